Background: an optimization exercise with open tools, aiming at small area and a short achievable clock period. Do not read the settings as production practice.
At most, simulation tests tie the RTL to the original design; equivalence was not proved.
Runs are listed by start time; runs that overlapped did not see each other's results, and the first one shown may already differ from the original design.
Not every run is shown, and edits may drop behaviour that the tests do not exercise.
The RTL of runs 5 to 11 was laid out without a check of its function.
No activity file was given, so power comes from the tool's default toggle rates.

==> flow/config.mk <==
export PLATFORM = sky130hd
export DESIGN_NAME = lab1
export DESIGN_NICKNAME = lab1
export VERILOG_FILES = /design/flow/design.v
export SDC_FILE = /design/flow/constraint.sdc
export NUM_CORES = 4
export LEC_CHECK = 0
export CAP_MARGIN = 20
export CORE_MARGIN = 2
export CORE_UTILIZATION = 30
export SLEW_MARGIN = 20
==> flow/constraint.sdc <==
create_clock -name core_clock -period 15.0 [get_ports {clk}]
set_input_delay 3.0000 -clock core_clock [delete_from_list [all_inputs] [get_ports {clk}]]
set_output_delay 3.0000 -clock core_clock [all_outputs]
set_load 0.01 [all_outputs]
==> flow/design.v <==
module fulladder1bit(sum, cout, x, y, cin);
   input x, y, cin;
   output sum, cout;
   assign sum = x^y^cin;
   assign cout = (x&y)|(y&cin)|(x&cin);
endmodule
module s6bitadder(overflow, sum, a, b);
   input [5:0]  a, b;
   output [5:0] sum;
   output       overflow;
   wire [4:0] coutinner;
   wire       dummy;
   fulladder1bit fa1(sum[0], coutinner[0], a[0], b[0], 1'b0);
   fulladder1bit fa2(sum[1], coutinner[1], a[1], b[1], coutinner[0]);
   fulladder1bit fa3(sum[2], coutinner[2], a[2], b[2], coutinner[1]);
   fulladder1bit fa4(sum[3], coutinner[3], a[3], b[3], coutinner[2]);
   fulladder1bit fa5(sum[4], coutinner[4], a[4], b[4], coutinner[3]);
   fulladder1bit fa6(sum[5], dummy, a[5], b[5], coutinner[4]);
   assign overflow = ((~a[5])&(~b[5])&(sum[5]))|((a[5])&(b[5])&(~sum[5]));
endmodule
module s6bitsubtractor(overflow, diff, a, b);
   input [5:0]  a, b;
   output [5:0] diff;
   output       overflow;
   wire         is32, wo;
   wire [5:0]   negb;
   s6bitadder ad1(is32, negb, ~b, 6'b000001);
   s6bitadder ad2(wo, diff, a, negb);
   assign overflow = ((is32)&((~a[5])&b[5])) |((~is32)&wo); 
endmodule
module s6bitmultiplier(product, a, b);
   input [5:0] a, b;
   output [11:0] product;
   wire [30:0]   coutinner;
   wire [19:0]   suminner;
   assign product[0] = a[0]&b[0];
   fulladder1bit fa1(product[1], coutinner[0], a[1]&b[0], a[0]&b[1], 1'b0);
   fulladder1bit fa2(suminner[0], coutinner[1], a[2]&b[0], a[1]&b[1], coutinner[0]);
   fulladder1bit fa3(product[2], coutinner[2], suminner[0], a[0]&b[2], 1'b0);
   fulladder1bit fa4(suminner[1], coutinner[3], a[3]&b[0], a[2]&b[1], a[1]&b[2]);
   fulladder1bit fa5(suminner[2], coutinner[4], a[0]&b[3], suminner[1], coutinner[1]);
   fulladder1bit fa6(product[3], coutinner[5], coutinner[2], suminner[2], 1'b0);
   fulladder1bit fa7(suminner[3], coutinner[6], a[4]&b[0], a[3]&b[1], a[2]&b[2]);
   fulladder1bit fa8(suminner[4], coutinner[7], a[1]&b[3], a[0]&b[4], suminner[3]);
   fulladder1bit fa9(suminner[5], coutinner[8], coutinner[3], coutinner[4], coutinner[5]);
   fulladder1bit fa10(product[4], coutinner[9], suminner[5], suminner[4], 1'b0);
   fulladder1bit fa11(suminner[6], coutinner[10], ~(a[5]&b[0]), a[4]&b[1], a[3]&b[2]);
   fulladder1bit fa12(suminner[7], coutinner[11], ~(a[0]&b[5]), a[1]&b[4], a[2]&b[3]);
   fulladder1bit fa13(suminner[8], coutinner[12], coutinner[6], coutinner[7], coutinner[8]);
   fulladder1bit fa14(suminner[9], coutinner[13], coutinner[9], suminner[7], suminner[6]);
   fulladder1bit fa15(product[5], coutinner[14], suminner[9], suminner[8], 1'b0);
   fulladder1bit fa16(suminner[10], coutinner[15], ~(a[5]&b[1]), a[4]&b[2], a[3]&b[3]);
   fulladder1bit fa17(suminner[11], coutinner[16], ~(a[1]&b[5]), a[2]&b[4], suminner[10]);
   fulladder1bit fa18(suminner[12], coutinner[17], coutinner[10], coutinner[11], coutinner[12]);
   fulladder1bit fa19(suminner[13], coutinner[18], suminner[11], suminner[12], coutinner[13]);
   fulladder1bit fa20(product[6], coutinner[19], suminner[13], coutinner[14], 1'b1);
   fulladder1bit fa21(suminner[14], coutinner[20], ~(a[5]&b[2]), a[4]&b[3], a[3]&b[4]);
   fulladder1bit fa22(suminner[15], coutinner[21], coutinner[15], coutinner[16], coutinner[17]);
   fulladder1bit fa23(suminner[16], coutinner[22], coutinner[18], coutinner[19], ~(a[2]&b[5]));
   fulladder1bit fa24(product[7], coutinner[23], suminner[14], suminner[15], suminner[16]);
   fulladder1bit fa25(suminner[17], coutinner[24], ~(a[5]&b[3]), a[4]&b[4], ~(a[3]&b[5]));
   fulladder1bit fa26(suminner[18], coutinner[25], coutinner[20], coutinner[21], coutinner[22]);
   fulladder1bit fa27(product[8], coutinner[26], coutinner[23], suminner[17], suminner[18]);
   fulladder1bit fa28(suminner[19], coutinner[27], ~(a[5]&b[4]), ~(a[4]&b[5]), coutinner[24]);
   fulladder1bit fa29(product[9], coutinner[28], coutinner[25], coutinner[26], suminner[19]);
   fulladder1bit fa30(product[10], coutinner[29], a[5]&b[5], coutinner[27], coutinner[28]);
   fulladder1bit fa31(product[11], coutinner[30], coutinner[29], 1'b1, 1'b0);
endmodule
module s6bitdivider(q, r, a, b);
   input [5:0] a, b;
   output [5:0] q, r;
assign q[5] = 1'b0;
assign q[4] = ((~a[5])&( a[4])&(~a[3])&(~a[2])&(~a[1])&(~a[0])&(~b[5])&(~b[4])&(~b[3])&(~b[2])&(~b[1])&( b[0])) |
    ((~a[5])&( a[4])&(~a[3])&(~a[2])&(~a[1])&( a[0])&(~b[5])&(~b[4])&(~b[3])&(~b[2])&(~b[1])&( b[0])) |
    ((~a[5])&( a[4])&(~a[3])&(~a[2])&( a[1])&(~a[0])&(~b[5])&(~b[4])&(~b[3])&(~b[2])&(~b[1])&( b[0])) |
    ((~a[5])&( a[4])&(~a[3])&(~a[2])&( a[1])&( a[0])&(~b[5])&(~b[4])&(~b[3])&(~b[2])&(~b[1])&( b[0])) |
    ((~a[5])&( a[4])&(~a[3])&( a[2])&(~a[1])&(~a[0])&(~b[5])&(~b[4])&(~b[3])&(~b[2])&(~b[1])&( b[0])) |
    ((~a[5])&( a[4])&(~a[3])&( a[2])&(~a[1])&( a[0])&(~b[5])&(~b[4])&(~b[3])&(~b[2])&(~b[1])&( b[0])) |
    ((~a[5])&( a[4])&(~a[3])&( a[2])&( a[1])&(~a[0])&(~b[5])&(~b[4])&(~b[3])&(~b[2])&(~b[1])&( b[0])) |
    ((~a[5])&( a[4])&(~a[3])&( a[2])&( a[1])&( a[0])&(~b[5])&(~b[4])&(~b[3])&(~b[2])&(~b[1])&( b[0])) |
    ((~a[5])&( a[4])&( a[3])&(~a[2])&(~a[1])&(~a[0])&(~b[5])&(~b[4])&(~b[3])&(~b[2])&(~b[1])&( b[0])) |
    ((~a[5])&( a[4])&( a[3])&(~a[2])&(~a[1])&( a[0])&(~b[5])&(~b[4])&(~b[3])&(~b[2])&(~b[1])&( b[0])) |
    ((~a[5])&( a[4])&( a[3])&(~a[2])&( a[1])&(~a[0])&(~b[5])&(~b[4])&(~b[3])&(~b[2])&(~b[1])&( b[0])) |
    ((~a[5])&( a[4])&( a[3])&(~a[2])&( a[1])&( a[0])&(~b[5])&(~b[4])&(~b[3])&(~b[2])&(~b[1])&( b[0])) |
    ((~a[5])&( a[4])&( a[3])&( a[2])&(~a[1])&(~a[0])&(~b[5])&(~b[4])&(~b[3])&(~b[2])&(~b[1])&( b[0])) |
    ((~a[5])&( a[4])&( a[3])&( a[2])&(~a[1])&( a[0])&(~b[5])&(~b[4])&(~b[3])&(~b[2])&(~b[1])&( b[0])) |
    ((~a[5])&( a[4])&( a[3])&( a[2])&( a[1])&(~a[0])&(~b[5])&(~b[4])&(~b[3])&(~b[2])&(~b[1])&( b[0])) |
    ((~a[5])&( a[4])&( a[3])&( a[2])&( a[1])&( a[0])&(~b[5])&(~b[4])&(~b[3])&(~b[2])&(~b[1])&( b[0]));
assign q[3] = ((~a[5])&(~a[4])&( a[3])&(~a[2])&(~a[1])&(~a[0])&(~b[5])&(~b[4])&(~b[3])&(~b[2])&(~b[1])&( b[0])) |
    ((~a[5])&(~a[4])&( a[3])&(~a[2])&(~a[1])&( a[0])&(~b[5])&(~b[4])&(~b[3])&(~b[2])&(~b[1])&( b[0])) |
    ((~a[5])&(~a[4])&( a[3])&(~a[2])&( a[1])&(~a[0])&(~b[5])&(~b[4])&(~b[3])&(~b[2])&(~b[1])&( b[0])) |
    ((~a[5])&(~a[4])&( a[3])&(~a[2])&( a[1])&( a[0])&(~b[5])&(~b[4])&(~b[3])&(~b[2])&(~b[1])&( b[0])) |
    ((~a[5])&(~a[4])&( a[3])&( a[2])&(~a[1])&(~a[0])&(~b[5])&(~b[4])&(~b[3])&(~b[2])&(~b[1])&( b[0])) |
    ((~a[5])&(~a[4])&( a[3])&( a[2])&(~a[1])&( a[0])&(~b[5])&(~b[4])&(~b[3])&(~b[2])&(~b[1])&( b[0])) |
    ((~a[5])&(~a[4])&( a[3])&( a[2])&( a[1])&(~a[0])&(~b[5])&(~b[4])&(~b[3])&(~b[2])&(~b[1])&( b[0])) |
    ((~a[5])&(~a[4])&( a[3])&( a[2])&( a[1])&( a[0])&(~b[5])&(~b[4])&(~b[3])&(~b[2])&(~b[1])&( b[0])) |
    ((~a[5])&( a[4])&(~a[3])&(~a[2])&(~a[1])&(~a[0])&(~b[5])&(~b[4])&(~b[3])&(~b[2])&( b[1])&(~b[0])) |
    ((~a[5])&( a[4])&(~a[3])&(~a[2])&(~a[1])&( a[0])&(~b[5])&(~b[4])&(~b[3])&(~b[2])&( b[1])&(~b[0])) |
    ((~a[5])&( a[4])&(~a[3])&(~a[2])&( a[1])&(~a[0])&(~b[5])&(~b[4])&(~b[3])&(~b[2])&( b[1])&(~b[0])) |
    ((~a[5])&( a[4])&(~a[3])&(~a[2])&( a[1])&( a[0])&(~b[5])&(~b[4])&(~b[3])&(~b[2])&( b[1])&(~b[0])) |
    ((~a[5])&( a[4])&(~a[3])&( a[2])&(~a[1])&(~a[0])&(~b[5])&(~b[4])&(~b[3])&(~b[2])&( b[1])&(~b[0])) |
    ((~a[5])&( a[4])&(~a[3])&( a[2])&(~a[1])&( a[0])&(~b[5])&(~b[4])&(~b[3])&(~b[2])&( b[1])&(~b[0])) |
    ((~a[5])&( a[4])&(~a[3])&( a[2])&( a[1])&(~a[0])&(~b[5])&(~b[4])&(~b[3])&(~b[2])&( b[1])&(~b[0])) |
    ((~a[5])&( a[4])&(~a[3])&( a[2])&( a[1])&( a[0])&(~b[5])&(~b[4])&(~b[3])&(~b[2])&( b[1])&(~b[0])) |
    ((~a[5])&( a[4])&( a[3])&(~a[2])&(~a[1])&(~a[0])&(~b[5])&(~b[4])&(~b[3])&(~b[2])&(~b[1])&( b[0])) |
    ((~a[5])&( a[4])&( a[3])&(~a[2])&(~a[1])&(~a[0])&(~b[5])&(~b[4])&(~b[3])&(~b[2])&( b[1])&(~b[0])) |
    ((~a[5])&( a[4])&( a[3])&(~a[2])&(~a[1])&(~a[0])&(~b[5])&(~b[4])&(~b[3])&(~b[2])&( b[1])&( b[0])) |
    ((~a[5])&( a[4])&( a[3])&(~a[2])&(~a[1])&( a[0])&(~b[5])&(~b[4])&(~b[3])&(~b[2])&(~b[1])&( b[0])) |
    ((~a[5])&( a[4])&( a[3])&(~a[2])&(~a[1])&( a[0])&(~b[5])&(~b[4])&(~b[3])&(~b[2])&( b[1])&(~b[0])) |
    ((~a[5])&( a[4])&( a[3])&(~a[2])&(~a[1])&( a[0])&(~b[5])&(~b[4])&(~b[3])&(~b[2])&( b[1])&( b[0])) |
    ((~a[5])&( a[4])&( a[3])&(~a[2])&( a[1])&(~a[0])&(~b[5])&(~b[4])&(~b[3])&(~b[2])&(~b[1])&( b[0])) |
    ((~a[5])&( a[4])&( a[3])&(~a[2])&( a[1])&(~a[0])&(~b[5])&(~b[4])&(~b[3])&(~b[2])&( b[1])&(~b[0])) |
    ((~a[5])&( a[4])&( a[3])&(~a[2])&( a[1])&(~a[0])&(~b[5])&(~b[4])&(~b[3])&(~b[2])&( b[1])&( b[0])) |
    ((~a[5])&( a[4])&( a[3])&(~a[2])&( a[1])&( a[0])&(~b[5])&(~b[4])&(~b[3])&(~b[2])&(~b[1])&( b[0])) |
    ((~a[5])&( a[4])&( a[3])&(~a[2])&( a[1])&( a[0])&(~b[5])&(~b[4])&(~b[3])&(~b[2])&( b[1])&(~b[0])) |
    ((~a[5])&( a[4])&( a[3])&(~a[2])&( a[1])&( a[0])&(~b[5])&(~b[4])&(~b[3])&(~b[2])&( b[1])&( b[0])) |
    ((~a[5])&( a[4])&( a[3])&( a[2])&(~a[1])&(~a[0])&(~b[5])&(~b[4])&(~b[3])&(~b[2])&(~b[1])&( b[0])) |
    ((~a[5])&( a[4])&( a[3])&( a[2])&(~a[1])&(~a[0])&(~b[5])&(~b[4])&(~b[3])&(~b[2])&( b[1])&(~b[0])) |
    ((~a[5])&( a[4])&( a[3])&( a[2])&(~a[1])&(~a[0])&(~b[5])&(~b[4])&(~b[3])&(~b[2])&( b[1])&( b[0])) |
    ((~a[5])&( a[4])&( a[3])&( a[2])&(~a[1])&( a[0])&(~b[5])&(~b[4])&(~b[3])&(~b[2])&(~b[1])&( b[0])) |
    ((~a[5])&( a[4])&( a[3])&( a[2])&(~a[1])&( a[0])&(~b[5])&(~b[4])&(~b[3])&(~b[2])&( b[1])&(~b[0])) |
    ((~a[5])&( a[4])&( a[3])&( a[2])&(~a[1])&( a[0])&(~b[5])&(~b[4])&(~b[3])&(~b[2])&( b[1])&( b[0])) |
    ((~a[5])&( a[4])&( a[3])&( a[2])&( a[1])&(~a[0])&(~b[5])&(~b[4])&(~b[3])&(~b[2])&(~b[1])&( b[0])) |
    ((~a[5])&( a[4])&( a[3])&( a[2])&( a[1])&(~a[0])&(~b[5])&(~b[4])&(~b[3])&(~b[2])&( b[1])&(~b[0])) |
    ((~a[5])&( a[4])&( a[3])&( a[2])&( a[1])&(~a[0])&(~b[5])&(~b[4])&(~b[3])&(~b[2])&( b[1])&( b[0])) |
    ((~a[5])&( a[4])&( a[3])&( a[2])&( a[1])&( a[0])&(~b[5])&(~b[4])&(~b[3])&(~b[2])&(~b[1])&( b[0])) |
    ((~a[5])&( a[4])&( a[3])&( a[2])&( a[1])&( a[0])&(~b[5])&(~b[4])&(~b[3])&(~b[2])&( b[1])&(~b[0])) |
    ((~a[5])&( a[4])&( a[3])&( a[2])&( a[1])&( a[0])&(~b[5])&(~b[4])&(~b[3])&(~b[2])&( b[1])&( b[0]));
assign q[2] = ((~a[5])&(~a[4])&(~a[3])&( a[2])&(~a[1])&(~a[0])&(~b[5])&(~b[4])&(~b[3])&(~b[2])&(~b[1])&( b[0])) |
    ((~a[5])&(~a[4])&(~a[3])&( a[2])&(~a[1])&( a[0])&(~b[5])&(~b[4])&(~b[3])&(~b[2])&(~b[1])&( b[0])) |
    ((~a[5])&(~a[4])&(~a[3])&( a[2])&( a[1])&(~a[0])&(~b[5])&(~b[4])&(~b[3])&(~b[2])&(~b[1])&( b[0])) |
    ((~a[5])&(~a[4])&(~a[3])&( a[2])&( a[1])&( a[0])&(~b[5])&(~b[4])&(~b[3])&(~b[2])&(~b[1])&( b[0])) |
    ((~a[5])&(~a[4])&( a[3])&(~a[2])&(~a[1])&(~a[0])&(~b[5])&(~b[4])&(~b[3])&(~b[2])&( b[1])&(~b[0])) |
    ((~a[5])&(~a[4])&( a[3])&(~a[2])&(~a[1])&( a[0])&(~b[5])&(~b[4])&(~b[3])&(~b[2])&( b[1])&(~b[0])) |
    ((~a[5])&(~a[4])&( a[3])&(~a[2])&( a[1])&(~a[0])&(~b[5])&(~b[4])&(~b[3])&(~b[2])&( b[1])&(~b[0])) |
    ((~a[5])&(~a[4])&( a[3])&(~a[2])&( a[1])&( a[0])&(~b[5])&(~b[4])&(~b[3])&(~b[2])&( b[1])&(~b[0])) |
    ((~a[5])&(~a[4])&( a[3])&( a[2])&(~a[1])&(~a[0])&(~b[5])&(~b[4])&(~b[3])&(~b[2])&(~b[1])&( b[0])) |
    ((~a[5])&(~a[4])&( a[3])&( a[2])&(~a[1])&(~a[0])&(~b[5])&(~b[4])&(~b[3])&(~b[2])&( b[1])&(~b[0])) |
    ((~a[5])&(~a[4])&( a[3])&( a[2])&(~a[1])&(~a[0])&(~b[5])&(~b[4])&(~b[3])&(~b[2])&( b[1])&( b[0])) |
    ((~a[5])&(~a[4])&( a[3])&( a[2])&(~a[1])&( a[0])&(~b[5])&(~b[4])&(~b[3])&(~b[2])&(~b[1])&( b[0])) |
    ((~a[5])&(~a[4])&( a[3])&( a[2])&(~a[1])&( a[0])&(~b[5])&(~b[4])&(~b[3])&(~b[2])&( b[1])&(~b[0])) |
    ((~a[5])&(~a[4])&( a[3])&( a[2])&(~a[1])&( a[0])&(~b[5])&(~b[4])&(~b[3])&(~b[2])&( b[1])&( b[0])) |
    ((~a[5])&(~a[4])&( a[3])&( a[2])&( a[1])&(~a[0])&(~b[5])&(~b[4])&(~b[3])&(~b[2])&(~b[1])&( b[0])) |
    ((~a[5])&(~a[4])&( a[3])&( a[2])&( a[1])&(~a[0])&(~b[5])&(~b[4])&(~b[3])&(~b[2])&( b[1])&(~b[0])) |
    ((~a[5])&(~a[4])&( a[3])&( a[2])&( a[1])&(~a[0])&(~b[5])&(~b[4])&(~b[3])&(~b[2])&( b[1])&( b[0])) |
    ((~a[5])&(~a[4])&( a[3])&( a[2])&( a[1])&( a[0])&(~b[5])&(~b[4])&(~b[3])&(~b[2])&(~b[1])&( b[0])) |
    ((~a[5])&(~a[4])&( a[3])&( a[2])&( a[1])&( a[0])&(~b[5])&(~b[4])&(~b[3])&(~b[2])&( b[1])&(~b[0])) |
    ((~a[5])&(~a[4])&( a[3])&( a[2])&( a[1])&( a[0])&(~b[5])&(~b[4])&(~b[3])&(~b[2])&( b[1])&( b[0])) |
    ((~a[5])&( a[4])&(~a[3])&(~a[2])&(~a[1])&(~a[0])&(~b[5])&(~b[4])&(~b[3])&(~b[2])&( b[1])&( b[0])) |
    ((~a[5])&( a[4])&(~a[3])&(~a[2])&(~a[1])&(~a[0])&(~b[5])&(~b[4])&(~b[3])&( b[2])&(~b[1])&(~b[0])) |
    ((~a[5])&( a[4])&(~a[3])&(~a[2])&(~a[1])&( a[0])&(~b[5])&(~b[4])&(~b[3])&(~b[2])&( b[1])&( b[0])) |
    ((~a[5])&( a[4])&(~a[3])&(~a[2])&(~a[1])&( a[0])&(~b[5])&(~b[4])&(~b[3])&( b[2])&(~b[1])&(~b[0])) |
    ((~a[5])&( a[4])&(~a[3])&(~a[2])&( a[1])&(~a[0])&(~b[5])&(~b[4])&(~b[3])&(~b[2])&( b[1])&( b[0])) |
    ((~a[5])&( a[4])&(~a[3])&(~a[2])&( a[1])&(~a[0])&(~b[5])&(~b[4])&(~b[3])&( b[2])&(~b[1])&(~b[0])) |
    ((~a[5])&( a[4])&(~a[3])&(~a[2])&( a[1])&( a[0])&(~b[5])&(~b[4])&(~b[3])&(~b[2])&( b[1])&( b[0])) |
    ((~a[5])&( a[4])&(~a[3])&(~a[2])&( a[1])&( a[0])&(~b[5])&(~b[4])&(~b[3])&( b[2])&(~b[1])&(~b[0])) |
    ((~a[5])&( a[4])&(~a[3])&( a[2])&(~a[1])&(~a[0])&(~b[5])&(~b[4])&(~b[3])&(~b[2])&(~b[1])&( b[0])) |
    ((~a[5])&( a[4])&(~a[3])&( a[2])&(~a[1])&(~a[0])&(~b[5])&(~b[4])&(~b[3])&(~b[2])&( b[1])&( b[0])) |
    ((~a[5])&( a[4])&(~a[3])&( a[2])&(~a[1])&(~a[0])&(~b[5])&(~b[4])&(~b[3])&( b[2])&(~b[1])&(~b[0])) |
    ((~a[5])&( a[4])&(~a[3])&( a[2])&(~a[1])&(~a[0])&(~b[5])&(~b[4])&(~b[3])&( b[2])&(~b[1])&( b[0])) |
    ((~a[5])&( a[4])&(~a[3])&( a[2])&(~a[1])&( a[0])&(~b[5])&(~b[4])&(~b[3])&(~b[2])&(~b[1])&( b[0])) |
    ((~a[5])&( a[4])&(~a[3])&( a[2])&(~a[1])&( a[0])&(~b[5])&(~b[4])&(~b[3])&(~b[2])&( b[1])&( b[0])) |
    ((~a[5])&( a[4])&(~a[3])&( a[2])&(~a[1])&( a[0])&(~b[5])&(~b[4])&(~b[3])&( b[2])&(~b[1])&(~b[0])) |
    ((~a[5])&( a[4])&(~a[3])&( a[2])&(~a[1])&( a[0])&(~b[5])&(~b[4])&(~b[3])&( b[2])&(~b[1])&( b[0])) |
    ((~a[5])&( a[4])&(~a[3])&( a[2])&( a[1])&(~a[0])&(~b[5])&(~b[4])&(~b[3])&(~b[2])&(~b[1])&( b[0])) |
    ((~a[5])&( a[4])&(~a[3])&( a[2])&( a[1])&(~a[0])&(~b[5])&(~b[4])&(~b[3])&(~b[2])&( b[1])&( b[0])) |
    ((~a[5])&( a[4])&(~a[3])&( a[2])&( a[1])&(~a[0])&(~b[5])&(~b[4])&(~b[3])&( b[2])&(~b[1])&(~b[0])) |
    ((~a[5])&( a[4])&(~a[3])&( a[2])&( a[1])&(~a[0])&(~b[5])&(~b[4])&(~b[3])&( b[2])&(~b[1])&( b[0])) |
    ((~a[5])&( a[4])&(~a[3])&( a[2])&( a[1])&( a[0])&(~b[5])&(~b[4])&(~b[3])&(~b[2])&(~b[1])&( b[0])) |
    ((~a[5])&( a[4])&(~a[3])&( a[2])&( a[1])&( a[0])&(~b[5])&(~b[4])&(~b[3])&(~b[2])&( b[1])&( b[0])) |
    ((~a[5])&( a[4])&(~a[3])&( a[2])&( a[1])&( a[0])&(~b[5])&(~b[4])&(~b[3])&( b[2])&(~b[1])&(~b[0])) |
    ((~a[5])&( a[4])&(~a[3])&( a[2])&( a[1])&( a[0])&(~b[5])&(~b[4])&(~b[3])&( b[2])&(~b[1])&( b[0])) |
    ((~a[5])&( a[4])&( a[3])&(~a[2])&(~a[1])&(~a[0])&(~b[5])&(~b[4])&(~b[3])&(~b[2])&( b[1])&(~b[0])) |
    ((~a[5])&( a[4])&( a[3])&(~a[2])&(~a[1])&(~a[0])&(~b[5])&(~b[4])&(~b[3])&( b[2])&(~b[1])&(~b[0])) |
    ((~a[5])&( a[4])&( a[3])&(~a[2])&(~a[1])&(~a[0])&(~b[5])&(~b[4])&(~b[3])&( b[2])&(~b[1])&( b[0])) |
    ((~a[5])&( a[4])&( a[3])&(~a[2])&(~a[1])&(~a[0])&(~b[5])&(~b[4])&(~b[3])&( b[2])&( b[1])&(~b[0])) |
    ((~a[5])&( a[4])&( a[3])&(~a[2])&(~a[1])&( a[0])&(~b[5])&(~b[4])&(~b[3])&(~b[2])&( b[1])&(~b[0])) |
    ((~a[5])&( a[4])&( a[3])&(~a[2])&(~a[1])&( a[0])&(~b[5])&(~b[4])&(~b[3])&( b[2])&(~b[1])&(~b[0])) |
    ((~a[5])&( a[4])&( a[3])&(~a[2])&(~a[1])&( a[0])&(~b[5])&(~b[4])&(~b[3])&( b[2])&(~b[1])&( b[0])) |
    ((~a[5])&( a[4])&( a[3])&(~a[2])&(~a[1])&( a[0])&(~b[5])&(~b[4])&(~b[3])&( b[2])&( b[1])&(~b[0])) |
    ((~a[5])&( a[4])&( a[3])&(~a[2])&( a[1])&(~a[0])&(~b[5])&(~b[4])&(~b[3])&(~b[2])&( b[1])&(~b[0])) |
    ((~a[5])&( a[4])&( a[3])&(~a[2])&( a[1])&(~a[0])&(~b[5])&(~b[4])&(~b[3])&( b[2])&(~b[1])&(~b[0])) |
    ((~a[5])&( a[4])&( a[3])&(~a[2])&( a[1])&(~a[0])&(~b[5])&(~b[4])&(~b[3])&( b[2])&(~b[1])&( b[0])) |
    ((~a[5])&( a[4])&( a[3])&(~a[2])&( a[1])&(~a[0])&(~b[5])&(~b[4])&(~b[3])&( b[2])&( b[1])&(~b[0])) |
    ((~a[5])&( a[4])&( a[3])&(~a[2])&( a[1])&( a[0])&(~b[5])&(~b[4])&(~b[3])&(~b[2])&( b[1])&(~b[0])) |
    ((~a[5])&( a[4])&( a[3])&(~a[2])&( a[1])&( a[0])&(~b[5])&(~b[4])&(~b[3])&( b[2])&(~b[1])&(~b[0])) |
    ((~a[5])&( a[4])&( a[3])&(~a[2])&( a[1])&( a[0])&(~b[5])&(~b[4])&(~b[3])&( b[2])&(~b[1])&( b[0])) |
    ((~a[5])&( a[4])&( a[3])&(~a[2])&( a[1])&( a[0])&(~b[5])&(~b[4])&(~b[3])&( b[2])&( b[1])&(~b[0])) |
    ((~a[5])&( a[4])&( a[3])&( a[2])&(~a[1])&(~a[0])&(~b[5])&(~b[4])&(~b[3])&(~b[2])&(~b[1])&( b[0])) |
    ((~a[5])&( a[4])&( a[3])&( a[2])&(~a[1])&(~a[0])&(~b[5])&(~b[4])&(~b[3])&(~b[2])&( b[1])&(~b[0])) |
    ((~a[5])&( a[4])&( a[3])&( a[2])&(~a[1])&(~a[0])&(~b[5])&(~b[4])&(~b[3])&( b[2])&(~b[1])&(~b[0])) |
    ((~a[5])&( a[4])&( a[3])&( a[2])&(~a[1])&(~a[0])&(~b[5])&(~b[4])&(~b[3])&( b[2])&(~b[1])&( b[0])) |
    ((~a[5])&( a[4])&( a[3])&( a[2])&(~a[1])&(~a[0])&(~b[5])&(~b[4])&(~b[3])&( b[2])&( b[1])&(~b[0])) |
    ((~a[5])&( a[4])&( a[3])&( a[2])&(~a[1])&(~a[0])&(~b[5])&(~b[4])&(~b[3])&( b[2])&( b[1])&( b[0])) |
    ((~a[5])&( a[4])&( a[3])&( a[2])&(~a[1])&( a[0])&(~b[5])&(~b[4])&(~b[3])&(~b[2])&(~b[1])&( b[0])) |
    ((~a[5])&( a[4])&( a[3])&( a[2])&(~a[1])&( a[0])&(~b[5])&(~b[4])&(~b[3])&(~b[2])&( b[1])&(~b[0])) |
    ((~a[5])&( a[4])&( a[3])&( a[2])&(~a[1])&( a[0])&(~b[5])&(~b[4])&(~b[3])&( b[2])&(~b[1])&(~b[0])) |
    ((~a[5])&( a[4])&( a[3])&( a[2])&(~a[1])&( a[0])&(~b[5])&(~b[4])&(~b[3])&( b[2])&(~b[1])&( b[0])) |
    ((~a[5])&( a[4])&( a[3])&( a[2])&(~a[1])&( a[0])&(~b[5])&(~b[4])&(~b[3])&( b[2])&( b[1])&(~b[0])) |
    ((~a[5])&( a[4])&( a[3])&( a[2])&(~a[1])&( a[0])&(~b[5])&(~b[4])&(~b[3])&( b[2])&( b[1])&( b[0])) |
    ((~a[5])&( a[4])&( a[3])&( a[2])&( a[1])&(~a[0])&(~b[5])&(~b[4])&(~b[3])&(~b[2])&(~b[1])&( b[0])) |
    ((~a[5])&( a[4])&( a[3])&( a[2])&( a[1])&(~a[0])&(~b[5])&(~b[4])&(~b[3])&(~b[2])&( b[1])&(~b[0])) |
    ((~a[5])&( a[4])&( a[3])&( a[2])&( a[1])&(~a[0])&(~b[5])&(~b[4])&(~b[3])&( b[2])&(~b[1])&(~b[0])) |
    ((~a[5])&( a[4])&( a[3])&( a[2])&( a[1])&(~a[0])&(~b[5])&(~b[4])&(~b[3])&( b[2])&(~b[1])&( b[0])) |
    ((~a[5])&( a[4])&( a[3])&( a[2])&( a[1])&(~a[0])&(~b[5])&(~b[4])&(~b[3])&( b[2])&( b[1])&(~b[0])) |
    ((~a[5])&( a[4])&( a[3])&( a[2])&( a[1])&(~a[0])&(~b[5])&(~b[4])&(~b[3])&( b[2])&( b[1])&( b[0])) |
    ((~a[5])&( a[4])&( a[3])&( a[2])&( a[1])&( a[0])&(~b[5])&(~b[4])&(~b[3])&(~b[2])&(~b[1])&( b[0])) |
    ((~a[5])&( a[4])&( a[3])&( a[2])&( a[1])&( a[0])&(~b[5])&(~b[4])&(~b[3])&(~b[2])&( b[1])&(~b[0])) |
    ((~a[5])&( a[4])&( a[3])&( a[2])&( a[1])&( a[0])&(~b[5])&(~b[4])&(~b[3])&( b[2])&(~b[1])&(~b[0])) |
    ((~a[5])&( a[4])&( a[3])&( a[2])&( a[1])&( a[0])&(~b[5])&(~b[4])&(~b[3])&( b[2])&(~b[1])&( b[0])) |
    ((~a[5])&( a[4])&( a[3])&( a[2])&( a[1])&( a[0])&(~b[5])&(~b[4])&(~b[3])&( b[2])&( b[1])&(~b[0])) |
    ((~a[5])&( a[4])&( a[3])&( a[2])&( a[1])&( a[0])&(~b[5])&(~b[4])&(~b[3])&( b[2])&( b[1])&( b[0]));
assign q[1] = ((~a[5])&(~a[4])&(~a[3])&(~a[2])&( a[1])&(~a[0])&(~b[5])&(~b[4])&(~b[3])&(~b[2])&(~b[1])&( b[0])) |
    ((~a[5])&(~a[4])&(~a[3])&(~a[2])&( a[1])&( a[0])&(~b[5])&(~b[4])&(~b[3])&(~b[2])&(~b[1])&( b[0])) |
    ((~a[5])&(~a[4])&(~a[3])&( a[2])&(~a[1])&(~a[0])&(~b[5])&(~b[4])&(~b[3])&(~b[2])&( b[1])&(~b[0])) |
    ((~a[5])&(~a[4])&(~a[3])&( a[2])&(~a[1])&( a[0])&(~b[5])&(~b[4])&(~b[3])&(~b[2])&( b[1])&(~b[0])) |
    ((~a[5])&(~a[4])&(~a[3])&( a[2])&( a[1])&(~a[0])&(~b[5])&(~b[4])&(~b[3])&(~b[2])&(~b[1])&( b[0])) |
    ((~a[5])&(~a[4])&(~a[3])&( a[2])&( a[1])&(~a[0])&(~b[5])&(~b[4])&(~b[3])&(~b[2])&( b[1])&(~b[0])) |
    ((~a[5])&(~a[4])&(~a[3])&( a[2])&( a[1])&(~a[0])&(~b[5])&(~b[4])&(~b[3])&(~b[2])&( b[1])&( b[0])) |
    ((~a[5])&(~a[4])&(~a[3])&( a[2])&( a[1])&( a[0])&(~b[5])&(~b[4])&(~b[3])&(~b[2])&(~b[1])&( b[0])) |
    ((~a[5])&(~a[4])&(~a[3])&( a[2])&( a[1])&( a[0])&(~b[5])&(~b[4])&(~b[3])&(~b[2])&( b[1])&(~b[0])) |
    ((~a[5])&(~a[4])&(~a[3])&( a[2])&( a[1])&( a[0])&(~b[5])&(~b[4])&(~b[3])&(~b[2])&( b[1])&( b[0])) |
    ((~a[5])&(~a[4])&( a[3])&(~a[2])&(~a[1])&(~a[0])&(~b[5])&(~b[4])&(~b[3])&(~b[2])&( b[1])&( b[0])) |
    ((~a[5])&(~a[4])&( a[3])&(~a[2])&(~a[1])&(~a[0])&(~b[5])&(~b[4])&(~b[3])&( b[2])&(~b[1])&(~b[0])) |
    ((~a[5])&(~a[4])&( a[3])&(~a[2])&(~a[1])&( a[0])&(~b[5])&(~b[4])&(~b[3])&(~b[2])&( b[1])&( b[0])) |
    ((~a[5])&(~a[4])&( a[3])&(~a[2])&(~a[1])&( a[0])&(~b[5])&(~b[4])&(~b[3])&( b[2])&(~b[1])&(~b[0])) |
    ((~a[5])&(~a[4])&( a[3])&(~a[2])&( a[1])&(~a[0])&(~b[5])&(~b[4])&(~b[3])&(~b[2])&(~b[1])&( b[0])) |
    ((~a[5])&(~a[4])&( a[3])&(~a[2])&( a[1])&(~a[0])&(~b[5])&(~b[4])&(~b[3])&(~b[2])&( b[1])&( b[0])) |
    ((~a[5])&(~a[4])&( a[3])&(~a[2])&( a[1])&(~a[0])&(~b[5])&(~b[4])&(~b[3])&( b[2])&(~b[1])&(~b[0])) |
    ((~a[5])&(~a[4])&( a[3])&(~a[2])&( a[1])&(~a[0])&(~b[5])&(~b[4])&(~b[3])&( b[2])&(~b[1])&( b[0])) |
    ((~a[5])&(~a[4])&( a[3])&(~a[2])&( a[1])&( a[0])&(~b[5])&(~b[4])&(~b[3])&(~b[2])&(~b[1])&( b[0])) |
    ((~a[5])&(~a[4])&( a[3])&(~a[2])&( a[1])&( a[0])&(~b[5])&(~b[4])&(~b[3])&(~b[2])&( b[1])&( b[0])) |
    ((~a[5])&(~a[4])&( a[3])&(~a[2])&( a[1])&( a[0])&(~b[5])&(~b[4])&(~b[3])&( b[2])&(~b[1])&(~b[0])) |
    ((~a[5])&(~a[4])&( a[3])&(~a[2])&( a[1])&( a[0])&(~b[5])&(~b[4])&(~b[3])&( b[2])&(~b[1])&( b[0])) |
    ((~a[5])&(~a[4])&( a[3])&( a[2])&(~a[1])&(~a[0])&(~b[5])&(~b[4])&(~b[3])&(~b[2])&( b[1])&(~b[0])) |
    ((~a[5])&(~a[4])&( a[3])&( a[2])&(~a[1])&(~a[0])&(~b[5])&(~b[4])&(~b[3])&( b[2])&(~b[1])&(~b[0])) |
    ((~a[5])&(~a[4])&( a[3])&( a[2])&(~a[1])&(~a[0])&(~b[5])&(~b[4])&(~b[3])&( b[2])&(~b[1])&( b[0])) |
    ((~a[5])&(~a[4])&( a[3])&( a[2])&(~a[1])&(~a[0])&(~b[5])&(~b[4])&(~b[3])&( b[2])&( b[1])&(~b[0])) |
    ((~a[5])&(~a[4])&( a[3])&( a[2])&(~a[1])&( a[0])&(~b[5])&(~b[4])&(~b[3])&(~b[2])&( b[1])&(~b[0])) |
    ((~a[5])&(~a[4])&( a[3])&( a[2])&(~a[1])&( a[0])&(~b[5])&(~b[4])&(~b[3])&( b[2])&(~b[1])&(~b[0])) |
    ((~a[5])&(~a[4])&( a[3])&( a[2])&(~a[1])&( a[0])&(~b[5])&(~b[4])&(~b[3])&( b[2])&(~b[1])&( b[0])) |
    ((~a[5])&(~a[4])&( a[3])&( a[2])&(~a[1])&( a[0])&(~b[5])&(~b[4])&(~b[3])&( b[2])&( b[1])&(~b[0])) |
    ((~a[5])&(~a[4])&( a[3])&( a[2])&( a[1])&(~a[0])&(~b[5])&(~b[4])&(~b[3])&(~b[2])&(~b[1])&( b[0])) |
    ((~a[5])&(~a[4])&( a[3])&( a[2])&( a[1])&(~a[0])&(~b[5])&(~b[4])&(~b[3])&(~b[2])&( b[1])&(~b[0])) |
    ((~a[5])&(~a[4])&( a[3])&( a[2])&( a[1])&(~a[0])&(~b[5])&(~b[4])&(~b[3])&( b[2])&(~b[1])&(~b[0])) |
    ((~a[5])&(~a[4])&( a[3])&( a[2])&( a[1])&(~a[0])&(~b[5])&(~b[4])&(~b[3])&( b[2])&(~b[1])&( b[0])) |
    ((~a[5])&(~a[4])&( a[3])&( a[2])&( a[1])&(~a[0])&(~b[5])&(~b[4])&(~b[3])&( b[2])&( b[1])&(~b[0])) |
    ((~a[5])&(~a[4])&( a[3])&( a[2])&( a[1])&(~a[0])&(~b[5])&(~b[4])&(~b[3])&( b[2])&( b[1])&( b[0])) |
    ((~a[5])&(~a[4])&( a[3])&( a[2])&( a[1])&( a[0])&(~b[5])&(~b[4])&(~b[3])&(~b[2])&(~b[1])&( b[0])) |
    ((~a[5])&(~a[4])&( a[3])&( a[2])&( a[1])&( a[0])&(~b[5])&(~b[4])&(~b[3])&(~b[2])&( b[1])&(~b[0])) |
    ((~a[5])&(~a[4])&( a[3])&( a[2])&( a[1])&( a[0])&(~b[5])&(~b[4])&(~b[3])&( b[2])&(~b[1])&(~b[0])) |
    ((~a[5])&(~a[4])&( a[3])&( a[2])&( a[1])&( a[0])&(~b[5])&(~b[4])&(~b[3])&( b[2])&(~b[1])&( b[0])) |
    ((~a[5])&(~a[4])&( a[3])&( a[2])&( a[1])&( a[0])&(~b[5])&(~b[4])&(~b[3])&( b[2])&( b[1])&(~b[0])) |
    ((~a[5])&(~a[4])&( a[3])&( a[2])&( a[1])&( a[0])&(~b[5])&(~b[4])&(~b[3])&( b[2])&( b[1])&( b[0])) |
    ((~a[5])&( a[4])&(~a[3])&(~a[2])&(~a[1])&(~a[0])&(~b[5])&(~b[4])&(~b[3])&( b[2])&(~b[1])&( b[0])) |
    ((~a[5])&( a[4])&(~a[3])&(~a[2])&(~a[1])&(~a[0])&(~b[5])&(~b[4])&(~b[3])&( b[2])&( b[1])&(~b[0])) |
    ((~a[5])&( a[4])&(~a[3])&(~a[2])&(~a[1])&(~a[0])&(~b[5])&(~b[4])&(~b[3])&( b[2])&( b[1])&( b[0])) |
    ((~a[5])&( a[4])&(~a[3])&(~a[2])&(~a[1])&(~a[0])&(~b[5])&(~b[4])&( b[3])&(~b[2])&(~b[1])&(~b[0])) |
    ((~a[5])&( a[4])&(~a[3])&(~a[2])&(~a[1])&( a[0])&(~b[5])&(~b[4])&(~b[3])&( b[2])&(~b[1])&( b[0])) |
    ((~a[5])&( a[4])&(~a[3])&(~a[2])&(~a[1])&( a[0])&(~b[5])&(~b[4])&(~b[3])&( b[2])&( b[1])&(~b[0])) |
    ((~a[5])&( a[4])&(~a[3])&(~a[2])&(~a[1])&( a[0])&(~b[5])&(~b[4])&(~b[3])&( b[2])&( b[1])&( b[0])) |
    ((~a[5])&( a[4])&(~a[3])&(~a[2])&(~a[1])&( a[0])&(~b[5])&(~b[4])&( b[3])&(~b[2])&(~b[1])&(~b[0])) |
    ((~a[5])&( a[4])&(~a[3])&(~a[2])&( a[1])&(~a[0])&(~b[5])&(~b[4])&(~b[3])&(~b[2])&(~b[1])&( b[0])) |
    ((~a[5])&( a[4])&(~a[3])&(~a[2])&( a[1])&(~a[0])&(~b[5])&(~b[4])&(~b[3])&(~b[2])&( b[1])&( b[0])) |
    ((~a[5])&( a[4])&(~a[3])&(~a[2])&( a[1])&(~a[0])&(~b[5])&(~b[4])&(~b[3])&( b[2])&(~b[1])&( b[0])) |
    ((~a[5])&( a[4])&(~a[3])&(~a[2])&( a[1])&(~a[0])&(~b[5])&(~b[4])&(~b[3])&( b[2])&( b[1])&(~b[0])) |
    ((~a[5])&( a[4])&(~a[3])&(~a[2])&( a[1])&(~a[0])&(~b[5])&(~b[4])&(~b[3])&( b[2])&( b[1])&( b[0])) |
    ((~a[5])&( a[4])&(~a[3])&(~a[2])&( a[1])&(~a[0])&(~b[5])&(~b[4])&( b[3])&(~b[2])&(~b[1])&(~b[0])) |
    ((~a[5])&( a[4])&(~a[3])&(~a[2])&( a[1])&(~a[0])&(~b[5])&(~b[4])&( b[3])&(~b[2])&(~b[1])&( b[0])) |
    ((~a[5])&( a[4])&(~a[3])&(~a[2])&( a[1])&( a[0])&(~b[5])&(~b[4])&(~b[3])&(~b[2])&(~b[1])&( b[0])) |
    ((~a[5])&( a[4])&(~a[3])&(~a[2])&( a[1])&( a[0])&(~b[5])&(~b[4])&(~b[3])&(~b[2])&( b[1])&( b[0])) |
    ((~a[5])&( a[4])&(~a[3])&(~a[2])&( a[1])&( a[0])&(~b[5])&(~b[4])&(~b[3])&( b[2])&(~b[1])&( b[0])) |
    ((~a[5])&( a[4])&(~a[3])&(~a[2])&( a[1])&( a[0])&(~b[5])&(~b[4])&(~b[3])&( b[2])&( b[1])&(~b[0])) |
    ((~a[5])&( a[4])&(~a[3])&(~a[2])&( a[1])&( a[0])&(~b[5])&(~b[4])&(~b[3])&( b[2])&( b[1])&( b[0])) |
    ((~a[5])&( a[4])&(~a[3])&(~a[2])&( a[1])&( a[0])&(~b[5])&(~b[4])&( b[3])&(~b[2])&(~b[1])&(~b[0])) |
    ((~a[5])&( a[4])&(~a[3])&(~a[2])&( a[1])&( a[0])&(~b[5])&(~b[4])&( b[3])&(~b[2])&(~b[1])&( b[0])) |
    ((~a[5])&( a[4])&(~a[3])&( a[2])&(~a[1])&(~a[0])&(~b[5])&(~b[4])&(~b[3])&(~b[2])&( b[1])&(~b[0])) |
    ((~a[5])&( a[4])&(~a[3])&( a[2])&(~a[1])&(~a[0])&(~b[5])&(~b[4])&(~b[3])&(~b[2])&( b[1])&( b[0])) |
    ((~a[5])&( a[4])&(~a[3])&( a[2])&(~a[1])&(~a[0])&(~b[5])&(~b[4])&(~b[3])&( b[2])&( b[1])&(~b[0])) |
    ((~a[5])&( a[4])&(~a[3])&( a[2])&(~a[1])&(~a[0])&(~b[5])&(~b[4])&(~b[3])&( b[2])&( b[1])&( b[0])) |
    ((~a[5])&( a[4])&(~a[3])&( a[2])&(~a[1])&(~a[0])&(~b[5])&(~b[4])&( b[3])&(~b[2])&(~b[1])&(~b[0])) |
    ((~a[5])&( a[4])&(~a[3])&( a[2])&(~a[1])&(~a[0])&(~b[5])&(~b[4])&( b[3])&(~b[2])&(~b[1])&( b[0])) |
    ((~a[5])&( a[4])&(~a[3])&( a[2])&(~a[1])&(~a[0])&(~b[5])&(~b[4])&( b[3])&(~b[2])&( b[1])&(~b[0])) |
    ((~a[5])&( a[4])&(~a[3])&( a[2])&(~a[1])&( a[0])&(~b[5])&(~b[4])&(~b[3])&(~b[2])&( b[1])&(~b[0])) |
    ((~a[5])&( a[4])&(~a[3])&( a[2])&(~a[1])&( a[0])&(~b[5])&(~b[4])&(~b[3])&(~b[2])&( b[1])&( b[0])) |
    ((~a[5])&( a[4])&(~a[3])&( a[2])&(~a[1])&( a[0])&(~b[5])&(~b[4])&(~b[3])&( b[2])&( b[1])&(~b[0])) |
    ((~a[5])&( a[4])&(~a[3])&( a[2])&(~a[1])&( a[0])&(~b[5])&(~b[4])&(~b[3])&( b[2])&( b[1])&( b[0])) |
    ((~a[5])&( a[4])&(~a[3])&( a[2])&(~a[1])&( a[0])&(~b[5])&(~b[4])&( b[3])&(~b[2])&(~b[1])&(~b[0])) |
    ((~a[5])&( a[4])&(~a[3])&( a[2])&(~a[1])&( a[0])&(~b[5])&(~b[4])&( b[3])&(~b[2])&(~b[1])&( b[0])) |
    ((~a[5])&( a[4])&(~a[3])&( a[2])&(~a[1])&( a[0])&(~b[5])&(~b[4])&( b[3])&(~b[2])&( b[1])&(~b[0])) |
    ((~a[5])&( a[4])&(~a[3])&( a[2])&( a[1])&(~a[0])&(~b[5])&(~b[4])&(~b[3])&(~b[2])&(~b[1])&( b[0])) |
    ((~a[5])&( a[4])&(~a[3])&( a[2])&( a[1])&(~a[0])&(~b[5])&(~b[4])&(~b[3])&(~b[2])&( b[1])&(~b[0])) |
    ((~a[5])&( a[4])&(~a[3])&( a[2])&( a[1])&(~a[0])&(~b[5])&(~b[4])&(~b[3])&(~b[2])&( b[1])&( b[0])) |
    ((~a[5])&( a[4])&(~a[3])&( a[2])&( a[1])&(~a[0])&(~b[5])&(~b[4])&(~b[3])&( b[2])&( b[1])&(~b[0])) |
    ((~a[5])&( a[4])&(~a[3])&( a[2])&( a[1])&(~a[0])&(~b[5])&(~b[4])&(~b[3])&( b[2])&( b[1])&( b[0])) |
    ((~a[5])&( a[4])&(~a[3])&( a[2])&( a[1])&(~a[0])&(~b[5])&(~b[4])&( b[3])&(~b[2])&(~b[1])&(~b[0])) |
    ((~a[5])&( a[4])&(~a[3])&( a[2])&( a[1])&(~a[0])&(~b[5])&(~b[4])&( b[3])&(~b[2])&(~b[1])&( b[0])) |
    ((~a[5])&( a[4])&(~a[3])&( a[2])&( a[1])&(~a[0])&(~b[5])&(~b[4])&( b[3])&(~b[2])&( b[1])&(~b[0])) |
    ((~a[5])&( a[4])&(~a[3])&( a[2])&( a[1])&(~a[0])&(~b[5])&(~b[4])&( b[3])&(~b[2])&( b[1])&( b[0])) |
    ((~a[5])&( a[4])&(~a[3])&( a[2])&( a[1])&( a[0])&(~b[5])&(~b[4])&(~b[3])&(~b[2])&(~b[1])&( b[0])) |
    ((~a[5])&( a[4])&(~a[3])&( a[2])&( a[1])&( a[0])&(~b[5])&(~b[4])&(~b[3])&(~b[2])&( b[1])&(~b[0])) |
    ((~a[5])&( a[4])&(~a[3])&( a[2])&( a[1])&( a[0])&(~b[5])&(~b[4])&(~b[3])&(~b[2])&( b[1])&( b[0])) |
    ((~a[5])&( a[4])&(~a[3])&( a[2])&( a[1])&( a[0])&(~b[5])&(~b[4])&(~b[3])&( b[2])&( b[1])&(~b[0])) |
    ((~a[5])&( a[4])&(~a[3])&( a[2])&( a[1])&( a[0])&(~b[5])&(~b[4])&(~b[3])&( b[2])&( b[1])&( b[0])) |
    ((~a[5])&( a[4])&(~a[3])&( a[2])&( a[1])&( a[0])&(~b[5])&(~b[4])&( b[3])&(~b[2])&(~b[1])&(~b[0])) |
    ((~a[5])&( a[4])&(~a[3])&( a[2])&( a[1])&( a[0])&(~b[5])&(~b[4])&( b[3])&(~b[2])&(~b[1])&( b[0])) |
    ((~a[5])&( a[4])&(~a[3])&( a[2])&( a[1])&( a[0])&(~b[5])&(~b[4])&( b[3])&(~b[2])&( b[1])&(~b[0])) |
    ((~a[5])&( a[4])&(~a[3])&( a[2])&( a[1])&( a[0])&(~b[5])&(~b[4])&( b[3])&(~b[2])&( b[1])&( b[0])) |
    ((~a[5])&( a[4])&( a[3])&(~a[2])&(~a[1])&(~a[0])&(~b[5])&(~b[4])&(~b[3])&( b[2])&(~b[1])&(~b[0])) |
    ((~a[5])&( a[4])&( a[3])&(~a[2])&(~a[1])&(~a[0])&(~b[5])&(~b[4])&(~b[3])&( b[2])&( b[1])&( b[0])) |
    ((~a[5])&( a[4])&( a[3])&(~a[2])&(~a[1])&(~a[0])&(~b[5])&(~b[4])&( b[3])&(~b[2])&(~b[1])&(~b[0])) |
    ((~a[5])&( a[4])&( a[3])&(~a[2])&(~a[1])&(~a[0])&(~b[5])&(~b[4])&( b[3])&(~b[2])&(~b[1])&( b[0])) |
    ((~a[5])&( a[4])&( a[3])&(~a[2])&(~a[1])&(~a[0])&(~b[5])&(~b[4])&( b[3])&(~b[2])&( b[1])&(~b[0])) |
    ((~a[5])&( a[4])&( a[3])&(~a[2])&(~a[1])&(~a[0])&(~b[5])&(~b[4])&( b[3])&(~b[2])&( b[1])&( b[0])) |
    ((~a[5])&( a[4])&( a[3])&(~a[2])&(~a[1])&(~a[0])&(~b[5])&(~b[4])&( b[3])&( b[2])&(~b[1])&(~b[0])) |
    ((~a[5])&( a[4])&( a[3])&(~a[2])&(~a[1])&( a[0])&(~b[5])&(~b[4])&(~b[3])&( b[2])&(~b[1])&(~b[0])) |
    ((~a[5])&( a[4])&( a[3])&(~a[2])&(~a[1])&( a[0])&(~b[5])&(~b[4])&(~b[3])&( b[2])&( b[1])&( b[0])) |
    ((~a[5])&( a[4])&( a[3])&(~a[2])&(~a[1])&( a[0])&(~b[5])&(~b[4])&( b[3])&(~b[2])&(~b[1])&(~b[0])) |
    ((~a[5])&( a[4])&( a[3])&(~a[2])&(~a[1])&( a[0])&(~b[5])&(~b[4])&( b[3])&(~b[2])&(~b[1])&( b[0])) |
    ((~a[5])&( a[4])&( a[3])&(~a[2])&(~a[1])&( a[0])&(~b[5])&(~b[4])&( b[3])&(~b[2])&( b[1])&(~b[0])) |
    ((~a[5])&( a[4])&( a[3])&(~a[2])&(~a[1])&( a[0])&(~b[5])&(~b[4])&( b[3])&(~b[2])&( b[1])&( b[0])) |
    ((~a[5])&( a[4])&( a[3])&(~a[2])&(~a[1])&( a[0])&(~b[5])&(~b[4])&( b[3])&( b[2])&(~b[1])&(~b[0])) |
    ((~a[5])&( a[4])&( a[3])&(~a[2])&( a[1])&(~a[0])&(~b[5])&(~b[4])&(~b[3])&(~b[2])&(~b[1])&( b[0])) |
    ((~a[5])&( a[4])&( a[3])&(~a[2])&( a[1])&(~a[0])&(~b[5])&(~b[4])&(~b[3])&( b[2])&(~b[1])&(~b[0])) |
    ((~a[5])&( a[4])&( a[3])&(~a[2])&( a[1])&(~a[0])&(~b[5])&(~b[4])&(~b[3])&( b[2])&( b[1])&( b[0])) |
    ((~a[5])&( a[4])&( a[3])&(~a[2])&( a[1])&(~a[0])&(~b[5])&(~b[4])&( b[3])&(~b[2])&(~b[1])&(~b[0])) |
    ((~a[5])&( a[4])&( a[3])&(~a[2])&( a[1])&(~a[0])&(~b[5])&(~b[4])&( b[3])&(~b[2])&(~b[1])&( b[0])) |
    ((~a[5])&( a[4])&( a[3])&(~a[2])&( a[1])&(~a[0])&(~b[5])&(~b[4])&( b[3])&(~b[2])&( b[1])&(~b[0])) |
    ((~a[5])&( a[4])&( a[3])&(~a[2])&( a[1])&(~a[0])&(~b[5])&(~b[4])&( b[3])&(~b[2])&( b[1])&( b[0])) |
    ((~a[5])&( a[4])&( a[3])&(~a[2])&( a[1])&(~a[0])&(~b[5])&(~b[4])&( b[3])&( b[2])&(~b[1])&(~b[0])) |
    ((~a[5])&( a[4])&( a[3])&(~a[2])&( a[1])&(~a[0])&(~b[5])&(~b[4])&( b[3])&( b[2])&(~b[1])&( b[0])) |
    ((~a[5])&( a[4])&( a[3])&(~a[2])&( a[1])&( a[0])&(~b[5])&(~b[4])&(~b[3])&(~b[2])&(~b[1])&( b[0])) |
    ((~a[5])&( a[4])&( a[3])&(~a[2])&( a[1])&( a[0])&(~b[5])&(~b[4])&(~b[3])&( b[2])&(~b[1])&(~b[0])) |
    ((~a[5])&( a[4])&( a[3])&(~a[2])&( a[1])&( a[0])&(~b[5])&(~b[4])&(~b[3])&( b[2])&( b[1])&( b[0])) |
    ((~a[5])&( a[4])&( a[3])&(~a[2])&( a[1])&( a[0])&(~b[5])&(~b[4])&( b[3])&(~b[2])&(~b[1])&(~b[0])) |
    ((~a[5])&( a[4])&( a[3])&(~a[2])&( a[1])&( a[0])&(~b[5])&(~b[4])&( b[3])&(~b[2])&(~b[1])&( b[0])) |
    ((~a[5])&( a[4])&( a[3])&(~a[2])&( a[1])&( a[0])&(~b[5])&(~b[4])&( b[3])&(~b[2])&( b[1])&(~b[0])) |
    ((~a[5])&( a[4])&( a[3])&(~a[2])&( a[1])&( a[0])&(~b[5])&(~b[4])&( b[3])&(~b[2])&( b[1])&( b[0])) |
    ((~a[5])&( a[4])&( a[3])&(~a[2])&( a[1])&( a[0])&(~b[5])&(~b[4])&( b[3])&( b[2])&(~b[1])&(~b[0])) |
    ((~a[5])&( a[4])&( a[3])&(~a[2])&( a[1])&( a[0])&(~b[5])&(~b[4])&( b[3])&( b[2])&(~b[1])&( b[0])) |
    ((~a[5])&( a[4])&( a[3])&( a[2])&(~a[1])&(~a[0])&(~b[5])&(~b[4])&(~b[3])&(~b[2])&( b[1])&(~b[0])) |
    ((~a[5])&( a[4])&( a[3])&( a[2])&(~a[1])&(~a[0])&(~b[5])&(~b[4])&(~b[3])&( b[2])&(~b[1])&(~b[0])) |
    ((~a[5])&( a[4])&( a[3])&( a[2])&(~a[1])&(~a[0])&(~b[5])&(~b[4])&( b[3])&(~b[2])&(~b[1])&(~b[0])) |
    ((~a[5])&( a[4])&( a[3])&( a[2])&(~a[1])&(~a[0])&(~b[5])&(~b[4])&( b[3])&(~b[2])&(~b[1])&( b[0])) |
    ((~a[5])&( a[4])&( a[3])&( a[2])&(~a[1])&(~a[0])&(~b[5])&(~b[4])&( b[3])&(~b[2])&( b[1])&(~b[0])) |
    ((~a[5])&( a[4])&( a[3])&( a[2])&(~a[1])&(~a[0])&(~b[5])&(~b[4])&( b[3])&(~b[2])&( b[1])&( b[0])) |
    ((~a[5])&( a[4])&( a[3])&( a[2])&(~a[1])&(~a[0])&(~b[5])&(~b[4])&( b[3])&( b[2])&(~b[1])&(~b[0])) |
    ((~a[5])&( a[4])&( a[3])&( a[2])&(~a[1])&(~a[0])&(~b[5])&(~b[4])&( b[3])&( b[2])&(~b[1])&( b[0])) |
    ((~a[5])&( a[4])&( a[3])&( a[2])&(~a[1])&(~a[0])&(~b[5])&(~b[4])&( b[3])&( b[2])&( b[1])&(~b[0])) |
    ((~a[5])&( a[4])&( a[3])&( a[2])&(~a[1])&( a[0])&(~b[5])&(~b[4])&(~b[3])&(~b[2])&( b[1])&(~b[0])) |
    ((~a[5])&( a[4])&( a[3])&( a[2])&(~a[1])&( a[0])&(~b[5])&(~b[4])&(~b[3])&( b[2])&(~b[1])&(~b[0])) |
    ((~a[5])&( a[4])&( a[3])&( a[2])&(~a[1])&( a[0])&(~b[5])&(~b[4])&( b[3])&(~b[2])&(~b[1])&(~b[0])) |
    ((~a[5])&( a[4])&( a[3])&( a[2])&(~a[1])&( a[0])&(~b[5])&(~b[4])&( b[3])&(~b[2])&(~b[1])&( b[0])) |
    ((~a[5])&( a[4])&( a[3])&( a[2])&(~a[1])&( a[0])&(~b[5])&(~b[4])&( b[3])&(~b[2])&( b[1])&(~b[0])) |
    ((~a[5])&( a[4])&( a[3])&( a[2])&(~a[1])&( a[0])&(~b[5])&(~b[4])&( b[3])&(~b[2])&( b[1])&( b[0])) |
    ((~a[5])&( a[4])&( a[3])&( a[2])&(~a[1])&( a[0])&(~b[5])&(~b[4])&( b[3])&( b[2])&(~b[1])&(~b[0])) |
    ((~a[5])&( a[4])&( a[3])&( a[2])&(~a[1])&( a[0])&(~b[5])&(~b[4])&( b[3])&( b[2])&(~b[1])&( b[0])) |
    ((~a[5])&( a[4])&( a[3])&( a[2])&(~a[1])&( a[0])&(~b[5])&(~b[4])&( b[3])&( b[2])&( b[1])&(~b[0])) |
    ((~a[5])&( a[4])&( a[3])&( a[2])&( a[1])&(~a[0])&(~b[5])&(~b[4])&(~b[3])&(~b[2])&(~b[1])&( b[0])) |
    ((~a[5])&( a[4])&( a[3])&( a[2])&( a[1])&(~a[0])&(~b[5])&(~b[4])&(~b[3])&(~b[2])&( b[1])&(~b[0])) |
    ((~a[5])&( a[4])&( a[3])&( a[2])&( a[1])&(~a[0])&(~b[5])&(~b[4])&(~b[3])&(~b[2])&( b[1])&( b[0])) |
    ((~a[5])&( a[4])&( a[3])&( a[2])&( a[1])&(~a[0])&(~b[5])&(~b[4])&(~b[3])&( b[2])&(~b[1])&(~b[0])) |
    ((~a[5])&( a[4])&( a[3])&( a[2])&( a[1])&(~a[0])&(~b[5])&(~b[4])&(~b[3])&( b[2])&(~b[1])&( b[0])) |
    ((~a[5])&( a[4])&( a[3])&( a[2])&( a[1])&(~a[0])&(~b[5])&(~b[4])&( b[3])&(~b[2])&(~b[1])&(~b[0])) |
    ((~a[5])&( a[4])&( a[3])&( a[2])&( a[1])&(~a[0])&(~b[5])&(~b[4])&( b[3])&(~b[2])&(~b[1])&( b[0])) |
    ((~a[5])&( a[4])&( a[3])&( a[2])&( a[1])&(~a[0])&(~b[5])&(~b[4])&( b[3])&(~b[2])&( b[1])&(~b[0])) |
    ((~a[5])&( a[4])&( a[3])&( a[2])&( a[1])&(~a[0])&(~b[5])&(~b[4])&( b[3])&(~b[2])&( b[1])&( b[0])) |
    ((~a[5])&( a[4])&( a[3])&( a[2])&( a[1])&(~a[0])&(~b[5])&(~b[4])&( b[3])&( b[2])&(~b[1])&(~b[0])) |
    ((~a[5])&( a[4])&( a[3])&( a[2])&( a[1])&(~a[0])&(~b[5])&(~b[4])&( b[3])&( b[2])&(~b[1])&( b[0])) |
    ((~a[5])&( a[4])&( a[3])&( a[2])&( a[1])&(~a[0])&(~b[5])&(~b[4])&( b[3])&( b[2])&( b[1])&(~b[0])) |
    ((~a[5])&( a[4])&( a[3])&( a[2])&( a[1])&(~a[0])&(~b[5])&(~b[4])&( b[3])&( b[2])&( b[1])&( b[0])) |
    ((~a[5])&( a[4])&( a[3])&( a[2])&( a[1])&( a[0])&(~b[5])&(~b[4])&(~b[3])&(~b[2])&(~b[1])&( b[0])) |
    ((~a[5])&( a[4])&( a[3])&( a[2])&( a[1])&( a[0])&(~b[5])&(~b[4])&(~b[3])&(~b[2])&( b[1])&(~b[0])) |
    ((~a[5])&( a[4])&( a[3])&( a[2])&( a[1])&( a[0])&(~b[5])&(~b[4])&(~b[3])&(~b[2])&( b[1])&( b[0])) |
    ((~a[5])&( a[4])&( a[3])&( a[2])&( a[1])&( a[0])&(~b[5])&(~b[4])&(~b[3])&( b[2])&(~b[1])&(~b[0])) |
    ((~a[5])&( a[4])&( a[3])&( a[2])&( a[1])&( a[0])&(~b[5])&(~b[4])&(~b[3])&( b[2])&(~b[1])&( b[0])) |
    ((~a[5])&( a[4])&( a[3])&( a[2])&( a[1])&( a[0])&(~b[5])&(~b[4])&( b[3])&(~b[2])&(~b[1])&(~b[0])) |
    ((~a[5])&( a[4])&( a[3])&( a[2])&( a[1])&( a[0])&(~b[5])&(~b[4])&( b[3])&(~b[2])&(~b[1])&( b[0])) |
    ((~a[5])&( a[4])&( a[3])&( a[2])&( a[1])&( a[0])&(~b[5])&(~b[4])&( b[3])&(~b[2])&( b[1])&(~b[0])) |
    ((~a[5])&( a[4])&( a[3])&( a[2])&( a[1])&( a[0])&(~b[5])&(~b[4])&( b[3])&(~b[2])&( b[1])&( b[0])) |
    ((~a[5])&( a[4])&( a[3])&( a[2])&( a[1])&( a[0])&(~b[5])&(~b[4])&( b[3])&( b[2])&(~b[1])&(~b[0])) |
    ((~a[5])&( a[4])&( a[3])&( a[2])&( a[1])&( a[0])&(~b[5])&(~b[4])&( b[3])&( b[2])&(~b[1])&( b[0])) |
    ((~a[5])&( a[4])&( a[3])&( a[2])&( a[1])&( a[0])&(~b[5])&(~b[4])&( b[3])&( b[2])&( b[1])&(~b[0])) |
    ((~a[5])&( a[4])&( a[3])&( a[2])&( a[1])&( a[0])&(~b[5])&(~b[4])&( b[3])&( b[2])&( b[1])&( b[0]));
assign q[0] = ((~a[5])&(~a[4])&(~a[3])&(~a[2])&(~a[1])&( a[0])&(~b[5])&(~b[4])&(~b[3])&(~b[2])&(~b[1])&( b[0])) |
    ((~a[5])&(~a[4])&(~a[3])&(~a[2])&( a[1])&(~a[0])&(~b[5])&(~b[4])&(~b[3])&(~b[2])&( b[1])&(~b[0])) |
    ((~a[5])&(~a[4])&(~a[3])&(~a[2])&( a[1])&( a[0])&(~b[5])&(~b[4])&(~b[3])&(~b[2])&(~b[1])&( b[0])) |
    ((~a[5])&(~a[4])&(~a[3])&(~a[2])&( a[1])&( a[0])&(~b[5])&(~b[4])&(~b[3])&(~b[2])&( b[1])&(~b[0])) |
    ((~a[5])&(~a[4])&(~a[3])&(~a[2])&( a[1])&( a[0])&(~b[5])&(~b[4])&(~b[3])&(~b[2])&( b[1])&( b[0])) |
    ((~a[5])&(~a[4])&(~a[3])&( a[2])&(~a[1])&(~a[0])&(~b[5])&(~b[4])&(~b[3])&(~b[2])&( b[1])&( b[0])) |
    ((~a[5])&(~a[4])&(~a[3])&( a[2])&(~a[1])&(~a[0])&(~b[5])&(~b[4])&(~b[3])&( b[2])&(~b[1])&(~b[0])) |
    ((~a[5])&(~a[4])&(~a[3])&( a[2])&(~a[1])&( a[0])&(~b[5])&(~b[4])&(~b[3])&(~b[2])&(~b[1])&( b[0])) |
    ((~a[5])&(~a[4])&(~a[3])&( a[2])&(~a[1])&( a[0])&(~b[5])&(~b[4])&(~b[3])&(~b[2])&( b[1])&( b[0])) |
    ((~a[5])&(~a[4])&(~a[3])&( a[2])&(~a[1])&( a[0])&(~b[5])&(~b[4])&(~b[3])&( b[2])&(~b[1])&(~b[0])) |
    ((~a[5])&(~a[4])&(~a[3])&( a[2])&(~a[1])&( a[0])&(~b[5])&(~b[4])&(~b[3])&( b[2])&(~b[1])&( b[0])) |
    ((~a[5])&(~a[4])&(~a[3])&( a[2])&( a[1])&(~a[0])&(~b[5])&(~b[4])&(~b[3])&(~b[2])&( b[1])&(~b[0])) |
    ((~a[5])&(~a[4])&(~a[3])&( a[2])&( a[1])&(~a[0])&(~b[5])&(~b[4])&(~b[3])&( b[2])&(~b[1])&(~b[0])) |
    ((~a[5])&(~a[4])&(~a[3])&( a[2])&( a[1])&(~a[0])&(~b[5])&(~b[4])&(~b[3])&( b[2])&(~b[1])&( b[0])) |
    ((~a[5])&(~a[4])&(~a[3])&( a[2])&( a[1])&(~a[0])&(~b[5])&(~b[4])&(~b[3])&( b[2])&( b[1])&(~b[0])) |
    ((~a[5])&(~a[4])&(~a[3])&( a[2])&( a[1])&( a[0])&(~b[5])&(~b[4])&(~b[3])&(~b[2])&(~b[1])&( b[0])) |
    ((~a[5])&(~a[4])&(~a[3])&( a[2])&( a[1])&( a[0])&(~b[5])&(~b[4])&(~b[3])&(~b[2])&( b[1])&(~b[0])) |
    ((~a[5])&(~a[4])&(~a[3])&( a[2])&( a[1])&( a[0])&(~b[5])&(~b[4])&(~b[3])&( b[2])&(~b[1])&(~b[0])) |
    ((~a[5])&(~a[4])&(~a[3])&( a[2])&( a[1])&( a[0])&(~b[5])&(~b[4])&(~b[3])&( b[2])&(~b[1])&( b[0])) |
    ((~a[5])&(~a[4])&(~a[3])&( a[2])&( a[1])&( a[0])&(~b[5])&(~b[4])&(~b[3])&( b[2])&( b[1])&(~b[0])) |
    ((~a[5])&(~a[4])&(~a[3])&( a[2])&( a[1])&( a[0])&(~b[5])&(~b[4])&(~b[3])&( b[2])&( b[1])&( b[0])) |
    ((~a[5])&(~a[4])&( a[3])&(~a[2])&(~a[1])&(~a[0])&(~b[5])&(~b[4])&(~b[3])&( b[2])&(~b[1])&( b[0])) |
    ((~a[5])&(~a[4])&( a[3])&(~a[2])&(~a[1])&(~a[0])&(~b[5])&(~b[4])&(~b[3])&( b[2])&( b[1])&(~b[0])) |
    ((~a[5])&(~a[4])&( a[3])&(~a[2])&(~a[1])&(~a[0])&(~b[5])&(~b[4])&(~b[3])&( b[2])&( b[1])&( b[0])) |
    ((~a[5])&(~a[4])&( a[3])&(~a[2])&(~a[1])&(~a[0])&(~b[5])&(~b[4])&( b[3])&(~b[2])&(~b[1])&(~b[0])) |
    ((~a[5])&(~a[4])&( a[3])&(~a[2])&(~a[1])&( a[0])&(~b[5])&(~b[4])&(~b[3])&(~b[2])&(~b[1])&( b[0])) |
    ((~a[5])&(~a[4])&( a[3])&(~a[2])&(~a[1])&( a[0])&(~b[5])&(~b[4])&(~b[3])&(~b[2])&( b[1])&( b[0])) |
    ((~a[5])&(~a[4])&( a[3])&(~a[2])&(~a[1])&( a[0])&(~b[5])&(~b[4])&(~b[3])&( b[2])&(~b[1])&( b[0])) |
    ((~a[5])&(~a[4])&( a[3])&(~a[2])&(~a[1])&( a[0])&(~b[5])&(~b[4])&(~b[3])&( b[2])&( b[1])&(~b[0])) |
    ((~a[5])&(~a[4])&( a[3])&(~a[2])&(~a[1])&( a[0])&(~b[5])&(~b[4])&(~b[3])&( b[2])&( b[1])&( b[0])) |
    ((~a[5])&(~a[4])&( a[3])&(~a[2])&(~a[1])&( a[0])&(~b[5])&(~b[4])&( b[3])&(~b[2])&(~b[1])&(~b[0])) |
    ((~a[5])&(~a[4])&( a[3])&(~a[2])&(~a[1])&( a[0])&(~b[5])&(~b[4])&( b[3])&(~b[2])&(~b[1])&( b[0])) |
    ((~a[5])&(~a[4])&( a[3])&(~a[2])&( a[1])&(~a[0])&(~b[5])&(~b[4])&(~b[3])&(~b[2])&( b[1])&(~b[0])) |
    ((~a[5])&(~a[4])&( a[3])&(~a[2])&( a[1])&(~a[0])&(~b[5])&(~b[4])&(~b[3])&(~b[2])&( b[1])&( b[0])) |
    ((~a[5])&(~a[4])&( a[3])&(~a[2])&( a[1])&(~a[0])&(~b[5])&(~b[4])&(~b[3])&( b[2])&( b[1])&(~b[0])) |
    ((~a[5])&(~a[4])&( a[3])&(~a[2])&( a[1])&(~a[0])&(~b[5])&(~b[4])&(~b[3])&( b[2])&( b[1])&( b[0])) |
    ((~a[5])&(~a[4])&( a[3])&(~a[2])&( a[1])&(~a[0])&(~b[5])&(~b[4])&( b[3])&(~b[2])&(~b[1])&(~b[0])) |
    ((~a[5])&(~a[4])&( a[3])&(~a[2])&( a[1])&(~a[0])&(~b[5])&(~b[4])&( b[3])&(~b[2])&(~b[1])&( b[0])) |
    ((~a[5])&(~a[4])&( a[3])&(~a[2])&( a[1])&(~a[0])&(~b[5])&(~b[4])&( b[3])&(~b[2])&( b[1])&(~b[0])) |
    ((~a[5])&(~a[4])&( a[3])&(~a[2])&( a[1])&( a[0])&(~b[5])&(~b[4])&(~b[3])&(~b[2])&(~b[1])&( b[0])) |
    ((~a[5])&(~a[4])&( a[3])&(~a[2])&( a[1])&( a[0])&(~b[5])&(~b[4])&(~b[3])&(~b[2])&( b[1])&(~b[0])) |
    ((~a[5])&(~a[4])&( a[3])&(~a[2])&( a[1])&( a[0])&(~b[5])&(~b[4])&(~b[3])&(~b[2])&( b[1])&( b[0])) |
    ((~a[5])&(~a[4])&( a[3])&(~a[2])&( a[1])&( a[0])&(~b[5])&(~b[4])&(~b[3])&( b[2])&( b[1])&(~b[0])) |
    ((~a[5])&(~a[4])&( a[3])&(~a[2])&( a[1])&( a[0])&(~b[5])&(~b[4])&(~b[3])&( b[2])&( b[1])&( b[0])) |
    ((~a[5])&(~a[4])&( a[3])&(~a[2])&( a[1])&( a[0])&(~b[5])&(~b[4])&( b[3])&(~b[2])&(~b[1])&(~b[0])) |
    ((~a[5])&(~a[4])&( a[3])&(~a[2])&( a[1])&( a[0])&(~b[5])&(~b[4])&( b[3])&(~b[2])&(~b[1])&( b[0])) |
    ((~a[5])&(~a[4])&( a[3])&(~a[2])&( a[1])&( a[0])&(~b[5])&(~b[4])&( b[3])&(~b[2])&( b[1])&(~b[0])) |
    ((~a[5])&(~a[4])&( a[3])&(~a[2])&( a[1])&( a[0])&(~b[5])&(~b[4])&( b[3])&(~b[2])&( b[1])&( b[0])) |
    ((~a[5])&(~a[4])&( a[3])&( a[2])&(~a[1])&(~a[0])&(~b[5])&(~b[4])&(~b[3])&( b[2])&(~b[1])&(~b[0])) |
    ((~a[5])&(~a[4])&( a[3])&( a[2])&(~a[1])&(~a[0])&(~b[5])&(~b[4])&(~b[3])&( b[2])&( b[1])&( b[0])) |
    ((~a[5])&(~a[4])&( a[3])&( a[2])&(~a[1])&(~a[0])&(~b[5])&(~b[4])&( b[3])&(~b[2])&(~b[1])&(~b[0])) |
    ((~a[5])&(~a[4])&( a[3])&( a[2])&(~a[1])&(~a[0])&(~b[5])&(~b[4])&( b[3])&(~b[2])&(~b[1])&( b[0])) |
    ((~a[5])&(~a[4])&( a[3])&( a[2])&(~a[1])&(~a[0])&(~b[5])&(~b[4])&( b[3])&(~b[2])&( b[1])&(~b[0])) |
    ((~a[5])&(~a[4])&( a[3])&( a[2])&(~a[1])&(~a[0])&(~b[5])&(~b[4])&( b[3])&(~b[2])&( b[1])&( b[0])) |
    ((~a[5])&(~a[4])&( a[3])&( a[2])&(~a[1])&(~a[0])&(~b[5])&(~b[4])&( b[3])&( b[2])&(~b[1])&(~b[0])) |
    ((~a[5])&(~a[4])&( a[3])&( a[2])&(~a[1])&( a[0])&(~b[5])&(~b[4])&(~b[3])&(~b[2])&(~b[1])&( b[0])) |
    ((~a[5])&(~a[4])&( a[3])&( a[2])&(~a[1])&( a[0])&(~b[5])&(~b[4])&(~b[3])&( b[2])&(~b[1])&(~b[0])) |
    ((~a[5])&(~a[4])&( a[3])&( a[2])&(~a[1])&( a[0])&(~b[5])&(~b[4])&(~b[3])&( b[2])&( b[1])&( b[0])) |
    ((~a[5])&(~a[4])&( a[3])&( a[2])&(~a[1])&( a[0])&(~b[5])&(~b[4])&( b[3])&(~b[2])&(~b[1])&(~b[0])) |
    ((~a[5])&(~a[4])&( a[3])&( a[2])&(~a[1])&( a[0])&(~b[5])&(~b[4])&( b[3])&(~b[2])&(~b[1])&( b[0])) |
    ((~a[5])&(~a[4])&( a[3])&( a[2])&(~a[1])&( a[0])&(~b[5])&(~b[4])&( b[3])&(~b[2])&( b[1])&(~b[0])) |
    ((~a[5])&(~a[4])&( a[3])&( a[2])&(~a[1])&( a[0])&(~b[5])&(~b[4])&( b[3])&(~b[2])&( b[1])&( b[0])) |
    ((~a[5])&(~a[4])&( a[3])&( a[2])&(~a[1])&( a[0])&(~b[5])&(~b[4])&( b[3])&( b[2])&(~b[1])&(~b[0])) |
    ((~a[5])&(~a[4])&( a[3])&( a[2])&(~a[1])&( a[0])&(~b[5])&(~b[4])&( b[3])&( b[2])&(~b[1])&( b[0])) |
    ((~a[5])&(~a[4])&( a[3])&( a[2])&( a[1])&(~a[0])&(~b[5])&(~b[4])&(~b[3])&(~b[2])&( b[1])&(~b[0])) |
    ((~a[5])&(~a[4])&( a[3])&( a[2])&( a[1])&(~a[0])&(~b[5])&(~b[4])&(~b[3])&( b[2])&(~b[1])&(~b[0])) |
    ((~a[5])&(~a[4])&( a[3])&( a[2])&( a[1])&(~a[0])&(~b[5])&(~b[4])&( b[3])&(~b[2])&(~b[1])&(~b[0])) |
    ((~a[5])&(~a[4])&( a[3])&( a[2])&( a[1])&(~a[0])&(~b[5])&(~b[4])&( b[3])&(~b[2])&(~b[1])&( b[0])) |
    ((~a[5])&(~a[4])&( a[3])&( a[2])&( a[1])&(~a[0])&(~b[5])&(~b[4])&( b[3])&(~b[2])&( b[1])&(~b[0])) |
    ((~a[5])&(~a[4])&( a[3])&( a[2])&( a[1])&(~a[0])&(~b[5])&(~b[4])&( b[3])&(~b[2])&( b[1])&( b[0])) |
    ((~a[5])&(~a[4])&( a[3])&( a[2])&( a[1])&(~a[0])&(~b[5])&(~b[4])&( b[3])&( b[2])&(~b[1])&(~b[0])) |
    ((~a[5])&(~a[4])&( a[3])&( a[2])&( a[1])&(~a[0])&(~b[5])&(~b[4])&( b[3])&( b[2])&(~b[1])&( b[0])) |
    ((~a[5])&(~a[4])&( a[3])&( a[2])&( a[1])&(~a[0])&(~b[5])&(~b[4])&( b[3])&( b[2])&( b[1])&(~b[0])) |
    ((~a[5])&(~a[4])&( a[3])&( a[2])&( a[1])&( a[0])&(~b[5])&(~b[4])&(~b[3])&(~b[2])&(~b[1])&( b[0])) |
    ((~a[5])&(~a[4])&( a[3])&( a[2])&( a[1])&( a[0])&(~b[5])&(~b[4])&(~b[3])&(~b[2])&( b[1])&(~b[0])) |
    ((~a[5])&(~a[4])&( a[3])&( a[2])&( a[1])&( a[0])&(~b[5])&(~b[4])&(~b[3])&(~b[2])&( b[1])&( b[0])) |
    ((~a[5])&(~a[4])&( a[3])&( a[2])&( a[1])&( a[0])&(~b[5])&(~b[4])&(~b[3])&( b[2])&(~b[1])&(~b[0])) |
    ((~a[5])&(~a[4])&( a[3])&( a[2])&( a[1])&( a[0])&(~b[5])&(~b[4])&(~b[3])&( b[2])&(~b[1])&( b[0])) |
    ((~a[5])&(~a[4])&( a[3])&( a[2])&( a[1])&( a[0])&(~b[5])&(~b[4])&( b[3])&(~b[2])&(~b[1])&(~b[0])) |
    ((~a[5])&(~a[4])&( a[3])&( a[2])&( a[1])&( a[0])&(~b[5])&(~b[4])&( b[3])&(~b[2])&(~b[1])&( b[0])) |
    ((~a[5])&(~a[4])&( a[3])&( a[2])&( a[1])&( a[0])&(~b[5])&(~b[4])&( b[3])&(~b[2])&( b[1])&(~b[0])) |
    ((~a[5])&(~a[4])&( a[3])&( a[2])&( a[1])&( a[0])&(~b[5])&(~b[4])&( b[3])&(~b[2])&( b[1])&( b[0])) |
    ((~a[5])&(~a[4])&( a[3])&( a[2])&( a[1])&( a[0])&(~b[5])&(~b[4])&( b[3])&( b[2])&(~b[1])&(~b[0])) |
    ((~a[5])&(~a[4])&( a[3])&( a[2])&( a[1])&( a[0])&(~b[5])&(~b[4])&( b[3])&( b[2])&(~b[1])&( b[0])) |
    ((~a[5])&(~a[4])&( a[3])&( a[2])&( a[1])&( a[0])&(~b[5])&(~b[4])&( b[3])&( b[2])&( b[1])&(~b[0])) |
    ((~a[5])&(~a[4])&( a[3])&( a[2])&( a[1])&( a[0])&(~b[5])&(~b[4])&( b[3])&( b[2])&( b[1])&( b[0])) |
    ((~a[5])&( a[4])&(~a[3])&(~a[2])&(~a[1])&(~a[0])&(~b[5])&(~b[4])&(~b[3])&(~b[2])&( b[1])&( b[0])) |
    ((~a[5])&( a[4])&(~a[3])&(~a[2])&(~a[1])&(~a[0])&(~b[5])&(~b[4])&(~b[3])&( b[2])&(~b[1])&( b[0])) |
    ((~a[5])&( a[4])&(~a[3])&(~a[2])&(~a[1])&(~a[0])&(~b[5])&(~b[4])&( b[3])&(~b[2])&(~b[1])&( b[0])) |
    ((~a[5])&( a[4])&(~a[3])&(~a[2])&(~a[1])&(~a[0])&(~b[5])&(~b[4])&( b[3])&(~b[2])&( b[1])&(~b[0])) |
    ((~a[5])&( a[4])&(~a[3])&(~a[2])&(~a[1])&(~a[0])&(~b[5])&(~b[4])&( b[3])&(~b[2])&( b[1])&( b[0])) |
    ((~a[5])&( a[4])&(~a[3])&(~a[2])&(~a[1])&(~a[0])&(~b[5])&(~b[4])&( b[3])&( b[2])&(~b[1])&(~b[0])) |
    ((~a[5])&( a[4])&(~a[3])&(~a[2])&(~a[1])&(~a[0])&(~b[5])&(~b[4])&( b[3])&( b[2])&(~b[1])&( b[0])) |
    ((~a[5])&( a[4])&(~a[3])&(~a[2])&(~a[1])&(~a[0])&(~b[5])&(~b[4])&( b[3])&( b[2])&( b[1])&(~b[0])) |
    ((~a[5])&( a[4])&(~a[3])&(~a[2])&(~a[1])&(~a[0])&(~b[5])&(~b[4])&( b[3])&( b[2])&( b[1])&( b[0])) |
    ((~a[5])&( a[4])&(~a[3])&(~a[2])&(~a[1])&(~a[0])&(~b[5])&( b[4])&(~b[3])&(~b[2])&(~b[1])&(~b[0])) |
    ((~a[5])&( a[4])&(~a[3])&(~a[2])&(~a[1])&( a[0])&(~b[5])&(~b[4])&(~b[3])&(~b[2])&(~b[1])&( b[0])) |
    ((~a[5])&( a[4])&(~a[3])&(~a[2])&(~a[1])&( a[0])&(~b[5])&(~b[4])&(~b[3])&(~b[2])&( b[1])&( b[0])) |
    ((~a[5])&( a[4])&(~a[3])&(~a[2])&(~a[1])&( a[0])&(~b[5])&(~b[4])&(~b[3])&( b[2])&(~b[1])&( b[0])) |
    ((~a[5])&( a[4])&(~a[3])&(~a[2])&(~a[1])&( a[0])&(~b[5])&(~b[4])&( b[3])&(~b[2])&(~b[1])&( b[0])) |
    ((~a[5])&( a[4])&(~a[3])&(~a[2])&(~a[1])&( a[0])&(~b[5])&(~b[4])&( b[3])&(~b[2])&( b[1])&(~b[0])) |
    ((~a[5])&( a[4])&(~a[3])&(~a[2])&(~a[1])&( a[0])&(~b[5])&(~b[4])&( b[3])&(~b[2])&( b[1])&( b[0])) |
    ((~a[5])&( a[4])&(~a[3])&(~a[2])&(~a[1])&( a[0])&(~b[5])&(~b[4])&( b[3])&( b[2])&(~b[1])&(~b[0])) |
    ((~a[5])&( a[4])&(~a[3])&(~a[2])&(~a[1])&( a[0])&(~b[5])&(~b[4])&( b[3])&( b[2])&(~b[1])&( b[0])) |
    ((~a[5])&( a[4])&(~a[3])&(~a[2])&(~a[1])&( a[0])&(~b[5])&(~b[4])&( b[3])&( b[2])&( b[1])&(~b[0])) |
    ((~a[5])&( a[4])&(~a[3])&(~a[2])&(~a[1])&( a[0])&(~b[5])&(~b[4])&( b[3])&( b[2])&( b[1])&( b[0])) |
    ((~a[5])&( a[4])&(~a[3])&(~a[2])&(~a[1])&( a[0])&(~b[5])&( b[4])&(~b[3])&(~b[2])&(~b[1])&(~b[0])) |
    ((~a[5])&( a[4])&(~a[3])&(~a[2])&(~a[1])&( a[0])&(~b[5])&( b[4])&(~b[3])&(~b[2])&(~b[1])&( b[0])) |
    ((~a[5])&( a[4])&(~a[3])&(~a[2])&( a[1])&(~a[0])&(~b[5])&(~b[4])&(~b[3])&(~b[2])&( b[1])&(~b[0])) |
    ((~a[5])&( a[4])&(~a[3])&(~a[2])&( a[1])&(~a[0])&(~b[5])&(~b[4])&(~b[3])&( b[2])&(~b[1])&( b[0])) |
    ((~a[5])&( a[4])&(~a[3])&(~a[2])&( a[1])&(~a[0])&(~b[5])&(~b[4])&(~b[3])&( b[2])&( b[1])&(~b[0])) |
    ((~a[5])&( a[4])&(~a[3])&(~a[2])&( a[1])&(~a[0])&(~b[5])&(~b[4])&( b[3])&(~b[2])&( b[1])&(~b[0])) |
    ((~a[5])&( a[4])&(~a[3])&(~a[2])&( a[1])&(~a[0])&(~b[5])&(~b[4])&( b[3])&(~b[2])&( b[1])&( b[0])) |
    ((~a[5])&( a[4])&(~a[3])&(~a[2])&( a[1])&(~a[0])&(~b[5])&(~b[4])&( b[3])&( b[2])&(~b[1])&(~b[0])) |
    ((~a[5])&( a[4])&(~a[3])&(~a[2])&( a[1])&(~a[0])&(~b[5])&(~b[4])&( b[3])&( b[2])&(~b[1])&( b[0])) |
    ((~a[5])&( a[4])&(~a[3])&(~a[2])&( a[1])&(~a[0])&(~b[5])&(~b[4])&( b[3])&( b[2])&( b[1])&(~b[0])) |
    ((~a[5])&( a[4])&(~a[3])&(~a[2])&( a[1])&(~a[0])&(~b[5])&(~b[4])&( b[3])&( b[2])&( b[1])&( b[0])) |
    ((~a[5])&( a[4])&(~a[3])&(~a[2])&( a[1])&(~a[0])&(~b[5])&( b[4])&(~b[3])&(~b[2])&(~b[1])&(~b[0])) |
    ((~a[5])&( a[4])&(~a[3])&(~a[2])&( a[1])&(~a[0])&(~b[5])&( b[4])&(~b[3])&(~b[2])&(~b[1])&( b[0])) |
    ((~a[5])&( a[4])&(~a[3])&(~a[2])&( a[1])&(~a[0])&(~b[5])&( b[4])&(~b[3])&(~b[2])&( b[1])&(~b[0])) |
    ((~a[5])&( a[4])&(~a[3])&(~a[2])&( a[1])&( a[0])&(~b[5])&(~b[4])&(~b[3])&(~b[2])&(~b[1])&( b[0])) |
    ((~a[5])&( a[4])&(~a[3])&(~a[2])&( a[1])&( a[0])&(~b[5])&(~b[4])&(~b[3])&(~b[2])&( b[1])&(~b[0])) |
    ((~a[5])&( a[4])&(~a[3])&(~a[2])&( a[1])&( a[0])&(~b[5])&(~b[4])&(~b[3])&( b[2])&(~b[1])&( b[0])) |
    ((~a[5])&( a[4])&(~a[3])&(~a[2])&( a[1])&( a[0])&(~b[5])&(~b[4])&(~b[3])&( b[2])&( b[1])&(~b[0])) |
    ((~a[5])&( a[4])&(~a[3])&(~a[2])&( a[1])&( a[0])&(~b[5])&(~b[4])&( b[3])&(~b[2])&( b[1])&(~b[0])) |
    ((~a[5])&( a[4])&(~a[3])&(~a[2])&( a[1])&( a[0])&(~b[5])&(~b[4])&( b[3])&(~b[2])&( b[1])&( b[0])) |
    ((~a[5])&( a[4])&(~a[3])&(~a[2])&( a[1])&( a[0])&(~b[5])&(~b[4])&( b[3])&( b[2])&(~b[1])&(~b[0])) |
    ((~a[5])&( a[4])&(~a[3])&(~a[2])&( a[1])&( a[0])&(~b[5])&(~b[4])&( b[3])&( b[2])&(~b[1])&( b[0])) |
    ((~a[5])&( a[4])&(~a[3])&(~a[2])&( a[1])&( a[0])&(~b[5])&(~b[4])&( b[3])&( b[2])&( b[1])&(~b[0])) |
    ((~a[5])&( a[4])&(~a[3])&(~a[2])&( a[1])&( a[0])&(~b[5])&(~b[4])&( b[3])&( b[2])&( b[1])&( b[0])) |
    ((~a[5])&( a[4])&(~a[3])&(~a[2])&( a[1])&( a[0])&(~b[5])&( b[4])&(~b[3])&(~b[2])&(~b[1])&(~b[0])) |
    ((~a[5])&( a[4])&(~a[3])&(~a[2])&( a[1])&( a[0])&(~b[5])&( b[4])&(~b[3])&(~b[2])&(~b[1])&( b[0])) |
    ((~a[5])&( a[4])&(~a[3])&(~a[2])&( a[1])&( a[0])&(~b[5])&( b[4])&(~b[3])&(~b[2])&( b[1])&(~b[0])) |
    ((~a[5])&( a[4])&(~a[3])&(~a[2])&( a[1])&( a[0])&(~b[5])&( b[4])&(~b[3])&(~b[2])&( b[1])&( b[0])) |
    ((~a[5])&( a[4])&(~a[3])&( a[2])&(~a[1])&(~a[0])&(~b[5])&(~b[4])&(~b[3])&( b[2])&(~b[1])&(~b[0])) |
    ((~a[5])&( a[4])&(~a[3])&( a[2])&(~a[1])&(~a[0])&(~b[5])&(~b[4])&(~b[3])&( b[2])&( b[1])&(~b[0])) |
    ((~a[5])&( a[4])&(~a[3])&( a[2])&(~a[1])&(~a[0])&(~b[5])&(~b[4])&( b[3])&(~b[2])&( b[1])&( b[0])) |
    ((~a[5])&( a[4])&(~a[3])&( a[2])&(~a[1])&(~a[0])&(~b[5])&(~b[4])&( b[3])&( b[2])&(~b[1])&(~b[0])) |
    ((~a[5])&( a[4])&(~a[3])&( a[2])&(~a[1])&(~a[0])&(~b[5])&(~b[4])&( b[3])&( b[2])&(~b[1])&( b[0])) |
    ((~a[5])&( a[4])&(~a[3])&( a[2])&(~a[1])&(~a[0])&(~b[5])&(~b[4])&( b[3])&( b[2])&( b[1])&(~b[0])) |
    ((~a[5])&( a[4])&(~a[3])&( a[2])&(~a[1])&(~a[0])&(~b[5])&(~b[4])&( b[3])&( b[2])&( b[1])&( b[0])) |
    ((~a[5])&( a[4])&(~a[3])&( a[2])&(~a[1])&(~a[0])&(~b[5])&( b[4])&(~b[3])&(~b[2])&(~b[1])&(~b[0])) |
    ((~a[5])&( a[4])&(~a[3])&( a[2])&(~a[1])&(~a[0])&(~b[5])&( b[4])&(~b[3])&(~b[2])&(~b[1])&( b[0])) |
    ((~a[5])&( a[4])&(~a[3])&( a[2])&(~a[1])&(~a[0])&(~b[5])&( b[4])&(~b[3])&(~b[2])&( b[1])&(~b[0])) |
    ((~a[5])&( a[4])&(~a[3])&( a[2])&(~a[1])&(~a[0])&(~b[5])&( b[4])&(~b[3])&(~b[2])&( b[1])&( b[0])) |
    ((~a[5])&( a[4])&(~a[3])&( a[2])&(~a[1])&(~a[0])&(~b[5])&( b[4])&(~b[3])&( b[2])&(~b[1])&(~b[0])) |
    ((~a[5])&( a[4])&(~a[3])&( a[2])&(~a[1])&( a[0])&(~b[5])&(~b[4])&(~b[3])&(~b[2])&(~b[1])&( b[0])) |
    ((~a[5])&( a[4])&(~a[3])&( a[2])&(~a[1])&( a[0])&(~b[5])&(~b[4])&(~b[3])&(~b[2])&( b[1])&( b[0])) |
    ((~a[5])&( a[4])&(~a[3])&( a[2])&(~a[1])&( a[0])&(~b[5])&(~b[4])&(~b[3])&( b[2])&(~b[1])&(~b[0])) |
    ((~a[5])&( a[4])&(~a[3])&( a[2])&(~a[1])&( a[0])&(~b[5])&(~b[4])&(~b[3])&( b[2])&( b[1])&(~b[0])) |
    ((~a[5])&( a[4])&(~a[3])&( a[2])&(~a[1])&( a[0])&(~b[5])&(~b[4])&(~b[3])&( b[2])&( b[1])&( b[0])) |
    ((~a[5])&( a[4])&(~a[3])&( a[2])&(~a[1])&( a[0])&(~b[5])&(~b[4])&( b[3])&(~b[2])&( b[1])&( b[0])) |
    ((~a[5])&( a[4])&(~a[3])&( a[2])&(~a[1])&( a[0])&(~b[5])&(~b[4])&( b[3])&( b[2])&(~b[1])&(~b[0])) |
    ((~a[5])&( a[4])&(~a[3])&( a[2])&(~a[1])&( a[0])&(~b[5])&(~b[4])&( b[3])&( b[2])&(~b[1])&( b[0])) |
    ((~a[5])&( a[4])&(~a[3])&( a[2])&(~a[1])&( a[0])&(~b[5])&(~b[4])&( b[3])&( b[2])&( b[1])&(~b[0])) |
    ((~a[5])&( a[4])&(~a[3])&( a[2])&(~a[1])&( a[0])&(~b[5])&(~b[4])&( b[3])&( b[2])&( b[1])&( b[0])) |
    ((~a[5])&( a[4])&(~a[3])&( a[2])&(~a[1])&( a[0])&(~b[5])&( b[4])&(~b[3])&(~b[2])&(~b[1])&(~b[0])) |
    ((~a[5])&( a[4])&(~a[3])&( a[2])&(~a[1])&( a[0])&(~b[5])&( b[4])&(~b[3])&(~b[2])&(~b[1])&( b[0])) |
    ((~a[5])&( a[4])&(~a[3])&( a[2])&(~a[1])&( a[0])&(~b[5])&( b[4])&(~b[3])&(~b[2])&( b[1])&(~b[0])) |
    ((~a[5])&( a[4])&(~a[3])&( a[2])&(~a[1])&( a[0])&(~b[5])&( b[4])&(~b[3])&(~b[2])&( b[1])&( b[0])) |
    ((~a[5])&( a[4])&(~a[3])&( a[2])&(~a[1])&( a[0])&(~b[5])&( b[4])&(~b[3])&( b[2])&(~b[1])&(~b[0])) |
    ((~a[5])&( a[4])&(~a[3])&( a[2])&(~a[1])&( a[0])&(~b[5])&( b[4])&(~b[3])&( b[2])&(~b[1])&( b[0])) |
    ((~a[5])&( a[4])&(~a[3])&( a[2])&( a[1])&(~a[0])&(~b[5])&(~b[4])&(~b[3])&(~b[2])&( b[1])&(~b[0])) |
    ((~a[5])&( a[4])&(~a[3])&( a[2])&( a[1])&(~a[0])&(~b[5])&(~b[4])&(~b[3])&(~b[2])&( b[1])&( b[0])) |
    ((~a[5])&( a[4])&(~a[3])&( a[2])&( a[1])&(~a[0])&(~b[5])&(~b[4])&(~b[3])&( b[2])&(~b[1])&(~b[0])) |
    ((~a[5])&( a[4])&(~a[3])&( a[2])&( a[1])&(~a[0])&(~b[5])&(~b[4])&(~b[3])&( b[2])&( b[1])&(~b[0])) |
    ((~a[5])&( a[4])&(~a[3])&( a[2])&( a[1])&(~a[0])&(~b[5])&(~b[4])&(~b[3])&( b[2])&( b[1])&( b[0])) |
    ((~a[5])&( a[4])&(~a[3])&( a[2])&( a[1])&(~a[0])&(~b[5])&(~b[4])&( b[3])&( b[2])&(~b[1])&(~b[0])) |
    ((~a[5])&( a[4])&(~a[3])&( a[2])&( a[1])&(~a[0])&(~b[5])&(~b[4])&( b[3])&( b[2])&(~b[1])&( b[0])) |
    ((~a[5])&( a[4])&(~a[3])&( a[2])&( a[1])&(~a[0])&(~b[5])&(~b[4])&( b[3])&( b[2])&( b[1])&(~b[0])) |
    ((~a[5])&( a[4])&(~a[3])&( a[2])&( a[1])&(~a[0])&(~b[5])&(~b[4])&( b[3])&( b[2])&( b[1])&( b[0])) |
    ((~a[5])&( a[4])&(~a[3])&( a[2])&( a[1])&(~a[0])&(~b[5])&( b[4])&(~b[3])&(~b[2])&(~b[1])&(~b[0])) |
    ((~a[5])&( a[4])&(~a[3])&( a[2])&( a[1])&(~a[0])&(~b[5])&( b[4])&(~b[3])&(~b[2])&(~b[1])&( b[0])) |
    ((~a[5])&( a[4])&(~a[3])&( a[2])&( a[1])&(~a[0])&(~b[5])&( b[4])&(~b[3])&(~b[2])&( b[1])&(~b[0])) |
    ((~a[5])&( a[4])&(~a[3])&( a[2])&( a[1])&(~a[0])&(~b[5])&( b[4])&(~b[3])&(~b[2])&( b[1])&( b[0])) |
    ((~a[5])&( a[4])&(~a[3])&( a[2])&( a[1])&(~a[0])&(~b[5])&( b[4])&(~b[3])&( b[2])&(~b[1])&(~b[0])) |
    ((~a[5])&( a[4])&(~a[3])&( a[2])&( a[1])&(~a[0])&(~b[5])&( b[4])&(~b[3])&( b[2])&(~b[1])&( b[0])) |
    ((~a[5])&( a[4])&(~a[3])&( a[2])&( a[1])&(~a[0])&(~b[5])&( b[4])&(~b[3])&( b[2])&( b[1])&(~b[0])) |
    ((~a[5])&( a[4])&(~a[3])&( a[2])&( a[1])&( a[0])&(~b[5])&(~b[4])&(~b[3])&(~b[2])&(~b[1])&( b[0])) |
    ((~a[5])&( a[4])&(~a[3])&( a[2])&( a[1])&( a[0])&(~b[5])&(~b[4])&(~b[3])&(~b[2])&( b[1])&(~b[0])) |
    ((~a[5])&( a[4])&(~a[3])&( a[2])&( a[1])&( a[0])&(~b[5])&(~b[4])&(~b[3])&(~b[2])&( b[1])&( b[0])) |
    ((~a[5])&( a[4])&(~a[3])&( a[2])&( a[1])&( a[0])&(~b[5])&(~b[4])&(~b[3])&( b[2])&(~b[1])&(~b[0])) |
    ((~a[5])&( a[4])&(~a[3])&( a[2])&( a[1])&( a[0])&(~b[5])&(~b[4])&(~b[3])&( b[2])&( b[1])&(~b[0])) |
    ((~a[5])&( a[4])&(~a[3])&( a[2])&( a[1])&( a[0])&(~b[5])&(~b[4])&(~b[3])&( b[2])&( b[1])&( b[0])) |
    ((~a[5])&( a[4])&(~a[3])&( a[2])&( a[1])&( a[0])&(~b[5])&(~b[4])&( b[3])&( b[2])&(~b[1])&(~b[0])) |
    ((~a[5])&( a[4])&(~a[3])&( a[2])&( a[1])&( a[0])&(~b[5])&(~b[4])&( b[3])&( b[2])&(~b[1])&( b[0])) |
    ((~a[5])&( a[4])&(~a[3])&( a[2])&( a[1])&( a[0])&(~b[5])&(~b[4])&( b[3])&( b[2])&( b[1])&(~b[0])) |
    ((~a[5])&( a[4])&(~a[3])&( a[2])&( a[1])&( a[0])&(~b[5])&(~b[4])&( b[3])&( b[2])&( b[1])&( b[0])) |
    ((~a[5])&( a[4])&(~a[3])&( a[2])&( a[1])&( a[0])&(~b[5])&( b[4])&(~b[3])&(~b[2])&(~b[1])&(~b[0])) |
    ((~a[5])&( a[4])&(~a[3])&( a[2])&( a[1])&( a[0])&(~b[5])&( b[4])&(~b[3])&(~b[2])&(~b[1])&( b[0])) |
    ((~a[5])&( a[4])&(~a[3])&( a[2])&( a[1])&( a[0])&(~b[5])&( b[4])&(~b[3])&(~b[2])&( b[1])&(~b[0])) |
    ((~a[5])&( a[4])&(~a[3])&( a[2])&( a[1])&( a[0])&(~b[5])&( b[4])&(~b[3])&(~b[2])&( b[1])&( b[0])) |
    ((~a[5])&( a[4])&(~a[3])&( a[2])&( a[1])&( a[0])&(~b[5])&( b[4])&(~b[3])&( b[2])&(~b[1])&(~b[0])) |
    ((~a[5])&( a[4])&(~a[3])&( a[2])&( a[1])&( a[0])&(~b[5])&( b[4])&(~b[3])&( b[2])&(~b[1])&( b[0])) |
    ((~a[5])&( a[4])&(~a[3])&( a[2])&( a[1])&( a[0])&(~b[5])&( b[4])&(~b[3])&( b[2])&( b[1])&(~b[0])) |
    ((~a[5])&( a[4])&(~a[3])&( a[2])&( a[1])&( a[0])&(~b[5])&( b[4])&(~b[3])&( b[2])&( b[1])&( b[0])) |
    ((~a[5])&( a[4])&( a[3])&(~a[2])&(~a[1])&(~a[0])&(~b[5])&(~b[4])&(~b[3])&( b[2])&( b[1])&( b[0])) |
    ((~a[5])&( a[4])&( a[3])&(~a[2])&(~a[1])&(~a[0])&(~b[5])&(~b[4])&( b[3])&(~b[2])&(~b[1])&(~b[0])) |
    ((~a[5])&( a[4])&( a[3])&(~a[2])&(~a[1])&(~a[0])&(~b[5])&(~b[4])&( b[3])&( b[2])&(~b[1])&( b[0])) |
    ((~a[5])&( a[4])&( a[3])&(~a[2])&(~a[1])&(~a[0])&(~b[5])&(~b[4])&( b[3])&( b[2])&( b[1])&(~b[0])) |
    ((~a[5])&( a[4])&( a[3])&(~a[2])&(~a[1])&(~a[0])&(~b[5])&(~b[4])&( b[3])&( b[2])&( b[1])&( b[0])) |
    ((~a[5])&( a[4])&( a[3])&(~a[2])&(~a[1])&(~a[0])&(~b[5])&( b[4])&(~b[3])&(~b[2])&(~b[1])&(~b[0])) |
    ((~a[5])&( a[4])&( a[3])&(~a[2])&(~a[1])&(~a[0])&(~b[5])&( b[4])&(~b[3])&(~b[2])&(~b[1])&( b[0])) |
    ((~a[5])&( a[4])&( a[3])&(~a[2])&(~a[1])&(~a[0])&(~b[5])&( b[4])&(~b[3])&(~b[2])&( b[1])&(~b[0])) |
    ((~a[5])&( a[4])&( a[3])&(~a[2])&(~a[1])&(~a[0])&(~b[5])&( b[4])&(~b[3])&(~b[2])&( b[1])&( b[0])) |
    ((~a[5])&( a[4])&( a[3])&(~a[2])&(~a[1])&(~a[0])&(~b[5])&( b[4])&(~b[3])&( b[2])&(~b[1])&(~b[0])) |
    ((~a[5])&( a[4])&( a[3])&(~a[2])&(~a[1])&(~a[0])&(~b[5])&( b[4])&(~b[3])&( b[2])&(~b[1])&( b[0])) |
    ((~a[5])&( a[4])&( a[3])&(~a[2])&(~a[1])&(~a[0])&(~b[5])&( b[4])&(~b[3])&( b[2])&( b[1])&(~b[0])) |
    ((~a[5])&( a[4])&( a[3])&(~a[2])&(~a[1])&(~a[0])&(~b[5])&( b[4])&(~b[3])&( b[2])&( b[1])&( b[0])) |
    ((~a[5])&( a[4])&( a[3])&(~a[2])&(~a[1])&(~a[0])&(~b[5])&( b[4])&( b[3])&(~b[2])&(~b[1])&(~b[0])) |
    ((~a[5])&( a[4])&( a[3])&(~a[2])&(~a[1])&( a[0])&(~b[5])&(~b[4])&(~b[3])&(~b[2])&(~b[1])&( b[0])) |
    ((~a[5])&( a[4])&( a[3])&(~a[2])&(~a[1])&( a[0])&(~b[5])&(~b[4])&(~b[3])&( b[2])&(~b[1])&( b[0])) |
    ((~a[5])&( a[4])&( a[3])&(~a[2])&(~a[1])&( a[0])&(~b[5])&(~b[4])&(~b[3])&( b[2])&( b[1])&( b[0])) |
    ((~a[5])&( a[4])&( a[3])&(~a[2])&(~a[1])&( a[0])&(~b[5])&(~b[4])&( b[3])&(~b[2])&(~b[1])&(~b[0])) |
    ((~a[5])&( a[4])&( a[3])&(~a[2])&(~a[1])&( a[0])&(~b[5])&(~b[4])&( b[3])&( b[2])&(~b[1])&( b[0])) |
    ((~a[5])&( a[4])&( a[3])&(~a[2])&(~a[1])&( a[0])&(~b[5])&(~b[4])&( b[3])&( b[2])&( b[1])&(~b[0])) |
    ((~a[5])&( a[4])&( a[3])&(~a[2])&(~a[1])&( a[0])&(~b[5])&(~b[4])&( b[3])&( b[2])&( b[1])&( b[0])) |
    ((~a[5])&( a[4])&( a[3])&(~a[2])&(~a[1])&( a[0])&(~b[5])&( b[4])&(~b[3])&(~b[2])&(~b[1])&(~b[0])) |
    ((~a[5])&( a[4])&( a[3])&(~a[2])&(~a[1])&( a[0])&(~b[5])&( b[4])&(~b[3])&(~b[2])&(~b[1])&( b[0])) |
    ((~a[5])&( a[4])&( a[3])&(~a[2])&(~a[1])&( a[0])&(~b[5])&( b[4])&(~b[3])&(~b[2])&( b[1])&(~b[0])) |
    ((~a[5])&( a[4])&( a[3])&(~a[2])&(~a[1])&( a[0])&(~b[5])&( b[4])&(~b[3])&(~b[2])&( b[1])&( b[0])) |
    ((~a[5])&( a[4])&( a[3])&(~a[2])&(~a[1])&( a[0])&(~b[5])&( b[4])&(~b[3])&( b[2])&(~b[1])&(~b[0])) |
    ((~a[5])&( a[4])&( a[3])&(~a[2])&(~a[1])&( a[0])&(~b[5])&( b[4])&(~b[3])&( b[2])&(~b[1])&( b[0])) |
    ((~a[5])&( a[4])&( a[3])&(~a[2])&(~a[1])&( a[0])&(~b[5])&( b[4])&(~b[3])&( b[2])&( b[1])&(~b[0])) |
    ((~a[5])&( a[4])&( a[3])&(~a[2])&(~a[1])&( a[0])&(~b[5])&( b[4])&(~b[3])&( b[2])&( b[1])&( b[0])) |
    ((~a[5])&( a[4])&( a[3])&(~a[2])&(~a[1])&( a[0])&(~b[5])&( b[4])&( b[3])&(~b[2])&(~b[1])&(~b[0])) |
    ((~a[5])&( a[4])&( a[3])&(~a[2])&(~a[1])&( a[0])&(~b[5])&( b[4])&( b[3])&(~b[2])&(~b[1])&( b[0])) |
    ((~a[5])&( a[4])&( a[3])&(~a[2])&( a[1])&(~a[0])&(~b[5])&(~b[4])&(~b[3])&(~b[2])&( b[1])&(~b[0])) |
    ((~a[5])&( a[4])&( a[3])&(~a[2])&( a[1])&(~a[0])&(~b[5])&(~b[4])&(~b[3])&( b[2])&(~b[1])&( b[0])) |
    ((~a[5])&( a[4])&( a[3])&(~a[2])&( a[1])&(~a[0])&(~b[5])&(~b[4])&(~b[3])&( b[2])&( b[1])&( b[0])) |
    ((~a[5])&( a[4])&( a[3])&(~a[2])&( a[1])&(~a[0])&(~b[5])&(~b[4])&( b[3])&(~b[2])&(~b[1])&(~b[0])) |
    ((~a[5])&( a[4])&( a[3])&(~a[2])&( a[1])&(~a[0])&(~b[5])&(~b[4])&( b[3])&( b[2])&( b[1])&(~b[0])) |
    ((~a[5])&( a[4])&( a[3])&(~a[2])&( a[1])&(~a[0])&(~b[5])&(~b[4])&( b[3])&( b[2])&( b[1])&( b[0])) |
    ((~a[5])&( a[4])&( a[3])&(~a[2])&( a[1])&(~a[0])&(~b[5])&( b[4])&(~b[3])&(~b[2])&(~b[1])&(~b[0])) |
    ((~a[5])&( a[4])&( a[3])&(~a[2])&( a[1])&(~a[0])&(~b[5])&( b[4])&(~b[3])&(~b[2])&(~b[1])&( b[0])) |
    ((~a[5])&( a[4])&( a[3])&(~a[2])&( a[1])&(~a[0])&(~b[5])&( b[4])&(~b[3])&(~b[2])&( b[1])&(~b[0])) |
    ((~a[5])&( a[4])&( a[3])&(~a[2])&( a[1])&(~a[0])&(~b[5])&( b[4])&(~b[3])&(~b[2])&( b[1])&( b[0])) |
    ((~a[5])&( a[4])&( a[3])&(~a[2])&( a[1])&(~a[0])&(~b[5])&( b[4])&(~b[3])&( b[2])&(~b[1])&(~b[0])) |
    ((~a[5])&( a[4])&( a[3])&(~a[2])&( a[1])&(~a[0])&(~b[5])&( b[4])&(~b[3])&( b[2])&(~b[1])&( b[0])) |
    ((~a[5])&( a[4])&( a[3])&(~a[2])&( a[1])&(~a[0])&(~b[5])&( b[4])&(~b[3])&( b[2])&( b[1])&(~b[0])) |
    ((~a[5])&( a[4])&( a[3])&(~a[2])&( a[1])&(~a[0])&(~b[5])&( b[4])&(~b[3])&( b[2])&( b[1])&( b[0])) |
    ((~a[5])&( a[4])&( a[3])&(~a[2])&( a[1])&(~a[0])&(~b[5])&( b[4])&( b[3])&(~b[2])&(~b[1])&(~b[0])) |
    ((~a[5])&( a[4])&( a[3])&(~a[2])&( a[1])&(~a[0])&(~b[5])&( b[4])&( b[3])&(~b[2])&(~b[1])&( b[0])) |
    ((~a[5])&( a[4])&( a[3])&(~a[2])&( a[1])&(~a[0])&(~b[5])&( b[4])&( b[3])&(~b[2])&( b[1])&(~b[0])) |
    ((~a[5])&( a[4])&( a[3])&(~a[2])&( a[1])&( a[0])&(~b[5])&(~b[4])&(~b[3])&(~b[2])&(~b[1])&( b[0])) |
    ((~a[5])&( a[4])&( a[3])&(~a[2])&( a[1])&( a[0])&(~b[5])&(~b[4])&(~b[3])&(~b[2])&( b[1])&(~b[0])) |
    ((~a[5])&( a[4])&( a[3])&(~a[2])&( a[1])&( a[0])&(~b[5])&(~b[4])&(~b[3])&(~b[2])&( b[1])&( b[0])) |
    ((~a[5])&( a[4])&( a[3])&(~a[2])&( a[1])&( a[0])&(~b[5])&(~b[4])&(~b[3])&( b[2])&(~b[1])&( b[0])) |
    ((~a[5])&( a[4])&( a[3])&(~a[2])&( a[1])&( a[0])&(~b[5])&(~b[4])&(~b[3])&( b[2])&( b[1])&( b[0])) |
    ((~a[5])&( a[4])&( a[3])&(~a[2])&( a[1])&( a[0])&(~b[5])&(~b[4])&( b[3])&(~b[2])&(~b[1])&(~b[0])) |
    ((~a[5])&( a[4])&( a[3])&(~a[2])&( a[1])&( a[0])&(~b[5])&(~b[4])&( b[3])&(~b[2])&(~b[1])&( b[0])) |
    ((~a[5])&( a[4])&( a[3])&(~a[2])&( a[1])&( a[0])&(~b[5])&(~b[4])&( b[3])&( b[2])&( b[1])&(~b[0])) |
    ((~a[5])&( a[4])&( a[3])&(~a[2])&( a[1])&( a[0])&(~b[5])&(~b[4])&( b[3])&( b[2])&( b[1])&( b[0])) |
    ((~a[5])&( a[4])&( a[3])&(~a[2])&( a[1])&( a[0])&(~b[5])&( b[4])&(~b[3])&(~b[2])&(~b[1])&(~b[0])) |
    ((~a[5])&( a[4])&( a[3])&(~a[2])&( a[1])&( a[0])&(~b[5])&( b[4])&(~b[3])&(~b[2])&(~b[1])&( b[0])) |
    ((~a[5])&( a[4])&( a[3])&(~a[2])&( a[1])&( a[0])&(~b[5])&( b[4])&(~b[3])&(~b[2])&( b[1])&(~b[0])) |
    ((~a[5])&( a[4])&( a[3])&(~a[2])&( a[1])&( a[0])&(~b[5])&( b[4])&(~b[3])&(~b[2])&( b[1])&( b[0])) |
    ((~a[5])&( a[4])&( a[3])&(~a[2])&( a[1])&( a[0])&(~b[5])&( b[4])&(~b[3])&( b[2])&(~b[1])&(~b[0])) |
    ((~a[5])&( a[4])&( a[3])&(~a[2])&( a[1])&( a[0])&(~b[5])&( b[4])&(~b[3])&( b[2])&(~b[1])&( b[0])) |
    ((~a[5])&( a[4])&( a[3])&(~a[2])&( a[1])&( a[0])&(~b[5])&( b[4])&(~b[3])&( b[2])&( b[1])&(~b[0])) |
    ((~a[5])&( a[4])&( a[3])&(~a[2])&( a[1])&( a[0])&(~b[5])&( b[4])&(~b[3])&( b[2])&( b[1])&( b[0])) |
    ((~a[5])&( a[4])&( a[3])&(~a[2])&( a[1])&( a[0])&(~b[5])&( b[4])&( b[3])&(~b[2])&(~b[1])&(~b[0])) |
    ((~a[5])&( a[4])&( a[3])&(~a[2])&( a[1])&( a[0])&(~b[5])&( b[4])&( b[3])&(~b[2])&(~b[1])&( b[0])) |
    ((~a[5])&( a[4])&( a[3])&(~a[2])&( a[1])&( a[0])&(~b[5])&( b[4])&( b[3])&(~b[2])&( b[1])&(~b[0])) |
    ((~a[5])&( a[4])&( a[3])&(~a[2])&( a[1])&( a[0])&(~b[5])&( b[4])&( b[3])&(~b[2])&( b[1])&( b[0])) |
    ((~a[5])&( a[4])&( a[3])&( a[2])&(~a[1])&(~a[0])&(~b[5])&(~b[4])&(~b[3])&(~b[2])&( b[1])&( b[0])) |
    ((~a[5])&( a[4])&( a[3])&( a[2])&(~a[1])&(~a[0])&(~b[5])&(~b[4])&(~b[3])&( b[2])&(~b[1])&(~b[0])) |
    ((~a[5])&( a[4])&( a[3])&( a[2])&(~a[1])&(~a[0])&(~b[5])&(~b[4])&(~b[3])&( b[2])&(~b[1])&( b[0])) |
    ((~a[5])&( a[4])&( a[3])&( a[2])&(~a[1])&(~a[0])&(~b[5])&(~b[4])&( b[3])&(~b[2])&(~b[1])&(~b[0])) |
    ((~a[5])&( a[4])&( a[3])&( a[2])&(~a[1])&(~a[0])&(~b[5])&(~b[4])&( b[3])&(~b[2])&(~b[1])&( b[0])) |
    ((~a[5])&( a[4])&( a[3])&( a[2])&(~a[1])&(~a[0])&(~b[5])&(~b[4])&( b[3])&( b[2])&( b[1])&( b[0])) |
    ((~a[5])&( a[4])&( a[3])&( a[2])&(~a[1])&(~a[0])&(~b[5])&( b[4])&(~b[3])&(~b[2])&(~b[1])&(~b[0])) |
    ((~a[5])&( a[4])&( a[3])&( a[2])&(~a[1])&(~a[0])&(~b[5])&( b[4])&(~b[3])&(~b[2])&(~b[1])&( b[0])) |
    ((~a[5])&( a[4])&( a[3])&( a[2])&(~a[1])&(~a[0])&(~b[5])&( b[4])&(~b[3])&(~b[2])&( b[1])&(~b[0])) |
    ((~a[5])&( a[4])&( a[3])&( a[2])&(~a[1])&(~a[0])&(~b[5])&( b[4])&(~b[3])&(~b[2])&( b[1])&( b[0])) |
    ((~a[5])&( a[4])&( a[3])&( a[2])&(~a[1])&(~a[0])&(~b[5])&( b[4])&(~b[3])&( b[2])&(~b[1])&(~b[0])) |
    ((~a[5])&( a[4])&( a[3])&( a[2])&(~a[1])&(~a[0])&(~b[5])&( b[4])&(~b[3])&( b[2])&(~b[1])&( b[0])) |
    ((~a[5])&( a[4])&( a[3])&( a[2])&(~a[1])&(~a[0])&(~b[5])&( b[4])&(~b[3])&( b[2])&( b[1])&(~b[0])) |
    ((~a[5])&( a[4])&( a[3])&( a[2])&(~a[1])&(~a[0])&(~b[5])&( b[4])&(~b[3])&( b[2])&( b[1])&( b[0])) |
    ((~a[5])&( a[4])&( a[3])&( a[2])&(~a[1])&(~a[0])&(~b[5])&( b[4])&( b[3])&(~b[2])&(~b[1])&(~b[0])) |
    ((~a[5])&( a[4])&( a[3])&( a[2])&(~a[1])&(~a[0])&(~b[5])&( b[4])&( b[3])&(~b[2])&(~b[1])&( b[0])) |
    ((~a[5])&( a[4])&( a[3])&( a[2])&(~a[1])&(~a[0])&(~b[5])&( b[4])&( b[3])&(~b[2])&( b[1])&(~b[0])) |
    ((~a[5])&( a[4])&( a[3])&( a[2])&(~a[1])&(~a[0])&(~b[5])&( b[4])&( b[3])&(~b[2])&( b[1])&( b[0])) |
    ((~a[5])&( a[4])&( a[3])&( a[2])&(~a[1])&(~a[0])&(~b[5])&( b[4])&( b[3])&( b[2])&(~b[1])&(~b[0])) |
    ((~a[5])&( a[4])&( a[3])&( a[2])&(~a[1])&( a[0])&(~b[5])&(~b[4])&(~b[3])&(~b[2])&(~b[1])&( b[0])) |
    ((~a[5])&( a[4])&( a[3])&( a[2])&(~a[1])&( a[0])&(~b[5])&(~b[4])&(~b[3])&(~b[2])&( b[1])&( b[0])) |
    ((~a[5])&( a[4])&( a[3])&( a[2])&(~a[1])&( a[0])&(~b[5])&(~b[4])&(~b[3])&( b[2])&(~b[1])&(~b[0])) |
    ((~a[5])&( a[4])&( a[3])&( a[2])&(~a[1])&( a[0])&(~b[5])&(~b[4])&(~b[3])&( b[2])&(~b[1])&( b[0])) |
    ((~a[5])&( a[4])&( a[3])&( a[2])&(~a[1])&( a[0])&(~b[5])&(~b[4])&( b[3])&(~b[2])&(~b[1])&(~b[0])) |
    ((~a[5])&( a[4])&( a[3])&( a[2])&(~a[1])&( a[0])&(~b[5])&(~b[4])&( b[3])&(~b[2])&(~b[1])&( b[0])) |
    ((~a[5])&( a[4])&( a[3])&( a[2])&(~a[1])&( a[0])&(~b[5])&(~b[4])&( b[3])&( b[2])&( b[1])&( b[0])) |
    ((~a[5])&( a[4])&( a[3])&( a[2])&(~a[1])&( a[0])&(~b[5])&( b[4])&(~b[3])&(~b[2])&(~b[1])&(~b[0])) |
    ((~a[5])&( a[4])&( a[3])&( a[2])&(~a[1])&( a[0])&(~b[5])&( b[4])&(~b[3])&(~b[2])&(~b[1])&( b[0])) |
    ((~a[5])&( a[4])&( a[3])&( a[2])&(~a[1])&( a[0])&(~b[5])&( b[4])&(~b[3])&(~b[2])&( b[1])&(~b[0])) |
    ((~a[5])&( a[4])&( a[3])&( a[2])&(~a[1])&( a[0])&(~b[5])&( b[4])&(~b[3])&(~b[2])&( b[1])&( b[0])) |
    ((~a[5])&( a[4])&( a[3])&( a[2])&(~a[1])&( a[0])&(~b[5])&( b[4])&(~b[3])&( b[2])&(~b[1])&(~b[0])) |
    ((~a[5])&( a[4])&( a[3])&( a[2])&(~a[1])&( a[0])&(~b[5])&( b[4])&(~b[3])&( b[2])&(~b[1])&( b[0])) |
    ((~a[5])&( a[4])&( a[3])&( a[2])&(~a[1])&( a[0])&(~b[5])&( b[4])&(~b[3])&( b[2])&( b[1])&(~b[0])) |
    ((~a[5])&( a[4])&( a[3])&( a[2])&(~a[1])&( a[0])&(~b[5])&( b[4])&(~b[3])&( b[2])&( b[1])&( b[0])) |
    ((~a[5])&( a[4])&( a[3])&( a[2])&(~a[1])&( a[0])&(~b[5])&( b[4])&( b[3])&(~b[2])&(~b[1])&(~b[0])) |
    ((~a[5])&( a[4])&( a[3])&( a[2])&(~a[1])&( a[0])&(~b[5])&( b[4])&( b[3])&(~b[2])&(~b[1])&( b[0])) |
    ((~a[5])&( a[4])&( a[3])&( a[2])&(~a[1])&( a[0])&(~b[5])&( b[4])&( b[3])&(~b[2])&( b[1])&(~b[0])) |
    ((~a[5])&( a[4])&( a[3])&( a[2])&(~a[1])&( a[0])&(~b[5])&( b[4])&( b[3])&(~b[2])&( b[1])&( b[0])) |
    ((~a[5])&( a[4])&( a[3])&( a[2])&(~a[1])&( a[0])&(~b[5])&( b[4])&( b[3])&( b[2])&(~b[1])&(~b[0])) |
    ((~a[5])&( a[4])&( a[3])&( a[2])&(~a[1])&( a[0])&(~b[5])&( b[4])&( b[3])&( b[2])&(~b[1])&( b[0])) |
    ((~a[5])&( a[4])&( a[3])&( a[2])&( a[1])&(~a[0])&(~b[5])&(~b[4])&(~b[3])&(~b[2])&( b[1])&(~b[0])) |
    ((~a[5])&( a[4])&( a[3])&( a[2])&( a[1])&(~a[0])&(~b[5])&(~b[4])&(~b[3])&( b[2])&(~b[1])&(~b[0])) |
    ((~a[5])&( a[4])&( a[3])&( a[2])&( a[1])&(~a[0])&(~b[5])&(~b[4])&(~b[3])&( b[2])&( b[1])&(~b[0])) |
    ((~a[5])&( a[4])&( a[3])&( a[2])&( a[1])&(~a[0])&(~b[5])&(~b[4])&( b[3])&(~b[2])&(~b[1])&(~b[0])) |
    ((~a[5])&( a[4])&( a[3])&( a[2])&( a[1])&(~a[0])&(~b[5])&(~b[4])&( b[3])&(~b[2])&(~b[1])&( b[0])) |
    ((~a[5])&( a[4])&( a[3])&( a[2])&( a[1])&(~a[0])&(~b[5])&(~b[4])&( b[3])&(~b[2])&( b[1])&(~b[0])) |
    ((~a[5])&( a[4])&( a[3])&( a[2])&( a[1])&(~a[0])&(~b[5])&( b[4])&(~b[3])&(~b[2])&(~b[1])&(~b[0])) |
    ((~a[5])&( a[4])&( a[3])&( a[2])&( a[1])&(~a[0])&(~b[5])&( b[4])&(~b[3])&(~b[2])&(~b[1])&( b[0])) |
    ((~a[5])&( a[4])&( a[3])&( a[2])&( a[1])&(~a[0])&(~b[5])&( b[4])&(~b[3])&(~b[2])&( b[1])&(~b[0])) |
    ((~a[5])&( a[4])&( a[3])&( a[2])&( a[1])&(~a[0])&(~b[5])&( b[4])&(~b[3])&(~b[2])&( b[1])&( b[0])) |
    ((~a[5])&( a[4])&( a[3])&( a[2])&( a[1])&(~a[0])&(~b[5])&( b[4])&(~b[3])&( b[2])&(~b[1])&(~b[0])) |
    ((~a[5])&( a[4])&( a[3])&( a[2])&( a[1])&(~a[0])&(~b[5])&( b[4])&(~b[3])&( b[2])&(~b[1])&( b[0])) |
    ((~a[5])&( a[4])&( a[3])&( a[2])&( a[1])&(~a[0])&(~b[5])&( b[4])&(~b[3])&( b[2])&( b[1])&(~b[0])) |
    ((~a[5])&( a[4])&( a[3])&( a[2])&( a[1])&(~a[0])&(~b[5])&( b[4])&(~b[3])&( b[2])&( b[1])&( b[0])) |
    ((~a[5])&( a[4])&( a[3])&( a[2])&( a[1])&(~a[0])&(~b[5])&( b[4])&( b[3])&(~b[2])&(~b[1])&(~b[0])) |
    ((~a[5])&( a[4])&( a[3])&( a[2])&( a[1])&(~a[0])&(~b[5])&( b[4])&( b[3])&(~b[2])&(~b[1])&( b[0])) |
    ((~a[5])&( a[4])&( a[3])&( a[2])&( a[1])&(~a[0])&(~b[5])&( b[4])&( b[3])&(~b[2])&( b[1])&(~b[0])) |
    ((~a[5])&( a[4])&( a[3])&( a[2])&( a[1])&(~a[0])&(~b[5])&( b[4])&( b[3])&(~b[2])&( b[1])&( b[0])) |
    ((~a[5])&( a[4])&( a[3])&( a[2])&( a[1])&(~a[0])&(~b[5])&( b[4])&( b[3])&( b[2])&(~b[1])&(~b[0])) |
    ((~a[5])&( a[4])&( a[3])&( a[2])&( a[1])&(~a[0])&(~b[5])&( b[4])&( b[3])&( b[2])&(~b[1])&( b[0])) |
    ((~a[5])&( a[4])&( a[3])&( a[2])&( a[1])&(~a[0])&(~b[5])&( b[4])&( b[3])&( b[2])&( b[1])&(~b[0])) |
    ((~a[5])&( a[4])&( a[3])&( a[2])&( a[1])&( a[0])&(~b[5])&(~b[4])&(~b[3])&(~b[2])&(~b[1])&( b[0])) |
    ((~a[5])&( a[4])&( a[3])&( a[2])&( a[1])&( a[0])&(~b[5])&(~b[4])&(~b[3])&(~b[2])&( b[1])&(~b[0])) |
    ((~a[5])&( a[4])&( a[3])&( a[2])&( a[1])&( a[0])&(~b[5])&(~b[4])&(~b[3])&( b[2])&(~b[1])&(~b[0])) |
    ((~a[5])&( a[4])&( a[3])&( a[2])&( a[1])&( a[0])&(~b[5])&(~b[4])&(~b[3])&( b[2])&( b[1])&(~b[0])) |
    ((~a[5])&( a[4])&( a[3])&( a[2])&( a[1])&( a[0])&(~b[5])&(~b[4])&( b[3])&(~b[2])&(~b[1])&(~b[0])) |
    ((~a[5])&( a[4])&( a[3])&( a[2])&( a[1])&( a[0])&(~b[5])&(~b[4])&( b[3])&(~b[2])&(~b[1])&( b[0])) |
    ((~a[5])&( a[4])&( a[3])&( a[2])&( a[1])&( a[0])&(~b[5])&(~b[4])&( b[3])&(~b[2])&( b[1])&(~b[0])) |
    ((~a[5])&( a[4])&( a[3])&( a[2])&( a[1])&( a[0])&(~b[5])&( b[4])&(~b[3])&(~b[2])&(~b[1])&(~b[0])) |
    ((~a[5])&( a[4])&( a[3])&( a[2])&( a[1])&( a[0])&(~b[5])&( b[4])&(~b[3])&(~b[2])&(~b[1])&( b[0])) |
    ((~a[5])&( a[4])&( a[3])&( a[2])&( a[1])&( a[0])&(~b[5])&( b[4])&(~b[3])&(~b[2])&( b[1])&(~b[0])) |
    ((~a[5])&( a[4])&( a[3])&( a[2])&( a[1])&( a[0])&(~b[5])&( b[4])&(~b[3])&(~b[2])&( b[1])&( b[0])) |
    ((~a[5])&( a[4])&( a[3])&( a[2])&( a[1])&( a[0])&(~b[5])&( b[4])&(~b[3])&( b[2])&(~b[1])&(~b[0])) |
    ((~a[5])&( a[4])&( a[3])&( a[2])&( a[1])&( a[0])&(~b[5])&( b[4])&(~b[3])&( b[2])&(~b[1])&( b[0])) |
    ((~a[5])&( a[4])&( a[3])&( a[2])&( a[1])&( a[0])&(~b[5])&( b[4])&(~b[3])&( b[2])&( b[1])&(~b[0])) |
    ((~a[5])&( a[4])&( a[3])&( a[2])&( a[1])&( a[0])&(~b[5])&( b[4])&(~b[3])&( b[2])&( b[1])&( b[0])) |
    ((~a[5])&( a[4])&( a[3])&( a[2])&( a[1])&( a[0])&(~b[5])&( b[4])&( b[3])&(~b[2])&(~b[1])&(~b[0])) |
    ((~a[5])&( a[4])&( a[3])&( a[2])&( a[1])&( a[0])&(~b[5])&( b[4])&( b[3])&(~b[2])&(~b[1])&( b[0])) |
    ((~a[5])&( a[4])&( a[3])&( a[2])&( a[1])&( a[0])&(~b[5])&( b[4])&( b[3])&(~b[2])&( b[1])&(~b[0])) |
    ((~a[5])&( a[4])&( a[3])&( a[2])&( a[1])&( a[0])&(~b[5])&( b[4])&( b[3])&(~b[2])&( b[1])&( b[0])) |
    ((~a[5])&( a[4])&( a[3])&( a[2])&( a[1])&( a[0])&(~b[5])&( b[4])&( b[3])&( b[2])&(~b[1])&(~b[0])) |
    ((~a[5])&( a[4])&( a[3])&( a[2])&( a[1])&( a[0])&(~b[5])&( b[4])&( b[3])&( b[2])&(~b[1])&( b[0])) |
    ((~a[5])&( a[4])&( a[3])&( a[2])&( a[1])&( a[0])&(~b[5])&( b[4])&( b[3])&( b[2])&( b[1])&(~b[0])) |
    ((~a[5])&( a[4])&( a[3])&( a[2])&( a[1])&( a[0])&(~b[5])&( b[4])&( b[3])&( b[2])&( b[1])&( b[0]));
assign r[5] = 1'b0;
assign r[4] = ((~a[5])&( a[4])&(~a[3])&(~a[2])&(~a[1])&(~a[0])&(~b[5])&( b[4])&(~b[3])&(~b[2])&(~b[1])&( b[0])) |
    ((~a[5])&( a[4])&(~a[3])&(~a[2])&(~a[1])&(~a[0])&(~b[5])&( b[4])&(~b[3])&(~b[2])&( b[1])&(~b[0])) |
    ((~a[5])&( a[4])&(~a[3])&(~a[2])&(~a[1])&(~a[0])&(~b[5])&( b[4])&(~b[3])&(~b[2])&( b[1])&( b[0])) |
    ((~a[5])&( a[4])&(~a[3])&(~a[2])&(~a[1])&(~a[0])&(~b[5])&( b[4])&(~b[3])&( b[2])&(~b[1])&(~b[0])) |
    ((~a[5])&( a[4])&(~a[3])&(~a[2])&(~a[1])&(~a[0])&(~b[5])&( b[4])&(~b[3])&( b[2])&(~b[1])&( b[0])) |
    ((~a[5])&( a[4])&(~a[3])&(~a[2])&(~a[1])&(~a[0])&(~b[5])&( b[4])&(~b[3])&( b[2])&( b[1])&(~b[0])) |
    ((~a[5])&( a[4])&(~a[3])&(~a[2])&(~a[1])&(~a[0])&(~b[5])&( b[4])&(~b[3])&( b[2])&( b[1])&( b[0])) |
    ((~a[5])&( a[4])&(~a[3])&(~a[2])&(~a[1])&(~a[0])&(~b[5])&( b[4])&( b[3])&(~b[2])&(~b[1])&(~b[0])) |
    ((~a[5])&( a[4])&(~a[3])&(~a[2])&(~a[1])&(~a[0])&(~b[5])&( b[4])&( b[3])&(~b[2])&(~b[1])&( b[0])) |
    ((~a[5])&( a[4])&(~a[3])&(~a[2])&(~a[1])&(~a[0])&(~b[5])&( b[4])&( b[3])&(~b[2])&( b[1])&(~b[0])) |
    ((~a[5])&( a[4])&(~a[3])&(~a[2])&(~a[1])&(~a[0])&(~b[5])&( b[4])&( b[3])&(~b[2])&( b[1])&( b[0])) |
    ((~a[5])&( a[4])&(~a[3])&(~a[2])&(~a[1])&(~a[0])&(~b[5])&( b[4])&( b[3])&( b[2])&(~b[1])&(~b[0])) |
    ((~a[5])&( a[4])&(~a[3])&(~a[2])&(~a[1])&(~a[0])&(~b[5])&( b[4])&( b[3])&( b[2])&(~b[1])&( b[0])) |
    ((~a[5])&( a[4])&(~a[3])&(~a[2])&(~a[1])&(~a[0])&(~b[5])&( b[4])&( b[3])&( b[2])&( b[1])&(~b[0])) |
    ((~a[5])&( a[4])&(~a[3])&(~a[2])&(~a[1])&(~a[0])&(~b[5])&( b[4])&( b[3])&( b[2])&( b[1])&( b[0])) |
    ((~a[5])&( a[4])&(~a[3])&(~a[2])&(~a[1])&( a[0])&(~b[5])&( b[4])&(~b[3])&(~b[2])&( b[1])&(~b[0])) |
    ((~a[5])&( a[4])&(~a[3])&(~a[2])&(~a[1])&( a[0])&(~b[5])&( b[4])&(~b[3])&(~b[2])&( b[1])&( b[0])) |
    ((~a[5])&( a[4])&(~a[3])&(~a[2])&(~a[1])&( a[0])&(~b[5])&( b[4])&(~b[3])&( b[2])&(~b[1])&(~b[0])) |
    ((~a[5])&( a[4])&(~a[3])&(~a[2])&(~a[1])&( a[0])&(~b[5])&( b[4])&(~b[3])&( b[2])&(~b[1])&( b[0])) |
    ((~a[5])&( a[4])&(~a[3])&(~a[2])&(~a[1])&( a[0])&(~b[5])&( b[4])&(~b[3])&( b[2])&( b[1])&(~b[0])) |
    ((~a[5])&( a[4])&(~a[3])&(~a[2])&(~a[1])&( a[0])&(~b[5])&( b[4])&(~b[3])&( b[2])&( b[1])&( b[0])) |
    ((~a[5])&( a[4])&(~a[3])&(~a[2])&(~a[1])&( a[0])&(~b[5])&( b[4])&( b[3])&(~b[2])&(~b[1])&(~b[0])) |
    ((~a[5])&( a[4])&(~a[3])&(~a[2])&(~a[1])&( a[0])&(~b[5])&( b[4])&( b[3])&(~b[2])&(~b[1])&( b[0])) |
    ((~a[5])&( a[4])&(~a[3])&(~a[2])&(~a[1])&( a[0])&(~b[5])&( b[4])&( b[3])&(~b[2])&( b[1])&(~b[0])) |
    ((~a[5])&( a[4])&(~a[3])&(~a[2])&(~a[1])&( a[0])&(~b[5])&( b[4])&( b[3])&(~b[2])&( b[1])&( b[0])) |
    ((~a[5])&( a[4])&(~a[3])&(~a[2])&(~a[1])&( a[0])&(~b[5])&( b[4])&( b[3])&( b[2])&(~b[1])&(~b[0])) |
    ((~a[5])&( a[4])&(~a[3])&(~a[2])&(~a[1])&( a[0])&(~b[5])&( b[4])&( b[3])&( b[2])&(~b[1])&( b[0])) |
    ((~a[5])&( a[4])&(~a[3])&(~a[2])&(~a[1])&( a[0])&(~b[5])&( b[4])&( b[3])&( b[2])&( b[1])&(~b[0])) |
    ((~a[5])&( a[4])&(~a[3])&(~a[2])&(~a[1])&( a[0])&(~b[5])&( b[4])&( b[3])&( b[2])&( b[1])&( b[0])) |
    ((~a[5])&( a[4])&(~a[3])&(~a[2])&( a[1])&(~a[0])&(~b[5])&( b[4])&(~b[3])&(~b[2])&( b[1])&( b[0])) |
    ((~a[5])&( a[4])&(~a[3])&(~a[2])&( a[1])&(~a[0])&(~b[5])&( b[4])&(~b[3])&( b[2])&(~b[1])&(~b[0])) |
    ((~a[5])&( a[4])&(~a[3])&(~a[2])&( a[1])&(~a[0])&(~b[5])&( b[4])&(~b[3])&( b[2])&(~b[1])&( b[0])) |
    ((~a[5])&( a[4])&(~a[3])&(~a[2])&( a[1])&(~a[0])&(~b[5])&( b[4])&(~b[3])&( b[2])&( b[1])&(~b[0])) |
    ((~a[5])&( a[4])&(~a[3])&(~a[2])&( a[1])&(~a[0])&(~b[5])&( b[4])&(~b[3])&( b[2])&( b[1])&( b[0])) |
    ((~a[5])&( a[4])&(~a[3])&(~a[2])&( a[1])&(~a[0])&(~b[5])&( b[4])&( b[3])&(~b[2])&(~b[1])&(~b[0])) |
    ((~a[5])&( a[4])&(~a[3])&(~a[2])&( a[1])&(~a[0])&(~b[5])&( b[4])&( b[3])&(~b[2])&(~b[1])&( b[0])) |
    ((~a[5])&( a[4])&(~a[3])&(~a[2])&( a[1])&(~a[0])&(~b[5])&( b[4])&( b[3])&(~b[2])&( b[1])&(~b[0])) |
    ((~a[5])&( a[4])&(~a[3])&(~a[2])&( a[1])&(~a[0])&(~b[5])&( b[4])&( b[3])&(~b[2])&( b[1])&( b[0])) |
    ((~a[5])&( a[4])&(~a[3])&(~a[2])&( a[1])&(~a[0])&(~b[5])&( b[4])&( b[3])&( b[2])&(~b[1])&(~b[0])) |
    ((~a[5])&( a[4])&(~a[3])&(~a[2])&( a[1])&(~a[0])&(~b[5])&( b[4])&( b[3])&( b[2])&(~b[1])&( b[0])) |
    ((~a[5])&( a[4])&(~a[3])&(~a[2])&( a[1])&(~a[0])&(~b[5])&( b[4])&( b[3])&( b[2])&( b[1])&(~b[0])) |
    ((~a[5])&( a[4])&(~a[3])&(~a[2])&( a[1])&(~a[0])&(~b[5])&( b[4])&( b[3])&( b[2])&( b[1])&( b[0])) |
    ((~a[5])&( a[4])&(~a[3])&(~a[2])&( a[1])&( a[0])&(~b[5])&( b[4])&(~b[3])&( b[2])&(~b[1])&(~b[0])) |
    ((~a[5])&( a[4])&(~a[3])&(~a[2])&( a[1])&( a[0])&(~b[5])&( b[4])&(~b[3])&( b[2])&(~b[1])&( b[0])) |
    ((~a[5])&( a[4])&(~a[3])&(~a[2])&( a[1])&( a[0])&(~b[5])&( b[4])&(~b[3])&( b[2])&( b[1])&(~b[0])) |
    ((~a[5])&( a[4])&(~a[3])&(~a[2])&( a[1])&( a[0])&(~b[5])&( b[4])&(~b[3])&( b[2])&( b[1])&( b[0])) |
    ((~a[5])&( a[4])&(~a[3])&(~a[2])&( a[1])&( a[0])&(~b[5])&( b[4])&( b[3])&(~b[2])&(~b[1])&(~b[0])) |
    ((~a[5])&( a[4])&(~a[3])&(~a[2])&( a[1])&( a[0])&(~b[5])&( b[4])&( b[3])&(~b[2])&(~b[1])&( b[0])) |
    ((~a[5])&( a[4])&(~a[3])&(~a[2])&( a[1])&( a[0])&(~b[5])&( b[4])&( b[3])&(~b[2])&( b[1])&(~b[0])) |
    ((~a[5])&( a[4])&(~a[3])&(~a[2])&( a[1])&( a[0])&(~b[5])&( b[4])&( b[3])&(~b[2])&( b[1])&( b[0])) |
    ((~a[5])&( a[4])&(~a[3])&(~a[2])&( a[1])&( a[0])&(~b[5])&( b[4])&( b[3])&( b[2])&(~b[1])&(~b[0])) |
    ((~a[5])&( a[4])&(~a[3])&(~a[2])&( a[1])&( a[0])&(~b[5])&( b[4])&( b[3])&( b[2])&(~b[1])&( b[0])) |
    ((~a[5])&( a[4])&(~a[3])&(~a[2])&( a[1])&( a[0])&(~b[5])&( b[4])&( b[3])&( b[2])&( b[1])&(~b[0])) |
    ((~a[5])&( a[4])&(~a[3])&(~a[2])&( a[1])&( a[0])&(~b[5])&( b[4])&( b[3])&( b[2])&( b[1])&( b[0])) |
    ((~a[5])&( a[4])&(~a[3])&( a[2])&(~a[1])&(~a[0])&(~b[5])&( b[4])&(~b[3])&( b[2])&(~b[1])&( b[0])) |
    ((~a[5])&( a[4])&(~a[3])&( a[2])&(~a[1])&(~a[0])&(~b[5])&( b[4])&(~b[3])&( b[2])&( b[1])&(~b[0])) |
    ((~a[5])&( a[4])&(~a[3])&( a[2])&(~a[1])&(~a[0])&(~b[5])&( b[4])&(~b[3])&( b[2])&( b[1])&( b[0])) |
    ((~a[5])&( a[4])&(~a[3])&( a[2])&(~a[1])&(~a[0])&(~b[5])&( b[4])&( b[3])&(~b[2])&(~b[1])&(~b[0])) |
    ((~a[5])&( a[4])&(~a[3])&( a[2])&(~a[1])&(~a[0])&(~b[5])&( b[4])&( b[3])&(~b[2])&(~b[1])&( b[0])) |
    ((~a[5])&( a[4])&(~a[3])&( a[2])&(~a[1])&(~a[0])&(~b[5])&( b[4])&( b[3])&(~b[2])&( b[1])&(~b[0])) |
    ((~a[5])&( a[4])&(~a[3])&( a[2])&(~a[1])&(~a[0])&(~b[5])&( b[4])&( b[3])&(~b[2])&( b[1])&( b[0])) |
    ((~a[5])&( a[4])&(~a[3])&( a[2])&(~a[1])&(~a[0])&(~b[5])&( b[4])&( b[3])&( b[2])&(~b[1])&(~b[0])) |
    ((~a[5])&( a[4])&(~a[3])&( a[2])&(~a[1])&(~a[0])&(~b[5])&( b[4])&( b[3])&( b[2])&(~b[1])&( b[0])) |
    ((~a[5])&( a[4])&(~a[3])&( a[2])&(~a[1])&(~a[0])&(~b[5])&( b[4])&( b[3])&( b[2])&( b[1])&(~b[0])) |
    ((~a[5])&( a[4])&(~a[3])&( a[2])&(~a[1])&(~a[0])&(~b[5])&( b[4])&( b[3])&( b[2])&( b[1])&( b[0])) |
    ((~a[5])&( a[4])&(~a[3])&( a[2])&(~a[1])&( a[0])&(~b[5])&( b[4])&(~b[3])&( b[2])&( b[1])&(~b[0])) |
    ((~a[5])&( a[4])&(~a[3])&( a[2])&(~a[1])&( a[0])&(~b[5])&( b[4])&(~b[3])&( b[2])&( b[1])&( b[0])) |
    ((~a[5])&( a[4])&(~a[3])&( a[2])&(~a[1])&( a[0])&(~b[5])&( b[4])&( b[3])&(~b[2])&(~b[1])&(~b[0])) |
    ((~a[5])&( a[4])&(~a[3])&( a[2])&(~a[1])&( a[0])&(~b[5])&( b[4])&( b[3])&(~b[2])&(~b[1])&( b[0])) |
    ((~a[5])&( a[4])&(~a[3])&( a[2])&(~a[1])&( a[0])&(~b[5])&( b[4])&( b[3])&(~b[2])&( b[1])&(~b[0])) |
    ((~a[5])&( a[4])&(~a[3])&( a[2])&(~a[1])&( a[0])&(~b[5])&( b[4])&( b[3])&(~b[2])&( b[1])&( b[0])) |
    ((~a[5])&( a[4])&(~a[3])&( a[2])&(~a[1])&( a[0])&(~b[5])&( b[4])&( b[3])&( b[2])&(~b[1])&(~b[0])) |
    ((~a[5])&( a[4])&(~a[3])&( a[2])&(~a[1])&( a[0])&(~b[5])&( b[4])&( b[3])&( b[2])&(~b[1])&( b[0])) |
    ((~a[5])&( a[4])&(~a[3])&( a[2])&(~a[1])&( a[0])&(~b[5])&( b[4])&( b[3])&( b[2])&( b[1])&(~b[0])) |
    ((~a[5])&( a[4])&(~a[3])&( a[2])&(~a[1])&( a[0])&(~b[5])&( b[4])&( b[3])&( b[2])&( b[1])&( b[0])) |
    ((~a[5])&( a[4])&(~a[3])&( a[2])&( a[1])&(~a[0])&(~b[5])&( b[4])&(~b[3])&( b[2])&( b[1])&( b[0])) |
    ((~a[5])&( a[4])&(~a[3])&( a[2])&( a[1])&(~a[0])&(~b[5])&( b[4])&( b[3])&(~b[2])&(~b[1])&(~b[0])) |
    ((~a[5])&( a[4])&(~a[3])&( a[2])&( a[1])&(~a[0])&(~b[5])&( b[4])&( b[3])&(~b[2])&(~b[1])&( b[0])) |
    ((~a[5])&( a[4])&(~a[3])&( a[2])&( a[1])&(~a[0])&(~b[5])&( b[4])&( b[3])&(~b[2])&( b[1])&(~b[0])) |
    ((~a[5])&( a[4])&(~a[3])&( a[2])&( a[1])&(~a[0])&(~b[5])&( b[4])&( b[3])&(~b[2])&( b[1])&( b[0])) |
    ((~a[5])&( a[4])&(~a[3])&( a[2])&( a[1])&(~a[0])&(~b[5])&( b[4])&( b[3])&( b[2])&(~b[1])&(~b[0])) |
    ((~a[5])&( a[4])&(~a[3])&( a[2])&( a[1])&(~a[0])&(~b[5])&( b[4])&( b[3])&( b[2])&(~b[1])&( b[0])) |
    ((~a[5])&( a[4])&(~a[3])&( a[2])&( a[1])&(~a[0])&(~b[5])&( b[4])&( b[3])&( b[2])&( b[1])&(~b[0])) |
    ((~a[5])&( a[4])&(~a[3])&( a[2])&( a[1])&(~a[0])&(~b[5])&( b[4])&( b[3])&( b[2])&( b[1])&( b[0])) |
    ((~a[5])&( a[4])&(~a[3])&( a[2])&( a[1])&( a[0])&(~b[5])&( b[4])&( b[3])&(~b[2])&(~b[1])&(~b[0])) |
    ((~a[5])&( a[4])&(~a[3])&( a[2])&( a[1])&( a[0])&(~b[5])&( b[4])&( b[3])&(~b[2])&(~b[1])&( b[0])) |
    ((~a[5])&( a[4])&(~a[3])&( a[2])&( a[1])&( a[0])&(~b[5])&( b[4])&( b[3])&(~b[2])&( b[1])&(~b[0])) |
    ((~a[5])&( a[4])&(~a[3])&( a[2])&( a[1])&( a[0])&(~b[5])&( b[4])&( b[3])&(~b[2])&( b[1])&( b[0])) |
    ((~a[5])&( a[4])&(~a[3])&( a[2])&( a[1])&( a[0])&(~b[5])&( b[4])&( b[3])&( b[2])&(~b[1])&(~b[0])) |
    ((~a[5])&( a[4])&(~a[3])&( a[2])&( a[1])&( a[0])&(~b[5])&( b[4])&( b[3])&( b[2])&(~b[1])&( b[0])) |
    ((~a[5])&( a[4])&(~a[3])&( a[2])&( a[1])&( a[0])&(~b[5])&( b[4])&( b[3])&( b[2])&( b[1])&(~b[0])) |
    ((~a[5])&( a[4])&(~a[3])&( a[2])&( a[1])&( a[0])&(~b[5])&( b[4])&( b[3])&( b[2])&( b[1])&( b[0])) |
    ((~a[5])&( a[4])&( a[3])&(~a[2])&(~a[1])&(~a[0])&(~b[5])&( b[4])&( b[3])&(~b[2])&(~b[1])&( b[0])) |
    ((~a[5])&( a[4])&( a[3])&(~a[2])&(~a[1])&(~a[0])&(~b[5])&( b[4])&( b[3])&(~b[2])&( b[1])&(~b[0])) |
    ((~a[5])&( a[4])&( a[3])&(~a[2])&(~a[1])&(~a[0])&(~b[5])&( b[4])&( b[3])&(~b[2])&( b[1])&( b[0])) |
    ((~a[5])&( a[4])&( a[3])&(~a[2])&(~a[1])&(~a[0])&(~b[5])&( b[4])&( b[3])&( b[2])&(~b[1])&(~b[0])) |
    ((~a[5])&( a[4])&( a[3])&(~a[2])&(~a[1])&(~a[0])&(~b[5])&( b[4])&( b[3])&( b[2])&(~b[1])&( b[0])) |
    ((~a[5])&( a[4])&( a[3])&(~a[2])&(~a[1])&(~a[0])&(~b[5])&( b[4])&( b[3])&( b[2])&( b[1])&(~b[0])) |
    ((~a[5])&( a[4])&( a[3])&(~a[2])&(~a[1])&(~a[0])&(~b[5])&( b[4])&( b[3])&( b[2])&( b[1])&( b[0])) |
    ((~a[5])&( a[4])&( a[3])&(~a[2])&(~a[1])&( a[0])&(~b[5])&( b[4])&( b[3])&(~b[2])&( b[1])&(~b[0])) |
    ((~a[5])&( a[4])&( a[3])&(~a[2])&(~a[1])&( a[0])&(~b[5])&( b[4])&( b[3])&(~b[2])&( b[1])&( b[0])) |
    ((~a[5])&( a[4])&( a[3])&(~a[2])&(~a[1])&( a[0])&(~b[5])&( b[4])&( b[3])&( b[2])&(~b[1])&(~b[0])) |
    ((~a[5])&( a[4])&( a[3])&(~a[2])&(~a[1])&( a[0])&(~b[5])&( b[4])&( b[3])&( b[2])&(~b[1])&( b[0])) |
    ((~a[5])&( a[4])&( a[3])&(~a[2])&(~a[1])&( a[0])&(~b[5])&( b[4])&( b[3])&( b[2])&( b[1])&(~b[0])) |
    ((~a[5])&( a[4])&( a[3])&(~a[2])&(~a[1])&( a[0])&(~b[5])&( b[4])&( b[3])&( b[2])&( b[1])&( b[0])) |
    ((~a[5])&( a[4])&( a[3])&(~a[2])&( a[1])&(~a[0])&(~b[5])&( b[4])&( b[3])&(~b[2])&( b[1])&( b[0])) |
    ((~a[5])&( a[4])&( a[3])&(~a[2])&( a[1])&(~a[0])&(~b[5])&( b[4])&( b[3])&( b[2])&(~b[1])&(~b[0])) |
    ((~a[5])&( a[4])&( a[3])&(~a[2])&( a[1])&(~a[0])&(~b[5])&( b[4])&( b[3])&( b[2])&(~b[1])&( b[0])) |
    ((~a[5])&( a[4])&( a[3])&(~a[2])&( a[1])&(~a[0])&(~b[5])&( b[4])&( b[3])&( b[2])&( b[1])&(~b[0])) |
    ((~a[5])&( a[4])&( a[3])&(~a[2])&( a[1])&(~a[0])&(~b[5])&( b[4])&( b[3])&( b[2])&( b[1])&( b[0])) |
    ((~a[5])&( a[4])&( a[3])&(~a[2])&( a[1])&( a[0])&(~b[5])&( b[4])&( b[3])&( b[2])&(~b[1])&(~b[0])) |
    ((~a[5])&( a[4])&( a[3])&(~a[2])&( a[1])&( a[0])&(~b[5])&( b[4])&( b[3])&( b[2])&(~b[1])&( b[0])) |
    ((~a[5])&( a[4])&( a[3])&(~a[2])&( a[1])&( a[0])&(~b[5])&( b[4])&( b[3])&( b[2])&( b[1])&(~b[0])) |
    ((~a[5])&( a[4])&( a[3])&(~a[2])&( a[1])&( a[0])&(~b[5])&( b[4])&( b[3])&( b[2])&( b[1])&( b[0])) |
    ((~a[5])&( a[4])&( a[3])&( a[2])&(~a[1])&(~a[0])&(~b[5])&( b[4])&( b[3])&( b[2])&(~b[1])&( b[0])) |
    ((~a[5])&( a[4])&( a[3])&( a[2])&(~a[1])&(~a[0])&(~b[5])&( b[4])&( b[3])&( b[2])&( b[1])&(~b[0])) |
    ((~a[5])&( a[4])&( a[3])&( a[2])&(~a[1])&(~a[0])&(~b[5])&( b[4])&( b[3])&( b[2])&( b[1])&( b[0])) |
    ((~a[5])&( a[4])&( a[3])&( a[2])&(~a[1])&( a[0])&(~b[5])&( b[4])&( b[3])&( b[2])&( b[1])&(~b[0])) |
    ((~a[5])&( a[4])&( a[3])&( a[2])&(~a[1])&( a[0])&(~b[5])&( b[4])&( b[3])&( b[2])&( b[1])&( b[0])) |
    ((~a[5])&( a[4])&( a[3])&( a[2])&( a[1])&(~a[0])&(~b[5])&( b[4])&( b[3])&( b[2])&( b[1])&( b[0]));
assign r[3] = ((~a[5])&(~a[4])&( a[3])&(~a[2])&(~a[1])&(~a[0])&(~b[5])&(~b[4])&( b[3])&(~b[2])&(~b[1])&( b[0])) |
    ((~a[5])&(~a[4])&( a[3])&(~a[2])&(~a[1])&(~a[0])&(~b[5])&(~b[4])&( b[3])&(~b[2])&( b[1])&(~b[0])) |
    ((~a[5])&(~a[4])&( a[3])&(~a[2])&(~a[1])&(~a[0])&(~b[5])&(~b[4])&( b[3])&(~b[2])&( b[1])&( b[0])) |
    ((~a[5])&(~a[4])&( a[3])&(~a[2])&(~a[1])&(~a[0])&(~b[5])&(~b[4])&( b[3])&( b[2])&(~b[1])&(~b[0])) |
    ((~a[5])&(~a[4])&( a[3])&(~a[2])&(~a[1])&(~a[0])&(~b[5])&(~b[4])&( b[3])&( b[2])&(~b[1])&( b[0])) |
    ((~a[5])&(~a[4])&( a[3])&(~a[2])&(~a[1])&(~a[0])&(~b[5])&(~b[4])&( b[3])&( b[2])&( b[1])&(~b[0])) |
    ((~a[5])&(~a[4])&( a[3])&(~a[2])&(~a[1])&(~a[0])&(~b[5])&(~b[4])&( b[3])&( b[2])&( b[1])&( b[0])) |
    ((~a[5])&(~a[4])&( a[3])&(~a[2])&(~a[1])&(~a[0])&(~b[5])&( b[4])&(~b[3])&(~b[2])&(~b[1])&(~b[0])) |
    ((~a[5])&(~a[4])&( a[3])&(~a[2])&(~a[1])&(~a[0])&(~b[5])&( b[4])&(~b[3])&(~b[2])&(~b[1])&( b[0])) |
    ((~a[5])&(~a[4])&( a[3])&(~a[2])&(~a[1])&(~a[0])&(~b[5])&( b[4])&(~b[3])&(~b[2])&( b[1])&(~b[0])) |
    ((~a[5])&(~a[4])&( a[3])&(~a[2])&(~a[1])&(~a[0])&(~b[5])&( b[4])&(~b[3])&(~b[2])&( b[1])&( b[0])) |
    ((~a[5])&(~a[4])&( a[3])&(~a[2])&(~a[1])&(~a[0])&(~b[5])&( b[4])&(~b[3])&( b[2])&(~b[1])&(~b[0])) |
    ((~a[5])&(~a[4])&( a[3])&(~a[2])&(~a[1])&(~a[0])&(~b[5])&( b[4])&(~b[3])&( b[2])&(~b[1])&( b[0])) |
    ((~a[5])&(~a[4])&( a[3])&(~a[2])&(~a[1])&(~a[0])&(~b[5])&( b[4])&(~b[3])&( b[2])&( b[1])&(~b[0])) |
    ((~a[5])&(~a[4])&( a[3])&(~a[2])&(~a[1])&(~a[0])&(~b[5])&( b[4])&(~b[3])&( b[2])&( b[1])&( b[0])) |
    ((~a[5])&(~a[4])&( a[3])&(~a[2])&(~a[1])&(~a[0])&(~b[5])&( b[4])&( b[3])&(~b[2])&(~b[1])&(~b[0])) |
    ((~a[5])&(~a[4])&( a[3])&(~a[2])&(~a[1])&(~a[0])&(~b[5])&( b[4])&( b[3])&(~b[2])&(~b[1])&( b[0])) |
    ((~a[5])&(~a[4])&( a[3])&(~a[2])&(~a[1])&(~a[0])&(~b[5])&( b[4])&( b[3])&(~b[2])&( b[1])&(~b[0])) |
    ((~a[5])&(~a[4])&( a[3])&(~a[2])&(~a[1])&(~a[0])&(~b[5])&( b[4])&( b[3])&(~b[2])&( b[1])&( b[0])) |
    ((~a[5])&(~a[4])&( a[3])&(~a[2])&(~a[1])&(~a[0])&(~b[5])&( b[4])&( b[3])&( b[2])&(~b[1])&(~b[0])) |
    ((~a[5])&(~a[4])&( a[3])&(~a[2])&(~a[1])&(~a[0])&(~b[5])&( b[4])&( b[3])&( b[2])&(~b[1])&( b[0])) |
    ((~a[5])&(~a[4])&( a[3])&(~a[2])&(~a[1])&(~a[0])&(~b[5])&( b[4])&( b[3])&( b[2])&( b[1])&(~b[0])) |
    ((~a[5])&(~a[4])&( a[3])&(~a[2])&(~a[1])&(~a[0])&(~b[5])&( b[4])&( b[3])&( b[2])&( b[1])&( b[0])) |
    ((~a[5])&(~a[4])&( a[3])&(~a[2])&(~a[1])&( a[0])&(~b[5])&(~b[4])&( b[3])&(~b[2])&( b[1])&(~b[0])) |
    ((~a[5])&(~a[4])&( a[3])&(~a[2])&(~a[1])&( a[0])&(~b[5])&(~b[4])&( b[3])&(~b[2])&( b[1])&( b[0])) |
    ((~a[5])&(~a[4])&( a[3])&(~a[2])&(~a[1])&( a[0])&(~b[5])&(~b[4])&( b[3])&( b[2])&(~b[1])&(~b[0])) |
    ((~a[5])&(~a[4])&( a[3])&(~a[2])&(~a[1])&( a[0])&(~b[5])&(~b[4])&( b[3])&( b[2])&(~b[1])&( b[0])) |
    ((~a[5])&(~a[4])&( a[3])&(~a[2])&(~a[1])&( a[0])&(~b[5])&(~b[4])&( b[3])&( b[2])&( b[1])&(~b[0])) |
    ((~a[5])&(~a[4])&( a[3])&(~a[2])&(~a[1])&( a[0])&(~b[5])&(~b[4])&( b[3])&( b[2])&( b[1])&( b[0])) |
    ((~a[5])&(~a[4])&( a[3])&(~a[2])&(~a[1])&( a[0])&(~b[5])&( b[4])&(~b[3])&(~b[2])&(~b[1])&(~b[0])) |
    ((~a[5])&(~a[4])&( a[3])&(~a[2])&(~a[1])&( a[0])&(~b[5])&( b[4])&(~b[3])&(~b[2])&(~b[1])&( b[0])) |
    ((~a[5])&(~a[4])&( a[3])&(~a[2])&(~a[1])&( a[0])&(~b[5])&( b[4])&(~b[3])&(~b[2])&( b[1])&(~b[0])) |
    ((~a[5])&(~a[4])&( a[3])&(~a[2])&(~a[1])&( a[0])&(~b[5])&( b[4])&(~b[3])&(~b[2])&( b[1])&( b[0])) |
    ((~a[5])&(~a[4])&( a[3])&(~a[2])&(~a[1])&( a[0])&(~b[5])&( b[4])&(~b[3])&( b[2])&(~b[1])&(~b[0])) |
    ((~a[5])&(~a[4])&( a[3])&(~a[2])&(~a[1])&( a[0])&(~b[5])&( b[4])&(~b[3])&( b[2])&(~b[1])&( b[0])) |
    ((~a[5])&(~a[4])&( a[3])&(~a[2])&(~a[1])&( a[0])&(~b[5])&( b[4])&(~b[3])&( b[2])&( b[1])&(~b[0])) |
    ((~a[5])&(~a[4])&( a[3])&(~a[2])&(~a[1])&( a[0])&(~b[5])&( b[4])&(~b[3])&( b[2])&( b[1])&( b[0])) |
    ((~a[5])&(~a[4])&( a[3])&(~a[2])&(~a[1])&( a[0])&(~b[5])&( b[4])&( b[3])&(~b[2])&(~b[1])&(~b[0])) |
    ((~a[5])&(~a[4])&( a[3])&(~a[2])&(~a[1])&( a[0])&(~b[5])&( b[4])&( b[3])&(~b[2])&(~b[1])&( b[0])) |
    ((~a[5])&(~a[4])&( a[3])&(~a[2])&(~a[1])&( a[0])&(~b[5])&( b[4])&( b[3])&(~b[2])&( b[1])&(~b[0])) |
    ((~a[5])&(~a[4])&( a[3])&(~a[2])&(~a[1])&( a[0])&(~b[5])&( b[4])&( b[3])&(~b[2])&( b[1])&( b[0])) |
    ((~a[5])&(~a[4])&( a[3])&(~a[2])&(~a[1])&( a[0])&(~b[5])&( b[4])&( b[3])&( b[2])&(~b[1])&(~b[0])) |
    ((~a[5])&(~a[4])&( a[3])&(~a[2])&(~a[1])&( a[0])&(~b[5])&( b[4])&( b[3])&( b[2])&(~b[1])&( b[0])) |
    ((~a[5])&(~a[4])&( a[3])&(~a[2])&(~a[1])&( a[0])&(~b[5])&( b[4])&( b[3])&( b[2])&( b[1])&(~b[0])) |
    ((~a[5])&(~a[4])&( a[3])&(~a[2])&(~a[1])&( a[0])&(~b[5])&( b[4])&( b[3])&( b[2])&( b[1])&( b[0])) |
    ((~a[5])&(~a[4])&( a[3])&(~a[2])&( a[1])&(~a[0])&(~b[5])&(~b[4])&( b[3])&(~b[2])&( b[1])&( b[0])) |
    ((~a[5])&(~a[4])&( a[3])&(~a[2])&( a[1])&(~a[0])&(~b[5])&(~b[4])&( b[3])&( b[2])&(~b[1])&(~b[0])) |
    ((~a[5])&(~a[4])&( a[3])&(~a[2])&( a[1])&(~a[0])&(~b[5])&(~b[4])&( b[3])&( b[2])&(~b[1])&( b[0])) |
    ((~a[5])&(~a[4])&( a[3])&(~a[2])&( a[1])&(~a[0])&(~b[5])&(~b[4])&( b[3])&( b[2])&( b[1])&(~b[0])) |
    ((~a[5])&(~a[4])&( a[3])&(~a[2])&( a[1])&(~a[0])&(~b[5])&(~b[4])&( b[3])&( b[2])&( b[1])&( b[0])) |
    ((~a[5])&(~a[4])&( a[3])&(~a[2])&( a[1])&(~a[0])&(~b[5])&( b[4])&(~b[3])&(~b[2])&(~b[1])&(~b[0])) |
    ((~a[5])&(~a[4])&( a[3])&(~a[2])&( a[1])&(~a[0])&(~b[5])&( b[4])&(~b[3])&(~b[2])&(~b[1])&( b[0])) |
    ((~a[5])&(~a[4])&( a[3])&(~a[2])&( a[1])&(~a[0])&(~b[5])&( b[4])&(~b[3])&(~b[2])&( b[1])&(~b[0])) |
    ((~a[5])&(~a[4])&( a[3])&(~a[2])&( a[1])&(~a[0])&(~b[5])&( b[4])&(~b[3])&(~b[2])&( b[1])&( b[0])) |
    ((~a[5])&(~a[4])&( a[3])&(~a[2])&( a[1])&(~a[0])&(~b[5])&( b[4])&(~b[3])&( b[2])&(~b[1])&(~b[0])) |
    ((~a[5])&(~a[4])&( a[3])&(~a[2])&( a[1])&(~a[0])&(~b[5])&( b[4])&(~b[3])&( b[2])&(~b[1])&( b[0])) |
    ((~a[5])&(~a[4])&( a[3])&(~a[2])&( a[1])&(~a[0])&(~b[5])&( b[4])&(~b[3])&( b[2])&( b[1])&(~b[0])) |
    ((~a[5])&(~a[4])&( a[3])&(~a[2])&( a[1])&(~a[0])&(~b[5])&( b[4])&(~b[3])&( b[2])&( b[1])&( b[0])) |
    ((~a[5])&(~a[4])&( a[3])&(~a[2])&( a[1])&(~a[0])&(~b[5])&( b[4])&( b[3])&(~b[2])&(~b[1])&(~b[0])) |
    ((~a[5])&(~a[4])&( a[3])&(~a[2])&( a[1])&(~a[0])&(~b[5])&( b[4])&( b[3])&(~b[2])&(~b[1])&( b[0])) |
    ((~a[5])&(~a[4])&( a[3])&(~a[2])&( a[1])&(~a[0])&(~b[5])&( b[4])&( b[3])&(~b[2])&( b[1])&(~b[0])) |
    ((~a[5])&(~a[4])&( a[3])&(~a[2])&( a[1])&(~a[0])&(~b[5])&( b[4])&( b[3])&(~b[2])&( b[1])&( b[0])) |
    ((~a[5])&(~a[4])&( a[3])&(~a[2])&( a[1])&(~a[0])&(~b[5])&( b[4])&( b[3])&( b[2])&(~b[1])&(~b[0])) |
    ((~a[5])&(~a[4])&( a[3])&(~a[2])&( a[1])&(~a[0])&(~b[5])&( b[4])&( b[3])&( b[2])&(~b[1])&( b[0])) |
    ((~a[5])&(~a[4])&( a[3])&(~a[2])&( a[1])&(~a[0])&(~b[5])&( b[4])&( b[3])&( b[2])&( b[1])&(~b[0])) |
    ((~a[5])&(~a[4])&( a[3])&(~a[2])&( a[1])&(~a[0])&(~b[5])&( b[4])&( b[3])&( b[2])&( b[1])&( b[0])) |
    ((~a[5])&(~a[4])&( a[3])&(~a[2])&( a[1])&( a[0])&(~b[5])&(~b[4])&( b[3])&( b[2])&(~b[1])&(~b[0])) |
    ((~a[5])&(~a[4])&( a[3])&(~a[2])&( a[1])&( a[0])&(~b[5])&(~b[4])&( b[3])&( b[2])&(~b[1])&( b[0])) |
    ((~a[5])&(~a[4])&( a[3])&(~a[2])&( a[1])&( a[0])&(~b[5])&(~b[4])&( b[3])&( b[2])&( b[1])&(~b[0])) |
    ((~a[5])&(~a[4])&( a[3])&(~a[2])&( a[1])&( a[0])&(~b[5])&(~b[4])&( b[3])&( b[2])&( b[1])&( b[0])) |
    ((~a[5])&(~a[4])&( a[3])&(~a[2])&( a[1])&( a[0])&(~b[5])&( b[4])&(~b[3])&(~b[2])&(~b[1])&(~b[0])) |
    ((~a[5])&(~a[4])&( a[3])&(~a[2])&( a[1])&( a[0])&(~b[5])&( b[4])&(~b[3])&(~b[2])&(~b[1])&( b[0])) |
    ((~a[5])&(~a[4])&( a[3])&(~a[2])&( a[1])&( a[0])&(~b[5])&( b[4])&(~b[3])&(~b[2])&( b[1])&(~b[0])) |
    ((~a[5])&(~a[4])&( a[3])&(~a[2])&( a[1])&( a[0])&(~b[5])&( b[4])&(~b[3])&(~b[2])&( b[1])&( b[0])) |
    ((~a[5])&(~a[4])&( a[3])&(~a[2])&( a[1])&( a[0])&(~b[5])&( b[4])&(~b[3])&( b[2])&(~b[1])&(~b[0])) |
    ((~a[5])&(~a[4])&( a[3])&(~a[2])&( a[1])&( a[0])&(~b[5])&( b[4])&(~b[3])&( b[2])&(~b[1])&( b[0])) |
    ((~a[5])&(~a[4])&( a[3])&(~a[2])&( a[1])&( a[0])&(~b[5])&( b[4])&(~b[3])&( b[2])&( b[1])&(~b[0])) |
    ((~a[5])&(~a[4])&( a[3])&(~a[2])&( a[1])&( a[0])&(~b[5])&( b[4])&(~b[3])&( b[2])&( b[1])&( b[0])) |
    ((~a[5])&(~a[4])&( a[3])&(~a[2])&( a[1])&( a[0])&(~b[5])&( b[4])&( b[3])&(~b[2])&(~b[1])&(~b[0])) |
    ((~a[5])&(~a[4])&( a[3])&(~a[2])&( a[1])&( a[0])&(~b[5])&( b[4])&( b[3])&(~b[2])&(~b[1])&( b[0])) |
    ((~a[5])&(~a[4])&( a[3])&(~a[2])&( a[1])&( a[0])&(~b[5])&( b[4])&( b[3])&(~b[2])&( b[1])&(~b[0])) |
    ((~a[5])&(~a[4])&( a[3])&(~a[2])&( a[1])&( a[0])&(~b[5])&( b[4])&( b[3])&(~b[2])&( b[1])&( b[0])) |
    ((~a[5])&(~a[4])&( a[3])&(~a[2])&( a[1])&( a[0])&(~b[5])&( b[4])&( b[3])&( b[2])&(~b[1])&(~b[0])) |
    ((~a[5])&(~a[4])&( a[3])&(~a[2])&( a[1])&( a[0])&(~b[5])&( b[4])&( b[3])&( b[2])&(~b[1])&( b[0])) |
    ((~a[5])&(~a[4])&( a[3])&(~a[2])&( a[1])&( a[0])&(~b[5])&( b[4])&( b[3])&( b[2])&( b[1])&(~b[0])) |
    ((~a[5])&(~a[4])&( a[3])&(~a[2])&( a[1])&( a[0])&(~b[5])&( b[4])&( b[3])&( b[2])&( b[1])&( b[0])) |
    ((~a[5])&(~a[4])&( a[3])&( a[2])&(~a[1])&(~a[0])&(~b[5])&(~b[4])&( b[3])&( b[2])&(~b[1])&( b[0])) |
    ((~a[5])&(~a[4])&( a[3])&( a[2])&(~a[1])&(~a[0])&(~b[5])&(~b[4])&( b[3])&( b[2])&( b[1])&(~b[0])) |
    ((~a[5])&(~a[4])&( a[3])&( a[2])&(~a[1])&(~a[0])&(~b[5])&(~b[4])&( b[3])&( b[2])&( b[1])&( b[0])) |
    ((~a[5])&(~a[4])&( a[3])&( a[2])&(~a[1])&(~a[0])&(~b[5])&( b[4])&(~b[3])&(~b[2])&(~b[1])&(~b[0])) |
    ((~a[5])&(~a[4])&( a[3])&( a[2])&(~a[1])&(~a[0])&(~b[5])&( b[4])&(~b[3])&(~b[2])&(~b[1])&( b[0])) |
    ((~a[5])&(~a[4])&( a[3])&( a[2])&(~a[1])&(~a[0])&(~b[5])&( b[4])&(~b[3])&(~b[2])&( b[1])&(~b[0])) |
    ((~a[5])&(~a[4])&( a[3])&( a[2])&(~a[1])&(~a[0])&(~b[5])&( b[4])&(~b[3])&(~b[2])&( b[1])&( b[0])) |
    ((~a[5])&(~a[4])&( a[3])&( a[2])&(~a[1])&(~a[0])&(~b[5])&( b[4])&(~b[3])&( b[2])&(~b[1])&(~b[0])) |
    ((~a[5])&(~a[4])&( a[3])&( a[2])&(~a[1])&(~a[0])&(~b[5])&( b[4])&(~b[3])&( b[2])&(~b[1])&( b[0])) |
    ((~a[5])&(~a[4])&( a[3])&( a[2])&(~a[1])&(~a[0])&(~b[5])&( b[4])&(~b[3])&( b[2])&( b[1])&(~b[0])) |
    ((~a[5])&(~a[4])&( a[3])&( a[2])&(~a[1])&(~a[0])&(~b[5])&( b[4])&(~b[3])&( b[2])&( b[1])&( b[0])) |
    ((~a[5])&(~a[4])&( a[3])&( a[2])&(~a[1])&(~a[0])&(~b[5])&( b[4])&( b[3])&(~b[2])&(~b[1])&(~b[0])) |
    ((~a[5])&(~a[4])&( a[3])&( a[2])&(~a[1])&(~a[0])&(~b[5])&( b[4])&( b[3])&(~b[2])&(~b[1])&( b[0])) |
    ((~a[5])&(~a[4])&( a[3])&( a[2])&(~a[1])&(~a[0])&(~b[5])&( b[4])&( b[3])&(~b[2])&( b[1])&(~b[0])) |
    ((~a[5])&(~a[4])&( a[3])&( a[2])&(~a[1])&(~a[0])&(~b[5])&( b[4])&( b[3])&(~b[2])&( b[1])&( b[0])) |
    ((~a[5])&(~a[4])&( a[3])&( a[2])&(~a[1])&(~a[0])&(~b[5])&( b[4])&( b[3])&( b[2])&(~b[1])&(~b[0])) |
    ((~a[5])&(~a[4])&( a[3])&( a[2])&(~a[1])&(~a[0])&(~b[5])&( b[4])&( b[3])&( b[2])&(~b[1])&( b[0])) |
    ((~a[5])&(~a[4])&( a[3])&( a[2])&(~a[1])&(~a[0])&(~b[5])&( b[4])&( b[3])&( b[2])&( b[1])&(~b[0])) |
    ((~a[5])&(~a[4])&( a[3])&( a[2])&(~a[1])&(~a[0])&(~b[5])&( b[4])&( b[3])&( b[2])&( b[1])&( b[0])) |
    ((~a[5])&(~a[4])&( a[3])&( a[2])&(~a[1])&( a[0])&(~b[5])&(~b[4])&( b[3])&( b[2])&( b[1])&(~b[0])) |
    ((~a[5])&(~a[4])&( a[3])&( a[2])&(~a[1])&( a[0])&(~b[5])&(~b[4])&( b[3])&( b[2])&( b[1])&( b[0])) |
    ((~a[5])&(~a[4])&( a[3])&( a[2])&(~a[1])&( a[0])&(~b[5])&( b[4])&(~b[3])&(~b[2])&(~b[1])&(~b[0])) |
    ((~a[5])&(~a[4])&( a[3])&( a[2])&(~a[1])&( a[0])&(~b[5])&( b[4])&(~b[3])&(~b[2])&(~b[1])&( b[0])) |
    ((~a[5])&(~a[4])&( a[3])&( a[2])&(~a[1])&( a[0])&(~b[5])&( b[4])&(~b[3])&(~b[2])&( b[1])&(~b[0])) |
    ((~a[5])&(~a[4])&( a[3])&( a[2])&(~a[1])&( a[0])&(~b[5])&( b[4])&(~b[3])&(~b[2])&( b[1])&( b[0])) |
    ((~a[5])&(~a[4])&( a[3])&( a[2])&(~a[1])&( a[0])&(~b[5])&( b[4])&(~b[3])&( b[2])&(~b[1])&(~b[0])) |
    ((~a[5])&(~a[4])&( a[3])&( a[2])&(~a[1])&( a[0])&(~b[5])&( b[4])&(~b[3])&( b[2])&(~b[1])&( b[0])) |
    ((~a[5])&(~a[4])&( a[3])&( a[2])&(~a[1])&( a[0])&(~b[5])&( b[4])&(~b[3])&( b[2])&( b[1])&(~b[0])) |
    ((~a[5])&(~a[4])&( a[3])&( a[2])&(~a[1])&( a[0])&(~b[5])&( b[4])&(~b[3])&( b[2])&( b[1])&( b[0])) |
    ((~a[5])&(~a[4])&( a[3])&( a[2])&(~a[1])&( a[0])&(~b[5])&( b[4])&( b[3])&(~b[2])&(~b[1])&(~b[0])) |
    ((~a[5])&(~a[4])&( a[3])&( a[2])&(~a[1])&( a[0])&(~b[5])&( b[4])&( b[3])&(~b[2])&(~b[1])&( b[0])) |
    ((~a[5])&(~a[4])&( a[3])&( a[2])&(~a[1])&( a[0])&(~b[5])&( b[4])&( b[3])&(~b[2])&( b[1])&(~b[0])) |
    ((~a[5])&(~a[4])&( a[3])&( a[2])&(~a[1])&( a[0])&(~b[5])&( b[4])&( b[3])&(~b[2])&( b[1])&( b[0])) |
    ((~a[5])&(~a[4])&( a[3])&( a[2])&(~a[1])&( a[0])&(~b[5])&( b[4])&( b[3])&( b[2])&(~b[1])&(~b[0])) |
    ((~a[5])&(~a[4])&( a[3])&( a[2])&(~a[1])&( a[0])&(~b[5])&( b[4])&( b[3])&( b[2])&(~b[1])&( b[0])) |
    ((~a[5])&(~a[4])&( a[3])&( a[2])&(~a[1])&( a[0])&(~b[5])&( b[4])&( b[3])&( b[2])&( b[1])&(~b[0])) |
    ((~a[5])&(~a[4])&( a[3])&( a[2])&(~a[1])&( a[0])&(~b[5])&( b[4])&( b[3])&( b[2])&( b[1])&( b[0])) |
    ((~a[5])&(~a[4])&( a[3])&( a[2])&( a[1])&(~a[0])&(~b[5])&(~b[4])&( b[3])&( b[2])&( b[1])&( b[0])) |
    ((~a[5])&(~a[4])&( a[3])&( a[2])&( a[1])&(~a[0])&(~b[5])&( b[4])&(~b[3])&(~b[2])&(~b[1])&(~b[0])) |
    ((~a[5])&(~a[4])&( a[3])&( a[2])&( a[1])&(~a[0])&(~b[5])&( b[4])&(~b[3])&(~b[2])&(~b[1])&( b[0])) |
    ((~a[5])&(~a[4])&( a[3])&( a[2])&( a[1])&(~a[0])&(~b[5])&( b[4])&(~b[3])&(~b[2])&( b[1])&(~b[0])) |
    ((~a[5])&(~a[4])&( a[3])&( a[2])&( a[1])&(~a[0])&(~b[5])&( b[4])&(~b[3])&(~b[2])&( b[1])&( b[0])) |
    ((~a[5])&(~a[4])&( a[3])&( a[2])&( a[1])&(~a[0])&(~b[5])&( b[4])&(~b[3])&( b[2])&(~b[1])&(~b[0])) |
    ((~a[5])&(~a[4])&( a[3])&( a[2])&( a[1])&(~a[0])&(~b[5])&( b[4])&(~b[3])&( b[2])&(~b[1])&( b[0])) |
    ((~a[5])&(~a[4])&( a[3])&( a[2])&( a[1])&(~a[0])&(~b[5])&( b[4])&(~b[3])&( b[2])&( b[1])&(~b[0])) |
    ((~a[5])&(~a[4])&( a[3])&( a[2])&( a[1])&(~a[0])&(~b[5])&( b[4])&(~b[3])&( b[2])&( b[1])&( b[0])) |
    ((~a[5])&(~a[4])&( a[3])&( a[2])&( a[1])&(~a[0])&(~b[5])&( b[4])&( b[3])&(~b[2])&(~b[1])&(~b[0])) |
    ((~a[5])&(~a[4])&( a[3])&( a[2])&( a[1])&(~a[0])&(~b[5])&( b[4])&( b[3])&(~b[2])&(~b[1])&( b[0])) |
    ((~a[5])&(~a[4])&( a[3])&( a[2])&( a[1])&(~a[0])&(~b[5])&( b[4])&( b[3])&(~b[2])&( b[1])&(~b[0])) |
    ((~a[5])&(~a[4])&( a[3])&( a[2])&( a[1])&(~a[0])&(~b[5])&( b[4])&( b[3])&(~b[2])&( b[1])&( b[0])) |
    ((~a[5])&(~a[4])&( a[3])&( a[2])&( a[1])&(~a[0])&(~b[5])&( b[4])&( b[3])&( b[2])&(~b[1])&(~b[0])) |
    ((~a[5])&(~a[4])&( a[3])&( a[2])&( a[1])&(~a[0])&(~b[5])&( b[4])&( b[3])&( b[2])&(~b[1])&( b[0])) |
    ((~a[5])&(~a[4])&( a[3])&( a[2])&( a[1])&(~a[0])&(~b[5])&( b[4])&( b[3])&( b[2])&( b[1])&(~b[0])) |
    ((~a[5])&(~a[4])&( a[3])&( a[2])&( a[1])&(~a[0])&(~b[5])&( b[4])&( b[3])&( b[2])&( b[1])&( b[0])) |
    ((~a[5])&(~a[4])&( a[3])&( a[2])&( a[1])&( a[0])&(~b[5])&( b[4])&(~b[3])&(~b[2])&(~b[1])&(~b[0])) |
    ((~a[5])&(~a[4])&( a[3])&( a[2])&( a[1])&( a[0])&(~b[5])&( b[4])&(~b[3])&(~b[2])&(~b[1])&( b[0])) |
    ((~a[5])&(~a[4])&( a[3])&( a[2])&( a[1])&( a[0])&(~b[5])&( b[4])&(~b[3])&(~b[2])&( b[1])&(~b[0])) |
    ((~a[5])&(~a[4])&( a[3])&( a[2])&( a[1])&( a[0])&(~b[5])&( b[4])&(~b[3])&(~b[2])&( b[1])&( b[0])) |
    ((~a[5])&(~a[4])&( a[3])&( a[2])&( a[1])&( a[0])&(~b[5])&( b[4])&(~b[3])&( b[2])&(~b[1])&(~b[0])) |
    ((~a[5])&(~a[4])&( a[3])&( a[2])&( a[1])&( a[0])&(~b[5])&( b[4])&(~b[3])&( b[2])&(~b[1])&( b[0])) |
    ((~a[5])&(~a[4])&( a[3])&( a[2])&( a[1])&( a[0])&(~b[5])&( b[4])&(~b[3])&( b[2])&( b[1])&(~b[0])) |
    ((~a[5])&(~a[4])&( a[3])&( a[2])&( a[1])&( a[0])&(~b[5])&( b[4])&(~b[3])&( b[2])&( b[1])&( b[0])) |
    ((~a[5])&(~a[4])&( a[3])&( a[2])&( a[1])&( a[0])&(~b[5])&( b[4])&( b[3])&(~b[2])&(~b[1])&(~b[0])) |
    ((~a[5])&(~a[4])&( a[3])&( a[2])&( a[1])&( a[0])&(~b[5])&( b[4])&( b[3])&(~b[2])&(~b[1])&( b[0])) |
    ((~a[5])&(~a[4])&( a[3])&( a[2])&( a[1])&( a[0])&(~b[5])&( b[4])&( b[3])&(~b[2])&( b[1])&(~b[0])) |
    ((~a[5])&(~a[4])&( a[3])&( a[2])&( a[1])&( a[0])&(~b[5])&( b[4])&( b[3])&(~b[2])&( b[1])&( b[0])) |
    ((~a[5])&(~a[4])&( a[3])&( a[2])&( a[1])&( a[0])&(~b[5])&( b[4])&( b[3])&( b[2])&(~b[1])&(~b[0])) |
    ((~a[5])&(~a[4])&( a[3])&( a[2])&( a[1])&( a[0])&(~b[5])&( b[4])&( b[3])&( b[2])&(~b[1])&( b[0])) |
    ((~a[5])&(~a[4])&( a[3])&( a[2])&( a[1])&( a[0])&(~b[5])&( b[4])&( b[3])&( b[2])&( b[1])&(~b[0])) |
    ((~a[5])&(~a[4])&( a[3])&( a[2])&( a[1])&( a[0])&(~b[5])&( b[4])&( b[3])&( b[2])&( b[1])&( b[0])) |
    ((~a[5])&( a[4])&(~a[3])&(~a[2])&(~a[1])&( a[0])&(~b[5])&(~b[4])&( b[3])&(~b[2])&(~b[1])&( b[0])) |
    ((~a[5])&( a[4])&(~a[3])&(~a[2])&( a[1])&(~a[0])&(~b[5])&(~b[4])&( b[3])&(~b[2])&( b[1])&(~b[0])) |
    ((~a[5])&( a[4])&(~a[3])&(~a[2])&( a[1])&( a[0])&(~b[5])&(~b[4])&( b[3])&(~b[2])&( b[1])&(~b[0])) |
    ((~a[5])&( a[4])&(~a[3])&(~a[2])&( a[1])&( a[0])&(~b[5])&(~b[4])&( b[3])&(~b[2])&( b[1])&( b[0])) |
    ((~a[5])&( a[4])&(~a[3])&( a[2])&(~a[1])&(~a[0])&(~b[5])&(~b[4])&( b[3])&(~b[2])&( b[1])&( b[0])) |
    ((~a[5])&( a[4])&(~a[3])&( a[2])&(~a[1])&(~a[0])&(~b[5])&(~b[4])&( b[3])&( b[2])&(~b[1])&(~b[0])) |
    ((~a[5])&( a[4])&(~a[3])&( a[2])&(~a[1])&( a[0])&(~b[5])&(~b[4])&( b[3])&(~b[2])&( b[1])&( b[0])) |
    ((~a[5])&( a[4])&(~a[3])&( a[2])&(~a[1])&( a[0])&(~b[5])&(~b[4])&( b[3])&( b[2])&(~b[1])&(~b[0])) |
    ((~a[5])&( a[4])&(~a[3])&( a[2])&(~a[1])&( a[0])&(~b[5])&(~b[4])&( b[3])&( b[2])&(~b[1])&( b[0])) |
    ((~a[5])&( a[4])&(~a[3])&( a[2])&( a[1])&(~a[0])&(~b[5])&(~b[4])&( b[3])&( b[2])&(~b[1])&(~b[0])) |
    ((~a[5])&( a[4])&(~a[3])&( a[2])&( a[1])&(~a[0])&(~b[5])&(~b[4])&( b[3])&( b[2])&(~b[1])&( b[0])) |
    ((~a[5])&( a[4])&(~a[3])&( a[2])&( a[1])&(~a[0])&(~b[5])&(~b[4])&( b[3])&( b[2])&( b[1])&(~b[0])) |
    ((~a[5])&( a[4])&(~a[3])&( a[2])&( a[1])&( a[0])&(~b[5])&(~b[4])&( b[3])&( b[2])&(~b[1])&(~b[0])) |
    ((~a[5])&( a[4])&(~a[3])&( a[2])&( a[1])&( a[0])&(~b[5])&(~b[4])&( b[3])&( b[2])&(~b[1])&( b[0])) |
    ((~a[5])&( a[4])&(~a[3])&( a[2])&( a[1])&( a[0])&(~b[5])&(~b[4])&( b[3])&( b[2])&( b[1])&(~b[0])) |
    ((~a[5])&( a[4])&(~a[3])&( a[2])&( a[1])&( a[0])&(~b[5])&(~b[4])&( b[3])&( b[2])&( b[1])&( b[0])) |
    ((~a[5])&( a[4])&( a[3])&(~a[2])&(~a[1])&(~a[0])&(~b[5])&(~b[4])&( b[3])&( b[2])&(~b[1])&( b[0])) |
    ((~a[5])&( a[4])&( a[3])&(~a[2])&(~a[1])&(~a[0])&(~b[5])&(~b[4])&( b[3])&( b[2])&( b[1])&(~b[0])) |
    ((~a[5])&( a[4])&( a[3])&(~a[2])&(~a[1])&(~a[0])&(~b[5])&(~b[4])&( b[3])&( b[2])&( b[1])&( b[0])) |
    ((~a[5])&( a[4])&( a[3])&(~a[2])&(~a[1])&(~a[0])&(~b[5])&( b[4])&(~b[3])&(~b[2])&(~b[1])&(~b[0])) |
    ((~a[5])&( a[4])&( a[3])&(~a[2])&(~a[1])&(~a[0])&(~b[5])&( b[4])&( b[3])&(~b[2])&(~b[1])&( b[0])) |
    ((~a[5])&( a[4])&( a[3])&(~a[2])&(~a[1])&(~a[0])&(~b[5])&( b[4])&( b[3])&(~b[2])&( b[1])&(~b[0])) |
    ((~a[5])&( a[4])&( a[3])&(~a[2])&(~a[1])&(~a[0])&(~b[5])&( b[4])&( b[3])&(~b[2])&( b[1])&( b[0])) |
    ((~a[5])&( a[4])&( a[3])&(~a[2])&(~a[1])&(~a[0])&(~b[5])&( b[4])&( b[3])&( b[2])&(~b[1])&(~b[0])) |
    ((~a[5])&( a[4])&( a[3])&(~a[2])&(~a[1])&(~a[0])&(~b[5])&( b[4])&( b[3])&( b[2])&(~b[1])&( b[0])) |
    ((~a[5])&( a[4])&( a[3])&(~a[2])&(~a[1])&(~a[0])&(~b[5])&( b[4])&( b[3])&( b[2])&( b[1])&(~b[0])) |
    ((~a[5])&( a[4])&( a[3])&(~a[2])&(~a[1])&(~a[0])&(~b[5])&( b[4])&( b[3])&( b[2])&( b[1])&( b[0])) |
    ((~a[5])&( a[4])&( a[3])&(~a[2])&(~a[1])&( a[0])&(~b[5])&(~b[4])&( b[3])&( b[2])&(~b[1])&( b[0])) |
    ((~a[5])&( a[4])&( a[3])&(~a[2])&(~a[1])&( a[0])&(~b[5])&(~b[4])&( b[3])&( b[2])&( b[1])&(~b[0])) |
    ((~a[5])&( a[4])&( a[3])&(~a[2])&(~a[1])&( a[0])&(~b[5])&(~b[4])&( b[3])&( b[2])&( b[1])&( b[0])) |
    ((~a[5])&( a[4])&( a[3])&(~a[2])&(~a[1])&( a[0])&(~b[5])&( b[4])&(~b[3])&(~b[2])&(~b[1])&(~b[0])) |
    ((~a[5])&( a[4])&( a[3])&(~a[2])&(~a[1])&( a[0])&(~b[5])&( b[4])&(~b[3])&(~b[2])&(~b[1])&( b[0])) |
    ((~a[5])&( a[4])&( a[3])&(~a[2])&(~a[1])&( a[0])&(~b[5])&( b[4])&( b[3])&(~b[2])&( b[1])&(~b[0])) |
    ((~a[5])&( a[4])&( a[3])&(~a[2])&(~a[1])&( a[0])&(~b[5])&( b[4])&( b[3])&(~b[2])&( b[1])&( b[0])) |
    ((~a[5])&( a[4])&( a[3])&(~a[2])&(~a[1])&( a[0])&(~b[5])&( b[4])&( b[3])&( b[2])&(~b[1])&(~b[0])) |
    ((~a[5])&( a[4])&( a[3])&(~a[2])&(~a[1])&( a[0])&(~b[5])&( b[4])&( b[3])&( b[2])&(~b[1])&( b[0])) |
    ((~a[5])&( a[4])&( a[3])&(~a[2])&(~a[1])&( a[0])&(~b[5])&( b[4])&( b[3])&( b[2])&( b[1])&(~b[0])) |
    ((~a[5])&( a[4])&( a[3])&(~a[2])&(~a[1])&( a[0])&(~b[5])&( b[4])&( b[3])&( b[2])&( b[1])&( b[0])) |
    ((~a[5])&( a[4])&( a[3])&(~a[2])&( a[1])&(~a[0])&(~b[5])&(~b[4])&( b[3])&(~b[2])&(~b[1])&( b[0])) |
    ((~a[5])&( a[4])&( a[3])&(~a[2])&( a[1])&(~a[0])&(~b[5])&(~b[4])&( b[3])&( b[2])&( b[1])&(~b[0])) |
    ((~a[5])&( a[4])&( a[3])&(~a[2])&( a[1])&(~a[0])&(~b[5])&(~b[4])&( b[3])&( b[2])&( b[1])&( b[0])) |
    ((~a[5])&( a[4])&( a[3])&(~a[2])&( a[1])&(~a[0])&(~b[5])&( b[4])&(~b[3])&(~b[2])&(~b[1])&(~b[0])) |
    ((~a[5])&( a[4])&( a[3])&(~a[2])&( a[1])&(~a[0])&(~b[5])&( b[4])&(~b[3])&(~b[2])&(~b[1])&( b[0])) |
    ((~a[5])&( a[4])&( a[3])&(~a[2])&( a[1])&(~a[0])&(~b[5])&( b[4])&(~b[3])&(~b[2])&( b[1])&(~b[0])) |
    ((~a[5])&( a[4])&( a[3])&(~a[2])&( a[1])&(~a[0])&(~b[5])&( b[4])&( b[3])&(~b[2])&( b[1])&( b[0])) |
    ((~a[5])&( a[4])&( a[3])&(~a[2])&( a[1])&(~a[0])&(~b[5])&( b[4])&( b[3])&( b[2])&(~b[1])&(~b[0])) |
    ((~a[5])&( a[4])&( a[3])&(~a[2])&( a[1])&(~a[0])&(~b[5])&( b[4])&( b[3])&( b[2])&(~b[1])&( b[0])) |
    ((~a[5])&( a[4])&( a[3])&(~a[2])&( a[1])&(~a[0])&(~b[5])&( b[4])&( b[3])&( b[2])&( b[1])&(~b[0])) |
    ((~a[5])&( a[4])&( a[3])&(~a[2])&( a[1])&(~a[0])&(~b[5])&( b[4])&( b[3])&( b[2])&( b[1])&( b[0])) |
    ((~a[5])&( a[4])&( a[3])&(~a[2])&( a[1])&( a[0])&(~b[5])&(~b[4])&( b[3])&( b[2])&( b[1])&(~b[0])) |
    ((~a[5])&( a[4])&( a[3])&(~a[2])&( a[1])&( a[0])&(~b[5])&(~b[4])&( b[3])&( b[2])&( b[1])&( b[0])) |
    ((~a[5])&( a[4])&( a[3])&(~a[2])&( a[1])&( a[0])&(~b[5])&( b[4])&(~b[3])&(~b[2])&(~b[1])&(~b[0])) |
    ((~a[5])&( a[4])&( a[3])&(~a[2])&( a[1])&( a[0])&(~b[5])&( b[4])&(~b[3])&(~b[2])&(~b[1])&( b[0])) |
    ((~a[5])&( a[4])&( a[3])&(~a[2])&( a[1])&( a[0])&(~b[5])&( b[4])&(~b[3])&(~b[2])&( b[1])&(~b[0])) |
    ((~a[5])&( a[4])&( a[3])&(~a[2])&( a[1])&( a[0])&(~b[5])&( b[4])&(~b[3])&(~b[2])&( b[1])&( b[0])) |
    ((~a[5])&( a[4])&( a[3])&(~a[2])&( a[1])&( a[0])&(~b[5])&( b[4])&( b[3])&( b[2])&(~b[1])&(~b[0])) |
    ((~a[5])&( a[4])&( a[3])&(~a[2])&( a[1])&( a[0])&(~b[5])&( b[4])&( b[3])&( b[2])&(~b[1])&( b[0])) |
    ((~a[5])&( a[4])&( a[3])&(~a[2])&( a[1])&( a[0])&(~b[5])&( b[4])&( b[3])&( b[2])&( b[1])&(~b[0])) |
    ((~a[5])&( a[4])&( a[3])&(~a[2])&( a[1])&( a[0])&(~b[5])&( b[4])&( b[3])&( b[2])&( b[1])&( b[0])) |
    ((~a[5])&( a[4])&( a[3])&( a[2])&(~a[1])&(~a[0])&(~b[5])&(~b[4])&( b[3])&(~b[2])&( b[1])&(~b[0])) |
    ((~a[5])&( a[4])&( a[3])&( a[2])&(~a[1])&(~a[0])&(~b[5])&(~b[4])&( b[3])&( b[2])&( b[1])&( b[0])) |
    ((~a[5])&( a[4])&( a[3])&( a[2])&(~a[1])&(~a[0])&(~b[5])&( b[4])&(~b[3])&(~b[2])&(~b[1])&(~b[0])) |
    ((~a[5])&( a[4])&( a[3])&( a[2])&(~a[1])&(~a[0])&(~b[5])&( b[4])&(~b[3])&(~b[2])&(~b[1])&( b[0])) |
    ((~a[5])&( a[4])&( a[3])&( a[2])&(~a[1])&(~a[0])&(~b[5])&( b[4])&(~b[3])&(~b[2])&( b[1])&(~b[0])) |
    ((~a[5])&( a[4])&( a[3])&( a[2])&(~a[1])&(~a[0])&(~b[5])&( b[4])&(~b[3])&(~b[2])&( b[1])&( b[0])) |
    ((~a[5])&( a[4])&( a[3])&( a[2])&(~a[1])&(~a[0])&(~b[5])&( b[4])&(~b[3])&( b[2])&(~b[1])&(~b[0])) |
    ((~a[5])&( a[4])&( a[3])&( a[2])&(~a[1])&(~a[0])&(~b[5])&( b[4])&( b[3])&( b[2])&(~b[1])&( b[0])) |
    ((~a[5])&( a[4])&( a[3])&( a[2])&(~a[1])&(~a[0])&(~b[5])&( b[4])&( b[3])&( b[2])&( b[1])&(~b[0])) |
    ((~a[5])&( a[4])&( a[3])&( a[2])&(~a[1])&(~a[0])&(~b[5])&( b[4])&( b[3])&( b[2])&( b[1])&( b[0])) |
    ((~a[5])&( a[4])&( a[3])&( a[2])&(~a[1])&( a[0])&(~b[5])&(~b[4])&( b[3])&(~b[2])&( b[1])&(~b[0])) |
    ((~a[5])&( a[4])&( a[3])&( a[2])&(~a[1])&( a[0])&(~b[5])&(~b[4])&( b[3])&( b[2])&( b[1])&( b[0])) |
    ((~a[5])&( a[4])&( a[3])&( a[2])&(~a[1])&( a[0])&(~b[5])&( b[4])&(~b[3])&(~b[2])&(~b[1])&(~b[0])) |
    ((~a[5])&( a[4])&( a[3])&( a[2])&(~a[1])&( a[0])&(~b[5])&( b[4])&(~b[3])&(~b[2])&(~b[1])&( b[0])) |
    ((~a[5])&( a[4])&( a[3])&( a[2])&(~a[1])&( a[0])&(~b[5])&( b[4])&(~b[3])&(~b[2])&( b[1])&(~b[0])) |
    ((~a[5])&( a[4])&( a[3])&( a[2])&(~a[1])&( a[0])&(~b[5])&( b[4])&(~b[3])&(~b[2])&( b[1])&( b[0])) |
    ((~a[5])&( a[4])&( a[3])&( a[2])&(~a[1])&( a[0])&(~b[5])&( b[4])&(~b[3])&( b[2])&(~b[1])&(~b[0])) |
    ((~a[5])&( a[4])&( a[3])&( a[2])&(~a[1])&( a[0])&(~b[5])&( b[4])&(~b[3])&( b[2])&(~b[1])&( b[0])) |
    ((~a[5])&( a[4])&( a[3])&( a[2])&(~a[1])&( a[0])&(~b[5])&( b[4])&( b[3])&( b[2])&( b[1])&(~b[0])) |
    ((~a[5])&( a[4])&( a[3])&( a[2])&(~a[1])&( a[0])&(~b[5])&( b[4])&( b[3])&( b[2])&( b[1])&( b[0])) |
    ((~a[5])&( a[4])&( a[3])&( a[2])&( a[1])&(~a[0])&(~b[5])&(~b[4])&( b[3])&(~b[2])&( b[1])&( b[0])) |
    ((~a[5])&( a[4])&( a[3])&( a[2])&( a[1])&(~a[0])&(~b[5])&( b[4])&(~b[3])&(~b[2])&(~b[1])&(~b[0])) |
    ((~a[5])&( a[4])&( a[3])&( a[2])&( a[1])&(~a[0])&(~b[5])&( b[4])&(~b[3])&(~b[2])&(~b[1])&( b[0])) |
    ((~a[5])&( a[4])&( a[3])&( a[2])&( a[1])&(~a[0])&(~b[5])&( b[4])&(~b[3])&(~b[2])&( b[1])&(~b[0])) |
    ((~a[5])&( a[4])&( a[3])&( a[2])&( a[1])&(~a[0])&(~b[5])&( b[4])&(~b[3])&(~b[2])&( b[1])&( b[0])) |
    ((~a[5])&( a[4])&( a[3])&( a[2])&( a[1])&(~a[0])&(~b[5])&( b[4])&(~b[3])&( b[2])&(~b[1])&(~b[0])) |
    ((~a[5])&( a[4])&( a[3])&( a[2])&( a[1])&(~a[0])&(~b[5])&( b[4])&(~b[3])&( b[2])&(~b[1])&( b[0])) |
    ((~a[5])&( a[4])&( a[3])&( a[2])&( a[1])&(~a[0])&(~b[5])&( b[4])&(~b[3])&( b[2])&( b[1])&(~b[0])) |
    ((~a[5])&( a[4])&( a[3])&( a[2])&( a[1])&(~a[0])&(~b[5])&( b[4])&( b[3])&( b[2])&( b[1])&( b[0])) |
    ((~a[5])&( a[4])&( a[3])&( a[2])&( a[1])&( a[0])&(~b[5])&(~b[4])&( b[3])&(~b[2])&( b[1])&( b[0])) |
    ((~a[5])&( a[4])&( a[3])&( a[2])&( a[1])&( a[0])&(~b[5])&( b[4])&(~b[3])&(~b[2])&(~b[1])&(~b[0])) |
    ((~a[5])&( a[4])&( a[3])&( a[2])&( a[1])&( a[0])&(~b[5])&( b[4])&(~b[3])&(~b[2])&(~b[1])&( b[0])) |
    ((~a[5])&( a[4])&( a[3])&( a[2])&( a[1])&( a[0])&(~b[5])&( b[4])&(~b[3])&(~b[2])&( b[1])&(~b[0])) |
    ((~a[5])&( a[4])&( a[3])&( a[2])&( a[1])&( a[0])&(~b[5])&( b[4])&(~b[3])&(~b[2])&( b[1])&( b[0])) |
    ((~a[5])&( a[4])&( a[3])&( a[2])&( a[1])&( a[0])&(~b[5])&( b[4])&(~b[3])&( b[2])&(~b[1])&(~b[0])) |
    ((~a[5])&( a[4])&( a[3])&( a[2])&( a[1])&( a[0])&(~b[5])&( b[4])&(~b[3])&( b[2])&(~b[1])&( b[0])) |
    ((~a[5])&( a[4])&( a[3])&( a[2])&( a[1])&( a[0])&(~b[5])&( b[4])&(~b[3])&( b[2])&( b[1])&(~b[0])) |
    ((~a[5])&( a[4])&( a[3])&( a[2])&( a[1])&( a[0])&(~b[5])&( b[4])&(~b[3])&( b[2])&( b[1])&( b[0]));
assign r[2] = ((~a[5])&(~a[4])&(~a[3])&( a[2])&(~a[1])&(~a[0])&(~b[5])&(~b[4])&(~b[3])&( b[2])&(~b[1])&( b[0])) |
    ((~a[5])&(~a[4])&(~a[3])&( a[2])&(~a[1])&(~a[0])&(~b[5])&(~b[4])&(~b[3])&( b[2])&( b[1])&(~b[0])) |
    ((~a[5])&(~a[4])&(~a[3])&( a[2])&(~a[1])&(~a[0])&(~b[5])&(~b[4])&(~b[3])&( b[2])&( b[1])&( b[0])) |
    ((~a[5])&(~a[4])&(~a[3])&( a[2])&(~a[1])&(~a[0])&(~b[5])&(~b[4])&( b[3])&(~b[2])&(~b[1])&(~b[0])) |
    ((~a[5])&(~a[4])&(~a[3])&( a[2])&(~a[1])&(~a[0])&(~b[5])&(~b[4])&( b[3])&(~b[2])&(~b[1])&( b[0])) |
    ((~a[5])&(~a[4])&(~a[3])&( a[2])&(~a[1])&(~a[0])&(~b[5])&(~b[4])&( b[3])&(~b[2])&( b[1])&(~b[0])) |
    ((~a[5])&(~a[4])&(~a[3])&( a[2])&(~a[1])&(~a[0])&(~b[5])&(~b[4])&( b[3])&(~b[2])&( b[1])&( b[0])) |
    ((~a[5])&(~a[4])&(~a[3])&( a[2])&(~a[1])&(~a[0])&(~b[5])&(~b[4])&( b[3])&( b[2])&(~b[1])&(~b[0])) |
    ((~a[5])&(~a[4])&(~a[3])&( a[2])&(~a[1])&(~a[0])&(~b[5])&(~b[4])&( b[3])&( b[2])&(~b[1])&( b[0])) |
    ((~a[5])&(~a[4])&(~a[3])&( a[2])&(~a[1])&(~a[0])&(~b[5])&(~b[4])&( b[3])&( b[2])&( b[1])&(~b[0])) |
    ((~a[5])&(~a[4])&(~a[3])&( a[2])&(~a[1])&(~a[0])&(~b[5])&(~b[4])&( b[3])&( b[2])&( b[1])&( b[0])) |
    ((~a[5])&(~a[4])&(~a[3])&( a[2])&(~a[1])&(~a[0])&(~b[5])&( b[4])&(~b[3])&(~b[2])&(~b[1])&(~b[0])) |
    ((~a[5])&(~a[4])&(~a[3])&( a[2])&(~a[1])&(~a[0])&(~b[5])&( b[4])&(~b[3])&(~b[2])&(~b[1])&( b[0])) |
    ((~a[5])&(~a[4])&(~a[3])&( a[2])&(~a[1])&(~a[0])&(~b[5])&( b[4])&(~b[3])&(~b[2])&( b[1])&(~b[0])) |
    ((~a[5])&(~a[4])&(~a[3])&( a[2])&(~a[1])&(~a[0])&(~b[5])&( b[4])&(~b[3])&(~b[2])&( b[1])&( b[0])) |
    ((~a[5])&(~a[4])&(~a[3])&( a[2])&(~a[1])&(~a[0])&(~b[5])&( b[4])&(~b[3])&( b[2])&(~b[1])&(~b[0])) |
    ((~a[5])&(~a[4])&(~a[3])&( a[2])&(~a[1])&(~a[0])&(~b[5])&( b[4])&(~b[3])&( b[2])&(~b[1])&( b[0])) |
    ((~a[5])&(~a[4])&(~a[3])&( a[2])&(~a[1])&(~a[0])&(~b[5])&( b[4])&(~b[3])&( b[2])&( b[1])&(~b[0])) |
    ((~a[5])&(~a[4])&(~a[3])&( a[2])&(~a[1])&(~a[0])&(~b[5])&( b[4])&(~b[3])&( b[2])&( b[1])&( b[0])) |
    ((~a[5])&(~a[4])&(~a[3])&( a[2])&(~a[1])&(~a[0])&(~b[5])&( b[4])&( b[3])&(~b[2])&(~b[1])&(~b[0])) |
    ((~a[5])&(~a[4])&(~a[3])&( a[2])&(~a[1])&(~a[0])&(~b[5])&( b[4])&( b[3])&(~b[2])&(~b[1])&( b[0])) |
    ((~a[5])&(~a[4])&(~a[3])&( a[2])&(~a[1])&(~a[0])&(~b[5])&( b[4])&( b[3])&(~b[2])&( b[1])&(~b[0])) |
    ((~a[5])&(~a[4])&(~a[3])&( a[2])&(~a[1])&(~a[0])&(~b[5])&( b[4])&( b[3])&(~b[2])&( b[1])&( b[0])) |
    ((~a[5])&(~a[4])&(~a[3])&( a[2])&(~a[1])&(~a[0])&(~b[5])&( b[4])&( b[3])&( b[2])&(~b[1])&(~b[0])) |
    ((~a[5])&(~a[4])&(~a[3])&( a[2])&(~a[1])&(~a[0])&(~b[5])&( b[4])&( b[3])&( b[2])&(~b[1])&( b[0])) |
    ((~a[5])&(~a[4])&(~a[3])&( a[2])&(~a[1])&(~a[0])&(~b[5])&( b[4])&( b[3])&( b[2])&( b[1])&(~b[0])) |
    ((~a[5])&(~a[4])&(~a[3])&( a[2])&(~a[1])&(~a[0])&(~b[5])&( b[4])&( b[3])&( b[2])&( b[1])&( b[0])) |
    ((~a[5])&(~a[4])&(~a[3])&( a[2])&(~a[1])&( a[0])&(~b[5])&(~b[4])&(~b[3])&( b[2])&( b[1])&(~b[0])) |
    ((~a[5])&(~a[4])&(~a[3])&( a[2])&(~a[1])&( a[0])&(~b[5])&(~b[4])&(~b[3])&( b[2])&( b[1])&( b[0])) |
    ((~a[5])&(~a[4])&(~a[3])&( a[2])&(~a[1])&( a[0])&(~b[5])&(~b[4])&( b[3])&(~b[2])&(~b[1])&(~b[0])) |
    ((~a[5])&(~a[4])&(~a[3])&( a[2])&(~a[1])&( a[0])&(~b[5])&(~b[4])&( b[3])&(~b[2])&(~b[1])&( b[0])) |
    ((~a[5])&(~a[4])&(~a[3])&( a[2])&(~a[1])&( a[0])&(~b[5])&(~b[4])&( b[3])&(~b[2])&( b[1])&(~b[0])) |
    ((~a[5])&(~a[4])&(~a[3])&( a[2])&(~a[1])&( a[0])&(~b[5])&(~b[4])&( b[3])&(~b[2])&( b[1])&( b[0])) |
    ((~a[5])&(~a[4])&(~a[3])&( a[2])&(~a[1])&( a[0])&(~b[5])&(~b[4])&( b[3])&( b[2])&(~b[1])&(~b[0])) |
    ((~a[5])&(~a[4])&(~a[3])&( a[2])&(~a[1])&( a[0])&(~b[5])&(~b[4])&( b[3])&( b[2])&(~b[1])&( b[0])) |
    ((~a[5])&(~a[4])&(~a[3])&( a[2])&(~a[1])&( a[0])&(~b[5])&(~b[4])&( b[3])&( b[2])&( b[1])&(~b[0])) |
    ((~a[5])&(~a[4])&(~a[3])&( a[2])&(~a[1])&( a[0])&(~b[5])&(~b[4])&( b[3])&( b[2])&( b[1])&( b[0])) |
    ((~a[5])&(~a[4])&(~a[3])&( a[2])&(~a[1])&( a[0])&(~b[5])&( b[4])&(~b[3])&(~b[2])&(~b[1])&(~b[0])) |
    ((~a[5])&(~a[4])&(~a[3])&( a[2])&(~a[1])&( a[0])&(~b[5])&( b[4])&(~b[3])&(~b[2])&(~b[1])&( b[0])) |
    ((~a[5])&(~a[4])&(~a[3])&( a[2])&(~a[1])&( a[0])&(~b[5])&( b[4])&(~b[3])&(~b[2])&( b[1])&(~b[0])) |
    ((~a[5])&(~a[4])&(~a[3])&( a[2])&(~a[1])&( a[0])&(~b[5])&( b[4])&(~b[3])&(~b[2])&( b[1])&( b[0])) |
    ((~a[5])&(~a[4])&(~a[3])&( a[2])&(~a[1])&( a[0])&(~b[5])&( b[4])&(~b[3])&( b[2])&(~b[1])&(~b[0])) |
    ((~a[5])&(~a[4])&(~a[3])&( a[2])&(~a[1])&( a[0])&(~b[5])&( b[4])&(~b[3])&( b[2])&(~b[1])&( b[0])) |
    ((~a[5])&(~a[4])&(~a[3])&( a[2])&(~a[1])&( a[0])&(~b[5])&( b[4])&(~b[3])&( b[2])&( b[1])&(~b[0])) |
    ((~a[5])&(~a[4])&(~a[3])&( a[2])&(~a[1])&( a[0])&(~b[5])&( b[4])&(~b[3])&( b[2])&( b[1])&( b[0])) |
    ((~a[5])&(~a[4])&(~a[3])&( a[2])&(~a[1])&( a[0])&(~b[5])&( b[4])&( b[3])&(~b[2])&(~b[1])&(~b[0])) |
    ((~a[5])&(~a[4])&(~a[3])&( a[2])&(~a[1])&( a[0])&(~b[5])&( b[4])&( b[3])&(~b[2])&(~b[1])&( b[0])) |
    ((~a[5])&(~a[4])&(~a[3])&( a[2])&(~a[1])&( a[0])&(~b[5])&( b[4])&( b[3])&(~b[2])&( b[1])&(~b[0])) |
    ((~a[5])&(~a[4])&(~a[3])&( a[2])&(~a[1])&( a[0])&(~b[5])&( b[4])&( b[3])&(~b[2])&( b[1])&( b[0])) |
    ((~a[5])&(~a[4])&(~a[3])&( a[2])&(~a[1])&( a[0])&(~b[5])&( b[4])&( b[3])&( b[2])&(~b[1])&(~b[0])) |
    ((~a[5])&(~a[4])&(~a[3])&( a[2])&(~a[1])&( a[0])&(~b[5])&( b[4])&( b[3])&( b[2])&(~b[1])&( b[0])) |
    ((~a[5])&(~a[4])&(~a[3])&( a[2])&(~a[1])&( a[0])&(~b[5])&( b[4])&( b[3])&( b[2])&( b[1])&(~b[0])) |
    ((~a[5])&(~a[4])&(~a[3])&( a[2])&(~a[1])&( a[0])&(~b[5])&( b[4])&( b[3])&( b[2])&( b[1])&( b[0])) |
    ((~a[5])&(~a[4])&(~a[3])&( a[2])&( a[1])&(~a[0])&(~b[5])&(~b[4])&(~b[3])&( b[2])&( b[1])&( b[0])) |
    ((~a[5])&(~a[4])&(~a[3])&( a[2])&( a[1])&(~a[0])&(~b[5])&(~b[4])&( b[3])&(~b[2])&(~b[1])&(~b[0])) |
    ((~a[5])&(~a[4])&(~a[3])&( a[2])&( a[1])&(~a[0])&(~b[5])&(~b[4])&( b[3])&(~b[2])&(~b[1])&( b[0])) |
    ((~a[5])&(~a[4])&(~a[3])&( a[2])&( a[1])&(~a[0])&(~b[5])&(~b[4])&( b[3])&(~b[2])&( b[1])&(~b[0])) |
    ((~a[5])&(~a[4])&(~a[3])&( a[2])&( a[1])&(~a[0])&(~b[5])&(~b[4])&( b[3])&(~b[2])&( b[1])&( b[0])) |
    ((~a[5])&(~a[4])&(~a[3])&( a[2])&( a[1])&(~a[0])&(~b[5])&(~b[4])&( b[3])&( b[2])&(~b[1])&(~b[0])) |
    ((~a[5])&(~a[4])&(~a[3])&( a[2])&( a[1])&(~a[0])&(~b[5])&(~b[4])&( b[3])&( b[2])&(~b[1])&( b[0])) |
    ((~a[5])&(~a[4])&(~a[3])&( a[2])&( a[1])&(~a[0])&(~b[5])&(~b[4])&( b[3])&( b[2])&( b[1])&(~b[0])) |
    ((~a[5])&(~a[4])&(~a[3])&( a[2])&( a[1])&(~a[0])&(~b[5])&(~b[4])&( b[3])&( b[2])&( b[1])&( b[0])) |
    ((~a[5])&(~a[4])&(~a[3])&( a[2])&( a[1])&(~a[0])&(~b[5])&( b[4])&(~b[3])&(~b[2])&(~b[1])&(~b[0])) |
    ((~a[5])&(~a[4])&(~a[3])&( a[2])&( a[1])&(~a[0])&(~b[5])&( b[4])&(~b[3])&(~b[2])&(~b[1])&( b[0])) |
    ((~a[5])&(~a[4])&(~a[3])&( a[2])&( a[1])&(~a[0])&(~b[5])&( b[4])&(~b[3])&(~b[2])&( b[1])&(~b[0])) |
    ((~a[5])&(~a[4])&(~a[3])&( a[2])&( a[1])&(~a[0])&(~b[5])&( b[4])&(~b[3])&(~b[2])&( b[1])&( b[0])) |
    ((~a[5])&(~a[4])&(~a[3])&( a[2])&( a[1])&(~a[0])&(~b[5])&( b[4])&(~b[3])&( b[2])&(~b[1])&(~b[0])) |
    ((~a[5])&(~a[4])&(~a[3])&( a[2])&( a[1])&(~a[0])&(~b[5])&( b[4])&(~b[3])&( b[2])&(~b[1])&( b[0])) |
    ((~a[5])&(~a[4])&(~a[3])&( a[2])&( a[1])&(~a[0])&(~b[5])&( b[4])&(~b[3])&( b[2])&( b[1])&(~b[0])) |
    ((~a[5])&(~a[4])&(~a[3])&( a[2])&( a[1])&(~a[0])&(~b[5])&( b[4])&(~b[3])&( b[2])&( b[1])&( b[0])) |
    ((~a[5])&(~a[4])&(~a[3])&( a[2])&( a[1])&(~a[0])&(~b[5])&( b[4])&( b[3])&(~b[2])&(~b[1])&(~b[0])) |
    ((~a[5])&(~a[4])&(~a[3])&( a[2])&( a[1])&(~a[0])&(~b[5])&( b[4])&( b[3])&(~b[2])&(~b[1])&( b[0])) |
    ((~a[5])&(~a[4])&(~a[3])&( a[2])&( a[1])&(~a[0])&(~b[5])&( b[4])&( b[3])&(~b[2])&( b[1])&(~b[0])) |
    ((~a[5])&(~a[4])&(~a[3])&( a[2])&( a[1])&(~a[0])&(~b[5])&( b[4])&( b[3])&(~b[2])&( b[1])&( b[0])) |
    ((~a[5])&(~a[4])&(~a[3])&( a[2])&( a[1])&(~a[0])&(~b[5])&( b[4])&( b[3])&( b[2])&(~b[1])&(~b[0])) |
    ((~a[5])&(~a[4])&(~a[3])&( a[2])&( a[1])&(~a[0])&(~b[5])&( b[4])&( b[3])&( b[2])&(~b[1])&( b[0])) |
    ((~a[5])&(~a[4])&(~a[3])&( a[2])&( a[1])&(~a[0])&(~b[5])&( b[4])&( b[3])&( b[2])&( b[1])&(~b[0])) |
    ((~a[5])&(~a[4])&(~a[3])&( a[2])&( a[1])&(~a[0])&(~b[5])&( b[4])&( b[3])&( b[2])&( b[1])&( b[0])) |
    ((~a[5])&(~a[4])&(~a[3])&( a[2])&( a[1])&( a[0])&(~b[5])&(~b[4])&( b[3])&(~b[2])&(~b[1])&(~b[0])) |
    ((~a[5])&(~a[4])&(~a[3])&( a[2])&( a[1])&( a[0])&(~b[5])&(~b[4])&( b[3])&(~b[2])&(~b[1])&( b[0])) |
    ((~a[5])&(~a[4])&(~a[3])&( a[2])&( a[1])&( a[0])&(~b[5])&(~b[4])&( b[3])&(~b[2])&( b[1])&(~b[0])) |
    ((~a[5])&(~a[4])&(~a[3])&( a[2])&( a[1])&( a[0])&(~b[5])&(~b[4])&( b[3])&(~b[2])&( b[1])&( b[0])) |
    ((~a[5])&(~a[4])&(~a[3])&( a[2])&( a[1])&( a[0])&(~b[5])&(~b[4])&( b[3])&( b[2])&(~b[1])&(~b[0])) |
    ((~a[5])&(~a[4])&(~a[3])&( a[2])&( a[1])&( a[0])&(~b[5])&(~b[4])&( b[3])&( b[2])&(~b[1])&( b[0])) |
    ((~a[5])&(~a[4])&(~a[3])&( a[2])&( a[1])&( a[0])&(~b[5])&(~b[4])&( b[3])&( b[2])&( b[1])&(~b[0])) |
    ((~a[5])&(~a[4])&(~a[3])&( a[2])&( a[1])&( a[0])&(~b[5])&(~b[4])&( b[3])&( b[2])&( b[1])&( b[0])) |
    ((~a[5])&(~a[4])&(~a[3])&( a[2])&( a[1])&( a[0])&(~b[5])&( b[4])&(~b[3])&(~b[2])&(~b[1])&(~b[0])) |
    ((~a[5])&(~a[4])&(~a[3])&( a[2])&( a[1])&( a[0])&(~b[5])&( b[4])&(~b[3])&(~b[2])&(~b[1])&( b[0])) |
    ((~a[5])&(~a[4])&(~a[3])&( a[2])&( a[1])&( a[0])&(~b[5])&( b[4])&(~b[3])&(~b[2])&( b[1])&(~b[0])) |
    ((~a[5])&(~a[4])&(~a[3])&( a[2])&( a[1])&( a[0])&(~b[5])&( b[4])&(~b[3])&(~b[2])&( b[1])&( b[0])) |
    ((~a[5])&(~a[4])&(~a[3])&( a[2])&( a[1])&( a[0])&(~b[5])&( b[4])&(~b[3])&( b[2])&(~b[1])&(~b[0])) |
    ((~a[5])&(~a[4])&(~a[3])&( a[2])&( a[1])&( a[0])&(~b[5])&( b[4])&(~b[3])&( b[2])&(~b[1])&( b[0])) |
    ((~a[5])&(~a[4])&(~a[3])&( a[2])&( a[1])&( a[0])&(~b[5])&( b[4])&(~b[3])&( b[2])&( b[1])&(~b[0])) |
    ((~a[5])&(~a[4])&(~a[3])&( a[2])&( a[1])&( a[0])&(~b[5])&( b[4])&(~b[3])&( b[2])&( b[1])&( b[0])) |
    ((~a[5])&(~a[4])&(~a[3])&( a[2])&( a[1])&( a[0])&(~b[5])&( b[4])&( b[3])&(~b[2])&(~b[1])&(~b[0])) |
    ((~a[5])&(~a[4])&(~a[3])&( a[2])&( a[1])&( a[0])&(~b[5])&( b[4])&( b[3])&(~b[2])&(~b[1])&( b[0])) |
    ((~a[5])&(~a[4])&(~a[3])&( a[2])&( a[1])&( a[0])&(~b[5])&( b[4])&( b[3])&(~b[2])&( b[1])&(~b[0])) |
    ((~a[5])&(~a[4])&(~a[3])&( a[2])&( a[1])&( a[0])&(~b[5])&( b[4])&( b[3])&(~b[2])&( b[1])&( b[0])) |
    ((~a[5])&(~a[4])&(~a[3])&( a[2])&( a[1])&( a[0])&(~b[5])&( b[4])&( b[3])&( b[2])&(~b[1])&(~b[0])) |
    ((~a[5])&(~a[4])&(~a[3])&( a[2])&( a[1])&( a[0])&(~b[5])&( b[4])&( b[3])&( b[2])&(~b[1])&( b[0])) |
    ((~a[5])&(~a[4])&(~a[3])&( a[2])&( a[1])&( a[0])&(~b[5])&( b[4])&( b[3])&( b[2])&( b[1])&(~b[0])) |
    ((~a[5])&(~a[4])&(~a[3])&( a[2])&( a[1])&( a[0])&(~b[5])&( b[4])&( b[3])&( b[2])&( b[1])&( b[0])) |
    ((~a[5])&(~a[4])&( a[3])&(~a[2])&(~a[1])&( a[0])&(~b[5])&(~b[4])&(~b[3])&( b[2])&(~b[1])&( b[0])) |
    ((~a[5])&(~a[4])&( a[3])&(~a[2])&( a[1])&(~a[0])&(~b[5])&(~b[4])&(~b[3])&( b[2])&( b[1])&(~b[0])) |
    ((~a[5])&(~a[4])&( a[3])&(~a[2])&( a[1])&( a[0])&(~b[5])&(~b[4])&(~b[3])&( b[2])&( b[1])&(~b[0])) |
    ((~a[5])&(~a[4])&( a[3])&(~a[2])&( a[1])&( a[0])&(~b[5])&(~b[4])&(~b[3])&( b[2])&( b[1])&( b[0])) |
    ((~a[5])&(~a[4])&( a[3])&( a[2])&(~a[1])&(~a[0])&(~b[5])&(~b[4])&(~b[3])&( b[2])&( b[1])&( b[0])) |
    ((~a[5])&(~a[4])&( a[3])&( a[2])&(~a[1])&(~a[0])&(~b[5])&(~b[4])&( b[3])&(~b[2])&(~b[1])&(~b[0])) |
    ((~a[5])&(~a[4])&( a[3])&( a[2])&(~a[1])&(~a[0])&(~b[5])&(~b[4])&( b[3])&( b[2])&(~b[1])&( b[0])) |
    ((~a[5])&(~a[4])&( a[3])&( a[2])&(~a[1])&(~a[0])&(~b[5])&(~b[4])&( b[3])&( b[2])&( b[1])&(~b[0])) |
    ((~a[5])&(~a[4])&( a[3])&( a[2])&(~a[1])&(~a[0])&(~b[5])&(~b[4])&( b[3])&( b[2])&( b[1])&( b[0])) |
    ((~a[5])&(~a[4])&( a[3])&( a[2])&(~a[1])&(~a[0])&(~b[5])&( b[4])&(~b[3])&(~b[2])&(~b[1])&(~b[0])) |
    ((~a[5])&(~a[4])&( a[3])&( a[2])&(~a[1])&(~a[0])&(~b[5])&( b[4])&(~b[3])&(~b[2])&(~b[1])&( b[0])) |
    ((~a[5])&(~a[4])&( a[3])&( a[2])&(~a[1])&(~a[0])&(~b[5])&( b[4])&(~b[3])&(~b[2])&( b[1])&(~b[0])) |
    ((~a[5])&(~a[4])&( a[3])&( a[2])&(~a[1])&(~a[0])&(~b[5])&( b[4])&(~b[3])&(~b[2])&( b[1])&( b[0])) |
    ((~a[5])&(~a[4])&( a[3])&( a[2])&(~a[1])&(~a[0])&(~b[5])&( b[4])&(~b[3])&( b[2])&(~b[1])&(~b[0])) |
    ((~a[5])&(~a[4])&( a[3])&( a[2])&(~a[1])&(~a[0])&(~b[5])&( b[4])&(~b[3])&( b[2])&(~b[1])&( b[0])) |
    ((~a[5])&(~a[4])&( a[3])&( a[2])&(~a[1])&(~a[0])&(~b[5])&( b[4])&(~b[3])&( b[2])&( b[1])&(~b[0])) |
    ((~a[5])&(~a[4])&( a[3])&( a[2])&(~a[1])&(~a[0])&(~b[5])&( b[4])&(~b[3])&( b[2])&( b[1])&( b[0])) |
    ((~a[5])&(~a[4])&( a[3])&( a[2])&(~a[1])&(~a[0])&(~b[5])&( b[4])&( b[3])&(~b[2])&(~b[1])&(~b[0])) |
    ((~a[5])&(~a[4])&( a[3])&( a[2])&(~a[1])&(~a[0])&(~b[5])&( b[4])&( b[3])&(~b[2])&(~b[1])&( b[0])) |
    ((~a[5])&(~a[4])&( a[3])&( a[2])&(~a[1])&(~a[0])&(~b[5])&( b[4])&( b[3])&(~b[2])&( b[1])&(~b[0])) |
    ((~a[5])&(~a[4])&( a[3])&( a[2])&(~a[1])&(~a[0])&(~b[5])&( b[4])&( b[3])&(~b[2])&( b[1])&( b[0])) |
    ((~a[5])&(~a[4])&( a[3])&( a[2])&(~a[1])&(~a[0])&(~b[5])&( b[4])&( b[3])&( b[2])&(~b[1])&(~b[0])) |
    ((~a[5])&(~a[4])&( a[3])&( a[2])&(~a[1])&(~a[0])&(~b[5])&( b[4])&( b[3])&( b[2])&(~b[1])&( b[0])) |
    ((~a[5])&(~a[4])&( a[3])&( a[2])&(~a[1])&(~a[0])&(~b[5])&( b[4])&( b[3])&( b[2])&( b[1])&(~b[0])) |
    ((~a[5])&(~a[4])&( a[3])&( a[2])&(~a[1])&(~a[0])&(~b[5])&( b[4])&( b[3])&( b[2])&( b[1])&( b[0])) |
    ((~a[5])&(~a[4])&( a[3])&( a[2])&(~a[1])&( a[0])&(~b[5])&(~b[4])&(~b[3])&( b[2])&( b[1])&( b[0])) |
    ((~a[5])&(~a[4])&( a[3])&( a[2])&(~a[1])&( a[0])&(~b[5])&(~b[4])&( b[3])&(~b[2])&(~b[1])&(~b[0])) |
    ((~a[5])&(~a[4])&( a[3])&( a[2])&(~a[1])&( a[0])&(~b[5])&(~b[4])&( b[3])&(~b[2])&(~b[1])&( b[0])) |
    ((~a[5])&(~a[4])&( a[3])&( a[2])&(~a[1])&( a[0])&(~b[5])&(~b[4])&( b[3])&( b[2])&( b[1])&(~b[0])) |
    ((~a[5])&(~a[4])&( a[3])&( a[2])&(~a[1])&( a[0])&(~b[5])&(~b[4])&( b[3])&( b[2])&( b[1])&( b[0])) |
    ((~a[5])&(~a[4])&( a[3])&( a[2])&(~a[1])&( a[0])&(~b[5])&( b[4])&(~b[3])&(~b[2])&(~b[1])&(~b[0])) |
    ((~a[5])&(~a[4])&( a[3])&( a[2])&(~a[1])&( a[0])&(~b[5])&( b[4])&(~b[3])&(~b[2])&(~b[1])&( b[0])) |
    ((~a[5])&(~a[4])&( a[3])&( a[2])&(~a[1])&( a[0])&(~b[5])&( b[4])&(~b[3])&(~b[2])&( b[1])&(~b[0])) |
    ((~a[5])&(~a[4])&( a[3])&( a[2])&(~a[1])&( a[0])&(~b[5])&( b[4])&(~b[3])&(~b[2])&( b[1])&( b[0])) |
    ((~a[5])&(~a[4])&( a[3])&( a[2])&(~a[1])&( a[0])&(~b[5])&( b[4])&(~b[3])&( b[2])&(~b[1])&(~b[0])) |
    ((~a[5])&(~a[4])&( a[3])&( a[2])&(~a[1])&( a[0])&(~b[5])&( b[4])&(~b[3])&( b[2])&(~b[1])&( b[0])) |
    ((~a[5])&(~a[4])&( a[3])&( a[2])&(~a[1])&( a[0])&(~b[5])&( b[4])&(~b[3])&( b[2])&( b[1])&(~b[0])) |
    ((~a[5])&(~a[4])&( a[3])&( a[2])&(~a[1])&( a[0])&(~b[5])&( b[4])&(~b[3])&( b[2])&( b[1])&( b[0])) |
    ((~a[5])&(~a[4])&( a[3])&( a[2])&(~a[1])&( a[0])&(~b[5])&( b[4])&( b[3])&(~b[2])&(~b[1])&(~b[0])) |
    ((~a[5])&(~a[4])&( a[3])&( a[2])&(~a[1])&( a[0])&(~b[5])&( b[4])&( b[3])&(~b[2])&(~b[1])&( b[0])) |
    ((~a[5])&(~a[4])&( a[3])&( a[2])&(~a[1])&( a[0])&(~b[5])&( b[4])&( b[3])&(~b[2])&( b[1])&(~b[0])) |
    ((~a[5])&(~a[4])&( a[3])&( a[2])&(~a[1])&( a[0])&(~b[5])&( b[4])&( b[3])&(~b[2])&( b[1])&( b[0])) |
    ((~a[5])&(~a[4])&( a[3])&( a[2])&(~a[1])&( a[0])&(~b[5])&( b[4])&( b[3])&( b[2])&(~b[1])&(~b[0])) |
    ((~a[5])&(~a[4])&( a[3])&( a[2])&(~a[1])&( a[0])&(~b[5])&( b[4])&( b[3])&( b[2])&(~b[1])&( b[0])) |
    ((~a[5])&(~a[4])&( a[3])&( a[2])&(~a[1])&( a[0])&(~b[5])&( b[4])&( b[3])&( b[2])&( b[1])&(~b[0])) |
    ((~a[5])&(~a[4])&( a[3])&( a[2])&(~a[1])&( a[0])&(~b[5])&( b[4])&( b[3])&( b[2])&( b[1])&( b[0])) |
    ((~a[5])&(~a[4])&( a[3])&( a[2])&( a[1])&(~a[0])&(~b[5])&(~b[4])&(~b[3])&( b[2])&(~b[1])&( b[0])) |
    ((~a[5])&(~a[4])&( a[3])&( a[2])&( a[1])&(~a[0])&(~b[5])&(~b[4])&( b[3])&(~b[2])&(~b[1])&(~b[0])) |
    ((~a[5])&(~a[4])&( a[3])&( a[2])&( a[1])&(~a[0])&(~b[5])&(~b[4])&( b[3])&(~b[2])&(~b[1])&( b[0])) |
    ((~a[5])&(~a[4])&( a[3])&( a[2])&( a[1])&(~a[0])&(~b[5])&(~b[4])&( b[3])&(~b[2])&( b[1])&(~b[0])) |
    ((~a[5])&(~a[4])&( a[3])&( a[2])&( a[1])&(~a[0])&(~b[5])&(~b[4])&( b[3])&( b[2])&( b[1])&( b[0])) |
    ((~a[5])&(~a[4])&( a[3])&( a[2])&( a[1])&(~a[0])&(~b[5])&( b[4])&(~b[3])&(~b[2])&(~b[1])&(~b[0])) |
    ((~a[5])&(~a[4])&( a[3])&( a[2])&( a[1])&(~a[0])&(~b[5])&( b[4])&(~b[3])&(~b[2])&(~b[1])&( b[0])) |
    ((~a[5])&(~a[4])&( a[3])&( a[2])&( a[1])&(~a[0])&(~b[5])&( b[4])&(~b[3])&(~b[2])&( b[1])&(~b[0])) |
    ((~a[5])&(~a[4])&( a[3])&( a[2])&( a[1])&(~a[0])&(~b[5])&( b[4])&(~b[3])&(~b[2])&( b[1])&( b[0])) |
    ((~a[5])&(~a[4])&( a[3])&( a[2])&( a[1])&(~a[0])&(~b[5])&( b[4])&(~b[3])&( b[2])&(~b[1])&(~b[0])) |
    ((~a[5])&(~a[4])&( a[3])&( a[2])&( a[1])&(~a[0])&(~b[5])&( b[4])&(~b[3])&( b[2])&(~b[1])&( b[0])) |
    ((~a[5])&(~a[4])&( a[3])&( a[2])&( a[1])&(~a[0])&(~b[5])&( b[4])&(~b[3])&( b[2])&( b[1])&(~b[0])) |
    ((~a[5])&(~a[4])&( a[3])&( a[2])&( a[1])&(~a[0])&(~b[5])&( b[4])&(~b[3])&( b[2])&( b[1])&( b[0])) |
    ((~a[5])&(~a[4])&( a[3])&( a[2])&( a[1])&(~a[0])&(~b[5])&( b[4])&( b[3])&(~b[2])&(~b[1])&(~b[0])) |
    ((~a[5])&(~a[4])&( a[3])&( a[2])&( a[1])&(~a[0])&(~b[5])&( b[4])&( b[3])&(~b[2])&(~b[1])&( b[0])) |
    ((~a[5])&(~a[4])&( a[3])&( a[2])&( a[1])&(~a[0])&(~b[5])&( b[4])&( b[3])&(~b[2])&( b[1])&(~b[0])) |
    ((~a[5])&(~a[4])&( a[3])&( a[2])&( a[1])&(~a[0])&(~b[5])&( b[4])&( b[3])&(~b[2])&( b[1])&( b[0])) |
    ((~a[5])&(~a[4])&( a[3])&( a[2])&( a[1])&(~a[0])&(~b[5])&( b[4])&( b[3])&( b[2])&(~b[1])&(~b[0])) |
    ((~a[5])&(~a[4])&( a[3])&( a[2])&( a[1])&(~a[0])&(~b[5])&( b[4])&( b[3])&( b[2])&(~b[1])&( b[0])) |
    ((~a[5])&(~a[4])&( a[3])&( a[2])&( a[1])&(~a[0])&(~b[5])&( b[4])&( b[3])&( b[2])&( b[1])&(~b[0])) |
    ((~a[5])&(~a[4])&( a[3])&( a[2])&( a[1])&(~a[0])&(~b[5])&( b[4])&( b[3])&( b[2])&( b[1])&( b[0])) |
    ((~a[5])&(~a[4])&( a[3])&( a[2])&( a[1])&( a[0])&(~b[5])&(~b[4])&( b[3])&(~b[2])&(~b[1])&(~b[0])) |
    ((~a[5])&(~a[4])&( a[3])&( a[2])&( a[1])&( a[0])&(~b[5])&(~b[4])&( b[3])&(~b[2])&(~b[1])&( b[0])) |
    ((~a[5])&(~a[4])&( a[3])&( a[2])&( a[1])&( a[0])&(~b[5])&(~b[4])&( b[3])&(~b[2])&( b[1])&(~b[0])) |
    ((~a[5])&(~a[4])&( a[3])&( a[2])&( a[1])&( a[0])&(~b[5])&(~b[4])&( b[3])&(~b[2])&( b[1])&( b[0])) |
    ((~a[5])&(~a[4])&( a[3])&( a[2])&( a[1])&( a[0])&(~b[5])&( b[4])&(~b[3])&(~b[2])&(~b[1])&(~b[0])) |
    ((~a[5])&(~a[4])&( a[3])&( a[2])&( a[1])&( a[0])&(~b[5])&( b[4])&(~b[3])&(~b[2])&(~b[1])&( b[0])) |
    ((~a[5])&(~a[4])&( a[3])&( a[2])&( a[1])&( a[0])&(~b[5])&( b[4])&(~b[3])&(~b[2])&( b[1])&(~b[0])) |
    ((~a[5])&(~a[4])&( a[3])&( a[2])&( a[1])&( a[0])&(~b[5])&( b[4])&(~b[3])&(~b[2])&( b[1])&( b[0])) |
    ((~a[5])&(~a[4])&( a[3])&( a[2])&( a[1])&( a[0])&(~b[5])&( b[4])&(~b[3])&( b[2])&(~b[1])&(~b[0])) |
    ((~a[5])&(~a[4])&( a[3])&( a[2])&( a[1])&( a[0])&(~b[5])&( b[4])&(~b[3])&( b[2])&(~b[1])&( b[0])) |
    ((~a[5])&(~a[4])&( a[3])&( a[2])&( a[1])&( a[0])&(~b[5])&( b[4])&(~b[3])&( b[2])&( b[1])&(~b[0])) |
    ((~a[5])&(~a[4])&( a[3])&( a[2])&( a[1])&( a[0])&(~b[5])&( b[4])&(~b[3])&( b[2])&( b[1])&( b[0])) |
    ((~a[5])&(~a[4])&( a[3])&( a[2])&( a[1])&( a[0])&(~b[5])&( b[4])&( b[3])&(~b[2])&(~b[1])&(~b[0])) |
    ((~a[5])&(~a[4])&( a[3])&( a[2])&( a[1])&( a[0])&(~b[5])&( b[4])&( b[3])&(~b[2])&(~b[1])&( b[0])) |
    ((~a[5])&(~a[4])&( a[3])&( a[2])&( a[1])&( a[0])&(~b[5])&( b[4])&( b[3])&(~b[2])&( b[1])&(~b[0])) |
    ((~a[5])&(~a[4])&( a[3])&( a[2])&( a[1])&( a[0])&(~b[5])&( b[4])&( b[3])&(~b[2])&( b[1])&( b[0])) |
    ((~a[5])&(~a[4])&( a[3])&( a[2])&( a[1])&( a[0])&(~b[5])&( b[4])&( b[3])&( b[2])&(~b[1])&(~b[0])) |
    ((~a[5])&(~a[4])&( a[3])&( a[2])&( a[1])&( a[0])&(~b[5])&( b[4])&( b[3])&( b[2])&(~b[1])&( b[0])) |
    ((~a[5])&(~a[4])&( a[3])&( a[2])&( a[1])&( a[0])&(~b[5])&( b[4])&( b[3])&( b[2])&( b[1])&(~b[0])) |
    ((~a[5])&(~a[4])&( a[3])&( a[2])&( a[1])&( a[0])&(~b[5])&( b[4])&( b[3])&( b[2])&( b[1])&( b[0])) |
    ((~a[5])&( a[4])&(~a[3])&(~a[2])&(~a[1])&(~a[0])&(~b[5])&(~b[4])&(~b[3])&( b[2])&( b[1])&(~b[0])) |
    ((~a[5])&( a[4])&(~a[3])&(~a[2])&(~a[1])&(~a[0])&(~b[5])&(~b[4])&( b[3])&(~b[2])&(~b[1])&( b[0])) |
    ((~a[5])&( a[4])&(~a[3])&(~a[2])&(~a[1])&(~a[0])&(~b[5])&(~b[4])&( b[3])&(~b[2])&( b[1])&(~b[0])) |
    ((~a[5])&( a[4])&(~a[3])&(~a[2])&(~a[1])&(~a[0])&(~b[5])&(~b[4])&( b[3])&(~b[2])&( b[1])&( b[0])) |
    ((~a[5])&( a[4])&(~a[3])&(~a[2])&(~a[1])&(~a[0])&(~b[5])&(~b[4])&( b[3])&( b[2])&(~b[1])&(~b[0])) |
    ((~a[5])&( a[4])&(~a[3])&(~a[2])&(~a[1])&( a[0])&(~b[5])&(~b[4])&(~b[3])&( b[2])&( b[1])&(~b[0])) |
    ((~a[5])&( a[4])&(~a[3])&(~a[2])&(~a[1])&( a[0])&(~b[5])&(~b[4])&( b[3])&(~b[2])&( b[1])&(~b[0])) |
    ((~a[5])&( a[4])&(~a[3])&(~a[2])&(~a[1])&( a[0])&(~b[5])&(~b[4])&( b[3])&(~b[2])&( b[1])&( b[0])) |
    ((~a[5])&( a[4])&(~a[3])&(~a[2])&(~a[1])&( a[0])&(~b[5])&(~b[4])&( b[3])&( b[2])&(~b[1])&(~b[0])) |
    ((~a[5])&( a[4])&(~a[3])&(~a[2])&(~a[1])&( a[0])&(~b[5])&(~b[4])&( b[3])&( b[2])&(~b[1])&( b[0])) |
    ((~a[5])&( a[4])&(~a[3])&(~a[2])&( a[1])&(~a[0])&(~b[5])&(~b[4])&(~b[3])&( b[2])&( b[1])&( b[0])) |
    ((~a[5])&( a[4])&(~a[3])&(~a[2])&( a[1])&(~a[0])&(~b[5])&(~b[4])&( b[3])&(~b[2])&( b[1])&( b[0])) |
    ((~a[5])&( a[4])&(~a[3])&(~a[2])&( a[1])&(~a[0])&(~b[5])&(~b[4])&( b[3])&( b[2])&(~b[1])&(~b[0])) |
    ((~a[5])&( a[4])&(~a[3])&(~a[2])&( a[1])&(~a[0])&(~b[5])&(~b[4])&( b[3])&( b[2])&(~b[1])&( b[0])) |
    ((~a[5])&( a[4])&(~a[3])&(~a[2])&( a[1])&(~a[0])&(~b[5])&(~b[4])&( b[3])&( b[2])&( b[1])&(~b[0])) |
    ((~a[5])&( a[4])&(~a[3])&(~a[2])&( a[1])&( a[0])&(~b[5])&(~b[4])&(~b[3])&( b[2])&(~b[1])&( b[0])) |
    ((~a[5])&( a[4])&(~a[3])&(~a[2])&( a[1])&( a[0])&(~b[5])&(~b[4])&(~b[3])&( b[2])&( b[1])&( b[0])) |
    ((~a[5])&( a[4])&(~a[3])&(~a[2])&( a[1])&( a[0])&(~b[5])&(~b[4])&( b[3])&( b[2])&(~b[1])&(~b[0])) |
    ((~a[5])&( a[4])&(~a[3])&(~a[2])&( a[1])&( a[0])&(~b[5])&(~b[4])&( b[3])&( b[2])&(~b[1])&( b[0])) |
    ((~a[5])&( a[4])&(~a[3])&(~a[2])&( a[1])&( a[0])&(~b[5])&(~b[4])&( b[3])&( b[2])&( b[1])&(~b[0])) |
    ((~a[5])&( a[4])&(~a[3])&(~a[2])&( a[1])&( a[0])&(~b[5])&(~b[4])&( b[3])&( b[2])&( b[1])&( b[0])) |
    ((~a[5])&( a[4])&(~a[3])&( a[2])&(~a[1])&(~a[0])&(~b[5])&(~b[4])&(~b[3])&( b[2])&( b[1])&( b[0])) |
    ((~a[5])&( a[4])&(~a[3])&( a[2])&(~a[1])&(~a[0])&(~b[5])&(~b[4])&( b[3])&(~b[2])&(~b[1])&(~b[0])) |
    ((~a[5])&( a[4])&(~a[3])&( a[2])&(~a[1])&(~a[0])&(~b[5])&(~b[4])&( b[3])&( b[2])&(~b[1])&( b[0])) |
    ((~a[5])&( a[4])&(~a[3])&( a[2])&(~a[1])&(~a[0])&(~b[5])&(~b[4])&( b[3])&( b[2])&( b[1])&(~b[0])) |
    ((~a[5])&( a[4])&(~a[3])&( a[2])&(~a[1])&(~a[0])&(~b[5])&(~b[4])&( b[3])&( b[2])&( b[1])&( b[0])) |
    ((~a[5])&( a[4])&(~a[3])&( a[2])&(~a[1])&(~a[0])&(~b[5])&( b[4])&(~b[3])&(~b[2])&(~b[1])&(~b[0])) |
    ((~a[5])&( a[4])&(~a[3])&( a[2])&(~a[1])&(~a[0])&(~b[5])&( b[4])&(~b[3])&( b[2])&(~b[1])&( b[0])) |
    ((~a[5])&( a[4])&(~a[3])&( a[2])&(~a[1])&(~a[0])&(~b[5])&( b[4])&(~b[3])&( b[2])&( b[1])&(~b[0])) |
    ((~a[5])&( a[4])&(~a[3])&( a[2])&(~a[1])&(~a[0])&(~b[5])&( b[4])&(~b[3])&( b[2])&( b[1])&( b[0])) |
    ((~a[5])&( a[4])&(~a[3])&( a[2])&(~a[1])&(~a[0])&(~b[5])&( b[4])&( b[3])&(~b[2])&(~b[1])&(~b[0])) |
    ((~a[5])&( a[4])&(~a[3])&( a[2])&(~a[1])&(~a[0])&(~b[5])&( b[4])&( b[3])&(~b[2])&(~b[1])&( b[0])) |
    ((~a[5])&( a[4])&(~a[3])&( a[2])&(~a[1])&(~a[0])&(~b[5])&( b[4])&( b[3])&(~b[2])&( b[1])&(~b[0])) |
    ((~a[5])&( a[4])&(~a[3])&( a[2])&(~a[1])&(~a[0])&(~b[5])&( b[4])&( b[3])&(~b[2])&( b[1])&( b[0])) |
    ((~a[5])&( a[4])&(~a[3])&( a[2])&(~a[1])&(~a[0])&(~b[5])&( b[4])&( b[3])&( b[2])&(~b[1])&(~b[0])) |
    ((~a[5])&( a[4])&(~a[3])&( a[2])&(~a[1])&(~a[0])&(~b[5])&( b[4])&( b[3])&( b[2])&(~b[1])&( b[0])) |
    ((~a[5])&( a[4])&(~a[3])&( a[2])&(~a[1])&(~a[0])&(~b[5])&( b[4])&( b[3])&( b[2])&( b[1])&(~b[0])) |
    ((~a[5])&( a[4])&(~a[3])&( a[2])&(~a[1])&(~a[0])&(~b[5])&( b[4])&( b[3])&( b[2])&( b[1])&( b[0])) |
    ((~a[5])&( a[4])&(~a[3])&( a[2])&(~a[1])&( a[0])&(~b[5])&(~b[4])&( b[3])&(~b[2])&(~b[1])&(~b[0])) |
    ((~a[5])&( a[4])&(~a[3])&( a[2])&(~a[1])&( a[0])&(~b[5])&(~b[4])&( b[3])&( b[2])&( b[1])&(~b[0])) |
    ((~a[5])&( a[4])&(~a[3])&( a[2])&(~a[1])&( a[0])&(~b[5])&(~b[4])&( b[3])&( b[2])&( b[1])&( b[0])) |
    ((~a[5])&( a[4])&(~a[3])&( a[2])&(~a[1])&( a[0])&(~b[5])&( b[4])&(~b[3])&(~b[2])&(~b[1])&(~b[0])) |
    ((~a[5])&( a[4])&(~a[3])&( a[2])&(~a[1])&( a[0])&(~b[5])&( b[4])&(~b[3])&(~b[2])&(~b[1])&( b[0])) |
    ((~a[5])&( a[4])&(~a[3])&( a[2])&(~a[1])&( a[0])&(~b[5])&( b[4])&(~b[3])&( b[2])&( b[1])&(~b[0])) |
    ((~a[5])&( a[4])&(~a[3])&( a[2])&(~a[1])&( a[0])&(~b[5])&( b[4])&(~b[3])&( b[2])&( b[1])&( b[0])) |
    ((~a[5])&( a[4])&(~a[3])&( a[2])&(~a[1])&( a[0])&(~b[5])&( b[4])&( b[3])&(~b[2])&(~b[1])&(~b[0])) |
    ((~a[5])&( a[4])&(~a[3])&( a[2])&(~a[1])&( a[0])&(~b[5])&( b[4])&( b[3])&(~b[2])&(~b[1])&( b[0])) |
    ((~a[5])&( a[4])&(~a[3])&( a[2])&(~a[1])&( a[0])&(~b[5])&( b[4])&( b[3])&(~b[2])&( b[1])&(~b[0])) |
    ((~a[5])&( a[4])&(~a[3])&( a[2])&(~a[1])&( a[0])&(~b[5])&( b[4])&( b[3])&(~b[2])&( b[1])&( b[0])) |
    ((~a[5])&( a[4])&(~a[3])&( a[2])&(~a[1])&( a[0])&(~b[5])&( b[4])&( b[3])&( b[2])&(~b[1])&(~b[0])) |
    ((~a[5])&( a[4])&(~a[3])&( a[2])&(~a[1])&( a[0])&(~b[5])&( b[4])&( b[3])&( b[2])&(~b[1])&( b[0])) |
    ((~a[5])&( a[4])&(~a[3])&( a[2])&(~a[1])&( a[0])&(~b[5])&( b[4])&( b[3])&( b[2])&( b[1])&(~b[0])) |
    ((~a[5])&( a[4])&(~a[3])&( a[2])&(~a[1])&( a[0])&(~b[5])&( b[4])&( b[3])&( b[2])&( b[1])&( b[0])) |
    ((~a[5])&( a[4])&(~a[3])&( a[2])&( a[1])&(~a[0])&(~b[5])&(~b[4])&(~b[3])&( b[2])&( b[1])&(~b[0])) |
    ((~a[5])&( a[4])&(~a[3])&( a[2])&( a[1])&(~a[0])&(~b[5])&(~b[4])&( b[3])&(~b[2])&(~b[1])&(~b[0])) |
    ((~a[5])&( a[4])&(~a[3])&( a[2])&( a[1])&(~a[0])&(~b[5])&(~b[4])&( b[3])&(~b[2])&(~b[1])&( b[0])) |
    ((~a[5])&( a[4])&(~a[3])&( a[2])&( a[1])&(~a[0])&(~b[5])&(~b[4])&( b[3])&( b[2])&( b[1])&( b[0])) |
    ((~a[5])&( a[4])&(~a[3])&( a[2])&( a[1])&(~a[0])&(~b[5])&( b[4])&(~b[3])&(~b[2])&(~b[1])&(~b[0])) |
    ((~a[5])&( a[4])&(~a[3])&( a[2])&( a[1])&(~a[0])&(~b[5])&( b[4])&(~b[3])&(~b[2])&(~b[1])&( b[0])) |
    ((~a[5])&( a[4])&(~a[3])&( a[2])&( a[1])&(~a[0])&(~b[5])&( b[4])&(~b[3])&(~b[2])&( b[1])&(~b[0])) |
    ((~a[5])&( a[4])&(~a[3])&( a[2])&( a[1])&(~a[0])&(~b[5])&( b[4])&(~b[3])&( b[2])&( b[1])&( b[0])) |
    ((~a[5])&( a[4])&(~a[3])&( a[2])&( a[1])&(~a[0])&(~b[5])&( b[4])&( b[3])&(~b[2])&(~b[1])&(~b[0])) |
    ((~a[5])&( a[4])&(~a[3])&( a[2])&( a[1])&(~a[0])&(~b[5])&( b[4])&( b[3])&(~b[2])&(~b[1])&( b[0])) |
    ((~a[5])&( a[4])&(~a[3])&( a[2])&( a[1])&(~a[0])&(~b[5])&( b[4])&( b[3])&(~b[2])&( b[1])&(~b[0])) |
    ((~a[5])&( a[4])&(~a[3])&( a[2])&( a[1])&(~a[0])&(~b[5])&( b[4])&( b[3])&(~b[2])&( b[1])&( b[0])) |
    ((~a[5])&( a[4])&(~a[3])&( a[2])&( a[1])&(~a[0])&(~b[5])&( b[4])&( b[3])&( b[2])&(~b[1])&(~b[0])) |
    ((~a[5])&( a[4])&(~a[3])&( a[2])&( a[1])&(~a[0])&(~b[5])&( b[4])&( b[3])&( b[2])&(~b[1])&( b[0])) |
    ((~a[5])&( a[4])&(~a[3])&( a[2])&( a[1])&(~a[0])&(~b[5])&( b[4])&( b[3])&( b[2])&( b[1])&(~b[0])) |
    ((~a[5])&( a[4])&(~a[3])&( a[2])&( a[1])&(~a[0])&(~b[5])&( b[4])&( b[3])&( b[2])&( b[1])&( b[0])) |
    ((~a[5])&( a[4])&(~a[3])&( a[2])&( a[1])&( a[0])&(~b[5])&(~b[4])&(~b[3])&( b[2])&( b[1])&(~b[0])) |
    ((~a[5])&( a[4])&(~a[3])&( a[2])&( a[1])&( a[0])&(~b[5])&(~b[4])&( b[3])&(~b[2])&(~b[1])&(~b[0])) |
    ((~a[5])&( a[4])&(~a[3])&( a[2])&( a[1])&( a[0])&(~b[5])&(~b[4])&( b[3])&(~b[2])&(~b[1])&( b[0])) |
    ((~a[5])&( a[4])&(~a[3])&( a[2])&( a[1])&( a[0])&(~b[5])&( b[4])&(~b[3])&(~b[2])&(~b[1])&(~b[0])) |
    ((~a[5])&( a[4])&(~a[3])&( a[2])&( a[1])&( a[0])&(~b[5])&( b[4])&(~b[3])&(~b[2])&(~b[1])&( b[0])) |
    ((~a[5])&( a[4])&(~a[3])&( a[2])&( a[1])&( a[0])&(~b[5])&( b[4])&(~b[3])&(~b[2])&( b[1])&(~b[0])) |
    ((~a[5])&( a[4])&(~a[3])&( a[2])&( a[1])&( a[0])&(~b[5])&( b[4])&(~b[3])&(~b[2])&( b[1])&( b[0])) |
    ((~a[5])&( a[4])&(~a[3])&( a[2])&( a[1])&( a[0])&(~b[5])&( b[4])&( b[3])&(~b[2])&(~b[1])&(~b[0])) |
    ((~a[5])&( a[4])&(~a[3])&( a[2])&( a[1])&( a[0])&(~b[5])&( b[4])&( b[3])&(~b[2])&(~b[1])&( b[0])) |
    ((~a[5])&( a[4])&(~a[3])&( a[2])&( a[1])&( a[0])&(~b[5])&( b[4])&( b[3])&(~b[2])&( b[1])&(~b[0])) |
    ((~a[5])&( a[4])&(~a[3])&( a[2])&( a[1])&( a[0])&(~b[5])&( b[4])&( b[3])&(~b[2])&( b[1])&( b[0])) |
    ((~a[5])&( a[4])&(~a[3])&( a[2])&( a[1])&( a[0])&(~b[5])&( b[4])&( b[3])&( b[2])&(~b[1])&(~b[0])) |
    ((~a[5])&( a[4])&(~a[3])&( a[2])&( a[1])&( a[0])&(~b[5])&( b[4])&( b[3])&( b[2])&(~b[1])&( b[0])) |
    ((~a[5])&( a[4])&(~a[3])&( a[2])&( a[1])&( a[0])&(~b[5])&( b[4])&( b[3])&( b[2])&( b[1])&(~b[0])) |
    ((~a[5])&( a[4])&(~a[3])&( a[2])&( a[1])&( a[0])&(~b[5])&( b[4])&( b[3])&( b[2])&( b[1])&( b[0])) |
    ((~a[5])&( a[4])&( a[3])&(~a[2])&(~a[1])&(~a[0])&(~b[5])&(~b[4])&(~b[3])&( b[2])&(~b[1])&( b[0])) |
    ((~a[5])&( a[4])&( a[3])&(~a[2])&(~a[1])&(~a[0])&(~b[5])&(~b[4])&( b[3])&(~b[2])&(~b[1])&( b[0])) |
    ((~a[5])&( a[4])&( a[3])&(~a[2])&(~a[1])&(~a[0])&(~b[5])&(~b[4])&( b[3])&(~b[2])&( b[1])&(~b[0])) |
    ((~a[5])&( a[4])&( a[3])&(~a[2])&(~a[1])&(~a[0])&(~b[5])&( b[4])&(~b[3])&(~b[2])&(~b[1])&( b[0])) |
    ((~a[5])&( a[4])&( a[3])&(~a[2])&(~a[1])&(~a[0])&(~b[5])&( b[4])&(~b[3])&(~b[2])&( b[1])&(~b[0])) |
    ((~a[5])&( a[4])&( a[3])&(~a[2])&(~a[1])&(~a[0])&(~b[5])&( b[4])&(~b[3])&(~b[2])&( b[1])&( b[0])) |
    ((~a[5])&( a[4])&( a[3])&(~a[2])&(~a[1])&(~a[0])&(~b[5])&( b[4])&(~b[3])&( b[2])&(~b[1])&(~b[0])) |
    ((~a[5])&( a[4])&( a[3])&(~a[2])&(~a[1])&( a[0])&(~b[5])&(~b[4])&(~b[3])&( b[2])&( b[1])&( b[0])) |
    ((~a[5])&( a[4])&( a[3])&(~a[2])&(~a[1])&( a[0])&(~b[5])&(~b[4])&( b[3])&(~b[2])&(~b[1])&( b[0])) |
    ((~a[5])&( a[4])&( a[3])&(~a[2])&(~a[1])&( a[0])&(~b[5])&(~b[4])&( b[3])&(~b[2])&( b[1])&(~b[0])) |
    ((~a[5])&( a[4])&( a[3])&(~a[2])&(~a[1])&( a[0])&(~b[5])&(~b[4])&( b[3])&( b[2])&(~b[1])&( b[0])) |
    ((~a[5])&( a[4])&( a[3])&(~a[2])&(~a[1])&( a[0])&(~b[5])&( b[4])&(~b[3])&(~b[2])&( b[1])&(~b[0])) |
    ((~a[5])&( a[4])&( a[3])&(~a[2])&(~a[1])&( a[0])&(~b[5])&( b[4])&(~b[3])&(~b[2])&( b[1])&( b[0])) |
    ((~a[5])&( a[4])&( a[3])&(~a[2])&(~a[1])&( a[0])&(~b[5])&( b[4])&(~b[3])&( b[2])&(~b[1])&(~b[0])) |
    ((~a[5])&( a[4])&( a[3])&(~a[2])&(~a[1])&( a[0])&(~b[5])&( b[4])&(~b[3])&( b[2])&(~b[1])&( b[0])) |
    ((~a[5])&( a[4])&( a[3])&(~a[2])&( a[1])&(~a[0])&(~b[5])&(~b[4])&(~b[3])&( b[2])&( b[1])&( b[0])) |
    ((~a[5])&( a[4])&( a[3])&(~a[2])&( a[1])&(~a[0])&(~b[5])&(~b[4])&( b[3])&(~b[2])&( b[1])&(~b[0])) |
    ((~a[5])&( a[4])&( a[3])&(~a[2])&( a[1])&(~a[0])&(~b[5])&(~b[4])&( b[3])&(~b[2])&( b[1])&( b[0])) |
    ((~a[5])&( a[4])&( a[3])&(~a[2])&( a[1])&(~a[0])&(~b[5])&(~b[4])&( b[3])&( b[2])&( b[1])&(~b[0])) |
    ((~a[5])&( a[4])&( a[3])&(~a[2])&( a[1])&(~a[0])&(~b[5])&( b[4])&(~b[3])&(~b[2])&( b[1])&( b[0])) |
    ((~a[5])&( a[4])&( a[3])&(~a[2])&( a[1])&(~a[0])&(~b[5])&( b[4])&(~b[3])&( b[2])&(~b[1])&(~b[0])) |
    ((~a[5])&( a[4])&( a[3])&(~a[2])&( a[1])&(~a[0])&(~b[5])&( b[4])&(~b[3])&( b[2])&(~b[1])&( b[0])) |
    ((~a[5])&( a[4])&( a[3])&(~a[2])&( a[1])&(~a[0])&(~b[5])&( b[4])&(~b[3])&( b[2])&( b[1])&(~b[0])) |
    ((~a[5])&( a[4])&( a[3])&(~a[2])&( a[1])&( a[0])&(~b[5])&(~b[4])&(~b[3])&( b[2])&( b[1])&( b[0])) |
    ((~a[5])&( a[4])&( a[3])&(~a[2])&( a[1])&( a[0])&(~b[5])&(~b[4])&( b[3])&(~b[2])&( b[1])&(~b[0])) |
    ((~a[5])&( a[4])&( a[3])&(~a[2])&( a[1])&( a[0])&(~b[5])&(~b[4])&( b[3])&(~b[2])&( b[1])&( b[0])) |
    ((~a[5])&( a[4])&( a[3])&(~a[2])&( a[1])&( a[0])&(~b[5])&(~b[4])&( b[3])&( b[2])&( b[1])&(~b[0])) |
    ((~a[5])&( a[4])&( a[3])&(~a[2])&( a[1])&( a[0])&(~b[5])&(~b[4])&( b[3])&( b[2])&( b[1])&( b[0])) |
    ((~a[5])&( a[4])&( a[3])&(~a[2])&( a[1])&( a[0])&(~b[5])&( b[4])&(~b[3])&( b[2])&(~b[1])&(~b[0])) |
    ((~a[5])&( a[4])&( a[3])&(~a[2])&( a[1])&( a[0])&(~b[5])&( b[4])&(~b[3])&( b[2])&(~b[1])&( b[0])) |
    ((~a[5])&( a[4])&( a[3])&(~a[2])&( a[1])&( a[0])&(~b[5])&( b[4])&(~b[3])&( b[2])&( b[1])&(~b[0])) |
    ((~a[5])&( a[4])&( a[3])&(~a[2])&( a[1])&( a[0])&(~b[5])&( b[4])&(~b[3])&( b[2])&( b[1])&( b[0])) |
    ((~a[5])&( a[4])&( a[3])&( a[2])&(~a[1])&(~a[0])&(~b[5])&(~b[4])&(~b[3])&( b[2])&( b[1])&(~b[0])) |
    ((~a[5])&( a[4])&( a[3])&( a[2])&(~a[1])&(~a[0])&(~b[5])&(~b[4])&( b[3])&(~b[2])&(~b[1])&(~b[0])) |
    ((~a[5])&( a[4])&( a[3])&( a[2])&(~a[1])&(~a[0])&(~b[5])&(~b[4])&( b[3])&(~b[2])&( b[1])&( b[0])) |
    ((~a[5])&( a[4])&( a[3])&( a[2])&(~a[1])&(~a[0])&(~b[5])&(~b[4])&( b[3])&( b[2])&(~b[1])&(~b[0])) |
    ((~a[5])&( a[4])&( a[3])&( a[2])&(~a[1])&(~a[0])&(~b[5])&(~b[4])&( b[3])&( b[2])&( b[1])&( b[0])) |
    ((~a[5])&( a[4])&( a[3])&( a[2])&(~a[1])&(~a[0])&(~b[5])&( b[4])&(~b[3])&(~b[2])&(~b[1])&(~b[0])) |
    ((~a[5])&( a[4])&( a[3])&( a[2])&(~a[1])&(~a[0])&(~b[5])&( b[4])&(~b[3])&( b[2])&(~b[1])&( b[0])) |
    ((~a[5])&( a[4])&( a[3])&( a[2])&(~a[1])&(~a[0])&(~b[5])&( b[4])&(~b[3])&( b[2])&( b[1])&(~b[0])) |
    ((~a[5])&( a[4])&( a[3])&( a[2])&(~a[1])&(~a[0])&(~b[5])&( b[4])&(~b[3])&( b[2])&( b[1])&( b[0])) |
    ((~a[5])&( a[4])&( a[3])&( a[2])&(~a[1])&(~a[0])&(~b[5])&( b[4])&( b[3])&(~b[2])&(~b[1])&(~b[0])) |
    ((~a[5])&( a[4])&( a[3])&( a[2])&(~a[1])&(~a[0])&(~b[5])&( b[4])&( b[3])&( b[2])&(~b[1])&( b[0])) |
    ((~a[5])&( a[4])&( a[3])&( a[2])&(~a[1])&(~a[0])&(~b[5])&( b[4])&( b[3])&( b[2])&( b[1])&(~b[0])) |
    ((~a[5])&( a[4])&( a[3])&( a[2])&(~a[1])&(~a[0])&(~b[5])&( b[4])&( b[3])&( b[2])&( b[1])&( b[0])) |
    ((~a[5])&( a[4])&( a[3])&( a[2])&(~a[1])&( a[0])&(~b[5])&(~b[4])&(~b[3])&( b[2])&(~b[1])&( b[0])) |
    ((~a[5])&( a[4])&( a[3])&( a[2])&(~a[1])&( a[0])&(~b[5])&(~b[4])&(~b[3])&( b[2])&( b[1])&(~b[0])) |
    ((~a[5])&( a[4])&( a[3])&( a[2])&(~a[1])&( a[0])&(~b[5])&(~b[4])&( b[3])&(~b[2])&(~b[1])&(~b[0])) |
    ((~a[5])&( a[4])&( a[3])&( a[2])&(~a[1])&( a[0])&(~b[5])&(~b[4])&( b[3])&(~b[2])&( b[1])&( b[0])) |
    ((~a[5])&( a[4])&( a[3])&( a[2])&(~a[1])&( a[0])&(~b[5])&(~b[4])&( b[3])&( b[2])&(~b[1])&(~b[0])) |
    ((~a[5])&( a[4])&( a[3])&( a[2])&(~a[1])&( a[0])&(~b[5])&(~b[4])&( b[3])&( b[2])&( b[1])&( b[0])) |
    ((~a[5])&( a[4])&( a[3])&( a[2])&(~a[1])&( a[0])&(~b[5])&( b[4])&(~b[3])&(~b[2])&(~b[1])&(~b[0])) |
    ((~a[5])&( a[4])&( a[3])&( a[2])&(~a[1])&( a[0])&(~b[5])&( b[4])&(~b[3])&(~b[2])&(~b[1])&( b[0])) |
    ((~a[5])&( a[4])&( a[3])&( a[2])&(~a[1])&( a[0])&(~b[5])&( b[4])&(~b[3])&( b[2])&( b[1])&(~b[0])) |
    ((~a[5])&( a[4])&( a[3])&( a[2])&(~a[1])&( a[0])&(~b[5])&( b[4])&(~b[3])&( b[2])&( b[1])&( b[0])) |
    ((~a[5])&( a[4])&( a[3])&( a[2])&(~a[1])&( a[0])&(~b[5])&( b[4])&( b[3])&(~b[2])&(~b[1])&(~b[0])) |
    ((~a[5])&( a[4])&( a[3])&( a[2])&(~a[1])&( a[0])&(~b[5])&( b[4])&( b[3])&(~b[2])&(~b[1])&( b[0])) |
    ((~a[5])&( a[4])&( a[3])&( a[2])&(~a[1])&( a[0])&(~b[5])&( b[4])&( b[3])&( b[2])&( b[1])&(~b[0])) |
    ((~a[5])&( a[4])&( a[3])&( a[2])&(~a[1])&( a[0])&(~b[5])&( b[4])&( b[3])&( b[2])&( b[1])&( b[0])) |
    ((~a[5])&( a[4])&( a[3])&( a[2])&( a[1])&(~a[0])&(~b[5])&(~b[4])&( b[3])&(~b[2])&(~b[1])&(~b[0])) |
    ((~a[5])&( a[4])&( a[3])&( a[2])&( a[1])&(~a[0])&(~b[5])&(~b[4])&( b[3])&( b[2])&(~b[1])&(~b[0])) |
    ((~a[5])&( a[4])&( a[3])&( a[2])&( a[1])&(~a[0])&(~b[5])&(~b[4])&( b[3])&( b[2])&(~b[1])&( b[0])) |
    ((~a[5])&( a[4])&( a[3])&( a[2])&( a[1])&(~a[0])&(~b[5])&( b[4])&(~b[3])&(~b[2])&(~b[1])&(~b[0])) |
    ((~a[5])&( a[4])&( a[3])&( a[2])&( a[1])&(~a[0])&(~b[5])&( b[4])&(~b[3])&(~b[2])&(~b[1])&( b[0])) |
    ((~a[5])&( a[4])&( a[3])&( a[2])&( a[1])&(~a[0])&(~b[5])&( b[4])&(~b[3])&(~b[2])&( b[1])&(~b[0])) |
    ((~a[5])&( a[4])&( a[3])&( a[2])&( a[1])&(~a[0])&(~b[5])&( b[4])&(~b[3])&( b[2])&( b[1])&( b[0])) |
    ((~a[5])&( a[4])&( a[3])&( a[2])&( a[1])&(~a[0])&(~b[5])&( b[4])&( b[3])&(~b[2])&(~b[1])&(~b[0])) |
    ((~a[5])&( a[4])&( a[3])&( a[2])&( a[1])&(~a[0])&(~b[5])&( b[4])&( b[3])&(~b[2])&(~b[1])&( b[0])) |
    ((~a[5])&( a[4])&( a[3])&( a[2])&( a[1])&(~a[0])&(~b[5])&( b[4])&( b[3])&(~b[2])&( b[1])&(~b[0])) |
    ((~a[5])&( a[4])&( a[3])&( a[2])&( a[1])&(~a[0])&(~b[5])&( b[4])&( b[3])&( b[2])&( b[1])&( b[0])) |
    ((~a[5])&( a[4])&( a[3])&( a[2])&( a[1])&( a[0])&(~b[5])&(~b[4])&( b[3])&(~b[2])&(~b[1])&(~b[0])) |
    ((~a[5])&( a[4])&( a[3])&( a[2])&( a[1])&( a[0])&(~b[5])&(~b[4])&( b[3])&(~b[2])&(~b[1])&( b[0])) |
    ((~a[5])&( a[4])&( a[3])&( a[2])&( a[1])&( a[0])&(~b[5])&(~b[4])&( b[3])&( b[2])&(~b[1])&(~b[0])) |
    ((~a[5])&( a[4])&( a[3])&( a[2])&( a[1])&( a[0])&(~b[5])&(~b[4])&( b[3])&( b[2])&(~b[1])&( b[0])) |
    ((~a[5])&( a[4])&( a[3])&( a[2])&( a[1])&( a[0])&(~b[5])&( b[4])&(~b[3])&(~b[2])&(~b[1])&(~b[0])) |
    ((~a[5])&( a[4])&( a[3])&( a[2])&( a[1])&( a[0])&(~b[5])&( b[4])&(~b[3])&(~b[2])&(~b[1])&( b[0])) |
    ((~a[5])&( a[4])&( a[3])&( a[2])&( a[1])&( a[0])&(~b[5])&( b[4])&(~b[3])&(~b[2])&( b[1])&(~b[0])) |
    ((~a[5])&( a[4])&( a[3])&( a[2])&( a[1])&( a[0])&(~b[5])&( b[4])&(~b[3])&(~b[2])&( b[1])&( b[0])) |
    ((~a[5])&( a[4])&( a[3])&( a[2])&( a[1])&( a[0])&(~b[5])&( b[4])&( b[3])&(~b[2])&(~b[1])&(~b[0])) |
    ((~a[5])&( a[4])&( a[3])&( a[2])&( a[1])&( a[0])&(~b[5])&( b[4])&( b[3])&(~b[2])&(~b[1])&( b[0])) |
    ((~a[5])&( a[4])&( a[3])&( a[2])&( a[1])&( a[0])&(~b[5])&( b[4])&( b[3])&(~b[2])&( b[1])&(~b[0])) |
    ((~a[5])&( a[4])&( a[3])&( a[2])&( a[1])&( a[0])&(~b[5])&( b[4])&( b[3])&(~b[2])&( b[1])&( b[0]));
assign r[1] = ((~a[5])&(~a[4])&(~a[3])&(~a[2])&( a[1])&(~a[0])&(~b[5])&(~b[4])&(~b[3])&(~b[2])&( b[1])&( b[0])) |
    ((~a[5])&(~a[4])&(~a[3])&(~a[2])&( a[1])&(~a[0])&(~b[5])&(~b[4])&(~b[3])&( b[2])&(~b[1])&(~b[0])) |
    ((~a[5])&(~a[4])&(~a[3])&(~a[2])&( a[1])&(~a[0])&(~b[5])&(~b[4])&(~b[3])&( b[2])&(~b[1])&( b[0])) |
    ((~a[5])&(~a[4])&(~a[3])&(~a[2])&( a[1])&(~a[0])&(~b[5])&(~b[4])&(~b[3])&( b[2])&( b[1])&(~b[0])) |
    ((~a[5])&(~a[4])&(~a[3])&(~a[2])&( a[1])&(~a[0])&(~b[5])&(~b[4])&(~b[3])&( b[2])&( b[1])&( b[0])) |
    ((~a[5])&(~a[4])&(~a[3])&(~a[2])&( a[1])&(~a[0])&(~b[5])&(~b[4])&( b[3])&(~b[2])&(~b[1])&(~b[0])) |
    ((~a[5])&(~a[4])&(~a[3])&(~a[2])&( a[1])&(~a[0])&(~b[5])&(~b[4])&( b[3])&(~b[2])&(~b[1])&( b[0])) |
    ((~a[5])&(~a[4])&(~a[3])&(~a[2])&( a[1])&(~a[0])&(~b[5])&(~b[4])&( b[3])&(~b[2])&( b[1])&(~b[0])) |
    ((~a[5])&(~a[4])&(~a[3])&(~a[2])&( a[1])&(~a[0])&(~b[5])&(~b[4])&( b[3])&(~b[2])&( b[1])&( b[0])) |
    ((~a[5])&(~a[4])&(~a[3])&(~a[2])&( a[1])&(~a[0])&(~b[5])&(~b[4])&( b[3])&( b[2])&(~b[1])&(~b[0])) |
    ((~a[5])&(~a[4])&(~a[3])&(~a[2])&( a[1])&(~a[0])&(~b[5])&(~b[4])&( b[3])&( b[2])&(~b[1])&( b[0])) |
    ((~a[5])&(~a[4])&(~a[3])&(~a[2])&( a[1])&(~a[0])&(~b[5])&(~b[4])&( b[3])&( b[2])&( b[1])&(~b[0])) |
    ((~a[5])&(~a[4])&(~a[3])&(~a[2])&( a[1])&(~a[0])&(~b[5])&(~b[4])&( b[3])&( b[2])&( b[1])&( b[0])) |
    ((~a[5])&(~a[4])&(~a[3])&(~a[2])&( a[1])&(~a[0])&(~b[5])&( b[4])&(~b[3])&(~b[2])&(~b[1])&(~b[0])) |
    ((~a[5])&(~a[4])&(~a[3])&(~a[2])&( a[1])&(~a[0])&(~b[5])&( b[4])&(~b[3])&(~b[2])&(~b[1])&( b[0])) |
    ((~a[5])&(~a[4])&(~a[3])&(~a[2])&( a[1])&(~a[0])&(~b[5])&( b[4])&(~b[3])&(~b[2])&( b[1])&(~b[0])) |
    ((~a[5])&(~a[4])&(~a[3])&(~a[2])&( a[1])&(~a[0])&(~b[5])&( b[4])&(~b[3])&(~b[2])&( b[1])&( b[0])) |
    ((~a[5])&(~a[4])&(~a[3])&(~a[2])&( a[1])&(~a[0])&(~b[5])&( b[4])&(~b[3])&( b[2])&(~b[1])&(~b[0])) |
    ((~a[5])&(~a[4])&(~a[3])&(~a[2])&( a[1])&(~a[0])&(~b[5])&( b[4])&(~b[3])&( b[2])&(~b[1])&( b[0])) |
    ((~a[5])&(~a[4])&(~a[3])&(~a[2])&( a[1])&(~a[0])&(~b[5])&( b[4])&(~b[3])&( b[2])&( b[1])&(~b[0])) |
    ((~a[5])&(~a[4])&(~a[3])&(~a[2])&( a[1])&(~a[0])&(~b[5])&( b[4])&(~b[3])&( b[2])&( b[1])&( b[0])) |
    ((~a[5])&(~a[4])&(~a[3])&(~a[2])&( a[1])&(~a[0])&(~b[5])&( b[4])&( b[3])&(~b[2])&(~b[1])&(~b[0])) |
    ((~a[5])&(~a[4])&(~a[3])&(~a[2])&( a[1])&(~a[0])&(~b[5])&( b[4])&( b[3])&(~b[2])&(~b[1])&( b[0])) |
    ((~a[5])&(~a[4])&(~a[3])&(~a[2])&( a[1])&(~a[0])&(~b[5])&( b[4])&( b[3])&(~b[2])&( b[1])&(~b[0])) |
    ((~a[5])&(~a[4])&(~a[3])&(~a[2])&( a[1])&(~a[0])&(~b[5])&( b[4])&( b[3])&(~b[2])&( b[1])&( b[0])) |
    ((~a[5])&(~a[4])&(~a[3])&(~a[2])&( a[1])&(~a[0])&(~b[5])&( b[4])&( b[3])&( b[2])&(~b[1])&(~b[0])) |
    ((~a[5])&(~a[4])&(~a[3])&(~a[2])&( a[1])&(~a[0])&(~b[5])&( b[4])&( b[3])&( b[2])&(~b[1])&( b[0])) |
    ((~a[5])&(~a[4])&(~a[3])&(~a[2])&( a[1])&(~a[0])&(~b[5])&( b[4])&( b[3])&( b[2])&( b[1])&(~b[0])) |
    ((~a[5])&(~a[4])&(~a[3])&(~a[2])&( a[1])&(~a[0])&(~b[5])&( b[4])&( b[3])&( b[2])&( b[1])&( b[0])) |
    ((~a[5])&(~a[4])&(~a[3])&(~a[2])&( a[1])&( a[0])&(~b[5])&(~b[4])&(~b[3])&( b[2])&(~b[1])&(~b[0])) |
    ((~a[5])&(~a[4])&(~a[3])&(~a[2])&( a[1])&( a[0])&(~b[5])&(~b[4])&(~b[3])&( b[2])&(~b[1])&( b[0])) |
    ((~a[5])&(~a[4])&(~a[3])&(~a[2])&( a[1])&( a[0])&(~b[5])&(~b[4])&(~b[3])&( b[2])&( b[1])&(~b[0])) |
    ((~a[5])&(~a[4])&(~a[3])&(~a[2])&( a[1])&( a[0])&(~b[5])&(~b[4])&(~b[3])&( b[2])&( b[1])&( b[0])) |
    ((~a[5])&(~a[4])&(~a[3])&(~a[2])&( a[1])&( a[0])&(~b[5])&(~b[4])&( b[3])&(~b[2])&(~b[1])&(~b[0])) |
    ((~a[5])&(~a[4])&(~a[3])&(~a[2])&( a[1])&( a[0])&(~b[5])&(~b[4])&( b[3])&(~b[2])&(~b[1])&( b[0])) |
    ((~a[5])&(~a[4])&(~a[3])&(~a[2])&( a[1])&( a[0])&(~b[5])&(~b[4])&( b[3])&(~b[2])&( b[1])&(~b[0])) |
    ((~a[5])&(~a[4])&(~a[3])&(~a[2])&( a[1])&( a[0])&(~b[5])&(~b[4])&( b[3])&(~b[2])&( b[1])&( b[0])) |
    ((~a[5])&(~a[4])&(~a[3])&(~a[2])&( a[1])&( a[0])&(~b[5])&(~b[4])&( b[3])&( b[2])&(~b[1])&(~b[0])) |
    ((~a[5])&(~a[4])&(~a[3])&(~a[2])&( a[1])&( a[0])&(~b[5])&(~b[4])&( b[3])&( b[2])&(~b[1])&( b[0])) |
    ((~a[5])&(~a[4])&(~a[3])&(~a[2])&( a[1])&( a[0])&(~b[5])&(~b[4])&( b[3])&( b[2])&( b[1])&(~b[0])) |
    ((~a[5])&(~a[4])&(~a[3])&(~a[2])&( a[1])&( a[0])&(~b[5])&(~b[4])&( b[3])&( b[2])&( b[1])&( b[0])) |
    ((~a[5])&(~a[4])&(~a[3])&(~a[2])&( a[1])&( a[0])&(~b[5])&( b[4])&(~b[3])&(~b[2])&(~b[1])&(~b[0])) |
    ((~a[5])&(~a[4])&(~a[3])&(~a[2])&( a[1])&( a[0])&(~b[5])&( b[4])&(~b[3])&(~b[2])&(~b[1])&( b[0])) |
    ((~a[5])&(~a[4])&(~a[3])&(~a[2])&( a[1])&( a[0])&(~b[5])&( b[4])&(~b[3])&(~b[2])&( b[1])&(~b[0])) |
    ((~a[5])&(~a[4])&(~a[3])&(~a[2])&( a[1])&( a[0])&(~b[5])&( b[4])&(~b[3])&(~b[2])&( b[1])&( b[0])) |
    ((~a[5])&(~a[4])&(~a[3])&(~a[2])&( a[1])&( a[0])&(~b[5])&( b[4])&(~b[3])&( b[2])&(~b[1])&(~b[0])) |
    ((~a[5])&(~a[4])&(~a[3])&(~a[2])&( a[1])&( a[0])&(~b[5])&( b[4])&(~b[3])&( b[2])&(~b[1])&( b[0])) |
    ((~a[5])&(~a[4])&(~a[3])&(~a[2])&( a[1])&( a[0])&(~b[5])&( b[4])&(~b[3])&( b[2])&( b[1])&(~b[0])) |
    ((~a[5])&(~a[4])&(~a[3])&(~a[2])&( a[1])&( a[0])&(~b[5])&( b[4])&(~b[3])&( b[2])&( b[1])&( b[0])) |
    ((~a[5])&(~a[4])&(~a[3])&(~a[2])&( a[1])&( a[0])&(~b[5])&( b[4])&( b[3])&(~b[2])&(~b[1])&(~b[0])) |
    ((~a[5])&(~a[4])&(~a[3])&(~a[2])&( a[1])&( a[0])&(~b[5])&( b[4])&( b[3])&(~b[2])&(~b[1])&( b[0])) |
    ((~a[5])&(~a[4])&(~a[3])&(~a[2])&( a[1])&( a[0])&(~b[5])&( b[4])&( b[3])&(~b[2])&( b[1])&(~b[0])) |
    ((~a[5])&(~a[4])&(~a[3])&(~a[2])&( a[1])&( a[0])&(~b[5])&( b[4])&( b[3])&(~b[2])&( b[1])&( b[0])) |
    ((~a[5])&(~a[4])&(~a[3])&(~a[2])&( a[1])&( a[0])&(~b[5])&( b[4])&( b[3])&( b[2])&(~b[1])&(~b[0])) |
    ((~a[5])&(~a[4])&(~a[3])&(~a[2])&( a[1])&( a[0])&(~b[5])&( b[4])&( b[3])&( b[2])&(~b[1])&( b[0])) |
    ((~a[5])&(~a[4])&(~a[3])&(~a[2])&( a[1])&( a[0])&(~b[5])&( b[4])&( b[3])&( b[2])&( b[1])&(~b[0])) |
    ((~a[5])&(~a[4])&(~a[3])&(~a[2])&( a[1])&( a[0])&(~b[5])&( b[4])&( b[3])&( b[2])&( b[1])&( b[0])) |
    ((~a[5])&(~a[4])&(~a[3])&( a[2])&(~a[1])&( a[0])&(~b[5])&(~b[4])&(~b[3])&(~b[2])&( b[1])&( b[0])) |
    ((~a[5])&(~a[4])&(~a[3])&( a[2])&( a[1])&(~a[0])&(~b[5])&(~b[4])&(~b[3])&( b[2])&(~b[1])&(~b[0])) |
    ((~a[5])&(~a[4])&(~a[3])&( a[2])&( a[1])&(~a[0])&(~b[5])&(~b[4])&(~b[3])&( b[2])&( b[1])&( b[0])) |
    ((~a[5])&(~a[4])&(~a[3])&( a[2])&( a[1])&(~a[0])&(~b[5])&(~b[4])&( b[3])&(~b[2])&(~b[1])&(~b[0])) |
    ((~a[5])&(~a[4])&(~a[3])&( a[2])&( a[1])&(~a[0])&(~b[5])&(~b[4])&( b[3])&(~b[2])&(~b[1])&( b[0])) |
    ((~a[5])&(~a[4])&(~a[3])&( a[2])&( a[1])&(~a[0])&(~b[5])&(~b[4])&( b[3])&(~b[2])&( b[1])&(~b[0])) |
    ((~a[5])&(~a[4])&(~a[3])&( a[2])&( a[1])&(~a[0])&(~b[5])&(~b[4])&( b[3])&(~b[2])&( b[1])&( b[0])) |
    ((~a[5])&(~a[4])&(~a[3])&( a[2])&( a[1])&(~a[0])&(~b[5])&(~b[4])&( b[3])&( b[2])&(~b[1])&(~b[0])) |
    ((~a[5])&(~a[4])&(~a[3])&( a[2])&( a[1])&(~a[0])&(~b[5])&(~b[4])&( b[3])&( b[2])&(~b[1])&( b[0])) |
    ((~a[5])&(~a[4])&(~a[3])&( a[2])&( a[1])&(~a[0])&(~b[5])&(~b[4])&( b[3])&( b[2])&( b[1])&(~b[0])) |
    ((~a[5])&(~a[4])&(~a[3])&( a[2])&( a[1])&(~a[0])&(~b[5])&(~b[4])&( b[3])&( b[2])&( b[1])&( b[0])) |
    ((~a[5])&(~a[4])&(~a[3])&( a[2])&( a[1])&(~a[0])&(~b[5])&( b[4])&(~b[3])&(~b[2])&(~b[1])&(~b[0])) |
    ((~a[5])&(~a[4])&(~a[3])&( a[2])&( a[1])&(~a[0])&(~b[5])&( b[4])&(~b[3])&(~b[2])&(~b[1])&( b[0])) |
    ((~a[5])&(~a[4])&(~a[3])&( a[2])&( a[1])&(~a[0])&(~b[5])&( b[4])&(~b[3])&(~b[2])&( b[1])&(~b[0])) |
    ((~a[5])&(~a[4])&(~a[3])&( a[2])&( a[1])&(~a[0])&(~b[5])&( b[4])&(~b[3])&(~b[2])&( b[1])&( b[0])) |
    ((~a[5])&(~a[4])&(~a[3])&( a[2])&( a[1])&(~a[0])&(~b[5])&( b[4])&(~b[3])&( b[2])&(~b[1])&(~b[0])) |
    ((~a[5])&(~a[4])&(~a[3])&( a[2])&( a[1])&(~a[0])&(~b[5])&( b[4])&(~b[3])&( b[2])&(~b[1])&( b[0])) |
    ((~a[5])&(~a[4])&(~a[3])&( a[2])&( a[1])&(~a[0])&(~b[5])&( b[4])&(~b[3])&( b[2])&( b[1])&(~b[0])) |
    ((~a[5])&(~a[4])&(~a[3])&( a[2])&( a[1])&(~a[0])&(~b[5])&( b[4])&(~b[3])&( b[2])&( b[1])&( b[0])) |
    ((~a[5])&(~a[4])&(~a[3])&( a[2])&( a[1])&(~a[0])&(~b[5])&( b[4])&( b[3])&(~b[2])&(~b[1])&(~b[0])) |
    ((~a[5])&(~a[4])&(~a[3])&( a[2])&( a[1])&(~a[0])&(~b[5])&( b[4])&( b[3])&(~b[2])&(~b[1])&( b[0])) |
    ((~a[5])&(~a[4])&(~a[3])&( a[2])&( a[1])&(~a[0])&(~b[5])&( b[4])&( b[3])&(~b[2])&( b[1])&(~b[0])) |
    ((~a[5])&(~a[4])&(~a[3])&( a[2])&( a[1])&(~a[0])&(~b[5])&( b[4])&( b[3])&(~b[2])&( b[1])&( b[0])) |
    ((~a[5])&(~a[4])&(~a[3])&( a[2])&( a[1])&(~a[0])&(~b[5])&( b[4])&( b[3])&( b[2])&(~b[1])&(~b[0])) |
    ((~a[5])&(~a[4])&(~a[3])&( a[2])&( a[1])&(~a[0])&(~b[5])&( b[4])&( b[3])&( b[2])&(~b[1])&( b[0])) |
    ((~a[5])&(~a[4])&(~a[3])&( a[2])&( a[1])&(~a[0])&(~b[5])&( b[4])&( b[3])&( b[2])&( b[1])&(~b[0])) |
    ((~a[5])&(~a[4])&(~a[3])&( a[2])&( a[1])&(~a[0])&(~b[5])&( b[4])&( b[3])&( b[2])&( b[1])&( b[0])) |
    ((~a[5])&(~a[4])&(~a[3])&( a[2])&( a[1])&( a[0])&(~b[5])&(~b[4])&(~b[3])&( b[2])&(~b[1])&(~b[0])) |
    ((~a[5])&(~a[4])&(~a[3])&( a[2])&( a[1])&( a[0])&(~b[5])&(~b[4])&(~b[3])&( b[2])&(~b[1])&( b[0])) |
    ((~a[5])&(~a[4])&(~a[3])&( a[2])&( a[1])&( a[0])&(~b[5])&(~b[4])&( b[3])&(~b[2])&(~b[1])&(~b[0])) |
    ((~a[5])&(~a[4])&(~a[3])&( a[2])&( a[1])&( a[0])&(~b[5])&(~b[4])&( b[3])&(~b[2])&(~b[1])&( b[0])) |
    ((~a[5])&(~a[4])&(~a[3])&( a[2])&( a[1])&( a[0])&(~b[5])&(~b[4])&( b[3])&(~b[2])&( b[1])&(~b[0])) |
    ((~a[5])&(~a[4])&(~a[3])&( a[2])&( a[1])&( a[0])&(~b[5])&(~b[4])&( b[3])&(~b[2])&( b[1])&( b[0])) |
    ((~a[5])&(~a[4])&(~a[3])&( a[2])&( a[1])&( a[0])&(~b[5])&(~b[4])&( b[3])&( b[2])&(~b[1])&(~b[0])) |
    ((~a[5])&(~a[4])&(~a[3])&( a[2])&( a[1])&( a[0])&(~b[5])&(~b[4])&( b[3])&( b[2])&(~b[1])&( b[0])) |
    ((~a[5])&(~a[4])&(~a[3])&( a[2])&( a[1])&( a[0])&(~b[5])&(~b[4])&( b[3])&( b[2])&( b[1])&(~b[0])) |
    ((~a[5])&(~a[4])&(~a[3])&( a[2])&( a[1])&( a[0])&(~b[5])&(~b[4])&( b[3])&( b[2])&( b[1])&( b[0])) |
    ((~a[5])&(~a[4])&(~a[3])&( a[2])&( a[1])&( a[0])&(~b[5])&( b[4])&(~b[3])&(~b[2])&(~b[1])&(~b[0])) |
    ((~a[5])&(~a[4])&(~a[3])&( a[2])&( a[1])&( a[0])&(~b[5])&( b[4])&(~b[3])&(~b[2])&(~b[1])&( b[0])) |
    ((~a[5])&(~a[4])&(~a[3])&( a[2])&( a[1])&( a[0])&(~b[5])&( b[4])&(~b[3])&(~b[2])&( b[1])&(~b[0])) |
    ((~a[5])&(~a[4])&(~a[3])&( a[2])&( a[1])&( a[0])&(~b[5])&( b[4])&(~b[3])&(~b[2])&( b[1])&( b[0])) |
    ((~a[5])&(~a[4])&(~a[3])&( a[2])&( a[1])&( a[0])&(~b[5])&( b[4])&(~b[3])&( b[2])&(~b[1])&(~b[0])) |
    ((~a[5])&(~a[4])&(~a[3])&( a[2])&( a[1])&( a[0])&(~b[5])&( b[4])&(~b[3])&( b[2])&(~b[1])&( b[0])) |
    ((~a[5])&(~a[4])&(~a[3])&( a[2])&( a[1])&( a[0])&(~b[5])&( b[4])&(~b[3])&( b[2])&( b[1])&(~b[0])) |
    ((~a[5])&(~a[4])&(~a[3])&( a[2])&( a[1])&( a[0])&(~b[5])&( b[4])&(~b[3])&( b[2])&( b[1])&( b[0])) |
    ((~a[5])&(~a[4])&(~a[3])&( a[2])&( a[1])&( a[0])&(~b[5])&( b[4])&( b[3])&(~b[2])&(~b[1])&(~b[0])) |
    ((~a[5])&(~a[4])&(~a[3])&( a[2])&( a[1])&( a[0])&(~b[5])&( b[4])&( b[3])&(~b[2])&(~b[1])&( b[0])) |
    ((~a[5])&(~a[4])&(~a[3])&( a[2])&( a[1])&( a[0])&(~b[5])&( b[4])&( b[3])&(~b[2])&( b[1])&(~b[0])) |
    ((~a[5])&(~a[4])&(~a[3])&( a[2])&( a[1])&( a[0])&(~b[5])&( b[4])&( b[3])&(~b[2])&( b[1])&( b[0])) |
    ((~a[5])&(~a[4])&(~a[3])&( a[2])&( a[1])&( a[0])&(~b[5])&( b[4])&( b[3])&( b[2])&(~b[1])&(~b[0])) |
    ((~a[5])&(~a[4])&(~a[3])&( a[2])&( a[1])&( a[0])&(~b[5])&( b[4])&( b[3])&( b[2])&(~b[1])&( b[0])) |
    ((~a[5])&(~a[4])&(~a[3])&( a[2])&( a[1])&( a[0])&(~b[5])&( b[4])&( b[3])&( b[2])&( b[1])&(~b[0])) |
    ((~a[5])&(~a[4])&(~a[3])&( a[2])&( a[1])&( a[0])&(~b[5])&( b[4])&( b[3])&( b[2])&( b[1])&( b[0])) |
    ((~a[5])&(~a[4])&( a[3])&(~a[2])&(~a[1])&(~a[0])&(~b[5])&(~b[4])&(~b[3])&(~b[2])&( b[1])&( b[0])) |
    ((~a[5])&(~a[4])&( a[3])&(~a[2])&(~a[1])&(~a[0])&(~b[5])&(~b[4])&(~b[3])&( b[2])&(~b[1])&( b[0])) |
    ((~a[5])&(~a[4])&( a[3])&(~a[2])&(~a[1])&(~a[0])&(~b[5])&(~b[4])&(~b[3])&( b[2])&( b[1])&(~b[0])) |
    ((~a[5])&(~a[4])&( a[3])&(~a[2])&(~a[1])&( a[0])&(~b[5])&(~b[4])&(~b[3])&( b[2])&( b[1])&(~b[0])) |
    ((~a[5])&(~a[4])&( a[3])&(~a[2])&(~a[1])&( a[0])&(~b[5])&(~b[4])&(~b[3])&( b[2])&( b[1])&( b[0])) |
    ((~a[5])&(~a[4])&( a[3])&(~a[2])&( a[1])&(~a[0])&(~b[5])&(~b[4])&(~b[3])&( b[2])&(~b[1])&(~b[0])) |
    ((~a[5])&(~a[4])&( a[3])&(~a[2])&( a[1])&(~a[0])&(~b[5])&(~b[4])&(~b[3])&( b[2])&( b[1])&( b[0])) |
    ((~a[5])&(~a[4])&( a[3])&(~a[2])&( a[1])&(~a[0])&(~b[5])&(~b[4])&( b[3])&(~b[2])&(~b[1])&(~b[0])) |
    ((~a[5])&(~a[4])&( a[3])&(~a[2])&( a[1])&(~a[0])&(~b[5])&(~b[4])&( b[3])&(~b[2])&( b[1])&( b[0])) |
    ((~a[5])&(~a[4])&( a[3])&(~a[2])&( a[1])&(~a[0])&(~b[5])&(~b[4])&( b[3])&( b[2])&(~b[1])&(~b[0])) |
    ((~a[5])&(~a[4])&( a[3])&(~a[2])&( a[1])&(~a[0])&(~b[5])&(~b[4])&( b[3])&( b[2])&(~b[1])&( b[0])) |
    ((~a[5])&(~a[4])&( a[3])&(~a[2])&( a[1])&(~a[0])&(~b[5])&(~b[4])&( b[3])&( b[2])&( b[1])&(~b[0])) |
    ((~a[5])&(~a[4])&( a[3])&(~a[2])&( a[1])&(~a[0])&(~b[5])&(~b[4])&( b[3])&( b[2])&( b[1])&( b[0])) |
    ((~a[5])&(~a[4])&( a[3])&(~a[2])&( a[1])&(~a[0])&(~b[5])&( b[4])&(~b[3])&(~b[2])&(~b[1])&(~b[0])) |
    ((~a[5])&(~a[4])&( a[3])&(~a[2])&( a[1])&(~a[0])&(~b[5])&( b[4])&(~b[3])&(~b[2])&(~b[1])&( b[0])) |
    ((~a[5])&(~a[4])&( a[3])&(~a[2])&( a[1])&(~a[0])&(~b[5])&( b[4])&(~b[3])&(~b[2])&( b[1])&(~b[0])) |
    ((~a[5])&(~a[4])&( a[3])&(~a[2])&( a[1])&(~a[0])&(~b[5])&( b[4])&(~b[3])&(~b[2])&( b[1])&( b[0])) |
    ((~a[5])&(~a[4])&( a[3])&(~a[2])&( a[1])&(~a[0])&(~b[5])&( b[4])&(~b[3])&( b[2])&(~b[1])&(~b[0])) |
    ((~a[5])&(~a[4])&( a[3])&(~a[2])&( a[1])&(~a[0])&(~b[5])&( b[4])&(~b[3])&( b[2])&(~b[1])&( b[0])) |
    ((~a[5])&(~a[4])&( a[3])&(~a[2])&( a[1])&(~a[0])&(~b[5])&( b[4])&(~b[3])&( b[2])&( b[1])&(~b[0])) |
    ((~a[5])&(~a[4])&( a[3])&(~a[2])&( a[1])&(~a[0])&(~b[5])&( b[4])&(~b[3])&( b[2])&( b[1])&( b[0])) |
    ((~a[5])&(~a[4])&( a[3])&(~a[2])&( a[1])&(~a[0])&(~b[5])&( b[4])&( b[3])&(~b[2])&(~b[1])&(~b[0])) |
    ((~a[5])&(~a[4])&( a[3])&(~a[2])&( a[1])&(~a[0])&(~b[5])&( b[4])&( b[3])&(~b[2])&(~b[1])&( b[0])) |
    ((~a[5])&(~a[4])&( a[3])&(~a[2])&( a[1])&(~a[0])&(~b[5])&( b[4])&( b[3])&(~b[2])&( b[1])&(~b[0])) |
    ((~a[5])&(~a[4])&( a[3])&(~a[2])&( a[1])&(~a[0])&(~b[5])&( b[4])&( b[3])&(~b[2])&( b[1])&( b[0])) |
    ((~a[5])&(~a[4])&( a[3])&(~a[2])&( a[1])&(~a[0])&(~b[5])&( b[4])&( b[3])&( b[2])&(~b[1])&(~b[0])) |
    ((~a[5])&(~a[4])&( a[3])&(~a[2])&( a[1])&(~a[0])&(~b[5])&( b[4])&( b[3])&( b[2])&(~b[1])&( b[0])) |
    ((~a[5])&(~a[4])&( a[3])&(~a[2])&( a[1])&(~a[0])&(~b[5])&( b[4])&( b[3])&( b[2])&( b[1])&(~b[0])) |
    ((~a[5])&(~a[4])&( a[3])&(~a[2])&( a[1])&(~a[0])&(~b[5])&( b[4])&( b[3])&( b[2])&( b[1])&( b[0])) |
    ((~a[5])&(~a[4])&( a[3])&(~a[2])&( a[1])&( a[0])&(~b[5])&(~b[4])&(~b[3])&(~b[2])&( b[1])&( b[0])) |
    ((~a[5])&(~a[4])&( a[3])&(~a[2])&( a[1])&( a[0])&(~b[5])&(~b[4])&(~b[3])&( b[2])&(~b[1])&(~b[0])) |
    ((~a[5])&(~a[4])&( a[3])&(~a[2])&( a[1])&( a[0])&(~b[5])&(~b[4])&( b[3])&(~b[2])&(~b[1])&(~b[0])) |
    ((~a[5])&(~a[4])&( a[3])&(~a[2])&( a[1])&( a[0])&(~b[5])&(~b[4])&( b[3])&(~b[2])&(~b[1])&( b[0])) |
    ((~a[5])&(~a[4])&( a[3])&(~a[2])&( a[1])&( a[0])&(~b[5])&(~b[4])&( b[3])&( b[2])&(~b[1])&(~b[0])) |
    ((~a[5])&(~a[4])&( a[3])&(~a[2])&( a[1])&( a[0])&(~b[5])&(~b[4])&( b[3])&( b[2])&(~b[1])&( b[0])) |
    ((~a[5])&(~a[4])&( a[3])&(~a[2])&( a[1])&( a[0])&(~b[5])&(~b[4])&( b[3])&( b[2])&( b[1])&(~b[0])) |
    ((~a[5])&(~a[4])&( a[3])&(~a[2])&( a[1])&( a[0])&(~b[5])&(~b[4])&( b[3])&( b[2])&( b[1])&( b[0])) |
    ((~a[5])&(~a[4])&( a[3])&(~a[2])&( a[1])&( a[0])&(~b[5])&( b[4])&(~b[3])&(~b[2])&(~b[1])&(~b[0])) |
    ((~a[5])&(~a[4])&( a[3])&(~a[2])&( a[1])&( a[0])&(~b[5])&( b[4])&(~b[3])&(~b[2])&(~b[1])&( b[0])) |
    ((~a[5])&(~a[4])&( a[3])&(~a[2])&( a[1])&( a[0])&(~b[5])&( b[4])&(~b[3])&(~b[2])&( b[1])&(~b[0])) |
    ((~a[5])&(~a[4])&( a[3])&(~a[2])&( a[1])&( a[0])&(~b[5])&( b[4])&(~b[3])&(~b[2])&( b[1])&( b[0])) |
    ((~a[5])&(~a[4])&( a[3])&(~a[2])&( a[1])&( a[0])&(~b[5])&( b[4])&(~b[3])&( b[2])&(~b[1])&(~b[0])) |
    ((~a[5])&(~a[4])&( a[3])&(~a[2])&( a[1])&( a[0])&(~b[5])&( b[4])&(~b[3])&( b[2])&(~b[1])&( b[0])) |
    ((~a[5])&(~a[4])&( a[3])&(~a[2])&( a[1])&( a[0])&(~b[5])&( b[4])&(~b[3])&( b[2])&( b[1])&(~b[0])) |
    ((~a[5])&(~a[4])&( a[3])&(~a[2])&( a[1])&( a[0])&(~b[5])&( b[4])&(~b[3])&( b[2])&( b[1])&( b[0])) |
    ((~a[5])&(~a[4])&( a[3])&(~a[2])&( a[1])&( a[0])&(~b[5])&( b[4])&( b[3])&(~b[2])&(~b[1])&(~b[0])) |
    ((~a[5])&(~a[4])&( a[3])&(~a[2])&( a[1])&( a[0])&(~b[5])&( b[4])&( b[3])&(~b[2])&(~b[1])&( b[0])) |
    ((~a[5])&(~a[4])&( a[3])&(~a[2])&( a[1])&( a[0])&(~b[5])&( b[4])&( b[3])&(~b[2])&( b[1])&(~b[0])) |
    ((~a[5])&(~a[4])&( a[3])&(~a[2])&( a[1])&( a[0])&(~b[5])&( b[4])&( b[3])&(~b[2])&( b[1])&( b[0])) |
    ((~a[5])&(~a[4])&( a[3])&(~a[2])&( a[1])&( a[0])&(~b[5])&( b[4])&( b[3])&( b[2])&(~b[1])&(~b[0])) |
    ((~a[5])&(~a[4])&( a[3])&(~a[2])&( a[1])&( a[0])&(~b[5])&( b[4])&( b[3])&( b[2])&(~b[1])&( b[0])) |
    ((~a[5])&(~a[4])&( a[3])&(~a[2])&( a[1])&( a[0])&(~b[5])&( b[4])&( b[3])&( b[2])&( b[1])&(~b[0])) |
    ((~a[5])&(~a[4])&( a[3])&(~a[2])&( a[1])&( a[0])&(~b[5])&( b[4])&( b[3])&( b[2])&( b[1])&( b[0])) |
    ((~a[5])&(~a[4])&( a[3])&( a[2])&(~a[1])&(~a[0])&(~b[5])&(~b[4])&(~b[3])&( b[2])&(~b[1])&( b[0])) |
    ((~a[5])&(~a[4])&( a[3])&( a[2])&(~a[1])&(~a[0])&(~b[5])&(~b[4])&( b[3])&(~b[2])&(~b[1])&( b[0])) |
    ((~a[5])&(~a[4])&( a[3])&( a[2])&(~a[1])&(~a[0])&(~b[5])&(~b[4])&( b[3])&(~b[2])&( b[1])&(~b[0])) |
    ((~a[5])&(~a[4])&( a[3])&( a[2])&(~a[1])&( a[0])&(~b[5])&(~b[4])&(~b[3])&( b[2])&(~b[1])&( b[0])) |
    ((~a[5])&(~a[4])&( a[3])&( a[2])&(~a[1])&( a[0])&(~b[5])&(~b[4])&(~b[3])&( b[2])&( b[1])&( b[0])) |
    ((~a[5])&(~a[4])&( a[3])&( a[2])&(~a[1])&( a[0])&(~b[5])&(~b[4])&( b[3])&(~b[2])&( b[1])&(~b[0])) |
    ((~a[5])&(~a[4])&( a[3])&( a[2])&(~a[1])&( a[0])&(~b[5])&(~b[4])&( b[3])&(~b[2])&( b[1])&( b[0])) |
    ((~a[5])&(~a[4])&( a[3])&( a[2])&( a[1])&(~a[0])&(~b[5])&(~b[4])&(~b[3])&(~b[2])&( b[1])&( b[0])) |
    ((~a[5])&(~a[4])&( a[3])&( a[2])&( a[1])&(~a[0])&(~b[5])&(~b[4])&(~b[3])&( b[2])&(~b[1])&(~b[0])) |
    ((~a[5])&(~a[4])&( a[3])&( a[2])&( a[1])&(~a[0])&(~b[5])&(~b[4])&(~b[3])&( b[2])&( b[1])&(~b[0])) |
    ((~a[5])&(~a[4])&( a[3])&( a[2])&( a[1])&(~a[0])&(~b[5])&(~b[4])&( b[3])&(~b[2])&(~b[1])&(~b[0])) |
    ((~a[5])&(~a[4])&( a[3])&( a[2])&( a[1])&(~a[0])&(~b[5])&(~b[4])&( b[3])&(~b[2])&( b[1])&( b[0])) |
    ((~a[5])&(~a[4])&( a[3])&( a[2])&( a[1])&(~a[0])&(~b[5])&(~b[4])&( b[3])&( b[2])&(~b[1])&(~b[0])) |
    ((~a[5])&(~a[4])&( a[3])&( a[2])&( a[1])&(~a[0])&(~b[5])&(~b[4])&( b[3])&( b[2])&( b[1])&( b[0])) |
    ((~a[5])&(~a[4])&( a[3])&( a[2])&( a[1])&(~a[0])&(~b[5])&( b[4])&(~b[3])&(~b[2])&(~b[1])&(~b[0])) |
    ((~a[5])&(~a[4])&( a[3])&( a[2])&( a[1])&(~a[0])&(~b[5])&( b[4])&(~b[3])&(~b[2])&(~b[1])&( b[0])) |
    ((~a[5])&(~a[4])&( a[3])&( a[2])&( a[1])&(~a[0])&(~b[5])&( b[4])&(~b[3])&(~b[2])&( b[1])&(~b[0])) |
    ((~a[5])&(~a[4])&( a[3])&( a[2])&( a[1])&(~a[0])&(~b[5])&( b[4])&(~b[3])&(~b[2])&( b[1])&( b[0])) |
    ((~a[5])&(~a[4])&( a[3])&( a[2])&( a[1])&(~a[0])&(~b[5])&( b[4])&(~b[3])&( b[2])&(~b[1])&(~b[0])) |
    ((~a[5])&(~a[4])&( a[3])&( a[2])&( a[1])&(~a[0])&(~b[5])&( b[4])&(~b[3])&( b[2])&(~b[1])&( b[0])) |
    ((~a[5])&(~a[4])&( a[3])&( a[2])&( a[1])&(~a[0])&(~b[5])&( b[4])&(~b[3])&( b[2])&( b[1])&(~b[0])) |
    ((~a[5])&(~a[4])&( a[3])&( a[2])&( a[1])&(~a[0])&(~b[5])&( b[4])&(~b[3])&( b[2])&( b[1])&( b[0])) |
    ((~a[5])&(~a[4])&( a[3])&( a[2])&( a[1])&(~a[0])&(~b[5])&( b[4])&( b[3])&(~b[2])&(~b[1])&(~b[0])) |
    ((~a[5])&(~a[4])&( a[3])&( a[2])&( a[1])&(~a[0])&(~b[5])&( b[4])&( b[3])&(~b[2])&(~b[1])&( b[0])) |
    ((~a[5])&(~a[4])&( a[3])&( a[2])&( a[1])&(~a[0])&(~b[5])&( b[4])&( b[3])&(~b[2])&( b[1])&(~b[0])) |
    ((~a[5])&(~a[4])&( a[3])&( a[2])&( a[1])&(~a[0])&(~b[5])&( b[4])&( b[3])&(~b[2])&( b[1])&( b[0])) |
    ((~a[5])&(~a[4])&( a[3])&( a[2])&( a[1])&(~a[0])&(~b[5])&( b[4])&( b[3])&( b[2])&(~b[1])&(~b[0])) |
    ((~a[5])&(~a[4])&( a[3])&( a[2])&( a[1])&(~a[0])&(~b[5])&( b[4])&( b[3])&( b[2])&(~b[1])&( b[0])) |
    ((~a[5])&(~a[4])&( a[3])&( a[2])&( a[1])&(~a[0])&(~b[5])&( b[4])&( b[3])&( b[2])&( b[1])&(~b[0])) |
    ((~a[5])&(~a[4])&( a[3])&( a[2])&( a[1])&(~a[0])&(~b[5])&( b[4])&( b[3])&( b[2])&( b[1])&( b[0])) |
    ((~a[5])&(~a[4])&( a[3])&( a[2])&( a[1])&( a[0])&(~b[5])&(~b[4])&(~b[3])&( b[2])&(~b[1])&(~b[0])) |
    ((~a[5])&(~a[4])&( a[3])&( a[2])&( a[1])&( a[0])&(~b[5])&(~b[4])&(~b[3])&( b[2])&( b[1])&(~b[0])) |
    ((~a[5])&(~a[4])&( a[3])&( a[2])&( a[1])&( a[0])&(~b[5])&(~b[4])&( b[3])&(~b[2])&(~b[1])&(~b[0])) |
    ((~a[5])&(~a[4])&( a[3])&( a[2])&( a[1])&( a[0])&(~b[5])&(~b[4])&( b[3])&(~b[2])&(~b[1])&( b[0])) |
    ((~a[5])&(~a[4])&( a[3])&( a[2])&( a[1])&( a[0])&(~b[5])&(~b[4])&( b[3])&( b[2])&(~b[1])&(~b[0])) |
    ((~a[5])&(~a[4])&( a[3])&( a[2])&( a[1])&( a[0])&(~b[5])&(~b[4])&( b[3])&( b[2])&(~b[1])&( b[0])) |
    ((~a[5])&(~a[4])&( a[3])&( a[2])&( a[1])&( a[0])&(~b[5])&( b[4])&(~b[3])&(~b[2])&(~b[1])&(~b[0])) |
    ((~a[5])&(~a[4])&( a[3])&( a[2])&( a[1])&( a[0])&(~b[5])&( b[4])&(~b[3])&(~b[2])&(~b[1])&( b[0])) |
    ((~a[5])&(~a[4])&( a[3])&( a[2])&( a[1])&( a[0])&(~b[5])&( b[4])&(~b[3])&(~b[2])&( b[1])&(~b[0])) |
    ((~a[5])&(~a[4])&( a[3])&( a[2])&( a[1])&( a[0])&(~b[5])&( b[4])&(~b[3])&(~b[2])&( b[1])&( b[0])) |
    ((~a[5])&(~a[4])&( a[3])&( a[2])&( a[1])&( a[0])&(~b[5])&( b[4])&(~b[3])&( b[2])&(~b[1])&(~b[0])) |
    ((~a[5])&(~a[4])&( a[3])&( a[2])&( a[1])&( a[0])&(~b[5])&( b[4])&(~b[3])&( b[2])&(~b[1])&( b[0])) |
    ((~a[5])&(~a[4])&( a[3])&( a[2])&( a[1])&( a[0])&(~b[5])&( b[4])&(~b[3])&( b[2])&( b[1])&(~b[0])) |
    ((~a[5])&(~a[4])&( a[3])&( a[2])&( a[1])&( a[0])&(~b[5])&( b[4])&(~b[3])&( b[2])&( b[1])&( b[0])) |
    ((~a[5])&(~a[4])&( a[3])&( a[2])&( a[1])&( a[0])&(~b[5])&( b[4])&( b[3])&(~b[2])&(~b[1])&(~b[0])) |
    ((~a[5])&(~a[4])&( a[3])&( a[2])&( a[1])&( a[0])&(~b[5])&( b[4])&( b[3])&(~b[2])&(~b[1])&( b[0])) |
    ((~a[5])&(~a[4])&( a[3])&( a[2])&( a[1])&( a[0])&(~b[5])&( b[4])&( b[3])&(~b[2])&( b[1])&(~b[0])) |
    ((~a[5])&(~a[4])&( a[3])&( a[2])&( a[1])&( a[0])&(~b[5])&( b[4])&( b[3])&(~b[2])&( b[1])&( b[0])) |
    ((~a[5])&(~a[4])&( a[3])&( a[2])&( a[1])&( a[0])&(~b[5])&( b[4])&( b[3])&( b[2])&(~b[1])&(~b[0])) |
    ((~a[5])&(~a[4])&( a[3])&( a[2])&( a[1])&( a[0])&(~b[5])&( b[4])&( b[3])&( b[2])&(~b[1])&( b[0])) |
    ((~a[5])&(~a[4])&( a[3])&( a[2])&( a[1])&( a[0])&(~b[5])&( b[4])&( b[3])&( b[2])&( b[1])&(~b[0])) |
    ((~a[5])&(~a[4])&( a[3])&( a[2])&( a[1])&( a[0])&(~b[5])&( b[4])&( b[3])&( b[2])&( b[1])&( b[0])) |
    ((~a[5])&( a[4])&(~a[3])&(~a[2])&(~a[1])&(~a[0])&(~b[5])&(~b[4])&(~b[3])&( b[2])&( b[1])&( b[0])) |
    ((~a[5])&( a[4])&(~a[3])&(~a[2])&(~a[1])&(~a[0])&(~b[5])&(~b[4])&( b[3])&(~b[2])&(~b[1])&( b[0])) |
    ((~a[5])&( a[4])&(~a[3])&(~a[2])&(~a[1])&(~a[0])&(~b[5])&(~b[4])&( b[3])&(~b[2])&( b[1])&(~b[0])) |
    ((~a[5])&( a[4])&(~a[3])&(~a[2])&(~a[1])&(~a[0])&(~b[5])&(~b[4])&( b[3])&( b[2])&(~b[1])&( b[0])) |
    ((~a[5])&( a[4])&(~a[3])&(~a[2])&(~a[1])&(~a[0])&(~b[5])&(~b[4])&( b[3])&( b[2])&( b[1])&(~b[0])) |
    ((~a[5])&( a[4])&(~a[3])&(~a[2])&(~a[1])&( a[0])&(~b[5])&(~b[4])&(~b[3])&(~b[2])&( b[1])&( b[0])) |
    ((~a[5])&( a[4])&(~a[3])&(~a[2])&(~a[1])&( a[0])&(~b[5])&(~b[4])&(~b[3])&( b[2])&(~b[1])&( b[0])) |
    ((~a[5])&( a[4])&(~a[3])&(~a[2])&(~a[1])&( a[0])&(~b[5])&(~b[4])&(~b[3])&( b[2])&( b[1])&( b[0])) |
    ((~a[5])&( a[4])&(~a[3])&(~a[2])&(~a[1])&( a[0])&(~b[5])&(~b[4])&( b[3])&(~b[2])&( b[1])&(~b[0])) |
    ((~a[5])&( a[4])&(~a[3])&(~a[2])&(~a[1])&( a[0])&(~b[5])&(~b[4])&( b[3])&(~b[2])&( b[1])&( b[0])) |
    ((~a[5])&( a[4])&(~a[3])&(~a[2])&(~a[1])&( a[0])&(~b[5])&(~b[4])&( b[3])&( b[2])&( b[1])&(~b[0])) |
    ((~a[5])&( a[4])&(~a[3])&(~a[2])&(~a[1])&( a[0])&(~b[5])&(~b[4])&( b[3])&( b[2])&( b[1])&( b[0])) |
    ((~a[5])&( a[4])&(~a[3])&(~a[2])&( a[1])&(~a[0])&(~b[5])&(~b[4])&(~b[3])&( b[2])&(~b[1])&(~b[0])) |
    ((~a[5])&( a[4])&(~a[3])&(~a[2])&( a[1])&(~a[0])&(~b[5])&(~b[4])&(~b[3])&( b[2])&(~b[1])&( b[0])) |
    ((~a[5])&( a[4])&(~a[3])&(~a[2])&( a[1])&(~a[0])&(~b[5])&(~b[4])&( b[3])&(~b[2])&(~b[1])&(~b[0])) |
    ((~a[5])&( a[4])&(~a[3])&(~a[2])&( a[1])&(~a[0])&(~b[5])&(~b[4])&( b[3])&(~b[2])&( b[1])&( b[0])) |
    ((~a[5])&( a[4])&(~a[3])&(~a[2])&( a[1])&(~a[0])&(~b[5])&(~b[4])&( b[3])&( b[2])&(~b[1])&(~b[0])) |
    ((~a[5])&( a[4])&(~a[3])&(~a[2])&( a[1])&(~a[0])&(~b[5])&(~b[4])&( b[3])&( b[2])&( b[1])&( b[0])) |
    ((~a[5])&( a[4])&(~a[3])&(~a[2])&( a[1])&(~a[0])&(~b[5])&( b[4])&(~b[3])&(~b[2])&(~b[1])&(~b[0])) |
    ((~a[5])&( a[4])&(~a[3])&(~a[2])&( a[1])&(~a[0])&(~b[5])&( b[4])&(~b[3])&(~b[2])&( b[1])&( b[0])) |
    ((~a[5])&( a[4])&(~a[3])&(~a[2])&( a[1])&(~a[0])&(~b[5])&( b[4])&(~b[3])&( b[2])&(~b[1])&(~b[0])) |
    ((~a[5])&( a[4])&(~a[3])&(~a[2])&( a[1])&(~a[0])&(~b[5])&( b[4])&(~b[3])&( b[2])&(~b[1])&( b[0])) |
    ((~a[5])&( a[4])&(~a[3])&(~a[2])&( a[1])&(~a[0])&(~b[5])&( b[4])&(~b[3])&( b[2])&( b[1])&(~b[0])) |
    ((~a[5])&( a[4])&(~a[3])&(~a[2])&( a[1])&(~a[0])&(~b[5])&( b[4])&(~b[3])&( b[2])&( b[1])&( b[0])) |
    ((~a[5])&( a[4])&(~a[3])&(~a[2])&( a[1])&(~a[0])&(~b[5])&( b[4])&( b[3])&(~b[2])&(~b[1])&(~b[0])) |
    ((~a[5])&( a[4])&(~a[3])&(~a[2])&( a[1])&(~a[0])&(~b[5])&( b[4])&( b[3])&(~b[2])&(~b[1])&( b[0])) |
    ((~a[5])&( a[4])&(~a[3])&(~a[2])&( a[1])&(~a[0])&(~b[5])&( b[4])&( b[3])&(~b[2])&( b[1])&(~b[0])) |
    ((~a[5])&( a[4])&(~a[3])&(~a[2])&( a[1])&(~a[0])&(~b[5])&( b[4])&( b[3])&(~b[2])&( b[1])&( b[0])) |
    ((~a[5])&( a[4])&(~a[3])&(~a[2])&( a[1])&(~a[0])&(~b[5])&( b[4])&( b[3])&( b[2])&(~b[1])&(~b[0])) |
    ((~a[5])&( a[4])&(~a[3])&(~a[2])&( a[1])&(~a[0])&(~b[5])&( b[4])&( b[3])&( b[2])&(~b[1])&( b[0])) |
    ((~a[5])&( a[4])&(~a[3])&(~a[2])&( a[1])&(~a[0])&(~b[5])&( b[4])&( b[3])&( b[2])&( b[1])&(~b[0])) |
    ((~a[5])&( a[4])&(~a[3])&(~a[2])&( a[1])&(~a[0])&(~b[5])&( b[4])&( b[3])&( b[2])&( b[1])&( b[0])) |
    ((~a[5])&( a[4])&(~a[3])&(~a[2])&( a[1])&( a[0])&(~b[5])&(~b[4])&(~b[3])&( b[2])&(~b[1])&(~b[0])) |
    ((~a[5])&( a[4])&(~a[3])&(~a[2])&( a[1])&( a[0])&(~b[5])&(~b[4])&( b[3])&(~b[2])&(~b[1])&(~b[0])) |
    ((~a[5])&( a[4])&(~a[3])&(~a[2])&( a[1])&( a[0])&(~b[5])&(~b[4])&( b[3])&( b[2])&(~b[1])&(~b[0])) |
    ((~a[5])&( a[4])&(~a[3])&(~a[2])&( a[1])&( a[0])&(~b[5])&(~b[4])&( b[3])&( b[2])&(~b[1])&( b[0])) |
    ((~a[5])&( a[4])&(~a[3])&(~a[2])&( a[1])&( a[0])&(~b[5])&( b[4])&(~b[3])&(~b[2])&(~b[1])&(~b[0])) |
    ((~a[5])&( a[4])&(~a[3])&(~a[2])&( a[1])&( a[0])&(~b[5])&( b[4])&(~b[3])&(~b[2])&(~b[1])&( b[0])) |
    ((~a[5])&( a[4])&(~a[3])&(~a[2])&( a[1])&( a[0])&(~b[5])&( b[4])&(~b[3])&( b[2])&(~b[1])&(~b[0])) |
    ((~a[5])&( a[4])&(~a[3])&(~a[2])&( a[1])&( a[0])&(~b[5])&( b[4])&(~b[3])&( b[2])&(~b[1])&( b[0])) |
    ((~a[5])&( a[4])&(~a[3])&(~a[2])&( a[1])&( a[0])&(~b[5])&( b[4])&(~b[3])&( b[2])&( b[1])&(~b[0])) |
    ((~a[5])&( a[4])&(~a[3])&(~a[2])&( a[1])&( a[0])&(~b[5])&( b[4])&(~b[3])&( b[2])&( b[1])&( b[0])) |
    ((~a[5])&( a[4])&(~a[3])&(~a[2])&( a[1])&( a[0])&(~b[5])&( b[4])&( b[3])&(~b[2])&(~b[1])&(~b[0])) |
    ((~a[5])&( a[4])&(~a[3])&(~a[2])&( a[1])&( a[0])&(~b[5])&( b[4])&( b[3])&(~b[2])&(~b[1])&( b[0])) |
    ((~a[5])&( a[4])&(~a[3])&(~a[2])&( a[1])&( a[0])&(~b[5])&( b[4])&( b[3])&(~b[2])&( b[1])&(~b[0])) |
    ((~a[5])&( a[4])&(~a[3])&(~a[2])&( a[1])&( a[0])&(~b[5])&( b[4])&( b[3])&(~b[2])&( b[1])&( b[0])) |
    ((~a[5])&( a[4])&(~a[3])&(~a[2])&( a[1])&( a[0])&(~b[5])&( b[4])&( b[3])&( b[2])&(~b[1])&(~b[0])) |
    ((~a[5])&( a[4])&(~a[3])&(~a[2])&( a[1])&( a[0])&(~b[5])&( b[4])&( b[3])&( b[2])&(~b[1])&( b[0])) |
    ((~a[5])&( a[4])&(~a[3])&(~a[2])&( a[1])&( a[0])&(~b[5])&( b[4])&( b[3])&( b[2])&( b[1])&(~b[0])) |
    ((~a[5])&( a[4])&(~a[3])&(~a[2])&( a[1])&( a[0])&(~b[5])&( b[4])&( b[3])&( b[2])&( b[1])&( b[0])) |
    ((~a[5])&( a[4])&(~a[3])&( a[2])&(~a[1])&(~a[0])&(~b[5])&(~b[4])&(~b[3])&(~b[2])&( b[1])&( b[0])) |
    ((~a[5])&( a[4])&(~a[3])&( a[2])&(~a[1])&(~a[0])&(~b[5])&(~b[4])&(~b[3])&( b[2])&( b[1])&(~b[0])) |
    ((~a[5])&( a[4])&(~a[3])&( a[2])&(~a[1])&(~a[0])&(~b[5])&(~b[4])&(~b[3])&( b[2])&( b[1])&( b[0])) |
    ((~a[5])&( a[4])&(~a[3])&( a[2])&(~a[1])&(~a[0])&(~b[5])&(~b[4])&( b[3])&(~b[2])&(~b[1])&( b[0])) |
    ((~a[5])&( a[4])&(~a[3])&( a[2])&(~a[1])&(~a[0])&(~b[5])&(~b[4])&( b[3])&( b[2])&(~b[1])&( b[0])) |
    ((~a[5])&( a[4])&(~a[3])&( a[2])&(~a[1])&(~a[0])&(~b[5])&(~b[4])&( b[3])&( b[2])&( b[1])&(~b[0])) |
    ((~a[5])&( a[4])&(~a[3])&( a[2])&(~a[1])&(~a[0])&(~b[5])&( b[4])&(~b[3])&(~b[2])&(~b[1])&( b[0])) |
    ((~a[5])&( a[4])&(~a[3])&( a[2])&(~a[1])&(~a[0])&(~b[5])&( b[4])&(~b[3])&(~b[2])&( b[1])&(~b[0])) |
    ((~a[5])&( a[4])&(~a[3])&( a[2])&(~a[1])&( a[0])&(~b[5])&(~b[4])&(~b[3])&( b[2])&( b[1])&(~b[0])) |
    ((~a[5])&( a[4])&(~a[3])&( a[2])&(~a[1])&( a[0])&(~b[5])&(~b[4])&( b[3])&(~b[2])&(~b[1])&( b[0])) |
    ((~a[5])&( a[4])&(~a[3])&( a[2])&(~a[1])&( a[0])&(~b[5])&(~b[4])&( b[3])&(~b[2])&( b[1])&( b[0])) |
    ((~a[5])&( a[4])&(~a[3])&( a[2])&(~a[1])&( a[0])&(~b[5])&(~b[4])&( b[3])&( b[2])&( b[1])&(~b[0])) |
    ((~a[5])&( a[4])&(~a[3])&( a[2])&(~a[1])&( a[0])&(~b[5])&(~b[4])&( b[3])&( b[2])&( b[1])&( b[0])) |
    ((~a[5])&( a[4])&(~a[3])&( a[2])&(~a[1])&( a[0])&(~b[5])&( b[4])&(~b[3])&(~b[2])&( b[1])&(~b[0])) |
    ((~a[5])&( a[4])&(~a[3])&( a[2])&(~a[1])&( a[0])&(~b[5])&( b[4])&(~b[3])&(~b[2])&( b[1])&( b[0])) |
    ((~a[5])&( a[4])&(~a[3])&( a[2])&( a[1])&(~a[0])&(~b[5])&(~b[4])&(~b[3])&( b[2])&(~b[1])&(~b[0])) |
    ((~a[5])&( a[4])&(~a[3])&( a[2])&( a[1])&(~a[0])&(~b[5])&(~b[4])&(~b[3])&( b[2])&(~b[1])&( b[0])) |
    ((~a[5])&( a[4])&(~a[3])&( a[2])&( a[1])&(~a[0])&(~b[5])&(~b[4])&( b[3])&(~b[2])&(~b[1])&(~b[0])) |
    ((~a[5])&( a[4])&(~a[3])&( a[2])&( a[1])&(~a[0])&(~b[5])&(~b[4])&( b[3])&(~b[2])&( b[1])&(~b[0])) |
    ((~a[5])&( a[4])&(~a[3])&( a[2])&( a[1])&(~a[0])&(~b[5])&(~b[4])&( b[3])&( b[2])&(~b[1])&(~b[0])) |
    ((~a[5])&( a[4])&(~a[3])&( a[2])&( a[1])&(~a[0])&(~b[5])&(~b[4])&( b[3])&( b[2])&( b[1])&( b[0])) |
    ((~a[5])&( a[4])&(~a[3])&( a[2])&( a[1])&(~a[0])&(~b[5])&( b[4])&(~b[3])&(~b[2])&(~b[1])&(~b[0])) |
    ((~a[5])&( a[4])&(~a[3])&( a[2])&( a[1])&(~a[0])&(~b[5])&( b[4])&(~b[3])&(~b[2])&( b[1])&( b[0])) |
    ((~a[5])&( a[4])&(~a[3])&( a[2])&( a[1])&(~a[0])&(~b[5])&( b[4])&(~b[3])&( b[2])&(~b[1])&(~b[0])) |
    ((~a[5])&( a[4])&(~a[3])&( a[2])&( a[1])&(~a[0])&(~b[5])&( b[4])&(~b[3])&( b[2])&( b[1])&( b[0])) |
    ((~a[5])&( a[4])&(~a[3])&( a[2])&( a[1])&(~a[0])&(~b[5])&( b[4])&( b[3])&(~b[2])&(~b[1])&(~b[0])) |
    ((~a[5])&( a[4])&(~a[3])&( a[2])&( a[1])&(~a[0])&(~b[5])&( b[4])&( b[3])&(~b[2])&(~b[1])&( b[0])) |
    ((~a[5])&( a[4])&(~a[3])&( a[2])&( a[1])&(~a[0])&(~b[5])&( b[4])&( b[3])&(~b[2])&( b[1])&(~b[0])) |
    ((~a[5])&( a[4])&(~a[3])&( a[2])&( a[1])&(~a[0])&(~b[5])&( b[4])&( b[3])&(~b[2])&( b[1])&( b[0])) |
    ((~a[5])&( a[4])&(~a[3])&( a[2])&( a[1])&(~a[0])&(~b[5])&( b[4])&( b[3])&( b[2])&(~b[1])&(~b[0])) |
    ((~a[5])&( a[4])&(~a[3])&( a[2])&( a[1])&(~a[0])&(~b[5])&( b[4])&( b[3])&( b[2])&(~b[1])&( b[0])) |
    ((~a[5])&( a[4])&(~a[3])&( a[2])&( a[1])&(~a[0])&(~b[5])&( b[4])&( b[3])&( b[2])&( b[1])&(~b[0])) |
    ((~a[5])&( a[4])&(~a[3])&( a[2])&( a[1])&(~a[0])&(~b[5])&( b[4])&( b[3])&( b[2])&( b[1])&( b[0])) |
    ((~a[5])&( a[4])&(~a[3])&( a[2])&( a[1])&( a[0])&(~b[5])&(~b[4])&(~b[3])&(~b[2])&( b[1])&( b[0])) |
    ((~a[5])&( a[4])&(~a[3])&( a[2])&( a[1])&( a[0])&(~b[5])&(~b[4])&(~b[3])&( b[2])&(~b[1])&(~b[0])) |
    ((~a[5])&( a[4])&(~a[3])&( a[2])&( a[1])&( a[0])&(~b[5])&(~b[4])&(~b[3])&( b[2])&(~b[1])&( b[0])) |
    ((~a[5])&( a[4])&(~a[3])&( a[2])&( a[1])&( a[0])&(~b[5])&(~b[4])&(~b[3])&( b[2])&( b[1])&( b[0])) |
    ((~a[5])&( a[4])&(~a[3])&( a[2])&( a[1])&( a[0])&(~b[5])&(~b[4])&( b[3])&(~b[2])&(~b[1])&(~b[0])) |
    ((~a[5])&( a[4])&(~a[3])&( a[2])&( a[1])&( a[0])&(~b[5])&(~b[4])&( b[3])&(~b[2])&( b[1])&(~b[0])) |
    ((~a[5])&( a[4])&(~a[3])&( a[2])&( a[1])&( a[0])&(~b[5])&(~b[4])&( b[3])&( b[2])&(~b[1])&(~b[0])) |
    ((~a[5])&( a[4])&(~a[3])&( a[2])&( a[1])&( a[0])&(~b[5])&(~b[4])&( b[3])&( b[2])&(~b[1])&( b[0])) |
    ((~a[5])&( a[4])&(~a[3])&( a[2])&( a[1])&( a[0])&(~b[5])&( b[4])&(~b[3])&(~b[2])&(~b[1])&(~b[0])) |
    ((~a[5])&( a[4])&(~a[3])&( a[2])&( a[1])&( a[0])&(~b[5])&( b[4])&(~b[3])&(~b[2])&(~b[1])&( b[0])) |
    ((~a[5])&( a[4])&(~a[3])&( a[2])&( a[1])&( a[0])&(~b[5])&( b[4])&(~b[3])&( b[2])&(~b[1])&(~b[0])) |
    ((~a[5])&( a[4])&(~a[3])&( a[2])&( a[1])&( a[0])&(~b[5])&( b[4])&(~b[3])&( b[2])&(~b[1])&( b[0])) |
    ((~a[5])&( a[4])&(~a[3])&( a[2])&( a[1])&( a[0])&(~b[5])&( b[4])&( b[3])&(~b[2])&(~b[1])&(~b[0])) |
    ((~a[5])&( a[4])&(~a[3])&( a[2])&( a[1])&( a[0])&(~b[5])&( b[4])&( b[3])&(~b[2])&(~b[1])&( b[0])) |
    ((~a[5])&( a[4])&(~a[3])&( a[2])&( a[1])&( a[0])&(~b[5])&( b[4])&( b[3])&(~b[2])&( b[1])&(~b[0])) |
    ((~a[5])&( a[4])&(~a[3])&( a[2])&( a[1])&( a[0])&(~b[5])&( b[4])&( b[3])&(~b[2])&( b[1])&( b[0])) |
    ((~a[5])&( a[4])&(~a[3])&( a[2])&( a[1])&( a[0])&(~b[5])&( b[4])&( b[3])&( b[2])&(~b[1])&(~b[0])) |
    ((~a[5])&( a[4])&(~a[3])&( a[2])&( a[1])&( a[0])&(~b[5])&( b[4])&( b[3])&( b[2])&(~b[1])&( b[0])) |
    ((~a[5])&( a[4])&(~a[3])&( a[2])&( a[1])&( a[0])&(~b[5])&( b[4])&( b[3])&( b[2])&( b[1])&(~b[0])) |
    ((~a[5])&( a[4])&(~a[3])&( a[2])&( a[1])&( a[0])&(~b[5])&( b[4])&( b[3])&( b[2])&( b[1])&( b[0])) |
    ((~a[5])&( a[4])&( a[3])&(~a[2])&(~a[1])&(~a[0])&(~b[5])&(~b[4])&(~b[3])&( b[2])&( b[1])&( b[0])) |
    ((~a[5])&( a[4])&( a[3])&(~a[2])&(~a[1])&(~a[0])&(~b[5])&(~b[4])&( b[3])&(~b[2])&(~b[1])&( b[0])) |
    ((~a[5])&( a[4])&( a[3])&(~a[2])&(~a[1])&(~a[0])&(~b[5])&(~b[4])&( b[3])&(~b[2])&( b[1])&( b[0])) |
    ((~a[5])&( a[4])&( a[3])&(~a[2])&(~a[1])&(~a[0])&(~b[5])&(~b[4])&( b[3])&( b[2])&(~b[1])&( b[0])) |
    ((~a[5])&( a[4])&( a[3])&(~a[2])&(~a[1])&(~a[0])&(~b[5])&(~b[4])&( b[3])&( b[2])&( b[1])&(~b[0])) |
    ((~a[5])&( a[4])&( a[3])&(~a[2])&(~a[1])&(~a[0])&(~b[5])&( b[4])&(~b[3])&(~b[2])&(~b[1])&( b[0])) |
    ((~a[5])&( a[4])&( a[3])&(~a[2])&(~a[1])&(~a[0])&(~b[5])&( b[4])&(~b[3])&(~b[2])&( b[1])&(~b[0])) |
    ((~a[5])&( a[4])&( a[3])&(~a[2])&(~a[1])&(~a[0])&(~b[5])&( b[4])&(~b[3])&( b[2])&(~b[1])&( b[0])) |
    ((~a[5])&( a[4])&( a[3])&(~a[2])&(~a[1])&(~a[0])&(~b[5])&( b[4])&(~b[3])&( b[2])&( b[1])&(~b[0])) |
    ((~a[5])&( a[4])&( a[3])&(~a[2])&(~a[1])&( a[0])&(~b[5])&(~b[4])&( b[3])&(~b[2])&(~b[1])&( b[0])) |
    ((~a[5])&( a[4])&( a[3])&(~a[2])&(~a[1])&( a[0])&(~b[5])&(~b[4])&( b[3])&(~b[2])&( b[1])&( b[0])) |
    ((~a[5])&( a[4])&( a[3])&(~a[2])&(~a[1])&( a[0])&(~b[5])&(~b[4])&( b[3])&( b[2])&( b[1])&(~b[0])) |
    ((~a[5])&( a[4])&( a[3])&(~a[2])&(~a[1])&( a[0])&(~b[5])&(~b[4])&( b[3])&( b[2])&( b[1])&( b[0])) |
    ((~a[5])&( a[4])&( a[3])&(~a[2])&(~a[1])&( a[0])&(~b[5])&( b[4])&(~b[3])&(~b[2])&( b[1])&(~b[0])) |
    ((~a[5])&( a[4])&( a[3])&(~a[2])&(~a[1])&( a[0])&(~b[5])&( b[4])&(~b[3])&(~b[2])&( b[1])&( b[0])) |
    ((~a[5])&( a[4])&( a[3])&(~a[2])&(~a[1])&( a[0])&(~b[5])&( b[4])&(~b[3])&( b[2])&( b[1])&(~b[0])) |
    ((~a[5])&( a[4])&( a[3])&(~a[2])&(~a[1])&( a[0])&(~b[5])&( b[4])&(~b[3])&( b[2])&( b[1])&( b[0])) |
    ((~a[5])&( a[4])&( a[3])&(~a[2])&( a[1])&(~a[0])&(~b[5])&(~b[4])&(~b[3])&(~b[2])&( b[1])&( b[0])) |
    ((~a[5])&( a[4])&( a[3])&(~a[2])&( a[1])&(~a[0])&(~b[5])&(~b[4])&(~b[3])&( b[2])&(~b[1])&(~b[0])) |
    ((~a[5])&( a[4])&( a[3])&(~a[2])&( a[1])&(~a[0])&(~b[5])&(~b[4])&(~b[3])&( b[2])&( b[1])&(~b[0])) |
    ((~a[5])&( a[4])&( a[3])&(~a[2])&( a[1])&(~a[0])&(~b[5])&(~b[4])&( b[3])&(~b[2])&(~b[1])&(~b[0])) |
    ((~a[5])&( a[4])&( a[3])&(~a[2])&( a[1])&(~a[0])&(~b[5])&(~b[4])&( b[3])&(~b[2])&( b[1])&(~b[0])) |
    ((~a[5])&( a[4])&( a[3])&(~a[2])&( a[1])&(~a[0])&(~b[5])&(~b[4])&( b[3])&( b[2])&(~b[1])&(~b[0])) |
    ((~a[5])&( a[4])&( a[3])&(~a[2])&( a[1])&(~a[0])&(~b[5])&(~b[4])&( b[3])&( b[2])&( b[1])&( b[0])) |
    ((~a[5])&( a[4])&( a[3])&(~a[2])&( a[1])&(~a[0])&(~b[5])&( b[4])&(~b[3])&(~b[2])&(~b[1])&(~b[0])) |
    ((~a[5])&( a[4])&( a[3])&(~a[2])&( a[1])&(~a[0])&(~b[5])&( b[4])&(~b[3])&(~b[2])&( b[1])&( b[0])) |
    ((~a[5])&( a[4])&( a[3])&(~a[2])&( a[1])&(~a[0])&(~b[5])&( b[4])&(~b[3])&( b[2])&(~b[1])&(~b[0])) |
    ((~a[5])&( a[4])&( a[3])&(~a[2])&( a[1])&(~a[0])&(~b[5])&( b[4])&(~b[3])&( b[2])&( b[1])&( b[0])) |
    ((~a[5])&( a[4])&( a[3])&(~a[2])&( a[1])&(~a[0])&(~b[5])&( b[4])&( b[3])&(~b[2])&(~b[1])&(~b[0])) |
    ((~a[5])&( a[4])&( a[3])&(~a[2])&( a[1])&(~a[0])&(~b[5])&( b[4])&( b[3])&(~b[2])&( b[1])&( b[0])) |
    ((~a[5])&( a[4])&( a[3])&(~a[2])&( a[1])&(~a[0])&(~b[5])&( b[4])&( b[3])&( b[2])&(~b[1])&(~b[0])) |
    ((~a[5])&( a[4])&( a[3])&(~a[2])&( a[1])&(~a[0])&(~b[5])&( b[4])&( b[3])&( b[2])&(~b[1])&( b[0])) |
    ((~a[5])&( a[4])&( a[3])&(~a[2])&( a[1])&(~a[0])&(~b[5])&( b[4])&( b[3])&( b[2])&( b[1])&(~b[0])) |
    ((~a[5])&( a[4])&( a[3])&(~a[2])&( a[1])&(~a[0])&(~b[5])&( b[4])&( b[3])&( b[2])&( b[1])&( b[0])) |
    ((~a[5])&( a[4])&( a[3])&(~a[2])&( a[1])&( a[0])&(~b[5])&(~b[4])&(~b[3])&( b[2])&(~b[1])&(~b[0])) |
    ((~a[5])&( a[4])&( a[3])&(~a[2])&( a[1])&( a[0])&(~b[5])&(~b[4])&(~b[3])&( b[2])&(~b[1])&( b[0])) |
    ((~a[5])&( a[4])&( a[3])&(~a[2])&( a[1])&( a[0])&(~b[5])&(~b[4])&(~b[3])&( b[2])&( b[1])&(~b[0])) |
    ((~a[5])&( a[4])&( a[3])&(~a[2])&( a[1])&( a[0])&(~b[5])&(~b[4])&(~b[3])&( b[2])&( b[1])&( b[0])) |
    ((~a[5])&( a[4])&( a[3])&(~a[2])&( a[1])&( a[0])&(~b[5])&(~b[4])&( b[3])&(~b[2])&(~b[1])&(~b[0])) |
    ((~a[5])&( a[4])&( a[3])&(~a[2])&( a[1])&( a[0])&(~b[5])&(~b[4])&( b[3])&(~b[2])&( b[1])&(~b[0])) |
    ((~a[5])&( a[4])&( a[3])&(~a[2])&( a[1])&( a[0])&(~b[5])&(~b[4])&( b[3])&( b[2])&(~b[1])&(~b[0])) |
    ((~a[5])&( a[4])&( a[3])&(~a[2])&( a[1])&( a[0])&(~b[5])&( b[4])&(~b[3])&(~b[2])&(~b[1])&(~b[0])) |
    ((~a[5])&( a[4])&( a[3])&(~a[2])&( a[1])&( a[0])&(~b[5])&( b[4])&(~b[3])&(~b[2])&(~b[1])&( b[0])) |
    ((~a[5])&( a[4])&( a[3])&(~a[2])&( a[1])&( a[0])&(~b[5])&( b[4])&(~b[3])&( b[2])&(~b[1])&(~b[0])) |
    ((~a[5])&( a[4])&( a[3])&(~a[2])&( a[1])&( a[0])&(~b[5])&( b[4])&(~b[3])&( b[2])&(~b[1])&( b[0])) |
    ((~a[5])&( a[4])&( a[3])&(~a[2])&( a[1])&( a[0])&(~b[5])&( b[4])&( b[3])&(~b[2])&(~b[1])&(~b[0])) |
    ((~a[5])&( a[4])&( a[3])&(~a[2])&( a[1])&( a[0])&(~b[5])&( b[4])&( b[3])&(~b[2])&(~b[1])&( b[0])) |
    ((~a[5])&( a[4])&( a[3])&(~a[2])&( a[1])&( a[0])&(~b[5])&( b[4])&( b[3])&( b[2])&(~b[1])&(~b[0])) |
    ((~a[5])&( a[4])&( a[3])&(~a[2])&( a[1])&( a[0])&(~b[5])&( b[4])&( b[3])&( b[2])&(~b[1])&( b[0])) |
    ((~a[5])&( a[4])&( a[3])&(~a[2])&( a[1])&( a[0])&(~b[5])&( b[4])&( b[3])&( b[2])&( b[1])&(~b[0])) |
    ((~a[5])&( a[4])&( a[3])&(~a[2])&( a[1])&( a[0])&(~b[5])&( b[4])&( b[3])&( b[2])&( b[1])&( b[0])) |
    ((~a[5])&( a[4])&( a[3])&( a[2])&(~a[1])&(~a[0])&(~b[5])&(~b[4])&(~b[3])&( b[2])&(~b[1])&( b[0])) |
    ((~a[5])&( a[4])&( a[3])&( a[2])&(~a[1])&(~a[0])&(~b[5])&(~b[4])&( b[3])&(~b[2])&( b[1])&( b[0])) |
    ((~a[5])&( a[4])&( a[3])&( a[2])&(~a[1])&(~a[0])&(~b[5])&(~b[4])&( b[3])&( b[2])&(~b[1])&( b[0])) |
    ((~a[5])&( a[4])&( a[3])&( a[2])&(~a[1])&(~a[0])&(~b[5])&( b[4])&(~b[3])&(~b[2])&(~b[1])&( b[0])) |
    ((~a[5])&( a[4])&( a[3])&( a[2])&(~a[1])&(~a[0])&(~b[5])&( b[4])&(~b[3])&(~b[2])&( b[1])&(~b[0])) |
    ((~a[5])&( a[4])&( a[3])&( a[2])&(~a[1])&(~a[0])&(~b[5])&( b[4])&(~b[3])&( b[2])&(~b[1])&( b[0])) |
    ((~a[5])&( a[4])&( a[3])&( a[2])&(~a[1])&(~a[0])&(~b[5])&( b[4])&(~b[3])&( b[2])&( b[1])&(~b[0])) |
    ((~a[5])&( a[4])&( a[3])&( a[2])&(~a[1])&(~a[0])&(~b[5])&( b[4])&( b[3])&(~b[2])&(~b[1])&( b[0])) |
    ((~a[5])&( a[4])&( a[3])&( a[2])&(~a[1])&(~a[0])&(~b[5])&( b[4])&( b[3])&(~b[2])&( b[1])&(~b[0])) |
    ((~a[5])&( a[4])&( a[3])&( a[2])&(~a[1])&( a[0])&(~b[5])&(~b[4])&(~b[3])&(~b[2])&( b[1])&( b[0])) |
    ((~a[5])&( a[4])&( a[3])&( a[2])&(~a[1])&( a[0])&(~b[5])&(~b[4])&( b[3])&(~b[2])&(~b[1])&( b[0])) |
    ((~a[5])&( a[4])&( a[3])&( a[2])&(~a[1])&( a[0])&(~b[5])&(~b[4])&( b[3])&(~b[2])&( b[1])&( b[0])) |
    ((~a[5])&( a[4])&( a[3])&( a[2])&(~a[1])&( a[0])&(~b[5])&(~b[4])&( b[3])&( b[2])&(~b[1])&( b[0])) |
    ((~a[5])&( a[4])&( a[3])&( a[2])&(~a[1])&( a[0])&(~b[5])&(~b[4])&( b[3])&( b[2])&( b[1])&( b[0])) |
    ((~a[5])&( a[4])&( a[3])&( a[2])&(~a[1])&( a[0])&(~b[5])&( b[4])&(~b[3])&(~b[2])&( b[1])&(~b[0])) |
    ((~a[5])&( a[4])&( a[3])&( a[2])&(~a[1])&( a[0])&(~b[5])&( b[4])&(~b[3])&(~b[2])&( b[1])&( b[0])) |
    ((~a[5])&( a[4])&( a[3])&( a[2])&(~a[1])&( a[0])&(~b[5])&( b[4])&(~b[3])&( b[2])&( b[1])&(~b[0])) |
    ((~a[5])&( a[4])&( a[3])&( a[2])&(~a[1])&( a[0])&(~b[5])&( b[4])&(~b[3])&( b[2])&( b[1])&( b[0])) |
    ((~a[5])&( a[4])&( a[3])&( a[2])&(~a[1])&( a[0])&(~b[5])&( b[4])&( b[3])&(~b[2])&( b[1])&(~b[0])) |
    ((~a[5])&( a[4])&( a[3])&( a[2])&(~a[1])&( a[0])&(~b[5])&( b[4])&( b[3])&(~b[2])&( b[1])&( b[0])) |
    ((~a[5])&( a[4])&( a[3])&( a[2])&( a[1])&(~a[0])&(~b[5])&(~b[4])&(~b[3])&( b[2])&(~b[1])&(~b[0])) |
    ((~a[5])&( a[4])&( a[3])&( a[2])&( a[1])&(~a[0])&(~b[5])&(~b[4])&(~b[3])&( b[2])&( b[1])&( b[0])) |
    ((~a[5])&( a[4])&( a[3])&( a[2])&( a[1])&(~a[0])&(~b[5])&(~b[4])&( b[3])&(~b[2])&(~b[1])&(~b[0])) |
    ((~a[5])&( a[4])&( a[3])&( a[2])&( a[1])&(~a[0])&(~b[5])&(~b[4])&( b[3])&(~b[2])&(~b[1])&( b[0])) |
    ((~a[5])&( a[4])&( a[3])&( a[2])&( a[1])&(~a[0])&(~b[5])&(~b[4])&( b[3])&( b[2])&(~b[1])&(~b[0])) |
    ((~a[5])&( a[4])&( a[3])&( a[2])&( a[1])&(~a[0])&(~b[5])&(~b[4])&( b[3])&( b[2])&( b[1])&(~b[0])) |
    ((~a[5])&( a[4])&( a[3])&( a[2])&( a[1])&(~a[0])&(~b[5])&( b[4])&(~b[3])&(~b[2])&(~b[1])&(~b[0])) |
    ((~a[5])&( a[4])&( a[3])&( a[2])&( a[1])&(~a[0])&(~b[5])&( b[4])&(~b[3])&(~b[2])&( b[1])&( b[0])) |
    ((~a[5])&( a[4])&( a[3])&( a[2])&( a[1])&(~a[0])&(~b[5])&( b[4])&(~b[3])&( b[2])&(~b[1])&(~b[0])) |
    ((~a[5])&( a[4])&( a[3])&( a[2])&( a[1])&(~a[0])&(~b[5])&( b[4])&(~b[3])&( b[2])&( b[1])&( b[0])) |
    ((~a[5])&( a[4])&( a[3])&( a[2])&( a[1])&(~a[0])&(~b[5])&( b[4])&( b[3])&(~b[2])&(~b[1])&(~b[0])) |
    ((~a[5])&( a[4])&( a[3])&( a[2])&( a[1])&(~a[0])&(~b[5])&( b[4])&( b[3])&(~b[2])&( b[1])&( b[0])) |
    ((~a[5])&( a[4])&( a[3])&( a[2])&( a[1])&(~a[0])&(~b[5])&( b[4])&( b[3])&( b[2])&(~b[1])&(~b[0])) |
    ((~a[5])&( a[4])&( a[3])&( a[2])&( a[1])&(~a[0])&(~b[5])&( b[4])&( b[3])&( b[2])&( b[1])&( b[0])) |
    ((~a[5])&( a[4])&( a[3])&( a[2])&( a[1])&( a[0])&(~b[5])&(~b[4])&(~b[3])&( b[2])&(~b[1])&(~b[0])) |
    ((~a[5])&( a[4])&( a[3])&( a[2])&( a[1])&( a[0])&(~b[5])&(~b[4])&(~b[3])&( b[2])&( b[1])&( b[0])) |
    ((~a[5])&( a[4])&( a[3])&( a[2])&( a[1])&( a[0])&(~b[5])&(~b[4])&( b[3])&(~b[2])&(~b[1])&(~b[0])) |
    ((~a[5])&( a[4])&( a[3])&( a[2])&( a[1])&( a[0])&(~b[5])&(~b[4])&( b[3])&( b[2])&(~b[1])&(~b[0])) |
    ((~a[5])&( a[4])&( a[3])&( a[2])&( a[1])&( a[0])&(~b[5])&(~b[4])&( b[3])&( b[2])&( b[1])&(~b[0])) |
    ((~a[5])&( a[4])&( a[3])&( a[2])&( a[1])&( a[0])&(~b[5])&( b[4])&(~b[3])&(~b[2])&(~b[1])&(~b[0])) |
    ((~a[5])&( a[4])&( a[3])&( a[2])&( a[1])&( a[0])&(~b[5])&( b[4])&(~b[3])&(~b[2])&(~b[1])&( b[0])) |
    ((~a[5])&( a[4])&( a[3])&( a[2])&( a[1])&( a[0])&(~b[5])&( b[4])&(~b[3])&( b[2])&(~b[1])&(~b[0])) |
    ((~a[5])&( a[4])&( a[3])&( a[2])&( a[1])&( a[0])&(~b[5])&( b[4])&(~b[3])&( b[2])&(~b[1])&( b[0])) |
    ((~a[5])&( a[4])&( a[3])&( a[2])&( a[1])&( a[0])&(~b[5])&( b[4])&( b[3])&(~b[2])&(~b[1])&(~b[0])) |
    ((~a[5])&( a[4])&( a[3])&( a[2])&( a[1])&( a[0])&(~b[5])&( b[4])&( b[3])&(~b[2])&(~b[1])&( b[0])) |
    ((~a[5])&( a[4])&( a[3])&( a[2])&( a[1])&( a[0])&(~b[5])&( b[4])&( b[3])&( b[2])&(~b[1])&(~b[0])) |
    ((~a[5])&( a[4])&( a[3])&( a[2])&( a[1])&( a[0])&(~b[5])&( b[4])&( b[3])&( b[2])&(~b[1])&( b[0]));
assign r[0] = ((~a[5])&(~a[4])&(~a[3])&(~a[2])&(~a[1])&( a[0])&(~b[5])&(~b[4])&(~b[3])&(~b[2])&( b[1])&(~b[0])) |
    ((~a[5])&(~a[4])&(~a[3])&(~a[2])&(~a[1])&( a[0])&(~b[5])&(~b[4])&(~b[3])&(~b[2])&( b[1])&( b[0])) |
    ((~a[5])&(~a[4])&(~a[3])&(~a[2])&(~a[1])&( a[0])&(~b[5])&(~b[4])&(~b[3])&( b[2])&(~b[1])&(~b[0])) |
    ((~a[5])&(~a[4])&(~a[3])&(~a[2])&(~a[1])&( a[0])&(~b[5])&(~b[4])&(~b[3])&( b[2])&(~b[1])&( b[0])) |
    ((~a[5])&(~a[4])&(~a[3])&(~a[2])&(~a[1])&( a[0])&(~b[5])&(~b[4])&(~b[3])&( b[2])&( b[1])&(~b[0])) |
    ((~a[5])&(~a[4])&(~a[3])&(~a[2])&(~a[1])&( a[0])&(~b[5])&(~b[4])&(~b[3])&( b[2])&( b[1])&( b[0])) |
    ((~a[5])&(~a[4])&(~a[3])&(~a[2])&(~a[1])&( a[0])&(~b[5])&(~b[4])&( b[3])&(~b[2])&(~b[1])&(~b[0])) |
    ((~a[5])&(~a[4])&(~a[3])&(~a[2])&(~a[1])&( a[0])&(~b[5])&(~b[4])&( b[3])&(~b[2])&(~b[1])&( b[0])) |
    ((~a[5])&(~a[4])&(~a[3])&(~a[2])&(~a[1])&( a[0])&(~b[5])&(~b[4])&( b[3])&(~b[2])&( b[1])&(~b[0])) |
    ((~a[5])&(~a[4])&(~a[3])&(~a[2])&(~a[1])&( a[0])&(~b[5])&(~b[4])&( b[3])&(~b[2])&( b[1])&( b[0])) |
    ((~a[5])&(~a[4])&(~a[3])&(~a[2])&(~a[1])&( a[0])&(~b[5])&(~b[4])&( b[3])&( b[2])&(~b[1])&(~b[0])) |
    ((~a[5])&(~a[4])&(~a[3])&(~a[2])&(~a[1])&( a[0])&(~b[5])&(~b[4])&( b[3])&( b[2])&(~b[1])&( b[0])) |
    ((~a[5])&(~a[4])&(~a[3])&(~a[2])&(~a[1])&( a[0])&(~b[5])&(~b[4])&( b[3])&( b[2])&( b[1])&(~b[0])) |
    ((~a[5])&(~a[4])&(~a[3])&(~a[2])&(~a[1])&( a[0])&(~b[5])&(~b[4])&( b[3])&( b[2])&( b[1])&( b[0])) |
    ((~a[5])&(~a[4])&(~a[3])&(~a[2])&(~a[1])&( a[0])&(~b[5])&( b[4])&(~b[3])&(~b[2])&(~b[1])&(~b[0])) |
    ((~a[5])&(~a[4])&(~a[3])&(~a[2])&(~a[1])&( a[0])&(~b[5])&( b[4])&(~b[3])&(~b[2])&(~b[1])&( b[0])) |
    ((~a[5])&(~a[4])&(~a[3])&(~a[2])&(~a[1])&( a[0])&(~b[5])&( b[4])&(~b[3])&(~b[2])&( b[1])&(~b[0])) |
    ((~a[5])&(~a[4])&(~a[3])&(~a[2])&(~a[1])&( a[0])&(~b[5])&( b[4])&(~b[3])&(~b[2])&( b[1])&( b[0])) |
    ((~a[5])&(~a[4])&(~a[3])&(~a[2])&(~a[1])&( a[0])&(~b[5])&( b[4])&(~b[3])&( b[2])&(~b[1])&(~b[0])) |
    ((~a[5])&(~a[4])&(~a[3])&(~a[2])&(~a[1])&( a[0])&(~b[5])&( b[4])&(~b[3])&( b[2])&(~b[1])&( b[0])) |
    ((~a[5])&(~a[4])&(~a[3])&(~a[2])&(~a[1])&( a[0])&(~b[5])&( b[4])&(~b[3])&( b[2])&( b[1])&(~b[0])) |
    ((~a[5])&(~a[4])&(~a[3])&(~a[2])&(~a[1])&( a[0])&(~b[5])&( b[4])&(~b[3])&( b[2])&( b[1])&( b[0])) |
    ((~a[5])&(~a[4])&(~a[3])&(~a[2])&(~a[1])&( a[0])&(~b[5])&( b[4])&( b[3])&(~b[2])&(~b[1])&(~b[0])) |
    ((~a[5])&(~a[4])&(~a[3])&(~a[2])&(~a[1])&( a[0])&(~b[5])&( b[4])&( b[3])&(~b[2])&(~b[1])&( b[0])) |
    ((~a[5])&(~a[4])&(~a[3])&(~a[2])&(~a[1])&( a[0])&(~b[5])&( b[4])&( b[3])&(~b[2])&( b[1])&(~b[0])) |
    ((~a[5])&(~a[4])&(~a[3])&(~a[2])&(~a[1])&( a[0])&(~b[5])&( b[4])&( b[3])&(~b[2])&( b[1])&( b[0])) |
    ((~a[5])&(~a[4])&(~a[3])&(~a[2])&(~a[1])&( a[0])&(~b[5])&( b[4])&( b[3])&( b[2])&(~b[1])&(~b[0])) |
    ((~a[5])&(~a[4])&(~a[3])&(~a[2])&(~a[1])&( a[0])&(~b[5])&( b[4])&( b[3])&( b[2])&(~b[1])&( b[0])) |
    ((~a[5])&(~a[4])&(~a[3])&(~a[2])&(~a[1])&( a[0])&(~b[5])&( b[4])&( b[3])&( b[2])&( b[1])&(~b[0])) |
    ((~a[5])&(~a[4])&(~a[3])&(~a[2])&(~a[1])&( a[0])&(~b[5])&( b[4])&( b[3])&( b[2])&( b[1])&( b[0])) |
    ((~a[5])&(~a[4])&(~a[3])&(~a[2])&( a[1])&( a[0])&(~b[5])&(~b[4])&(~b[3])&(~b[2])&( b[1])&(~b[0])) |
    ((~a[5])&(~a[4])&(~a[3])&(~a[2])&( a[1])&( a[0])&(~b[5])&(~b[4])&(~b[3])&( b[2])&(~b[1])&(~b[0])) |
    ((~a[5])&(~a[4])&(~a[3])&(~a[2])&( a[1])&( a[0])&(~b[5])&(~b[4])&(~b[3])&( b[2])&(~b[1])&( b[0])) |
    ((~a[5])&(~a[4])&(~a[3])&(~a[2])&( a[1])&( a[0])&(~b[5])&(~b[4])&(~b[3])&( b[2])&( b[1])&(~b[0])) |
    ((~a[5])&(~a[4])&(~a[3])&(~a[2])&( a[1])&( a[0])&(~b[5])&(~b[4])&(~b[3])&( b[2])&( b[1])&( b[0])) |
    ((~a[5])&(~a[4])&(~a[3])&(~a[2])&( a[1])&( a[0])&(~b[5])&(~b[4])&( b[3])&(~b[2])&(~b[1])&(~b[0])) |
    ((~a[5])&(~a[4])&(~a[3])&(~a[2])&( a[1])&( a[0])&(~b[5])&(~b[4])&( b[3])&(~b[2])&(~b[1])&( b[0])) |
    ((~a[5])&(~a[4])&(~a[3])&(~a[2])&( a[1])&( a[0])&(~b[5])&(~b[4])&( b[3])&(~b[2])&( b[1])&(~b[0])) |
    ((~a[5])&(~a[4])&(~a[3])&(~a[2])&( a[1])&( a[0])&(~b[5])&(~b[4])&( b[3])&(~b[2])&( b[1])&( b[0])) |
    ((~a[5])&(~a[4])&(~a[3])&(~a[2])&( a[1])&( a[0])&(~b[5])&(~b[4])&( b[3])&( b[2])&(~b[1])&(~b[0])) |
    ((~a[5])&(~a[4])&(~a[3])&(~a[2])&( a[1])&( a[0])&(~b[5])&(~b[4])&( b[3])&( b[2])&(~b[1])&( b[0])) |
    ((~a[5])&(~a[4])&(~a[3])&(~a[2])&( a[1])&( a[0])&(~b[5])&(~b[4])&( b[3])&( b[2])&( b[1])&(~b[0])) |
    ((~a[5])&(~a[4])&(~a[3])&(~a[2])&( a[1])&( a[0])&(~b[5])&(~b[4])&( b[3])&( b[2])&( b[1])&( b[0])) |
    ((~a[5])&(~a[4])&(~a[3])&(~a[2])&( a[1])&( a[0])&(~b[5])&( b[4])&(~b[3])&(~b[2])&(~b[1])&(~b[0])) |
    ((~a[5])&(~a[4])&(~a[3])&(~a[2])&( a[1])&( a[0])&(~b[5])&( b[4])&(~b[3])&(~b[2])&(~b[1])&( b[0])) |
    ((~a[5])&(~a[4])&(~a[3])&(~a[2])&( a[1])&( a[0])&(~b[5])&( b[4])&(~b[3])&(~b[2])&( b[1])&(~b[0])) |
    ((~a[5])&(~a[4])&(~a[3])&(~a[2])&( a[1])&( a[0])&(~b[5])&( b[4])&(~b[3])&(~b[2])&( b[1])&( b[0])) |
    ((~a[5])&(~a[4])&(~a[3])&(~a[2])&( a[1])&( a[0])&(~b[5])&( b[4])&(~b[3])&( b[2])&(~b[1])&(~b[0])) |
    ((~a[5])&(~a[4])&(~a[3])&(~a[2])&( a[1])&( a[0])&(~b[5])&( b[4])&(~b[3])&( b[2])&(~b[1])&( b[0])) |
    ((~a[5])&(~a[4])&(~a[3])&(~a[2])&( a[1])&( a[0])&(~b[5])&( b[4])&(~b[3])&( b[2])&( b[1])&(~b[0])) |
    ((~a[5])&(~a[4])&(~a[3])&(~a[2])&( a[1])&( a[0])&(~b[5])&( b[4])&(~b[3])&( b[2])&( b[1])&( b[0])) |
    ((~a[5])&(~a[4])&(~a[3])&(~a[2])&( a[1])&( a[0])&(~b[5])&( b[4])&( b[3])&(~b[2])&(~b[1])&(~b[0])) |
    ((~a[5])&(~a[4])&(~a[3])&(~a[2])&( a[1])&( a[0])&(~b[5])&( b[4])&( b[3])&(~b[2])&(~b[1])&( b[0])) |
    ((~a[5])&(~a[4])&(~a[3])&(~a[2])&( a[1])&( a[0])&(~b[5])&( b[4])&( b[3])&(~b[2])&( b[1])&(~b[0])) |
    ((~a[5])&(~a[4])&(~a[3])&(~a[2])&( a[1])&( a[0])&(~b[5])&( b[4])&( b[3])&(~b[2])&( b[1])&( b[0])) |
    ((~a[5])&(~a[4])&(~a[3])&(~a[2])&( a[1])&( a[0])&(~b[5])&( b[4])&( b[3])&( b[2])&(~b[1])&(~b[0])) |
    ((~a[5])&(~a[4])&(~a[3])&(~a[2])&( a[1])&( a[0])&(~b[5])&( b[4])&( b[3])&( b[2])&(~b[1])&( b[0])) |
    ((~a[5])&(~a[4])&(~a[3])&(~a[2])&( a[1])&( a[0])&(~b[5])&( b[4])&( b[3])&( b[2])&( b[1])&(~b[0])) |
    ((~a[5])&(~a[4])&(~a[3])&(~a[2])&( a[1])&( a[0])&(~b[5])&( b[4])&( b[3])&( b[2])&( b[1])&( b[0])) |
    ((~a[5])&(~a[4])&(~a[3])&( a[2])&(~a[1])&(~a[0])&(~b[5])&(~b[4])&(~b[3])&(~b[2])&( b[1])&( b[0])) |
    ((~a[5])&(~a[4])&(~a[3])&( a[2])&(~a[1])&( a[0])&(~b[5])&(~b[4])&(~b[3])&(~b[2])&( b[1])&(~b[0])) |
    ((~a[5])&(~a[4])&(~a[3])&( a[2])&(~a[1])&( a[0])&(~b[5])&(~b[4])&(~b[3])&( b[2])&(~b[1])&(~b[0])) |
    ((~a[5])&(~a[4])&(~a[3])&( a[2])&(~a[1])&( a[0])&(~b[5])&(~b[4])&(~b[3])&( b[2])&( b[1])&(~b[0])) |
    ((~a[5])&(~a[4])&(~a[3])&( a[2])&(~a[1])&( a[0])&(~b[5])&(~b[4])&(~b[3])&( b[2])&( b[1])&( b[0])) |
    ((~a[5])&(~a[4])&(~a[3])&( a[2])&(~a[1])&( a[0])&(~b[5])&(~b[4])&( b[3])&(~b[2])&(~b[1])&(~b[0])) |
    ((~a[5])&(~a[4])&(~a[3])&( a[2])&(~a[1])&( a[0])&(~b[5])&(~b[4])&( b[3])&(~b[2])&(~b[1])&( b[0])) |
    ((~a[5])&(~a[4])&(~a[3])&( a[2])&(~a[1])&( a[0])&(~b[5])&(~b[4])&( b[3])&(~b[2])&( b[1])&(~b[0])) |
    ((~a[5])&(~a[4])&(~a[3])&( a[2])&(~a[1])&( a[0])&(~b[5])&(~b[4])&( b[3])&(~b[2])&( b[1])&( b[0])) |
    ((~a[5])&(~a[4])&(~a[3])&( a[2])&(~a[1])&( a[0])&(~b[5])&(~b[4])&( b[3])&( b[2])&(~b[1])&(~b[0])) |
    ((~a[5])&(~a[4])&(~a[3])&( a[2])&(~a[1])&( a[0])&(~b[5])&(~b[4])&( b[3])&( b[2])&(~b[1])&( b[0])) |
    ((~a[5])&(~a[4])&(~a[3])&( a[2])&(~a[1])&( a[0])&(~b[5])&(~b[4])&( b[3])&( b[2])&( b[1])&(~b[0])) |
    ((~a[5])&(~a[4])&(~a[3])&( a[2])&(~a[1])&( a[0])&(~b[5])&(~b[4])&( b[3])&( b[2])&( b[1])&( b[0])) |
    ((~a[5])&(~a[4])&(~a[3])&( a[2])&(~a[1])&( a[0])&(~b[5])&( b[4])&(~b[3])&(~b[2])&(~b[1])&(~b[0])) |
    ((~a[5])&(~a[4])&(~a[3])&( a[2])&(~a[1])&( a[0])&(~b[5])&( b[4])&(~b[3])&(~b[2])&(~b[1])&( b[0])) |
    ((~a[5])&(~a[4])&(~a[3])&( a[2])&(~a[1])&( a[0])&(~b[5])&( b[4])&(~b[3])&(~b[2])&( b[1])&(~b[0])) |
    ((~a[5])&(~a[4])&(~a[3])&( a[2])&(~a[1])&( a[0])&(~b[5])&( b[4])&(~b[3])&(~b[2])&( b[1])&( b[0])) |
    ((~a[5])&(~a[4])&(~a[3])&( a[2])&(~a[1])&( a[0])&(~b[5])&( b[4])&(~b[3])&( b[2])&(~b[1])&(~b[0])) |
    ((~a[5])&(~a[4])&(~a[3])&( a[2])&(~a[1])&( a[0])&(~b[5])&( b[4])&(~b[3])&( b[2])&(~b[1])&( b[0])) |
    ((~a[5])&(~a[4])&(~a[3])&( a[2])&(~a[1])&( a[0])&(~b[5])&( b[4])&(~b[3])&( b[2])&( b[1])&(~b[0])) |
    ((~a[5])&(~a[4])&(~a[3])&( a[2])&(~a[1])&( a[0])&(~b[5])&( b[4])&(~b[3])&( b[2])&( b[1])&( b[0])) |
    ((~a[5])&(~a[4])&(~a[3])&( a[2])&(~a[1])&( a[0])&(~b[5])&( b[4])&( b[3])&(~b[2])&(~b[1])&(~b[0])) |
    ((~a[5])&(~a[4])&(~a[3])&( a[2])&(~a[1])&( a[0])&(~b[5])&( b[4])&( b[3])&(~b[2])&(~b[1])&( b[0])) |
    ((~a[5])&(~a[4])&(~a[3])&( a[2])&(~a[1])&( a[0])&(~b[5])&( b[4])&( b[3])&(~b[2])&( b[1])&(~b[0])) |
    ((~a[5])&(~a[4])&(~a[3])&( a[2])&(~a[1])&( a[0])&(~b[5])&( b[4])&( b[3])&(~b[2])&( b[1])&( b[0])) |
    ((~a[5])&(~a[4])&(~a[3])&( a[2])&(~a[1])&( a[0])&(~b[5])&( b[4])&( b[3])&( b[2])&(~b[1])&(~b[0])) |
    ((~a[5])&(~a[4])&(~a[3])&( a[2])&(~a[1])&( a[0])&(~b[5])&( b[4])&( b[3])&( b[2])&(~b[1])&( b[0])) |
    ((~a[5])&(~a[4])&(~a[3])&( a[2])&(~a[1])&( a[0])&(~b[5])&( b[4])&( b[3])&( b[2])&( b[1])&(~b[0])) |
    ((~a[5])&(~a[4])&(~a[3])&( a[2])&(~a[1])&( a[0])&(~b[5])&( b[4])&( b[3])&( b[2])&( b[1])&( b[0])) |
    ((~a[5])&(~a[4])&(~a[3])&( a[2])&( a[1])&(~a[0])&(~b[5])&(~b[4])&(~b[3])&( b[2])&(~b[1])&( b[0])) |
    ((~a[5])&(~a[4])&(~a[3])&( a[2])&( a[1])&( a[0])&(~b[5])&(~b[4])&(~b[3])&(~b[2])&( b[1])&(~b[0])) |
    ((~a[5])&(~a[4])&(~a[3])&( a[2])&( a[1])&( a[0])&(~b[5])&(~b[4])&(~b[3])&(~b[2])&( b[1])&( b[0])) |
    ((~a[5])&(~a[4])&(~a[3])&( a[2])&( a[1])&( a[0])&(~b[5])&(~b[4])&(~b[3])&( b[2])&(~b[1])&(~b[0])) |
    ((~a[5])&(~a[4])&(~a[3])&( a[2])&( a[1])&( a[0])&(~b[5])&(~b[4])&(~b[3])&( b[2])&( b[1])&(~b[0])) |
    ((~a[5])&(~a[4])&(~a[3])&( a[2])&( a[1])&( a[0])&(~b[5])&(~b[4])&( b[3])&(~b[2])&(~b[1])&(~b[0])) |
    ((~a[5])&(~a[4])&(~a[3])&( a[2])&( a[1])&( a[0])&(~b[5])&(~b[4])&( b[3])&(~b[2])&(~b[1])&( b[0])) |
    ((~a[5])&(~a[4])&(~a[3])&( a[2])&( a[1])&( a[0])&(~b[5])&(~b[4])&( b[3])&(~b[2])&( b[1])&(~b[0])) |
    ((~a[5])&(~a[4])&(~a[3])&( a[2])&( a[1])&( a[0])&(~b[5])&(~b[4])&( b[3])&(~b[2])&( b[1])&( b[0])) |
    ((~a[5])&(~a[4])&(~a[3])&( a[2])&( a[1])&( a[0])&(~b[5])&(~b[4])&( b[3])&( b[2])&(~b[1])&(~b[0])) |
    ((~a[5])&(~a[4])&(~a[3])&( a[2])&( a[1])&( a[0])&(~b[5])&(~b[4])&( b[3])&( b[2])&(~b[1])&( b[0])) |
    ((~a[5])&(~a[4])&(~a[3])&( a[2])&( a[1])&( a[0])&(~b[5])&(~b[4])&( b[3])&( b[2])&( b[1])&(~b[0])) |
    ((~a[5])&(~a[4])&(~a[3])&( a[2])&( a[1])&( a[0])&(~b[5])&(~b[4])&( b[3])&( b[2])&( b[1])&( b[0])) |
    ((~a[5])&(~a[4])&(~a[3])&( a[2])&( a[1])&( a[0])&(~b[5])&( b[4])&(~b[3])&(~b[2])&(~b[1])&(~b[0])) |
    ((~a[5])&(~a[4])&(~a[3])&( a[2])&( a[1])&( a[0])&(~b[5])&( b[4])&(~b[3])&(~b[2])&(~b[1])&( b[0])) |
    ((~a[5])&(~a[4])&(~a[3])&( a[2])&( a[1])&( a[0])&(~b[5])&( b[4])&(~b[3])&(~b[2])&( b[1])&(~b[0])) |
    ((~a[5])&(~a[4])&(~a[3])&( a[2])&( a[1])&( a[0])&(~b[5])&( b[4])&(~b[3])&(~b[2])&( b[1])&( b[0])) |
    ((~a[5])&(~a[4])&(~a[3])&( a[2])&( a[1])&( a[0])&(~b[5])&( b[4])&(~b[3])&( b[2])&(~b[1])&(~b[0])) |
    ((~a[5])&(~a[4])&(~a[3])&( a[2])&( a[1])&( a[0])&(~b[5])&( b[4])&(~b[3])&( b[2])&(~b[1])&( b[0])) |
    ((~a[5])&(~a[4])&(~a[3])&( a[2])&( a[1])&( a[0])&(~b[5])&( b[4])&(~b[3])&( b[2])&( b[1])&(~b[0])) |
    ((~a[5])&(~a[4])&(~a[3])&( a[2])&( a[1])&( a[0])&(~b[5])&( b[4])&(~b[3])&( b[2])&( b[1])&( b[0])) |
    ((~a[5])&(~a[4])&(~a[3])&( a[2])&( a[1])&( a[0])&(~b[5])&( b[4])&( b[3])&(~b[2])&(~b[1])&(~b[0])) |
    ((~a[5])&(~a[4])&(~a[3])&( a[2])&( a[1])&( a[0])&(~b[5])&( b[4])&( b[3])&(~b[2])&(~b[1])&( b[0])) |
    ((~a[5])&(~a[4])&(~a[3])&( a[2])&( a[1])&( a[0])&(~b[5])&( b[4])&( b[3])&(~b[2])&( b[1])&(~b[0])) |
    ((~a[5])&(~a[4])&(~a[3])&( a[2])&( a[1])&( a[0])&(~b[5])&( b[4])&( b[3])&(~b[2])&( b[1])&( b[0])) |
    ((~a[5])&(~a[4])&(~a[3])&( a[2])&( a[1])&( a[0])&(~b[5])&( b[4])&( b[3])&( b[2])&(~b[1])&(~b[0])) |
    ((~a[5])&(~a[4])&(~a[3])&( a[2])&( a[1])&( a[0])&(~b[5])&( b[4])&( b[3])&( b[2])&(~b[1])&( b[0])) |
    ((~a[5])&(~a[4])&(~a[3])&( a[2])&( a[1])&( a[0])&(~b[5])&( b[4])&( b[3])&( b[2])&( b[1])&(~b[0])) |
    ((~a[5])&(~a[4])&(~a[3])&( a[2])&( a[1])&( a[0])&(~b[5])&( b[4])&( b[3])&( b[2])&( b[1])&( b[0])) |
    ((~a[5])&(~a[4])&( a[3])&(~a[2])&(~a[1])&(~a[0])&(~b[5])&(~b[4])&(~b[3])&( b[2])&(~b[1])&( b[0])) |
    ((~a[5])&(~a[4])&( a[3])&(~a[2])&(~a[1])&(~a[0])&(~b[5])&(~b[4])&(~b[3])&( b[2])&( b[1])&( b[0])) |
    ((~a[5])&(~a[4])&( a[3])&(~a[2])&(~a[1])&( a[0])&(~b[5])&(~b[4])&(~b[3])&(~b[2])&( b[1])&(~b[0])) |
    ((~a[5])&(~a[4])&( a[3])&(~a[2])&(~a[1])&( a[0])&(~b[5])&(~b[4])&(~b[3])&( b[2])&(~b[1])&(~b[0])) |
    ((~a[5])&(~a[4])&( a[3])&(~a[2])&(~a[1])&( a[0])&(~b[5])&(~b[4])&(~b[3])&( b[2])&( b[1])&(~b[0])) |
    ((~a[5])&(~a[4])&( a[3])&(~a[2])&(~a[1])&( a[0])&(~b[5])&(~b[4])&( b[3])&(~b[2])&(~b[1])&(~b[0])) |
    ((~a[5])&(~a[4])&( a[3])&(~a[2])&(~a[1])&( a[0])&(~b[5])&(~b[4])&( b[3])&(~b[2])&( b[1])&(~b[0])) |
    ((~a[5])&(~a[4])&( a[3])&(~a[2])&(~a[1])&( a[0])&(~b[5])&(~b[4])&( b[3])&(~b[2])&( b[1])&( b[0])) |
    ((~a[5])&(~a[4])&( a[3])&(~a[2])&(~a[1])&( a[0])&(~b[5])&(~b[4])&( b[3])&( b[2])&(~b[1])&(~b[0])) |
    ((~a[5])&(~a[4])&( a[3])&(~a[2])&(~a[1])&( a[0])&(~b[5])&(~b[4])&( b[3])&( b[2])&(~b[1])&( b[0])) |
    ((~a[5])&(~a[4])&( a[3])&(~a[2])&(~a[1])&( a[0])&(~b[5])&(~b[4])&( b[3])&( b[2])&( b[1])&(~b[0])) |
    ((~a[5])&(~a[4])&( a[3])&(~a[2])&(~a[1])&( a[0])&(~b[5])&(~b[4])&( b[3])&( b[2])&( b[1])&( b[0])) |
    ((~a[5])&(~a[4])&( a[3])&(~a[2])&(~a[1])&( a[0])&(~b[5])&( b[4])&(~b[3])&(~b[2])&(~b[1])&(~b[0])) |
    ((~a[5])&(~a[4])&( a[3])&(~a[2])&(~a[1])&( a[0])&(~b[5])&( b[4])&(~b[3])&(~b[2])&(~b[1])&( b[0])) |
    ((~a[5])&(~a[4])&( a[3])&(~a[2])&(~a[1])&( a[0])&(~b[5])&( b[4])&(~b[3])&(~b[2])&( b[1])&(~b[0])) |
    ((~a[5])&(~a[4])&( a[3])&(~a[2])&(~a[1])&( a[0])&(~b[5])&( b[4])&(~b[3])&(~b[2])&( b[1])&( b[0])) |
    ((~a[5])&(~a[4])&( a[3])&(~a[2])&(~a[1])&( a[0])&(~b[5])&( b[4])&(~b[3])&( b[2])&(~b[1])&(~b[0])) |
    ((~a[5])&(~a[4])&( a[3])&(~a[2])&(~a[1])&( a[0])&(~b[5])&( b[4])&(~b[3])&( b[2])&(~b[1])&( b[0])) |
    ((~a[5])&(~a[4])&( a[3])&(~a[2])&(~a[1])&( a[0])&(~b[5])&( b[4])&(~b[3])&( b[2])&( b[1])&(~b[0])) |
    ((~a[5])&(~a[4])&( a[3])&(~a[2])&(~a[1])&( a[0])&(~b[5])&( b[4])&(~b[3])&( b[2])&( b[1])&( b[0])) |
    ((~a[5])&(~a[4])&( a[3])&(~a[2])&(~a[1])&( a[0])&(~b[5])&( b[4])&( b[3])&(~b[2])&(~b[1])&(~b[0])) |
    ((~a[5])&(~a[4])&( a[3])&(~a[2])&(~a[1])&( a[0])&(~b[5])&( b[4])&( b[3])&(~b[2])&(~b[1])&( b[0])) |
    ((~a[5])&(~a[4])&( a[3])&(~a[2])&(~a[1])&( a[0])&(~b[5])&( b[4])&( b[3])&(~b[2])&( b[1])&(~b[0])) |
    ((~a[5])&(~a[4])&( a[3])&(~a[2])&(~a[1])&( a[0])&(~b[5])&( b[4])&( b[3])&(~b[2])&( b[1])&( b[0])) |
    ((~a[5])&(~a[4])&( a[3])&(~a[2])&(~a[1])&( a[0])&(~b[5])&( b[4])&( b[3])&( b[2])&(~b[1])&(~b[0])) |
    ((~a[5])&(~a[4])&( a[3])&(~a[2])&(~a[1])&( a[0])&(~b[5])&( b[4])&( b[3])&( b[2])&(~b[1])&( b[0])) |
    ((~a[5])&(~a[4])&( a[3])&(~a[2])&(~a[1])&( a[0])&(~b[5])&( b[4])&( b[3])&( b[2])&( b[1])&(~b[0])) |
    ((~a[5])&(~a[4])&( a[3])&(~a[2])&(~a[1])&( a[0])&(~b[5])&( b[4])&( b[3])&( b[2])&( b[1])&( b[0])) |
    ((~a[5])&(~a[4])&( a[3])&(~a[2])&( a[1])&(~a[0])&(~b[5])&(~b[4])&(~b[3])&(~b[2])&( b[1])&( b[0])) |
    ((~a[5])&(~a[4])&( a[3])&(~a[2])&( a[1])&(~a[0])&(~b[5])&(~b[4])&(~b[3])&( b[2])&( b[1])&( b[0])) |
    ((~a[5])&(~a[4])&( a[3])&(~a[2])&( a[1])&(~a[0])&(~b[5])&(~b[4])&( b[3])&(~b[2])&(~b[1])&( b[0])) |
    ((~a[5])&(~a[4])&( a[3])&(~a[2])&( a[1])&( a[0])&(~b[5])&(~b[4])&(~b[3])&(~b[2])&( b[1])&(~b[0])) |
    ((~a[5])&(~a[4])&( a[3])&(~a[2])&( a[1])&( a[0])&(~b[5])&(~b[4])&(~b[3])&( b[2])&(~b[1])&(~b[0])) |
    ((~a[5])&(~a[4])&( a[3])&(~a[2])&( a[1])&( a[0])&(~b[5])&(~b[4])&(~b[3])&( b[2])&(~b[1])&( b[0])) |
    ((~a[5])&(~a[4])&( a[3])&(~a[2])&( a[1])&( a[0])&(~b[5])&(~b[4])&(~b[3])&( b[2])&( b[1])&(~b[0])) |
    ((~a[5])&(~a[4])&( a[3])&(~a[2])&( a[1])&( a[0])&(~b[5])&(~b[4])&( b[3])&(~b[2])&(~b[1])&(~b[0])) |
    ((~a[5])&(~a[4])&( a[3])&(~a[2])&( a[1])&( a[0])&(~b[5])&(~b[4])&( b[3])&(~b[2])&( b[1])&(~b[0])) |
    ((~a[5])&(~a[4])&( a[3])&(~a[2])&( a[1])&( a[0])&(~b[5])&(~b[4])&( b[3])&( b[2])&(~b[1])&(~b[0])) |
    ((~a[5])&(~a[4])&( a[3])&(~a[2])&( a[1])&( a[0])&(~b[5])&(~b[4])&( b[3])&( b[2])&(~b[1])&( b[0])) |
    ((~a[5])&(~a[4])&( a[3])&(~a[2])&( a[1])&( a[0])&(~b[5])&(~b[4])&( b[3])&( b[2])&( b[1])&(~b[0])) |
    ((~a[5])&(~a[4])&( a[3])&(~a[2])&( a[1])&( a[0])&(~b[5])&(~b[4])&( b[3])&( b[2])&( b[1])&( b[0])) |
    ((~a[5])&(~a[4])&( a[3])&(~a[2])&( a[1])&( a[0])&(~b[5])&( b[4])&(~b[3])&(~b[2])&(~b[1])&(~b[0])) |
    ((~a[5])&(~a[4])&( a[3])&(~a[2])&( a[1])&( a[0])&(~b[5])&( b[4])&(~b[3])&(~b[2])&(~b[1])&( b[0])) |
    ((~a[5])&(~a[4])&( a[3])&(~a[2])&( a[1])&( a[0])&(~b[5])&( b[4])&(~b[3])&(~b[2])&( b[1])&(~b[0])) |
    ((~a[5])&(~a[4])&( a[3])&(~a[2])&( a[1])&( a[0])&(~b[5])&( b[4])&(~b[3])&(~b[2])&( b[1])&( b[0])) |
    ((~a[5])&(~a[4])&( a[3])&(~a[2])&( a[1])&( a[0])&(~b[5])&( b[4])&(~b[3])&( b[2])&(~b[1])&(~b[0])) |
    ((~a[5])&(~a[4])&( a[3])&(~a[2])&( a[1])&( a[0])&(~b[5])&( b[4])&(~b[3])&( b[2])&(~b[1])&( b[0])) |
    ((~a[5])&(~a[4])&( a[3])&(~a[2])&( a[1])&( a[0])&(~b[5])&( b[4])&(~b[3])&( b[2])&( b[1])&(~b[0])) |
    ((~a[5])&(~a[4])&( a[3])&(~a[2])&( a[1])&( a[0])&(~b[5])&( b[4])&(~b[3])&( b[2])&( b[1])&( b[0])) |
    ((~a[5])&(~a[4])&( a[3])&(~a[2])&( a[1])&( a[0])&(~b[5])&( b[4])&( b[3])&(~b[2])&(~b[1])&(~b[0])) |
    ((~a[5])&(~a[4])&( a[3])&(~a[2])&( a[1])&( a[0])&(~b[5])&( b[4])&( b[3])&(~b[2])&(~b[1])&( b[0])) |
    ((~a[5])&(~a[4])&( a[3])&(~a[2])&( a[1])&( a[0])&(~b[5])&( b[4])&( b[3])&(~b[2])&( b[1])&(~b[0])) |
    ((~a[5])&(~a[4])&( a[3])&(~a[2])&( a[1])&( a[0])&(~b[5])&( b[4])&( b[3])&(~b[2])&( b[1])&( b[0])) |
    ((~a[5])&(~a[4])&( a[3])&(~a[2])&( a[1])&( a[0])&(~b[5])&( b[4])&( b[3])&( b[2])&(~b[1])&(~b[0])) |
    ((~a[5])&(~a[4])&( a[3])&(~a[2])&( a[1])&( a[0])&(~b[5])&( b[4])&( b[3])&( b[2])&(~b[1])&( b[0])) |
    ((~a[5])&(~a[4])&( a[3])&(~a[2])&( a[1])&( a[0])&(~b[5])&( b[4])&( b[3])&( b[2])&( b[1])&(~b[0])) |
    ((~a[5])&(~a[4])&( a[3])&(~a[2])&( a[1])&( a[0])&(~b[5])&( b[4])&( b[3])&( b[2])&( b[1])&( b[0])) |
    ((~a[5])&(~a[4])&( a[3])&( a[2])&(~a[1])&(~a[0])&(~b[5])&(~b[4])&(~b[3])&( b[2])&( b[1])&( b[0])) |
    ((~a[5])&(~a[4])&( a[3])&( a[2])&(~a[1])&(~a[0])&(~b[5])&(~b[4])&( b[3])&(~b[2])&(~b[1])&( b[0])) |
    ((~a[5])&(~a[4])&( a[3])&( a[2])&(~a[1])&(~a[0])&(~b[5])&(~b[4])&( b[3])&(~b[2])&( b[1])&( b[0])) |
    ((~a[5])&(~a[4])&( a[3])&( a[2])&(~a[1])&( a[0])&(~b[5])&(~b[4])&(~b[3])&(~b[2])&( b[1])&(~b[0])) |
    ((~a[5])&(~a[4])&( a[3])&( a[2])&(~a[1])&( a[0])&(~b[5])&(~b[4])&(~b[3])&(~b[2])&( b[1])&( b[0])) |
    ((~a[5])&(~a[4])&( a[3])&( a[2])&(~a[1])&( a[0])&(~b[5])&(~b[4])&(~b[3])&( b[2])&(~b[1])&(~b[0])) |
    ((~a[5])&(~a[4])&( a[3])&( a[2])&(~a[1])&( a[0])&(~b[5])&(~b[4])&(~b[3])&( b[2])&(~b[1])&( b[0])) |
    ((~a[5])&(~a[4])&( a[3])&( a[2])&(~a[1])&( a[0])&(~b[5])&(~b[4])&(~b[3])&( b[2])&( b[1])&(~b[0])) |
    ((~a[5])&(~a[4])&( a[3])&( a[2])&(~a[1])&( a[0])&(~b[5])&(~b[4])&( b[3])&(~b[2])&(~b[1])&(~b[0])) |
    ((~a[5])&(~a[4])&( a[3])&( a[2])&(~a[1])&( a[0])&(~b[5])&(~b[4])&( b[3])&(~b[2])&( b[1])&(~b[0])) |
    ((~a[5])&(~a[4])&( a[3])&( a[2])&(~a[1])&( a[0])&(~b[5])&(~b[4])&( b[3])&( b[2])&(~b[1])&(~b[0])) |
    ((~a[5])&(~a[4])&( a[3])&( a[2])&(~a[1])&( a[0])&(~b[5])&(~b[4])&( b[3])&( b[2])&( b[1])&(~b[0])) |
    ((~a[5])&(~a[4])&( a[3])&( a[2])&(~a[1])&( a[0])&(~b[5])&(~b[4])&( b[3])&( b[2])&( b[1])&( b[0])) |
    ((~a[5])&(~a[4])&( a[3])&( a[2])&(~a[1])&( a[0])&(~b[5])&( b[4])&(~b[3])&(~b[2])&(~b[1])&(~b[0])) |
    ((~a[5])&(~a[4])&( a[3])&( a[2])&(~a[1])&( a[0])&(~b[5])&( b[4])&(~b[3])&(~b[2])&(~b[1])&( b[0])) |
    ((~a[5])&(~a[4])&( a[3])&( a[2])&(~a[1])&( a[0])&(~b[5])&( b[4])&(~b[3])&(~b[2])&( b[1])&(~b[0])) |
    ((~a[5])&(~a[4])&( a[3])&( a[2])&(~a[1])&( a[0])&(~b[5])&( b[4])&(~b[3])&(~b[2])&( b[1])&( b[0])) |
    ((~a[5])&(~a[4])&( a[3])&( a[2])&(~a[1])&( a[0])&(~b[5])&( b[4])&(~b[3])&( b[2])&(~b[1])&(~b[0])) |
    ((~a[5])&(~a[4])&( a[3])&( a[2])&(~a[1])&( a[0])&(~b[5])&( b[4])&(~b[3])&( b[2])&(~b[1])&( b[0])) |
    ((~a[5])&(~a[4])&( a[3])&( a[2])&(~a[1])&( a[0])&(~b[5])&( b[4])&(~b[3])&( b[2])&( b[1])&(~b[0])) |
    ((~a[5])&(~a[4])&( a[3])&( a[2])&(~a[1])&( a[0])&(~b[5])&( b[4])&(~b[3])&( b[2])&( b[1])&( b[0])) |
    ((~a[5])&(~a[4])&( a[3])&( a[2])&(~a[1])&( a[0])&(~b[5])&( b[4])&( b[3])&(~b[2])&(~b[1])&(~b[0])) |
    ((~a[5])&(~a[4])&( a[3])&( a[2])&(~a[1])&( a[0])&(~b[5])&( b[4])&( b[3])&(~b[2])&(~b[1])&( b[0])) |
    ((~a[5])&(~a[4])&( a[3])&( a[2])&(~a[1])&( a[0])&(~b[5])&( b[4])&( b[3])&(~b[2])&( b[1])&(~b[0])) |
    ((~a[5])&(~a[4])&( a[3])&( a[2])&(~a[1])&( a[0])&(~b[5])&( b[4])&( b[3])&(~b[2])&( b[1])&( b[0])) |
    ((~a[5])&(~a[4])&( a[3])&( a[2])&(~a[1])&( a[0])&(~b[5])&( b[4])&( b[3])&( b[2])&(~b[1])&(~b[0])) |
    ((~a[5])&(~a[4])&( a[3])&( a[2])&(~a[1])&( a[0])&(~b[5])&( b[4])&( b[3])&( b[2])&(~b[1])&( b[0])) |
    ((~a[5])&(~a[4])&( a[3])&( a[2])&(~a[1])&( a[0])&(~b[5])&( b[4])&( b[3])&( b[2])&( b[1])&(~b[0])) |
    ((~a[5])&(~a[4])&( a[3])&( a[2])&(~a[1])&( a[0])&(~b[5])&( b[4])&( b[3])&( b[2])&( b[1])&( b[0])) |
    ((~a[5])&(~a[4])&( a[3])&( a[2])&( a[1])&(~a[0])&(~b[5])&(~b[4])&( b[3])&(~b[2])&(~b[1])&( b[0])) |
    ((~a[5])&(~a[4])&( a[3])&( a[2])&( a[1])&(~a[0])&(~b[5])&(~b[4])&( b[3])&(~b[2])&( b[1])&( b[0])) |
    ((~a[5])&(~a[4])&( a[3])&( a[2])&( a[1])&(~a[0])&(~b[5])&(~b[4])&( b[3])&( b[2])&(~b[1])&( b[0])) |
    ((~a[5])&(~a[4])&( a[3])&( a[2])&( a[1])&( a[0])&(~b[5])&(~b[4])&(~b[3])&(~b[2])&( b[1])&(~b[0])) |
    ((~a[5])&(~a[4])&( a[3])&( a[2])&( a[1])&( a[0])&(~b[5])&(~b[4])&(~b[3])&( b[2])&(~b[1])&(~b[0])) |
    ((~a[5])&(~a[4])&( a[3])&( a[2])&( a[1])&( a[0])&(~b[5])&(~b[4])&(~b[3])&( b[2])&( b[1])&(~b[0])) |
    ((~a[5])&(~a[4])&( a[3])&( a[2])&( a[1])&( a[0])&(~b[5])&(~b[4])&(~b[3])&( b[2])&( b[1])&( b[0])) |
    ((~a[5])&(~a[4])&( a[3])&( a[2])&( a[1])&( a[0])&(~b[5])&(~b[4])&( b[3])&(~b[2])&(~b[1])&(~b[0])) |
    ((~a[5])&(~a[4])&( a[3])&( a[2])&( a[1])&( a[0])&(~b[5])&(~b[4])&( b[3])&(~b[2])&( b[1])&(~b[0])) |
    ((~a[5])&(~a[4])&( a[3])&( a[2])&( a[1])&( a[0])&(~b[5])&(~b[4])&( b[3])&( b[2])&(~b[1])&(~b[0])) |
    ((~a[5])&(~a[4])&( a[3])&( a[2])&( a[1])&( a[0])&(~b[5])&(~b[4])&( b[3])&( b[2])&( b[1])&(~b[0])) |
    ((~a[5])&(~a[4])&( a[3])&( a[2])&( a[1])&( a[0])&(~b[5])&( b[4])&(~b[3])&(~b[2])&(~b[1])&(~b[0])) |
    ((~a[5])&(~a[4])&( a[3])&( a[2])&( a[1])&( a[0])&(~b[5])&( b[4])&(~b[3])&(~b[2])&(~b[1])&( b[0])) |
    ((~a[5])&(~a[4])&( a[3])&( a[2])&( a[1])&( a[0])&(~b[5])&( b[4])&(~b[3])&(~b[2])&( b[1])&(~b[0])) |
    ((~a[5])&(~a[4])&( a[3])&( a[2])&( a[1])&( a[0])&(~b[5])&( b[4])&(~b[3])&(~b[2])&( b[1])&( b[0])) |
    ((~a[5])&(~a[4])&( a[3])&( a[2])&( a[1])&( a[0])&(~b[5])&( b[4])&(~b[3])&( b[2])&(~b[1])&(~b[0])) |
    ((~a[5])&(~a[4])&( a[3])&( a[2])&( a[1])&( a[0])&(~b[5])&( b[4])&(~b[3])&( b[2])&(~b[1])&( b[0])) |
    ((~a[5])&(~a[4])&( a[3])&( a[2])&( a[1])&( a[0])&(~b[5])&( b[4])&(~b[3])&( b[2])&( b[1])&(~b[0])) |
    ((~a[5])&(~a[4])&( a[3])&( a[2])&( a[1])&( a[0])&(~b[5])&( b[4])&(~b[3])&( b[2])&( b[1])&( b[0])) |
    ((~a[5])&(~a[4])&( a[3])&( a[2])&( a[1])&( a[0])&(~b[5])&( b[4])&( b[3])&(~b[2])&(~b[1])&(~b[0])) |
    ((~a[5])&(~a[4])&( a[3])&( a[2])&( a[1])&( a[0])&(~b[5])&( b[4])&( b[3])&(~b[2])&(~b[1])&( b[0])) |
    ((~a[5])&(~a[4])&( a[3])&( a[2])&( a[1])&( a[0])&(~b[5])&( b[4])&( b[3])&(~b[2])&( b[1])&(~b[0])) |
    ((~a[5])&(~a[4])&( a[3])&( a[2])&( a[1])&( a[0])&(~b[5])&( b[4])&( b[3])&(~b[2])&( b[1])&( b[0])) |
    ((~a[5])&(~a[4])&( a[3])&( a[2])&( a[1])&( a[0])&(~b[5])&( b[4])&( b[3])&( b[2])&(~b[1])&(~b[0])) |
    ((~a[5])&(~a[4])&( a[3])&( a[2])&( a[1])&( a[0])&(~b[5])&( b[4])&( b[3])&( b[2])&(~b[1])&( b[0])) |
    ((~a[5])&(~a[4])&( a[3])&( a[2])&( a[1])&( a[0])&(~b[5])&( b[4])&( b[3])&( b[2])&( b[1])&(~b[0])) |
    ((~a[5])&(~a[4])&( a[3])&( a[2])&( a[1])&( a[0])&(~b[5])&( b[4])&( b[3])&( b[2])&( b[1])&( b[0])) |
    ((~a[5])&( a[4])&(~a[3])&(~a[2])&(~a[1])&(~a[0])&(~b[5])&(~b[4])&(~b[3])&(~b[2])&( b[1])&( b[0])) |
    ((~a[5])&( a[4])&(~a[3])&(~a[2])&(~a[1])&(~a[0])&(~b[5])&(~b[4])&(~b[3])&( b[2])&(~b[1])&( b[0])) |
    ((~a[5])&( a[4])&(~a[3])&(~a[2])&(~a[1])&(~a[0])&(~b[5])&(~b[4])&( b[3])&(~b[2])&(~b[1])&( b[0])) |
    ((~a[5])&( a[4])&(~a[3])&(~a[2])&(~a[1])&(~a[0])&(~b[5])&(~b[4])&( b[3])&(~b[2])&( b[1])&( b[0])) |
    ((~a[5])&( a[4])&(~a[3])&(~a[2])&(~a[1])&(~a[0])&(~b[5])&(~b[4])&( b[3])&( b[2])&(~b[1])&( b[0])) |
    ((~a[5])&( a[4])&(~a[3])&(~a[2])&(~a[1])&(~a[0])&(~b[5])&(~b[4])&( b[3])&( b[2])&( b[1])&( b[0])) |
    ((~a[5])&( a[4])&(~a[3])&(~a[2])&(~a[1])&( a[0])&(~b[5])&(~b[4])&(~b[3])&(~b[2])&( b[1])&(~b[0])) |
    ((~a[5])&( a[4])&(~a[3])&(~a[2])&(~a[1])&( a[0])&(~b[5])&(~b[4])&(~b[3])&( b[2])&(~b[1])&(~b[0])) |
    ((~a[5])&( a[4])&(~a[3])&(~a[2])&(~a[1])&( a[0])&(~b[5])&(~b[4])&(~b[3])&( b[2])&( b[1])&(~b[0])) |
    ((~a[5])&( a[4])&(~a[3])&(~a[2])&(~a[1])&( a[0])&(~b[5])&(~b[4])&(~b[3])&( b[2])&( b[1])&( b[0])) |
    ((~a[5])&( a[4])&(~a[3])&(~a[2])&(~a[1])&( a[0])&(~b[5])&(~b[4])&( b[3])&(~b[2])&(~b[1])&(~b[0])) |
    ((~a[5])&( a[4])&(~a[3])&(~a[2])&(~a[1])&( a[0])&(~b[5])&(~b[4])&( b[3])&(~b[2])&( b[1])&(~b[0])) |
    ((~a[5])&( a[4])&(~a[3])&(~a[2])&(~a[1])&( a[0])&(~b[5])&(~b[4])&( b[3])&( b[2])&(~b[1])&(~b[0])) |
    ((~a[5])&( a[4])&(~a[3])&(~a[2])&(~a[1])&( a[0])&(~b[5])&(~b[4])&( b[3])&( b[2])&( b[1])&(~b[0])) |
    ((~a[5])&( a[4])&(~a[3])&(~a[2])&(~a[1])&( a[0])&(~b[5])&( b[4])&(~b[3])&(~b[2])&(~b[1])&(~b[0])) |
    ((~a[5])&( a[4])&(~a[3])&(~a[2])&(~a[1])&( a[0])&(~b[5])&( b[4])&(~b[3])&(~b[2])&( b[1])&(~b[0])) |
    ((~a[5])&( a[4])&(~a[3])&(~a[2])&(~a[1])&( a[0])&(~b[5])&( b[4])&(~b[3])&(~b[2])&( b[1])&( b[0])) |
    ((~a[5])&( a[4])&(~a[3])&(~a[2])&(~a[1])&( a[0])&(~b[5])&( b[4])&(~b[3])&( b[2])&(~b[1])&(~b[0])) |
    ((~a[5])&( a[4])&(~a[3])&(~a[2])&(~a[1])&( a[0])&(~b[5])&( b[4])&(~b[3])&( b[2])&(~b[1])&( b[0])) |
    ((~a[5])&( a[4])&(~a[3])&(~a[2])&(~a[1])&( a[0])&(~b[5])&( b[4])&(~b[3])&( b[2])&( b[1])&(~b[0])) |
    ((~a[5])&( a[4])&(~a[3])&(~a[2])&(~a[1])&( a[0])&(~b[5])&( b[4])&(~b[3])&( b[2])&( b[1])&( b[0])) |
    ((~a[5])&( a[4])&(~a[3])&(~a[2])&(~a[1])&( a[0])&(~b[5])&( b[4])&( b[3])&(~b[2])&(~b[1])&(~b[0])) |
    ((~a[5])&( a[4])&(~a[3])&(~a[2])&(~a[1])&( a[0])&(~b[5])&( b[4])&( b[3])&(~b[2])&(~b[1])&( b[0])) |
    ((~a[5])&( a[4])&(~a[3])&(~a[2])&(~a[1])&( a[0])&(~b[5])&( b[4])&( b[3])&(~b[2])&( b[1])&(~b[0])) |
    ((~a[5])&( a[4])&(~a[3])&(~a[2])&(~a[1])&( a[0])&(~b[5])&( b[4])&( b[3])&(~b[2])&( b[1])&( b[0])) |
    ((~a[5])&( a[4])&(~a[3])&(~a[2])&(~a[1])&( a[0])&(~b[5])&( b[4])&( b[3])&( b[2])&(~b[1])&(~b[0])) |
    ((~a[5])&( a[4])&(~a[3])&(~a[2])&(~a[1])&( a[0])&(~b[5])&( b[4])&( b[3])&( b[2])&(~b[1])&( b[0])) |
    ((~a[5])&( a[4])&(~a[3])&(~a[2])&(~a[1])&( a[0])&(~b[5])&( b[4])&( b[3])&( b[2])&( b[1])&(~b[0])) |
    ((~a[5])&( a[4])&(~a[3])&(~a[2])&(~a[1])&( a[0])&(~b[5])&( b[4])&( b[3])&( b[2])&( b[1])&( b[0])) |
    ((~a[5])&( a[4])&(~a[3])&(~a[2])&( a[1])&(~a[0])&(~b[5])&(~b[4])&(~b[3])&( b[2])&(~b[1])&( b[0])) |
    ((~a[5])&( a[4])&(~a[3])&(~a[2])&( a[1])&(~a[0])&(~b[5])&(~b[4])&( b[3])&(~b[2])&( b[1])&( b[0])) |
    ((~a[5])&( a[4])&(~a[3])&(~a[2])&( a[1])&(~a[0])&(~b[5])&(~b[4])&( b[3])&( b[2])&(~b[1])&( b[0])) |
    ((~a[5])&( a[4])&(~a[3])&(~a[2])&( a[1])&(~a[0])&(~b[5])&(~b[4])&( b[3])&( b[2])&( b[1])&( b[0])) |
    ((~a[5])&( a[4])&(~a[3])&(~a[2])&( a[1])&(~a[0])&(~b[5])&( b[4])&(~b[3])&(~b[2])&(~b[1])&( b[0])) |
    ((~a[5])&( a[4])&(~a[3])&(~a[2])&( a[1])&( a[0])&(~b[5])&(~b[4])&(~b[3])&(~b[2])&( b[1])&(~b[0])) |
    ((~a[5])&( a[4])&(~a[3])&(~a[2])&( a[1])&( a[0])&(~b[5])&(~b[4])&(~b[3])&(~b[2])&( b[1])&( b[0])) |
    ((~a[5])&( a[4])&(~a[3])&(~a[2])&( a[1])&( a[0])&(~b[5])&(~b[4])&(~b[3])&( b[2])&(~b[1])&(~b[0])) |
    ((~a[5])&( a[4])&(~a[3])&(~a[2])&( a[1])&( a[0])&(~b[5])&(~b[4])&(~b[3])&( b[2])&( b[1])&(~b[0])) |
    ((~a[5])&( a[4])&(~a[3])&(~a[2])&( a[1])&( a[0])&(~b[5])&(~b[4])&(~b[3])&( b[2])&( b[1])&( b[0])) |
    ((~a[5])&( a[4])&(~a[3])&(~a[2])&( a[1])&( a[0])&(~b[5])&(~b[4])&( b[3])&(~b[2])&(~b[1])&(~b[0])) |
    ((~a[5])&( a[4])&(~a[3])&(~a[2])&( a[1])&( a[0])&(~b[5])&(~b[4])&( b[3])&(~b[2])&(~b[1])&( b[0])) |
    ((~a[5])&( a[4])&(~a[3])&(~a[2])&( a[1])&( a[0])&(~b[5])&(~b[4])&( b[3])&(~b[2])&( b[1])&(~b[0])) |
    ((~a[5])&( a[4])&(~a[3])&(~a[2])&( a[1])&( a[0])&(~b[5])&(~b[4])&( b[3])&( b[2])&(~b[1])&(~b[0])) |
    ((~a[5])&( a[4])&(~a[3])&(~a[2])&( a[1])&( a[0])&(~b[5])&(~b[4])&( b[3])&( b[2])&( b[1])&(~b[0])) |
    ((~a[5])&( a[4])&(~a[3])&(~a[2])&( a[1])&( a[0])&(~b[5])&( b[4])&(~b[3])&(~b[2])&(~b[1])&(~b[0])) |
    ((~a[5])&( a[4])&(~a[3])&(~a[2])&( a[1])&( a[0])&(~b[5])&( b[4])&(~b[3])&(~b[2])&( b[1])&(~b[0])) |
    ((~a[5])&( a[4])&(~a[3])&(~a[2])&( a[1])&( a[0])&(~b[5])&( b[4])&(~b[3])&( b[2])&(~b[1])&(~b[0])) |
    ((~a[5])&( a[4])&(~a[3])&(~a[2])&( a[1])&( a[0])&(~b[5])&( b[4])&(~b[3])&( b[2])&(~b[1])&( b[0])) |
    ((~a[5])&( a[4])&(~a[3])&(~a[2])&( a[1])&( a[0])&(~b[5])&( b[4])&(~b[3])&( b[2])&( b[1])&(~b[0])) |
    ((~a[5])&( a[4])&(~a[3])&(~a[2])&( a[1])&( a[0])&(~b[5])&( b[4])&(~b[3])&( b[2])&( b[1])&( b[0])) |
    ((~a[5])&( a[4])&(~a[3])&(~a[2])&( a[1])&( a[0])&(~b[5])&( b[4])&( b[3])&(~b[2])&(~b[1])&(~b[0])) |
    ((~a[5])&( a[4])&(~a[3])&(~a[2])&( a[1])&( a[0])&(~b[5])&( b[4])&( b[3])&(~b[2])&(~b[1])&( b[0])) |
    ((~a[5])&( a[4])&(~a[3])&(~a[2])&( a[1])&( a[0])&(~b[5])&( b[4])&( b[3])&(~b[2])&( b[1])&(~b[0])) |
    ((~a[5])&( a[4])&(~a[3])&(~a[2])&( a[1])&( a[0])&(~b[5])&( b[4])&( b[3])&(~b[2])&( b[1])&( b[0])) |
    ((~a[5])&( a[4])&(~a[3])&(~a[2])&( a[1])&( a[0])&(~b[5])&( b[4])&( b[3])&( b[2])&(~b[1])&(~b[0])) |
    ((~a[5])&( a[4])&(~a[3])&(~a[2])&( a[1])&( a[0])&(~b[5])&( b[4])&( b[3])&( b[2])&(~b[1])&( b[0])) |
    ((~a[5])&( a[4])&(~a[3])&(~a[2])&( a[1])&( a[0])&(~b[5])&( b[4])&( b[3])&( b[2])&( b[1])&(~b[0])) |
    ((~a[5])&( a[4])&(~a[3])&(~a[2])&( a[1])&( a[0])&(~b[5])&( b[4])&( b[3])&( b[2])&( b[1])&( b[0])) |
    ((~a[5])&( a[4])&(~a[3])&( a[2])&(~a[1])&(~a[0])&(~b[5])&(~b[4])&( b[3])&(~b[2])&( b[1])&( b[0])) |
    ((~a[5])&( a[4])&(~a[3])&( a[2])&(~a[1])&(~a[0])&(~b[5])&(~b[4])&( b[3])&( b[2])&(~b[1])&( b[0])) |
    ((~a[5])&( a[4])&(~a[3])&( a[2])&(~a[1])&(~a[0])&(~b[5])&(~b[4])&( b[3])&( b[2])&( b[1])&( b[0])) |
    ((~a[5])&( a[4])&(~a[3])&( a[2])&(~a[1])&(~a[0])&(~b[5])&( b[4])&(~b[3])&(~b[2])&(~b[1])&( b[0])) |
    ((~a[5])&( a[4])&(~a[3])&( a[2])&(~a[1])&(~a[0])&(~b[5])&( b[4])&(~b[3])&(~b[2])&( b[1])&( b[0])) |
    ((~a[5])&( a[4])&(~a[3])&( a[2])&(~a[1])&( a[0])&(~b[5])&(~b[4])&(~b[3])&(~b[2])&( b[1])&(~b[0])) |
    ((~a[5])&( a[4])&(~a[3])&( a[2])&(~a[1])&( a[0])&(~b[5])&(~b[4])&(~b[3])&( b[2])&(~b[1])&(~b[0])) |
    ((~a[5])&( a[4])&(~a[3])&( a[2])&(~a[1])&( a[0])&(~b[5])&(~b[4])&(~b[3])&( b[2])&(~b[1])&( b[0])) |
    ((~a[5])&( a[4])&(~a[3])&( a[2])&(~a[1])&( a[0])&(~b[5])&(~b[4])&(~b[3])&( b[2])&( b[1])&(~b[0])) |
    ((~a[5])&( a[4])&(~a[3])&( a[2])&(~a[1])&( a[0])&(~b[5])&(~b[4])&( b[3])&(~b[2])&(~b[1])&(~b[0])) |
    ((~a[5])&( a[4])&(~a[3])&( a[2])&(~a[1])&( a[0])&(~b[5])&(~b[4])&( b[3])&(~b[2])&(~b[1])&( b[0])) |
    ((~a[5])&( a[4])&(~a[3])&( a[2])&(~a[1])&( a[0])&(~b[5])&(~b[4])&( b[3])&(~b[2])&( b[1])&(~b[0])) |
    ((~a[5])&( a[4])&(~a[3])&( a[2])&(~a[1])&( a[0])&(~b[5])&(~b[4])&( b[3])&( b[2])&(~b[1])&(~b[0])) |
    ((~a[5])&( a[4])&(~a[3])&( a[2])&(~a[1])&( a[0])&(~b[5])&(~b[4])&( b[3])&( b[2])&( b[1])&(~b[0])) |
    ((~a[5])&( a[4])&(~a[3])&( a[2])&(~a[1])&( a[0])&(~b[5])&( b[4])&(~b[3])&(~b[2])&(~b[1])&(~b[0])) |
    ((~a[5])&( a[4])&(~a[3])&( a[2])&(~a[1])&( a[0])&(~b[5])&( b[4])&(~b[3])&(~b[2])&( b[1])&(~b[0])) |
    ((~a[5])&( a[4])&(~a[3])&( a[2])&(~a[1])&( a[0])&(~b[5])&( b[4])&(~b[3])&( b[2])&(~b[1])&(~b[0])) |
    ((~a[5])&( a[4])&(~a[3])&( a[2])&(~a[1])&( a[0])&(~b[5])&( b[4])&(~b[3])&( b[2])&( b[1])&(~b[0])) |
    ((~a[5])&( a[4])&(~a[3])&( a[2])&(~a[1])&( a[0])&(~b[5])&( b[4])&(~b[3])&( b[2])&( b[1])&( b[0])) |
    ((~a[5])&( a[4])&(~a[3])&( a[2])&(~a[1])&( a[0])&(~b[5])&( b[4])&( b[3])&(~b[2])&(~b[1])&(~b[0])) |
    ((~a[5])&( a[4])&(~a[3])&( a[2])&(~a[1])&( a[0])&(~b[5])&( b[4])&( b[3])&(~b[2])&(~b[1])&( b[0])) |
    ((~a[5])&( a[4])&(~a[3])&( a[2])&(~a[1])&( a[0])&(~b[5])&( b[4])&( b[3])&(~b[2])&( b[1])&(~b[0])) |
    ((~a[5])&( a[4])&(~a[3])&( a[2])&(~a[1])&( a[0])&(~b[5])&( b[4])&( b[3])&(~b[2])&( b[1])&( b[0])) |
    ((~a[5])&( a[4])&(~a[3])&( a[2])&(~a[1])&( a[0])&(~b[5])&( b[4])&( b[3])&( b[2])&(~b[1])&(~b[0])) |
    ((~a[5])&( a[4])&(~a[3])&( a[2])&(~a[1])&( a[0])&(~b[5])&( b[4])&( b[3])&( b[2])&(~b[1])&( b[0])) |
    ((~a[5])&( a[4])&(~a[3])&( a[2])&(~a[1])&( a[0])&(~b[5])&( b[4])&( b[3])&( b[2])&( b[1])&(~b[0])) |
    ((~a[5])&( a[4])&(~a[3])&( a[2])&(~a[1])&( a[0])&(~b[5])&( b[4])&( b[3])&( b[2])&( b[1])&( b[0])) |
    ((~a[5])&( a[4])&(~a[3])&( a[2])&( a[1])&(~a[0])&(~b[5])&(~b[4])&(~b[3])&(~b[2])&( b[1])&( b[0])) |
    ((~a[5])&( a[4])&(~a[3])&( a[2])&( a[1])&(~a[0])&(~b[5])&(~b[4])&(~b[3])&( b[2])&( b[1])&( b[0])) |
    ((~a[5])&( a[4])&(~a[3])&( a[2])&( a[1])&(~a[0])&(~b[5])&(~b[4])&( b[3])&( b[2])&(~b[1])&( b[0])) |
    ((~a[5])&( a[4])&(~a[3])&( a[2])&( a[1])&(~a[0])&(~b[5])&(~b[4])&( b[3])&( b[2])&( b[1])&( b[0])) |
    ((~a[5])&( a[4])&(~a[3])&( a[2])&( a[1])&(~a[0])&(~b[5])&( b[4])&(~b[3])&(~b[2])&(~b[1])&( b[0])) |
    ((~a[5])&( a[4])&(~a[3])&( a[2])&( a[1])&(~a[0])&(~b[5])&( b[4])&(~b[3])&(~b[2])&( b[1])&( b[0])) |
    ((~a[5])&( a[4])&(~a[3])&( a[2])&( a[1])&(~a[0])&(~b[5])&( b[4])&(~b[3])&( b[2])&(~b[1])&( b[0])) |
    ((~a[5])&( a[4])&(~a[3])&( a[2])&( a[1])&( a[0])&(~b[5])&(~b[4])&(~b[3])&(~b[2])&( b[1])&(~b[0])) |
    ((~a[5])&( a[4])&(~a[3])&( a[2])&( a[1])&( a[0])&(~b[5])&(~b[4])&(~b[3])&( b[2])&(~b[1])&(~b[0])) |
    ((~a[5])&( a[4])&(~a[3])&( a[2])&( a[1])&( a[0])&(~b[5])&(~b[4])&(~b[3])&( b[2])&(~b[1])&( b[0])) |
    ((~a[5])&( a[4])&(~a[3])&( a[2])&( a[1])&( a[0])&(~b[5])&(~b[4])&(~b[3])&( b[2])&( b[1])&(~b[0])) |
    ((~a[5])&( a[4])&(~a[3])&( a[2])&( a[1])&( a[0])&(~b[5])&(~b[4])&( b[3])&(~b[2])&(~b[1])&(~b[0])) |
    ((~a[5])&( a[4])&(~a[3])&( a[2])&( a[1])&( a[0])&(~b[5])&(~b[4])&( b[3])&(~b[2])&(~b[1])&( b[0])) |
    ((~a[5])&( a[4])&(~a[3])&( a[2])&( a[1])&( a[0])&(~b[5])&(~b[4])&( b[3])&(~b[2])&( b[1])&(~b[0])) |
    ((~a[5])&( a[4])&(~a[3])&( a[2])&( a[1])&( a[0])&(~b[5])&(~b[4])&( b[3])&(~b[2])&( b[1])&( b[0])) |
    ((~a[5])&( a[4])&(~a[3])&( a[2])&( a[1])&( a[0])&(~b[5])&(~b[4])&( b[3])&( b[2])&(~b[1])&(~b[0])) |
    ((~a[5])&( a[4])&(~a[3])&( a[2])&( a[1])&( a[0])&(~b[5])&(~b[4])&( b[3])&( b[2])&( b[1])&(~b[0])) |
    ((~a[5])&( a[4])&(~a[3])&( a[2])&( a[1])&( a[0])&(~b[5])&( b[4])&(~b[3])&(~b[2])&(~b[1])&(~b[0])) |
    ((~a[5])&( a[4])&(~a[3])&( a[2])&( a[1])&( a[0])&(~b[5])&( b[4])&(~b[3])&(~b[2])&( b[1])&(~b[0])) |
    ((~a[5])&( a[4])&(~a[3])&( a[2])&( a[1])&( a[0])&(~b[5])&( b[4])&(~b[3])&( b[2])&(~b[1])&(~b[0])) |
    ((~a[5])&( a[4])&(~a[3])&( a[2])&( a[1])&( a[0])&(~b[5])&( b[4])&(~b[3])&( b[2])&( b[1])&(~b[0])) |
    ((~a[5])&( a[4])&(~a[3])&( a[2])&( a[1])&( a[0])&(~b[5])&( b[4])&( b[3])&(~b[2])&(~b[1])&(~b[0])) |
    ((~a[5])&( a[4])&(~a[3])&( a[2])&( a[1])&( a[0])&(~b[5])&( b[4])&( b[3])&(~b[2])&(~b[1])&( b[0])) |
    ((~a[5])&( a[4])&(~a[3])&( a[2])&( a[1])&( a[0])&(~b[5])&( b[4])&( b[3])&(~b[2])&( b[1])&(~b[0])) |
    ((~a[5])&( a[4])&(~a[3])&( a[2])&( a[1])&( a[0])&(~b[5])&( b[4])&( b[3])&(~b[2])&( b[1])&( b[0])) |
    ((~a[5])&( a[4])&(~a[3])&( a[2])&( a[1])&( a[0])&(~b[5])&( b[4])&( b[3])&( b[2])&(~b[1])&(~b[0])) |
    ((~a[5])&( a[4])&(~a[3])&( a[2])&( a[1])&( a[0])&(~b[5])&( b[4])&( b[3])&( b[2])&(~b[1])&( b[0])) |
    ((~a[5])&( a[4])&(~a[3])&( a[2])&( a[1])&( a[0])&(~b[5])&( b[4])&( b[3])&( b[2])&( b[1])&(~b[0])) |
    ((~a[5])&( a[4])&(~a[3])&( a[2])&( a[1])&( a[0])&(~b[5])&( b[4])&( b[3])&( b[2])&( b[1])&( b[0])) |
    ((~a[5])&( a[4])&( a[3])&(~a[2])&(~a[1])&(~a[0])&(~b[5])&(~b[4])&(~b[3])&( b[2])&( b[1])&( b[0])) |
    ((~a[5])&( a[4])&( a[3])&(~a[2])&(~a[1])&(~a[0])&(~b[5])&(~b[4])&( b[3])&( b[2])&(~b[1])&( b[0])) |
    ((~a[5])&( a[4])&( a[3])&(~a[2])&(~a[1])&(~a[0])&(~b[5])&(~b[4])&( b[3])&( b[2])&( b[1])&( b[0])) |
    ((~a[5])&( a[4])&( a[3])&(~a[2])&(~a[1])&(~a[0])&(~b[5])&( b[4])&(~b[3])&(~b[2])&(~b[1])&( b[0])) |
    ((~a[5])&( a[4])&( a[3])&(~a[2])&(~a[1])&(~a[0])&(~b[5])&( b[4])&(~b[3])&(~b[2])&( b[1])&( b[0])) |
    ((~a[5])&( a[4])&( a[3])&(~a[2])&(~a[1])&(~a[0])&(~b[5])&( b[4])&(~b[3])&( b[2])&(~b[1])&( b[0])) |
    ((~a[5])&( a[4])&( a[3])&(~a[2])&(~a[1])&(~a[0])&(~b[5])&( b[4])&(~b[3])&( b[2])&( b[1])&( b[0])) |
    ((~a[5])&( a[4])&( a[3])&(~a[2])&(~a[1])&( a[0])&(~b[5])&(~b[4])&(~b[3])&(~b[2])&( b[1])&(~b[0])) |
    ((~a[5])&( a[4])&( a[3])&(~a[2])&(~a[1])&( a[0])&(~b[5])&(~b[4])&(~b[3])&(~b[2])&( b[1])&( b[0])) |
    ((~a[5])&( a[4])&( a[3])&(~a[2])&(~a[1])&( a[0])&(~b[5])&(~b[4])&(~b[3])&( b[2])&(~b[1])&(~b[0])) |
    ((~a[5])&( a[4])&( a[3])&(~a[2])&(~a[1])&( a[0])&(~b[5])&(~b[4])&(~b[3])&( b[2])&( b[1])&(~b[0])) |
    ((~a[5])&( a[4])&( a[3])&(~a[2])&(~a[1])&( a[0])&(~b[5])&(~b[4])&( b[3])&(~b[2])&(~b[1])&(~b[0])) |
    ((~a[5])&( a[4])&( a[3])&(~a[2])&(~a[1])&( a[0])&(~b[5])&(~b[4])&( b[3])&(~b[2])&(~b[1])&( b[0])) |
    ((~a[5])&( a[4])&( a[3])&(~a[2])&(~a[1])&( a[0])&(~b[5])&(~b[4])&( b[3])&(~b[2])&( b[1])&(~b[0])) |
    ((~a[5])&( a[4])&( a[3])&(~a[2])&(~a[1])&( a[0])&(~b[5])&(~b[4])&( b[3])&(~b[2])&( b[1])&( b[0])) |
    ((~a[5])&( a[4])&( a[3])&(~a[2])&(~a[1])&( a[0])&(~b[5])&(~b[4])&( b[3])&( b[2])&(~b[1])&(~b[0])) |
    ((~a[5])&( a[4])&( a[3])&(~a[2])&(~a[1])&( a[0])&(~b[5])&(~b[4])&( b[3])&( b[2])&( b[1])&(~b[0])) |
    ((~a[5])&( a[4])&( a[3])&(~a[2])&(~a[1])&( a[0])&(~b[5])&( b[4])&(~b[3])&(~b[2])&(~b[1])&(~b[0])) |
    ((~a[5])&( a[4])&( a[3])&(~a[2])&(~a[1])&( a[0])&(~b[5])&( b[4])&(~b[3])&(~b[2])&( b[1])&(~b[0])) |
    ((~a[5])&( a[4])&( a[3])&(~a[2])&(~a[1])&( a[0])&(~b[5])&( b[4])&(~b[3])&( b[2])&(~b[1])&(~b[0])) |
    ((~a[5])&( a[4])&( a[3])&(~a[2])&(~a[1])&( a[0])&(~b[5])&( b[4])&(~b[3])&( b[2])&( b[1])&(~b[0])) |
    ((~a[5])&( a[4])&( a[3])&(~a[2])&(~a[1])&( a[0])&(~b[5])&( b[4])&( b[3])&(~b[2])&(~b[1])&(~b[0])) |
    ((~a[5])&( a[4])&( a[3])&(~a[2])&(~a[1])&( a[0])&(~b[5])&( b[4])&( b[3])&(~b[2])&( b[1])&(~b[0])) |
    ((~a[5])&( a[4])&( a[3])&(~a[2])&(~a[1])&( a[0])&(~b[5])&( b[4])&( b[3])&(~b[2])&( b[1])&( b[0])) |
    ((~a[5])&( a[4])&( a[3])&(~a[2])&(~a[1])&( a[0])&(~b[5])&( b[4])&( b[3])&( b[2])&(~b[1])&(~b[0])) |
    ((~a[5])&( a[4])&( a[3])&(~a[2])&(~a[1])&( a[0])&(~b[5])&( b[4])&( b[3])&( b[2])&(~b[1])&( b[0])) |
    ((~a[5])&( a[4])&( a[3])&(~a[2])&(~a[1])&( a[0])&(~b[5])&( b[4])&( b[3])&( b[2])&( b[1])&(~b[0])) |
    ((~a[5])&( a[4])&( a[3])&(~a[2])&(~a[1])&( a[0])&(~b[5])&( b[4])&( b[3])&( b[2])&( b[1])&( b[0])) |
    ((~a[5])&( a[4])&( a[3])&(~a[2])&( a[1])&(~a[0])&(~b[5])&(~b[4])&(~b[3])&( b[2])&(~b[1])&( b[0])) |
    ((~a[5])&( a[4])&( a[3])&(~a[2])&( a[1])&(~a[0])&(~b[5])&(~b[4])&(~b[3])&( b[2])&( b[1])&( b[0])) |
    ((~a[5])&( a[4])&( a[3])&(~a[2])&( a[1])&(~a[0])&(~b[5])&(~b[4])&( b[3])&( b[2])&( b[1])&( b[0])) |
    ((~a[5])&( a[4])&( a[3])&(~a[2])&( a[1])&(~a[0])&(~b[5])&( b[4])&(~b[3])&(~b[2])&(~b[1])&( b[0])) |
    ((~a[5])&( a[4])&( a[3])&(~a[2])&( a[1])&(~a[0])&(~b[5])&( b[4])&(~b[3])&(~b[2])&( b[1])&( b[0])) |
    ((~a[5])&( a[4])&( a[3])&(~a[2])&( a[1])&(~a[0])&(~b[5])&( b[4])&(~b[3])&( b[2])&(~b[1])&( b[0])) |
    ((~a[5])&( a[4])&( a[3])&(~a[2])&( a[1])&(~a[0])&(~b[5])&( b[4])&(~b[3])&( b[2])&( b[1])&( b[0])) |
    ((~a[5])&( a[4])&( a[3])&(~a[2])&( a[1])&(~a[0])&(~b[5])&( b[4])&( b[3])&(~b[2])&(~b[1])&( b[0])) |
    ((~a[5])&( a[4])&( a[3])&(~a[2])&( a[1])&( a[0])&(~b[5])&(~b[4])&(~b[3])&(~b[2])&( b[1])&(~b[0])) |
    ((~a[5])&( a[4])&( a[3])&(~a[2])&( a[1])&( a[0])&(~b[5])&(~b[4])&(~b[3])&( b[2])&(~b[1])&(~b[0])) |
    ((~a[5])&( a[4])&( a[3])&(~a[2])&( a[1])&( a[0])&(~b[5])&(~b[4])&(~b[3])&( b[2])&( b[1])&(~b[0])) |
    ((~a[5])&( a[4])&( a[3])&(~a[2])&( a[1])&( a[0])&(~b[5])&(~b[4])&( b[3])&(~b[2])&(~b[1])&(~b[0])) |
    ((~a[5])&( a[4])&( a[3])&(~a[2])&( a[1])&( a[0])&(~b[5])&(~b[4])&( b[3])&(~b[2])&( b[1])&(~b[0])) |
    ((~a[5])&( a[4])&( a[3])&(~a[2])&( a[1])&( a[0])&(~b[5])&(~b[4])&( b[3])&(~b[2])&( b[1])&( b[0])) |
    ((~a[5])&( a[4])&( a[3])&(~a[2])&( a[1])&( a[0])&(~b[5])&(~b[4])&( b[3])&( b[2])&(~b[1])&(~b[0])) |
    ((~a[5])&( a[4])&( a[3])&(~a[2])&( a[1])&( a[0])&(~b[5])&(~b[4])&( b[3])&( b[2])&(~b[1])&( b[0])) |
    ((~a[5])&( a[4])&( a[3])&(~a[2])&( a[1])&( a[0])&(~b[5])&(~b[4])&( b[3])&( b[2])&( b[1])&(~b[0])) |
    ((~a[5])&( a[4])&( a[3])&(~a[2])&( a[1])&( a[0])&(~b[5])&( b[4])&(~b[3])&(~b[2])&(~b[1])&(~b[0])) |
    ((~a[5])&( a[4])&( a[3])&(~a[2])&( a[1])&( a[0])&(~b[5])&( b[4])&(~b[3])&(~b[2])&( b[1])&(~b[0])) |
    ((~a[5])&( a[4])&( a[3])&(~a[2])&( a[1])&( a[0])&(~b[5])&( b[4])&(~b[3])&( b[2])&(~b[1])&(~b[0])) |
    ((~a[5])&( a[4])&( a[3])&(~a[2])&( a[1])&( a[0])&(~b[5])&( b[4])&(~b[3])&( b[2])&( b[1])&(~b[0])) |
    ((~a[5])&( a[4])&( a[3])&(~a[2])&( a[1])&( a[0])&(~b[5])&( b[4])&( b[3])&(~b[2])&(~b[1])&(~b[0])) |
    ((~a[5])&( a[4])&( a[3])&(~a[2])&( a[1])&( a[0])&(~b[5])&( b[4])&( b[3])&(~b[2])&( b[1])&(~b[0])) |
    ((~a[5])&( a[4])&( a[3])&(~a[2])&( a[1])&( a[0])&(~b[5])&( b[4])&( b[3])&( b[2])&(~b[1])&(~b[0])) |
    ((~a[5])&( a[4])&( a[3])&(~a[2])&( a[1])&( a[0])&(~b[5])&( b[4])&( b[3])&( b[2])&(~b[1])&( b[0])) |
    ((~a[5])&( a[4])&( a[3])&(~a[2])&( a[1])&( a[0])&(~b[5])&( b[4])&( b[3])&( b[2])&( b[1])&(~b[0])) |
    ((~a[5])&( a[4])&( a[3])&(~a[2])&( a[1])&( a[0])&(~b[5])&( b[4])&( b[3])&( b[2])&( b[1])&( b[0])) |
    ((~a[5])&( a[4])&( a[3])&( a[2])&(~a[1])&(~a[0])&(~b[5])&(~b[4])&(~b[3])&(~b[2])&( b[1])&( b[0])) |
    ((~a[5])&( a[4])&( a[3])&( a[2])&(~a[1])&(~a[0])&(~b[5])&(~b[4])&(~b[3])&( b[2])&(~b[1])&( b[0])) |
    ((~a[5])&( a[4])&( a[3])&( a[2])&(~a[1])&(~a[0])&(~b[5])&(~b[4])&( b[3])&(~b[2])&(~b[1])&( b[0])) |
    ((~a[5])&( a[4])&( a[3])&( a[2])&(~a[1])&(~a[0])&(~b[5])&(~b[4])&( b[3])&( b[2])&( b[1])&( b[0])) |
    ((~a[5])&( a[4])&( a[3])&( a[2])&(~a[1])&(~a[0])&(~b[5])&( b[4])&(~b[3])&(~b[2])&(~b[1])&( b[0])) |
    ((~a[5])&( a[4])&( a[3])&( a[2])&(~a[1])&(~a[0])&(~b[5])&( b[4])&(~b[3])&(~b[2])&( b[1])&( b[0])) |
    ((~a[5])&( a[4])&( a[3])&( a[2])&(~a[1])&(~a[0])&(~b[5])&( b[4])&(~b[3])&( b[2])&(~b[1])&( b[0])) |
    ((~a[5])&( a[4])&( a[3])&( a[2])&(~a[1])&(~a[0])&(~b[5])&( b[4])&(~b[3])&( b[2])&( b[1])&( b[0])) |
    ((~a[5])&( a[4])&( a[3])&( a[2])&(~a[1])&(~a[0])&(~b[5])&( b[4])&( b[3])&(~b[2])&(~b[1])&( b[0])) |
    ((~a[5])&( a[4])&( a[3])&( a[2])&(~a[1])&(~a[0])&(~b[5])&( b[4])&( b[3])&(~b[2])&( b[1])&( b[0])) |
    ((~a[5])&( a[4])&( a[3])&( a[2])&(~a[1])&( a[0])&(~b[5])&(~b[4])&(~b[3])&(~b[2])&( b[1])&(~b[0])) |
    ((~a[5])&( a[4])&( a[3])&( a[2])&(~a[1])&( a[0])&(~b[5])&(~b[4])&(~b[3])&( b[2])&(~b[1])&(~b[0])) |
    ((~a[5])&( a[4])&( a[3])&( a[2])&(~a[1])&( a[0])&(~b[5])&(~b[4])&(~b[3])&( b[2])&( b[1])&(~b[0])) |
    ((~a[5])&( a[4])&( a[3])&( a[2])&(~a[1])&( a[0])&(~b[5])&(~b[4])&(~b[3])&( b[2])&( b[1])&( b[0])) |
    ((~a[5])&( a[4])&( a[3])&( a[2])&(~a[1])&( a[0])&(~b[5])&(~b[4])&( b[3])&(~b[2])&(~b[1])&(~b[0])) |
    ((~a[5])&( a[4])&( a[3])&( a[2])&(~a[1])&( a[0])&(~b[5])&(~b[4])&( b[3])&(~b[2])&( b[1])&(~b[0])) |
    ((~a[5])&( a[4])&( a[3])&( a[2])&(~a[1])&( a[0])&(~b[5])&(~b[4])&( b[3])&(~b[2])&( b[1])&( b[0])) |
    ((~a[5])&( a[4])&( a[3])&( a[2])&(~a[1])&( a[0])&(~b[5])&(~b[4])&( b[3])&( b[2])&(~b[1])&(~b[0])) |
    ((~a[5])&( a[4])&( a[3])&( a[2])&(~a[1])&( a[0])&(~b[5])&(~b[4])&( b[3])&( b[2])&(~b[1])&( b[0])) |
    ((~a[5])&( a[4])&( a[3])&( a[2])&(~a[1])&( a[0])&(~b[5])&(~b[4])&( b[3])&( b[2])&( b[1])&(~b[0])) |
    ((~a[5])&( a[4])&( a[3])&( a[2])&(~a[1])&( a[0])&(~b[5])&( b[4])&(~b[3])&(~b[2])&(~b[1])&(~b[0])) |
    ((~a[5])&( a[4])&( a[3])&( a[2])&(~a[1])&( a[0])&(~b[5])&( b[4])&(~b[3])&(~b[2])&( b[1])&(~b[0])) |
    ((~a[5])&( a[4])&( a[3])&( a[2])&(~a[1])&( a[0])&(~b[5])&( b[4])&(~b[3])&( b[2])&(~b[1])&(~b[0])) |
    ((~a[5])&( a[4])&( a[3])&( a[2])&(~a[1])&( a[0])&(~b[5])&( b[4])&(~b[3])&( b[2])&( b[1])&(~b[0])) |
    ((~a[5])&( a[4])&( a[3])&( a[2])&(~a[1])&( a[0])&(~b[5])&( b[4])&( b[3])&(~b[2])&(~b[1])&(~b[0])) |
    ((~a[5])&( a[4])&( a[3])&( a[2])&(~a[1])&( a[0])&(~b[5])&( b[4])&( b[3])&(~b[2])&( b[1])&(~b[0])) |
    ((~a[5])&( a[4])&( a[3])&( a[2])&(~a[1])&( a[0])&(~b[5])&( b[4])&( b[3])&( b[2])&(~b[1])&(~b[0])) |
    ((~a[5])&( a[4])&( a[3])&( a[2])&(~a[1])&( a[0])&(~b[5])&( b[4])&( b[3])&( b[2])&( b[1])&(~b[0])) |
    ((~a[5])&( a[4])&( a[3])&( a[2])&(~a[1])&( a[0])&(~b[5])&( b[4])&( b[3])&( b[2])&( b[1])&( b[0])) |
    ((~a[5])&( a[4])&( a[3])&( a[2])&( a[1])&(~a[0])&(~b[5])&(~b[4])&( b[3])&(~b[2])&(~b[1])&( b[0])) |
    ((~a[5])&( a[4])&( a[3])&( a[2])&( a[1])&(~a[0])&(~b[5])&( b[4])&(~b[3])&(~b[2])&(~b[1])&( b[0])) |
    ((~a[5])&( a[4])&( a[3])&( a[2])&( a[1])&(~a[0])&(~b[5])&( b[4])&(~b[3])&(~b[2])&( b[1])&( b[0])) |
    ((~a[5])&( a[4])&( a[3])&( a[2])&( a[1])&(~a[0])&(~b[5])&( b[4])&(~b[3])&( b[2])&(~b[1])&( b[0])) |
    ((~a[5])&( a[4])&( a[3])&( a[2])&( a[1])&(~a[0])&(~b[5])&( b[4])&(~b[3])&( b[2])&( b[1])&( b[0])) |
    ((~a[5])&( a[4])&( a[3])&( a[2])&( a[1])&(~a[0])&(~b[5])&( b[4])&( b[3])&(~b[2])&(~b[1])&( b[0])) |
    ((~a[5])&( a[4])&( a[3])&( a[2])&( a[1])&(~a[0])&(~b[5])&( b[4])&( b[3])&(~b[2])&( b[1])&( b[0])) |
    ((~a[5])&( a[4])&( a[3])&( a[2])&( a[1])&(~a[0])&(~b[5])&( b[4])&( b[3])&( b[2])&(~b[1])&( b[0])) |
    ((~a[5])&( a[4])&( a[3])&( a[2])&( a[1])&( a[0])&(~b[5])&(~b[4])&(~b[3])&(~b[2])&( b[1])&(~b[0])) |
    ((~a[5])&( a[4])&( a[3])&( a[2])&( a[1])&( a[0])&(~b[5])&(~b[4])&(~b[3])&(~b[2])&( b[1])&( b[0])) |
    ((~a[5])&( a[4])&( a[3])&( a[2])&( a[1])&( a[0])&(~b[5])&(~b[4])&(~b[3])&( b[2])&(~b[1])&(~b[0])) |
    ((~a[5])&( a[4])&( a[3])&( a[2])&( a[1])&( a[0])&(~b[5])&(~b[4])&(~b[3])&( b[2])&(~b[1])&( b[0])) |
    ((~a[5])&( a[4])&( a[3])&( a[2])&( a[1])&( a[0])&(~b[5])&(~b[4])&(~b[3])&( b[2])&( b[1])&(~b[0])) |
    ((~a[5])&( a[4])&( a[3])&( a[2])&( a[1])&( a[0])&(~b[5])&(~b[4])&(~b[3])&( b[2])&( b[1])&( b[0])) |
    ((~a[5])&( a[4])&( a[3])&( a[2])&( a[1])&( a[0])&(~b[5])&(~b[4])&( b[3])&(~b[2])&(~b[1])&(~b[0])) |
    ((~a[5])&( a[4])&( a[3])&( a[2])&( a[1])&( a[0])&(~b[5])&(~b[4])&( b[3])&(~b[2])&( b[1])&(~b[0])) |
    ((~a[5])&( a[4])&( a[3])&( a[2])&( a[1])&( a[0])&(~b[5])&(~b[4])&( b[3])&(~b[2])&( b[1])&( b[0])) |
    ((~a[5])&( a[4])&( a[3])&( a[2])&( a[1])&( a[0])&(~b[5])&(~b[4])&( b[3])&( b[2])&(~b[1])&(~b[0])) |
    ((~a[5])&( a[4])&( a[3])&( a[2])&( a[1])&( a[0])&(~b[5])&(~b[4])&( b[3])&( b[2])&(~b[1])&( b[0])) |
    ((~a[5])&( a[4])&( a[3])&( a[2])&( a[1])&( a[0])&(~b[5])&(~b[4])&( b[3])&( b[2])&( b[1])&(~b[0])) |
    ((~a[5])&( a[4])&( a[3])&( a[2])&( a[1])&( a[0])&(~b[5])&(~b[4])&( b[3])&( b[2])&( b[1])&( b[0])) |
    ((~a[5])&( a[4])&( a[3])&( a[2])&( a[1])&( a[0])&(~b[5])&( b[4])&(~b[3])&(~b[2])&(~b[1])&(~b[0])) |
    ((~a[5])&( a[4])&( a[3])&( a[2])&( a[1])&( a[0])&(~b[5])&( b[4])&(~b[3])&(~b[2])&( b[1])&(~b[0])) |
    ((~a[5])&( a[4])&( a[3])&( a[2])&( a[1])&( a[0])&(~b[5])&( b[4])&(~b[3])&( b[2])&(~b[1])&(~b[0])) |
    ((~a[5])&( a[4])&( a[3])&( a[2])&( a[1])&( a[0])&(~b[5])&( b[4])&(~b[3])&( b[2])&( b[1])&(~b[0])) |
    ((~a[5])&( a[4])&( a[3])&( a[2])&( a[1])&( a[0])&(~b[5])&( b[4])&( b[3])&(~b[2])&(~b[1])&(~b[0])) |
    ((~a[5])&( a[4])&( a[3])&( a[2])&( a[1])&( a[0])&(~b[5])&( b[4])&( b[3])&(~b[2])&( b[1])&(~b[0])) |
    ((~a[5])&( a[4])&( a[3])&( a[2])&( a[1])&( a[0])&(~b[5])&( b[4])&( b[3])&( b[2])&(~b[1])&(~b[0])) |
    ((~a[5])&( a[4])&( a[3])&( a[2])&( a[1])&( a[0])&(~b[5])&( b[4])&( b[3])&( b[2])&( b[1])&(~b[0]));
   endmodule
module s6bittobcd(sign, out_flat, binary);
   input [5:0] binary;
   output       sign;
   output [7:0] out_flat;
   reg [5:0]    temp;
   reg [3:0]     out[1:0];
   wire [3:0]    wout[1:0];
   assign out_flat = {wout[1], wout[0]};
   assign sign = binary[5];
   genvar        index;
   generate
      for (index = 0; index < 2; index = index + 1)
        assign wout[index] = out[index];
   endgenerate
   integer       i, j;
   always @(binary)
     begin
        if (sign)
          temp = ~binary + 1;
        else
          temp = binary;
        for (i = 0; i < 2; i = i + 1)
          begin
             out[i] = 4'd0;
          end
        for (j = 5; j >= 0; j = j - 1)
          begin
             for (i = 0; i < 2; i = i + 1)
               begin
                  if (out[i] > 4) out [i] = out[i] + 3;
               end
             for (i = 1; i > 0; i = i - 1)
               begin
                  out[i] = out[i] << 1;
                  out[i][0] = out[i - 1][3];
               end
             out[0] = out[0] << 1;
             out[0][0] = temp[j];
          end
     end
endmodule
module s12bittobcd(sign, out_flat, binary);
   input [11:0] binary;
   output       sign;
   output [15:0] out_flat;
   reg [11:0]    temp;
   reg [3:0]     out[3:0];
   wire [3:0]    wout[3:0];
   assign out_flat = {wout[3], wout[2], wout[1], wout[0]};
   assign sign = binary[11];
   genvar        index;
   generate
      for (index = 0; index < 4; index = index + 1)
        assign wout[index] = out[index];
   endgenerate
   integer       i, j;
   always @(binary)
     begin
        if (sign)
          temp = ~binary + 1;
        else
          temp = binary;
        for (i = 0; i < 4; i = i + 1)
          begin
             out[i] = 4'd0;
          end
        for (j = 11; j >= 0; j = j - 1)
          begin
             for (i = 0; i < 4; i = i + 1)
               begin
                  if (out[i] > 4) out [i] = out[i] + 3;
               end
             for (i = 3; i > 0; i = i - 1)
               begin
                  out[i] = out[i] << 1;
                  out[i][0] = out[i - 1][3];
               end
             out[0] = out[0] << 1;
             out[0][0] = temp[j];
          end
     end
endmodule
module bcd(out, in);
   input [3:0] in;
   output [6:0] out;
   assign out[0] = in[3] | ((~in[2])&(in[1])) | ((~in[2])&(~in[0])) | (in[1]&(~in[0])) | (in[2]&(~in[1])&(in[0]));
   assign out[1] = in[3] | in[2] | (~in[1]) | in[0];
   assign out[2] = ((~in[2])&(~in[0])) | (in[1]&(~in[0]));
   assign out[3] = in[3] | (in[2]&(~in[1])) | (in[1]&(~in[0])) | ((~in[2])&in[1]);
   assign out[4] = in[3] | (~in[2]) | ((~in[1])&(~in[0])) | (in[1]&in[0]);
   assign out[5] = in[3] | (in[2]&(~in[1])) | ((~in[1])&(~in[0])) | (in[2]&(~in[0]));
   assign out[6] = in[3] | in[1] | (in[2]&in[0]) | ((~in[2])&(~in[0]));
endmodule
module lab1(clear, sign, bcd_out, overflow, c, a, b, f, w, clk);
   input [5:0] a, b;
   input [1:0] f;
   input       w;
   input       clk;
   output reg [11:0] c;
   output        overflow;
   output [27:0] bcd_out;
   output       sign;
   output [5:0] clear;
   wire [11:0]   wsum, wdiff, wproduct, wqr;
   wire          wsum_overflow, wdiff_overflow, dummy;
   wire [27:0]   bcd_temp;
   wire [1:0]    wsign_temp;
   wire [3:0]    bcd_condition;
   wire [15:0]   wbcd_format[1:0];
   s6bitadder add(wsum_overflow, wsum[5:0], a, b);
   s6bitsubtractor sub(wdiff_overflow, wdiff[5:0], a, b);
   s6bitmultiplier mul(wproduct, a, b);
   s6bitdivider div(wqr[11:6], wqr[5:0], a, b);
   s6bittobcd  s6convert_1(wsign_temp[0], wbcd_format[0][7:0], c[5:0]);
   s6bittobcd  s6convert_2(dummy, wbcd_format[0][15:8], c[11:6]);
   s12bittobcd s12convert(wsign_temp[1], wbcd_format[1], c);
   bcd bcd_1(bcd_temp[6:0], ((~bcd_condition)&wbcd_format[0][3:0])|(bcd_condition&wbcd_format[1][3:0]));
   bcd bcd_2(bcd_temp[13:7], ((~bcd_condition)&wbcd_format[0][7:4])|(bcd_condition&wbcd_format[1][7:4]));
   bcd bcd_3(bcd_temp[20:14], ((~bcd_condition)&wbcd_format[0][11:8])|(bcd_condition&wbcd_format[1][11:8]));
   bcd bcd_4(bcd_temp[27:21], ((~bcd_condition)&wbcd_format[0][15:12])|(bcd_condition&wbcd_format[1][15:12]));
   assign bcd_condition = {f[1]&(~f[0]),f[1]&(~f[0]),f[1]&(~f[0]),f[1]&(~f[0])};
   assign bcd_out = ~bcd_temp;
   assign sign = ~(((~f[1])&wsign_temp[0]) | (f[1]&wsign_temp[1]));
   assign clear = 6'b111111;
   assign wsum[11:6] = 6'b000000;
   assign wdiff[11:6] = 6'b000000;
   assign overflow = ((~f[0])&(~f[1])&wsum_overflow) | ((f[0])&(~f[1])&wdiff_overflow) | (1'b0);
   always @(posedge clk)
     begin
        if (w == 1'b0)
          begin
             case(f)
               2'b00: begin
                  c <= {wsum};
               end
               2'b01: begin
                  c <= {wdiff};
               end
               2'b10: begin
                  c <= {wproduct};
               end
               2'b11: begin
                  c <= {wqr};
               end
             endcase
          end
        else
          begin
             c <= {a, b};
          end
     end
endmodule
==> flow/run.sh <==
#!/bin/bash
# synth_recipe.tcl (not shown) runs the flow's synth.tcl, then flattens the netlist and writes it again
# the make line also repeats each setting of config.mk as NAME=value (left out here)
make -C /OpenROAD-flow-scripts/flow DESIGN_CONFIG=/design/flow/config.mk WORK_HOME=/design/flow/orfs CLKGATE_MAP_FILE= SYNTH_SCRIPT=/design/flow/synth_recipe.tcl finish
==> flow_summary.yaml, run 1 <==
sta:
  setup_violations: 0
  hold_viol: 0
  slew_viol_final: 0
  min_period_ns: 14.54
  setup_tns_ns: 0
  max_slew_margin: 0.154
  tightest_slew_ns: 1.26
  period_share: 0.969
  max_freq_mhz: 68.8
drt:
  drt-initial-drc-count: 2522
  wl_met2_um: 33900
  vias_per_cell: 6.98
  routed_wl_um: 78700
  ant_nets: 0
  firstDrtPassIters: 6
  wl_met1_um: 28300
  wl_met3_um: 9590
  routed.top_layer: "met5"
  routedWlPerCell_um: 34.9
  vias: 15700
  route.detailed.drc: 0
clock_network:
  clk_pin_slew_worst_paths_ns: 0.05
  numClockSinks: 12
  hold_buffers: 0
  clk_path_buf_depth: 2
  cts_buffers: 3
  cts_tree: "yes"
  clock-root-buffer: "clkbuf_16"
  htree_levels: 1
synthesis:
  ys_seq_elements: 12
  ys_seq_area_frac: 0.0218
  syn_inst: 1732
  synth_edf_count: 0
  avgSynthCellArea_sq_um: 6.37
  ys_types: 103
  dominantRegCellSynth: "dfxtp_1"
  netlist_area_sq_mm: 0.0110
  synthArstFlopShare: 0
  ys_warn_count: 5
global_routing:
  grt_max_degree: 85
  antenna_found_initial: 4
  grt-ovfl-total: 0
  grt_pass1_wl_um: 111000
  grt_use_total: 0.400
  first_global_vias: 14900
cells_and_area:
  drive_gt1_frac: 0.117
  regMostFlops: "c"
  nets: 1907
  final_common_cell: "nand2_1"
  mostFrequentLayoutCells: "223 x nand2_1, 186 x nor2_1, 148 x a21oi_1"
  final-seq-area_sq_um: 240
  largest_reg_flops: 12
  area_growth_pct: 16.3
  top_regs: "c: 12 flops"
  multi_input_area_sq_mm: 0.0102
  fill_cells: 4047
worst_setup_path:
  critPathTopFamily: "compound AO/OA/AOI/OAI gates"
  crit_top_cell: "ha_1"
  worst_ep_arrival_time_ns: 11.54
  path_class: "flop to output port"
  crit_slowest_cell: "or3b_2"
  critPathBufInv: 6
  required_ns: 12.00
  worstSetupStartpointType: "flop"
  cp-end-kind: "output port"
  max_stage_delay_ns: 0.52
  worstPathMaxFanout: 7
hold_path:
  min_path_cells: 3
  min_from: "b[3]"
  hold_path_end: "c[3]"
  hold_class: "input pin to flop"
run:
  maxCapViolCount: 0
floorplanning:
  chipWidth_um: 196
  std_cell_rows: 70
  core-area_sq_mm: 0.0364
  io_pins: 64
  die-area_sq_mm: 0.0383
  dieHeight_um: 196
  initial_core_util: 0.303
place:
  gp_congestion: 1.10
  io_buffers: 57
  dp_hpwl_um: 56600
run_status:
  status: "complete, no violations"
repair_timing:
action	in CTS	in global routing
setup buffers	0	7
pin swaps	1	5
gates resized for setup	3	36
endpoints found under the setup margin	10	28
final cells by class:
cell class                 instances  area share
inverter                          86      0.0252
antenna                            4    0.000780
sequential                        12      0.0187
timing repair buffer             163       0.105
clock buffer                       4     0.00693
multi-input combinational       1516       0.797
tap                              468      0.0457
logic make-up (layout without fill, tap and decap cells):
group / count (synthesis) / after routing / synth area share
XOR/XNOR: 40 / 40 / 0.0344
adder cells (fa/ha/maj): 110 / 110 / 0.146
AO/OA/AOI/OAI: 647 / 647 / 0.401
flip-flops: 12 / 12 / 0.0218
AND/OR/NAND/NOR: 673 / 673 / 0.281
buffers and inverters: 209 / 253 / 0.0757
other: 1 / 10 / 0.000340
multiplexers: 40 / 40 / 0.0394
per-layer routing:
metal  vias to the layer above  GRT usage
met5                         -          0
met4                         4      0.275
met3                       411      0.127
met2                      1246      0.632
met1                      7486      0.462
li1                       6580          -
worst max-delay path by stage:
| stage | startpoint | end | slack, ns | cells past startpoint |
|---|---|---|---|---|
| 2_1_floorplan | c[6] | bcd_out[7] | 1.25 | 51 |
| 3_3_place_gp | c[0] | bcd_out[7] | 0.50 | 53 |
| 3_5_place_dp | c[0] | bcd_out[7] | 0.14 | 49 |
| 4_1_cts | c[0] | bcd_out[7] | 0.02 | 49 |
| 5_1_grt | c[6] | bcd_out[7] | -0.17 | 54 |
| 6_report | c[6] | bcd_out[7] | 0.46 | 49 |
cells in the mapped netlist (11+ instances only):
cell type	instances	area share
buf_1	18	0.0061
o21ai_0	145	0.066
ha_1	77	0.087
a211oi_1	30	0.020
a21oi_1	148	0.067
xnor2_1	23	0.018
nor4_1	14	0.0079
clkbuf_1	91	0.031
nand2_1	224	0.076
o31ai_1	17	0.012
a22oi_1	20	0.014
a2111oi_0	12	0.0095
o2111ai_1	17	0.014
xor2_1	14	0.011
nor3b_1	12	0.0082
nand4_1	20	0.011
dfxtp_1	12	0.022
nor2_1	193	0.066
and2_1	25	0.014
mux2i_1	26	0.024
o22ai_1	36	0.020
nand3_1	43	0.020
or3_1	12	0.0068
nor3_1	72	0.033
fa_1	32	0.058
a31oi_1	33	0.019
o221ai_1	19	0.015
o211ai_1	22	0.015
a32oi_1	11	0.0087
inv_1	82	0.028
nand2b_1	16	0.0091
worst min-delay path, delay by kind of cell:
kind,cells,cell delay (ns)
and+or+nand+nor,1,0.12
AOI/OAI and AO/OA,1,0.08
buffers and inverters,1,0.30
stage by stage:
step                      hold WS (ns)  utilization  cell area (sq um)  cells  setup slack (ns)
after global placement            3.54        0.342              12500   2238             0.497
after floorplan                   3.10            -              11000   1737              1.25
after detailed placement          3.55        0.342              12500   2238             0.138
after CTS                         3.28        0.345              12600   2242            0.0179
after global routing              3.32        0.352              12800   2249            -0.174
final                             3.32        0.352              12800   2253             0.459
Power of run 1 is not shown: the default activity estimate is doubtful for this run.
## Run 2: large edit since run 1, in outline
flow/design.v: 2488 -> 724 lines; modules unchanged: 0
  mul6s: new, 113 lines, not shown
  div6: new, 127 lines, not shown
  bcd6: new, 60 lines, not shown
  dd12: new, 266 lines, shown in part
  segm: new, 128 lines, not shown
  lab1: edited, 59 -> 30 lines
  removed: fulladder1bit, s6bitadder, s6bitsubtractor, s6bitmultiplier, s6bitdivider, s6bittobcd, s12bittobcd, bcd
==> module dd12 as of run 2, first 26 of 266 lines <==
module dd12(c, y);
  input [11:0] c;
  output [15:0] y;
  wire new_n31, new_n32, new_n33, new_n34, new_n35, new_n36, new_n37,
    new_n38, new_n39, new_n40, new_n41, new_n42, new_n43, new_n44, new_n45,
    new_n46, new_n47, new_n48, new_n49, new_n50, new_n51, new_n52, new_n53,
    new_n54, new_n55, new_n56, new_n57, new_n58, new_n59, new_n60, new_n61,
    new_n62, new_n63, new_n64, new_n65, new_n66, new_n67, new_n68, new_n69,
    new_n70, new_n71, new_n72, new_n73, new_n74, new_n75, new_n76, new_n77,
    new_n78, new_n79, new_n80, new_n81, new_n82, new_n83, new_n84, new_n85,
    new_n86, new_n87, new_n88, new_n89, new_n90, new_n91, new_n92, new_n93,
    new_n94, new_n95, new_n96, new_n97, new_n98, new_n99, new_n100,
    new_n101, new_n102, new_n103, new_n104, new_n105, new_n106, new_n107,
    new_n108, new_n109, new_n110, new_n111, new_n112, new_n113, new_n114,
    new_n115, new_n116, new_n117, new_n118, new_n119, new_n120, new_n121,
    new_n122, new_n123, new_n124, new_n125, new_n126, new_n127, new_n128,
    new_n129, new_n130, new_n131, new_n132, new_n133, new_n134, new_n135,
    new_n136, new_n137, new_n138, new_n139, new_n140, new_n141, new_n142,
    new_n143, new_n144, new_n145, new_n146, new_n147, new_n148, new_n149,
    new_n150, new_n151, new_n152, new_n153, new_n154, new_n155, new_n156,
    new_n157, new_n158, new_n159, new_n160, new_n161, new_n162, new_n163,
    new_n164, new_n165, new_n166, new_n167, new_n168, new_n169, new_n170,
    new_n171, new_n172, new_n173, new_n174, new_n175, new_n176, new_n177,
    new_n179, new_n180, new_n182, new_n183, new_n184, new_n187, new_n188,
    new_n189, new_n190, new_n191, new_n192, new_n193, new_n194, new_n195,
    new_n196, new_n197, new_n198, new_n199, new_n200, new_n201, new_n202,
==> module lab1 as of run 2 <==
module lab1(clear, sign, bcd_out, overflow, c, a, b, f, w, clk);
   input [5:0] a, b;
   input [1:0] f;
   input       w;
   input       clk;
   output reg [11:0] c;
   output        overflow;
   output [27:0] bcd_out;
   output        sign;
   output [5:0]  clear;
   wire       sub = f[0];
   wire [5:0] bx = b ^ {6{sub}};
   wire [5:0] as = a + bx + {5'd0, sub};
   wire [11:0] prod, qr;
   mul6s mul(.a(a), .b(b), .p(prod));
   div6  div(.a(a), .b(b), .qr(qr));
   assign overflow = ~f[1] & (a[5] ~^ bx[5]) & (as[5] ^ a[5]);
   assign clear = 6'b111111;
   always @(posedge clk)
     if (w) c <= {a, b};
     else if (f[1]) c <= f[0] ? qr : prod;
     else c <= {6'b0, as};
   wire [15:0] bw;
   wire [5:0]  bl, bh;
   dd12 conv12(.c(c), .y(bw));
   bcd6 conv_lo(.x(c[5:0]), .y(bl));
   bcd6 conv_hi(.x(c[11:6]), .y(bh));
   segm disp(.x(bw), .y({2'b00, bh, bl}), .f(f), .bcd_out(bcd_out));
   assign sign = f[1] ? ~c[11] : ~c[5];
endmodule
==> run 2 against run 1 <==
  * Synthesized cell count fell by 56%
  * Final cell count decreased by 55%
  * Design area fell by 52%
  * Synthesized area decreased by 50%
  * Worst hold slack gained 0.31 ns
  * Setup slack improved by 4.4 ns
  * Still clean
  * First-iteration DRC count decreased by 87%
==> flow_summary.yaml, run 2 <==
place:
  placed_cells: 1006
  io_buffers: 56
  dp_hpwl_um: 12600
  gp_congestion: 0.875
sta:
  min_period_ns: 10.17
  setup_violations: 0
  max_slew_margin: 0.355
  hold_viol: 0
  tightest_slew_ns: 0.961
  slew_viol_final: 0
  period_share: 0.678
  setup_tns_ns: 0
  rsz0062_at_grt: "false"
  hold_ws_ns: 3.63
  max_freq_mhz: 98.3
clock_network:
  clk_pin_slew_worst_paths_ns: 0.04
  clk_path_buf_depth: 2
  clock-root-buffer: "clkbuf_16"
  cts_tree: "yes"
  numClockSinks: 12
  cts_setup_buffers: 0
  htree_levels: 1
  cts_buffers: 3
  cts_resized: 0
  hold_buffers: 0
drt:
  routed_wl_um: 16400
  routedWlPerCell_um: 16.3
  firstDrtPassIters: 5
  vias: 5601
  drt-initial-drc-count: 335
  ant_nets: 0
  vias_per_cell: 5.55
  route.detailed.drc: 0
synthesis:
  ys_seq_area_frac: 0.0437
  syn_inst: 769
  ys_types: 102
  dominantRegCellSynth: "dfxtp_1"
  yosys-top-cells-count: "76 x nor2_1, 69 x nand2_1, 67 x inv_1"
  netlist_area_sq_mm: 0.00549
  synth_top_area_share: 0.0948
  yosysMostFrequentCell: "nor2_1"
  ys_seq_elements: 12
  synth_edf_count: 0
  avgSynthCellArea_sq_um: 7.14
  ys_warn_count: 1
  synthArstFlopShare: 0
  synth_top_cells_by_area: "fa_1 9.5%, ha_1 6.6%, nor2_1 5.2%"
  synth_top_cell_by_area: "fa_1"
run:
  maxCapViolCount: 0
cells_and_area:
  drive_gt1_frac: 0.0845
  nets: 853
  final_common_cell: "nor2_1"
  antennaDiodeCount: 0
  fin_cells: 1010
  top_regs: "c: 12 flops"
  largest_reg_flops: 12
  post-route-util: 0.341
  regMostFlops: "c"
  mostFrequentLayoutCells: "76 x nor2_1, 69 x nand2_1, 67 x inv_1"
  area_growth_pct: 11.6
global_routing:
  grt_pass1_wl_um: 27700
  grt_use_total: 0.167
  antenna_found_initial: 0
  first_global_vias: 5311
  grt_max_degree: 40
  grt-ovfl-total: 0
worst_setup_path:
  required_ns: 12.00
  cp-end-kind: "output port"
  worstPathMaxFanout: 16
  worst_ep_arrival_time_ns: 7.17
  path_class: "flop to output port"
  worstSetupStartpointType: "flop"
floorplanning:
  chipWidth_um: 139
  initial_core_util: 0.306
  std_cell_rows: 49
  core-area_sq_mm: 0.0180
  die-area_sq_mm: 0.0194
  dieHeight_um: 139
  io_pins: 64
power_and_ir_drop:
  leakage_uw: 0.00247
  irDropWorstVdd_mv: 0.0934
  finalPower_uw: 1080
  cellPowerDensity_mw_per_mm2: 176
run_status:
  status: "complete, no violations"
hold_path:
  hold_class: "input pin to flop"
[run 2: changes by cell type in the layout (fill, tap and decap cells not counted), sizes merged, moves of 20 or more]
cell / before / now
nor3: 74 / 22
o22ai: 36 / 6
o21ai: 151 / 41
nand2: 224 / 70
ha: 77 / 29
a21oi: 150 / 40
mux2i: 28 / 8
nand3: 44 / 23
nor2: 193 / 78
buf: 112 / 4
[run 2: kinds of logic after synthesis]
group | after synthesis | synth area share
xor+xnor | 38 | 0.0606
fa+ha+maj | 57 | 0.164
buf+inv | 124 | 0.109
mux | 10 | 0.0187
simple gates | 296 | 0.288
compound gates | 230 | 0.313
other cells | 2 | 0.00137
flops | 12 | 0.0437
[run 2: report_power, final]
| part | total, uW | internal, uW | switching, uW |
|---|---|---|---|
| clock | 53.4 | 40.2 | 13.2 |
| sequential | 58.0 | 36.8 | 21.2 |
| combinational | 967 | 415 | 552 |
| total | 1080 | 492 | 587 |
[run 2: layout make-up]
| type | count | area (sq um) |
|---|---|---|
| fill | 1916 | 11800 |
| multi-input combinational | 638 | 4670 |
| timing repair buffer | 60 | 591 |
| tap | 229 | 287 |
| inverter | 67 | 251 |
| sequential | 12 | 240 |
| clock buffer | 4 | 88.8 |
[run 2: worst paths after layout]
kind | startpoint | end | slack [ns] | depth (start not counted)
setup / recovery | c[1] | bcd_out[17] | 4.83 | 22
hold / removal | b[5] | c[5] | 3.63 | 3
[run 2: critical path: stages, from the launching register on]
cell and delay [ns]:
dfxtp_1 0.48, nor4_4 0.81, a31oi_1 0.25, nor4_2 0.86
a21o_2 0.36, a22oi_1 0.14, or2_2 0.34, a211oi_2 0.29
nor2_2 0.10, nor2_1 0.11, a21oi_1 0.05, ha_1 0.31
inv_1 0.05, fa_1 0.43, nor2b_1 0.16, mux2i_1 0.28
nor2_1 0.10, a21oi_2 0.40, nor2_1 0.10, a21boi_0 0.18
o211ai_1 0.16, nor4_2 0.35, clkdlybuf4s50_1 0.62
[run 2: layer usage]
metal  vias up  share of wire  track usage
li1       2757              -            -
met1      2681           0.46        0.230
met2       149           0.49        0.294
met3        14          0.044       0.0120
met4         0         0.0087       0.0218
met5         -              0            0
[run 2: stage by stage]
step / area [sq um] / setup WS (ns)
after floorplan: 5510 / 6.80
after global placement: 6040 / 5.33
after detailed placement: 6040 / 5.19
after CTS: 6130 / 4.91
after global routing: 6130 / 4.26
final: 6130 / 4.83
==> run 3, diff against run 2 <==
--- a/flow/config.mk
+++ b/flow/config.mk
@@ -7,2 +7,3 @@
 export LEC_CHECK = 0
+export ABC_AREA = 1
 export CAP_MARGIN = 20
==> run 3 against run 2 <==
  * Sequential power fell by 19%
  * Clock power fell by 11%
  * Worst hold slack got worse by 0.036 ns
  * Setup slack improved by 1.0 ns
  * Highest routed layer unchanged
  * Via count fell by 20%
  * Total power fell by 24%
  * Core utilization rose by 1.5 points
  * Still clean
  * Flip-flop and latch count did not move
  * Largest cell class unchanged
  * Final cell count fell by 6.3%
  * Combinational power fell by 25%
  * Non-clock buffer count fell by 3
==> flow_summary.yaml, run 3 <==
run_status:
  status: "complete, no violations"
synthesis:
  ys_warn_count: 1
  ys_seq_elements: 12
  synth_top_cells_by_area: "nand2_1 13%, inv_1 12%, fa_1 12%"
  synth_edf_count: 0
  avgSynthCellArea_sq_um: 6.07
  ys_seq_area_frac: 0.0546
  netlist_area_sq_mm: 0.00440
  syn_inst: 725
  ys_types: 53
  yosysMostFrequentCell: "nand2_1"
  synth_top_area_share: 0.127
  synth_top_cell_by_area: "nand2_1"
  dominantRegCellSynth: "dfxtp_1"
  synthArstFlopShare: 0
  yosys-top-cells-count: "149 x nand2_1, 141 x inv_1, 57 x nor2_1"
sta:
  slew_viol_final: 0
  tightest_slew_ns: 0.657
  max_slew_margin: 0.561
  max_freq_mhz: 109
  setup_violations: 0
  min_period_ns: 9.16
  period_share: 0.611
  setup_tns_ns: 0
  rsz0062_at_grt: "false"
  hold_viol: 0
drt:
  vias_per_cell: 4.75
  route.detailed.drc: 0
  drt-initial-drc-count: 277
  firstDrtPassIters: 4
  ant_nets: 0
  vias: 4492
  routed_wl_um: 11600
  routedWlPerCell_um: 12.3
clock_network:
  clk_pin_slew_worst_paths_ns: 0.04
  clock-root-buffer: "clkbuf_16"
  htree_levels: 1
  cts_tree: "yes"
  numClockSinks: 12
  clk_path_buf_depth: 2
  hold_buffers: 0
  cts_setup_buffers: 0
  cts_resized: 0
  cts_buffers: 3
worst_setup_path:
  max_stage_delay_ns: 0.63
  worstPathMaxFanout: 17
  worstSetupStartpointType: "input pin"
  critPathBufInv: 6
  critPathTopFamily: "buffers and inverters"
  crit_chain: "clkdlybuf4s50_1 > inv_1 > nor2_1 > clkinv_1 > o21ai_0 > inv_1 > nor2_1 > inv_1 > nand2_1 > nor2_1 > nor4_1 > clkdlybuf4s50_1"
  required_ns: 12.00
  cp-end-kind: "output port"
  crit_slowest_cell: "clkdlybuf4s50_1"
  worst_ep_arrival_time_ns: 6.16
  path_class: "input pin to output port"
cells_and_area:
  regMostFlops: "c"
  antennaDiodeCount: 0
  post-route-util: 0.356
  drive_gt1_frac: 0.112
  final_common_cell: "nand2_1"
  postLayoutCellArea_sq_mm: 0.00514
  mostFrequentLayoutCells: "149 x nand2_1, 141 x inv_1, 57 x nor2_1"
  fin_cells: 946
  top_regs: "c: 12 flops"
  area_growth_pct: 16.9
  nets: 835
  largest_reg_flops: 12
power_and_ir_drop:
  irDropWorstVdd_mv: 0.0752
  leakage_uw: 0.00271
  cellPowerDensity_mw_per_mm2: 159
floorplanning:
  chipWidth_um: 125
  io_pins: 64
  initial_core_util: 0.305
  die-area_sq_mm: 0.0156
  std_cell_rows: 44
  dieHeight_um: 125
  core-area_sq_mm: 0.0144
place:
  dp_hpwl_um: 9610
  placed_cell_area_sq_mm: 0.00507
  placed_cells: 943
  gp_congestion: 0.889
  io_buffers: 56
hold_path:
  min_from: "w"
  min_path_cells: 3
  hold_class: "input pin to flop"
  hold_path_end: "c[8]"
global_routing:
  grt_max_degree: 18
  antenna_found_initial: 0
  grt_pass1_wl_um: 19500
  grt_use_total: 0.146
  grt-ovfl-total: 0
  first_global_vias: 4206
run:
  maxCapViolCount: 0
run 3: worst max path at each step:
stage,from,to,slack (ns),cells after the start
floorplan,f[0],overflow,7.21,13
global placement,f[0],bcd_out[6],5.90,11
detailed placement,f[0],bcd_out[6],5.82,11
CTS,f[0],bcd_out[6],5.80,11
global route,f[0],bcd_out[6],5.51,11
finish,f[1],bcd_out[6],5.84,12
run 3: layer usage:
metal	global-route usage	routed length (um)	vias up
met5	0	0	-
met4	0.0451	260	0
met3	0.00599	304	21
met1	0.189	5360	2019
li1	-	-	2363
met2	0.264	5690	89
run 3: layout make-up:
cell class	count	area [sq um]
clock buffers	3	75.1
fillers	1593	9280
inverters	158	598
multi-input cells	532	3430
flip-flops and latches	12	240
well taps	184	230
repair buffers	57	568
run 3: where the power goes:
part	internal, uW	switching [uW]	leakage [uW]
clock network	34.6	12.9	0.0000370
logic	295	426	0.00257
registers	36.4	10.5	0.000101
run 3: tightest hold or removal path, stage by stage:
cell             delay, ns
clkdlybuf4s50_1       0.57
nand2_1               0.13
o31ai_1               0.08
run 3: cells by family after synthesis:
| family | synth area share |
|---|---|
| and+or+nand+nor | 0.391 |
| buffers and inverters | 0.170 |
| AOI/OAI and AO/OA | 0.154 |
| xor gates and xnor gates | 0.0279 |
| other | 0.00171 |
| adders and majority gates | 0.201 |
| DFF | 0.0546 |
run 3: stage by stage:
stage	setup WS [ns]	power (uW)	hold slack (ns)
2_1_floorplan	7.21	559	3.10
3_3_place_gp	5.90	775	3.80
3_5_place_dp	5.82	773	3.80
4_1_cts	5.80	824	3.58
5_1_grt	5.51	915	3.61
6_report	5.84	815	3.60
==> run 4, diff against run 3 <==
==> flow/flow/run.sh (new file) <==
#!/bin/bash
# The standard layout (standard.sh, unchanged synthesis), with one change:
# the port buffers that ORFS inserts at global placement use sky130_fd_sc_hd__buf_2
# instead of the cell buffer_ports picks by default (clkdlybuf4s50_1, a slow delay cell).
set -euo pipefail
export BUFFER_PORTS_ARGS="-buffer_cell sky130_fd_sc_hd__buf_2"
bash standard.sh > standard_flow.log 2>&1
==> flow/standard.sh (new file) <==
#!/bin/bash
# synth_recipe.tcl (not shown) runs the flow's synth.tcl, then flattens the netlist and writes it again
# the make line also repeats each setting of config.mk as NAME=value (left out here)
make -C /OpenROAD-flow-scripts/flow DESIGN_CONFIG=/design/flow/config.mk WORK_HOME=/design/flow/orfs CLKGATE_MAP_FILE= SYNTH_SCRIPT=/design/flow/synth_recipe.tcl "${@:-finish}"
removed: flow/run.sh
==> run 4 against run 3 <==
  * Clock power is 2% lower
  * Setup slack better by 0.95 ns
  * Still clean on timing, DRC and antenna
  * First-iteration DRC count fell by 0.36%
  * Combinational power shrank 8.0%
  * Flip-flop and latch count unchanged
  * Design area shrank 5.5%
==> flow_summary.yaml, run 4 <==
clock_network:
  clock-root-buffer: "clkbuf_16"
  cts_tree: "yes"
  cts_setup_buffers: 0
  clk_pin_slew_worst_paths_ns: 0.04
  clk_path_buf_depth: 2
  hold_buffers: 0
  numClockSinks: 12
  cts_resized: 0
  htree_levels: 1
  cts_buffers: 3
worst_setup_path:
  critPathTopFamily: "simple AND/OR/NAND/NOR gates"
  required_ns: 12.00
  path_class: "flop to output port"
  max_stage_delay_ns: 0.75
  worst_ep_arrival_time_ns: 5.21
  worstSetupStartpointType: "flop"
  worstPathMaxFanout: 16
  crit_top_cell: "nand2_1"
  cp-end-kind: "output port"
  critPathBufInv: 7
  crit_slowest_cell: "dfxtp_1"
place:
  io_buffers: 56
  gp_congestion: 0.880
  place_ws_ns: 6.87
  dp_hpwl_um: 9680
sta:
  hold_ws_ns: 3.10
  max_slew_margin: 0.548
  min_period_ns: 8.21
  period_share: 0.547
  tightest_slew_ns: 0.677
  hold_viol: 0
  rsz0062_at_grt: "false"
  fin_ws_ns: 6.79
  slew_viol_final: 0
  setup_violations: 0
  setup_tns_ns: 0
  max_freq_mhz: 122
synthesis:
  synth_top_cells_by_area: "nand2_1 13%, inv_1 12%, fa_1 12%"
  synth_top_area_share: 0.127
  ys_warn_count: 1
  synth_top_cell_by_area: "nand2_1"
  yosysMostFrequentCell: "nand2_1"
  dominantRegCellSynth: "dfxtp_1"
  ys_seq_area_frac: 0.0546
  netlist_area_sq_mm: 0.00440
  yosys-top-cells-count: "149 x nand2_1, 141 x inv_1, 57 x nor2_1"
  ys_types: 53
  avgSynthCellArea_sq_um: 6.07
  synthArstFlopShare: 0
  syn_inst: 725
  synth_edf_count: 0
  ys_seq_elements: 12
global_routing:
  first_global_vias: 4197
  grt_pass1_wl_um: 19500
  grt-ovfl-total: 0
  antenna_found_initial: 1
  grt_max_degree: 18
  grt_use_total: 0.146
power_and_ir_drop:
  leakage_uw: 0.00273
  cellPowerDensity_mw_per_mm2: 156
  irDropWorstVdd_mv: 0.0723
cells_and_area:
  top_regs: "c: 12 flops"
  largest_reg_flops: 12
  nets: 835
  regMostFlops: "c"
  area_growth_pct: 10.5
  antennaDiodeCount: 0
  final_common_cell: "nand2_1"
  mostFrequentLayoutCells: "149 x nand2_1, 141 x inv_1, 57 x nor2_1"
  drive_gt1_frac: 0.185
drt:
  vias: 4534
  ant_nets: 0
  firstDrtPassIters: 5
  route.detailed.drc: 0
  routedWlPerCell_um: 12.3
  routed_wl_um: 11600
  drt-initial-drc-count: 276
  vias_per_cell: 4.79
floorplanning:
  die-area_sq_mm: 0.0156
  initial_core_util: 0.305
  io_pins: 64
  chipWidth_um: 125
  std_cell_rows: 44
  core-area_sq_mm: 0.0144
  dieHeight_um: 125
hold_path:
  hold_class: "input pin to flop"
run_status:
  status: "complete, no violations"
run:
  maxCapViolCount: 0
[run 4: worst paths after layout]
path  slack (ns)   from     endpoint  cells after the start
max         6.79  c[11]  bcd_out[20]                     34
min         3.10      w         c[8]                      2
[run 4: final cells by class]
| class | instances | area (sq um) |
|---|---|---|
| Tap cell | 184 | 230 |
| Inverter | 158 | 598 |
| Clock buffer | 3 | 75.1 |
| Multi-Input combinational cell | 532 | 3430 |
| Timing Repair Buffer | 57 | 288 |
| Sequential cell | 12 | 240 |
| Fill cell | 1642 | 9560 |
[run 4: power breakdown]
| part | switching [uW] | internal [uW] | total [uW] |
|---|---|---|---|
| logic | 424 | 238 | 663 |
| clock network | 12.1 | 34.6 | 46.7 |
| registers | 10.4 | 36.4 | 46.8 |
| total | 447 | 309 | 756 |
[run 4: per-layer routing]
metal	global-route usage	up-vias	share of wire
met1	0.189	2076	0.46
li1	-	2359	-
met3	0.00856	14	0.038
met4	0.0320	0	0.016
met2	0.267	85	0.49
met5	0	-	0
[run 4: logic make-up after synthesis]
kind of cell               Yosys count  synth area share
and+or+nand+nor                    343             0.391
buffers and inverters              186             0.170
AOI/OAI and AO/OA                  113             0.154
adders and majority gates           55             0.201
xor gates and xnor gates            14            0.0279
DFF                                 12            0.0546
other                                2           0.00171
[run 4: metrics by stage]
| step | power, uW | instance area, sq um | utilization | std cells |
|---|---|---|---|---|
| 2_1_floorplan | 559 | 4420 | - | 730 |
| 3_3_place_gp | 713 | 4790 | 0.332 | 943 |
| 3_5_place_dp | 714 | 4790 | 0.332 | 943 |
| 4_1_cts | 764 | 4860 | 0.337 | 946 |
| 5_1_grt | 856 | 4860 | 0.337 | 946 |
| 6_report | 756 | 4860 | 0.337 | 946 |
==> run 5: too many edits to list; what changed since run 4 <==
flow/design.v: 724 -> 1014 lines; modules unchanged: 3
  nextc: new, 537 lines, shown in part
  lab1: edited, 30 -> 23 lines
  removed: mul6s, div6
==> module nextc as of run 5, first 29 of 537 lines <==
module nextc(a, b, f, w, cn, overflow);
  input [5:0] a;
  input [5:0] b;
  input [1:0] f;
  input w;
  output [11:0] cn;
  output overflow;
  wire new_n29, new_n30, new_n31, new_n32, new_n33, new_n34, new_n35,
    new_n36, new_n37, new_n38, new_n39, new_n40, new_n41, new_n42, new_n43,
    new_n44, new_n45, new_n46, new_n47, new_n48, new_n49, new_n50, new_n51,
    new_n52, new_n53, new_n54, new_n55, new_n56, new_n57, new_n58, new_n59,
    new_n60, new_n61, new_n62, new_n63, new_n64, new_n65, new_n66, new_n67,
    new_n68, new_n69, new_n70, new_n71, new_n72, new_n73, new_n74, new_n75,
    new_n76, new_n77, new_n78, new_n79, new_n80, new_n81, new_n82, new_n83,
    new_n84, new_n85, new_n86, new_n87, new_n88, new_n89, new_n90, new_n91,
    new_n92, new_n93, new_n94, new_n95, new_n96, new_n97, new_n98, new_n99,
    new_n100, new_n101, new_n102, new_n103, new_n104, new_n105, new_n106,
    new_n107, new_n108, new_n109, new_n110, new_n111, new_n112, new_n113,
    new_n114, new_n115, new_n116, new_n117, new_n118, new_n119, new_n120,
    new_n121, new_n122, new_n123, new_n124, new_n126, new_n127, new_n128,
    new_n129, new_n130, new_n131, new_n132, new_n133, new_n134, new_n135,
    new_n136, new_n137, new_n138, new_n139, new_n140, new_n141, new_n142,
    new_n143, new_n144, new_n145, new_n146, new_n147, new_n148, new_n149,
    new_n150, new_n151, new_n152, new_n153, new_n154, new_n155, new_n156,
    new_n157, new_n158, new_n159, new_n161, new_n162, new_n163, new_n164,
    new_n165, new_n166, new_n167, new_n168, new_n169, new_n170, new_n171,
    new_n172, new_n173, new_n174, new_n175, new_n176, new_n177, new_n178,
    new_n179, new_n180, new_n181, new_n182, new_n183, new_n184, new_n185,
    new_n186, new_n187, new_n188, new_n189, new_n190, new_n191, new_n192,
==> module lab1 as of run 5 <==
module lab1(clear, sign, bcd_out, overflow, c, a, b, f, w, clk);
   input [5:0] a, b;
   input [1:0] f;
   input       w;
   input       clk;
   output reg [11:0] c;
   output        overflow;
   output [27:0] bcd_out;
   output        sign;
   output [5:0]  clear;
   wire [11:0] cn;
   nextc nxt(.a(a), .b(b), .f(f), .w(w), .cn(cn), .overflow(overflow));
   assign clear = 6'b111111;
   always @(posedge clk)
     c <= cn;
   wire [15:0] bw;
   wire [5:0]  bl, bh;
   dd12 conv12(.c(c), .y(bw));
   bcd6 conv_lo(.x(c[5:0]), .y(bl));
   bcd6 conv_hi(.x(c[11:6]), .y(bh));
   segm disp(.x(bw), .y({2'b00, bh, bl}), .f(f), .bcd_out(bcd_out));
   assign sign = f[1] ? ~c[11] : ~c[5];
endmodule
==> run 5 against run 4 <==
  * Routed wire length up 4.0%
  * Flip-flop and latch count unchanged
  * Largest power group unchanged
  * Total power increased by 0.64%
  * Sequential power rose by 1%
  * Synthesized cell count rose by 2.9%
  * Synthesized area decreased by 1.1%
  * Maximum frequency shrank 9.8%
  * Global-route usage grew 0.94 points
  * Setup slack lost 0.89 ns
  * Worst hold slack better by 0.077 ns
==> flow_summary.yaml, run 5 <==
power_and_ir_drop:
  cellPowerDensity_mw_per_mm2: 158
  pwr-share-clk: 0.060
  seqPwrFrac: 0.062
  pwr-share-comb: 0.877
  irDropWorstVdd_mv: 0.0512
  p_int_uw: 310
  switching_power_uw: 451
  p_sw_frac: 0.593
  finalPower_uw: 761
  leakage_uw: 0.00267
sta:
  max_slew_margin: 0.519
  max_freq_mhz: 110
  tightest_slew_ns: 0.715
  setup_tns_ns: 0
  setup_violations: 0
  min_period_ns: 9.10
  hold_viol: 0
  rsz0062_at_grt: "false"
  slew_viol_final: 0
  period_share: 0.607
cells_and_area:
  area_growth_pct: 10.6
  antennaDiodeCount: 0
  largest_reg_flops: 12
  postLayoutCellArea_sq_mm: 0.00482
  top_regs: "c: 12 flops"
  regMostFlops: "c"
  drive_gt1_frac: 0.157
  final_common_cell: "nand2_1"
  mostFrequentLayoutCells: "166 x nand2_1, 134 x inv_1, 81 x nor2_1"
  nets: 848
drt:
  firstDrtPassIters: 4
  ant_nets: 0
  vias: 4641
  routed_wl_um: 12100
  route.detailed.drc: 0
  drt-initial-drc-count: 215
  vias_per_cell: 4.80
  routedWlPerCell_um: 12.5
synthesis:
  synth_top_cell_by_area: "nand2_1"
  avgSynthCellArea_sq_um: 5.84
  synth_top_area_share: 0.143
  synth_top_cells_by_area: "nand2_1 14%, inv_1 12%, ha_1 8.3%"
  synthArstFlopShare: 0
  syn_inst: 746
  netlist_area_sq_mm: 0.00435
  dominantRegCellSynth: "dfxtp_1"
  yosysMostFrequentCell: "nand2_1"
  yosys-top-cells-count: "166 x nand2_1, 134 x inv_1, 81 x nor2_1"
  synth_edf_count: 0
  ys_seq_elements: 12
  ys_seq_area_frac: 0.0552
  ys_warn_count: 1
  ys_types: 53
global_routing:
  grt-ovfl-total: 0
  antenna_found_initial: 0
  grt_use_total: 0.155
  grt_pass1_wl_um: 20600
  first_global_vias: 4398
  grt_max_degree: 18
floorplanning:
  std_cell_rows: 44
  chipWidth_um: 124
  io_pins: 64
  dieHeight_um: 124
  initial_core_util: 0.303
  core-area_sq_mm: 0.0144
  die-area_sq_mm: 0.0155
worst_setup_path:
  worst_ep_arrival_time_ns: 6.10
  path_class: "input pin to output port"
  worstPathMaxFanout: 10
  required_ns: 12.00
  cp-end-kind: "output port"
  worstSetupStartpointType: "input pin"
run:
  maxCapViolCount: 0
clock_network:
  cts_tree: "yes"
  clock-root-buffer: "clkbuf_16"
  clk_path_buf_depth: 2
  htree_levels: 1
  clk_pin_slew_worst_paths_ns: 0.04
  cts_setup_buffers: 0
  cts_buffers: 3
  cts_resized: 0
  numClockSinks: 12
  hold_buffers: 0
run_status:
  status: "complete, no violations"
place:
  io_buffers: 56
  placed_cell_area_sq_mm: 0.00474
  dp_hpwl_um: 10200
  gp_congestion: 0.895
hold_path:
  hold_class: "input pin to flop"
==> run 5: cell families (layout without fill, tap and decap cells) <==
| family | after synthesis | count (layout) | synth area share |
|---|---|---|---|
| simple gates | 387 | 387 | 0.427 |
| buf+inv | 172 | 204 | 0.158 |
| compound gates | 106 | 106 | 0.151 |
| fa+ha+maj | 47 | 47 | 0.166 |
| xor+xnor | 20 | 20 | 0.0402 |
| flops | 12 | 12 | 0.0552 |
| other cells | 2 | 7 | 0.00173 |
==> run 5: cell type report <==
| cell class | instances | area, sq um |
|---|---|---|
| clock buffers | 3 | 75.1 |
| well taps | 184 | 230 |
| multi-input cells | 567 | 3440 |
| fillers | 1593 | 9550 |
| repair buffers | 57 | 288 |
| flip-flops and latches | 12 | 240 |
| inverters | 144 | 541 |
==> run 5: layer usage <==
| layer | share of wire | GRT usage | vias to the layer above |
|---|---|---|---|
| li1 | - | - | 2445 |
| met3 | 0.035 | 0.00430 | 8 |
| met1 | 0.44 | 0.192 | 2107 |
| met2 | 0.51 | 0.300 | 81 |
| met5 | 0 | 0 | - |
| met4 | 0.010 | 0.0297 | 0 |
==> run 5: power by group through the flow <==
stage / combinational, uW / sequential [uW] / clock [uW]
6_report: 668 / 47.4 / 45.8
5_1_grt: 773 / 48.8 / 48.5
4_1_cts: 677 / 47.5 / 46.7
3_5_place_dp: 675 / 48.1 / 0
3_3_place_gp: 672 / 48.2 / 0
2_1_floorplan: 514 / 44.4 / 0
==> run 5: final timing paths <==
check | start | to | slack, ns | cells past startpoint
hold / removal | w | c[8] | 3.18 | 3
setup / recovery | f[0] | overflow | 5.90 | 18
==> run 5: metrics by stage <==
stage                      util  setup slack [ns]  hold WS [ns]  cells
after floorplan               -              6.07          3.19    751
final                     0.335              5.90          3.18    967
after CTS                 0.335              5.91          3.18    967
after global routing      0.335              5.70          3.20    967
after detailed placement  0.330              5.92          3.42    964
after global placement    0.330              5.88          3.43    964
==> run 5: critical path, cell delays in order <==
cell       delay, ns
buf_2           0.18
xor2_1          0.19
ha_1            0.30
inv_1           0.05
nor2_1          0.10
inv_1           0.05
o21bai_1        0.17
fa_1            0.19
inv_1           0.05
fa_1            0.49
inv_1           0.04
ha_1            0.16
nor2_1          0.13
nand2_1         0.08
nand2_1         0.11
nor2_1          0.05
a2111oi_0       0.51
buf_2           0.25
--- run 6: outline of the changes from run 5 ---
flow/design.v: 1014 -> 649 lines; modules unchanged: 0
  mul6s: new, 113 lines, not shown
  div6: new, 127 lines, not shown
  fseg: new, 74 lines, not shown
  segb: new, 304 lines, shown in part
  lab1: edited, 23 -> 31 lines
  removed: nextc, bcd6, dd12, segm
==> module segb as of run 6, first 26 of 304 lines <==
module segb(c, y);
  input [11:0] c;
  output [27:0] y;
  wire new_n42, new_n43, new_n44, new_n45, new_n46, new_n47, new_n48,
    new_n49, new_n50, new_n51, new_n52, new_n53, new_n54, new_n55, new_n56,
    new_n57, new_n58, new_n59, new_n60, new_n61, new_n62, new_n63, new_n64,
    new_n65, new_n66, new_n67, new_n68, new_n69, new_n70, new_n71, new_n72,
    new_n73, new_n74, new_n75, new_n76, new_n77, new_n78, new_n79, new_n80,
    new_n81, new_n82, new_n83, new_n84, new_n85, new_n86, new_n87, new_n88,
    new_n89, new_n90, new_n91, new_n92, new_n93, new_n94, new_n95, new_n96,
    new_n97, new_n98, new_n99, new_n100, new_n101, new_n102, new_n103,
    new_n104, new_n105, new_n106, new_n107, new_n108, new_n109, new_n110,
    new_n111, new_n112, new_n113, new_n114, new_n115, new_n116, new_n117,
    new_n118, new_n119, new_n120, new_n121, new_n122, new_n123, new_n124,
    new_n125, new_n126, new_n127, new_n128, new_n129, new_n130, new_n131,
    new_n132, new_n133, new_n134, new_n135, new_n136, new_n137, new_n138,
    new_n139, new_n140, new_n141, new_n142, new_n143, new_n144, new_n145,
    new_n146, new_n147, new_n148, new_n149, new_n150, new_n151, new_n152,
    new_n153, new_n154, new_n155, new_n156, new_n157, new_n158, new_n159,
    new_n160, new_n161, new_n162, new_n163, new_n164, new_n165, new_n166,
    new_n167, new_n169, new_n170, new_n171, new_n172, new_n173, new_n174,
    new_n177, new_n178, new_n179, new_n180, new_n181, new_n182, new_n183,
    new_n184, new_n185, new_n186, new_n187, new_n189, new_n190, new_n192,
    new_n193, new_n195, new_n197, new_n198, new_n199, new_n200, new_n201,
    new_n202, new_n203, new_n204, new_n205, new_n206, new_n207, new_n208,
    new_n209, new_n210, new_n211, new_n212, new_n213, new_n214, new_n215,
==> module lab1 as of run 6 <==
module lab1(clear, sign, bcd_out, overflow, c, a, b, f, w, clk);
   input [5:0] a, b;
   input [1:0] f;
   input       w;
   input       clk;
   output reg [11:0] c;
   output        overflow;
   output [27:0] bcd_out;
   output        sign;
   output [5:0]  clear;
   wire       sub = f[0];
   wire [5:0] bx = b ^ {6{sub}};
   wire [5:0] as = a + bx + {5'd0, sub};
   wire [11:0] prod, qr;
   mul6s mul(.a(a), .b(b), .p(prod));
   div6  div(.a(a), .b(b), .qr(qr));
   assign overflow = ~f[1] & (a[5] ~^ bx[5]) & (as[5] ^ a[5]);
   assign clear = 6'b111111;
   always @(posedge clk)
     if (w) c <= {a, b};
     else if (f[1]) c <= f[0] ? qr : prod;
     else c <= {6'b0, as};
   wire [13:0] seg_lo, seg_hi;
   wire [27:0] seg_w;
   fseg conv_lo(.x(c[5:0]), .y(seg_lo));
   fseg conv_hi(.x(c[11:6]), .y(seg_hi));
   segb conv12(.c(c), .y(seg_w));
   wire m2 = f[1] & ~f[0];
   assign bcd_out = m2 ? seg_w : {seg_hi[13:7], seg_hi[6:0], seg_lo[13:7], seg_lo[6:0]};
   assign sign = f[1] ? ~c[11] : ~c[5];
endmodule
==> run 6 against run 5 <==
  * Final cell count grew 0.41%
  * Maximum frequency is 11% higher
  * Still clean
  * Total power is 4.4% higher
  * Highest routed layer unchanged
  * Flip-flop and latch count unchanged
  * Critical endpoint is now bcd_out[20]
  * Largest cell class unchanged
==> flow_summary.yaml, run 6 <==
place:
  dp_hpwl_um: 10100
  io_buffers: 56
  gp_congestion: 0.892
floorplanning:
  dieHeight_um: 126
  std_cell_rows: 44
  core-area_sq_mm: 0.0145
  io_pins: 64
  chipWidth_um: 126
  initial_core_util: 0.307
  die-area_sq_mm: 0.0159
worst_setup_path:
  worstSetupStartpointType: "flop"
  crit_top_cell: "ha_1"
  path_class: "flop to output port"
  worst_ep_arrival_time_ns: 5.23
  crit_slowest_cell: "dfxtp_1"
  required_ns: 12.00
  worstPathMaxFanout: 12
  cp-end-kind: "output port"
  max_stage_delay_ns: 0.65
synthesis:
  ys_warn_count: 1
  synth_top_area_share: 0.167
  avgSynthCellArea_sq_um: 5.94
  yosys-top-cells-count: "198 x nand2_1, 150 x inv_1, 51 x nand3_1"
  syn_inst: 750
  netlist_area_sq_mm: 0.00446
  synthArstFlopShare: 0
  ys_types: 53
  synth_edf_count: 0
  yosysMostFrequentCell: "nand2_1"
  synth_top_cells_by_area: "nand2_1 17%, inv_1 13%, fa_1 11%"
  ys_seq_area_frac: 0.0539
  dominantRegCellSynth: "dfxtp_1"
  ys_seq_elements: 12
  synth_top_cell_by_area: "nand2_1"
run_status:
  status: "complete, no violations"
global_routing:
  grt_use_total: 0.157
  first_global_vias: 4319
  grt_max_degree: 34
  grt-ovfl-total: 0
  antenna_found_initial: 0
  grt_pass1_wl_um: 21100
cells_and_area:
  final_common_cell: "nand2_1"
  drive_gt1_frac: 0.169
  top_regs: "c: 12 flops"
  largest_reg_flops: 12
  nets: 867
  area_growth_pct: 10.5
  antennaDiodeCount: 0
  regMostFlops: "c"
  mostFrequentLayoutCells: "198 x nand2_1, 150 x inv_1, 56 x buf_2"
sta:
  hold_viol: 0
  rsz0062_at_grt: "false"
  setup_violations: 0
  slew_viol_final: 0
  setup_tns_ns: 0
  max_slew_margin: 0.554
  min_period_ns: 8.23
  max_freq_mhz: 121
  tightest_slew_ns: 0.667
  period_share: 0.549
clock_network:
  cts_tree: "yes"
  hold_buffers: 0
  clock-root-buffer: "clkbuf_16"
  clk_pin_slew_worst_paths_ns: 0.04
  clk_path_buf_depth: 2
  numClockSinks: 12
  cts_setup_buffers: 0
  cts_buffers: 3
  htree_levels: 1
  cts_resized: 0
power_and_ir_drop:
  leakage_uw: 0.00283
  irDropWorstVdd_mv: 0.0914
  finalPower_uw: 795
  cellPowerDensity_mw_per_mm2: 161
hold_path:
  min_path_cells: 3
  hold_class: "input pin to flop"
drt:
  vias_per_cell: 4.78
  drt-initial-drc-count: 323
  routedWlPerCell_um: 12.6
  route.detailed.drc: 0
  firstDrtPassIters: 5
  routed_wl_um: 12200
  vias: 4642
  ant_nets: 0
run:
  maxCapViolCount: 0
==> run 6: cell count changes after synthesis, moves of 7 or more <==
cell and change:
fa_1 +7, nand2_2 +10, inv_1 +16, ha_1 +9, o22ai_1 +8, nor3_1 -9, nor2_1 -42, nand2_1 +32
==> run 6: critical path: cells and delay by family, from the launching register on <==
family,cells,cell delay [ns]
AO/OA/AOI/OAI,4,0.80
adder cells (fa/ha/maj),7,1.65
buffers and inverters,4,0.36
flip-flops,1,0.65
AND/OR/NAND/NOR,16,1.50
==> run 6: cell families (layout without fill, tap and decap cells) <==
| group | count (synthesis) | after routing | synth area share |
|---|---|---|---|
| AND/OR/NAND/NOR | 361 | 361 | 0.385 |
| buffers and inverters | 193 | 225 | 0.174 |
| XOR/XNOR | 11 | 11 | 0.0216 |
| other | 2 | 7 | 0.00168 |
| flip-flops | 12 | 12 | 0.0539 |
| adder cells (fa/ha/maj) | 63 | 63 | 0.219 |
| AO/OA/AOI/OAI | 108 | 108 | 0.145 |
==> run 6: report_power, final <==
group          total (uW)  internal, uW  switching [uW]
registers            46.4          36.4            10.0
clock network        53.4          40.1            13.2
logic                 695           243             452
==> run 6: metrics by stage <==
stage                     std cells  worst slack, ns  area [sq um]  utilization  hold slack [ns]
after CTS                       971             6.76          4930        0.339             3.11
after global placement          967             7.01          4840        0.333             3.36
final                           971             6.77          4930        0.339             3.11
after floorplan                 755             7.21          4480            -             3.10
after global routing            971             6.28          4930        0.339             3.13
after detailed placement        967             6.95          4840        0.333             3.36
==> run 6: area by class of cell <==
class                   count  area [sq um]
clock buffers               4          88.8
inverters                 164           616
repair buffers             57           288
well taps                 184           230
multi-input cells         550          3460
fillers                  1636          9610
flip-flops and latches     12           240
==> run 6: worst paths after layout <==
| kind | startpoint | end | slack (ns) |
|---|---|---|---|
| hold / removal | w | c[6] | 3.11 |
| setup / recovery | c[0] | bcd_out[20] | 6.77 |
==> run 6: per-layer routing <==
metal	up-vias	GRT usage	routed length [um]
met5	-	0	0
met4	0	0.0323	118
met3	12	0.00637	470
met2	100	0.262	5660
met1	2109	0.227	5950
li1	2421	-	-
==> run 7, diff against run 6 <==
==> flow/flow/run.sh (replaced) <==
#!/bin/bash
# The standard layout (standard.sh, unchanged synthesis), with two changes:
# - the port buffers that ORFS inserts at global placement use sky130_fd_sc_hd__buf_2
#   instead of the default pick (clkdlybuf4s50_1, a slow delay cell);
# - repair_timing aims for 9 ns of setup slack instead of 0, so that it keeps sizing
#   and buffering the paths that set the achieved period.
set -euo pipefail
export BUFFER_PORTS_ARGS="-buffer_cell sky130_fd_sc_hd__buf_2"
export SETUP_SLACK_MARGIN=9
bash standard.sh > standard_flow.log 2>&1
==> run 7 against run 6 <==
  * First-iteration DRC count decreased by 22%
  * Clock power increased by 3%
  * Worst hold slack got worse by 0.086 ns
  * Combinational power increased by 87%
  * Global-route usage increased by 3.0 points
  * Highest routed layer unchanged
==> flow_summary.yaml, run 7 <==
run_status:
  status: "complete, no violations"
worst_setup_path:
  path_class: "input pin to output port"
  worstPathMaxFanout: 4
  worst_ep_arrival_time_ns: 4.92
  cp-end-kind: "output port"
  required_ns: 12.00
  crit_top_cell: "nor2_1"
  worstSetupStartpointType: "input pin"
  max_stage_delay_ns: 0.31
  crit_chain: "buf_12 > xnor2_4 > inv_1 > ha_1 > nand2_2 > nor2_2 > a211oi_2 > nor2_1 > nor2_1 > nor2_1 > nor2_2 > o21ai_2 > a21oi_4 > buf_6"
  crit_slowest_cell: "ha_1"
global_routing:
  first_global_vias: 5111
  grt-ovfl-total: 0
  grt_pass1_wl_um: 24700
  antenna_found_initial: 0
  grt_use_total: 0.188
  grt_max_degree: 19
synthesis:
  synth_top_area_share: 0.167
  synth_top_cells_by_area: "nand2_1 17%, inv_1 13%, fa_1 11%"
  synth_edf_count: 0
  synth_top_cell_by_area: "nand2_1"
  dominantRegCellSynth: "dfxtp_1"
  yosysMostFrequentCell: "nand2_1"
  yosys-top-cells-count: "198 x nand2_1, 150 x inv_1, 51 x nand3_1"
  synthArstFlopShare: 0
  netlist_area_sq_mm: 0.00446
  avgSynthCellArea_sq_um: 5.94
  ys_seq_elements: 12
  ys_warn_count: 1
  syn_inst: 750
  ys_types: 53
  ys_seq_area_frac: 0.0539
drt:
  routed_wl_um: 16100
  vias_per_cell: 4.89
  ant_nets: 0
  firstDrtPassIters: 5
  route.detailed.drc: 0
  routedWlPerCell_um: 15.1
  drt-initial-drc-count: 252
  vias: 5220
sta:
  tightest_slew_ns: 0.520
  setup_violations: 0
  max_slew_margin: 0.651
  setup_tns_ns: 0
  rsz0062_at_grt: "true"
  min_period_ns: 7.92
  max_freq_mhz: 126
  hold_viol: 0
  slew_viol_final: 0
  period_share: 0.528
cells_and_area:
  postLayoutCellArea_sq_mm: 0.00698
  largest_reg_flops: 12
  regMostFlops: "c"
  drive_gt1_frac: 0.428
  mostFrequentLayoutCells: "161 x nand2_1, 134 x inv_1, 55 x buf_4"
  final_common_cell: "nand2_1"
  fin_cells: 1067
  nets: 963
  top_regs: "c: 12 flops"
  post-route-util: 0.480
  area_growth_pct: 56.5
  antennaDiodeCount: 0
place:
  placed_cell_area_sq_mm: 0.00517
  placed_cells: 967
  gp_congestion: 0.872
  io_buffers: 56
  dp_hpwl_um: 10200
clock_network:
  cts_tree: "yes"
  clk_pin_slew_worst_paths_ns: 0.04
  hold_buffers: 0
  clk_path_buf_depth: 2
  htree_levels: 1
  numClockSinks: 12
  cts_buffers: 3
  clock-root-buffer: "clkbuf_16"
power_and_ir_drop:
  leakage_uw: 0.00359
  cellPowerDensity_mw_per_mm2: 201
  irDropWorstVdd_mv: 0.116
floorplanning:
  core-area_sq_mm: 0.0145
  chipWidth_um: 126
  io_pins: 64
  die-area_sq_mm: 0.0159
  initial_core_util: 0.307
  std_cell_rows: 44
  dieHeight_um: 126
run:
  maxCapViolCount: 0
hold_path:
  hold_class: "input pin to flop"
## run 7: cell type report
type	count	area, sq um
fillers	1410	7560
inverters	164	658
multi-input cells	550	4350
flip-flops and latches	12	270
clock buffers	4	88.8
repair buffers	153	1380
well taps	184	230
## run 7: per-layer routing
layer,track usage,vias to the layer above,share of wire
met5,0,-,0
met4,0.0743,0,0.037
met3,0.0102,44,0.029
met2,0.350,114,0.52
met1,0.224,2447,0.41
li1,-,2615,-
## run 7: power by group
part,internal (uW),switching [uW]
sequential,37.3,8.55
combinational,555,750
clock,40.3,14.7
## run 7: per-stage QoR
stage | setup slack [ns] | hold slack, ns | total power, uW
2_1_floorplan | 7.43 | 3.10 | 662
3_3_place_gp | 7.01 | 3.32 | 816
3_5_place_dp | 6.98 | 3.32 | 814
4_1_cts | 7.35 | 3.01 | 1070
5_1_grt | 6.99 | 3.04 | 1510
6_report | 7.08 | 3.03 | 1410
## run 7: cell families after synthesis
group / Yosys count / share of synthesized area
other: 2 / 0.00168
AOI/OAI and AO/OA: 108 / 0.145
buffers and inverters: 193 / 0.174
DFF: 12 / 0.0539
xor gates and xnor gates: 11 / 0.0216
and+or+nand+nor: 361 / 0.385
adders and majority gates: 63 / 0.219
## run 7: worst max-delay path, delay by kind of cell
family,cells,cell delay (ns)
AO/OA/AOI/OAI,3,0.53
XOR/XNOR,1,0.16
AND/OR/NAND/NOR,6,0.63
adder cells (fa/ha/maj),1,0.31
buffers and inverters,3,0.29
## run 7: repair_timing
action	4_1_cts	5_1_grt
endpoints found under the setup margin	39	39
gates resized for setup	138	93
setup buffers	68	26
cloned	2	0
pin swaps	63	60
## run 7: path summary, 6_finish.rpt
check / startpoint / to / slack (ns) / cells after the start
setup / recovery: f[0] / overflow / 7.08 / 14
hold / removal: a[2] / c[8] / 3.03 / 3
==> run 8, diff against run 7 <==
==> flow/flow/run.sh (replaced) <==
#!/bin/bash
# The standard layout (standard.sh, unchanged synthesis), with two changes:
# - the port buffers that ORFS inserts at global placement use sky130_fd_sc_hd__buf_2
#   instead of the default pick (clkdlybuf4s50_1, a slow delay cell);
# - repair_timing aims for 8 ns of setup slack instead of 0, so that it keeps sizing
#   and buffering the paths that set the achieved period.
set -euo pipefail
export BUFFER_PORTS_ARGS="-buffer_cell sky130_fd_sc_hd__buf_2"
export SETUP_SLACK_MARGIN=8
bash standard.sh > standard_flow.log 2>&1
==> run 8 against run 7 <==
  * Routed wire length is 2.0% lower
  * Via count is 3.3% higher
  * Clock power is 14% lower
  * Combinational power is 11% lower
  * Critical path depth is 25 higher
  * Synthesized cell count stayed put
  * Final cell count is 1.0% higher
  * First-iteration DRC count is 48% higher
  * Sequential share of layout area is 0.28 points higher
  * Non-clock buffer count is 11 higher
  * Critical path type is now input pin to flop
  * Largest power group unchanged
==> flow_summary.yaml, run 8 <==
sta:
  max_freq_mhz: 129
  rsz0062_at_grt: "true"
  setup_tns_ns: 0
  period_share: 0.516
  fin_ws_ns: 7.25
  hold_viol: 0
  slew_viol_final: 0
  min_period_ns: 7.75
  setup_violations: 0
synthesis:
  ys_warn_count: 1
  netlist_area_sq_mm: 0.00446
  synth_top_cell_by_area: "nand2_1"
  ys_seq_area_frac: 0.0539
  dominantRegCellSynth: "dfxtp_1"
  synth_top_cells_by_area: "nand2_1 17%, inv_1 13%, fa_1 11%"
  ys_types: 53
  avgSynthCellArea_sq_um: 5.94
  ys_seq_elements: 12
  synth_edf_count: 0
  synthArstFlopShare: 0
  synth_top_area_share: 0.167
  yosys-top-cells-count: "198 x nand2_1, 150 x inv_1, 51 x nand3_1"
  syn_inst: 750
  yosysMostFrequentCell: "nand2_1"
cells_and_area:
  nets: 974
  top_regs: "c: 12 flops"
  multi_input_area_sq_mm: 0.00411
  fill_cells: 1446
  regMostFlops: "c"
  antennaDiodeCount: 0
  mostFrequentLayoutCells: "178 x nand2_1, 138 x inv_1, 90 x buf_4"
  final_common_cell: "nand2_1"
  area_growth_pct: 50.7
  largest_reg_flops: 12
  drive_gt1_frac: 0.387
  final-seq-area_sq_um: 279
clock_network:
  clk_path_buf_depth: 2
  htree_levels: 1
  hold_buffers: 0
  cts_tree: "yes"
  numClockSinks: 12
  clk_pin_slew_worst_paths_ns: 0.04
  clock-root-buffer: "clkbuf_16"
  cts_buffers: 3
worst_setup_path:
  path_class: "input pin to flop"
  crit_slowest_cell: "ha_1"
  worstSetupStartpointType: "input pin"
  max_stage_delay_ns: 0.34
  cp-end-kind: "flop"
  worstPathMaxFanout: 3
  required_ns: 15.14
  worst_ep_arrival_time_ns: 7.89
  crit_top_cell: "buf_4"
place:
  io_buffers: 56
  dp_hpwl_um: 10300
  place_ws_ns: 7.03
  gp_congestion: 0.871
hold_path:
  hold_class: "input pin to flop"
  min_from: "b[1]"
  min_path_cells: 3
  hold_path_end: "c[1]"
drt:
  routedWlPerCell_um: 14.7
  ant_nets: 0
  firstDrtPassIters: 5
  route.detailed.drc: 0
  vias_per_cell: 5.00
  routed_wl_um: 15800
  vias: 5390
  drt-initial-drc-count: 373
global_routing:
  grt_pass1_wl_um: 24800
  grt_max_degree: 17
  first_global_vias: 5145
  grt_use_total: 0.186
  grt-ovfl-total: 0
  antenna_found_initial: 0
floorplanning:
  chipWidth_um: 126
  std_cell_rows: 44
  die-area_sq_mm: 0.0159
  core-area_sq_mm: 0.0145
  io_pins: 64
  dieHeight_um: 126
  initial_core_util: 0.307
power_and_ir_drop:
  irDropWorstVdd_mv: 0.140
  leakage_uw: 0.00355
  cellPowerDensity_mw_per_mm2: 187
run:
  maxCapViolCount: 0
run_status:
  status: "complete, no violations"
-- run 8: cell counts after synthesis --
No cell type changed its count.
-- run 8: repair_timing --
action / in CTS / in global routing
pin swaps: 61 / 51
gates cloned: 2 / 0
resized for setup: 128 / 72
setup endpoints to repair: 30 / 32
setup buffers: 85 / 20
-- run 8: routing by layer --
layer,GRT usage,up-vias,wire (um)
met3,0.0119,45,934
met1,0.241,2489,6370
met4,0.0459,0,438
li1,-,2638,-
met5,0,-,0
met2,0.336,218,8090
-- run 8: worst max path at each step --
| stage | startpoint | to | slack [ns] |
|---|---|---|---|
| final | b[2] | c[3] | 7.25 |
| after global routing | b[2] | c[3] | 7.15 |
| after CTS | b[2] | overflow | 7.37 |
| after detailed placement | f[0] | overflow | 7.03 |
| after global placement | f[0] | overflow | 7.10 |
| after floorplan | f[0] | overflow | 7.43 |
-- run 8: logic make-up (layout without fill, tap and decap cells) --
kind of cell               after synthesis  count (layout)  share of synthesized area
DFF                                     12              12                     0.0539
buffers and inverters                  193             332                      0.174
xor gates and xnor gates                11              11                     0.0216
AOI/OAI and AO/OA                      108             108                      0.145
adders and majority gates               63              63                      0.219
and+or+nand+nor                        361             361                      0.385
other                                    2               7                    0.00168
-- run 8: final cells by class --
type	count	share of cell area
multi-input cells	550	0.613
repair buffers	164	0.202
inverters	164	0.0982
flip-flops and latches	12	0.0415
well taps	184	0.0343
clock buffers	4	0.0117
-- run 8: worst max-delay path, delay by kind of cell --
family | cells | cell delay [ns]
AOI/OAI and AO/OA | 3 | 0.45
xor gates and xnor gates | 1 | 0.16
adders and majority gates | 1 | 0.34
buffers and inverters | 30 | 3.61
and+or+nand+nor | 4 | 0.31
-- run 8: power by group --
| part | switching, uW | internal [uW] | total, uW | leakage [uW] |
|---|---|---|---|---|
| Clock | 11.9 | 35.6 | 47.5 | 0.0000382 |
| Combinational | 662 | 500 | 1160 | 0.00341 |
| Sequential | 7.98 | 37.3 | 45.3 | 0.000105 |
-- run 8: through the flow --
| step | utilization | hold slack (ns) | std cells | power [uW] | cell area, sq um |
|---|---|---|---|---|---|
| after floorplan | - | 3.10 | 755 | 604 | 4670 |
| after global placement | 0.343 | 3.35 | 967 | 761 | 4980 |
| after detailed placement | 0.343 | 3.35 | 967 | 765 | 4980 |
| after CTS | 0.428 | 3.07 | 1058 | 1060 | 6220 |
| after global routing | 0.462 | 3.09 | 1078 | 1360 | 6720 |
| final | 0.462 | 3.08 | 1078 | 1250 | 6720 |
==> run 9, diff against run 8 <==
--- a/flow/config.mk
+++ b/flow/config.mk
@@ -12 +12,2 @@
 export SLEW_MARGIN = 20
+export TNS_END_PERCENT = 0
==> run 9 against run 8 <==
  * Sequential power grew 4%
  * Design area shrank 16%
  * Critical path type unchanged
  * Total power shrank 27%
  * Still clean
  * Synthesized area stayed put
  * Sequential share of layout area up 0.61 points
  * Core utilization down 7.3 points
  * Non-clock buffer count decreased by 53
  * Clock-buffer cell count unchanged
  * Synthesized cell count stayed put
  * Maximum frequency shrank 1.4%
==> flow_summary.yaml, run 9 <==
floorplanning:
  io_pins: 64
  std_cell_rows: 44
  chipWidth_um: 126
  die-area_sq_mm: 0.0159
  initial_core_util: 0.307
  core-area_sq_mm: 0.0145
  dieHeight_um: 126
synthesis:
  synth_top_area_share: 0.167
  synth-simple-area-share: 0.385
  ys_seq_area_frac: 0.0539
  synth_edf_count: 0
  avgSynthCellArea_sq_um: 5.94
  synthArstFlopShare: 0
  yosys-top-cells-count: "198 x nand2_1, 150 x inv_1, 51 x nand3_1"
  netlist_area_sq_mm: 0.00446
  synth_top_cell_by_area: "nand2_1"
  synth_top_family_by_area: "simple AND/OR/NAND/NOR gates"
  ys_warn_count: 1
  yosysMostFrequentCell: "nand2_1"
  muxShareOfSynthArea: 0
  dominantRegCellSynth: "dfxtp_1"
  ys_seq_elements: 12
  synth_top_cells_by_area: "nand2_1 17%, inv_1 13%, fa_1 11%"
  synth_fa_ha_area_frac: 0.219
  synth_compound_area_frac: 0.145
  syn_inst: 750
  synth_xor_area_frac: 0.0216
  ys_types: 53
clock_network:
  clk_path_buf_depth: 2
  clock-root-buffer: "clkbuf_16"
  cts_buffers: 3
  numClockSinks: 12
  htree_levels: 1
  clk_pin_slew_worst_paths_ns: 0.04
  cts_tree: "yes"
cells_and_area:
  top_regs: "c: 12 flops"
  area_growth_pct: 26.7
  mostFrequentLayoutCells: "191 x nand2_1, 146 x inv_1, 52 x buf_2"
  fin_cells: 1025
  nets: 921
  final_common_cell: "nand2_1"
  largest_reg_flops: 12
  drive_gt1_frac: 0.282
  regMostFlops: "c"
  antennaDiodeCount: 0
worst_setup_path:
  worstSetupStartpointType: "input pin"
  path_class: "input pin to flop"
  startpoint: "b[2]"
  crit_path_end: "c[3]"
  required_ns: 15.14
  worstPathMaxFanout: 3
  max_stage_delay_ns: 0.34
  crit_top_cell: "buf_4"
  crit_slowest_cell: "ha_1"
  worst_ep_arrival_time_ns: 7.99
  cp-end-kind: "flop"
power_and_ir_drop:
  p_int_uw: 393
  cellPowerDensity_mw_per_mm2: 162
  leakage_uw: 0.00315
  pwr-share-comb: 0.892
  irDropWorstVdd_mv: 0.0800
  p_sw_frac: 0.571
  pwr-share-clk: 0.057
  seqPwrFrac: 0.051
  switching_power_uw: 523
drt:
  routed_wl_um: 13800
  route.detailed.drc: 0
  ant_nets: 0
  vias: 5006
  firstDrtPassIters: 5
  routedWlPerCell_um: 13.5
  drt-initial-drc-count: 332
  vias_per_cell: 4.88
sta:
  fin_ws_ns: 7.14
  min_period_ns: 7.86
  hold_viol: 0
  rsz0062_at_grt: "true"
  setup_tns_ns: 0
  slew_viol_final: 0
  period_share: 0.524
  setup_violations: 0
  max_freq_mhz: 127
place:
  placed_cells: 967
  place_ws_ns: 7.03
  dp_hpwl_um: 10100
  gp_congestion: 0.868
  io_buffers: 56
global_routing:
  grt_max_degree: 33
  grt_use_total: 0.164
  antenna_found_initial: 0
  grt-ovfl-total: 0
  first_global_vias: 4593
  grt_pass1_wl_um: 21800
run:
  maxCapViolCount: 0
hold_path:
  hold_class: "input pin to flop"
run_status:
  status: "complete, no violations"
## run 9: worst min-delay path by stage
stage               depth (start not counted)   end  start
finish                                      3  c[1]   b[1]
global route                                2  c[8]      w
CTS                                         3  c[1]   b[1]
detailed placement                          3  c[6]      w
global placement                            3  c[6]      w
floorplan                                   1  c[8]      w
## run 9: stage by stage
| step | instance area (sq um) | total power, uW | hold WS [ns] | util |
|---|---|---|---|---|
| after global routing | 5650 | 1030 | 3.14 | 0.389 |
| after global placement | 4870 | 739 | 3.36 | 0.335 |
| final | 5650 | 916 | 3.11 | 0.389 |
| after detailed placement | 4870 | 742 | 3.36 | 0.335 |
| after floorplan | 4530 | 585 | 3.10 | - |
| after CTS | 5430 | 863 | 3.11 | 0.374 |
## run 9: cell families after synthesis
kind of cell | count (synthesis)
AO/OA/AOI/OAI | 108
XOR/XNOR | 11
adder cells (fa/ha/maj) | 63
buffers and inverters | 193
flip-flops | 12
other | 2
AND/OR/NAND/NOR | 361
## run 9: power groups by stage
stage | clock [uW] | sequential (uW) | combinational [uW]
finish | 52.4 | 47.0 | 817
global route | 54.7 | 48.0 | 924
CTS | 53.0 | 47.2 | 762
detailed placement | 0 | 47.4 | 695
global placement | 0 | 47.3 | 692
floorplan | 0 | 44.4 | 541
## run 9: final cells by class
| type | instances | area (sq um) |
|---|---|---|
| Multi-Input combinational cell | 550 | 3680 |
| Clock buffer | 4 | 88.8 |
| Timing Repair Buffer | 111 | 758 |
| Inverter | 164 | 619 |
| Tap cell | 184 | 230 |
| Sequential cell | 12 | 269 |
| Fill cell | 1607 | 8880 |
## run 9: per-layer routing
metal / part of all wire / routed length [um] / vias to the layer above / global-route usage
met5: 0 / 0 / - / 0
met2: 0.49 / 6700 / 139 / 0.287
met3: 0.041 / 560 / 30 / 0.00765
met4: 0.029 / 394 / 0 / 0.0517
met1: 0.45 / 6140 / 2307 / 0.218
li1: - / - / 2530 / -
## run 9: worst max-delay path: cells and delay by family
family	cells	cell delay (ns)
fa+ha+maj	1	0.34
compound gates	3	0.49
simple gates	4	0.35
buf+inv	30	3.66
xor+xnor	1	0.16
## run 9: what timing repair did
action / 4_1_cts / 5_1_grt
gates resized for setup: 49 / 35
pin swaps: 24 / 31
hold buffers: 0 / 0
buffers inserted: 42 / 12
endpoints found under the setup margin: 32 / 33
==> run 10, diff against run 9 <==
==> flow/flow/run.sh (replaced) <==
#!/bin/bash
# The standard layout (standard.sh, unchanged synthesis), with two changes:
# - the port buffers that ORFS inserts at global placement use sky130_fd_sc_hd__buf_2
#   instead of the default pick (clkdlybuf4s50_1, a slow delay cell);
# - repair_timing aims for 9 ns of setup slack instead of 0, so that it keeps sizing
#   and buffering the paths that set the achieved period.
set -euo pipefail
export BUFFER_PORTS_ARGS="-buffer_cell sky130_fd_sc_hd__buf_2"
export SETUP_SLACK_MARGIN=9
bash standard.sh > standard_flow.log 2>&1
==> run 10 against run 9 <==
  * Still clean
  * Via count did not move
  * Flip-flop and latch count stayed put
  * Clock-buffer cell count unchanged
  * Total power stayed put
  * Sequential power barely moved
  * Maximum frequency is the same
  * Design area did not move
  * Non-clock buffer count did not move
  * Combinational power about the same
  * Sequential share of layout area unchanged
  * Critical endpoint unchanged
  * Highest routed layer unchanged
==> flow_summary.yaml, run 10 <==
run_status:
  status: "complete, no violations"
global_routing:
  grt-ovfl-total: 0
  first_global_vias: 4593
  grt_pass1_wl_um: 21800
  antenna_found_initial: 0
  grt_max_degree: 33
  grt_use_total: 0.164
sta:
  setup_violations: 0
  period_share: 0.524
  min_period_ns: 7.86
  slew_viol_final: 0
  rsz0062_at_grt: "true"
  setup_tns_ns: 0
  max_freq_mhz: 127
  hold_viol: 0
floorplanning:
  initial_core_util: 0.307
  dieHeight_um: 126
  std_cell_rows: 44
  die-area_sq_mm: 0.0159
  io_pins: 64
  chipWidth_um: 126
  core-area_sq_mm: 0.0145
drt:
  drt-initial-drc-count: 332
  routedWlPerCell_um: 13.5
  route.detailed.drc: 0
  routed_wl_um: 13800
  vias_per_cell: 4.88
  firstDrtPassIters: 5
  ant_nets: 0
  vias: 5006
cells_and_area:
  fin_cells: 1025
  regMostFlops: "c"
  antennaDiodeCount: 0
  fill_cells: 1607
  nets: 921
  largest_reg_flops: 12
  top_regs: "c: 12 flops"
  drive_gt1_frac: 0.282
  final_common_cell: "nand2_1"
  mostFrequentLayoutCells: "191 x nand2_1, 146 x inv_1, 52 x buf_2"
  area_growth_pct: 26.7
synthesis:
  syn_inst: 750
  ys_types: 53
  dominantRegCellSynth: "dfxtp_1"
  yosys-top-cells-count: "198 x nand2_1, 150 x inv_1, 51 x nand3_1"
  ys_seq_area_frac: 0.0539
  avgSynthCellArea_sq_um: 5.94
  synth_edf_count: 0
  synth_top_area_share: 0.167
  yosysMostFrequentCell: "nand2_1"
  ys_warn_count: 1
  synth_top_cell_by_area: "nand2_1"
  ys_seq_elements: 12
  netlist_area_sq_mm: 0.00446
  synth_top_cells_by_area: "nand2_1 17%, inv_1 13%, fa_1 11%"
  synthArstFlopShare: 0
clock_network:
  clock-root-buffer: "clkbuf_16"
  numClockSinks: 12
  clk_path_buf_depth: 2
  clk_pin_slew_worst_paths_ns: 0.04
  htree_levels: 1
  cts_buffers: 3
  hold_buffers: 0
  cts_tree: "yes"
hold_path:
  hold_path_end: "c[1]"
  hold_class: "input pin to flop"
  min_from: "b[1]"
  min_path_cells: 3
worst_setup_path:
  crit_slowest_cell: "ha_1"
  worstPathMaxFanout: 3
  path_class: "input pin to flop"
  cp-end-kind: "flop"
  startpoint: "b[2]"
  max_stage_delay_ns: 0.34
  crit_top_cell: "buf_4"
  worst_ep_arrival_time_ns: 7.99
  worstSetupStartpointType: "input pin"
  required_ns: 15.14
power_and_ir_drop:
  leakage_uw: 0.00315
  cellPowerDensity_mw_per_mm2: 162
  irDropWorstVdd_mv: 0.0800
place:
  gp_congestion: 0.868
  placed_cells: 967
  dp_hpwl_um: 10100
  io_buffers: 56
run:
  maxCapViolCount: 0
run 10: cell counts in the layout (fill, tap and decap cells not counted):
Identical to the previous run, type by type.
run 10: critical path: cells and delay by family:
kind,cells,cell delay (ns)
and+or+nand+nor,4,0.35
buffers and inverters,30,3.66
adders and majority gates,1,0.34
AOI/OAI and AO/OA,3,0.49
xor gates and xnor gates,1,0.16
run 10: logic make-up (layout without fill, tap and decap cells):
logic type	Yosys count	in the layout	synth area share
fa+ha+maj	63	63	0.219
buf+inv	193	279	0.174
xor+xnor	11	11	0.0216
flops	12	12	0.0539
compound gates	108	108	0.145
other cells	2	7	0.00168
simple gates	361	361	0.385
run 10: timing repair:
action,4_1_cts,5_1_grt
setup endpoints to repair,38,39
gates resized for setup,49,35
pin swaps,24,31
buffers inserted,42,12
run 10: worst max-delay path by stage:
stage	end	slack, ns	depth (start not counted)
3_3_place_gp	overflow	7.07	13
2_1_floorplan	overflow	7.43	12
6_report	c[3]	7.14	39
3_5_place_dp	bcd_out[18]	7.03	32
5_1_grt	overflow	7.07	13
4_1_cts	overflow	7.39	13
run 10: through the flow:
step / area [sq um] / hold WS [ns] / total power [uW] / worst slack, ns / util
after floorplan: 4530 / 3.10 / 585 / 7.43 / -
after global placement: 4870 / 3.36 / 739 / 7.07 / 0.335
after detailed placement: 4870 / 3.36 / 742 / 7.03 / 0.335
after CTS: 5430 / 3.11 / 863 / 7.39 / 0.374
after global routing: 5650 / 3.14 / 1030 / 7.07 / 0.389
final: 5650 / 3.11 / 916 / 7.14 / 0.389
run 10: area by class of cell:
cell class,count,area [sq um],share of cell area
inverter,164,619,0.110
tap,184,230,0.0407
sequential,12,269,0.0476
multi-input combinational,550,3680,0.652
clock buffer,4,88.8,0.0157
timing repair buffer,111,758,0.134
run 10: routing by layer:
layer | GRT usage | vias up | wire length, um
met1 | 0.218 | 2307 | 6140
met4 | 0.0517 | 0 | 394
met5 | 0 | - | 0
met3 | 0.00765 | 30 | 560
met2 | 0.287 | 139 | 6700
li1 | - | 2530 | -
run 10: where the power goes:
part | internal, uW | total (uW) | switching [uW] | leakage [uW]
Clock | 40.1 | 52.4 | 12.3 | 0.0000442
Sequential | 37.3 | 47.0 | 9.77 | 0.000104
Combinational | 316 | 817 | 501 | 0.00301
Total | 393 | 916 | 523 | 0.00315
==> run 11, diff against run 10 <==
==> flow/flow/run.sh (replaced) <==
#!/bin/bash
# The standard layout (standard.sh), with two changes:
# - the port buffers that ORFS inserts at global placement use sky130_fd_sc_hd__buf_2
#   instead of the default pick (clkdlybuf4s50_1, a slow delay cell);
# - no adder map file, so Yosys's extract_fa step is skipped and ABC maps the adder
#   logic with the other gates (extract_fa wraps its full adders in inverters).
#   The registers are the same as the standard synthesis's.
set -euo pipefail
export BUFFER_PORTS_ARGS="-buffer_cell sky130_fd_sc_hd__buf_2"
export ADDER_MAP_FILE=
bash standard.sh > standard_flow.log 2>&1
--- a/flow/config.mk
+++ b/flow/config.mk
@@ -12,2 +12 @@
 export SLEW_MARGIN = 20
-export TNS_END_PERCENT = 0
==> run 11 against run 10 <==
  * Flip-flop and latch count unchanged
  * Synthesized area decreased by 4.1%
  * Total power fell by 26%
  * Non-clock buffer count fell by 54
  * Setup slack got worse by 0.32 ns
  * Global-route usage grew 0.98 points
  * Sequential share of layout area grew 0.32 points
  * Sequential power fell by 5.7%
  * Core utilization fell by 4.8 points
  * Combinational power decreased by 29%
  * Worst hold slack got worse by 0.0021 ns
  * Clock-buffer cell count stayed put
  * Largest cell class unchanged
==> flow_summary.yaml, run 11 <==
cells_and_area:
  mostFrequentLayoutCells: "256 x nand2_1, 104 x inv_1, 77 x nor2_1"
  drive_gt1_frac: 0.155
  top_regs: "c: 12 flops"
  largest_reg_flops: 12
  area_growth_pct: 10.6
  final_common_cell: "nand2_1"
  post-route-util: 0.341
  antennaDiodeCount: 0
  nets: 888
  regMostFlops: "c"
worst_setup_path:
  worstPathMaxFanout: 25
  critPathTopFamily: "buffers and inverters"
  required_ns: 12.00
  crit_chain: "buf_2 > inv_1 > nor2_1 > buf_4 > clkinv_1 > nand3_1 > o21ai_0 > o21bai_1 > buf_2"
  max_stage_delay_ns: 0.65
  worstSetupStartpointType: "input pin"
  path_class: "input pin to output port"
  critPathBufInv: 5
  crit_slowest_cell: "clkinv_1"
  worst_ep_arrival_time_ns: 5.17
  cp-end-kind: "output port"
  crit_top_cell: "buf_2"
sta:
  tightest_slew_ns: 0.729
  max_freq_mhz: 122
  min_period_ns: 8.17
  slew_viol_final: 0
  rsz0062_at_grt: "false"
  period_share: 0.545
  max_slew_margin: 0.511
  setup_tns_ns: 0
  setup_violations: 0
  hold_viol: 0
  fin_ws_ns: 6.83
place:
  gp_congestion: 0.904
  place_ws_ns: 6.79
  io_buffers: 56
  dp_hpwl_um: 10500
clock_network:
  clk_pin_slew_worst_paths_ns: 0.04
  htree_levels: 1
  clock-root-buffer: "clkbuf_16"
  cts_buffers: 3
  numClockSinks: 12
  cts_resized: 0
  cts_tree: "yes"
  cts_setup_buffers: 0
  clk_path_buf_depth: 2
  hold_buffers: 0
hold_path:
  hold_class: "input pin to flop"
floorplanning:
  core-area_sq_mm: 0.0139
  die-area_sq_mm: 0.0152
  chipWidth_um: 123
  dieHeight_um: 123
  io_pins: 64
  initial_core_util: 0.308
  std_cell_rows: 43
synthesis:
  yosysMostFrequentCell: "nand2_1"
  avgSynthCellArea_sq_um: 5.12
  ys_seq_elements: 12
  syn_inst: 835
  synth_top_cells_by_area: "nand2_1 22%, inv_1 9.1%, nand3_1 8.4%"
  yosys-top-cells-count: "256 x nand2_1, 104 x inv_1, 77 x nor2_1"
  ys_types: 53
  ys_seq_area_frac: 0.0562
  synth_edf_count: 0
  synth_top_area_share: 0.225
  dominantRegCellSynth: "dfxtp_1"
  synthArstFlopShare: 0
  synth_top_cell_by_area: "nand2_1"
  netlist_area_sq_mm: 0.00428
  ys_warn_count: 1
drt:
  routedWlPerCell_um: 12.2
  drt-initial-drc-count: 327
  vias: 5151
  route.detailed.drc: 0
  firstDrtPassIters: 6
  routed_wl_um: 12900
  ant_nets: 0
  vias_per_cell: 4.90
global_routing:
  first_global_vias: 4722
  antenna_found_initial: 0
  grt_pass1_wl_um: 21800
  grt_use_total: 0.174
  grt-ovfl-total: 0
  grt_max_degree: 26
power_and_ir_drop:
  cellPowerDensity_mw_per_mm2: 142
  irDropWorstVdd_mv: 0.0643
  leakage_uw: 0.00262
run_status:
  status: "complete, no violations"
run:
  maxCapViolCount: 0
[run 11: kinds of logic after synthesis]
logic type,Yosys count,synth area share
AND/OR/NAND/NOR,492,0.513
buffers and inverters,153,0.147
AO/OA/AOI/OAI,135,0.192
XOR/XNOR,40,0.0881
flip-flops,12,0.0562
other,2,0.00176
multiplexers,1,0.00234
[run 11: report_power, final]
group          internal (uW)  switching (uW)
logic                    199             378
clock network           40.1            12.4
registers               35.9            8.44
total                    275             399
[run 11: final timing paths]
kind | from | to | cells past startpoint
worst max-delay path | f[1] | bcd_out[10] | 9
worst min-delay path | w | c[1] | 3
[run 11: stage by stage]
stage	instance area, sq um	hold slack, ns	power [uW]	std cells
2_1_floorplan	4290	3.11	508	840
3_3_place_gp	4640	3.37	619	1047
3_5_place_dp	4640	3.35	620	1047
4_1_cts	4730	3.10	675	1051
5_1_grt	4730	3.12	764	1051
6_report	4730	3.11	674	1051
[run 11: metal layers]
metal	up-vias	wire, um	global-route usage
li1	2757	-	-
met1	2227	5920	0.225
met2	152	5990	0.312
met3	15	800	0.0129
met4	0	146	0.0412
met5	-	0	0
[run 11: area by class of cell]
class / count / area (sq um)
flip-flops and latches: 12 / 240
repair buffers: 57 / 288
fillers: 1624 / 9150
well taps: 180 / 225
inverters: 123 / 462
multi-input cells: 675 / 3430
clock buffers: 4 / 88.8
==> run 12, diff against run 11 <==
==> flow/design.v: back to that of run 2 <==
==> run 12 against run 11 <==
  * Still clean on timing, DRC and antenna
  * Flip-flop and latch count unchanged
  * Core utilization decreased by 0.20 points
  * Routed wire length decreased by 4.3%
  * Final cell count increased by 0.19%
  * Global-route usage decreased by 0.96 points
  * Synthesized area increased by 0.44%
  * Non-clock buffer count unchanged
  * Clock power decreased by 11%
==> flow_summary.yaml, run 12 <==
cells_and_area:
  antennaDiodeCount: 0
  nets: 891
  area_growth_pct: 9.91
  post-route-util: 0.339
  fin_cells: 1053
  regMostFlops: "c"
  top_regs: "c: 12 flops"
  largest_reg_flops: 12
  final_common_cell: "nand2_1"
  drive_gt1_frac: 0.163
  mostFrequentLayoutCells: "252 x nand2_1, 118 x inv_1, 89 x nor2_1"
run_status:
  status: "complete, no violations"
floorplanning:
  dieHeight_um: 124
  io_pins: 64
  chipWidth_um: 124
  initial_core_util: 0.308
  die-area_sq_mm: 0.0153
  std_cell_rows: 43
  core-area_sq_mm: 0.0139
global_routing:
  grt-ovfl-total: 0
  grt_use_total: 0.164
  grt_max_degree: 18
  met1_usage: 0.216
  first_global_vias: 4648
  grt_pass1_wl_um: 20700
  grtUsageMet3: 0.0110
  grt_use_met2: 0.287
  antenna_found_initial: 0
  grt-busiest-layer: "met2"
synthesis:
  ys_warn_count: 1
  dominantRegCellSynth: "dfxtp_1"
  synth_top_area_share: 0.220
  synth_edf_count: 0
  ys_seq_elements: 12
  avgSynthCellArea_sq_um: 5.14
  synthArstFlopShare: 0
  yosys-top-cells-count: "252 x nand2_1, 118 x inv_1, 89 x nor2_1"
  ys_seq_area_frac: 0.0559
  synth_top_cells_by_area: "nand2_1 22%, inv_1 10%, nor2_1 7.8%"
  yosysMostFrequentCell: "nand2_1"
  synth_top_cell_by_area: "nand2_1"
  ys_types: 53
  syn_inst: 836
  netlist_area_sq_mm: 0.00429
clock_network:
  cts_setup_buffers: 0
  htree_levels: 1
  hold_buffers: 0
  numClockSinks: 12
  clock-root-buffer: "clkbuf_16"
  clk_pin_slew_worst_paths_ns: 0.04
  cts_resized: 0
  cts_tree: "yes"
  cts_buffers: 3
  clk_path_buf_depth: 2
drt:
  firstDrtPassIters: 5
  drt-initial-drc-count: 434
  routed_wl_um: 12300
  routedWlPerCell_um: 11.7
  vias: 5176
  route.detailed.drc: 0
  vias_per_cell: 4.92
  ant_nets: 0
sta:
  slew_viol_final: 0
  min_period_ns: 8.08
  max_freq_mhz: 124
  period_share: 0.539
  fin_ws_ns: 6.92
  hold_viol: 0
  max_slew_margin: 0.599
  setup_tns_ns: 0
  setup_violations: 0
  tightest_slew_ns: 0.601
  rsz0062_at_grt: "false"
power_and_ir_drop:
  cellPowerDensity_mw_per_mm2: 141
  irDropWorstVdd_mv: 0.0502
  finalPower_uw: 667
  leakage_uw: 0.00260
worst_setup_path:
  worst_ep_arrival_time_ns: 5.08
  worstPathMaxFanout: 14
  crit_chain: "buf_2 > xnor2_1 > or2_2 > nand2_1 > or2_2 > nand2_1 > a21oi_1 > or2_2 > nand2_1 > nand3_1 > nand2_1 > o21ai_0 > a21oi_1 > buf_2"
  path_class: "input pin to output port"
  cp-end-kind: "output port"
  required_ns: 12.00
  crit_slowest_cell: "or2_2"
  max_stage_delay_ns: 0.30
  worstSetupStartpointType: "input pin"
  crit_top_cell: "nand2_1"
place:
  place_ws_ns: 6.86
  gp_congestion: 0.919
  placed_cells: 1050
  io_buffers: 56
  dp_hpwl_um: 10100
run:
  maxCapViolCount: 0
hold_path:
  hold_class: "input pin to flop"
==> run 12: cell types whose count changed after synthesis, sizes merged, moves of 4 or more <==
cell,before,now
nor2,85,99
inv,120,130
nand4,20,11
buf,22,14
nand3,77,70
clkbuf,8,14
xor2,26,20
nand3b,3,8
a21oi,31,35
==> run 12: worst max-delay path: cells and delay by family <==
kind | cells | cell delay (ns)
AO/OA/AOI/OAI | 3 | 0.35
buffers and inverters | 2 | 0.43
XOR/XNOR | 1 | 0.17
AND/OR/NAND/NOR | 8 | 1.13
==> run 12: final timing paths <==
path,cells past startpoint,endpoint,startpoint,slack [ns]
min,3,c[2],w,3.06
max,14,overflow,f[0],6.92
==> run 12: layer usage <==
layer | part of all wire | wire, um | vias up
met2 | 0.47 | 5750 | 171
met5 | 0 | 0 | -
met1 | 0.46 | 5660 | 2253
met3 | 0.058 | 714 | 14
li1 | - | - | 2738
met4 | 0.015 | 186 | 0
==> run 12: logic make-up after synthesis <==
logic type	share of synthesized area
XOR/XNOR	0.0714
AND/OR/NAND/NOR	0.538
buffers and inverters	0.157
AO/OA/AOI/OAI	0.173
adder cells (fa/ha/maj)	0.00233
flip-flops	0.0559
other	0.00175
==> run 12: area by class of cell <==
class | instances | area (sq um)
multi-input cells | 670 | 3400
repair buffers | 57 | 288
clock buffers | 3 | 75.1
well taps | 180 | 225
flip-flops and latches | 12 | 240
inverters | 131 | 493
fillers | 1573 | 9220
==> run 12: per-stage QoR <==
step           area (sq um)  hold slack [ns]
3_5_place_dp           4640             3.30
2_1_floorplan          4310             3.11
5_1_grt                4720             3.08
3_3_place_gp           4640             3.31
6_report               4720             3.06
4_1_cts                4720             3.06
==> run 12: power breakdown <==
part / total [uW] / internal [uW] / switching (uW) / leakage, uW
clock: 46.5 / 34.5 / 12.0 / 0.0000370
combinational: 577 / 204 / 373 / 0.00246
sequential: 44.3 / 35.9 / 8.39 / 0.000101

## separate check: timing with driven ports
The flow's constraints put no driver on any port. The routed layouts listed below were extracted and timed again, unchanged, in two steps. Step 1 (the two cells are an assumption about what drives the block):
set clk [get_ports {clk}]
set_driving_cell -lib_cell sky130_fd_sc_hd__clkbuf_16 $clk
set_driving_cell -lib_cell sky130_fd_sc_hd__buf_2 [delete_from_list [all_inputs] $clk]
Step 2 also shifts input and output timing later by t, the mid clock arrival at the registers, as if the neighbouring blocks saw the same clock. Slacks: no drivers / after step 1 / after step 2; pairs: no drivers / after step 1.
run	t, ns	setup slack, ns	worst setup path at the end
run 1	0.286	0.459 / 0.422 / 0.709	register to output
run 2	0.271	4.826 / 4.792 / 5.062	register to output
run 3	0.274	5.839 / 5.801 / 5.801	input to output
run 4	0.266	6.788 / 6.756 / 6.826	input to output
run 5	0.263	5.898 / 5.866 / 5.866	input to output
run 6	0.272	6.765 / 6.732 / 6.927	input to output
run 7	0.273	7.078 / 7.018 / 6.807	input to register
run 8	0.263	7.253 / 7.234 / 6.971	input to register
run 9	0.266	7.144 / 7.120 / 6.864	input to register
run 10	0.266	7.144 / 7.120 / 6.864	input to register
run 11	0.267	6.828 / 6.781 / 6.781	input to output
run 12	0.271	6.916 / 6.870 / 6.870	input to output
After both steps every run listed still meets setup and hold. For run 8, which loses most, drivers alone change the setup slack by -0.019 ns; drivers and shift together by -0.282 ns.
